This design comes from an exercise in tuning for small area on the open sky130 flow, not from production work. RTL that was checked went through simulation tests only; none was proved equivalent to the original. The runs stand in the order in which they began. Some may have run side by side, so a run need not build on the results above it, and the first need not be the original design. Some runs may be left out. An edit can pass the tests and still lose a function that they never use. Only the layout flow was run in runs 2, 3 and 7; the RTL was not checked for function there. Power figures rest on the tool's default switching activity, not on a simulated workload.

$ cat design/flow/run.sh
#!/bin/bash
# synth_recipe.tcl (not shown) runs the flow's synth.tcl, then flattens the netlist and writes it again
# the make line also repeats each setting of config.mk as NAME=value (left out here)
make -C /OpenROAD-flow-scripts/flow DESIGN_CONFIG=/design/flow/config.mk WORK_HOME=/design/flow/orfs CLKGATE_MAP_FILE= SYNTH_SCRIPT=/design/flow/synth_recipe.tcl finish
$ cat design/flow/config.mk
export PLATFORM = sky130hd
export DESIGN_NAME = error_correction
export DESIGN_NICKNAME = error_correction
export VERILOG_FILES = /design/flow/design.v
export SDC_FILE = /design/flow/constraint.sdc
export NUM_CORES = 4
export LEC_CHECK = 0
export CAP_MARGIN = 20
export CORE_MARGIN = 2
export CORE_UTILIZATION = 40
export PLACE_DENSITY = 0.6
export SLEW_MARGIN = 20
$ cat design/flow/constraint.sdc
create_clock -name core_clock -period 5.0 [get_ports {clk}]
set_input_delay 1.0000 -clock core_clock [delete_from_list [all_inputs] [get_ports {clk}]]
set_output_delay 1.0000 -clock core_clock [all_outputs]
set_load 0.01 [all_outputs]
$ cat design/flow/design.v
module	inv (A, Y);
   input A;
   output Y;
   not u1 (Y,A);
endmodule 
module	and2 (A, B, Y);
   input A, B;
   output Y;
   and u1 (Y,A,B);
endmodule 
module	and3 (A, B, C, Y);
   input A, B,C;
   output Y;
   and u1 (Y,A,B,C);
endmodule 
module	and4 (A,B,C,D, Y);
   input A,B,C,D;
   output Y;
   and u1 (Y,A,B,C,D);
endmodule 
module	and5 (A,B,C,D,E, Y);
   input A,B,C,D,E;
   output Y;
   and u1 (Y,A,B,C,D,E);
endmodule 
module	and8 (A,B,C,D,E,F,G,H, Y);
   input A,B,C,D,E,F,G,H;
   output Y;
   and u1 (Y,A,B,C,D,E,F,G,H);
endmodule 
module	nand2 (A, B, Y);
   input A, B;
   output Y;
   nand u1 (Y,A,B);
endmodule 
module	nand3 (A, B, C, Y);
   input A, B,C;
   output Y;
   nand u1 (Y,A,B,C);
endmodule 
module	nand4 (A,B,C,D, Y);
   input A,B,C,D;
   output Y;
   nand u1 (Y,A,B,C,D);
endmodule 
module	nand5 (A,B,C,D,E, Y);
   input A,B,C,D,E;
   output Y;
   nand u1 (Y,A,B,C,D,E);
endmodule 
module	nand8 (A,B,C,D,E,F,G,H, Y);
   input A,B,C,D,E,F,G,H;
   output Y;
   nand u1 (Y,A,B,C,D,E,F,G,H);
endmodule 
module	xor2 (A, B, Y);
   input A, B;
   output Y;
   xor u1 (Y,A,B);
endmodule 
module	xor3 (A, B, C, Y);
   input A, B,C;
   output Y;
   xor u1 (Y,A,B,C);
endmodule 
module	xor4 (A,B,C,D, Y);
   input A,B,C,D;
   output Y;
   xor u1 (Y,A,B,C,D);
endmodule 
module	xor5 (A,B,C,D,E, Y);
   input A,B,C,D,E;
   output Y;
   xor u1 (Y,A,B,C,D,E);
endmodule 
module	xor8 (A,B,C,D,E,F,G,H, Y);
   input A,B,C,D,E,F,G,H;
   output Y;
   xor u1 (Y,A,B,C,D,E,F,G,H);
endmodule 
module	nor2 (A, B, Y);
   input A, B;
   output Y;
   nor u1 (Y,A,B);
endmodule 
module	or2 (A, B, Y);
   input A, B;
   output Y;
   or u1 (Y,A,B);
endmodule 
module	or8 (A,B,C,D,E,F,G,H, Y);
   input A,B,C,D,E,F,G,H;
   output Y;
   or u1 (Y,A,B,C,D,E,F,G,H);
endmodule 
module	c1908 (InDataBus, InCheckBits, InExtSynBits,
				    ContE, ContB, ContF, ContG, ContH, ContK, ContL,
				    OutDataBus, OutSynCheckBits,
				    ByteParLo, ByteParHi, UncorrError);
   input [15:0] 	InDataBus;
   output [15:0] 	OutDataBus;
   input [5:0] 	InCheckBits;
   output [5:0] 	OutSynCheckBits;
   input [3:0] 	InExtSynBits;
   input 	ContE, ContB, ContF, ContG, ContH, ContK, ContL;
   output 	ByteParLo, ByteParHi, UncorrError;
   TopLevel1908 Ckt1908(InDataBus, InCheckBits, InExtSynBits,
				    ContE, ContB, ContF, ContG, ContH, ContK, ContL,
				    OutDataBus, OutSynCheckBits,
				    ByteParLo, ByteParHi, UncorrError);
endmodule  
module TopLevel1908(InDataBus, InCheckBits, InExtSynBits,
				    ContE, ContB, ContF, ContG, ContH, ContK, ContL,
				    OutDataBus, OutSynCheckBits,
				    ByteParLo, ByteParHi, UncorrError);
   input [15:0]  InDataBus;
   input [5:0]	  InCheckBits;
   input [3:0]	  InExtSynBits;
   input		  ContE, ContB, ContF, ContG, ContH, ContK, ContL;
   output [15:0] OutDataBus;
   output [5:0]  OutSynCheckBits;
   output		  ByteParLo, ByteParHi, UncorrError;
   wire [5:0]	  SynBits, NewSynBits, Not_NewSynBits, AllExtSynBits;
   wire		  ContIntM, ContIntP, CorrectionFlag;
   wire		  CorrectionFlagLo, CorrectionFlagHi;
   wire		  InDBParityLo, InDBParityHi;
   wire [15:0]	  DecodedSyn;
   wire [11:0]	  ProductSyn;
   SyndromeGenerator M1(InDataBus, InCheckBits, ContB, ContG, ContH,
			SynBits, InDBParityLo, InDBParityHi);
   ModifySyndrome M2(SynBits, InExtSynBits, InCheckBits, ContE, ContG, ContH,
		     NewSynBits, Not_NewSynBits, AllExtSynBits,
		     ContIntM, ContIntP);
   SyndromeDecode M3(NewSynBits, Not_NewSynBits, ContIntM, ContIntP,
		     ContE, ContB, ContF, ContG, ContH, ContK, ContL,
		     DecodedSyn, ProductSyn,
		     CorrectionFlag, CorrectionFlagLo, CorrectionFlagHi);
   DataBusCorrect M4(InDataBus, DecodedSyn, OutDataBus);
   SynCheckGenerator M5(SynBits, AllExtSynBits, CorrectionFlag, ContE, ContF, ContB,
			OutSynCheckBits);
   ByteParity M6(InDBParityHi, InCheckBits[3], CorrectionFlagHi, ContB, ContL,
		 ByteParHi);
   ByteParity M7(InDBParityLo, InCheckBits[5], CorrectionFlagLo, ContB, ContK,
		 ByteParLo);
   UncorrErrorGenerator M8(ProductSyn, Not_NewSynBits, CorrectionFlagHi, CorrectionFlagLo,
			   InCheckBits[1], InCheckBits[4],			   
			   ContE, ContF, ContB, ContG, ContH, ContIntM, ContIntP,
			   UncorrError);
endmodule  
module SyndromeGenerator(InDataBus, InCheckBits, ContB, ContG, ContH,
				    SynBits, InDBParityLo, InDBParityHi);
   input [15:0] InDataBus;
   input [5:0]	 InCheckBits;
   input		 ContB, ContG, ContH;
   output [5:0] SynBits;
   output		 InDBParityLo, InDBParityHi;
   wire         line0, line1, line2, line3, line4, line5, line6, line7, line8, line9, line10, 
                   line11, line12, line13, line14, line15, line16, line17, line18, line19, line20,
                   line21, line22, line23, line24, line25, line26, line27, line28, line29, line30, 
                   line31, line32, line33, line34, line35, line36, line37, line38, line39, line40,
                   line41, line42, line43, line44, line45, line46, line47, line48, line49, line50, 
                   line51, line52, line53, line54, line55, line56, line57, line58, line59, line60,
                   line61, line62, line63, line64, line65, line66, line67, line68, line69, line70, 
                   line71, line72, line73, line74, line75, line76, line77, line78, line79,
                   line80, line81, line82, line83, line84, line85, line86, line87, line88, line89, 
                   line90, line91, line92, line93;
  wire         Not_ContB, Not_ContH;
  wire         temp0, temp1, temp2, temp3, temp4, temp5;
   wire [15:0]	 NotInDataBus;
   inv UM1_0( .A(ContB), .Y(Not_ContB) );
   inv UM1_1( .A(ContH), .Y(Not_ContH) );
   and3 UM1_2( .A(InCheckBits[0]), .B(ContG), .C(Not_ContB), .Y(temp0) );
   and3 UM1_3( .A(InCheckBits[1]), .B(Not_ContH), .C(Not_ContB), .Y(temp1) );
   and3 UM1_4( .A(InCheckBits[2]), .B(Not_ContH), .C(Not_ContB), .Y(temp2) );
   and2 UM1_5( .A(InCheckBits[3]), .B(Not_ContB), .Y(temp3) );
   and3 UM1_6( .A(InCheckBits[4]), .B(ContG), .C(Not_ContB), .Y(temp4) );
   and2 UM1_7( .A(InCheckBits[5]), .B(Not_ContB), .Y(temp5) );
   inv UM1_8( .A(InDataBus[0]), .Y(NotInDataBus[0]) ),
      UM1_9( .A(InDataBus[1]), .Y(NotInDataBus[1]) ),
      UM1_10( .A(InDataBus[2]), .Y(NotInDataBus[2]) ),
      UM1_11( .A(InDataBus[3]), .Y(NotInDataBus[3]) ),
      UM1_12( .A(InDataBus[4]), .Y(NotInDataBus[4]) ),
      UM1_13( .A(InDataBus[5]), .Y(NotInDataBus[5]) ),
      UM1_14( .A(InDataBus[6]), .Y(NotInDataBus[6]) ),
      UM1_15( .A(InDataBus[7]), .Y(NotInDataBus[7]) ),
      UM1_16( .A(InDataBus[8]), .Y(NotInDataBus[8]) ),
      UM1_17( .A(InDataBus[9]), .Y(NotInDataBus[9]) ),
      UM1_18( .A(InDataBus[10]), .Y(NotInDataBus[10]) ),
      UM1_19( .A(InDataBus[11]), .Y(NotInDataBus[11]) ),
      UM1_20( .A(InDataBus[12]), .Y(NotInDataBus[12]) ),
      UM1_21( .A(InDataBus[13]), .Y(NotInDataBus[13]) ),
      UM1_22( .A(InDataBus[14]), .Y(NotInDataBus[14]) ),
      UM1_23( .A(InDataBus[15]), .Y(NotInDataBus[15]) );
   xor2 UM1_46( .A(NotInDataBus[7]), .B(NotInDataBus[5]), .Y(line46) );
   xor2 UM1_47( .A(line46), .B(NotInDataBus[2]), .Y(line47) );
   xor2 UM1_48( .A(NotInDataBus[14]), .B(NotInDataBus[9]), .Y(line48) );
   xor2 UM1_49( .A(line48), .B(NotInDataBus[11]), .Y(line49) );
   xor2 UM1_50( .A(line47), .B(line49), .Y(line50) );
   xor2 UM1_51( .A(line50), .B(temp0), .Y(SynBits[0]) );
   xor2 UM1_38( .A(NotInDataBus[8]), .B(NotInDataBus[13]), .Y(line38) );
   xor2 UM1_39( .A(line38), .B(NotInDataBus[15]), .Y(line39) );
   xor2 UM1_40( .A(NotInDataBus[14]), .B(temp1), .Y(line40) );
   xor2 UM1_41( .A(line40), .B(NotInDataBus[10]), .Y(line41) );
   xor2 UM1_42( .A(line39), .B(line41), .Y(line42) );
   xor2 UM1_43( .A(NotInDataBus[7]), .B(NotInDataBus[4]), .Y(line43) );
   xor2 UM1_44( .A(line43), .B(NotInDataBus[1]), .Y(line44) );
   xor2 UM1_45( .A(line42), .B(line44), .Y(SynBits[1]) );
   xor2 UM1_24( .A(NotInDataBus[0]), .B(temp2), .Y(line24) );
   xor2 UM1_25( .A(NotInDataBus[12]), .B(NotInDataBus[11]), .Y(line25) );
   xor2 UM1_26( .A(line25), .B(NotInDataBus[10]), .Y(line26) );
   inv UM1_27( .A(line26), .Y(line27) );
   xor2 UM1_28( .A(NotInDataBus[15]), .B(NotInDataBus[14]), .Y(line28) );
   xor2 UM1_29( .A(line28), .B(NotInDataBus[9]), .Y(line29) );
   xor2 UM1_30( .A(line27), .B(line29), .Y(line30) );
   xor2 UM1_31( .A(NotInDataBus[6]), .B(NotInDataBus[5]), .Y(line31) );
   xor2 UM1_32( .A(line31), .B(NotInDataBus[4]), .Y(line32) );
   inv UM1_33( .A(line32), .Y(line33) );
   xor2 UM1_34( .A(line30), .B(line33), .Y(line34) );
   inv UM1_35( .A(line34), .Y(line35) );
   inv UM1_36( .A(line24), .Y(line36) );
   xor2 UM1_37( .A(line36), .B(line35), .Y(SynBits[2]) );
   xor2 UM1_76( .A(NotInDataBus[3]), .B(NotInDataBus[13]), .Y(line76) );
   xor2 UM1_77( .A(line76), .B(temp3), .Y(line77) );
   xor2 UM1_78( .A(NotInDataBus[2]), .B(NotInDataBus[1]), .Y(line78) );
   xor2 UM1_79( .A(line78), .B(NotInDataBus[0]), .Y(line79) );
   xor2 UM1_80( .A(NotInDataBus[15]), .B(NotInDataBus[14]), .Y(line80) );
   xor2 UM1_81( .A(line80), .B(NotInDataBus[9]), .Y(line81) );
   inv UM1_82( .A(line81), .Y(line82) );
   xor2 UM1_83( .A(line79), .B(line82), .Y(line83) );
   xor2 UM1_84( .A(line83), .B(line27), .Y(line84) );
   inv UM1_85( .A(line84), .Y(line85) );
   xor2 UM1_86( .A(line77), .B(line85), .Y(SynBits[3]) );
   xor2 UM1_52( .A(NotInDataBus[8]), .B(NotInDataBus[13]), .Y(line52) );
   xor2 UM1_53( .A(line52), .B(NotInDataBus[15]), .Y(line53) );
   inv UM1_54( .A(line53), .Y(line54) );
   xor2 UM1_55( .A(NotInDataBus[9]), .B(NotInDataBus[6]), .Y(line55) );
   xor2 UM1_56( .A(line55), .B(NotInDataBus[3]), .Y(line56) );
   inv UM1_57( .A(line56), .Y(line57) );
   xor2 UM1_58( .A(line54), .B(line57), .Y(line58) );
   xor2 UM1_59( .A(temp4), .B(NotInDataBus[12]), .Y(line59) );
   inv UM1_60( .A(line59), .Y(line60) );
   xor2 UM1_61( .A(line58), .B(line60), .Y(SynBits[4]) );
   xor2 UM1_62( .A(line29), .B(NotInDataBus[8]), .Y(line62) );
   xor2 UM1_63( .A(line62), .B(temp5), .Y(line63) );
   inv UM1_64( .A(line63), .Y(line64) );
   xor2 UM1_65( .A(NotInDataBus[2]), .B(NotInDataBus[1]), .Y(line65) );
   xor2 UM1_66( .A(line65), .B(NotInDataBus[0]), .Y(line66) );
   inv UM1_67( .A(line66), .Y(line67) );
   xor2 UM1_68( .A(NotInDataBus[6]), .B(NotInDataBus[5]), .Y(line68) );
   xor2 UM1_69( .A(line68), .B(NotInDataBus[4]), .Y(line69) );
   xor2 UM1_70( .A(line67), .B(line69), .Y(line70) );
   xor2 UM1_71( .A(NotInDataBus[7]), .B(NotInDataBus[3]), .Y(line71) );
   inv UM1_72( .A(line71), .Y(line72) );
   xor2 UM1_73( .A(line70), .B(line72), .Y(line73) );
   xor2 UM1_74( .A(line64), .B(line73), .Y(line74) );
   inv UM1_75( .A(line74), .Y(SynBits[5]) );
   xor2 UM1_87( .A(line67), .B(line69), .Y(line87) );
   xor2 UM1_88( .A(line87), .B(line72), .Y(InDBParityLo) );
   xor2 UM1_89( .A(NotInDataBus[12]), .B(NotInDataBus[11]), .Y(line89) );
   xor2 UM1_90( .A(line89), .B(NotInDataBus[10]), .Y(line90) );
   xor2 UM1_91( .A(line82), .B(line90), .Y(line91) );
   xor2 UM1_92( .A(NotInDataBus[13]), .B(NotInDataBus[8]), .Y(line92) );
   inv UM1_93( .A(line92), .Y(line93) );
   xor2 UM1_94( .A(line91), .B(line93), .Y(InDBParityHi) );
endmodule  
module ModifySyndrome(SynBits, InExtSynBits, InCheckBits, ContE, ContG, ContH,
				  NewSynBits, Not_NewSynBits, AllExtSynBits,
				  ContIntM, ContIntP);
   input [5:0]	 SynBits;
   input [3:0]	 InExtSynBits;
   input [5:0]	 InCheckBits;
   input		 ContE, ContG, ContH;
   output [5:0] NewSynBits, Not_NewSynBits, AllExtSynBits;
   output		 ContIntM, ContIntP;
   wire         Not_ContE, Not_ContH;
   wire         temp0, temp1, temp2, temp3, temp4, temp5, line7, line10;
   inv  UM2_0( .A(ContE), .Y(Not_ContE) );
   and2 UM2_1( .A(SynBits[0]), .B(Not_ContE), .Y(temp0) ),
        UM2_2( .A(SynBits[1]), .B(Not_ContE), .Y(temp1) ),
        UM2_3( .A(SynBits[2]), .B(Not_ContE), .Y(temp2) ),
        UM2_4( .A(SynBits[3]), .B(Not_ContE), .Y(temp3) ),
        UM2_5( .A(SynBits[4]), .B(Not_ContE), .Y(temp4) ),
        UM2_6( .A(SynBits[5]), .B(Not_ContE), .Y(temp5) );
   assign AllExtSynBits[3:0] = InExtSynBits[3:0];
   nand2 UM2_7( .A(ContG), .B(Not_ContE), .Y(line7) );
   and2 UM2_8( .A(InCheckBits[0]), .B(line7), .Y(AllExtSynBits[4]) );
   inv  UM2_9( .A(ContH), .Y(Not_ContH) );
   nand2 UM2_10( .A(Not_ContH), .B(Not_ContE), .Y(line10) );
   and2 UM2_11( .A(line10), .B(InCheckBits[2]), .Y(AllExtSynBits[5]) );
   nand2 UM2_12( .A(InCheckBits[1]), .B(line10), .Y(ContIntM) );
   nand2 UM2_13( .A(InCheckBits[4]), .B(line7), .Y(ContIntP) );
   xor2  UM2_14( .A(temp0), .B(AllExtSynBits[0]), .Y(NewSynBits[0]) ),
        UM2_15( .A(temp1), .B(AllExtSynBits[1]), .Y(NewSynBits[1]) ),
        UM2_16( .A(temp2), .B(AllExtSynBits[2]), .Y(NewSynBits[2]) ),
        UM2_17( .A(temp3), .B(AllExtSynBits[3]), .Y(NewSynBits[3]) ),
        UM2_18( .A(temp4), .B(AllExtSynBits[4]), .Y(NewSynBits[4]) ),
        UM2_19( .A(temp5), .B(AllExtSynBits[5]), .Y(NewSynBits[5]) );
   inv  UM2_20( .A(NewSynBits[0]), .Y(Not_NewSynBits[0]) ),
        UM2_21( .A(NewSynBits[1]), .Y(Not_NewSynBits[1]) ),
        UM2_22( .A(NewSynBits[2]), .Y(Not_NewSynBits[2]) ),
        UM2_23( .A(NewSynBits[3]), .Y(Not_NewSynBits[3]) ),
        UM2_24( .A(NewSynBits[4]), .Y(Not_NewSynBits[4]) ),
        UM2_25( .A(NewSynBits[5]), .Y(Not_NewSynBits[5]) );
endmodule  
module SyndromeDecode(NewSynBits, Not_NewSynBits, ContIntM, ContIntP,
				  ContE, ContB, ContF, ContG, ContH, ContK, ContL,
				  DecodedSyn, ProductSyn,
				  CorrectionFlag, CorrectionFlagLo, CorrectionFlagHi);
   input [5:0]	  NewSynBits, Not_NewSynBits;
   input		  ContIntM, ContIntP;
   input		  ContE, ContB, ContF, ContG, ContH, ContK, ContL;
   output [15:0] DecodedSyn;
   output [11:0] ProductSyn;
   output		  CorrectionFlag, CorrectionFlagLo, CorrectionFlagHi;
   wire         line0, line1, line2, line3, line4, line5, line6, line7;
   wire         Not_ContK, Not_ContL, Not_ContB, NotGH, ContIntLo, ContIntHi;
   inv  UM3_0( .A(ContK), .Y(Not_ContK) );
   inv  UM3_1( .A(ContL), .Y(Not_ContL) );  
   inv  UM3_2( .A(ContB), .Y(Not_ContB) );
   nand2 UM3_3( .A(ContG), .B(ContH), .Y(NotGH) );
   nand4 UM3_4( .A(Not_ContK), .B(ContE), .C(ContB), .D(NotGH), .Y(line4) );
   nand3 UM3_5( .A(ContF), .B(Not_ContB), .C(NotGH), .Y(line5) );
   nand2 UM3_6( .A(line4), .B(line5), .Y(ContIntLo) );
   nand4 UM3_7( .A(Not_ContL), .B(ContE), .C(ContB), .D(NotGH), .Y(line7) );
   nand2 UM3_8( .A(line7), .B(line5), .Y(ContIntHi) );
   and2 UM3_9 ( .A(ContIntM), .B(NewSynBits[5]), .Y(ProductSyn[0]) ),
       UM3_10( .A(Not_NewSynBits[0]), .B(Not_NewSynBits[1]), .Y(ProductSyn[1]) ),
       UM3_11( .A(Not_NewSynBits[4]), .B(Not_NewSynBits[2]), .Y(ProductSyn[2]) ),
       UM3_12( .A(Not_NewSynBits[0]), .B(NewSynBits[1]), .Y(ProductSyn[3]) ),
       UM3_13( .A(NewSynBits[0]), .B(Not_NewSynBits[1]), .Y(ProductSyn[4]) ),
       UM3_14( .A(NewSynBits[4]), .B(Not_NewSynBits[2]), .Y(ProductSyn[5]) ),
       UM3_15( .A(ContIntP), .B(Not_NewSynBits[3]), .Y(ProductSyn[6]) ),
       UM3_16( .A(NewSynBits[4]), .B(NewSynBits[2]), .Y(ProductSyn[7]) ),
       UM3_17( .A(ContIntM), .B(Not_NewSynBits[5]), .Y(ProductSyn[8]) ),
       UM3_18( .A(Not_NewSynBits[4]), .B(NewSynBits[2]), .Y(ProductSyn[9]) ),
       UM3_19( .A(ContIntP), .B(NewSynBits[3]), .Y(ProductSyn[10]) ),
       UM3_20( .A(NewSynBits[0]), .B(NewSynBits[1]), .Y(ProductSyn[11]) );
   and5 UM3_21( .A(ProductSyn[0]), .B(ProductSyn[10]), .C(ProductSyn[9]),
			.D(ProductSyn[1]), .E(ContIntLo), .Y(DecodedSyn[0]) ),
       UM3_22( .A(ProductSyn[0]), .B(ProductSyn[10]), .C(ProductSyn[2]),
			.D(ProductSyn[3]), .E(ContIntLo), .Y(DecodedSyn[1]) ),
       UM3_23( .A(ProductSyn[0]), .B(ProductSyn[10]), .C(ProductSyn[2]),
			.D(ProductSyn[4]), .E(ContIntLo), .Y(DecodedSyn[2]) ),
       UM3_24( .A(ProductSyn[0]), .B(ProductSyn[10]), .C(ProductSyn[5]),
			.D(ProductSyn[1]), .E(ContIntLo), .Y(DecodedSyn[3]) ),
       UM3_25( .A(ProductSyn[0]), .B(ProductSyn[6]), .C(ProductSyn[9]),
			.D(ProductSyn[3]), .E(ContIntLo), .Y(DecodedSyn[4]) ),
       UM3_26( .A(ProductSyn[0]), .B(ProductSyn[6]), .C(ProductSyn[9]),
			.D(ProductSyn[4]), .E(ContIntLo), .Y(DecodedSyn[5]) ),
       UM3_27( .A(ProductSyn[0]), .B(ProductSyn[6]), .C(ProductSyn[7]),
			.D(ProductSyn[1]), .E(ContIntLo), .Y(DecodedSyn[6]) ),
       UM3_28( .A(ProductSyn[0]), .B(ProductSyn[6]), .C(ProductSyn[2]),
			.D(ProductSyn[11]), .E(ContIntLo), .Y(DecodedSyn[7]) ),
       UM3_29( .A(ProductSyn[0]), .B(ProductSyn[6]), .C(ProductSyn[5]),
			.D(ProductSyn[3]), .E(ContIntHi), .Y(DecodedSyn[8]) ),
       UM3_30( .A(ProductSyn[0]), .B(ProductSyn[10]), .C(ProductSyn[7]),
			.D(ProductSyn[4]), .E(ContIntHi), .Y(DecodedSyn[9]) ),
       UM3_31( .A(ProductSyn[8]), .B(ProductSyn[10]), .C(ProductSyn[9]),
			.D(ProductSyn[3]), .E(ContIntHi), .Y(DecodedSyn[10]) ),
       UM3_32( .A(ProductSyn[8]), .B(ProductSyn[10]), .C(ProductSyn[9]),
			.D(ProductSyn[4]), .E(ContIntHi), .Y(DecodedSyn[11]) ),
       UM3_33( .A(ProductSyn[8]), .B(ProductSyn[10]), .C(ProductSyn[7]),
			.D(ProductSyn[1]), .E(ContIntHi), .Y(DecodedSyn[12]) ),
       UM3_34( .A(ProductSyn[8]), .B(ProductSyn[10]), .C(ProductSyn[5]),
			.D(ProductSyn[3]), .E(ContIntHi), .Y(DecodedSyn[13]) ),
       UM3_35( .A(ProductSyn[0]), .B(ProductSyn[10]), .C(ProductSyn[9]),
			.D(ProductSyn[11]), .E(ContIntHi), .Y(DecodedSyn[14]) ),
       UM3_36( .A(ProductSyn[0]), .B(ProductSyn[10]), .C(ProductSyn[7]),
			.D(ProductSyn[3]), .E(ContIntHi), .Y(DecodedSyn[15]) );
   or8 UM3_37( .A(DecodedSyn[0]), .B(DecodedSyn[1]), .C(DecodedSyn[2]),
			.D(DecodedSyn[3]), .E(DecodedSyn[4]), .F(DecodedSyn[5]),
			.G(DecodedSyn[6]), .H(DecodedSyn[7]), .Y(CorrectionFlagLo) );
   or8 UM3_38( .A(DecodedSyn[8]), .B(DecodedSyn[9]), .C(DecodedSyn[10]),
			.D(DecodedSyn[11]), .E(DecodedSyn[12]), .F(DecodedSyn[13]),
			.G(DecodedSyn[14]), .H(DecodedSyn[15]), .Y(CorrectionFlagHi) );
   or2 UM3_39( .A(CorrectionFlagLo), .B(CorrectionFlagHi), .Y(CorrectionFlag) );
endmodule  
module DataBusCorrect(InDataBus, DecodedSyn, OutDataBus);
   input [15:0]  InDataBus, DecodedSyn;
   output [15:0] OutDataBus;
   xor2 UM4_0( .A(InDataBus[0]), .B(DecodedSyn[0]), .Y(OutDataBus[0]) ),
      UM4_1( .A(InDataBus[1]), .B(DecodedSyn[1]), .Y(OutDataBus[1]) ),
      UM4_2( .A(InDataBus[2]), .B(DecodedSyn[2]), .Y(OutDataBus[2]) ),
      UM4_3( .A(InDataBus[3]), .B(DecodedSyn[3]), .Y(OutDataBus[3]) ),
      UM4_4( .A(InDataBus[4]), .B(DecodedSyn[4]), .Y(OutDataBus[4]) ),
      UM4_5( .A(InDataBus[5]), .B(DecodedSyn[5]), .Y(OutDataBus[5]) ),
      UM4_6( .A(InDataBus[6]), .B(DecodedSyn[6]), .Y(OutDataBus[6]) ),
      UM4_7( .A(InDataBus[7]), .B(DecodedSyn[7]), .Y(OutDataBus[7]) ),
      UM4_8( .A(InDataBus[8]), .B(DecodedSyn[8]), .Y(OutDataBus[8]) ),
      UM4_9( .A(InDataBus[9]), .B(DecodedSyn[9]), .Y(OutDataBus[9]) ),
      UM4_10( .A(InDataBus[10]), .B(DecodedSyn[10]), .Y(OutDataBus[10]) ),
      UM4_11( .A(InDataBus[11]), .B(DecodedSyn[11]), .Y(OutDataBus[11]) ),
      UM4_12( .A(InDataBus[12]), .B(DecodedSyn[12]), .Y(OutDataBus[12]) ),
      UM4_13( .A(InDataBus[13]), .B(DecodedSyn[13]), .Y(OutDataBus[13]) ),
      UM4_14( .A(InDataBus[14]), .B(DecodedSyn[14]), .Y(OutDataBus[14]) ),
      UM4_15( .A(InDataBus[15]), .B(DecodedSyn[15]), .Y(OutDataBus[15]) );
endmodule  
module SynCheckGenerator(SynBits, AllExtSynBits, CorrectionFlag, ContE,
					ContF, ContB, OutSynCheckBits);
   input [5:0]	 SynBits, AllExtSynBits;
   input		 CorrectionFlag;
   input		 ContE, ContF, ContB;
   output [5:0] OutSynCheckBits;
   wire         Not_ContF;
   inv  UM5_0( .A(ContF), .Y(Not_ContF) );
   SynCheckSlice UM5_1(SynBits[0], AllExtSynBits[0], CorrectionFlag, ContE,
				   Not_ContF, ContB, OutSynCheckBits[0]),
                 UM5_2(SynBits[1], AllExtSynBits[1], CorrectionFlag, ContE,
				   Not_ContF, ContB, OutSynCheckBits[1]),
                 UM5_3(SynBits[2], AllExtSynBits[2], CorrectionFlag, ContE,
				   Not_ContF, ContB, OutSynCheckBits[2]),
                 UM5_4(SynBits[3], AllExtSynBits[3], CorrectionFlag, ContE,
				   Not_ContF, ContB, OutSynCheckBits[3]),
                 UM5_5(SynBits[4], AllExtSynBits[4], CorrectionFlag, ContE,
				   Not_ContF, ContB, OutSynCheckBits[4]),
                 UM5_6(SynBits[5], AllExtSynBits[5], CorrectionFlag, ContE,
				   Not_ContF, ContB, OutSynCheckBits[5]);
endmodule  
module SynCheckSlice(SynBits_i, AllExtSynBits_i, CorrectionFlag, ContE,
				 NotContF, ContB, OutSynCheckBits_i);
   input	SynBits_i, AllExtSynBits_i;
   input	CorrectionFlag;
   input	ContE, NotContF, ContB;
   output	OutSynCheckBits_i;
   wire         line0, line1, line2 ;
   and3 SCS_0( .A(AllExtSynBits_i), .B(ContE), .C(CorrectionFlag), .Y(line0) );
   xor2  SCS_1( .A(SynBits_i), .B(line0), .Y(line1) );
   nand2 SCS_2( .A(NotContF), .B(ContB), .Y(line2) );
   and2 SCS_3( .A(line2), .B(line1), .Y(OutSynCheckBits_i) );
endmodule  
module ByteParity (InDBParity_N, InCheckBit_N, CorrectionFlag_N, ContB, Cont_N,
			    ByteParity_N);
   input	InDBParity_N, InCheckBit_N, CorrectionFlag_N;
   input	ContB, Cont_N;
   output	ByteParity_N;
   wire         line0, line1, line2, line3, line4, line5, line6, line7, line8;
   wire         Not_Cont_N, Not_ContB, Not_InDBParity_N;
   inv UM6_7_0( .A(ContB), .Y(Not_ContB) ),
      UM6_7_1( .A(Cont_N), .Y(Not_Cont_N) ),
      UM6_7_2( .A(InDBParity_N), .Y(Not_InDBParity_N) );
   nand2 UM6_7_3( .A(ContB), .B(Not_Cont_N), .Y(line3) );
   and2 UM6_7_4( .A(line3), .B(Not_InDBParity_N), .Y(line4) );
   and2 UM6_7_5( .A(CorrectionFlag_N), .B(Not_ContB), .Y(line5) );
   xor2  UM6_7_6( .A(line5), .B(line4), .Y(line6) );
   nand2 UM6_7_7( .A(InCheckBit_N), .B(Cont_N), .Y(line7) );
   and2 UM6_7_8( .A(line7), .B(ContB), .Y(line8) );
   xor2  UM6_7_9( .A(line6), .B(line8), .Y(ByteParity_N) );
endmodule  
module UncorrErrorGenerator (ProductSyn, Not_NewSynBits, CorrectionFlagHi, CorrectionFlagLo,
			     InCheckBit1, InCheckBit4,
			     ContE,ContF, ContB, ContG, ContH, ContIntM, ContIntP,
			     UncorrError);
   input [11:0]	ProductSyn;
   input [5:0]	Not_NewSynBits;
   input	InCheckBit1, InCheckBit4;	
   input	CorrectionFlagHi, CorrectionFlagLo;
   input	ContE, ContF, ContB, ContG, ContH, ContIntM, ContIntP;
   output	UncorrError;
   wire		 UESignal, ErrorFREE;
   wire         line0, line1, line2, line3, line4, line5, line6, line7, line8, line9,
		line10, line11, line12, line13, line14, line15, line16, line17, line18;
   wire         Not_ContH, Not_ContE, Not_ContB, Not_ContF, NotM, NotP, NotGH, ContIntUE, NotCorrFlagHi, NotCorrFlagLo;
   inv  UM8_0( .A(ContH), .Y(Not_ContH) ),
        UM8_1( .A(ContE), .Y(Not_ContE) ),
        UM8_2( .A(ContB), .Y(Not_ContB) ),
        UM8_3( .A(ContF), .Y(Not_ContF) ),
        UM8_4( .A(ContIntM), .Y(NotM) ),
        UM8_5( .A(ContIntP), .Y(NotP) );
   nand2 UM8_6( .A(ContG), .B(ContH), .Y(NotGH) );
   and3 UM8_7( .A(ContF), .B(Not_ContB), .C(NotGH), .Y(ContIntUE) );
   UEGen UM8_8(ProductSyn, ContIntUE, NotM, NotP, Not_NewSynBits[3], Not_NewSynBits[5],
	       UESignal);
   nand2 UM8_9( .A(Not_ContH), .B(Not_ContE), .Y(line9) ),
         UM8_10( .A(InCheckBit1), .B(line9), .Y(line10) ),
         UM8_11( .A(ContG), .B(Not_ContE), .Y(line11) ),
         UM8_12( .A(InCheckBit4), .B(line11), .Y(line12 ) );
   nand8 UM8_13( .A(Not_NewSynBits[0]), .B(Not_NewSynBits[1]), .C(Not_NewSynBits[2]),
		 .D(Not_NewSynBits[3]), .E(Not_NewSynBits[4]), .F(Not_NewSynBits[5]),
		 .G(line10), .H(line12), .Y(ErrorFREE) );
   inv  UM8_14( .A(CorrectionFlagHi), .Y(NotCorrFlagHi) ),
        UM8_15( .A(CorrectionFlagLo), .Y(NotCorrFlagLo) );
   and3 UM8_16( .A(NotCorrFlagLo), .B(NotCorrFlagHi), .C(UESignal), .Y(line16) );
   and4 UM8_17( .A(Not_ContB), .B(ErrorFREE), .C(ContF), .D(line16), .Y(line17) );
   and3 UM8_18( .A(Not_ContB), .B(ErrorFREE), .C(Not_ContF), .Y(line18) );
   nor2 UM8_19( .A(line18), .B(line17), .Y(UncorrError) );
endmodule  
module UEGen(ProductSyn, ContIntUE, NotM, NotP, NotNewSynBit3, NotNewSynBit5,
		   UESignal);
   input [11:0] ProductSyn;
   input	ContIntUE, NotM, NotP, NotNewSynBit3, NotNewSynBit5;
   output	UESignal;
   wire line0, line1, line2, line3, line4, line5, line6, line7, line8, line9;
   and2 UEG_0( .A(NotP), .B(NotNewSynBit3), .Y(line0) ),
        UEG_1( .A(NotM), .B(NotNewSynBit5), .Y(line1) );
   nand5 UEG_2( .A(ProductSyn[0]), .B(ProductSyn[6]), .C(ProductSyn[2]),
		.D(ProductSyn[1]), .E(ContIntUE), .Y(line2) ),
         UEG_3( .A(ProductSyn[8]), .B(ProductSyn[10]), .C(ProductSyn[2]),
		.D(ProductSyn[1]), .E(ContIntUE), .Y(line3) ),
         UEG_4( .A(ProductSyn[8]), .B(ProductSyn[6]), .C(ProductSyn[9]),
		.D(ProductSyn[1]), .E(ContIntUE), .Y(line4) ),
         UEG_5( .A(ProductSyn[8]), .B(ProductSyn[6]), .C(ProductSyn[2]),
		.D(ProductSyn[3]), .E(ContIntUE), .Y(line5) ),
         UEG_6( .A(ProductSyn[8]), .B(ProductSyn[6]), .C(ProductSyn[2]),
		.D(ProductSyn[4]), .E(ContIntUE), .Y(line6) ),
         UEG_7( .A(ProductSyn[8]), .B(ProductSyn[6]), .C(ProductSyn[5]),
		.D(ProductSyn[1]), .E(ContIntUE), .Y(line7) ),
         UEG_8( .A(ProductSyn[8]), .B(line0), .C(ProductSyn[2]),
		.D(ProductSyn[1]), .E(ContIntUE), .Y(line8) ),
         UEG_9( .A(line1), .B(ProductSyn[6]), .C(ProductSyn[2]),
	        .D(ProductSyn[1]), .E(ContIntUE), .Y(line9) );
   and8 UEG_10( .A(line2), .B(line3), .C(line4), .D(line5), .E(line6),
		.F(line7), .G(line8), .H(line9), .Y(UESignal) );
endmodule  
module error_correction # (
    parameter puf_sig_length     = 256,
    parameter ipid_N             = 16
)
(
    input                                clk,
    input                                rst_n,
    input        [1:0]                   pcm_instruction,
    input        [puf_sig_length-1:0]    pcm_puf_in,
    input                                pcm_puf_in_valid,
    input        [$clog2(ipid_N)-1:0]    pcm_ipid_number,
    output logic [puf_sig_length-1:0]    pcm_puf_out,
    output logic                         pcm_puf_out_valid,
    output logic                         pcm_S_c  
);  
typedef enum logic [1:0] {IDLE, PROVISION_ID, CORRECT_SIG} state_t;
state_t state_r; 
logic [(6*(puf_sig_length/16))-1:0] parity_bits [0:ipid_N-1];
wire [puf_sig_length-1:0] temp_corrected_out; 
genvar j;
generate
    for (j =0; j < puf_sig_length/16; j++) begin
        error_module errorX (.data(pcm_puf_in[((j+1)*16)-1:j*16]), .parity(parity_bits[pcm_ipid_number][((j+1)*6)-1:j*6]), .corrected_out(temp_corrected_out[((j+1)*16)-1:j*16]));
    end 
endgenerate 
always @(posedge clk) begin
    if (state_r == PROVISION_ID && pcm_puf_in_valid) begin
        for (int i = 0; i < puf_sig_length/16; i++) begin
            parity_bits[pcm_ipid_number][0+(6*i)] <= pcm_puf_in[2+(16*i)] ^ pcm_puf_in[5+(16*i)] ^ pcm_puf_in[7+(16*i)] ^ pcm_puf_in[9+(16*i)] ^ pcm_puf_in[11+(16*i)] ^ pcm_puf_in[14+(16*i)];
            parity_bits[pcm_ipid_number][1+(6*i)] <= pcm_puf_in[1+(16*i)] ^ pcm_puf_in[4+(16*i)] ^ pcm_puf_in[7+(16*i)] ^ pcm_puf_in[8+(16*i)] ^ pcm_puf_in[10+(16*i)] ^ pcm_puf_in[13+(16*i)] ^ pcm_puf_in[14+(16*i)] ^ pcm_puf_in[15+(16*i)];
            parity_bits[pcm_ipid_number][2+(6*i)] <= pcm_puf_in[0+(16*i)] ^ pcm_puf_in[4+(16*i)] ^ pcm_puf_in[5+(16*i)] ^ pcm_puf_in[6+(16*i)] ^ pcm_puf_in[9+(16*i)] ^ pcm_puf_in[10+(16*i)] ^ pcm_puf_in[11+(16*i)] ^ pcm_puf_in[12+(16*i)] ^ pcm_puf_in[14+(16*i)] ^ pcm_puf_in[15+(16*i)];
            parity_bits[pcm_ipid_number][3+(6*i)] <= pcm_puf_in[0+(16*i)] ^ pcm_puf_in[1+(16*i)] ^ pcm_puf_in[2+(16*i)] ^ pcm_puf_in[3+(16*i)] ^ pcm_puf_in[4+(16*i)] ^ pcm_puf_in[9+(16*i)] ^ pcm_puf_in[10+(16*i)] ^ pcm_puf_in[11+(16*i)] ^ pcm_puf_in[12+(16*i)] ^ pcm_puf_in[13+(16*i)] ^ pcm_puf_in[14+(16*i)] ^ pcm_puf_in[15+(16*i)];
            parity_bits[pcm_ipid_number][4+(6*i)] <= pcm_puf_in[3+(16*i)] ^ pcm_puf_in[6+(16*i)] ^ pcm_puf_in[8+(16*i)] ^ pcm_puf_in[9+(16*i)] ^ pcm_puf_in[12+(16*i)]  ^ pcm_puf_in[13+(16*i)] ^ pcm_puf_in[15+(16*i)];
            parity_bits[pcm_ipid_number][5+(6*i)] <= pcm_puf_in[0+(16*i)] ^ pcm_puf_in[1+(16*i)] ^ pcm_puf_in[2+(16*i)] ^ pcm_puf_in[3+(16*i)] ^ pcm_puf_in[4+(16*i)] ^ pcm_puf_in[5+(16*i)] ^ pcm_puf_in[6+(16*i)] ^ pcm_puf_in[7+(16*i)] ^ pcm_puf_in[8+(16*i)] ^ pcm_puf_in[9+(16*i)] ^ pcm_puf_in[14+(16*i)] ^ pcm_puf_in[15+(16*i)];                 
        end 
    end
end
always @(posedge clk, negedge rst_n) begin
    if (~rst_n) begin
        state_r <= IDLE; 
        pcm_puf_out_valid <= 0;
        pcm_puf_out <= 0; 
        pcm_S_c <= 0; 
    end 
    else begin
        case (state_r) 
            IDLE : begin
                pcm_S_c <= 0; 
                pcm_puf_out_valid <= 0;
                pcm_puf_out_valid <= 0;
                if (pcm_instruction == 2'b01) begin
                    state_r <= PROVISION_ID; 
                end 
                else if (pcm_instruction == 2'b10) begin
                    state_r <= CORRECT_SIG; 
                end 
            end 
            PROVISION_ID : begin  
                if (pcm_puf_in_valid) begin 
                    pcm_S_c <= 1; 
                    if (pcm_instruction == 2'b00) begin 
                        state_r <= IDLE; 
                        pcm_S_c <= 0; 
                    end 
                end 
            end 
            CORRECT_SIG : begin
                pcm_puf_out <= temp_corrected_out; 
                pcm_puf_out_valid <= 1;
                if (pcm_instruction == 2'b00) begin
                    state_r <= IDLE; 
                end 
            end 
        endcase 
    end 
end 
endmodule 
module error_module (
    input   [15:0]  data, 
    input   [5:0]   parity, 
    output logic [15:0]  corrected_out
    );
	wire ContG = 1'b1;
	wire ContH = 1'b0;
	wire ContB = 1'b0;
	wire ContE = 1'b0;
	wire ContF = 1'b1;
	wire ContK = 1'b1;
	wire ContL = 1'b1;
    wire ByteParLo1, ByteParHi1;
	wire UncorrError1;
    wire [5 :0] OutSynCheckBits;
	c1908 error_correction_1 (.InDataBus(data), .InCheckBits(parity), .InExtSynBits(4'b0000), 
	.ContE(ContE), .ContB(ContB), .ContF(ContF), .ContG(ContG), .ContH(ContH), .ContK(ContK), .ContL(ContL),
	.OutDataBus(corrected_out), .ByteParLo(ByteParLo1), .ByteParHi(ByteParHi1), .UncorrError(UncorrError1),
	.OutSynCheckBits(OutSynCheckBits));
endmodule
==> impl_table.tex, run 1 <==
\begin{tabular}{lr}
\hline
Metric & Value \\
\hline
\multicolumn{2}{l}{\textbf{Hold path}} \\
Classification of the worst-slack hold path & input pin to async pin \\
\multicolumn{2}{l}{\textbf{Detailed routing}} \\
Number of nets with antenna violations after detailed routing & 0 \\
Average wire per cell in the routed design & 26.2 um \\
Sum of routed wire length over all layers & 208 mm \\
Routed metal-1 wirelength & 91.8 mm \\
Initial drt markers & 3,820 \\
Met3 wire length & 11.2 mm \\
Drt via density & 5.48 \\
Met2 wire len & 102 mm \\
DRC Markers & 0 \\
Top metal layer carrying routed signals & met4 \\
Number of vias in the routed layout & 43,611 \\
Detailed-router iteration count before antenna repair & 5 \\
\multicolumn{2}{l}{\textbf{CTS}} \\
Worst-skew pair later-pin latency & 840 ps \\
Number of buffers on the longest clock path & 3 \\
Number of clock sinks & 1,796 \\
Root buffer cell & sky130\_fd\_sc\_hd\_\_clkbuf\_16 \\
Clock slew at reported path FFs & 60 ps \\
CTS H-tree lvls & 4 \\
Num CTS Buffers & 188 \\
TritonCTS clock tree & done \\
Number of buffers inserted by hold repair at cts & 0 \\
CTS-repair resized insts & 0 \\
Post-CTS setup buffers & 0 \\
\multicolumn{2}{l}{\textbf{Timing}} \\
Maximum clock rate & 265 MHz \\
Rel. slew slack & 0.299 \\
Transition time of the tightest slew-check pin & 1050 ps \\
Fin crit period & 3770 ps \\
Setup repair after global routing missed its margin & no \\
Maximum clock skew at final layout & 59.6 ps \\
Number of setup violations in the final report & 0 \\
Fraction of the cycle the final worst path needs & 0.753 \\
Number of endpoints with negative hold slack in the final report & 0 \\
Count of final max-slew check failures & 0 \\
\multicolumn{2}{l}{\textbf{Setup path}} \\
Crit path DAT & 4460 ps \\
Kind of end point of the critical path & register \\
Largest incremental delay on the critical path & 630 ps \\
Type of the worst setup path & input pin to register \\
CP startpoint & pcm\_ipid\_number[0] \\
CP startpoint kind & input pin \\
Worst-path maximum fanout & 37 \\
Worst EP required & 5690 ps \\
Setup slack of the worst register-to-register path & 1890 ps \\
Worst-path cell chain & buf\_8 -> buf\_12 -> buf\_4 -> mux4\_1 -> mux4\_2 -> xnor3\_1 -> nand2\_1 -> nor4\_1 -> xnor2\_1 -> a21oi\_1 \\
Launching point of the worst reg2reg path & parity\_bits[15][51] \\
Slowest stage cell, crit path & sky130\_fd\_sc\_hd\_\_nor4\_1 \\
\multicolumn{2}{l}{\textbf{Logic synthesis}} \\
Primary FF master, synth & sky130\_fd\_sc\_hd\_\_edfxtp\_1 \\
Complex-gate fraction of the synthesized area & 0.0294 \\
Synthesized-area fraction occupied by xor and xnor cells & 0.110 \\
Sequential element share of the synthesized area & 0.651 \\
Post-synthesis area per instance & 18.3 um\^{}2 \\
Adder and majority cell fraction of the synthesized area & 0.000928 \\
Dominant combinational cell family by area after synthesis & multiplexers \\
Number of enable-type register cells in the synthesized netlist & 1,536 \\
Number of distinct library cells after synthesis & 80 \\
Flop and latch count out of synthesis & 1,796 \\
Synthesized area & 80,900 um\^{}2 \\
Gate count of the mapped netlist & 4,432 \\
Area share of the largest cell type after synthesis & 0.570 \\
Syn nets & 4,703 \\
Share of flip-flops with an asynchronous set or reset & 0.145 \\
Cell taking the most area after synthesis & sky130\_fd\_sc\_hd\_\_edfxtp\_1 \\
Multiplexer share of the synthesized area & 0.134 \\
Simple-gate area share of the yosys netlist & 0.0575 \\
Biggest area contributors in the synthesized netlist & sky130\_fd\_sc\_hd\_\_edfxtp\_1, sky130\_fd\_sc\_hd\_\_mux4\_2, sky130\_fd\_sc\_hd\_\_dfrtp\_1 \\
Yosys synthesis warning count & 1 \\
\multicolumn{2}{l}{\textbf{Final layout}} \\
Commonest cells after routing, fill and taps aside & sky130\_fd\_sc\_hd\_\_edfxtp\_1, sky130\_fd\_sc\_hd\_\_clkdlybuf4s50\_1, sky130\_fd\_sc\_hd\_\_mux4\_2 \\
Ratio of cells with drive above 1 in the final layout & 0.201 \\
Finished layout cell area & 96,800 um\^{}2 \\
Filler instances & 16,871 \\
Nets & 5,393 \\
Growth of design area from synthesis to finish & 19.7\% \\
Final core utilization & 0.481 \\
Commonest non-fill, non-tap cell in the layout & sky130\_fd\_sc\_hd\_\_edfxtp\_1 \\
\multicolumn{2}{l}{\textbf{Global routing}} \\
Antenna violations before repair & 2 \\
Via count of the first global-routing pass & 44,705 \\
Pin count of the biggest net entering global routing & 162 \\
Remaining Overflow, GRT & 0 \\
GRT Total Usage & 0.200 \\
Global-route wire length before repair & 305 mm \\
\multicolumn{2}{l}{\textbf{Placement}} \\
Weighted congestion at the end of routability-driven global placement & 0.848 \\
HPWL after DPL & 127 mm \\
Port bufs & 522 \\
Area post-placement & 90,400 um\^{}2 \\
\multicolumn{2}{l}{\textbf{Power and ir drop}} \\
Maximum ir drop on the vdd rail & 0.000370 V \\
Cell area power density & 491 nW/um\^{}2 \\
Leakage power of the design & 0.0323 uW \\
Sum of internal, switching and leakage power & 47,600 uW \\
\multicolumn{2}{l}{\textbf{Floorplan}} \\
Starting utilization of the core area & 0.401 \\
I/O pin count & 523 \\
Total Die Area & 206,000 um\^{}2 \\
Row count & 165 \\
Die Height & 454 um \\
Horizontal die dimension & 454 um \\
Core area & 201,000 um\^{}2 \\
\multicolumn{2}{l}{\textbf{Job}} \\
Max cap viols & 0 \\
\multicolumn{2}{l}{\textbf{Run status}} \\
Outcome & no timing/DRC/antenna violations \\
\hline
\end{tabular}
==> area by class of cell <==
type / count / area [um^2] / share of cell area
diodes: 2 / 5.00 / 0.0000517
clock buffers: 227 / 4850 / 0.0501
clock inverters: 123 / 1480 / 0.0152
inverters: 19 / 71.3 / 0.000737
multi-input cells: 2413 / 27100 / 0.280
flip-flops and latches: 1796 / 52600 / 0.544
well taps: 2672 / 3340 / 0.0345
repair buffers: 704 / 7350 / 0.0759
==> metal layers <==
metal | vias to the layer above | global-route usage
met1 | 22900 | 0.283
li1 | 19114 | -
met5 | - | 0
met4 | 0 | 0.0459
met2 | 1380 | 0.329
met3 | 217 | 0.0287
==> power by group <==
group / total [uW] / leakage, uW / switching [uW] / internal, uW
Clock: 14300 / 0.00307 / 6080 / 8240
Sequential: 20100 / 0.0167 / 902 / 19200
Combinational: 13100 / 0.0125 / 7660 / 5490
Total: 47600 / 0.0323 / 14600 / 32900
==> worst paths after layout <==
check	cells past startpoint	endpoint
worst min-delay path	1	pcm_puf_out[76]
min in group core_clock	2	pcm_puf_out[224]
max in group asynchronous	2	pcm_puf_out[136]
worst min register to register	2	pcm_puf_out[224]
worst max register to register	6	pcm_puf_out[137]
worst max-delay path	10	pcm_puf_out[73]
==> critical path: cells and delay by family <==
family	cells	cell delay, ps
AOI/OAI and AO/OA	1	90
xor gates and xnor gates	2	470
buffers and inverters	3	890
muxes	2	1110
and+or+nand+nor	2	780
==> kinds of logic (layout without fill, tap and decap cells) <==
logic type | count (synthesis) | in the layout
AO/OA/AOI/OAI | 386 | 386
XOR/XNOR | 731 | 731
adder cells (fa/ha/maj) | 6 | 6
buffers and inverters | 223 | 1073
flip-flops | 1796 | 1796
multiplexers | 484 | 484
other | 0 | 2
AND/OR/NAND/NOR | 806 | 806
==> registers in the layout, summed over array words and instances (netlist names) <==
register	cells
parity_bits	1536
pcm_S_c	1
pcm_puf_out	256
pcm_puf_out_valid	1
state_r	2
==> synth_stat cells, types with 8 or more instances <==
cell type and number:
sky130_fd_sc_hd__a2111o_1 15, sky130_fd_sc_hd__a21oi_1 175, sky130_fd_sc_hd__a22oi_1 10, sky130_fd_sc_hd__a31oi_1 69, sky130_fd_sc_hd__and2_1 8, sky130_fd_sc_hd__buf_12 12
sky130_fd_sc_hd__buf_2 44, sky130_fd_sc_hd__buf_6 34, sky130_fd_sc_hd__clkbuf_1 93, sky130_fd_sc_hd__dfrtp_1 260, sky130_fd_sc_hd__edfxtp_1 1536, sky130_fd_sc_hd__inv_1 19
sky130_fd_sc_hd__mux2i_1 11, sky130_fd_sc_hd__mux4_1 25, sky130_fd_sc_hd__mux4_2 445, sky130_fd_sc_hd__nand2_1 90, sky130_fd_sc_hd__nand2b_1 42, sky130_fd_sc_hd__nand3_1 64
sky130_fd_sc_hd__nand4_1 34, sky130_fd_sc_hd__nand4b_1 10, sky130_fd_sc_hd__nor2_1 256, sky130_fd_sc_hd__nor2b_1 18, sky130_fd_sc_hd__nor3_1 53, sky130_fd_sc_hd__nor4_1 32
sky130_fd_sc_hd__nor4_2 37, sky130_fd_sc_hd__nor4b_2 24, sky130_fd_sc_hd__o21ai_0 43, sky130_fd_sc_hd__o31ai_1 27, sky130_fd_sc_hd__or2_2 8, sky130_fd_sc_hd__or3_1 44
sky130_fd_sc_hd__or4_1 37, sky130_fd_sc_hd__xnor2_1 421, sky130_fd_sc_hd__xnor2_2 21, sky130_fd_sc_hd__xnor3_1 123, sky130_fd_sc_hd__xor2_1 125, sky130_fd_sc_hd__xor3_1 31
==> stage by stage <==
| step | hold WS (ps) | cells | setup slack, ps | TNS [ps] |
|---|---|---|---|---|
| after CTS | 81.1 | 7954 | 1280 | 0 |
| after detailed placement | 477 | 7604 | 366 | 0 |
| after global placement | 477 | 7604 | 435 | 0 |
| after floorplan | 519 | 4432 | -617 | -573790 |
| final | 104 | 7956 | 1230 | 0 |
| after global routing | 101 | 7956 | 1090 | 0 |
==> run 2: changes to the inputs <==
==> design/flow/design.v (replaced) <==
module error_correction # (
    parameter puf_sig_length     = 256,
    parameter ipid_N             = 16
)
(
    input                                clk,
    input                                rst_n,
    input        [1:0]                   pcm_instruction,
    input        [puf_sig_length-1:0]    pcm_puf_in,
    input                                pcm_puf_in_valid,
    input        [$clog2(ipid_N)-1:0]    pcm_ipid_number,
    output logic [puf_sig_length-1:0]    pcm_puf_out,
    output logic                         pcm_puf_out_valid,
    output logic                         pcm_S_c  
);
localparam NW = puf_sig_length/16;
localparam [1:0] IDLE = 2'd0, PROVISION_ID = 2'd1, CORRECT_SIG = 2'd2;
logic [1:0] state_r;
wire [6*NW-1:0] par;    
wire [6*NW-1:0] wchk;   
genvar j;
generate
    for (j = 0; j < NW; j++) begin : w
        wire [15:0] s = pcm_puf_in[16*j +: 16];
        wire t3 = s[0]^s[1]^s[2]^s[3]^s[9]^s[10]^s[11]^s[12]^s[13]^s[14]^s[15];
        assign par[6*j +: 6] = {
            s[0]^s[1]^s[2]^s[3]^s[4]^s[5]^s[6]^s[7]^s[8]^s[9]^s[14]^s[15],
            s[3]^s[6]^s[8]^s[9]^s[12]^s[13]^s[15],
            t3,
            s[0]^s[4]^s[5]^s[6]^s[9]^s[10]^s[11]^s[12]^s[14]^s[15],
            s[1]^s[4]^s[7]^s[8]^s[10]^s[13]^s[14]^s[15],
            s[2]^s[5]^s[7]^s[9]^s[11]^s[14]};
        assign wchk[6*j +: 6] = par[6*j +: 6] ^ {2'b00, s[4], 3'b000};
    end
endgenerate
logic [6*NW-1:0] parity_bits [0:ipid_N-1];
always @(posedge clk) begin
    if (state_r == PROVISION_ID && pcm_puf_in_valid)
        parity_bits[pcm_ipid_number] <= wchk;
end
wire [6*NW-1:0] rd = parity_bits[pcm_ipid_number];
localparam [6*16-1:0] COL = {
    6'b111110, 6'b101111, 6'b011010, 6'b011100, 6'b001101, 6'b001110, 6'b111101, 6'b110010,
    6'b100011, 6'b110100, 6'b100101, 6'b100110, 6'b111000, 6'b101001, 6'b101010, 6'b101100};
wire [puf_sig_length-1:0] corrected;
generate
    for (j = 0; j < NW; j++) begin : d
        wire [5:0] syn = par[6*j +: 6] ^ rd[6*j +: 6];
        genvar i;
        for (i = 0; i < 16; i++) begin : b
            assign corrected[16*j+i] = pcm_puf_in[16*j+i] ^ (syn == COL[6*i +: 6]);
        end
    end
endgenerate
always @(posedge clk, negedge rst_n) begin
    if (~rst_n) begin
        state_r <= IDLE;
        pcm_puf_out_valid <= 0;
        pcm_puf_out <= 0;
        pcm_S_c <= 0;
    end
    else begin
        case (state_r)
            IDLE : begin
                pcm_S_c <= 0;
                pcm_puf_out_valid <= 0;
                if (pcm_instruction == 2'd1) state_r <= PROVISION_ID;
                else if (pcm_instruction == 2'd2) state_r <= CORRECT_SIG;
            end
            PROVISION_ID : begin
                if (pcm_puf_in_valid) begin
                    pcm_S_c <= 1;
                    if (pcm_instruction == 2'd0) begin
                        state_r <= IDLE;
                        pcm_S_c <= 0;
                    end
                end
            end
            CORRECT_SIG : begin
                pcm_puf_out <= corrected;
                pcm_puf_out_valid <= 1;
                if (pcm_instruction == 2'd0) state_r <= IDLE;
            end
            default : ;
        endcase
    end
end
endmodule
==> design/flow/flow/run.sh (new file) <==
#!/bin/bash
set -euo pipefail
here=$(pwd)
{
  echo '# synth_recipe.tcl with the ABC script replaced'
  echo 'proc abc {args} {'
  echo '  set i [lsearch -exact $args -script]'
  echo "  if { \$i >= 0 } { set args [lreplace \$args [expr {\$i + 1}] [expr {\$i + 1}] $here/flow/area.abc] }"
  echo '  yosys abc {*}$args'
  echo '}'
  cat synth_recipe.tcl
} > my_synth.tcl
sed -e "s#SYNTH_SCRIPT=[^ ]*#SYNTH_SCRIPT=$here/my_synth.tcl#" standard.sh > my_standard.sh
grep -q "SYNTH_SCRIPT=$here/my_synth.tcl" my_standard.sh
export BUFFER_PORTS_ARGS="-buffer_cell sky130_fd_sc_hd__buf_1"
bash my_standard.sh > flow_make.log 2>&1
==> design/flow/flow/area.abc (new file) <==
strash
&get -n
&fraig -x
&put
dc2
strash
&get -n
&dch -f
&nf -R 1000 -p
&put
==> design/flow/standard.sh (new file) <==
#!/bin/bash
# synth_recipe.tcl (not shown) runs the flow's synth.tcl, then flattens the netlist and writes it again
# the make line also repeats each setting of config.mk as NAME=value (left out here)
make -C /OpenROAD-flow-scripts/flow DESIGN_CONFIG=/design/flow/config.mk WORK_HOME=/design/flow/orfs CLKGATE_MAP_FILE= SYNTH_SCRIPT=/design/flow/synth_recipe.tcl "${@:-finish}"
--- a/design/flow/config.mk
+++ b/design/flow/config.mk
@@ -8,5 +8,8 @@
 export CAP_MARGIN = 20
 export CORE_MARGIN = 2
-export CORE_UTILIZATION = 40
-export PLACE_DENSITY = 0.6
+export CORE_UTILIZATION = 55
+export CTS_BUF_LIST = sky130_fd_sc_hd__clkbuf_16
+export CTS_CLUSTER_DIAMETER = 60
+export CTS_CLUSTER_SIZE = 20
+export PLACE_DENSITY = 0.65
 export SLEW_MARGIN = 20
removed: design/flow/run.sh
==> run 2 against run 1 <==
  * Clock skew fell by 39 ps
  * Cell area fell by 12%
  * First-iteration DRC count grew 29%
  * Global-route usage is 7.5 points higher
  * Sequential power hardly changed
  * Via count grew 9.1%
  * Cell count shrank 1.4%
  * Wire length decreased by 7.7%
  * Total power down 13%
  * Maximum frequency increased by 1.5%
  * Synthesized cell count increased by 16%
  * Critical path type unchanged
  * Highest routed layer unchanged
==> impl_table.tex, run 2 <==
\begin{tabular}{lr}
\hline
Metric & Value \\
\hline
\multicolumn{2}{l}{\textbf{Run status}} \\
Outcome & no timing/DRC/antenna violations \\
\multicolumn{2}{l}{\textbf{Timing}} \\
Maximum clock skew at final layout & 20.5 ps (-39.2 ps) \\
Setup repair after global routing missed its margin & no \\
Setup TNS Final & 0 ps (unchanged) \\
Count of final max-slew check failures & 0 (unchanged) \\
Transition time of the tightest slew-check pin & 1120 ps (+77.0 ps) \\
Number of setup violations in the final report & 0 (unchanged) \\
Fraction of the cycle the final worst path needs & 0.742 (-0.0111) \\
Rel. slew slack & 0.245 (-0.0543) \\
Number of endpoints with negative hold slack in the final report & 0 (unchanged) \\
Fin crit period & 3710 ps (-55.4 ps) \\
Maximum clock rate & 269 MHz (+1.5\%) \\
\multicolumn{2}{l}{\textbf{Floorplan}} \\
Total Die Area & 137,000 um\^{}2 (-33\%) \\
Row count & 134 (-19\%) \\
Core area & 133,000 um\^{}2 (-34\%) \\
I/O pin count & 523 (unchanged) \\
Starting utilization of the core area & 0.554 (+0.153) \\
Horizontal die dimension & 370 um (-18\%) \\
Die Height & 370 um (-18\%) \\
\multicolumn{2}{l}{\textbf{Global routing}} \\
Pin count of the biggest net entering global routing & 117 (-28\%) \\
GRT Total Usage & 0.275 (+0.0751) \\
Via count of the first global-routing pass & 46,508 (+4.0\%) \\
Antenna violations before repair & 0 (-2) \\
Remaining Overflow, GRT & 0 (unchanged) \\
Global-route wire length before repair & 287 mm (-5.7\%) \\
\multicolumn{2}{l}{\textbf{Setup path}} \\
Critical Path End & pcm\_puf\_out[78] \\
CP startpoint & pcm\_ipid\_number[0] \\
Crit path top cell by count & sky130\_fd\_sc\_hd\_\_xnor2\_1 \\
R2r worst-path depth & 5 (-1) \\
Worst EP required & 5650 ps (-40 ps) \\
Kind of end point of the critical path & register \\
Setup slack of the worst register-to-register path & 2070 ps (+180 ps) \\
Reg-to-reg endpoint & parity\_bits[5][1] \\
CP startpoint kind & input pin \\
Type of the worst setup path & input pin to register \\
Crit path DAT & 4360 ps (-100 ps) \\
Worst-path cell chain & buf\_1 -> nand2b\_4 -> buf\_4 -> o22ai\_1 -> o21ai\_0 -> nand4\_1 -> xnor2\_1 -> nand2\_1 -> nor4\_1 -> xnor2\_1 -> a21oi\_1 \\
Largest incremental delay on the critical path & 590 ps (-40 ps) \\
Launching point of the worst reg2reg path & state\_r[1] \\
Slowest stage cell, crit path & sky130\_fd\_sc\_hd\_\_nor4\_1 \\
Worst-path maximum fanout & 35 (-5.4\%) \\
\multicolumn{2}{l}{\textbf{Final layout}} \\
Antenna cells & 0 (-2) \\
Largest reg by FF count & parity\_bits \\
Commonest cells after routing, fill and taps aside & sky130\_fd\_sc\_hd\_\_edfxtp\_1, sky130\_fd\_sc\_hd\_\_o22ai\_1, sky130\_fd\_sc\_hd\_\_xnor2\_1 \\
Nets & 6,256 (+16\%) \\
Ratio of cells with drive above 1 in the final layout & 0.0762 (-0.125) \\
Final instance count without filler cells & 7,847 (-1.4\%) \\
Flip-flop count of the largest register after layout & 1,536 (unchanged) \\
Commonest non-fill, non-tap cell in the layout & sky130\_fd\_sc\_hd\_\_edfxtp\_1 \\
Growth of design area from synthesis to finish & 15.3\% \\
Largest registers & parity\_bits: 1536 flops, pcm\_puf\_out: 256 flops, state\_r: 2 flops \\
\multicolumn{2}{l}{\textbf{Logic synthesis}} \\
Primary FF master, synth & sky130\_fd\_sc\_hd\_\_edfxtp\_1 \\
Number of enable-type register cells in the synthesized netlist & 1,536 (unchanged) \\
Post-synthesis area per instance & 14.4 um\^{}2 (-21\%) \\
Biggest area contributors in the synthesized netlist & sky130\_fd\_sc\_hd\_\_edfxtp\_1, sky130\_fd\_sc\_hd\_\_dfrtp\_1, sky130\_fd\_sc\_hd\_\_xnor2\_1 \\
Gate count of the mapped netlist & 5,133 (+16\%) \\
Flop and latch count out of synthesis & 1,796 (unchanged) \\
Syn nets & 5,404 (+15\%) \\
Area share of the largest cell type after synthesis & 0.625 (+0.0544) \\
Dominant cell by count in the synthesized netlist & sky130\_fd\_sc\_hd\_\_edfxtp\_1 \\
Top cells by count, synth & sky130\_fd\_sc\_hd\_\_edfxtp\_1, sky130\_fd\_sc\_hd\_\_o22ai\_1, sky130\_fd\_sc\_hd\_\_xnor2\_1, sky130\_fd\_sc\_hd\_\_o21ai\_0, sky130\_fd\_sc\_hd\_\_nor2\_1 \\
Sequential element share of the synthesized area & 0.713 (+0.0621) \\
Cell taking the most area after synthesis & sky130\_fd\_sc\_hd\_\_edfxtp\_1 \\
Synthesized area & 73,800 um\^{}2 (-8.7\%) \\
Yosys synthesis warning count & 1 (unchanged) \\
Share of flip-flops with an asynchronous set or reset & 0.145 (unchanged) \\
Number of distinct library cells after synthesis & 27 (-66\%) \\
\multicolumn{2}{l}{\textbf{Detailed routing}} \\
Average wire per cell in the routed design & 24.5 um (-6.4\%) \\
Detailed-router iteration count before antenna repair & 5 (unchanged) \\
DRC Markers & 0 (unchanged) \\
Number of vias in the routed layout & 47,583 (+9.1\%) \\
Number of nets with antenna violations after detailed routing & 0 (unchanged) \\
Initial drt markers & 4,923 (+29\%) \\
Sum of routed wire length over all layers & 192 mm (-7.7\%) \\
Drt via density & 6.06 (+11\%) \\
\multicolumn{2}{l}{\textbf{Power and ir drop}} \\
Leakage power of the design & 0.0269 uW (-17\%) \\
Cell area power density & 487 nW/um\^{}2 (-0.83\%) \\
Maximum ir drop on the vdd rail & 0.000329 V (-11\%) \\
\multicolumn{2}{l}{\textbf{CTS}} \\
Clock slew at reported path FFs & 80 ps (+20 ps) \\
Number of buffers on the longest clock path & 3 (unchanged) \\
CTS H-tree lvls & 4 (unchanged) \\
TritonCTS clock tree & done \\
Num CTS Buffers & 137 (-27\%) \\
Number of buffers inserted by hold repair at cts & 0 (unchanged) \\
CTS-repair resized insts & 0 (unchanged) \\
Worst-skew pair later-pin latency & 800 ps (-40 ps) \\
Root buffer cell & sky130\_fd\_sc\_hd\_\_clkbuf\_16 \\
Number of clock sinks & 1,796 (unchanged) \\
Post-CTS setup buffers & 0 (unchanged) \\
\multicolumn{2}{l}{\textbf{Job}} \\
Max cap viols & 0 (unchanged) \\
\multicolumn{2}{l}{\textbf{Hold path}} \\
Classification of the worst-slack hold path & input pin to async pin \\
\multicolumn{2}{l}{\textbf{Placement}} \\
HPWL after DPL & 107 mm (-16\%) \\
Inst Count DP & 7,614 (+0.13\%) \\
Port bufs & 522 (unchanged) \\
Weighted congestion at the end of routability-driven global placement & 0.860 (+1.4\%) \\
\hline
\end{tabular}
[run 2: cell count changes after synthesis, moves of 81 or more]
cell                       before  now
sky130_fd_sc_hd__o22ai_1        1  769
sky130_fd_sc_hd__mux4_2       445    0
sky130_fd_sc_hd__o21ai_0       43  387
sky130_fd_sc_hd__xor2_1       125  382
sky130_fd_sc_hd__xnor2_1      421  611
sky130_fd_sc_hd__nor2_1       256  385
sky130_fd_sc_hd__xnor3_1      123    0
sky130_fd_sc_hd__clkbuf_1      93    0
sky130_fd_sc_hd__a21oi_1      175  256
[run 2: cell families after synthesis]
logic type,after synthesis,share of synthesized area
adders and majority gates,6,0.00102
DFF,1796,0.713
and+or+nand+nor,902,0.0584
buffers and inverters,22,0.00112
AOI/OAI and AO/OA,1414,0.109
xor gates and xnor gates,993,0.118
[run 2: stage by stage]
step	hold slack [ps]	setup WS (ps)	total power (uW)	utilization	instance area, um^2
after global routing	360	1060	43400	0.639	85100
after detailed placement	468	486	30400	0.603	80400
final	321	1290	41500	0.639	85100
after global placement	462	581	30200	0.603	80300
after CTS	320	1330	41600	0.638	85000
after floorplan	521	-5540	26600	-	73900
[run 2: how the worst min path moves through the flow]
stage                                  from                 to  cells past startpoint
after global routing                  rst_n    pcm_puf_out[18]                      1
after global placement    pcm_puf_out_valid  pcm_puf_out_valid                      1
final                                 rst_n    pcm_puf_out[18]                      1
after floorplan           pcm_puf_out_valid  pcm_puf_out_valid                      1
after CTS                             rst_n    pcm_puf_out[18]                      1
after detailed placement  pcm_puf_out_valid  pcm_puf_out_valid                      1
[run 2: area by class of cell]
| type | count | area, um^2 |
|---|---|---|
| sequential | 1796 | 52600 |
| tap | 1768 | 2210 |
| inverter | 22 | 82.6 |
| clock inverter | 88 | 941 |
| timing repair buffer | 713 | 4100 |
| clock buffer | 145 | 3630 |
| fill | 10031 | 48200 |
| multi-input combinational | 3315 | 21500 |
[run 2: power breakdown]
part	leakage, uW	internal [uW]	switching (uW)
registers	0.0166	19200	688
clock network	0.00225	5730	5530
logic	0.00795	3260	7090
total	0.0269	28100	13300
[run 2: worst max-delay path: cells and delay by family]
kind	cells	cell delay, ps
compound gates	3	410
buf+inv	2	800
simple gates	4	1500
xor+xnor	2	610
[run 2: layer usage]
metal | routed length, um | track usage
met5 | 0 | 0
met4 | 4060 | 0.0701
met3 | 13400 | 0.0372
met2 | 93100 | 0.450
met1 | 81600 | 0.393
==> run 3: changes to the inputs <==
--- a/design/flow/config.mk
+++ b/design/flow/config.mk
@@ -9,7 +9,7 @@
 export CORE_MARGIN = 2
 export CORE_UTILIZATION = 55
-export CTS_BUF_LIST = sky130_fd_sc_hd__clkbuf_16
-export CTS_CLUSTER_DIAMETER = 60
-export CTS_CLUSTER_SIZE = 20
+export CTS_BUF_LIST = sky130_fd_sc_hd__clkbuf_8
+export CTS_CLUSTER_DIAMETER = 50
+export CTS_CLUSTER_SIZE = 16
 export PLACE_DENSITY = 0.65
 export SLEW_MARGIN = 20
==> run 3 against run 2 <==
  * Critical path type unchanged
  * Die area stayed put
  * Via count is 0.18% higher
  * Area after synthesis stayed put
  * Critical path depth is 1 higher
  * First-iteration DRC count is 1.1% lower
  * Core utilization is 0.81 points lower
  * Clock skew is 22 ps higher
  * Sequential share of layout area is 0.79 points higher
==> impl_table.tex, run 3 <==
\begin{tabular}{lr}
\hline
Metric & Value \\
\hline
\multicolumn{2}{l}{\textbf{Placement}} \\
Port bufs & 522 (unchanged) \\
Weighted congestion at the end of routability-driven global placement & 0.860 (unchanged) \\
Placement-stage worst setup slack & 486 ps (unchanged) \\
HPWL after DPL & 107 mm (unchanged) \\
Area post-placement & 80,400 um\^{}2 (unchanged) \\
\multicolumn{2}{l}{\textbf{Final layout}} \\
Nets & 6,284 (+0.45\%) \\
Largest reg by FF count & parity\_bits \\
Finished layout cell area & 84,000 um\^{}2 (-1.3\%) \\
Commonest cells after routing, fill and taps aside & sky130\_fd\_sc\_hd\_\_edfxtp\_1, sky130\_fd\_sc\_hd\_\_o22ai\_1, sky130\_fd\_sc\_hd\_\_xnor2\_1 \\
Largest registers & parity\_bits: 1536 flops, pcm\_puf\_out: 256 flops, state\_r: 2 flops \\
Growth of design area from synthesis to finish & 13.8\% \\
Commonest non-fill, non-tap cell in the layout & sky130\_fd\_sc\_hd\_\_edfxtp\_1 \\
Flip-flop count of the largest register after layout & 1,536 (unchanged) \\
Ratio of cells with drive above 1 in the final layout & 0.0824 (+0.00626) \\
Filler instances & 10,191 (+1.6\%) \\
\multicolumn{2}{l}{\textbf{CTS}} \\
CTS-repair resized insts & 0 (unchanged) \\
TritonCTS clock tree & done \\
Number of buffers inserted by hold repair at cts & 0 (unchanged) \\
Number of clock sinks & 1,796 (unchanged) \\
Number of buffers on the longest clock path & 3 (unchanged) \\
CTS H-tree lvls & 4 (unchanged) \\
Worst-skew pair later-pin latency & 930 ps (+130 ps) \\
Num CTS Buffers & 165 (+20\%) \\
Post-CTS setup buffers & 0 (unchanged) \\
Clock slew at reported path FFs & 90 ps (about the same) \\
Root buffer cell & sky130\_fd\_sc\_hd\_\_clkbuf\_8 \\
\multicolumn{2}{l}{\textbf{Setup path}} \\
Type of the worst setup path & input pin to register \\
Largest incremental delay on the critical path & 500 ps (-90 ps) \\
Kind of end point of the critical path & register \\
Crit path DAT & 4330 ps (-30 ps) \\
Setup slack of the worst register-to-register path & 2060 ps (about the same) \\
Slowest stage cell, crit path & sky130\_fd\_sc\_hd\_\_nor4\_1 \\
Reg-to-reg endpoint & parity\_bits[5][1] \\
CP startpoint kind & input pin \\
Launching point of the worst reg2reg path & state\_r[1] \\
Worst EP required & 5770 ps (+120 ps) \\
Worst-path cell chain & buf\_1 -> nand2b\_4 -> buf\_12 -> buf\_4 -> o22ai\_1 -> o21ai\_0 -> nand4\_1 -> xor2\_1 -> nand2\_1 -> nor4\_1 -> xnor2\_1 -> a21oi\_1 \\
Worst-path maximum fanout & 34 (-2.9\%) \\
Cell family with most CP delay & simple AND/OR/NAND/NOR gates \\
R2r worst-path depth & 5 (unchanged) \\
CP Buf/Inv Count & 3 (+1) \\
\multicolumn{2}{l}{\textbf{Logic synthesis}} \\
Gate count of the mapped netlist & 5,133 (unchanged) \\
Number of enable-type register cells in the synthesized netlist & 1,536 (unchanged) \\
Yosys synthesis warning count & 1 (unchanged) \\
Area share of the largest cell type after synthesis & 0.625 (unchanged) \\
Biggest area contributors in the synthesized netlist & sky130\_fd\_sc\_hd\_\_edfxtp\_1, sky130\_fd\_sc\_hd\_\_dfrtp\_1, sky130\_fd\_sc\_hd\_\_xnor2\_1 \\
Cell taking the most area after synthesis & sky130\_fd\_sc\_hd\_\_edfxtp\_1 \\
Sequential element share of the synthesized area & 0.713 (unchanged) \\
Top cells by count, synth & sky130\_fd\_sc\_hd\_\_edfxtp\_1, sky130\_fd\_sc\_hd\_\_o22ai\_1, sky130\_fd\_sc\_hd\_\_xnor2\_1, sky130\_fd\_sc\_hd\_\_o21ai\_0, sky130\_fd\_sc\_hd\_\_nor2\_1 \\
Number of distinct library cells after synthesis & 27 (unchanged) \\
Primary FF master, synth & sky130\_fd\_sc\_hd\_\_edfxtp\_1 \\
Share of flip-flops with an asynchronous set or reset & 0.145 (unchanged) \\
Post-synthesis area per instance & 14.4 um\^{}2 (unchanged) \\
Dominant cell by count in the synthesized netlist & sky130\_fd\_sc\_hd\_\_edfxtp\_1 \\
Synthesized area & 73,800 um\^{}2 (unchanged) \\
Flop and latch count out of synthesis & 1,796 (unchanged) \\
Syn nets & 5,404 (unchanged) \\
\multicolumn{2}{l}{\textbf{Timing}} \\
Maximum clock rate & 281 MHz (+4.2\%) \\
Worst-case setup margin in the final layout & 1440 ps (+151 ps) \\
Transition time of the tightest slew-check pin & 1070 ps (-52.9 ps) \\
Number of endpoints with negative hold slack in the final report & 0 (unchanged) \\
Number of setup violations in the final report & 0 (unchanged) \\
Setup repair after global routing missed its margin & no \\
Fraction of the cycle the final worst path needs & 0.712 (-0.0302) \\
Count of final max-slew check failures & 0 (unchanged) \\
Fin crit period & 3560 ps (-151 ps) \\
Rel. slew slack & 0.280 (+0.0355) \\
Maximum clock skew at final layout & 42.6 ps (+22.1 ps) \\
\multicolumn{2}{l}{\textbf{Floorplan}} \\
Starting utilization of the core area & 0.554 (unchanged) \\
Core area & 133,000 um\^{}2 (unchanged) \\
Die Height & 370 um (unchanged) \\
I/O pin count & 523 (unchanged) \\
Horizontal die dimension & 370 um (unchanged) \\
Total Die Area & 137,000 um\^{}2 (unchanged) \\
Row count & 134 (unchanged) \\
\multicolumn{2}{l}{\textbf{Detailed routing}} \\
DRC Markers & 0 (unchanged) \\
Number of vias in the routed layout & 47,670 (+0.18\%) \\
Number of nets with antenna violations after detailed routing & 0 (unchanged) \\
Sum of routed wire length over all layers & 192 mm (+0.15\%) \\
Average wire per cell in the routed design & 24.4 um (-0.47\%) \\
Detailed-router iteration count before antenna repair & 6 (+1) \\
Initial drt markers & 4,869 (-1.1\%) \\
Drt via density & 6.04 (-0.44\%) \\
\multicolumn{2}{l}{\textbf{Global routing}} \\
Remaining Overflow, GRT & 0 (unchanged) \\
Global-route wire length before repair & 287 mm (about the same) \\
Pin count of the biggest net entering global routing & 117 (unchanged) \\
Via count of the first global-routing pass & 46,484 (-0.052\%) \\
GRT Total Usage & 0.275 (about the same) \\
Antenna violations before repair & 1 (+1) \\
\multicolumn{2}{l}{\textbf{Run status}} \\
Outcome & no timing/DRC/antenna violations \\
\multicolumn{2}{l}{\textbf{Hold path}} \\
Classification of the worst-slack hold path & input pin to async pin \\
\multicolumn{2}{l}{\textbf{Job}} \\
Max cap viols & 0 (unchanged) \\
\multicolumn{2}{l}{\textbf{Power and ir drop}} \\
Maximum ir drop on the vdd rail & 0.000333 V (+1.2\%) \\
Cell area power density & 470 nW/um\^{}2 (-3.5\%) \\
Leakage power of the design & 0.0264 uW (-1.5\%) \\
\hline
\end{tabular}
run 3: cell counts after synthesis:
Identical to the previous run, type by type.
run 3: per-stage QoR:
step,util,power (uW),TNS [ps],instances,hold slack [ps]
detailed placement,0.603,30400,0,7614,468
global route,0.631,41400,0,7896,185
finish,0.631,39500,0,7896,188
global placement,0.603,30200,0,7612,462
floorplan,-,26600,-7503390,5133,521
CTS,0.629,39600,0,7895,141
run 3: worst reg2reg max path, stage by stage (launching register included):
cell	delay, ps
sky130_fd_sc_hd__dfrtp_1	430
sky130_fd_sc_hd__clkinv_1	100
sky130_fd_sc_hd__ha_1	200
sky130_fd_sc_hd__nand2_1	540
sky130_fd_sc_hd__nor3_2	820
sky130_fd_sc_hd__buf_12	430
run 3: cell type report:
cell class                 instances  area [um^2]  share of cell area
clock inverter                   107         1100              0.0130
clock buffer                     174         2390              0.0285
sequential                      1796        52600               0.626
multi-input combinational       3315        21500               0.256
timing repair buffer             713         4100              0.0488
inverter                          22         82.6            0.000983
antenna                            1         2.50           0.0000298
tap                             1768         2210              0.0263
run 3: power breakdown:
| group | switching (uW) | leakage, uW | internal (uW) |
|---|---|---|---|
| logic | 7090 | 0.00795 | 3260 |
| registers | 688 | 0.0166 | 19100 |
| clock network | 5300 | 0.00184 | 4010 |
| total | 13100 | 0.0264 | 26400 |
run 3: layer usage:
metal | vias up | global-route usage | wire, um
met5 | - | 0 | 0
met4 | 0 | 0.0674 | 3870
met3 | 285 | 0.0372 | 13300
met2 | 1967 | 0.451 | 93400
met1 | 23775 | 0.394 | 81900
li1 | 21643 | - | -
run 3: worst max path at each step:
stage | from | end | slack [ps] | cells past startpoint
floorplan | pcm_ipid_number[0] | parity_bits[14][0] | -5540 | 2
global placement | pcm_ipid_number[1] | pcm_puf_out[78] | 580 | 12
detailed placement | pcm_ipid_number[0] | pcm_puf_out[78] | 490 | 11
CTS | pcm_ipid_number[0] | pcm_puf_out[78] | 1520 | 11
global route | pcm_ipid_number[1] | pcm_puf_out[10] | 1230 | 12
finish | pcm_ipid_number[1] | pcm_puf_out[46] | 1440 | 12
run 3: cells by family (layout without fill, tap and decap cells):
logic type / Yosys count / count (layout) / synth area share
DFF: 1796 / 1796 / 0.713
AOI/OAI and AO/OA: 1414 / 1414 / 0.109
xor gates and xnor gates: 993 / 993 / 0.118
and+or+nand+nor: 902 / 902 / 0.0584
buffers and inverters: 22 / 1016 / 0.00112
adders and majority gates: 6 / 6 / 0.00102
other: 0 / 1 / 0
==> run 4: changes to the inputs <==
==> design/flow/design.v (replaced) <==
module error_correction # (
    parameter puf_sig_length     = 256,
    parameter ipid_N             = 16
)
(
    input                                clk,
    input                                rst_n,
    input        [1:0]                   pcm_instruction,
    input        [puf_sig_length-1:0]    pcm_puf_in,
    input                                pcm_puf_in_valid,
    input        [$clog2(ipid_N)-1:0]    pcm_ipid_number,
    output logic [puf_sig_length-1:0]    pcm_puf_out,
    output logic                         pcm_puf_out_valid,
    output logic                         pcm_S_c  
);
localparam NW = puf_sig_length/16;
localparam NB = 6*NW;
localparam [1:0] IDLE = 2'd0, PROVISION_ID = 2'd1, CORRECT_SIG = 2'd2;
logic [1:0] state_r;
wire correcting = (state_r == CORRECT_SIG);
wire ncorrecting = ~(state_r == CORRECT_SIG);
wire wen = (state_r == PROVISION_ID) && pcm_puf_in_valid;
wire [ipid_N-1:0] rsel, we, nwe;
genvar k, j;
generate
    for (k = 0; k < ipid_N; k++) begin : sel
        assign rsel[k] = (pcm_ipid_number == k);
        assign we[k]   = wen & rsel[k];
        assign nwe[k]  = ~(wen & rsel[k]);
    end
endgenerate
wire [NB-1:0] wchk;
logic [NB-1:0] parity_bits [0:ipid_N-1];
wire  [NB-1:0] parity_next [0:ipid_N-1];
generate
    for (k = 0; k < ipid_N; k++) begin : st
        ec_hold #(.W(NB)) u_hold (.q(parity_bits[k]), .w(wchk), .we(we[k]), .nwe(nwe[k]), .d(parity_next[k]));
        always @(posedge clk) parity_bits[k] <= parity_next[k];
    end
endgenerate
wire [NB-1:0] rd_n;
ec_read #(.W(NB)) u_read (
    .v0(parity_bits[0]), .v1(parity_bits[1]), .v2(parity_bits[2]), .v3(parity_bits[3]),
    .v4(parity_bits[4]), .v5(parity_bits[5]), .v6(parity_bits[6]), .v7(parity_bits[7]),
    .v8(parity_bits[8]), .v9(parity_bits[9]), .v10(parity_bits[10]), .v11(parity_bits[11]),
    .v12(parity_bits[12]), .v13(parity_bits[13]), .v14(parity_bits[14]), .v15(parity_bits[15]),
    .sel(pcm_ipid_number), .y_n(rd_n));
wire [puf_sig_length-1:0] out_next;
generate
    for (j = 0; j < NW; j++) begin : w
        ec_word u_word (.s(pcm_puf_in[16*j +: 16]), .rd_n(rd_n[6*j +: 6]), .en(correcting), .nen(ncorrecting),
                        .q(pcm_puf_out[16*j +: 16]), .wchk(wchk[6*j +: 6]), .q_next(out_next[16*j +: 16]));
    end
endgenerate
always @(posedge clk, negedge rst_n) begin
    if (~rst_n) begin
        state_r <= IDLE;
        pcm_puf_out_valid <= 0;
        pcm_puf_out <= 0;
        pcm_S_c <= 0;
    end
    else begin
        pcm_puf_out <= out_next;
        case (state_r)
            IDLE : begin
                pcm_S_c <= 0;
                pcm_puf_out_valid <= 0;
                if (pcm_instruction == 2'd1) state_r <= PROVISION_ID;
                else if (pcm_instruction == 2'd2) state_r <= CORRECT_SIG;
            end
            PROVISION_ID : begin
                if (pcm_puf_in_valid) begin
                    pcm_S_c <= 1;
                    if (pcm_instruction == 2'd0) begin
                        state_r <= IDLE;
                        pcm_S_c <= 0;
                    end
                end
            end
            CORRECT_SIG : begin
                pcm_puf_out_valid <= 1;
                if (pcm_instruction == 2'd0) state_r <= IDLE;
            end
            default : ;
        endcase
    end
end
endmodule
module ec_hold #(parameter W = 96) (
    input  [W-1:0] q,
    input  [W-1:0] w,
    input          we,
    input          nwe,
    output [W-1:0] d
);
assign d = (q & {W{nwe}}) | (w & {W{we}});
endmodule
module ec_read #(parameter W = 96) (
    input  [W-1:0] v0, v1, v2, v3, v4, v5, v6, v7, v8, v9, v10, v11, v12, v13, v14, v15,
    input  [3:0]   sel,
    output [W-1:0] y_n
);
wire [15:0] dec;
genvar k;
generate
    for (k = 0; k < 16; k++) begin : d
        assign dec[k] = (sel == k);
    end
endgenerate
assign y_n = ~((v0 & {W{dec[0]}}) | (v1 & {W{dec[1]}}) | (v2 & {W{dec[2]}}) | (v3 & {W{dec[3]}}) |
               (v4 & {W{dec[4]}}) | (v5 & {W{dec[5]}}) | (v6 & {W{dec[6]}}) | (v7 & {W{dec[7]}}) |
               (v8 & {W{dec[8]}}) | (v9 & {W{dec[9]}}) | (v10 & {W{dec[10]}}) | (v11 & {W{dec[11]}}) |
               (v12 & {W{dec[12]}}) | (v13 & {W{dec[13]}}) | (v14 & {W{dec[14]}}) | (v15 & {W{dec[15]}}));
endmodule
module ec_word (
    input  [15:0] s,
    input  [5:0]  rd_n,
    input         en,
    input         nen,    
    input  [15:0] q,
    output [5:0]  wchk,
    output [15:0] q_next
);
wire t3 = s[0]^s[1]^s[2]^s[3]^s[9]^s[10]^s[11]^s[12]^s[13]^s[14]^s[15];
wire [5:0] par = {
    s[0]^s[1]^s[2]^s[3]^s[4]^s[5]^s[6]^s[7]^s[8]^s[9]^s[14]^s[15],
    s[3]^s[6]^s[8]^s[9]^s[12]^s[13]^s[15],
    t3,
    s[0]^s[4]^s[5]^s[6]^s[9]^s[10]^s[11]^s[12]^s[14]^s[15],
    s[1]^s[4]^s[7]^s[8]^s[10]^s[13]^s[14]^s[15],
    s[2]^s[5]^s[7]^s[9]^s[11]^s[14]};
assign wchk = par ^ {2'b00, s[4], 3'b000};
localparam [6*16-1:0] COL = {
    6'b111110, 6'b101111, 6'b011010, 6'b011100, 6'b001101, 6'b001110, 6'b111101, 6'b110010,
    6'b100011, 6'b110100, 6'b100101, 6'b100110, 6'b111000, 6'b101001, 6'b101010, 6'b101100};
wire [5:0] syn = ~(par ^ rd_n);
wire [3:0] pa_n, pb_n, pc_n;
genvar i;
generate
    for (i = 0; i < 4; i++) begin : p
        assign pa_n[i] = ~(syn[1:0] == i);
        assign pb_n[i] = ~(syn[3:2] == i);
        assign pc_n[i] = ~(syn[5:4] == i);
    end
    for (i = 0; i < 16; i++) begin : b
        ec_obit u_bit (.s(s[i]), .a_n(pa_n[COL[6*i +: 2]]), .b_n(pb_n[COL[6*i+2 +: 2]]), .c_n(pc_n[COL[6*i+4 +: 2]]),
                       .q(q[i]), .en(en), .nen(nen), .q_next(q_next[i]));
    end
endgenerate
endmodule
module ec_obit (
    input  s,
    input  a_n,
    input  b_n,
    input  c_n,
    input  q,
    input  en,
    input  nen,    
    output q_next
);
wire x = s ^ ~(a_n | b_n | c_n);
assign q_next = (q & nen) | (x & en);
endmodule
--- a/design/flow/flow/run.sh
+++ b/design/flow/flow/run.sh
@@ -1,3 +1,9 @@
 #!/bin/bash
+# The standard layout (standard.sh), with three changes:
+#  - synthesis maps the logic with an area-oriented ABC script (flow/area.abc);
+#    everything else in synthesis, and so every register, is as in synth_recipe.tcl
+#  - the port buffers use the smallest buffer cell
+#  - CTS uses small clock buffers and no dummy loads
+# Each tool's output is in flow_make.log here and in orfs/logs/.
 set -euo pipefail
 here=$(pwd)
@@ -14,3 +20,4 @@
 grep -q "SYNTH_SCRIPT=$here/my_synth.tcl" my_standard.sh
 export BUFFER_PORTS_ARGS="-buffer_cell sky130_fd_sc_hd__buf_1"
+export CTS_ARGS="-sink_clustering_enable -repair_clock_nets -buf_list sky130_fd_sc_hd__clkbuf_4 -sink_clustering_size 10 -sink_clustering_max_diameter 40 -dont_use_dummy_load"
 bash my_standard.sh > flow_make.log 2>&1
--- a/design/flow/config.mk
+++ b/design/flow/config.mk
@@ -9,7 +9,6 @@
 export CORE_MARGIN = 2
 export CORE_UTILIZATION = 55
-export CTS_BUF_LIST = sky130_fd_sc_hd__clkbuf_8
-export CTS_CLUSTER_DIAMETER = 50
-export CTS_CLUSTER_SIZE = 16
 export PLACE_DENSITY = 0.65
 export SLEW_MARGIN = 20
+export SYNTH_HIERARCHICAL = 1
+export SYNTH_MINIMUM_KEEP_SIZE = 0
==> run 4 against run 3 <==
  * Still clean
  * First-iteration DRC count is 86% higher
  * Total power is 14% higher
  * Via count is 33% higher
  * Sequential share of layout area is 16 points lower
  * Maximum frequency is 11% lower
  * Largest cell class unchanged
  * Largest power group unchanged
==> impl_table.tex, run 4 <==
\begin{tabular}{lr}
\hline
Metric & Value \\
\hline
\multicolumn{2}{l}{\textbf{Run status}} \\
Outcome & no timing/DRC/antenna violations \\
\multicolumn{2}{l}{\textbf{CTS}} \\
Root buffer cell & sky130\_fd\_sc\_hd\_\_clkbuf\_4 \\
Clock slew at reported path FFs & 100 ps (about the same) \\
CTS H-tree lvls & 4 (unchanged) \\
CTS-repair resized insts & 0 (unchanged) \\
Number of clock sinks & 1,796 (unchanged) \\
Post-CTS setup buffers & 0 (unchanged) \\
TritonCTS clock tree & done \\
Worst-skew pair later-pin latency & 1340 ps (+410 ps) \\
Number of buffers on the longest clock path & 3 (unchanged) \\
Num CTS Buffers & 237 (+44\%) \\
\multicolumn{2}{l}{\textbf{Global routing}} \\
Via count of the first global-routing pass & 61,175 (+32\%) \\
Pin count of the biggest net entering global routing & 129 (+10\%) \\
Remaining Overflow, GRT & 0 (unchanged) \\
GRT Total Usage & 0.382 (+0.106) \\
Global-route wire length before repair & 389 mm (+35\%) \\
Antenna violations before repair & 6 (+5) \\
\multicolumn{2}{l}{\textbf{Power and ir drop}} \\
Switching component of the power & 16,500 uW (+26\%) \\
Share of total power consumed by net switching & 0.366 (+0.0348) \\
Share of power burned in the clock network & 0.154 (-0.082) \\
Share of total power in combinational logic & 0.356 (+0.094) \\
Maximum ir drop on the vdd rail & 0.000309 V (-7.1\%) \\
Internal & 28,600 uW (+8.1\%) \\
Leakage power of the design & 0.0316 uW (+20\%) \\
Cell area power density & 558 nW/um\^{}2 (+19\%) \\
Sequential power share & 0.490 (-0.012) \\
\multicolumn{2}{l}{\textbf{Timing}} \\
Worst-case setup margin in the final layout & 985 ps (-454 ps) \\
Worst Hold Slack & 76.1 ps (-112 ps) \\
Setup TNS Final & 0 ps (unchanged) \\
Maximum clock rate & 249 MHz (-11\%) \\
Number of setup violations in the final report & 0 (unchanged) \\
Number of endpoints with negative hold slack in the final report & 0 (unchanged) \\
Count of final max-slew check failures & 0 (unchanged) \\
Rel. slew slack & 0.215 (-0.0652) \\
Transition time of the tightest slew-check pin & 1180 ps (+105 ps) \\
Fin crit period & 4010 ps (+454 ps) \\
Fraction of the cycle the final worst path needs & 0.803 (+0.0908) \\
Maximum clock skew at final layout & 83.7 ps (+41.1 ps) \\
Setup repair after global routing missed its margin & no \\
\multicolumn{2}{l}{\textbf{Placement}} \\
Weighted congestion at the end of routability-driven global placement & 0.881 (+2.5\%) \\
Port bufs & 522 (unchanged) \\
HPWL after DPL & 144 mm (+35\%) \\
Area post-placement & 78,600 um\^{}2 (-2.3\%) \\
Placement-stage worst setup slack & 338 ps (-148 ps) \\
\multicolumn{2}{l}{\textbf{Logic synthesis}} \\
Number of enable-type register cells in the synthesized netlist & 0 (-100\%) \\
Flop and latch count out of synthesis & 1,796 (unchanged) \\
Yosys synthesis warning count & 9 (+8) \\
Syn nets & 6,639 (+23\%) \\
Biggest area contributors in the synthesized netlist & sky130\_fd\_sc\_hd\_\_dfxtp\_1, sky130\_fd\_sc\_hd\_\_a22o\_1, sky130\_fd\_sc\_hd\_\_dfrtp\_1 \\
Area share of the largest cell type after synthesis & 0.431 (-0.194) \\
Sequential element share of the synthesized area & 0.522 (-0.191) \\
Primary FF master, synth & sky130\_fd\_sc\_hd\_\_dfxtp\_1 \\
Share of flip-flops with an asynchronous set or reset & 0.145 (unchanged) \\
Gate count of the mapped netlist & 6,368 (+24\%) \\
Cell taking the most area after synthesis & sky130\_fd\_sc\_hd\_\_dfxtp\_1 \\
Synthesized area & 71,300 um\^{}2 (-3.4\%) \\
Dominant cell by count in the synthesized netlist & sky130\_fd\_sc\_hd\_\_a22o\_1 \\
Top cells by count, synth & sky130\_fd\_sc\_hd\_\_a22o\_1, sky130\_fd\_sc\_hd\_\_dfxtp\_1, sky130\_fd\_sc\_hd\_\_xnor2\_1, sky130\_fd\_sc\_hd\_\_nand2\_1, sky130\_fd\_sc\_hd\_\_a222oi\_1 \\
Number of distinct library cells after synthesis & 28 (+3.7\%) \\
Post-synthesis area per instance & 11.2 um\^{}2 (-22\%) \\
\multicolumn{2}{l}{\textbf{Setup path}} \\
Crit path DAT & 5200 ps (+870 ps) \\
Slowest stage cell, crit path & sky130\_fd\_sc\_hd\_\_inv\_6 \\
Worst-path maximum fanout & 54 (+59\%) \\
CP startpoint & state\_r[1] \\
Type of the worst setup path & register to register \\
CP startpoint kind & register \\
Reg-to-reg endpoint & parity\_bits[8][48] \\
Launching point of the worst reg2reg path & state\_r[1] \\
Cell family with most CP delay & buffers and inverters \\
R2r worst-path depth & 9 (+4) \\
Largest incremental delay on the critical path & 730 ps (+230 ps) \\
Kind of end point of the critical path & register \\
Setup slack of the worst register-to-register path & 990 ps (-1070 ps) \\
CP Buf/Inv Count & 4 (+1) \\
Worst EP required & 6180 ps (+410 ps) \\
Worst-path cell chain & clkinv\_1 -> ha\_1 -> nand2\_1 -> nor3\_1 -> buf\_4 -> nand2\_8 -> inv\_6 -> buf\_12 -> a22o\_1 \\
\multicolumn{2}{l}{\textbf{Floorplan}} \\
I/O pin count & 523 (unchanged) \\
Core area & 129,000 um\^{}2 (-3.1\%) \\
Horizontal die dimension & 364 um (-1.7\%) \\
Starting utilization of the core area & 0.552 (-0.00161) \\
Row count & 132 (-1.5\%) \\
Die Height & 364 um (-1.7\%) \\
Total Die Area & 133,000 um\^{}2 (-3.3\%) \\
\multicolumn{2}{l}{\textbf{Hold path}} \\
Source of the worst hold timing path & pcm\_puf\_in[247] \\
Worst Hold End & pcm\_puf\_out[247] \\
Number of instances on the worst hold path & 3 \\
Classification of the worst-slack hold path & input pin to register \\
\multicolumn{2}{l}{\textbf{Final layout}} \\
Largest reg by FF count & parity\_bits \\
Final core utilization & 0.624 (-0.00608) \\
Growth of design area from synthesis to finish & 13.0\% \\
Largest registers & parity\_bits: 1536 flops, pcm\_puf\_out: 256 flops, state\_r: 2 flops \\
Commonest non-fill, non-tap cell in the layout & sky130\_fd\_sc\_hd\_\_a22o\_1 \\
Commonest cells after routing, fill and taps aside & sky130\_fd\_sc\_hd\_\_a22o\_1, sky130\_fd\_sc\_hd\_\_dfxtp\_1, sky130\_fd\_sc\_hd\_\_buf\_1 \\
Ratio of cells with drive above 1 in the final layout & 0.0718 (-0.0106) \\
Finished layout cell area & 80,600 um\^{}2 (-4.0\%) \\
Nets & 7,670 (+22\%) \\
Flip-flop count of the largest register after layout & 1,536 (unchanged) \\
\multicolumn{2}{l}{\textbf{Detailed routing}} \\
Initial drt markers & 9,070 (+86\%) \\
Sum of routed wire length over all layers & 262 mm (+36\%) \\
Average wire per cell in the routed design & 28.7 um (+18\%) \\
Number of nets with antenna violations after detailed routing & 0 (unchanged) \\
DRC Markers & 0 (unchanged) \\
Number of vias in the routed layout & 63,593 (+33\%) \\
Drt via density & 6.95 (+15\%) \\
Detailed-router iteration count before antenna repair & 7 (+1) \\
\multicolumn{2}{l}{\textbf{Job}} \\
Max cap viols & 0 (unchanged) \\
\hline
\end{tabular}
run 4: cell types whose count changed after synthesis, sizes merged, moves of 291 or more:
cell and change:
a22o +1568, dfxtp +1536, edfxtp -1536, o22ai -768, a222oi +365, nor2 -291
run 4: layer usage:
layer  vias to the layer above  track usage  routed length, um
met1                     31346        0.519             107000
met5                         -      0.00218                 46
met2                      3996        0.590             116000
met4                         6        0.139               8530
met3                       681       0.0920              30000
li1                      27564            -                  -
run 4: kinds of logic (layout without fill, tap and decap cells):
| kind of cell | count (synthesis) | count (layout) | synth area share |
|---|---|---|---|
| other | 0 | 8 | 0 |
| AOI/OAI and AO/OA | 2841 | 2841 | 0.322 |
| DFF | 1796 | 1796 | 0.522 |
| and+or+nand+nor | 902 | 902 | 0.0567 |
| buffers and inverters | 39 | 1068 | 0.00205 |
| adders and majority gates | 6 | 6 | 0.00105 |
| xor gates and xnor gates | 784 | 784 | 0.0962 |
run 4: worst reg2reg max path, cell delays in order, from the launching register on:
cell and delay, ps:
sky130_fd_sc_hd__dfrtp_1 430, sky130_fd_sc_hd__clkinv_1 100, sky130_fd_sc_hd__ha_1 400, sky130_fd_sc_hd__nand2_1 470, sky130_fd_sc_hd__nor3_1 590, sky130_fd_sc_hd__buf_4 280, sky130_fd_sc_hd__nand2_8 320, sky130_fd_sc_hd__inv_6 740
sky130_fd_sc_hd__buf_12 400, sky130_fd_sc_hd__a22o_1 210
run 4: final cells by class:
cell class / count / area [um^2]
well taps: 1742 / 2180
fillers: 10915 / 48500
inverters: 39 / 231
diodes: 8 / 20.0
repair buffers: 792 / 4860
flip-flops and latches: 1796 / 37300
clock buffers: 237 / 1780
multi-input cells: 4533 / 34300
run 4: per-module statistics from Yosys (local to each module, per instance), excerpt:
module / copies in the design / flip-flops and latches / area, um^2 / cells inside
error_correction: 1 / 1796 / 37600 / 1866
ec_word: 16 / 0 / 478 / 62
ec_obit: 256 / 0 / 22.5 / 4
run 4: stage by stage:
stage | instances | total power (uW)
after floorplan | 6368 | 32900
after global placement | 8874 | 37500
after detailed placement | 8874 | 38000
after CTS | 9139 | 44800
after global routing | 9143 | 47500
final | 9147 | 45000
run 4: power by group through the flow:
| stage | clock (uW) | combinational (uW) | sequential (uW) |
|---|---|---|---|
| 2_1_floorplan | 0 | 10900 | 22000 |
| 3_3_place_gp | 0 | 15500 | 22100 |
| 3_5_place_dp | 0 | 15800 | 22200 |
| 4_1_cts | 7020 | 15800 | 21900 |
| 5_1_grt | 7600 | 17400 | 22600 |
| 6_report | 6940 | 16000 | 22100 |
run 4: worst max-delay path by stage:
stage / depth (start not counted) / to / slack [ps]
2_1_floorplan: 5 / parity_bits[5][0] / -520
3_3_place_gp: 13 / pcm_puf_out[229] / 400
3_5_place_dp: 13 / pcm_puf_out[229] / 340
4_1_cts: 9 / parity_bits[0][52] / 1060
5_1_grt: 9 / parity_bits[8][48] / 950
6_report: 9 / parity_bits[8][48] / 990
run 4: timing repair:
item	CTS	global route
setup endpoints to repair	0	0
hold buffers	28	0
endpoints found under the hold margin	71	0
==> run 5: changes to the inputs <==
--- a/design/flow/config.mk
+++ b/design/flow/config.mk
@@ -6,9 +6,10 @@
 export NUM_CORES = 4
 export LEC_CHECK = 0
-export CAP_MARGIN = 20
+export CAP_MARGIN = 5
 export CORE_MARGIN = 2
 export CORE_UTILIZATION = 55
+export GPL_TIMING_DRIVEN = 0
 export PLACE_DENSITY = 0.65
-export SLEW_MARGIN = 20
+export SLEW_MARGIN = 5
 export SYNTH_HIERARCHICAL = 1
 export SYNTH_MINIMUM_KEEP_SIZE = 0
==> run 5 against run 4 <==
  * Still clean
  * Cell count fell by 0.67%
  * Wire length rose by 1.9%
  * Core utilization rose by 1.3 points
  * Synthesized cell count did not move
  * Maximum frequency fell by 14%
  * Worst hold slack improved by 6.7 ps
  * Clock power barely moved
==> impl_table.tex, run 5 <==
\begin{tabular}{lr}
\hline
Metric & Value \\
\hline
\multicolumn{2}{l}{\textbf{Run status}} \\
Outcome & no timing/DRC/antenna violations \\
\multicolumn{2}{l}{\textbf{CTS}} \\
Number of clock sinks & 1,796 (unchanged) \\
Worst-skew pair later-pin latency & 1340 ps (about the same) \\
CTS H-tree lvls & 4 (unchanged) \\
Num CTS Buffers & 239 (+0.84\%) \\
TritonCTS clock tree & done \\
Number of buffers on the longest clock path & 3 (unchanged) \\
Root buffer cell & sky130\_fd\_sc\_hd\_\_clkbuf\_4 \\
Clock slew at reported path FFs & 100 ps (about the same) \\
CTS-repair resized insts & 0 (unchanged) \\
\multicolumn{2}{l}{\textbf{Power and ir drop}} \\
Maximum ir drop on the vdd rail & 0.000425 V (+37\%) \\
Cell area power density & 545 nW/um\^{}2 (-2.3\%) \\
Leakage power of the design & 0.0323 uW (+2.1\%) \\
\multicolumn{2}{l}{\textbf{Hold path}} \\
Classification of the worst-slack hold path & input pin to register \\
\multicolumn{2}{l}{\textbf{Final layout}} \\
Flip-flop and latch area & 37,300 um\^{}2 (unchanged) \\
Growth of design area from synthesis to finish & 15.4\% \\
Filler instances & 10,635 (-2.6\%) \\
Flip-flop count of the largest register after layout & 1,536 (unchanged) \\
Commonest non-fill, non-tap cell in the layout & sky130\_fd\_sc\_hd\_\_a22o\_1 \\
Ratio of cells with drive above 1 in the final layout & 0.0729 (+0.00116) \\
Largest registers & parity\_bits: 1536 flops, pcm\_puf\_out: 256 flops, state\_r: 2 flops \\
Largest reg by FF count & parity\_bits \\
Commonest cells after routing, fill and taps aside & sky130\_fd\_sc\_hd\_\_a22o\_1, sky130\_fd\_sc\_hd\_\_dfxtp\_1, sky130\_fd\_sc\_hd\_\_buf\_1 \\
Multi-input logic area & 34,900 um\^{}2 (+1.7\%) \\
Nets & 7,607 (-0.82\%) \\
Final core utilization & 0.637 (+0.0128) \\
\multicolumn{2}{l}{\textbf{Placement}} \\
HPWL after DPL & 154 mm (+6.9\%) \\
Weighted congestion at the end of routability-driven global placement & 0.869 (-1.3\%) \\
Port bufs & 522 (unchanged) \\
\multicolumn{2}{l}{\textbf{Detailed routing}} \\
Number of nets with antenna violations after detailed routing & 0 (unchanged) \\
DRC Markers & 0 (unchanged) \\
Average wire per cell in the routed design & 29.4 um (+2.6\%) \\
Initial drt markers & 9,902 (+9.2\%) \\
Sum of routed wire length over all layers & 267 mm (+1.9\%) \\
Number of vias in the routed layout & 63,811 (+0.34\%) \\
Detailed-router iteration count before antenna repair & 10 (+3) \\
Drt via density & 7.02 (+1.0\%) \\
\multicolumn{2}{l}{\textbf{Setup path}} \\
Worst EP required & 6280 ps (+100 ps) \\
Crit path DAT & 5930 ps (+730 ps) \\
CP startpoint kind & input pin \\
Reg-to-reg endpoint & parity\_bits[14][23] \\
Kind of end point of the critical path & register \\
Critical Path End & pcm\_puf\_out[85] \\
R2r worst-path depth & 9 (unchanged) \\
Launching point of the worst reg2reg path & state\_r[1] \\
Worst-path maximum fanout & 15 (-72\%) \\
Setup slack of the worst register-to-register path & 670 ps (-320 ps) \\
CP startpoint & pcm\_ipid\_number[2] \\
Type of the worst setup path & input pin to register \\
\multicolumn{2}{l}{\textbf{Timing}} \\
Maximum clock rate & 215 MHz (-14\%) \\
Fraction of the cycle the final worst path needs & 0.930 (+0.127) \\
Count of final max-slew check failures & 0 (unchanged) \\
Number of endpoints with negative hold slack in the final report & 0 (unchanged) \\
Setup repair after global routing missed its margin & no \\
Rel. slew slack & 0.0965 (-0.118) \\
Transition time of the tightest slew-check pin & 1350 ps (+168 ps) \\
Number of setup violations in the final report & 0 (unchanged) \\
Fin crit period & 4650 ps (+637 ps) \\
Maximum clock skew at final layout & 102 ps (+18.6 ps) \\
Worst Hold Slack & 82.8 ps (+6.74 ps) \\
\multicolumn{2}{l}{\textbf{Logic synthesis}} \\
Flop and latch count out of synthesis & 1,796 (unchanged) \\
Primary FF master, synth & sky130\_fd\_sc\_hd\_\_dfxtp\_1 \\
Area share of the largest cell type after synthesis & 0.431 (unchanged) \\
Complex-gate fraction of the synthesized area & 0.322 (unchanged) \\
Simple-gate area share of the yosys netlist & 0.0567 (unchanged) \\
Post-synthesis area per instance & 11.2 um\^{}2 (unchanged) \\
Syn nets & 6,639 (unchanged) \\
Number of distinct library cells after synthesis & 28 (unchanged) \\
Synthesized area & 71,300 um\^{}2 (unchanged) \\
Share of flip-flops with an asynchronous set or reset & 0.145 (unchanged) \\
Number of enable-type register cells in the synthesized netlist & 0 (unchanged) \\
Adder and majority cell fraction of the synthesized area & 0.00105 (unchanged) \\
Multiplexer share of the synthesized area & 0 (unchanged) \\
Sequential element share of the synthesized area & 0.522 (unchanged) \\
Dominant combinational cell family by area after synthesis & compound AO/OA/AOI/OAI gates \\
Cell taking the most area after synthesis & sky130\_fd\_sc\_hd\_\_dfxtp\_1 \\
Gate count of the mapped netlist & 6,368 (unchanged) \\
Synthesized-area fraction occupied by xor and xnor cells & 0.0962 (unchanged) \\
Yosys synthesis warning count & 9 (unchanged) \\
Biggest area contributors in the synthesized netlist & sky130\_fd\_sc\_hd\_\_dfxtp\_1, sky130\_fd\_sc\_hd\_\_a22o\_1, sky130\_fd\_sc\_hd\_\_dfrtp\_1 \\
Top cells by count, synth & sky130\_fd\_sc\_hd\_\_a22o\_1, sky130\_fd\_sc\_hd\_\_dfxtp\_1, sky130\_fd\_sc\_hd\_\_xnor2\_1, sky130\_fd\_sc\_hd\_\_nand2\_1, sky130\_fd\_sc\_hd\_\_a222oi\_1 \\
Dominant cell by count in the synthesized netlist & sky130\_fd\_sc\_hd\_\_a22o\_1 \\
\multicolumn{2}{l}{\textbf{Floorplan}} \\
I/O pin count & 523 (unchanged) \\
Die Height & 364 um (unchanged) \\
Core area & 129,000 um\^{}2 (unchanged) \\
Horizontal die dimension & 364 um (unchanged) \\
Row count & 132 (unchanged) \\
Total Die Area & 133,000 um\^{}2 (unchanged) \\
Starting utilization of the core area & 0.552 (unchanged) \\
\multicolumn{2}{l}{\textbf{Global routing}} \\
Pin count of the biggest net entering global routing & 130 (+0.78\%) \\
Remaining Overflow, GRT & 0 (unchanged) \\
GRT Total Usage & 0.388 (+0.00679) \\
Via count of the first global-routing pass & 61,091 (-0.14\%) \\
Global-route wire length before repair & 394 mm (+1.3\%) \\
Antenna violations before repair & 11 (+5) \\
\multicolumn{2}{l}{\textbf{Job}} \\
Max cap viols & 0 (unchanged) \\
\hline
\end{tabular}
## run 5: worst max-delay path, stage by stage
cell	delay [ps]
sky130_fd_sc_hd__buf_1	870
sky130_fd_sc_hd__nand2b_1	490
sky130_fd_sc_hd__nor3_4	830
sky130_fd_sc_hd__buf_16	240
sky130_fd_sc_hd__buf_16	180
sky130_fd_sc_hd__buf_8	210
sky130_fd_sc_hd__buf_16	180
sky130_fd_sc_hd__a222oi_1	90
sky130_fd_sc_hd__nand4_1	120
sky130_fd_sc_hd__nor2_1	80
sky130_fd_sc_hd__xnor2_1	200
sky130_fd_sc_hd__nand2_1	230
sky130_fd_sc_hd__nor3_1	370
sky130_fd_sc_hd__o21ai_0	130
sky130_fd_sc_hd__a21oi_1	530
sky130_fd_sc_hd__a21o_1	140
## run 5: worst min-delay path by stage
stage / depth (start not counted) / slack (ps) / from / to
after global routing: 3 / 60 / pcm_puf_in[134] / pcm_puf_out[134]
after global placement: 1 / 460 / pcm_puf_out[179] / pcm_puf_out[179]
after floorplan: 1 / 450 / parity_bits[10][11] / parity_bits[10][11]
final: 3 / 80 / pcm_puf_in[195] / pcm_puf_out[195]
after detailed placement: 1 / 470 / pcm_puf_out[224] / pcm_puf_out[224]
after CTS: 3 / 0.8 / pcm_puf_in[172] / pcm_puf_out[172]
## run 5: final cells by class
cell class | count | area share
diodes | 10 | 0.000304
clock buffers | 239 | 0.0218
inverters | 39 | 0.00290
multi-input cells | 4533 | 0.424
flip-flops and latches | 1796 | 0.453
well taps | 1742 | 0.0265
repair buffers | 727 | 0.0718
## run 5: per-stage QoR
stage / cells / setup TNS (ps) / cell area (um^2) / power [uW] / setup slack, ps
2_1_floorplan: 6368 / -99590 / 71500 / 32900 / -519
3_3_place_gp: 8632 / - / 75600 / 36800 / -10680
3_5_place_dp: 8799 / -125550 / 80000 / 37700 / -752
4_1_cts: 9076 / 0 / 82200 / 44500 / 629
5_1_grt: 9082 / 0 / 82300 / 47300 / 194
6_report: 9086 / 0 / 82300 / 44900 / 348
## run 5: logic make-up after synthesis
kind of cell,after synthesis
AO/OA/AOI/OAI,2841
flip-flops,1796
XOR/XNOR,784
buffers and inverters,39
adder cells (fa/ha/maj),6
AND/OR/NAND/NOR,902
## run 5: what timing repair did
action | 4_1_cts | 5_1_grt
setup buffers | 0 | 0
hold endpoints to repair | 56 | 0
hold buffers | 38 | 0
## run 5: where the power goes
part / internal, uW / total, uW / switching (uW)
logic: 7050 / 15900 / 8900
clock network: 2170 / 6950 / 4780
registers: 19300 / 22000 / 2710
total: 28500 / 44900 / 16400
## run 5: per-module statistics from Yosys, one instance, submodules excluded, excerpt
module,flops+latches,area (um^2),cells inside
ec_obit,0,22.5,4
ec_word,0,478,62
error_correction,1796,37600,1866
## run 5: per-layer routing
layer  up-vias  track usage  part of all wire
met5         -            0           0.00027
met4        12        0.138             0.032
met3       714       0.0915              0.12
met2      4225        0.599              0.44
met1     31407        0.532              0.40
li1      27453            -                 -
==> run 6: changes to the inputs <==
--- a/design/flow/flow/run.sh
+++ b/design/flow/flow/run.sh
@@ -20,4 +20,4 @@
 grep -q "SYNTH_SCRIPT=$here/my_synth.tcl" my_standard.sh
 export BUFFER_PORTS_ARGS="-buffer_cell sky130_fd_sc_hd__buf_1"
-export CTS_ARGS="-sink_clustering_enable -repair_clock_nets -buf_list sky130_fd_sc_hd__clkbuf_4 -sink_clustering_size 10 -sink_clustering_max_diameter 40 -dont_use_dummy_load"
+export CTS_ARGS="-sink_clustering_enable -repair_clock_nets -buf_list sky130_fd_sc_hd__clkbuf_4 -sink_clustering_size 9 -sink_clustering_max_diameter 40 -dont_use_dummy_load"
 bash my_standard.sh > flow_make.log 2>&1
--- a/design/flow/config.mk
+++ b/design/flow/config.mk
@@ -6,10 +6,9 @@
 export NUM_CORES = 4
 export LEC_CHECK = 0
-export CAP_MARGIN = 5
+export CAP_MARGIN = 20
 export CORE_MARGIN = 2
 export CORE_UTILIZATION = 55
-export GPL_TIMING_DRIVEN = 0
 export PLACE_DENSITY = 0.65
-export SLEW_MARGIN = 5
+export SLEW_MARGIN = 20
 export SYNTH_HIERARCHICAL = 1
 export SYNTH_MINIMUM_KEEP_SIZE = 0
==> run 6 against run 5 <==
  * Area after synthesis did not move
  * Largest cell class unchanged
  * Sequential power barely moved
  * Critical endpoint is now parity_bits[8][48]
  * Critical path type is now register to register
  * Synthesized cell count did not move
  * Still clean on timing, DRC and antenna
  * Clock-buffer cell count rose by 45
  * Global-route usage fell by 0.53 points
  * Wire length fell by 1.6%
  * Core utilization fell by 1.0 points
==> impl_table.tex, run 6 <==
\begin{tabular}{lr}
\hline
Metric & Value \\
\hline
\multicolumn{2}{l}{\textbf{Detailed routing}} \\
Drt via density & 6.94 (-1.2\%) \\
Number of vias in the routed layout & 63,759 (-0.081\%) \\
Sum of routed wire length over all layers & 263 mm (-1.6\%) \\
Detailed-router iteration count before antenna repair & 9 (-1) \\
DRC Markers & 0 (unchanged) \\
Met2 wire len & 116 mm (-2.1\%) \\
Routed metal-1 wirelength & 107 mm (-1.5\%) \\
Number of nets with antenna violations after detailed routing & 0 (unchanged) \\
Top metal layer carrying routed signals & met5 \\
Initial drt markers & 9,505 (-4.0\%) \\
Average wire per cell in the routed design & 28.6 um (-2.7\%) \\
Met3 wire length & 31.5 mm (-1.8\%) \\
\multicolumn{2}{l}{\textbf{Logic synthesis}} \\
Flop and latch count out of synthesis & 1,796 (unchanged) \\
Number of enable-type register cells in the synthesized netlist & 0 (unchanged) \\
Top cells by count, synth & sky130\_fd\_sc\_hd\_\_a22o\_1, sky130\_fd\_sc\_hd\_\_dfxtp\_1, sky130\_fd\_sc\_hd\_\_xnor2\_1, sky130\_fd\_sc\_hd\_\_nand2\_1, sky130\_fd\_sc\_hd\_\_a222oi\_1 \\
Dominant cell by count in the synthesized netlist & sky130\_fd\_sc\_hd\_\_a22o\_1 \\
Number of distinct library cells after synthesis & 28 (unchanged) \\
Synthesized area & 71,300 um\^{}2 (unchanged) \\
Yosys synthesis warning count & 9 (unchanged) \\
Cell taking the most area after synthesis & sky130\_fd\_sc\_hd\_\_dfxtp\_1 \\
Area share of the largest cell type after synthesis & 0.431 (unchanged) \\
Gate count of the mapped netlist & 6,368 (unchanged) \\
Biggest area contributors in the synthesized netlist & sky130\_fd\_sc\_hd\_\_dfxtp\_1, sky130\_fd\_sc\_hd\_\_a22o\_1, sky130\_fd\_sc\_hd\_\_dfrtp\_1 \\
Share of flip-flops with an asynchronous set or reset & 0.145 (unchanged) \\
Post-synthesis area per instance & 11.2 um\^{}2 (unchanged) \\
Syn nets & 6,639 (unchanged) \\
Primary FF master, synth & sky130\_fd\_sc\_hd\_\_dfxtp\_1 \\
Sequential element share of the synthesized area & 0.522 (unchanged) \\
\multicolumn{2}{l}{\textbf{Setup path}} \\
Worst-path cell chain & clkinv\_1 -> ha\_1 -> nand2\_1 -> nor3\_1 -> buf\_4 -> nand2\_8 -> inv\_6 -> buf\_12 -> a22o\_1 \\
Worst EP required & 6160 ps (-120 ps) \\
R2r worst-path depth & 9 (unchanged) \\
Cell family with most CP delay & buffers and inverters \\
Largest incremental delay on the critical path & 740 ps (-130 ps) \\
Kind of end point of the critical path & register \\
Crit path DAT & 5260 ps (-670 ps) \\
Critical path depth & 9 (-7) \\
Type of the worst setup path & register to register \\
CP startpoint kind & register \\
CP Buf/Inv Count & 4 (-1) \\
Worst-path maximum fanout & 54 (+39) \\
Slowest stage cell, crit path & sky130\_fd\_sc\_hd\_\_inv\_6 \\
\multicolumn{2}{l}{\textbf{Timing}} \\
Transition time of the tightest slew-check pin & 1190 ps (-155 ps) \\
Number of setup violations in the final report & 0 (unchanged) \\
Maximum clock skew at final layout & 113 ps (+10.5 ps) \\
Maximum clock rate & 244 MHz (+14\%) \\
Fraction of the cycle the final worst path needs & 0.819 (-0.111) \\
Count of final max-slew check failures & 0 (unchanged) \\
Setup repair after global routing missed its margin & no \\
Number of endpoints with negative hold slack in the final report & 0 (unchanged) \\
Fin crit period & 4100 ps (-556 ps) \\
Rel. slew slack & 0.206 (+0.110) \\
\multicolumn{2}{l}{\textbf{CTS}} \\
Number of buffers on the longest clock path & 4 (+1) \\
Post-CTS setup buffers & 0 (unchanged) \\
Root buffer cell & sky130\_fd\_sc\_hd\_\_clkbuf\_4 \\
Number of clock sinks & 1,796 (unchanged) \\
TritonCTS clock tree & done \\
CTS H-tree lvls & 5 (+1) \\
Num CTS Buffers & 284 (+19\%) \\
Worst-skew pair later-pin latency & 1310 ps (-30 ps) \\
Clock slew at reported path FFs & 100 ps (about the same) \\
\multicolumn{2}{l}{\textbf{Final layout}} \\
Commonest non-fill, non-tap cell in the layout & sky130\_fd\_sc\_hd\_\_a22o\_1 \\
Ratio of cells with drive above 1 in the final layout & 0.0777 (+0.00471) \\
Growth of design area from synthesis to finish & 13.5\% \\
Largest reg by FF count & parity\_bits \\
Nets & 7,716 (+1.4\%) \\
Largest registers & parity\_bits: 1536 flops, pcm\_puf\_out: 256 flops, state\_r: 2 flops \\
Flip-flop count of the largest register after layout & 1,536 (unchanged) \\
Finished layout cell area & 81,000 um\^{}2 (-1.6\%) \\
Commonest cells after routing, fill and taps aside & sky130\_fd\_sc\_hd\_\_a22o\_1, sky130\_fd\_sc\_hd\_\_dfxtp\_1, sky130\_fd\_sc\_hd\_\_buf\_1 \\
\multicolumn{2}{l}{\textbf{Floorplan}} \\
Starting utilization of the core area & 0.552 (unchanged) \\
Core area & 129,000 um\^{}2 (unchanged) \\
I/O pin count & 523 (unchanged) \\
Row count & 132 (unchanged) \\
Die Height & 364 um (unchanged) \\
Horizontal die dimension & 364 um (unchanged) \\
Total Die Area & 133,000 um\^{}2 (unchanged) \\
\multicolumn{2}{l}{\textbf{Global routing}} \\
Pin count of the biggest net entering global routing & 129 (-0.77\%) \\
Antenna violations before repair & 6 (-5) \\
GRT Total Usage & 0.383 (-0.00534) \\
Global-route wire length before repair & 391 mm (-0.90\%) \\
Via count of the first global-routing pass & 61,520 (+0.70\%) \\
Remaining Overflow, GRT & 0 (unchanged) \\
\multicolumn{2}{l}{\textbf{Power and ir drop}} \\
Maximum ir drop on the vdd rail & 0.000285 V (-33\%) \\
Sum of internal, switching and leakage power & 45,700 uW (+1.7\%) \\
Cell area power density & 564 nW/um\^{}2 (+3.4\%) \\
Leakage power of the design & 0.0318 uW (-1.4\%) \\
\multicolumn{2}{l}{\textbf{Placement}} \\
HPWL after DPL & 144 mm (-6.4\%) \\
Weighted congestion at the end of routability-driven global placement & 0.881 (+1.4\%) \\
Area post-placement & 78,600 um\^{}2 (-1.8\%) \\
Port bufs & 522 (unchanged) \\
\multicolumn{2}{l}{\textbf{Hold path}} \\
Number of instances on the worst hold path & 3 (unchanged) \\
Classification of the worst-slack hold path & input pin to register \\
\multicolumn{2}{l}{\textbf{Job}} \\
Max cap viols & 0 (unchanged) \\
\multicolumn{2}{l}{\textbf{Run status}} \\
Outcome & no timing/DRC/antenna violations \\
\hline
\end{tabular}
run 6: cell types whose count changed in the layout (fill, tap and decap cells not counted), moves of 2 or more:
| cell | change |
|---|---|
| sky130_fd_sc_hd__diode_2 | -2 |
| sky130_fd_sc_hd__xnor2_1 | +76 |
| sky130_fd_sc_hd__buf_8 | -33 |
| sky130_fd_sc_hd__clkinv_4 | -16 |
| sky130_fd_sc_hd__dlygate4sd3_1 | -11 |
| sky130_fd_sc_hd__buf_4 | +176 |
| sky130_fd_sc_hd__xnor2_2 | -76 |
| sky130_fd_sc_hd__buf_16 | -73 |
| sky130_fd_sc_hd__buf_6 | -15 |
| sky130_fd_sc_hd__clkbuf_4 | +46 |
| sky130_fd_sc_hd__buf_12 | +20 |
| sky130_fd_sc_hd__inv_6 | +15 |
run 6: final cells by class:
| type | instances | area (um^2) |
|---|---|---|
| fillers | 10902 | 48200 |
| flip-flops and latches | 1796 | 37300 |
| multi-input cells | 4533 | 34300 |
| repair buffers | 791 | 4850 |
| well taps | 1742 | 2180 |
| clock buffers | 284 | 2130 |
| inverters | 39 | 231 |
| diodes | 8 | 20.0 |
run 6: worst register-to-register path: stages (launching register included):
cell and delay [ps]:
sky130_fd_sc_hd__dfrtp_1 440, sky130_fd_sc_hd__clkinv_1 100, sky130_fd_sc_hd__ha_1 430, sky130_fd_sc_hd__nand2_1 480, sky130_fd_sc_hd__nor3_1 590, sky130_fd_sc_hd__buf_4 280
sky130_fd_sc_hd__nand2_8 320, sky130_fd_sc_hd__inv_6 750, sky130_fd_sc_hd__buf_12 410, sky130_fd_sc_hd__a22o_1 210
run 6: power breakdown:
part           total [uW]  internal (uW)  switching [uW]
logic               16000           7120            8910
registers           22100          19300            2780
clock network        7570           2620            4950
total               45700          29000           16600
run 6: what timing repair did:
action / 4_1_cts / 5_1_grt
gates resized for setup: 0 / 0
endpoints found under the hold margin: 70 / 0
hold buffers: 27 / 0
run 6: final timing paths:
kind	startpoint	endpoint	slack, ps
max in group asynchronous	rst_n	pcm_puf_out[2]	3490
hold / removal	pcm_puf_in[24]	pcm_puf_out[24]	110
hold reg to reg	pcm_puf_out[8]	pcm_puf_out[8]	480
setup / recovery	state_r[1]	parity_bits[8][48]	900
setup reg to reg	state_r[1]	parity_bits[8][48]	900
min in group asynchronous	rst_n	pcm_puf_out[223]	430
run 6: stage by stage:
stage           util  setup WS (ps)  hold slack [ps]  setup TNS, ps  std cells
2_1_floorplan      -           -519              455         -99590       6368
3_3_place_gp   0.608            395              459              0       8874
3_5_place_dp   0.608            338              466              0       8874
4_1_cts        0.627           1020            0.393              0       9185
5_1_grt        0.627            916             51.3              0       9189
6_report       0.627            904              112              0       9193
run 6: kinds of logic (layout without fill, tap and decap cells):
| group | Yosys count | in the layout | share of synthesized area |
|---|---|---|---|
| fa+ha+maj | 6 | 6 | 0.00105 |
| buf+inv | 39 | 1114 | 0.00205 |
| other cells | 0 | 8 | 0 |
| simple gates | 902 | 902 | 0.0567 |
| xor+xnor | 784 | 784 | 0.0962 |
| compound gates | 2841 | 2841 | 0.322 |
| flops | 1796 | 1796 | 0.522 |
run 6: per-module statistics from Yosys (local to each module, per instance), excerpt:
module	cells	copies in the design
ec_obit	4	256
ec_word	62	16
error_correction	1866	1
run 6: routing by layer:
metal | track usage | up-vias
met3 | 0.100 | 738
met1 | 0.520 | 31247
met2 | 0.588 | 4079
met4 | 0.139 | 6
met5 | 0 | -
li1 | - | 27689
==> run 7: changes to the inputs <==
--- a/design/flow/design.v
+++ b/design/flow/design.v
@@ -21,19 +21,19 @@
 wire ncorrecting = ~(state_r == CORRECT_SIG);
 wire wen = (state_r == PROVISION_ID) && pcm_puf_in_valid;
-wire [ipid_N-1:0] rsel, we, nwe;
+wire [ipid_N-1:0] dec, nwe;
 genvar k, j;
 generate
     for (k = 0; k < ipid_N; k++) begin : sel
-        assign rsel[k] = (pcm_ipid_number == k);
-        assign we[k]   = wen & rsel[k];
-        assign nwe[k]  = ~(wen & rsel[k]);
+        assign dec[k] = (pcm_ipid_number == k);
+        assign nwe[k] = ~(wen & dec[k]);
     end
 endgenerate
 wire [NB-1:0] wchk;
+wire [NB-1:0] wdata = wchk & {NB{wen}};
 logic [NB-1:0] parity_bits [0:ipid_N-1];
 wire  [NB-1:0] parity_next [0:ipid_N-1];
 generate
     for (k = 0; k < ipid_N; k++) begin : st
-        ec_hold #(.W(NB)) u_hold (.q(parity_bits[k]), .w(wchk), .we(we[k]), .nwe(nwe[k]), .d(parity_next[k]));
+        ec_hold #(.W(NB)) u_hold (.q(parity_bits[k]), .w(wdata), .load(dec[k]), .keep(nwe[k]), .d(parity_next[k]));
         always @(posedge clk) parity_bits[k] <= parity_next[k];
     end
@@ -45,5 +45,5 @@
     .v8(parity_bits[8]), .v9(parity_bits[9]), .v10(parity_bits[10]), .v11(parity_bits[11]),
     .v12(parity_bits[12]), .v13(parity_bits[13]), .v14(parity_bits[14]), .v15(parity_bits[15]),
-    .sel(pcm_ipid_number), .y_n(rd_n));
+    .dec(dec), .y_n(rd_n));
 wire [puf_sig_length-1:0] out_next;
 generate
@@ -90,22 +90,15 @@
     input  [W-1:0] q,
     input  [W-1:0] w,
-    input          we,
-    input          nwe,
+    input          load,
+    input          keep,
     output [W-1:0] d
 );
-assign d = (q & {W{nwe}}) | (w & {W{we}});
+assign d = (q & {W{keep}}) | (w & {W{load}});
 endmodule
 module ec_read #(parameter W = 96) (
     input  [W-1:0] v0, v1, v2, v3, v4, v5, v6, v7, v8, v9, v10, v11, v12, v13, v14, v15,
-    input  [3:0]   sel,
+    input  [15:0]  dec,    
     output [W-1:0] y_n
 );
-wire [15:0] dec;
-genvar k;
-generate
-    for (k = 0; k < 16; k++) begin : d
-        assign dec[k] = (sel == k);
-    end
-endgenerate
 assign y_n = ~((v0 & {W{dec[0]}}) | (v1 & {W{dec[1]}}) | (v2 & {W{dec[2]}}) | (v3 & {W{dec[3]}}) |
                (v4 & {W{dec[4]}}) | (v5 & {W{dec[5]}}) | (v6 & {W{dec[6]}}) | (v7 & {W{dec[7]}}) |
==> run 7 against run 6 <==
  * Clock power down 2%
  * Total power down 3.3%
  * Global-route usage fell by 4.6 points
  * First-iteration DRC count decreased by 17%
  * Combinational power is 8% lower
  * Cell area up 1.2%
  * Area after synthesis increased by 0.74%
  * Via count decreased by 3.0%
  * Register-to-register slack gained 930 ps
  * Critical endpoint is now pcm_puf_out[224]
==> impl_table.tex, run 7 <==
\begin{tabular}{lr}
\hline
Metric & Value \\
\hline
\multicolumn{2}{l}{\textbf{Run status}} \\
Outcome & no timing/DRC/antenna violations \\
\multicolumn{2}{l}{\textbf{Global routing}} \\
Global-route wire length before repair & 355 mm (-9.0\%) \\
Antenna violations before repair & 7 (+1) \\
GRT Total Usage & 0.337 (-0.0464) \\
Via count of the first global-routing pass & 59,165 (-3.8\%) \\
Pin count of the biggest net entering global routing & 125 (-3.1\%) \\
Remaining Overflow, GRT & 0 (unchanged) \\
\multicolumn{2}{l}{\textbf{Setup path}} \\
CP startpoint kind & input pin \\
Critical path depth & 14 (+5) \\
Setup slack of the worst register-to-register path & 1830 ps (+930 ps) \\
R2r worst-path depth & 6 (-3) \\
CP Buf/Inv Count & 3 (-1) \\
Worst EP required & 6160 ps (about the same) \\
Kind of end point of the critical path & register \\
Type of the worst setup path & input pin to register \\
Slowest stage cell, crit path & sky130\_fd\_sc\_hd\_\_a211oi\_1 \\
Worst-path cell chain & buf\_1 -> nand2b\_1 -> nor3\_4 -> buf\_12 -> a222oi\_1 -> nand4\_1 -> a211oi\_1 -> buf\_4 -> xor2\_1 -> nand2\_2 -> nor3\_1 -> o21ai\_0 -> a21oi\_1 -> a21o\_1 \\
Critical Path End & pcm\_puf\_out[224] \\
Cell family with most CP delay & compound AO/OA/AOI/OAI gates \\
Worst-path maximum fanout & 41 (-24\%) \\
Largest incremental delay on the critical path & 500 ps (-240 ps) \\
Launching point of the worst reg2reg path & state\_r[1] \\
Reg-to-reg endpoint & parity\_bits[11][25] \\
CP startpoint & pcm\_ipid\_number[3] \\
Crit path DAT & 4680 ps (-580 ps) \\
\multicolumn{2}{l}{\textbf{Final layout}} \\
Largest registers & parity\_bits: 1536 flops, pcm\_puf\_out: 256 flops, state\_r: 2 flops \\
Finished layout cell area & 82,000 um\^{}2 (+1.2\%) \\
Nets & 7,749 (+0.43\%) \\
Growth of design area from synthesis to finish & 14.1\% \\
Flip-flop count of the largest register after layout & 1,536 (unchanged) \\
Commonest non-fill, non-tap cell in the layout & sky130\_fd\_sc\_hd\_\_a22o\_1 \\
Final instance count without filler cells & 9,228 (+0.38\%) \\
Largest reg by FF count & parity\_bits \\
Ratio of cells with drive above 1 in the final layout & 0.0939 (+0.0162) \\
Final core utilization & 0.632 (+0.00534) \\
Commonest cells after routing, fill and taps aside & sky130\_fd\_sc\_hd\_\_a22o\_1, sky130\_fd\_sc\_hd\_\_dfxtp\_1, sky130\_fd\_sc\_hd\_\_buf\_1 \\
\multicolumn{2}{l}{\textbf{Floorplan}} \\
Die Height & 365 um (+0.37\%) \\
Starting utilization of the core area & 0.554 (+0.00197) \\
Row count & 132 (unchanged) \\
Core area & 130,000 um\^{}2 (+0.38\%) \\
Horizontal die dimension & 365 um (+0.37\%) \\
I/O pin count & 523 (unchanged) \\
Total Die Area & 134,000 um\^{}2 (+0.73\%) \\
\multicolumn{2}{l}{\textbf{Power and ir drop}} \\
Cell area power density & 539 nW/um\^{}2 (-4.5\%) \\
Leakage power of the design & 0.0324 uW (+1.7\%) \\
Maximum ir drop on the vdd rail & 0.000698 V (+140\%) \\
\multicolumn{2}{l}{\textbf{Job}} \\
Max cap viols & 0 (unchanged) \\
\multicolumn{2}{l}{\textbf{Logic synthesis}} \\
Syn nets & 6,720 (+1.2\%) \\
Cell taking the most area after synthesis & sky130\_fd\_sc\_hd\_\_dfxtp\_1 \\
Yosys synthesis warning count & 9 (unchanged) \\
Post-synthesis area per instance & 11.1 um\^{}2 (-0.52\%) \\
Flop and latch count out of synthesis & 1,796 (unchanged) \\
Top cells by count, synth & sky130\_fd\_sc\_hd\_\_a22o\_1, sky130\_fd\_sc\_hd\_\_dfxtp\_1, sky130\_fd\_sc\_hd\_\_xnor2\_1, sky130\_fd\_sc\_hd\_\_nand2\_1, sky130\_fd\_sc\_hd\_\_a222oi\_1 \\
Synthesized area & 71,900 um\^{}2 (+0.74\%) \\
Share of flip-flops with an asynchronous set or reset & 0.145 (unchanged) \\
Gate count of the mapped netlist & 6,449 (+1.3\%) \\
Dominant cell by count in the synthesized netlist & sky130\_fd\_sc\_hd\_\_a22o\_1 \\
Biggest area contributors in the synthesized netlist & sky130\_fd\_sc\_hd\_\_dfxtp\_1, sky130\_fd\_sc\_hd\_\_a22o\_1, sky130\_fd\_sc\_hd\_\_dfrtp\_1 \\
Sequential element share of the synthesized area & 0.518 (-0.00385) \\
Number of distinct library cells after synthesis & 26 (-7.1\%) \\
Area share of the largest cell type after synthesis & 0.428 (-0.00317) \\
Number of enable-type register cells in the synthesized netlist & 0 (unchanged) \\
Primary FF master, synth & sky130\_fd\_sc\_hd\_\_dfxtp\_1 \\
\multicolumn{2}{l}{\textbf{Timing}} \\
Setup repair after global routing missed its margin & no \\
Count of final max-slew check failures & 0 (unchanged) \\
Number of setup violations in the final report & 0 (unchanged) \\
Maximum clock rate & 284 MHz (+16\%) \\
Transition time of the tightest slew-check pin & 1080 ps (-110 ps) \\
Fin crit period & 3520 ps (-577 ps) \\
Maximum clock skew at final layout & 93.2 ps (-19.5 ps) \\
Number of endpoints with negative hold slack in the final report & 0 (unchanged) \\
Fraction of the cycle the final worst path needs & 0.704 (-0.115) \\
Rel. slew slack & 0.280 (+0.0732) \\
\multicolumn{2}{l}{\textbf{Placement}} \\
Port bufs & 522 (unchanged) \\
Weighted congestion at the end of routability-driven global placement & 0.893 (+1.4\%) \\
Inst Count DP & 8,934 (+0.68\%) \\
HPWL after DPL & 141 mm (-2.2\%) \\
Area post-placement & 79,800 um\^{}2 (+1.6\%) \\
\multicolumn{2}{l}{\textbf{CTS}} \\
Num CTS Buffers & 277 (-2.5\%) \\
Number of clock sinks & 1,796 (unchanged) \\
CTS H-tree lvls & 5 (unchanged) \\
Clock slew at reported path FFs & 90 ps (about the same) \\
CTS-repair resized insts & 0 (unchanged) \\
TritonCTS clock tree & done \\
Number of buffers on the longest clock path & 4 (unchanged) \\
Root buffer cell & sky130\_fd\_sc\_hd\_\_clkbuf\_4 \\
Worst-skew pair later-pin latency & 1320 ps (about the same) \\
\multicolumn{2}{l}{\textbf{Detailed routing}} \\
Number of vias in the routed layout & 61,835 (-3.0\%) \\
Initial drt markers & 7,914 (-17\%) \\
Sum of routed wire length over all layers & 233 mm (-11\%) \\
Drt via density & 6.70 (-3.4\%) \\
Detailed-router iteration count before antenna repair & 8 (-1) \\
Average wire per cell in the routed design & 25.3 um (-12\%) \\
DRC Markers & 0 (unchanged) \\
Number of nets with antenna violations after detailed routing & 0 (unchanged) \\
\multicolumn{2}{l}{\textbf{Hold path}} \\
Classification of the worst-slack hold path & input pin to register \\
\hline
\end{tabular}
[run 7: cell types whose count changed after synthesis, moves of 2 or more]
cell / delta
sky130_fd_sc_hd__and3_1: +96
sky130_fd_sc_hd__a222oi_1: -28
sky130_fd_sc_hd__a22oi_1: +25
sky130_fd_sc_hd__clkinv_1: -15
sky130_fd_sc_hd__a221oi_1: +9
sky130_fd_sc_hd__a22o_1: +9
sky130_fd_sc_hd__nand3_1: -6
sky130_fd_sc_hd__nor2_1: -5
sky130_fd_sc_hd__nor2b_1: -3
sky130_fd_sc_hd__a21oi_1: +2
sky130_fd_sc_hd__nand4_1: +2
[run 7: modules after synthesis, one instance, submodules excluded, excerpt]
module            flip-flops and latches  area (um^2)  times used
error_correction                    1796        38200           1
ec_word                                0          478          16
ec_obit                                0         22.5         256
[run 7: worst min-delay path by stage]
stage | start | end | cells past startpoint
after floorplan | parity_bits[10][15] | parity_bits[10][15] | 1
after detailed placement | pcm_puf_out[157] | pcm_puf_out[157] | 1
final | pcm_puf_in[122] | pcm_puf_out[122] | 3
after global placement | pcm_puf_out[157] | pcm_puf_out[157] | 1
after global routing | pcm_puf_in[122] | pcm_puf_out[122] | 3
after CTS | pcm_puf_in[215] | pcm_puf_out[215] | 3
[run 7: logic make-up after synthesis]
logic type,Yosys count,synth area share
AOI/OAI and AO/OA,2857,0.320
xor gates and xnor gates,784,0.0955
adders and majority gates,6,0.00104
buffers and inverters,24,0.00125
DFF,1796,0.518
and+or+nand+nor,982,0.0635
[run 7: layout make-up]
cell class | instances | area [um^2]
Fill cell | 10891 | 47700
Sequential cell | 1796 | 37300
Multi-Input combinational cell | 4629 | 35600
Timing Repair Buffer | 750 | 4780
Tap cell | 1742 | 2180
Clock buffer | 277 | 2080
Inverter | 24 | 97.6
Antenna cell | 10 | 25.0
[run 7: report_power, final]
group	leakage [uW]	switching (uW)	internal (uW)	total (uW)
combinational	0.0154	7920	6810	14700
sequential	0.0157	2740	19300	22000
clock	0.00127	4870	2560	7430
[run 7: worst min-delay path: stages]
cell                      delay [ps]
sky130_fd_sc_hd__buf_1           120
sky130_fd_sc_hd__a21oi_1         140
sky130_fd_sc_hd__a21o_1           90
[run 7: repair_timing]
item / CTS / global route
endpoints found under the hold margin: 33 / 0
setup buffers: 0 / 0
endpoints found under the setup margin: 0 / 0
hold buffers: 7 / 0
[run 7: metal layers]
layer	wire length [um]	track usage
met1	103000	0.479
met2	106000	0.530
met3	17600	0.0441
met4	6560	0.107
met5	13	0
[run 7: per-stage QoR]
stage               hold slack (ps)  setup TNS (ps)  total power [uW]  setup WS (ps)
floorplan                       455        -5393350             32600          -4080
global placement                460               0             36400            360
detailed placement              467               0             36700            342
CTS                           0.453               0             44100           1640
global route                   45.2               0             46700           1180
finish                         99.2               0             44200           1480
==> run 8: changes to the inputs <==
--- a/design/flow/design.v
+++ b/design/flow/design.v
@@ -21,19 +21,19 @@
 wire ncorrecting = ~(state_r == CORRECT_SIG);
 wire wen = (state_r == PROVISION_ID) && pcm_puf_in_valid;
-wire [ipid_N-1:0] dec, nwe;
+wire [ipid_N-1:0] rsel, we, nwe;
 genvar k, j;
 generate
     for (k = 0; k < ipid_N; k++) begin : sel
-        assign dec[k] = (pcm_ipid_number == k);
-        assign nwe[k] = ~(wen & dec[k]);
+        assign rsel[k] = (pcm_ipid_number == k);
+        assign we[k]   = wen & rsel[k];
+        assign nwe[k]  = ~(wen & rsel[k]);
     end
 endgenerate
 wire [NB-1:0] wchk;
-wire [NB-1:0] wdata = wchk & {NB{wen}};
 logic [NB-1:0] parity_bits [0:ipid_N-1];
 wire  [NB-1:0] parity_next [0:ipid_N-1];
 generate
     for (k = 0; k < ipid_N; k++) begin : st
-        ec_hold #(.W(NB)) u_hold (.q(parity_bits[k]), .w(wdata), .load(dec[k]), .keep(nwe[k]), .d(parity_next[k]));
+        ec_hold #(.W(NB)) u_hold (.q(parity_bits[k]), .w(wchk), .we(we[k]), .nwe(nwe[k]), .d(parity_next[k]));
         always @(posedge clk) parity_bits[k] <= parity_next[k];
     end
@@ -45,5 +45,5 @@
     .v8(parity_bits[8]), .v9(parity_bits[9]), .v10(parity_bits[10]), .v11(parity_bits[11]),
     .v12(parity_bits[12]), .v13(parity_bits[13]), .v14(parity_bits[14]), .v15(parity_bits[15]),
-    .dec(dec), .y_n(rd_n));
+    .sel(pcm_ipid_number), .y_n(rd_n));
 wire [puf_sig_length-1:0] out_next;
 generate
@@ -90,15 +90,22 @@
     input  [W-1:0] q,
     input  [W-1:0] w,
-    input          load,
-    input          keep,
+    input          we,
+    input          nwe,
     output [W-1:0] d
 );
-assign d = (q & {W{keep}}) | (w & {W{load}});
+assign d = (q & {W{nwe}}) | (w & {W{we}});
 endmodule
 module ec_read #(parameter W = 96) (
     input  [W-1:0] v0, v1, v2, v3, v4, v5, v6, v7, v8, v9, v10, v11, v12, v13, v14, v15,
-    input  [15:0]  dec,    
+    input  [3:0]   sel,
     output [W-1:0] y_n
 );
+wire [15:0] dec;
+genvar k;
+generate
+    for (k = 0; k < 16; k++) begin : d
+        assign dec[k] = (sel == k);
+    end
+endgenerate
 assign y_n = ~((v0 & {W{dec[0]}}) | (v1 & {W{dec[1]}}) | (v2 & {W{dec[2]}}) | (v3 & {W{dec[3]}}) |
                (v4 & {W{dec[4]}}) | (v5 & {W{dec[5]}}) | (v6 & {W{dec[6]}}) | (v7 & {W{dec[7]}}) |
--- a/design/flow/config.mk
+++ b/design/flow/config.mk
@@ -8,6 +8,6 @@
 export CAP_MARGIN = 20
 export CORE_MARGIN = 2
-export CORE_UTILIZATION = 55
-export PLACE_DENSITY = 0.65
+export CORE_UTILIZATION = 65
+export PLACE_DENSITY = 0.75
 export SLEW_MARGIN = 20
 export SYNTH_HIERARCHICAL = 1
==> run 8 against run 7 <==
  * Still clean
  * Die area down 16%
  * Worst hold slack better by 37 ps
  * Wire length up 7.2%
  * Area after synthesis down 0.74%
  * Total power up 2.1%
  * Cell area down 2.6%
  * Combinational power up 9.5%
  * Synthesized cell count down 1.3%
  * Via count up 4.2%
  * First-iteration DRC count up 30%
  * Critical endpoint is now pcm_puf_out[92]
==> impl_table.tex, run 8 <==
\begin{tabular}{lr}
\hline
Metric & Value \\
\hline
\multicolumn{2}{l}{\textbf{Final layout}} \\
Largest reg by FF count & parity\_bits \\
Ratio of cells with drive above 1 in the final layout & 0.0709 (-0.0230) \\
Growth of design area from synthesis to finish & 11.9\% \\
Largest registers & parity\_bits: 1536 flops, pcm\_puf\_out: 256 flops, state\_r: 2 flops \\
Commonest cells after routing, fill and taps aside & sky130\_fd\_sc\_hd\_\_a22o\_1, sky130\_fd\_sc\_hd\_\_dfxtp\_1, sky130\_fd\_sc\_hd\_\_buf\_1 \\
Flip-flop count of the largest register after layout & 1,536 (unchanged) \\
Final core utilization & 0.734 (+0.101) \\
Commonest non-fill, non-tap cell in the layout & sky130\_fd\_sc\_hd\_\_a22o\_1 \\
Nets & 7,631 (-1.5\%) \\
\multicolumn{2}{l}{\textbf{Timing}} \\
Setup repair after global routing missed its margin & no \\
Number of setup violations in the final report & 0 (unchanged) \\
Transition time of the tightest slew-check pin & 1310 ps (+234 ps) \\
Fin crit period & 3790 ps (+270 ps) \\
Maximum clock skew at final layout & 85.8 ps (-7.43 ps) \\
Maximum clock rate & 264 MHz (-7.1\%) \\
Number of endpoints with negative hold slack in the final report & 0 (unchanged) \\
Worst-case setup margin in the final layout & 1210 ps (-270 ps) \\
Fraction of the cycle the final worst path needs & 0.758 (+0.0540) \\
Count of final max-slew check failures & 0 (unchanged) \\
Worst Hold Slack & 136 ps (+36.6 ps) \\
Rel. slew slack & 0.124 (-0.156) \\
\multicolumn{2}{l}{\textbf{CTS}} \\
Worst-skew pair later-pin latency & 1240 ps (-80 ps) \\
Number of clock sinks & 1,796 (unchanged) \\
Root buffer cell & sky130\_fd\_sc\_hd\_\_clkbuf\_4 \\
TritonCTS clock tree & done \\
Clock slew at reported path FFs & 80 ps (about the same) \\
CTS H-tree lvls & 4 (-1) \\
CTS-repair resized insts & 0 (unchanged) \\
Number of buffers on the longest clock path & 3 (-1) \\
Num CTS Buffers & 239 (-14\%) \\
\multicolumn{2}{l}{\textbf{Job}} \\
Max cap viols & 0 (unchanged) \\
\multicolumn{2}{l}{\textbf{Logic synthesis}} \\
Number of distinct library cells after synthesis & 28 (+7.7\%) \\
Sequential element share of the synthesized area & 0.522 (+0.00385) \\
Dominant cell by count in the synthesized netlist & sky130\_fd\_sc\_hd\_\_a22o\_1 \\
Primary FF master, synth & sky130\_fd\_sc\_hd\_\_dfxtp\_1 \\
Synthesized area & 71,300 um\^{}2 (-0.74\%) \\
Syn nets & 6,639 (-1.2\%) \\
Share of flip-flops with an asynchronous set or reset & 0.145 (unchanged) \\
Area share of the largest cell type after synthesis & 0.431 (+0.00317) \\
Gate count of the mapped netlist & 6,368 (-1.3\%) \\
Number of enable-type register cells in the synthesized netlist & 0 (unchanged) \\
Yosys synthesis warning count & 9 (unchanged) \\
Post-synthesis area per instance & 11.2 um\^{}2 (+0.53\%) \\
Top cells by count, synth & sky130\_fd\_sc\_hd\_\_a22o\_1, sky130\_fd\_sc\_hd\_\_dfxtp\_1, sky130\_fd\_sc\_hd\_\_xnor2\_1, sky130\_fd\_sc\_hd\_\_nand2\_1, sky130\_fd\_sc\_hd\_\_a222oi\_1 \\
Flop and latch count out of synthesis & 1,796 (unchanged) \\
Biggest area contributors in the synthesized netlist & sky130\_fd\_sc\_hd\_\_dfxtp\_1, sky130\_fd\_sc\_hd\_\_a22o\_1, sky130\_fd\_sc\_hd\_\_dfrtp\_1 \\
Cell taking the most area after synthesis & sky130\_fd\_sc\_hd\_\_dfxtp\_1 \\
\multicolumn{2}{l}{\textbf{Power and ir drop}} \\
Leakage power of the design & 0.0315 uW (-2.9\%) \\
Maximum ir drop on the vdd rail & 0.000331 V (-52\%) \\
Cell area power density & 565 nW/um\^{}2 (+4.8\%) \\
Sum of internal, switching and leakage power & 45,100 uW (+2.1\%) \\
\multicolumn{2}{l}{\textbf{Global routing}} \\
Remaining Overflow, GRT & 0 (unchanged) \\
GR peak layer & met2 \\
Via count of the first global-routing pass & 62,009 (+4.8\%) \\
Antenna violations before repair & 5 (-2) \\
Pin count of the biggest net entering global routing & 132 (+5.6\%) \\
Met2 Use GR & 0.647 (+0.117) \\
Met1 Usage GRT & 0.579 (+0.0997) \\
GRT Total Usage & 0.426 (+0.0891) \\
Global-route wire length before repair & 375 mm (+5.5\%) \\
Grt met3 use & 0.102 (+0.0584) \\
\multicolumn{2}{l}{\textbf{Detailed routing}} \\
DRC Markers & 0 (unchanged) \\
Average wire per cell in the routed design & 28.5 um (+13\%) \\
Number of vias in the routed layout & 64,445 (+4.2\%) \\
Sum of routed wire length over all layers & 250 mm (+7.2\%) \\
Drt via density & 7.34 (+9.6\%) \\
Number of nets with antenna violations after detailed routing & 0 (unchanged) \\
Initial drt markers & 10,301 (+30\%) \\
Detailed-router iteration count before antenna repair & 11 (+3) \\
\multicolumn{2}{l}{\textbf{Floorplan}} \\
Total Die Area & 112,000 um\^{}2 (-16\%) \\
Row count & 121 (-8.3\%) \\
Die Height & 335 um (-8.3\%) \\
Core area & 109,000 um\^{}2 (-16\%) \\
I/O pin count & 523 (unchanged) \\
Starting utilization of the core area & 0.655 (+0.101) \\
Horizontal die dimension & 335 um (-8.3\%) \\
\multicolumn{2}{l}{\textbf{Setup path}} \\
Worst-path maximum fanout & 23 (-44\%) \\
Type of the worst setup path & input pin to register \\
Worst EP required & 6110 ps (-50 ps) \\
Largest incremental delay on the critical path & 1020 ps (+520 ps) \\
Worst-path cell chain & buf\_1 -> nand2b\_1 -> nor2\_4 -> a222oi\_1 -> nand4\_1 -> a211oi\_1 -> buf\_4 -> xnor2\_1 -> nand2\_1 -> nor3\_1 -> o21ai\_0 -> a21oi\_1 -> a21o\_1 \\
CP startpoint kind & input pin \\
CP Buf/Inv Count & 2 (-1) \\
Crit path DAT & 4900 ps (+220 ps) \\
Kind of end point of the critical path & register \\
Slowest stage cell, crit path & sky130\_fd\_sc\_hd\_\_nor2\_4 \\
CP startpoint & pcm\_ipid\_number[0] \\
Cell family with most CP delay & simple AND/OR/NAND/NOR gates \\
Launching point of the worst reg2reg path & state\_r[1] \\
\multicolumn{2}{l}{\textbf{Placement}} \\
Placement-stage worst setup slack & 276 ps (-66.4 ps) \\
Weighted congestion at the end of routability-driven global placement & 0.945 (+5.8\%) \\
HPWL after DPL & 142 mm (+0.68\%) \\
Port bufs & 522 (unchanged) \\
\multicolumn{2}{l}{\textbf{Hold path}} \\
Source of the worst hold timing path & pcm\_puf\_in[122] \\
Classification of the worst-slack hold path & input pin to register \\
\multicolumn{2}{l}{\textbf{Run status}} \\
Outcome & no timing/DRC/antenna violations \\
\hline
\end{tabular}
run 8: cells by family after synthesis:
kind of cell / after synthesis / synth area share
compound gates: 2841 / 0.322
xor+xnor: 784 / 0.0962
fa+ha+maj: 6 / 0.00105
buf+inv: 39 / 0.00205
flops: 1796 / 0.522
simple gates: 902 / 0.0567
run 8: modules after synthesis, one instance, submodules excluded, a selection:
module / copies in the design / area, um^2 / cells inside
error_correction: 1 / 37600 / 1866
ec_obit: 256 / 22.5 / 4
ec_word: 16 / 478 / 62
run 8: per-stage QoR:
step | setup TNS [ps] | cells | cell area (um^2)
2_1_floorplan | -99590 | 6368 | 71500
3_3_place_gp | 0 | 8531 | 78000
3_5_place_dp | 0 | 8532 | 78000
4_1_cts | 0 | 8772 | 79800
5_1_grt | 0 | 8773 | 79800
6_report | 0 | 8774 | 79800
run 8: final timing paths:
path / cells past startpoint / end / slack [ps]
setup / recovery: 13 / pcm_puf_out[92] / 1210
hold / removal: 3 / pcm_puf_out[122] / 140
max in group asynchronous: 4 / pcm_puf_out[229] / 3420
hold reg to reg: 1 / pcm_puf_out[21] / 480
setup reg to reg: 8 / parity_bits[12][84] / 1510
min in group asynchronous: 2 / pcm_puf_out[126] / 460
run 8: layout make-up:
type                       count  area [um^2]
timing repair buffer         751         4440
antenna                        2         5.00
sequential                  1796        37300
inverter                      39          234
fill                        8159        29000
clock buffer                 239         1790
multi-input combinational   4533        34300
tap                         1414         1770
run 8: worst min-delay path: stages:
cell and delay (ps):
sky130_fd_sc_hd__buf_1 110, sky130_fd_sc_hd__a21oi_1 130, sky130_fd_sc_hd__a21o_1 90
run 8: what timing repair did:
| item | 4_1_cts | 5_1_grt |
|---|---|---|
| hold buffers | 1 | 0 |
| endpoints found under the hold margin | 42 | 0 |
| setup buffers | 0 | 0 |
run 8: where the power goes:
part           leakage [uW]  switching, uW  total [uW]  internal (uW)
logic                0.0146           9010       16100           7090
clock network       0.00110           4730        6900           2170
registers            0.0157           2810       22100          19300
total                0.0315          16500       45100          28600
run 8: layer usage:
layer,routed length [um],part of all wire
met5,60,0.00024
met4,11100,0.044
met3,34100,0.14
met2,109000,0.43
met1,96500,0.39
==> run 9: changes to the inputs <==
--- a/design/flow/design.v
+++ b/design/flow/design.v
@@ -101,15 +101,15 @@
     output [W-1:0] y_n
 );
-wire [15:0] dec;
+wire [15:0] dec_n;    
 genvar k;
 generate
     for (k = 0; k < 16; k++) begin : d
-        assign dec[k] = (sel == k);
-    end
-endgenerate
-assign y_n = ~((v0 & {W{dec[0]}}) | (v1 & {W{dec[1]}}) | (v2 & {W{dec[2]}}) | (v3 & {W{dec[3]}}) |
-               (v4 & {W{dec[4]}}) | (v5 & {W{dec[5]}}) | (v6 & {W{dec[6]}}) | (v7 & {W{dec[7]}}) |
-               (v8 & {W{dec[8]}}) | (v9 & {W{dec[9]}}) | (v10 & {W{dec[10]}}) | (v11 & {W{dec[11]}}) |
-               (v12 & {W{dec[12]}}) | (v13 & {W{dec[13]}}) | (v14 & {W{dec[14]}}) | (v15 & {W{dec[15]}}));
+        assign dec_n[k] = ~(sel == k);
+    end
+endgenerate
+assign y_n = ~((v0 | {W{dec_n[0]}}) & (v1 | {W{dec_n[1]}}) & (v2 | {W{dec_n[2]}}) & (v3 | {W{dec_n[3]}}) &
+               (v4 | {W{dec_n[4]}}) & (v5 | {W{dec_n[5]}}) & (v6 | {W{dec_n[6]}}) & (v7 | {W{dec_n[7]}}) &
+               (v8 | {W{dec_n[8]}}) & (v9 | {W{dec_n[9]}}) & (v10 | {W{dec_n[10]}}) & (v11 | {W{dec_n[11]}}) &
+               (v12 | {W{dec_n[12]}}) & (v13 | {W{dec_n[13]}}) & (v14 | {W{dec_n[14]}}) & (v15 | {W{dec_n[15]}}));
 endmodule
 module ec_word (
@@ -122,17 +122,54 @@
     output [15:0] q_next
 );
-wire t3 = s[0]^s[1]^s[2]^s[3]^s[9]^s[10]^s[11]^s[12]^s[13]^s[14]^s[15];
-wire [5:0] par = {
-    s[0]^s[1]^s[2]^s[3]^s[4]^s[5]^s[6]^s[7]^s[8]^s[9]^s[14]^s[15],
-    s[3]^s[6]^s[8]^s[9]^s[12]^s[13]^s[15],
-    t3,
-    s[0]^s[4]^s[5]^s[6]^s[9]^s[10]^s[11]^s[12]^s[14]^s[15],
-    s[1]^s[4]^s[7]^s[8]^s[10]^s[13]^s[14]^s[15],
-    s[2]^s[5]^s[7]^s[9]^s[11]^s[14]};
-assign wchk = par ^ {2'b00, s[4], 3'b000};
+wire [47:0] x;
+wire       par3;    
+assign x[15:0] = s;
+ec_xor u_x0 (.a(x[13]), .b(x[15]), .y(x[16]));
+ec_xor u_x1 (.a(x[10]), .b(x[14]), .y(x[17]));
+ec_xor u_x2 (.a(x[9]), .b(x[11]), .y(x[18]));
+ec_xor u_x3 (.a(x[12]), .b(x[18]), .y(x[19]));
+ec_xor u_x4 (.a(x[1]), .b(x[16]), .y(x[20]));
+ec_xor u_x5 (.a(x[0]), .b(x[19]), .y(x[21]));
+ec_xor u_x6 (.a(x[17]), .b(x[21]), .y(x[22]));
+ec_xor u_x7 (.a(x[5]), .b(x[6]), .y(x[23]));
+ec_xor u_x8 (.a(x[3]), .b(x[8]), .y(x[24]));
+ec_xor u_x9 (.a(x[4]), .b(x[23]), .y(x[25]));
+ec_xor u_x10 (.a(x[7]), .b(x[14]), .y(x[26]));
+ec_xor u_x11 (.a(x[3]), .b(x[22]), .y(x[27]));
+ec_xor u_x12 (.a(x[4]), .b(x[20]), .y(x[28]));
+ec_xor u_x13 (.a(x[9]), .b(x[24]), .y(x[29]));
+ec_xor u_x14 (.a(x[2]), .b(x[27]), .y(x[30]));
+ec_xor u_x15 (.a(x[2]), .b(x[26]), .y(x[31]));
+assign wchk[3] = x[28] ^ x[30];
+ec_xor u_x17 (.a(x[15]), .b(x[25]), .y(x[33]));
+ec_xor u_x18 (.a(x[16]), .b(x[29]), .y(x[34]));
+ec_xor u_x19 (.a(x[0]), .b(x[29]), .y(x[35]));
+ec_xor u_x20 (.a(x[6]), .b(x[34]), .y(x[36]));
+ec_xor u_x21 (.a(x[8]), .b(x[17]), .y(x[37]));
+ec_xor u_x22 (.a(x[5]), .b(x[18]), .y(x[38]));
+ec_xor u_x23 (.a(x[7]), .b(x[28]), .y(x[39]));
+assign wchk[1] = x[37] ^ x[39];
+assign wchk[4] = x[12] ^ x[36];
+ec_xor u_x26 (.a(x[31]), .b(x[35]), .y(x[42]));
+assign par3 = x[20] ^ x[30];
+ec_xor u_x28 (.a(x[1]), .b(x[42]), .y(x[44]));
+assign wchk[0] = x[31] ^ x[38];
+assign wchk[5] = x[33] ^ x[44];
+assign wchk[2] = x[22] ^ x[33];
+wire [5:0] syn_n = {wchk[5:4], par3, wchk[2:0]} ^ rd_n;    
+ec_dec u_dec (.syn_n(syn_n), .s(s), .q(q), .en(en), .nen(nen), .q_next(q_next));
+endmodule
+module ec_dec (
+    input  [5:0]  syn_n,    
+    input  [15:0] s,
+    input  [15:0] q,
+    input         en,
+    input         nen,    
+    output [15:0] q_next
+);
 localparam [6*16-1:0] COL = {
     6'b111110, 6'b101111, 6'b011010, 6'b011100, 6'b001101, 6'b001110, 6'b111101, 6'b110010,
     6'b100011, 6'b110100, 6'b100101, 6'b100110, 6'b111000, 6'b101001, 6'b101010, 6'b101100};
-wire [5:0] syn = ~(par ^ rd_n);
+wire [5:0] syn = ~syn_n;
 wire [3:0] pa_n, pb_n, pc_n;
 genvar i;
@@ -162,2 +199,9 @@
 assign q_next = (q & nen) | (x & en);
 endmodule
+module ec_xor (
+    input  a,
+    input  b,
+    output y
+);
+assign y = a ^ b;
+endmodule
--- a/design/flow/config.mk
+++ b/design/flow/config.mk
@@ -8,6 +8,6 @@
 export CAP_MARGIN = 20
 export CORE_MARGIN = 2
-export CORE_UTILIZATION = 65
-export PLACE_DENSITY = 0.75
+export CORE_UTILIZATION = 72
+export PLACE_DENSITY = 0.8
 export SLEW_MARGIN = 20
 export SYNTH_HIERARCHICAL = 1
==> run 9 against run 8 <==
  * Still clean
  * Global-route usage is 5.2 points higher
  * Combinational power down 2%
  * Register-to-register slack got worse by 310 ps
  * Critical path type is now register to register
==> impl_table.tex, run 9 <==
\begin{tabular}{lr}
\hline
Metric & Value \\
\hline
\multicolumn{2}{l}{\textbf{Run status}} \\
Outcome & no timing/DRC/antenna violations \\
\multicolumn{2}{l}{\textbf{Placement}} \\
Port bufs & 522 (unchanged) \\
Weighted congestion at the end of routability-driven global placement & 0.950 (+0.56\%) \\
HPWL after DPL & 139 mm (-2.2\%) \\
Area post-placement & 76,300 um\^{}2 (-2.3\%) \\
Placement-stage worst setup slack & 494 ps (+218 ps) \\
Inst Count DP & 8,353 (-2.1\%) \\
\multicolumn{2}{l}{\textbf{Global routing}} \\
Via count of the first global-routing pass & 63,169 (+1.9\%) \\
Remaining Overflow, GRT & 0 (unchanged) \\
Pin count of the biggest net entering global routing & 114 (-14\%) \\
GRT Total Usage & 0.478 (+0.0522) \\
Global-route wire length before repair & 371 mm (-1.2\%) \\
Antenna violations before repair & 10 (+5) \\
\multicolumn{2}{l}{\textbf{Final layout}} \\
Flip-flop and latch area & 37,300 um\^{}2 (unchanged) \\
Finished layout cell area & 78,100 um\^{}2 (-2.2\%) \\
Nets & 7,582 (-0.64\%) \\
Flip-flop count of the largest register after layout & 1,536 (unchanged) \\
Ratio of cells with drive above 1 in the final layout & 0.0744 (+0.00349) \\
Largest reg by FF count & parity\_bits \\
Growth of design area from synthesis to finish & 12.0\% (about the same) \\
Multi-input logic area & 32,800 um\^{}2 (-4.5\%) \\
Final instance count without filler cells & 8,600 (-2.0\%) \\
Filler instances & 6,330 (-22\%) \\
Largest registers & parity\_bits: 1536 flops, pcm\_puf\_out: 256 flops, state\_r: 2 flops \\
Commonest cells after routing, fill and taps aside & sky130\_fd\_sc\_hd\_\_a22o\_1, sky130\_fd\_sc\_hd\_\_dfxtp\_1, sky130\_fd\_sc\_hd\_\_o22ai\_1 \\
\multicolumn{2}{l}{\textbf{Setup path}} \\
Setup slack of the worst register-to-register path & 1200 ps (-310 ps) \\
Worst EP required & 6140 ps (+30 ps) \\
Type of the worst setup path & register to register \\
CP startpoint kind & register \\
Launching point of the worst reg2reg path & state\_r[1] \\
Kind of end point of the critical path & register \\
R2r worst-path depth & 8 (unchanged) \\
Worst-path maximum fanout & 59 (+160\%) \\
Crit path DAT & 4940 ps (+40 ps) \\
Reg-to-reg endpoint & parity\_bits[9][1] \\
\multicolumn{2}{l}{\textbf{Timing}} \\
Rel. slew slack & 0.143 (+0.0194) \\
Number of endpoints with negative hold slack in the final report & 0 (unchanged) \\
Worst-case setup margin in the final layout & 1200 ps (-6.97 ps) \\
Number of setup violations in the final report & 0 (unchanged) \\
Count of final max-slew check failures & 0 (unchanged) \\
Maximum clock rate & 263 MHz (-0.18\%) \\
Fraction of the cycle the final worst path needs & 0.759 (+0.00139) \\
Transition time of the tightest slew-check pin & 1290 ps (-29.1 ps) \\
Maximum clock skew at final layout & 143 ps (+57.5 ps) \\
Setup repair after global routing missed its margin & no \\
Fin crit period & 3800 ps (+6.97 ps) \\
\multicolumn{2}{l}{\textbf{Job}} \\
Max cap viols & 0 (unchanged) \\
\multicolumn{2}{l}{\textbf{Hold path}} \\
Source of the worst hold timing path & pcm\_puf\_in[11] \\
Number of instances on the worst hold path & 3 (unchanged) \\
Classification of the worst-slack hold path & input pin to register \\
Worst Hold End & pcm\_puf\_out[11] \\
\multicolumn{2}{l}{\textbf{Floorplan}} \\
Total Die Area & 99,300 um\^{}2 (-12\%) \\
Row count & 114 (-5.8\%) \\
I/O pin count & 523 (unchanged) \\
Horizontal die dimension & 315 um (-6.0\%) \\
Core area & 96,300 um\^{}2 (-12\%) \\
Starting utilization of the core area & 0.724 (+0.0687) \\
Die Height & 315 um (-6.0\%) \\
\multicolumn{2}{l}{\textbf{Logic synthesis}} \\
Number of enable-type register cells in the synthesized netlist & 0 (unchanged) \\
Primary FF master, synth & sky130\_fd\_sc\_hd\_\_dfxtp\_1 \\
Biggest area contributors in the synthesized netlist & sky130\_fd\_sc\_hd\_\_dfxtp\_1, sky130\_fd\_sc\_hd\_\_a22o\_1, sky130\_fd\_sc\_hd\_\_dfrtp\_1 \\
Cell taking the most area after synthesis & sky130\_fd\_sc\_hd\_\_dfxtp\_1 \\
Sequential element share of the synthesized area & 0.534 (+0.0122) \\
Number of distinct library cells after synthesis & 25 (-11\%) \\
Flop and latch count out of synthesis & 1,796 (unchanged) \\
Syn nets & 6,575 (-0.96\%) \\
Gate count of the mapped netlist & 6,304 (-1.0\%) \\
Post-synthesis area per instance & 11.1 um\^{}2 (-1.3\%) \\
Area share of the largest cell type after synthesis & 0.441 (+0.0100) \\
Synthesized area & 69,700 um\^{}2 (-2.3\%) \\
Yosys synthesis warning count & 9 (unchanged) \\
Share of flip-flops with an asynchronous set or reset & 0.145 (unchanged) \\
Top cells by count, synth & sky130\_fd\_sc\_hd\_\_a22o\_1, sky130\_fd\_sc\_hd\_\_dfxtp\_1, sky130\_fd\_sc\_hd\_\_o22ai\_1, sky130\_fd\_sc\_hd\_\_xor2\_1, sky130\_fd\_sc\_hd\_\_dfrtp\_1 \\
\multicolumn{2}{l}{\textbf{CTS}} \\
Worst-skew pair later-pin latency & 1270 ps (+30 ps) \\
Number of clock sinks & 1,796 (unchanged) \\
Clock slew at reported path FFs & 100 ps (+20 ps) \\
CTS H-tree lvls & 4 (unchanged) \\
Num CTS Buffers & 231 (-3.3\%) \\
TritonCTS clock tree & done \\
Root buffer cell & sky130\_fd\_sc\_hd\_\_clkbuf\_4 \\
Number of buffers on the longest clock path & 3 (unchanged) \\
\multicolumn{2}{l}{\textbf{Detailed routing}} \\
Average wire per cell in the routed design & 28.8 um (+1.1\%) \\
Sum of routed wire length over all layers & 248 mm (-0.91\%) \\
Detailed-router iteration count before antenna repair & 6 (-5) \\
Drt via density & 7.59 (+3.3\%) \\
DRC Markers & 0 (unchanged) \\
Number of vias in the routed layout & 65,234 (+1.2\%) \\
Number of nets with antenna violations after detailed routing & 0 (unchanged) \\
Initial drt markers & 9,755 (-5.3\%) \\
\multicolumn{2}{l}{\textbf{Power and ir drop}} \\
Cell area power density & 572 nW/um\^{}2 (+1.3\%) \\
Leakage power of the design & 0.0325 uW (+3.4\%) \\
Maximum ir drop on the vdd rail & 0.000443 V (+34\%) \\
\hline
\end{tabular}
run 9: cell types whose count changed after synthesis, moves of 86 or more:
| cell | delta |
|---|---|
| sky130_fd_sc_hd__nor2_1 | -87 |
| sky130_fd_sc_hd__xnor2_1 | -480 |
| sky130_fd_sc_hd__nor4_1 | +191 |
| sky130_fd_sc_hd__a22oi_1 | -86 |
| sky130_fd_sc_hd__nand2b_1 | +92 |
| sky130_fd_sc_hd__xor2_1 | +304 |
| sky130_fd_sc_hd__nand2_1 | -231 |
| sky130_fd_sc_hd__a222oi_1 | -365 |
| sky130_fd_sc_hd__o22ai_1 | +768 |
| sky130_fd_sc_hd__nand4_1 | -96 |
run 9: logic make-up after synthesis:
family,share of synthesized area
XOR/XNOR,0.0764
AND/OR/NAND/NOR,0.0602
buffers and inverters,0.00124
AO/OA/AOI/OAI,0.327
adder cells (fa/ha/maj),0.00108
flip-flops,0.534
run 9: final cells by class:
cell class,instances,share of cell area
Tap cell,1276,0.0205
Sequential cell,1796,0.477
Antenna cell,15,0.000481
Timing Repair Buffer,774,0.0573
Multi-Input combinational cell,4485,0.420
Inverter,23,0.00223
Clock buffer,231,0.0222
run 9: stage by stage:
step	total power (uW)	setup TNS, ps	hold WS, ps	util
global route	46700	0	160	0.811
global placement	36800	0	459	0.792
floorplan	32500	-99710	456	-
finish	44700	0	97.8	0.811
CTS	44000	0	91.7	0.810
detailed placement	37500	0	466	0.792
run 9: what timing repair did:
item | in CTS | in global routing
endpoints found under the hold margin | 43 | 0
resized for setup | 0 | 0
hold buffers | 1 | 0
setup buffers | 0 | 0
run 9: worst max-delay path: stages (launching register included):
cell and delay (ps):
sky130_fd_sc_hd__dfrtp_1 430, sky130_fd_sc_hd__clkinv_1 100, sky130_fd_sc_hd__ha_1 260, sky130_fd_sc_hd__nand2_1 240, sky130_fd_sc_hd__nor2_1 730, sky130_fd_sc_hd__nand2_8 530
sky130_fd_sc_hd__inv_6 840, sky130_fd_sc_hd__buf_12 370, sky130_fd_sc_hd__a22o_1 180
run 9: per-layer routing:
| layer | vias up | wire, um | track usage |
|---|---|---|---|
| li1 | 27319 | - | - |
| met1 | 30763 | 88700 | 0.617 |
| met2 | 5678 | 106000 | 0.715 |
| met3 | 1470 | 36800 | 0.138 |
| met4 | 4 | 16500 | 0.284 |
| met5 | - | 21 | 0 |
run 9: worst max path at each step:
stage / from / endpoint / depth (start not counted)
detailed placement: pcm_ipid_number[3] / pcm_puf_out[65] / 14
finish: state_r[1] / parity_bits[9][1] / 8
global route: pcm_ipid_number[3] / pcm_puf_out[79] / 14
floorplan: pcm_puf_in_valid / parity_bits[5][0] / 5
CTS: state_r[1] / parity_bits[9][1] / 8
global placement: pcm_ipid_number[3] / pcm_puf_out[72] / 14
run 9: per-module statistics from Yosys (local to each module, per instance), excerpt:
module | area, um^2 | copies in the design
ec_word | 114 | 16
error_correction | 37600 | 1
ec_dec | 67.6 | 16
ec_xor | 8.76 | 400
ec_obit | 22.5 | 256
run 9: power breakdown:
part           internal (uW)  switching (uW)  leakage, uW
clock                   2100            4640      0.00106
sequential             19300            2930       0.0157
combinational           7010            8690       0.0157
==> run 10: changes to the inputs <==
--- a/design/flow/config.mk
+++ b/design/flow/config.mk
@@ -8,6 +8,6 @@
 export CAP_MARGIN = 20
 export CORE_MARGIN = 2
-export CORE_UTILIZATION = 72
-export PLACE_DENSITY = 0.8
+export CORE_UTILIZATION = 65
+export PLACE_DENSITY = 0.75
 export SLEW_MARGIN = 20
 export SYNTH_HIERARCHICAL = 1
==> run 10 against run 9 <==
  * Still clean
  * Cell area grew 0.22%
  * Sequential cell count is the same
  * Die area grew 11%
  * Synthesized cell count is the same
  * Worst hold slack gained 14 ps
  * Via count shrank 2.3%
  * Sequential share of layout area shrank 0.10 points
  * Non-clock buffer count grew 3
  * Register-to-register slack gained 110 ps
  * Core utilization shrank 7.8 points
  * Critical endpoint is now parity_bits[1][22]
  * Largest cell class unchanged
==> impl_table.tex, run 10 <==
\begin{tabular}{lr}
\hline
Metric & Value \\
\hline
\multicolumn{2}{l}{\textbf{Timing}} \\
Number of setup violations in the final report & 0 (unchanged) \\
Setup TNS Final & 0 ps (unchanged) \\
Fin crit period & 3690 ps (-107 ps) \\
Maximum clock rate & 271 MHz (+2.9\%) \\
Count of final max-slew check failures & 0 (unchanged) \\
Setup repair after global routing missed its margin & no \\
Rel. slew slack & 0.146 (+0.00332) \\
Maximum clock skew at final layout & 122 ps (-21.6 ps) \\
Transition time of the tightest slew-check pin & 1280 ps (-4.99 ps) \\
Number of endpoints with negative hold slack in the final report & 0 (unchanged) \\
Fraction of the cycle the final worst path needs & 0.738 (-0.0214) \\
\multicolumn{2}{l}{\textbf{Global routing}} \\
Grt met3 use & 0.0997 (-0.0378) \\
Met1 Usage GRT & 0.572 (-0.0441) \\
Global-route wire length before repair & 370 mm (about the same) \\
Antenna violations before repair & 3 (-7) \\
GR peak layer & met2 \\
Met2 Use GR & 0.664 (-0.0502) \\
Pin count of the biggest net entering global routing & 129 (+13\%) \\
GRT Total Usage & 0.427 (-0.0507) \\
Via count of the first global-routing pass & 61,620 (-2.5\%) \\
Remaining Overflow, GRT & 0 (unchanged) \\
\multicolumn{2}{l}{\textbf{Power and ir drop}} \\
Leakage power of the design & 0.0326 uW (+0.11\%) \\
Cell area power density & 568 nW/um\^{}2 (-0.70\%) \\
Maximum ir drop on the vdd rail & 0.000402 V (-9.4\%) \\
Sum of internal, switching and leakage power & 44,500 uW (-0.48\%) \\
\multicolumn{2}{l}{\textbf{CTS}} \\
CTS-repair resized insts & 0 (unchanged) \\
Clock slew at reported path FFs & 90 ps (about the same) \\
CTS H-tree lvls & 4 (unchanged) \\
Number of buffers on the longest clock path & 3 (unchanged) \\
Root buffer cell & sky130\_fd\_sc\_hd\_\_clkbuf\_4 \\
Num CTS Buffers & 235 (+1.7\%) \\
Number of clock sinks & 1,796 (unchanged) \\
TritonCTS clock tree & done \\
Worst-skew pair later-pin latency & 1270 ps (about the same) \\
\multicolumn{2}{l}{\textbf{Logic synthesis}} \\
Number of distinct library cells after synthesis & 25 (unchanged) \\
Post-synthesis area per instance & 11.1 um\^{}2 (unchanged) \\
Sequential element share of the synthesized area & 0.534 (unchanged) \\
Gate count of the mapped netlist & 6,304 (unchanged) \\
Biggest area contributors in the synthesized netlist & sky130\_fd\_sc\_hd\_\_dfxtp\_1, sky130\_fd\_sc\_hd\_\_a22o\_1, sky130\_fd\_sc\_hd\_\_dfrtp\_1 \\
Simple-gate area share of the yosys netlist & 0.0602 (unchanged) \\
Primary FF master, synth & sky130\_fd\_sc\_hd\_\_dfxtp\_1 \\
Yosys synthesis warning count & 9 (unchanged) \\
Share of flip-flops with an asynchronous set or reset & 0.145 (unchanged) \\
Dominant combinational cell family by area after synthesis & compound AO/OA/AOI/OAI gates \\
Multiplexer share of the synthesized area & 0 (unchanged) \\
Syn nets & 6,575 (unchanged) \\
Top cells by count, synth & sky130\_fd\_sc\_hd\_\_a22o\_1, sky130\_fd\_sc\_hd\_\_dfxtp\_1, sky130\_fd\_sc\_hd\_\_o22ai\_1, sky130\_fd\_sc\_hd\_\_xor2\_1, sky130\_fd\_sc\_hd\_\_dfrtp\_1 \\
Complex-gate fraction of the synthesized area & 0.327 (unchanged) \\
Adder and majority cell fraction of the synthesized area & 0.00108 (unchanged) \\
Cell taking the most area after synthesis & sky130\_fd\_sc\_hd\_\_dfxtp\_1 \\
Synthesized area & 69,700 um\^{}2 (unchanged) \\
Flop and latch count out of synthesis & 1,796 (unchanged) \\
Area share of the largest cell type after synthesis & 0.441 (unchanged) \\
Synthesized-area fraction occupied by xor and xnor cells & 0.0764 (unchanged) \\
Number of enable-type register cells in the synthesized netlist & 0 (unchanged) \\
\multicolumn{2}{l}{\textbf{Setup path}} \\
Largest incremental delay on the critical path & 800 ps (-40 ps) \\
CP startpoint kind & register \\
Worst-path maximum fanout & 60 (+1.7\%) \\
Crit path DAT & 4800 ps (-140 ps) \\
Type of the worst setup path & register to register \\
Worst-path cell chain & clkinv\_1 -> ha\_1 -> nand2\_1 -> nor2\_1 -> nand2\_8 -> inv\_6 -> buf\_4 -> a22o\_1 \\
Worst EP required & 6110 ps (-30 ps) \\
Kind of end point of the critical path & register \\
Slowest stage cell, crit path & sky130\_fd\_sc\_hd\_\_inv\_6 \\
\multicolumn{2}{l}{\textbf{Final layout}} \\
Nets & 7,589 (+0.092\%) \\
Growth of design area from synthesis to finish & 12.2\% \\
Largest registers & parity\_bits: 1536 flops, pcm\_puf\_out: 256 flops, state\_r: 2 flops \\
Flip-flop and latch area & 37,300 um\^{}2 (unchanged) \\
Flip-flop count of the largest register after layout & 1,536 (unchanged) \\
Multi-input logic area & 32,800 um\^{}2 (unchanged) \\
Filler instances & 8,091 (+28\%) \\
Final instance count without filler cells & 8,722 (+1.4\%) \\
Largest reg by FF count & parity\_bits \\
Ratio of cells with drive above 1 in the final layout & 0.0753 (+0.000886) \\
Commonest cells after routing, fill and taps aside & sky130\_fd\_sc\_hd\_\_a22o\_1, sky130\_fd\_sc\_hd\_\_dfxtp\_1, sky130\_fd\_sc\_hd\_\_o22ai\_1 \\
\multicolumn{2}{l}{\textbf{Floorplan}} \\
Starting utilization of the core area & 0.653 (-0.0710) \\
Row count & 120 (+5.3\%) \\
I/O pin count & 523 (unchanged) \\
Horizontal die dimension & 332 um (+5.2\%) \\
Total Die Area & 110,000 um\^{}2 (+11\%) \\
Die Height & 332 um (+5.2\%) \\
Core area & 107,000 um\^{}2 (+11\%) \\
\multicolumn{2}{l}{\textbf{Job}} \\
Max cap viols & 0 (unchanged) \\
\multicolumn{2}{l}{\textbf{Detailed routing}} \\
Initial drt markers & 7,699 (-21\%) \\
DRC Markers & 0 (unchanged) \\
Detailed-router iteration count before antenna repair & 17 (+11) \\
Drt via density & 7.30 (-3.7\%) \\
Number of vias in the routed layout & 63,704 (-2.3\%) \\
Number of nets with antenna violations after detailed routing & 0 (unchanged) \\
Average wire per cell in the routed design & 28.2 um (-2.0\%) \\
Sum of routed wire length over all layers & 246 mm (-0.62\%) \\
\multicolumn{2}{l}{\textbf{Hold path}} \\
Classification of the worst-slack hold path & input pin to register \\
\multicolumn{2}{l}{\textbf{Placement}} \\
Weighted congestion at the end of routability-driven global placement & 0.937 (-1.4\%) \\
Port bufs & 522 (unchanged) \\
Inst Count DP & 8,483 (+1.6\%) \\
HPWL after DPL & 137 mm (-1.6\%) \\
\multicolumn{2}{l}{\textbf{Run status}} \\
Outcome & no timing/DRC/antenna violations \\
\hline
\end{tabular}
## run 10: final timing paths
path	startpoint	endpoint	slack [ps]	cells after the start
min in group asynchronous	rst_n	pcm_puf_out[102]	460	2
min reg2reg	pcm_puf_out[9]	pcm_puf_out[9]	480	1
max in group asynchronous	rst_n	pcm_puf_out[13]	3490	3
max reg2reg	state_r[1]	parity_bits[1][22]	1310	8
min	pcm_puf_in[93]	pcm_puf_out[93]	110	3
max	state_r[1]	parity_bits[1][22]	1310	8
## run 10: Yosys stat by module (local to each module, per instance), a selection
module,area [um^2],cells,times used,flops+latches
ec_xor,8.76,1,400,0
ec_dec,67.6,12,16,0
ec_obit,22.5,4,256,0
error_correction,37600,1866,1,1796
ec_word,114,13,16,0
## run 10: cell type report
type	count	area share
multi-input combinational	4485	0.419
antenna	3	0.0000960
tap	1403	0.0224
timing repair buffer	777	0.0573
clock buffer	235	0.0226
inverter	23	0.00222
sequential	1796	0.476
## run 10: metrics by stage
stage / area, um^2 / hold slack (ps) / utilization / setup WS [ps]
finish: 78200 / 112 / 0.733 / 1310
global route: 78200 / 121 / 0.733 / 1250
CTS: 78200 / 43.7 / 0.733 / 1450
detailed placement: 76400 / 466 / 0.716 / 411
global placement: 76400 / 460 / 0.716 / 437
floorplan: 69800 / 456 / - / -519
## run 10: worst max-delay path: cells and delay by family (launching register included)
family	cells	cell delay, ps
adder cells (fa/ha/maj)	1	210
flip-flops	1	440
buffers and inverters	3	1360
AO/OA/AOI/OAI	1	180
AND/OR/NAND/NOR	3	1370
## run 10: metal layers
layer / vias to the layer above / part of all wire
met4: 0 / 0.044
met1: 30839 / 0.39
met2: 4655 / 0.44
met5: - / 0
met3: 913 / 0.12
li1: 27297 / -
## run 10: cell families after synthesis
logic type / count (synthesis)
DFF: 1796
adders and majority gates: 6
and+or+nand+nor: 793
xor gates and xnor gates: 608
buffers and inverters: 23
AOI/OAI and AO/OA: 3078
## run 10: timing repair
item                      CTS  global route
hold buffers                1             0
hold endpoints to repair   39             0
setup buffers               0             0
## run 10: power by group
| part | leakage, uW | switching [uW] | internal, uW | total [uW] |
|---|---|---|---|---|
| combinational | 0.0158 | 8570 | 7010 | 15600 |
| clock | 0.00108 | 4660 | 2140 | 6790 |
| sequential | 0.0157 | 2790 | 19300 | 22100 |
| total | 0.0326 | 16000 | 28400 | 44500 |
==> run 11: changes to the inputs <==
--- a/design/flow/config.mk
+++ b/design/flow/config.mk
@@ -6,9 +6,9 @@
 export NUM_CORES = 4
 export LEC_CHECK = 0
-export CAP_MARGIN = 20
+export CAP_MARGIN = 0
 export CORE_MARGIN = 2
 export CORE_UTILIZATION = 65
 export PLACE_DENSITY = 0.75
-export SLEW_MARGIN = 20
+export SLEW_MARGIN = 0
 export SYNTH_HIERARCHICAL = 1
 export SYNTH_MINIMUM_KEEP_SIZE = 0
==> run 11 against run 10 <==
  * Still clean on timing, DRC and antenna
  * Worst hold slack improved by 25 ps
  * Area after synthesis stayed put
  * Clock power hardly changed
  * Register-to-register slack improved by 40 ps
  * Critical path depth is the same
  * Wire length hardly changed
  * Critical path type unchanged
  * Largest cell class unchanged
  * Largest power group unchanged
==> impl_table.tex, run 11 <==
\begin{tabular}{lr}
\hline
Metric & Value \\
\hline
\multicolumn{2}{l}{\textbf{Run status}} \\
Outcome & no timing/DRC/antenna violations \\
\multicolumn{2}{l}{\textbf{Logic synthesis}} \\
Share of flip-flops with an asynchronous set or reset & 0.145 (unchanged) \\
Yosys synthesis warning count & 9 (unchanged) \\
Gate count of the mapped netlist & 6,304 (unchanged) \\
Number of enable-type register cells in the synthesized netlist & 0 (unchanged) \\
Multiplexer share of the synthesized area & 0 (unchanged) \\
Primary FF master, synth & sky130\_fd\_sc\_hd\_\_dfxtp\_1 \\
Biggest area contributors in the synthesized netlist & sky130\_fd\_sc\_hd\_\_dfxtp\_1, sky130\_fd\_sc\_hd\_\_a22o\_1, sky130\_fd\_sc\_hd\_\_dfrtp\_1 \\
Area share of the largest cell type after synthesis & 0.441 (unchanged) \\
Adder and majority cell fraction of the synthesized area & 0.00108 (unchanged) \\
Dominant combinational cell family by area after synthesis & compound AO/OA/AOI/OAI gates \\
Cell taking the most area after synthesis & sky130\_fd\_sc\_hd\_\_dfxtp\_1 \\
Synthesized area & 69,700 um\^{}2 (unchanged) \\
Sequential element share of the synthesized area & 0.534 (unchanged) \\
Number of distinct library cells after synthesis & 25 (unchanged) \\
Complex-gate fraction of the synthesized area & 0.327 (unchanged) \\
Post-synthesis area per instance & 11.1 um\^{}2 (unchanged) \\
Syn nets & 6,575 (unchanged) \\
Synthesized-area fraction occupied by xor and xnor cells & 0.0764 (unchanged) \\
Top cells by count, synth & sky130\_fd\_sc\_hd\_\_a22o\_1, sky130\_fd\_sc\_hd\_\_dfxtp\_1, sky130\_fd\_sc\_hd\_\_o22ai\_1, sky130\_fd\_sc\_hd\_\_xor2\_1, sky130\_fd\_sc\_hd\_\_dfrtp\_1 \\
Simple-gate area share of the yosys netlist & 0.0602 (unchanged) \\
Flop and latch count out of synthesis & 1,796 (unchanged) \\
\multicolumn{2}{l}{\textbf{Setup path}} \\
Worst EP required & 6120 ps (about the same) \\
Crit path DAT & 4770 ps (-30 ps) \\
Kind of end point of the critical path & register \\
Slowest stage cell, crit path & sky130\_fd\_sc\_hd\_\_inv\_6 \\
Worst-path maximum fanout & 60 (unchanged) \\
Worst-path cell chain & clkinv\_1 -> ha\_1 -> nand2\_1 -> nor2\_1 -> nand2\_8 -> inv\_6 -> buf\_4 -> a22o\_1 \\
Type of the worst setup path & register to register \\
Largest incremental delay on the critical path & 780 ps (-20 ps) \\
CP startpoint kind & register \\
\multicolumn{2}{l}{\textbf{Floorplan}} \\
I/O pin count & 523 (unchanged) \\
Total Die Area & 110,000 um\^{}2 (unchanged) \\
Row count & 120 (unchanged) \\
Horizontal die dimension & 332 um (unchanged) \\
Die Height & 332 um (unchanged) \\
Core area & 107,000 um\^{}2 (unchanged) \\
Starting utilization of the core area & 0.653 (unchanged) \\
\multicolumn{2}{l}{\textbf{Timing}} \\
Fraction of the cycle the final worst path needs & 0.730 (-0.00814) \\
Setup TNS Final & 0 ps (unchanged) \\
Maximum clock rate & 274 MHz (+1.1\%) \\
Count of final max-slew check failures & 0 (unchanged) \\
Fin crit period & 3650 ps (-40.7 ps) \\
Rel. slew slack & 0.172 (+0.0261) \\
Number of setup violations in the final report & 0 (unchanged) \\
Setup repair after global routing missed its margin & no \\
Number of endpoints with negative hold slack in the final report & 0 (unchanged) \\
Transition time of the tightest slew-check pin & 1240 ps (-39.2 ps) \\
Maximum clock skew at final layout & 111 ps (-10.6 ps) \\
\multicolumn{2}{l}{\textbf{Power and ir drop}} \\
Share of total power consumed by net switching & 0.360 (about the same) \\
Leakage power of the design & 0.0326 uW (about the same) \\
Internal & 28,400 uW (about the same) \\
Share of total power in combinational logic & 0.351 (about the same) \\
Sum of internal, switching and leakage power & 44,500 uW (about the same) \\
Cell area power density & 569 nW/um\^{}2 (about the same) \\
Sequential power share & 0.496 (about the same) \\
Share of power burned in the clock network & 0.153 (about the same) \\
Maximum ir drop on the vdd rail & 0.000437 V (+8.7\%) \\
Switching component of the power & 16,000 uW (+0.10\%) \\
\multicolumn{2}{l}{\textbf{Detailed routing}} \\
Number of vias in the routed layout & 63,420 (-0.45\%) \\
Initial drt markers & 7,727 (+0.36\%) \\
Number of nets with antenna violations after detailed routing & 0 (unchanged) \\
Drt via density & 7.27 (-0.45\%) \\
Average wire per cell in the routed design & 28.3 um (about the same) \\
Sum of routed wire length over all layers & 246 mm (about the same) \\
Detailed-router iteration count before antenna repair & 8 (-9) \\
DRC Markers & 0 (unchanged) \\
\multicolumn{2}{l}{\textbf{Global routing}} \\
Via count of the first global-routing pass & 61,484 (-0.22\%) \\
Remaining Overflow, GRT & 0 (unchanged) \\
Antenna violations before repair & 4 (+1) \\
Global-route wire length before repair & 370 mm (about the same) \\
GRT Total Usage & 0.428 (+0.000523) \\
Pin count of the biggest net entering global routing & 129 (unchanged) \\
\multicolumn{2}{l}{\textbf{Final layout}} \\
Flip-flop count of the largest register after layout & 1,536 (unchanged) \\
Largest reg by FF count & parity\_bits \\
Largest registers & parity\_bits: 1536 flops, pcm\_puf\_out: 256 flops, state\_r: 2 flops \\
Nets & 7,590 (+0.013\%) \\
Ratio of cells with drive above 1 in the final layout & 0.0753 (about the same) \\
Commonest cells after routing, fill and taps aside & sky130\_fd\_sc\_hd\_\_a22o\_1, sky130\_fd\_sc\_hd\_\_dfxtp\_1, sky130\_fd\_sc\_hd\_\_o22ai\_1 \\
Flip-flop and latch area & 37,300 um\^{}2 (unchanged) \\
Filler instances & 8,051 (-0.49\%) \\
Final core utilization & 0.733 (about the same) \\
Growth of design area from synthesis to finish & 12.2\% (about the same) \\
Multi-input logic area & 32,800 um\^{}2 (about the same) \\
\multicolumn{2}{l}{\textbf{Job}} \\
Max cap viols & 0 (unchanged) \\
\multicolumn{2}{l}{\textbf{CTS}} \\
Clock slew at reported path FFs & 100 ps (about the same) \\
Root buffer cell & sky130\_fd\_sc\_hd\_\_clkbuf\_4 \\
Number of buffers on the longest clock path & 3 (unchanged) \\
Worst-skew pair later-pin latency & 1250 ps (-20 ps) \\
CTS-repair resized insts & 0 (unchanged) \\
TritonCTS clock tree & done \\
CTS H-tree lvls & 4 (unchanged) \\
Num CTS Buffers & 235 (unchanged) \\
Number of clock sinks & 1,796 (unchanged) \\
\multicolumn{2}{l}{\textbf{Hold path}} \\
Classification of the worst-slack hold path & input pin to register \\
\multicolumn{2}{l}{\textbf{Placement}} \\
Weighted congestion at the end of routability-driven global placement & 0.937 (unchanged) \\
Port bufs & 522 (unchanged) \\
HPWL after DPL & 137 mm (about the same) \\
\hline
\end{tabular}
-- run 11: final timing paths --
path | from | end | slack [ps] | cells past startpoint
max reg2reg | state_r[1] | parity_bits[1][22] | 1350 | 8
max in group asynchronous | rst_n | pcm_puf_out[13] | 3480 | 3
min in group asynchronous | rst_n | pcm_puf_out[205] | 470 | 2
min reg2reg | pcm_puf_out[15] | pcm_puf_out[15] | 470 | 1
min | pcm_puf_in[93] | pcm_puf_out[93] | 140 | 3
max | state_r[1] | parity_bits[1][22] | 1350 | 8
-- run 11: cells by family after synthesis --
logic type,Yosys count
AO/OA/AOI/OAI,3078
flip-flops,1796
AND/OR/NAND/NOR,793
XOR/XNOR,608
buffers and inverters,23
adder cells (fa/ha/maj),6
-- run 11: through the flow --
step | hold WS (ps) | instances | worst slack (ps) | area (um^2)
after detailed placement | 466 | 8483 | 406 | 76400
after CTS | 52.9 | 8719 | 1470 | 78200
final | 137 | 8722 | 1350 | 78200
after floorplan | 456 | 6304 | -519 | 69800
after global routing | 126 | 8722 | 1270 | 78200
after global placement | 460 | 8483 | 437 | 76400
-- run 11: power by group through the flow --
stage	Sequential (uW)	Clock (uW)	Combinational, uW
2_1_floorplan	22000	0	10500
3_3_place_gp	22000	0	14800
3_5_place_dp	22200	0	15200
4_1_cts	21900	6810	15300
5_1_grt	22500	7380	16700
6_report	22100	6810	15600
-- run 11: critical path: cells and delay by family (launching register included) --
family / cells / cell delay (ps)
flops: 1 / 440
simple gates: 3 / 1350
buf+inv: 3 / 1330
compound gates: 1 / 190
fa+ha+maj: 1 / 210
-- run 11: routing by layer --
layer | wire length, um | GRT usage | share of wire
met5 | 24 | 0 | 0.000097
met4 | 10100 | 0.173 | 0.041
met3 | 30600 | 0.103 | 0.12
met2 | 109000 | 0.669 | 0.44
met1 | 96600 | 0.572 | 0.39
-- run 11: what timing repair did --
action / 4_1_cts / 5_1_grt
hold endpoints to repair: 39 / 0
hold buffers: 1 / 0
setup buffers: 0 / 0
-- run 11: layout make-up --
type	instances	share of cell area
Multi-Input combinational cell	4485	0.419
Antenna cell	2	0.0000640
Tap cell	1403	0.0224
Sequential cell	1796	0.476
Timing Repair Buffer	778	0.0574
Inverter	23	0.00222
Clock buffer	235	0.0226
-- run 11: modules after synthesis (local to each module, per instance), a selection --
module	cell area (um^2)	flip-flops and latches
ec_obit	22.5	0
ec_word	114	0
error_correction	37600	1796
ec_dec	67.6	0
ec_xor	8.76	0
==> run 12: changes to the inputs <==
--- a/design/flow/flow/run.sh
+++ b/design/flow/flow/run.sh
@@ -5,4 +5,6 @@
 #  - the port buffers use the smallest buffer cell
 #  - CTS uses small clock buffers and no dummy loads
+#  - no setup repair at floorplan (the netlist has no buffers to remove), and global route
+#    downsizes gates that have positive slack (RECOVER_POWER)
 # Each tool's output is in flow_make.log here and in orfs/logs/.
 set -euo pipefail
@@ -21,3 +23,5 @@
 export BUFFER_PORTS_ARGS="-buffer_cell sky130_fd_sc_hd__buf_1"
 export CTS_ARGS="-sink_clustering_enable -repair_clock_nets -buf_list sky130_fd_sc_hd__clkbuf_4 -sink_clustering_size 9 -sink_clustering_max_diameter 40 -dont_use_dummy_load"
+export REMOVE_ABC_BUFFERS=1
+export RECOVER_POWER=100
 bash my_standard.sh > flow_make.log 2>&1
--- a/design/flow/config.mk
+++ b/design/flow/config.mk
@@ -6,9 +6,9 @@
 export NUM_CORES = 4
 export LEC_CHECK = 0
-export CAP_MARGIN = 0
+export CAP_MARGIN = 20
 export CORE_MARGIN = 2
 export CORE_UTILIZATION = 65
 export PLACE_DENSITY = 0.75
-export SLEW_MARGIN = 0
+export SLEW_MARGIN = 20
 export SYNTH_HIERARCHICAL = 1
 export SYNTH_MINIMUM_KEEP_SIZE = 0
==> run 12 against run 11 <==
  * The layout now fails its checks (capacitance limit, slew limit)
  * Largest cell class unchanged
  * Sequential power about the same
  * Area after synthesis stayed put
  * Maximum frequency shrank 19%
  * Setup slack got worse by 850 ps
  * Sequential share of layout area grew 0.097 points
  * Global-route usage grew 0.24 points
  * Worst hold slack worse by 13 ps
==> impl_table.tex, run 12 <==
\begin{tabular}{lr}
\hline
Metric & Value \\
\hline
\multicolumn{2}{l}{\textbf{Run status}} \\
Outcome & finished with violations \\
Failed layout checks & capacitance limit, slew limit \\
\multicolumn{2}{l}{\textbf{Logic synthesis}} \\
Number of enable-type register cells in the synthesized netlist & 0 (unchanged) \\
Synthesized area & 69,700 um\^{}2 (unchanged) \\
Primary FF master, synth & sky130\_fd\_sc\_hd\_\_dfxtp\_1 \\
Flop and latch count out of synthesis & 1,796 (unchanged) \\
Yosys synthesis warning count & 9 (unchanged) \\
Gate count of the mapped netlist & 6,304 (unchanged) \\
Share of flip-flops with an asynchronous set or reset & 0.145 (unchanged) \\
Cell taking the most area after synthesis & sky130\_fd\_sc\_hd\_\_dfxtp\_1 \\
Top cells by count, synth & sky130\_fd\_sc\_hd\_\_a22o\_1, sky130\_fd\_sc\_hd\_\_dfxtp\_1, sky130\_fd\_sc\_hd\_\_o22ai\_1, sky130\_fd\_sc\_hd\_\_xor2\_1, sky130\_fd\_sc\_hd\_\_dfrtp\_1 \\
Number of distinct library cells after synthesis & 25 (unchanged) \\
Area share of the largest cell type after synthesis & 0.441 (unchanged) \\
Post-synthesis area per instance & 11.1 um\^{}2 (unchanged) \\
Biggest area contributors in the synthesized netlist & sky130\_fd\_sc\_hd\_\_dfxtp\_1, sky130\_fd\_sc\_hd\_\_a22o\_1, sky130\_fd\_sc\_hd\_\_dfrtp\_1 \\
Sequential element share of the synthesized area & 0.534 (unchanged) \\
\multicolumn{2}{l}{\textbf{Setup path}} \\
Largest incremental delay on the critical path & 1480 ps (+700 ps) \\
Cell family with most CP delay & buffers and inverters \\
Kind of end point of the critical path & register \\
Type of the worst setup path & register to register \\
CP startpoint kind & register \\
Worst-path maximum fanout & 55 (-8.3\%) \\
Worst EP required & 6050 ps (-70 ps) \\
Worst-path cell chain & clkinv\_1 -> ha\_1 -> nand2\_1 -> nor2\_1 -> nand3\_4 -> clkinvlp\_4 -> clkbuf\_1 -> a22o\_1 \\
Slowest stage cell, crit path & sky130\_fd\_sc\_hd\_\_clkinvlp\_4 \\
CP Buf/Inv Count & 3 (unchanged) \\
Crit path DAT & 5560 ps (+790 ps) \\
\multicolumn{2}{l}{\textbf{Power and ir drop}} \\
Maximum ir drop on the vdd rail & 0.000330 V (-24\%) \\
Leakage power of the design & 0.0325 uW (-0.21\%) \\
Cell area power density & 569 nW/um\^{}2 (about the same) \\
\multicolumn{2}{l}{\textbf{Final layout}} \\
Ratio of cells with drive above 1 in the final layout & 0.0714 (-0.00390) \\
Flip-flop count of the largest register after layout & 1,536 (unchanged) \\
Multi-input logic area & 32,600 um\^{}2 (-0.47\%) \\
Largest registers & parity\_bits: 1536 flops, pcm\_puf\_out: 256 flops, state\_r: 2 flops \\
Final core utilization & 0.731 (-0.00149) \\
Growth of design area from synthesis to finish & 12.0\% \\
Final instance count without filler cells & 8,738 (+0.18\%) \\
Commonest cells after routing, fill and taps aside & sky130\_fd\_sc\_hd\_\_a22o\_1, sky130\_fd\_sc\_hd\_\_dfxtp\_1, sky130\_fd\_sc\_hd\_\_o22ai\_1 \\
Filler instances & 8,094 (+0.53\%) \\
Flip-flop and latch area & 37,300 um\^{}2 (unchanged) \\
Nets & 7,597 (+0.092\%) \\
Largest reg by FF count & parity\_bits \\
\multicolumn{2}{l}{\textbf{Placement}} \\
HPWL after DPL & 138 mm (+0.61\%) \\
Weighted congestion at the end of routability-driven global placement & 0.922 (-1.6\%) \\
Inst Count DP & 8,492 (+0.11\%) \\
Port bufs & 522 (unchanged) \\
Placement-stage worst setup slack & 389 ps (-16.9 ps) \\
\multicolumn{2}{l}{\textbf{Timing}} \\
Worst Hold Slack & 124 ps (-12.7 ps) \\
Number of setup violations in the final report & 0 (unchanged) \\
Count of final max-slew check failures & 945 (+945) \\
Maximum clock skew at final layout & 99.3 ps (-11.7 ps) \\
Setup repair after global routing missed its margin & no \\
Fraction of the cycle the final worst path needs & 0.900 (+0.170) \\
Rel. slew slack & -1.44 (-1.61) \\
Maximum clock rate & 222 MHz (-19\%) \\
Transition time of the tightest slew-check pin & 3660 ps (+2420 ps) \\
Fin crit period & 4500 ps (+852 ps) \\
Setup TNS Final & 0 ps (unchanged) \\
Worst-case setup margin in the final layout & 500 ps (-852 ps) \\
Number of endpoints with negative hold slack in the final report & 0 (unchanged) \\
\multicolumn{2}{l}{\textbf{CTS}} \\
Num CTS Buffers & 234 (-0.43\%) \\
CTS H-tree lvls & 4 (unchanged) \\
Number of buffers on the longest clock path & 3 (unchanged) \\
Worst-skew pair later-pin latency & 1260 ps (about the same) \\
CTS-repair resized insts & 0 (unchanged) \\
TritonCTS clock tree & done \\
Root buffer cell & sky130\_fd\_sc\_hd\_\_clkbuf\_4 \\
Post-CTS setup buffers & 0 (unchanged) \\
Number of clock sinks & 1,796 (unchanged) \\
Clock slew at reported path FFs & 100 ps (about the same) \\
\multicolumn{2}{l}{\textbf{Detailed routing}} \\
Average wire per cell in the routed design & 28.4 um (+0.31\%) \\
Number of nets with antenna violations after detailed routing & 0 (unchanged) \\
Top metal layer carrying routed signals & met5 \\
DRC Markers & 0 (unchanged) \\
Sum of routed wire length over all layers & 248 mm (+0.50\%) \\
Routed metal-1 wirelength & 96.6 mm (about the same) \\
Detailed-router iteration count before antenna repair & 8 (unchanged) \\
Met3 wire length & 30.5 mm (-0.37\%) \\
Number of vias in the routed layout & 63,593 (+0.27\%) \\
Initial drt markers & 8,106 (+4.9\%) \\
Drt via density & 7.28 (about the same) \\
Met2 wire len & 108 mm (-1.0\%) \\
\multicolumn{2}{l}{\textbf{Floorplan}} \\
Row count & 120 (unchanged) \\
Starting utilization of the core area & 0.653 (unchanged) \\
I/O pin count & 523 (unchanged) \\
Horizontal die dimension & 332 um (unchanged) \\
Total Die Area & 110,000 um\^{}2 (unchanged) \\
Core area & 107,000 um\^{}2 (unchanged) \\
Die Height & 332 um (unchanged) \\
\multicolumn{2}{l}{\textbf{Global routing}} \\
Global-route wire length before repair & 371 mm (+0.34\%) \\
Pin count of the biggest net entering global routing & 130 (+0.78\%) \\
Via count of the first global-routing pass & 61,460 (-0.039\%) \\
Remaining Overflow, GRT & 0 (unchanged) \\
Antenna violations before repair & 7 (+3) \\
GRT Total Usage & 0.430 (+0.00239) \\
\multicolumn{2}{l}{\textbf{Hold path}} \\
Classification of the worst-slack hold path & input pin to register \\
\multicolumn{2}{l}{\textbf{Job}} \\
Max cap viols & 17 (+17) \\
\hline
\end{tabular}
## run 12: cell count changes in the layout (fill, tap and decap cells not counted), moves of 5 or more
cell	previous run	this run
sky130_fd_sc_hd__clkbuf_1	0	21
sky130_fd_sc_hd__buf_4	207	187
sky130_fd_sc_hd__or2_0	35	48
sky130_fd_sc_hd__clkbuf_2	0	9
sky130_fd_sc_hd__diode_2	2	11
sky130_fd_sc_hd__inv_6	16	8
sky130_fd_sc_hd__nand2_8	8	0
sky130_fd_sc_hd__or2_1	8	0
sky130_fd_sc_hd__clkinvlp_4	0	7
sky130_fd_sc_hd__nor3_1	252	258
sky130_fd_sc_hd__nor3_2	6	0
sky130_fd_sc_hd__or2_4	5	0
## run 12: path summary, 6_finish.rpt
| path | start | endpoint | slack, ps | cells after the start |
|---|---|---|---|---|
| worst min register to register | pcm_puf_out[157] | pcm_puf_out[157] | 480 | 1 |
| worst max register to register | state_r[1] | parity_bits[13][40] | 500 | 8 |
| worst max-delay path | state_r[1] | parity_bits[13][40] | 500 | 8 |
| max in group asynchronous | rst_n | pcm_puf_out[120] | 1320 | 2 |
| worst min-delay path | pcm_puf_in[107] | pcm_puf_out[107] | 120 | 3 |
| min in group asynchronous | rst_n | pcm_puf_out[116] | 1600 | 2 |
## run 12: cells by family (layout without fill, tap and decap cells)
| logic type | count (synthesis) | count (layout) | share of synthesized area |
|---|---|---|---|
| xor gates and xnor gates | 608 | 608 | 0.0764 |
| and+or+nand+nor | 793 | 793 | 0.0602 |
| AOI/OAI and AO/OA | 3078 | 3078 | 0.327 |
| adders and majority gates | 6 | 6 | 0.00108 |
| DFF | 1796 | 1796 | 0.534 |
| buffers and inverters | 23 | 1043 | 0.00124 |
| other | 0 | 11 | 0 |
## run 12: report_power, final
part           switching [uW]  internal, uW
logic                    8550          6970
clock network            4660          2130
registers                2830         19300
total                   16000         28400
## run 12: tightest hold or removal path: stages
cell	delay (ps)
sky130_fd_sc_hd__buf_1	100
sky130_fd_sc_hd__a21oi_1	130
sky130_fd_sc_hd__a21o_1	90
## run 12: layout make-up
class / count / area share
timing repair buffer: 786 / 0.0574
inverter: 23 / 0.00205
antenna: 11 / 0.000353
tap: 1403 / 0.0225
clock buffer: 234 / 0.0225
sequential: 1796 / 0.477
multi-input combinational: 4485 / 0.418
## run 12: metal layers
metal,track usage,vias up
met3,0.108,1043
met1,0.571,30578
met4,0.205,2
li1,-,27342
met2,0.660,4628
met5,0,-
## run 12: timing repair
item	in CTS	in global routing
hold buffers	1	0
setup endpoints to repair	0	0
hold endpoints to repair	48	0
## run 12: Yosys stat by module (local to each module, per instance), excerpt
module / area [um^2] / cells / flops+latches / times used
ec_dec: 67.6 / 12 / 0 / 16
ec_xor: 8.76 / 1 / 0 / 400
error_correction: 37600 / 1866 / 1796 / 1
ec_obit: 22.5 / 4 / 0 / 256
ec_word: 114 / 13 / 0 / 16
## run 12: through the flow
stage / area (um^2) / total power [uW]
floorplan: 69700 / 32500
global placement: 76400 / 36800
detailed placement: 76400 / 37400
CTS: 78200 / 44000
global route: 78100 / 46600
finish: 78100 / 44400
==> run 13: changes to the inputs <==
--- a/design/flow/flow/run.sh
+++ b/design/flow/flow/run.sh
@@ -7,4 +7,6 @@
 #  - no setup repair at floorplan (the netlist has no buffers to remove), and global route
 #    downsizes gates that have positive slack (RECOVER_POWER)
+#  - timing-driven global placement does not keep its early buffering (GPL_KEEP_OVERFLOW=0);
+#    the resizer step after placement buffers the nets instead
 # Each tool's output is in flow_make.log here and in orfs/logs/.
 set -euo pipefail
@@ -25,3 +27,4 @@
 export REMOVE_ABC_BUFFERS=1
 export RECOVER_POWER=100
+export GPL_KEEP_OVERFLOW=0
 bash my_standard.sh > flow_make.log 2>&1
==> run 13 against run 12 <==
  * Fails layout checks on capacitance limit, slew limit, setup timing
  * Sequential power about the same
  * Highest routed layer unchanged
  * Largest power group unchanged
  * Critical path type unchanged
  * Area after synthesis unchanged
  * Die area is the same
  * First-iteration DRC count rose by 7.7%
  * Total power fell by 0.18%
  * Worst hold slack improved by 24 ps
  * Cell count down 1.7%
  * Critical path depth unchanged
  * Sequential share of layout area decreased by 0.46 points
  * Synthesized cell count is the same
  * Critical endpoint is now parity_bits[4][77]
==> impl_table.tex, run 13 <==
\begin{tabular}{lr}
\hline
Metric & Value \\
\hline
\multicolumn{2}{l}{\textbf{Run status}} \\
Outcome & finished with violations \\
Failed layout checks & capacitance limit, slew limit, setup timing \\
\multicolumn{2}{l}{\textbf{Detailed routing}} \\
Average wire per cell in the routed design & 29.3 um (+3.2\%) \\
Top metal layer carrying routed signals & met5 \\
DRC Markers & 0 (unchanged) \\
Number of nets with antenna violations after detailed routing & 0 (unchanged) \\
Met3 wire length & 33.6 mm (+10\%) \\
Met2 wire len & 109 mm (+1.2\%) \\
Routed metal-1 wirelength & 95.9 mm (-0.68\%) \\
Drt via density & 7.44 (+2.2\%) \\
Sum of routed wire length over all layers & 251 mm (+1.5\%) \\
Initial drt markers & 8,732 (+7.7\%) \\
Number of vias in the routed layout & 63,908 (+0.50\%) \\
Detailed-router iteration count before antenna repair & 9 (+1) \\
\multicolumn{2}{l}{\textbf{Global routing}} \\
Via count of the first global-routing pass & 61,597 (+0.22\%) \\
Global-route wire length before repair & 377 mm (+1.4\%) \\
Remaining Overflow, GRT & 0 (unchanged) \\
Pin count of the biggest net entering global routing & 86 (-34\%) \\
GRT Total Usage & 0.436 (+0.00628) \\
Antenna violations before repair & 6 (-1) \\
\multicolumn{2}{l}{\textbf{Logic synthesis}} \\
Synthesized-area fraction occupied by xor and xnor cells & 0.0764 (unchanged) \\
Flop and latch count out of synthesis & 1,796 (unchanged) \\
Adder and majority cell fraction of the synthesized area & 0.00108 (unchanged) \\
Dominant combinational cell family by area after synthesis & compound AO/OA/AOI/OAI gates \\
Primary FF master, synth & sky130\_fd\_sc\_hd\_\_dfxtp\_1 \\
Share of flip-flops with an asynchronous set or reset & 0.145 (unchanged) \\
Sequential element share of the synthesized area & 0.534 (unchanged) \\
Synthesized area & 69,700 um\^{}2 (unchanged) \\
Yosys synthesis warning count & 9 (unchanged) \\
Number of enable-type register cells in the synthesized netlist & 0 (unchanged) \\
Biggest area contributors in the synthesized netlist & sky130\_fd\_sc\_hd\_\_dfxtp\_1, sky130\_fd\_sc\_hd\_\_a22o\_1, sky130\_fd\_sc\_hd\_\_dfrtp\_1 \\
Post-synthesis area per instance & 11.1 um\^{}2 (unchanged) \\
Top cells by count, synth & sky130\_fd\_sc\_hd\_\_a22o\_1, sky130\_fd\_sc\_hd\_\_dfxtp\_1, sky130\_fd\_sc\_hd\_\_o22ai\_1, sky130\_fd\_sc\_hd\_\_xor2\_1, sky130\_fd\_sc\_hd\_\_dfrtp\_1 \\
Area share of the largest cell type after synthesis & 0.441 (unchanged) \\
Simple-gate area share of the yosys netlist & 0.0602 (unchanged) \\
Gate count of the mapped netlist & 6,304 (unchanged) \\
Complex-gate fraction of the synthesized area & 0.327 (unchanged) \\
Multiplexer share of the synthesized area & 0 (unchanged) \\
Cell taking the most area after synthesis & sky130\_fd\_sc\_hd\_\_dfxtp\_1 \\
Number of distinct library cells after synthesis & 25 (unchanged) \\
\multicolumn{2}{l}{\textbf{Timing}} \\
Transition time of the tightest slew-check pin & 2660 ps (-1000 ps) \\
Setup repair after global routing missed its margin & no \\
Rel. slew slack & -0.776 (+0.665) \\
Worst Hold Slack & 148 ps (+24.0 ps) \\
Maximum clock rate & 200 MHz (-10\%) \\
Count of final max-slew check failures & 677 (-28\%) \\
Maximum clock skew at final layout & 129 ps (+29.4 ps) \\
Fin crit period & 5010 ps (+507 ps) \\
Number of endpoints with negative hold slack in the final report & 0 (unchanged) \\
Worst-case setup margin in the final layout & -7.93 ps (-507 ps) \\
Fraction of the cycle the final worst path needs & 1.00 (+0.101) \\
Number of setup violations in the final report & 1 (+1) \\
\multicolumn{2}{l}{\textbf{CTS}} \\
Clock slew at reported path FFs & 90 ps (about the same) \\
Number of clock sinks & 1,796 (unchanged) \\
Num CTS Buffers & 238 (+1.7\%) \\
CTS H-tree lvls & 4 (unchanged) \\
TritonCTS clock tree & done \\
Number of buffers on the longest clock path & 3 (unchanged) \\
Worst-skew pair later-pin latency & 1290 ps (+30 ps) \\
Root buffer cell & sky130\_fd\_sc\_hd\_\_clkbuf\_4 \\
\multicolumn{2}{l}{\textbf{Setup path}} \\
Crit path DAT & 6100 ps (+540 ps) \\
Launching point of the worst reg2reg path & state\_r[1] \\
Worst EP required & 6100 ps (+50 ps) \\
Kind of end point of the critical path & register \\
Type of the worst setup path & register to register \\
Worst-path maximum fanout & 58 (+5.5\%) \\
CP startpoint kind & register \\
CP startpoint & state\_r[1] \\
\multicolumn{2}{l}{\textbf{Hold path}} \\
Classification of the worst-slack hold path & input pin to register \\
Source of the worst hold timing path & pcm\_puf\_in[189] \\
\multicolumn{2}{l}{\textbf{Floorplan}} \\
Horizontal die dimension & 332 um (unchanged) \\
Starting utilization of the core area & 0.653 (unchanged) \\
Core area & 107,000 um\^{}2 (unchanged) \\
Total Die Area & 110,000 um\^{}2 (unchanged) \\
Die Height & 332 um (unchanged) \\
I/O pin count & 523 (unchanged) \\
Row count & 120 (unchanged) \\
\multicolumn{2}{l}{\textbf{Power and ir drop}} \\
Share of total power consumed by net switching & 0.364 (+0.00303) \\
Share of power burned in the clock network & 0.155 (+0.002) \\
Cell area power density & 563 nW/um\^{}2 (-1.1\%) \\
Switching component of the power & 16,100 uW (+0.66\%) \\
Maximum ir drop on the vdd rail & 0.000458 V (+39\%) \\
Leakage power of the design & 0.0324 uW (-0.21\%) \\
Internal & 28,200 uW (-0.65\%) \\
Sum of internal, switching and leakage power & 44,300 uW (-0.18\%) \\
Sequential power share & 0.499 (about the same) \\
Share of total power in combinational logic & 0.346 (-0.003) \\
\multicolumn{2}{l}{\textbf{Job}} \\
Max cap viols & 17 (unchanged) \\
\multicolumn{2}{l}{\textbf{Final layout}} \\
Largest registers & parity\_bits: 1536 flops, pcm\_puf\_out: 256 flops, state\_r: 2 flops \\
Filler instances & 7,666 (-5.3\%) \\
Ratio of cells with drive above 1 in the final layout & 0.0687 (-0.00268) \\
Nets & 7,461 (-1.8\%) \\
Commonest cells after routing, fill and taps aside & sky130\_fd\_sc\_hd\_\_a22o\_1, sky130\_fd\_sc\_hd\_\_dfxtp\_1, sky130\_fd\_sc\_hd\_\_o22ai\_1 \\
Final instance count without filler cells & 8,593 (-1.7\%) \\
Growth of design area from synthesis to finish & 13.1\% \\
Flip-flop count of the largest register after layout & 1,536 (unchanged) \\
Largest reg by FF count & parity\_bits \\
\multicolumn{2}{l}{\textbf{Placement}} \\
HPWL after DPL & 143 mm (+3.5\%) \\
Inst Count DP & 8,351 (-1.7\%) \\
Weighted congestion at the end of routability-driven global placement & 0.915 (-0.81\%) \\
Port bufs & 522 (unchanged) \\
\hline
\end{tabular}
[run 13: cell counts after synthesis]
Identical to the previous run, type by type.
[run 13: final timing paths]
kind | end | slack (ps) | cells past startpoint
setup / recovery | parity_bits[4][77] | -8 | 8
hold / removal | pcm_puf_out[189] | 150 | 3
setup reg to reg | parity_bits[4][77] | -8 | 8
hold reg to reg | pcm_puf_out[125] | 470 | 1
max in group asynchronous | pcm_puf_out[18] | 950 | 6
min in group asynchronous | pcm_puf_out[72] | 420 | 2
[run 13: kinds of logic (layout without fill, tap and decap cells)]
group,Yosys count,after routing
other,0,2
and+or+nand+nor,793,793
buffers and inverters,23,907
adders and majority gates,6,6
DFF,1796,1796
xor gates and xnor gates,608,608
AOI/OAI and AO/OA,3078,3078
[run 13: what timing repair did]
item                                   4_1_cts  5_1_grt
setup buffers                                0        0
gates resized for setup                      0        0
endpoints found under the hold margin       15        0
hold buffers                                 1        0
[run 13: cell type report]
| type | instances | area, um^2 | share of cell area |
|---|---|---|---|
| diodes | 2 | 5.00 | 0.0000635 |
| clock buffers | 238 | 1790 | 0.0227 |
| inverters | 23 | 149 | 0.00189 |
| multi-input cells | 4485 | 33300 | 0.423 |
| flip-flops and latches | 1796 | 37300 | 0.473 |
| well taps | 1403 | 1760 | 0.0223 |
| repair buffers | 646 | 4570 | 0.0579 |
[run 13: power groups by stage]
stage	logic, uW	clock network [uW]	registers, uW
finish	15400	6860	22100
global route	16500	7380	22600
CTS	15000	6840	22000
detailed placement	14900	0	22200
global placement	14100	0	22000
floorplan	10500	0	22000
[run 13: routing by layer]
metal,vias to the layer above,global-route usage
li1,26940,-
met1,30798,0.580
met2,5059,0.666
met3,1103,0.114
met4,8,0.206
met5,-,0
[run 13: worst max-delay path, stage by stage, from the launching register on]
cell,delay (ps)
sky130_fd_sc_hd__dfrtp_1,400
sky130_fd_sc_hd__clkinv_1,140
sky130_fd_sc_hd__ha_1,260
sky130_fd_sc_hd__nand4b_1,120
sky130_fd_sc_hd__or3_1,1500
sky130_fd_sc_hd__buf_16,350
sky130_fd_sc_hd__clkinvlp_4,1050
sky130_fd_sc_hd__buf_6,690
sky130_fd_sc_hd__a22o_1,320
[run 13: Yosys stat by module (local to each module, per instance), a selection]
module / times used / cell area [um^2] / cells inside
ec_dec: 16 / 67.6 / 12
ec_obit: 256 / 22.5 / 4
error_correction: 1 / 37600 / 1866
ec_xor: 400 / 8.76 / 1
ec_word: 16 / 114 / 13
[run 13: stage by stage]
stage / TNS, ps / utilization / setup slack (ps) / area [um^2]
2_1_floorplan: -2055570 / - / -4740 / 69700
3_3_place_gp: - / 0.688 / -12120 / 73400
3_5_place_dp: -105360 / 0.723 / -595 / 77200
4_1_cts: 0 / 0.740 / 653 / 79000
5_1_grt: 0 / 0.738 / 121 / 78800
6_report: -7.93 / 0.738 / -7.93 / 78800
==> run 14: changes to the inputs <==
--- a/design/flow/flow/run.sh
+++ b/design/flow/flow/run.sh
@@ -5,6 +5,5 @@
 #  - the port buffers use the smallest buffer cell
 #  - CTS uses small clock buffers and no dummy loads
-#  - no setup repair at floorplan (the netlist has no buffers to remove), and global route
-#    downsizes gates that have positive slack (RECOVER_POWER)
+#  - no setup repair at floorplan (the netlist has no buffers to remove)
 #  - timing-driven global placement does not keep its early buffering (GPL_KEEP_OVERFLOW=0);
 #    the resizer step after placement buffers the nets instead
@@ -26,5 +25,4 @@
 export CTS_ARGS="-sink_clustering_enable -repair_clock_nets -buf_list sky130_fd_sc_hd__clkbuf_4 -sink_clustering_size 9 -sink_clustering_max_diameter 40 -dont_use_dummy_load"
 export REMOVE_ABC_BUFFERS=1
-export RECOVER_POWER=100
 export GPL_KEEP_OVERFLOW=0
 bash my_standard.sh > flow_make.log 2>&1
==> run 14 against run 13 <==
  * Now clean on timing, DRC and antenna
  * Clock-buffer cell count is the same
  * Via count shrank 0.24%
  * Critical path depth grew 6
  * Die area is the same
  * Core utilization grew 0.33 points
  * Cell area grew 0.45%
  * Clock skew grew 5.3 ps
  * Sequential power is essentially flat
  * Worst hold slack gained 12 ps
  * Register-to-register slack gained 510 ps
  * Sequential cell count is the same
  * Largest power group unchanged
==> impl_table.tex, run 14 <==
\begin{tabular}{lr}
\hline
Metric & Value \\
\hline
\multicolumn{2}{l}{\textbf{Detailed routing}} \\
Sum of routed wire length over all layers & 252 mm (about the same) \\
DRC Markers & 0 (unchanged) \\
Initial drt markers & 8,982 (+2.9\%) \\
Drt via density & 7.42 (-0.24\%) \\
Average wire per cell in the routed design & 29.3 um (about the same) \\
Number of vias in the routed layout & 63,757 (-0.24\%) \\
Detailed-router iteration count before antenna repair & 8 (-1) \\
Number of nets with antenna violations after detailed routing & 0 (unchanged) \\
\multicolumn{2}{l}{\textbf{Floorplan}} \\
Horizontal die dimension & 332 um (unchanged) \\
Total Die Area & 110,000 um\^{}2 (unchanged) \\
Starting utilization of the core area & 0.653 (unchanged) \\
I/O pin count & 523 (unchanged) \\
Die Height & 332 um (unchanged) \\
Core area & 107,000 um\^{}2 (unchanged) \\
Row count & 120 (unchanged) \\
\multicolumn{2}{l}{\textbf{Final layout}} \\
Filler instances & 7,609 (-0.74\%) \\
Commonest cells after routing, fill and taps aside & sky130\_fd\_sc\_hd\_\_a22o\_1, sky130\_fd\_sc\_hd\_\_dfxtp\_1, sky130\_fd\_sc\_hd\_\_o22ai\_1 \\
Flip-flop count of the largest register after layout & 1,536 (unchanged) \\
Nets & 7,461 (unchanged) \\
Growth of design area from synthesis to finish & 13.6\% \\
Final instance count without filler cells & 8,593 (unchanged) \\
Largest registers & parity\_bits: 1536 flops, pcm\_puf\_out: 256 flops, state\_r: 2 flops \\
Ratio of cells with drive above 1 in the final layout & 0.0704 (+0.00167) \\
Largest reg by FF count & parity\_bits \\
\multicolumn{2}{l}{\textbf{Logic synthesis}} \\
Share of flip-flops with an asynchronous set or reset & 0.145 (unchanged) \\
Sequential element share of the synthesized area & 0.534 (unchanged) \\
Yosys synthesis warning count & 9 (unchanged) \\
Post-synthesis area per instance & 11.1 um\^{}2 (unchanged) \\
Area share of the largest cell type after synthesis & 0.441 (unchanged) \\
Flop and latch count out of synthesis & 1,796 (unchanged) \\
Gate count of the mapped netlist & 6,304 (unchanged) \\
Synthesized area & 69,700 um\^{}2 (unchanged) \\
Cell taking the most area after synthesis & sky130\_fd\_sc\_hd\_\_dfxtp\_1 \\
Primary FF master, synth & sky130\_fd\_sc\_hd\_\_dfxtp\_1 \\
Biggest area contributors in the synthesized netlist & sky130\_fd\_sc\_hd\_\_dfxtp\_1, sky130\_fd\_sc\_hd\_\_a22o\_1, sky130\_fd\_sc\_hd\_\_dfrtp\_1 \\
Top cells by count, synth & sky130\_fd\_sc\_hd\_\_a22o\_1, sky130\_fd\_sc\_hd\_\_dfxtp\_1, sky130\_fd\_sc\_hd\_\_o22ai\_1, sky130\_fd\_sc\_hd\_\_xor2\_1, sky130\_fd\_sc\_hd\_\_dfrtp\_1 \\
Number of distinct library cells after synthesis & 25 (unchanged) \\
Number of enable-type register cells in the synthesized netlist & 0 (unchanged) \\
\multicolumn{2}{l}{\textbf{Setup path}} \\
R2r worst-path depth & 11 (+3) \\
Type of the worst setup path & input pin to register \\
Setup slack of the worst register-to-register path & 500 ps (+510 ps) \\
Worst-path maximum fanout & 40 (-31\%) \\
Reg-to-reg endpoint & parity\_bits[7][76] \\
CP startpoint kind & input pin \\
Worst EP required & 6110 ps (about the same) \\
Kind of end point of the critical path & register \\
Crit path DAT & 5720 ps (-380 ps) \\
Launching point of the worst reg2reg path & state\_r[1] \\
\multicolumn{2}{l}{\textbf{Global routing}} \\
GRT Total Usage & 0.436 (unchanged) \\
Antenna violations before repair & 6 (unchanged) \\
Remaining Overflow, GRT & 0 (unchanged) \\
Via count of the first global-routing pass & 61,597 (unchanged) \\
Global-route wire length before repair & 377 mm (unchanged) \\
Pin count of the biggest net entering global routing & 86 (unchanged) \\
\multicolumn{2}{l}{\textbf{Run status}} \\
Outcome & no timing/DRC/antenna violations \\
\multicolumn{2}{l}{\textbf{Hold path}} \\
Number of instances on the worst hold path & 3 (unchanged) \\
Source of the worst hold timing path & pcm\_puf\_in[189] \\
Worst Hold End & pcm\_puf\_out[189] \\
Classification of the worst-slack hold path & input pin to register \\
\multicolumn{2}{l}{\textbf{Timing}} \\
Setup repair after global routing missed its margin & no \\
Number of setup violations in the final report & 0 (-1) \\
Maximum clock skew at final layout & 134 ps (+5.33 ps) \\
Worst Hold Slack & 160 ps (+11.6 ps) \\
Maximum clock rate & 217 MHz (+8.6\%) \\
Fraction of the cycle the final worst path needs & 0.923 (-0.0790) \\
Fin crit period & 4610 ps (-395 ps) \\
Transition time of the tightest slew-check pin & 1130 ps (-1540 ps) \\
Count of final max-slew check failures & 0 (-100\%) \\
Number of endpoints with negative hold slack in the final report & 0 (unchanged) \\
Rel. slew slack & 0.249 (+1.03) \\
\multicolumn{2}{l}{\textbf{Placement}} \\
Inst Count DP & 8,351 (unchanged) \\
Port bufs & 522 (unchanged) \\
Weighted congestion at the end of routability-driven global placement & 0.915 (unchanged) \\
HPWL after DPL & 143 mm (unchanged) \\
\multicolumn{2}{l}{\textbf{CTS}} \\
Num CTS Buffers & 238 (unchanged) \\
Number of buffers on the longest clock path & 3 (unchanged) \\
Post-CTS setup buffers & 0 (unchanged) \\
TritonCTS clock tree & done \\
Clock slew at reported path FFs & 90 ps (about the same) \\
Root buffer cell & sky130\_fd\_sc\_hd\_\_clkbuf\_4 \\
Number of clock sinks & 1,796 (unchanged) \\
Worst-skew pair later-pin latency & 1270 ps (-20 ps) \\
CTS H-tree lvls & 4 (unchanged) \\
\multicolumn{2}{l}{\textbf{Power and ir drop}} \\
Maximum ir drop on the vdd rail & 0.000459 V (+0.24\%) \\
Leakage power of the design & 0.0327 uW (+0.86\%) \\
Sum of internal, switching and leakage power & 44,400 uW (about the same) \\
Cell area power density & 560 nW/um\^{}2 (-0.40\%) \\
\multicolumn{2}{l}{\textbf{Job}} \\
Max cap viols & 0 (-17) \\
\hline
\end{tabular}
[run 14: report_power, final]
group / switching, uW / internal (uW) / leakage (uW)
Sequential: 2840 / 19300 / 0.0157
Clock: 4700 / 2160 / 0.00109
Combinational: 8620 / 6760 / 0.0159
Total: 16200 / 28200 / 0.0327
[run 14: logic make-up (layout without fill, tap and decap cells)]
logic type	count (synthesis)	in the layout	synth area share
AO/OA/AOI/OAI	3078	3078	0.327
XOR/XNOR	608	608	0.0764
adder cells (fa/ha/maj)	6	6	0.00108
buffers and inverters	23	907	0.00124
flip-flops	1796	1796	0.534
other	0	2	0
AND/OR/NAND/NOR	793	793	0.0602
[run 14: what timing repair did]
action,4_1_cts,5_1_grt
hold buffers,1,0
hold endpoints to repair,15,0
gates resized for setup,0,0
[run 14: worst max-delay path, stage by stage]
cell and delay, ps:
sky130_fd_sc_hd__buf_1 810, sky130_fd_sc_hd__nor2_1 430, sky130_fd_sc_hd__nand2_4 560, sky130_fd_sc_hd__buf_16 350, sky130_fd_sc_hd__buf_16 320, sky130_fd_sc_hd__o22ai_1 130
sky130_fd_sc_hd__nor4_1 490, sky130_fd_sc_hd__nand2_1 150, sky130_fd_sc_hd__xor2_1 210, sky130_fd_sc_hd__or2_0 430, sky130_fd_sc_hd__nor3_1 400, sky130_fd_sc_hd__o21ai_0 130
sky130_fd_sc_hd__a21oi_1 130, sky130_fd_sc_hd__a21o_1 100
[run 14: layer usage]
layer  track usage  vias to the layer above  part of all wire
li1              -                    26934                 -
met1         0.580                    30722              0.38
met2         0.666                     5024              0.44
met3         0.114                     1069              0.13
met4         0.206                        8             0.048
met5             0                        -           0.00099
[run 14: area by class of cell]
cell class	instances	area, um^2	share of cell area
Sequential cell	1796	37300	0.470
Timing Repair Buffer	646	4820	0.0609
Antenna cell	2	5.00	0.0000632
Multi-Input combinational cell	4485	33400	0.422
Clock buffer	238	1790	0.0226
Tap cell	1403	1760	0.0222
Inverter	23	171	0.00216
[run 14: through the flow]
stage | worst slack (ps) | util | cell area (um^2) | TNS [ps]
global route | 242 | 0.742 | 79200 | 0
global placement | -12120 | 0.688 | 73400 | -
detailed placement | -595 | 0.723 | 77200 | -105360
finish | 387 | 0.742 | 79200 | 0
CTS | 653 | 0.740 | 79000 | 0
floorplan | -4740 | - | 69700 | -2055570
[run 14: how the worst max path moves through the flow]
stage | startpoint | to | slack, ps
finish | pcm_ipid_number[2] | pcm_puf_out[136] | 390
detailed placement | pcm_ipid_number[3] | pcm_puf_out[136] | -590
floorplan | state_r[0] | pcm_puf_out[0] | -4740
CTS | pcm_ipid_number[3] | pcm_puf_out[136] | 650
global placement | state_r[0] | pcm_puf_out[167] | -12120
global route | pcm_ipid_number[2] | pcm_puf_out[136] | 240
[run 14: Yosys stat by module, one instance, submodules excluded, a selection]
module            copies in the design  cells
ec_word                             16     13
ec_obit                            256      4
error_correction                     1   1866
ec_xor                             400      1
ec_dec                              16     12
==> run 15: changes to the inputs <==
--- a/design/flow/flow/run.sh
+++ b/design/flow/flow/run.sh
@@ -6,6 +6,4 @@
 #  - CTS uses small clock buffers and no dummy loads
 #  - no setup repair at floorplan (the netlist has no buffers to remove)
-#  - timing-driven global placement does not keep its early buffering (GPL_KEEP_OVERFLOW=0);
-#    the resizer step after placement buffers the nets instead
 # Each tool's output is in flow_make.log here and in orfs/logs/.
 set -euo pipefail
@@ -25,4 +23,3 @@
 export CTS_ARGS="-sink_clustering_enable -repair_clock_nets -buf_list sky130_fd_sc_hd__clkbuf_4 -sink_clustering_size 9 -sink_clustering_max_diameter 40 -dont_use_dummy_load"
 export REMOVE_ABC_BUFFERS=1
-export GPL_KEEP_OVERFLOW=0
 bash my_standard.sh > flow_make.log 2>&1
==> run 15 against run 14 <==
  * Area after synthesis unchanged
  * Sequential power about the same
  * Register-to-register slack improved by 880 ps
  * Clock power down 1%
  * First-iteration DRC count decreased by 9.6%
  * Critical path depth down 6
  * Non-clock buffer count grew 140
  * Cell area down 1.2%
  * Highest routed layer unchanged
==> impl_table.tex, run 15 <==
\begin{tabular}{lr}
\hline
Metric & Value \\
\hline
\multicolumn{2}{l}{\textbf{Global routing}} \\
GR peak layer & met2 \\
Via count of the first global-routing pass & 61,460 (-0.22\%) \\
GRT Total Usage & 0.430 (-0.00628) \\
Met1 Usage GRT & 0.571 (-0.00925) \\
Remaining Overflow, GRT & 0 (unchanged) \\
Met2 Use GR & 0.660 (-0.00647) \\
Pin count of the biggest net entering global routing & 130 (+51\%) \\
Antenna violations before repair & 7 (+1) \\
Global-route wire length before repair & 371 mm (-1.4\%) \\
Grt met3 use & 0.108 (-0.00608) \\
\multicolumn{2}{l}{\textbf{CTS}} \\
Number of clock sinks & 1,796 (unchanged) \\
Root buffer cell & sky130\_fd\_sc\_hd\_\_clkbuf\_4 \\
TritonCTS clock tree & done \\
CTS-repair resized insts & 0 (unchanged) \\
Clock slew at reported path FFs & 100 ps (about the same) \\
Num CTS Buffers & 234 (-1.7\%) \\
CTS H-tree lvls & 4 (unchanged) \\
Worst-skew pair later-pin latency & 1270 ps (about the same) \\
Number of buffers on the longest clock path & 3 (unchanged) \\
\multicolumn{2}{l}{\textbf{Power and ir drop}} \\
Sum of internal, switching and leakage power & 44,500 uW (+0.18\%) \\
Internal & 28,400 uW (+0.63\%) \\
Leakage power of the design & 0.0327 uW (-0.14\%) \\
Maximum ir drop on the vdd rail & 0.000330 V (-28\%) \\
Share of total power consumed by net switching & 0.361 (-0.00287) \\
Sequential power share & 0.498 (about the same) \\
Share of power burned in the clock network & 0.153 (-0.002) \\
Cell area power density & 568 nW/um\^{}2 (+1.4\%) \\
Switching component of the power & 16,100 uW (-0.61\%) \\
Share of total power in combinational logic & 0.349 (+0.002) \\
\multicolumn{2}{l}{\textbf{Setup path}} \\
Worst EP required & 6130 ps (+20 ps) \\
Type of the worst setup path & register to register \\
CP startpoint kind & register \\
Crit path DAT & 4750 ps (-970 ps) \\
Worst-path maximum fanout & 60 (+50\%) \\
Kind of end point of the critical path & register \\
\multicolumn{2}{l}{\textbf{Detailed routing}} \\
Drt via density & 7.28 (-1.9\%) \\
Number of nets with antenna violations after detailed routing & 0 (unchanged) \\
Detailed-router iteration count before antenna repair & 5 (-3) \\
Average wire per cell in the routed design & 28.4 um (-3.1\%) \\
Sum of routed wire length over all layers & 248 mm (-1.5\%) \\
DRC Markers & 0 (unchanged) \\
Initial drt markers & 8,121 (-9.6\%) \\
Number of vias in the routed layout & 63,615 (-0.22\%) \\
\multicolumn{2}{l}{\textbf{Placement}} \\
Inst Count DP & 8,492 (+1.7\%) \\
HPWL after DPL & 138 mm (-3.4\%) \\
Placement-stage worst setup slack & 389 ps (+984 ps) \\
Port bufs & 522 (unchanged) \\
Weighted congestion at the end of routability-driven global placement & 0.922 (+0.82\%) \\
\multicolumn{2}{l}{\textbf{Logic synthesis}} \\
Cell taking the most area after synthesis & sky130\_fd\_sc\_hd\_\_dfxtp\_1 \\
Sequential element share of the synthesized area & 0.534 (unchanged) \\
Top cells by count, synth & sky130\_fd\_sc\_hd\_\_a22o\_1, sky130\_fd\_sc\_hd\_\_dfxtp\_1, sky130\_fd\_sc\_hd\_\_o22ai\_1, sky130\_fd\_sc\_hd\_\_xor2\_1, sky130\_fd\_sc\_hd\_\_dfrtp\_1 \\
Number of enable-type register cells in the synthesized netlist & 0 (unchanged) \\
Number of distinct library cells after synthesis & 25 (unchanged) \\
Share of flip-flops with an asynchronous set or reset & 0.145 (unchanged) \\
Yosys synthesis warning count & 9 (unchanged) \\
Synthesized area & 69,700 um\^{}2 (unchanged) \\
Area share of the largest cell type after synthesis & 0.441 (unchanged) \\
Biggest area contributors in the synthesized netlist & sky130\_fd\_sc\_hd\_\_dfxtp\_1, sky130\_fd\_sc\_hd\_\_a22o\_1, sky130\_fd\_sc\_hd\_\_dfrtp\_1 \\
Post-synthesis area per instance & 11.1 um\^{}2 (unchanged) \\
Gate count of the mapped netlist & 6,304 (unchanged) \\
Primary FF master, synth & sky130\_fd\_sc\_hd\_\_dfxtp\_1 \\
Flop and latch count out of synthesis & 1,796 (unchanged) \\
\multicolumn{2}{l}{\textbf{Floorplan}} \\
Core area & 107,000 um\^{}2 (unchanged) \\
Total Die Area & 110,000 um\^{}2 (unchanged) \\
Horizontal die dimension & 332 um (unchanged) \\
Starting utilization of the core area & 0.653 (unchanged) \\
I/O pin count & 523 (unchanged) \\
Row count & 120 (unchanged) \\
Die Height & 332 um (unchanged) \\
\multicolumn{2}{l}{\textbf{Timing}} \\
Number of setup violations in the final report & 0 (unchanged) \\
Setup repair after global routing missed its margin & no \\
Worst Hold Slack & 114 ps (-45.6 ps) \\
Worst-case setup margin in the final layout & 1380 ps (+989 ps) \\
Rel. slew slack & 0.119 (-0.130) \\
Count of final max-slew check failures & 0 (unchanged) \\
Maximum clock skew at final layout & 111 ps (-22.9 ps) \\
Fin crit period & 3620 ps (-989 ps) \\
Maximum clock rate & 276 MHz (+27\%) \\
Transition time of the tightest slew-check pin & 1320 ps (+195 ps) \\
Number of endpoints with negative hold slack in the final report & 0 (unchanged) \\
Fraction of the cycle the final worst path needs & 0.725 (-0.198) \\
\multicolumn{2}{l}{\textbf{Final layout}} \\
Largest registers & parity\_bits: 1536 flops, pcm\_puf\_out: 256 flops, state\_r: 2 flops \\
Flip-flop and latch area & 37,300 um\^{}2 (unchanged) \\
Multi-input logic area & 32,700 um\^{}2 (-2.1\%) \\
Final core utilization & 0.733 (-0.00894) \\
Filler instances & 8,054 (+5.8\%) \\
Ratio of cells with drive above 1 in the final layout & 0.0747 (+0.00429) \\
Growth of design area from synthesis to finish & 12.2\% \\
Final instance count without filler cells & 8,739 (+1.7\%) \\
Flip-flop count of the largest register after layout & 1,536 (unchanged) \\
Commonest cells after routing, fill and taps aside & sky130\_fd\_sc\_hd\_\_a22o\_1, sky130\_fd\_sc\_hd\_\_dfxtp\_1, sky130\_fd\_sc\_hd\_\_o22ai\_1 \\
Nets & 7,597 (+1.8\%) \\
Largest reg by FF count & parity\_bits \\
\multicolumn{2}{l}{\textbf{Job}} \\
Max cap viols & 0 (unchanged) \\
\multicolumn{2}{l}{\textbf{Hold path}} \\
Classification of the worst-slack hold path & input pin to register \\
\multicolumn{2}{l}{\textbf{Run status}} \\
Outcome & no timing/DRC/antenna violations \\
\hline
\end{tabular}
run 15: logic make-up after synthesis:
group                      Yosys count  share of synthesized area
and+or+nand+nor                    793                     0.0602
xor gates and xnor gates           608                     0.0764
adders and majority gates            6                    0.00108
DFF                               1796                      0.534
AOI/OAI and AO/OA                 3078                      0.327
buffers and inverters               23                    0.00124
run 15: what timing repair did:
action,4_1_cts,5_1_grt
hold buffers,1,0
setup buffers,0,0
endpoints found under the hold margin,48,0
run 15: path summary, 6_finish.rpt:
kind | startpoint | endpoint | slack [ps] | cells past startpoint
max in group asynchronous | rst_n | pcm_puf_out[12] | 3450 | 3
setup reg to reg | state_r[1] | parity_bits[10][59] | 1380 | 8
setup / recovery | state_r[1] | parity_bits[10][59] | 1380 | 8
hold / removal | pcm_puf_in[107] | pcm_puf_out[107] | 110 | 3
min in group asynchronous | rst_n | pcm_puf_out[35] | 500 | 2
hold reg to reg | pcm_puf_out[157] | pcm_puf_out[157] | 470 | 1
run 15: layout make-up:
type                       count  share of cell area
clock buffer                 234              0.0225
timing repair buffer         786              0.0586
antenna                       12            0.000384
multi-input combinational   4485               0.418
inverter                      23             0.00222
sequential                  1796               0.476
tap                         1403              0.0224
run 15: metrics by stage:
stage | setup TNS, ps | instance area, um^2
after floorplan | -2055570 | 69700
after global routing | 0 | 78200
after global placement | 0 | 76400
final | 0 | 78200
after detailed placement | 0 | 76400
after CTS | 0 | 78200
run 15: Yosys stat by module, one instance, submodules excluded, a selection:
module            cells  area, um^2
ec_dec               12        67.6
ec_word              13         114
error_correction   1866       37600
ec_xor                1        8.76
ec_obit               4        22.5
run 15: layer usage:
layer	vias to the layer above	wire, um
li1	27351	-
met1	30565	96400
met2	4671	108000
met3	1026	30900
met4	2	12400
met5	-	13
run 15: worst max-delay path, cell delays in order (launching register included):
cell and delay (ps):
sky130_fd_sc_hd__dfrtp_1 430, sky130_fd_sc_hd__clkinv_1 140, sky130_fd_sc_hd__ha_1 290, sky130_fd_sc_hd__nand2_1 310, sky130_fd_sc_hd__nor2_1 220, sky130_fd_sc_hd__nand2_4 140, sky130_fd_sc_hd__buf_4 640, sky130_fd_sc_hd__buf_4 1050
sky130_fd_sc_hd__a22o_1 310
run 15: power by group through the flow:
| stage | combinational (uW) | sequential, uW | clock (uW) |
|---|---|---|---|
| detailed placement | 15200 | 22200 | 0 |
| floorplan | 10500 | 22000 | 0 |
| global placement | 14800 | 22100 | 0 |
| CTS | 15200 | 21900 | 6770 |
| finish | 15500 | 22100 | 6790 |
| global route | 16700 | 22600 | 7330 |
==> run 16: changes to the inputs <==
--- a/design/flow/config.mk
+++ b/design/flow/config.mk
@@ -9,5 +9,5 @@
 export CORE_MARGIN = 2
 export CORE_UTILIZATION = 65
-export PLACE_DENSITY = 0.75
+export PLACE_DENSITY = 0.9
 export SLEW_MARGIN = 20
 export SYNTH_HIERARCHICAL = 1
==> run 16 against run 15 <==
  * Global-route usage down 0.39 points
  * Highest routed layer is now met4
  * Die area unchanged
  * Still clean
  * Core utilization down 0.060 points
  * Cell count down 0.19%
  * Sequential share of layout area about the same
  * Critical path type unchanged
  * Cell area about the same
==> impl_table.tex, run 16 <==
\begin{tabular}{lr}
\hline
Metric & Value \\
\hline
\multicolumn{2}{l}{\textbf{Run status}} \\
Outcome & no timing/DRC/antenna violations \\
\multicolumn{2}{l}{\textbf{Global routing}} \\
GR peak layer & met2 \\
Antenna violations before repair & 3 (-4) \\
Global-route wire length before repair & 373 mm (+0.29\%) \\
Met2 Use GR & 0.644 (-0.0162) \\
GRT Total Usage & 0.426 (-0.00391) \\
Pin count of the biggest net entering global routing & 145 (+12\%) \\
Remaining Overflow, GRT & 0 (unchanged) \\
Via count of the first global-routing pass & 64,217 (+4.5\%) \\
Met1 Usage GRT & 0.544 (-0.0265) \\
Grt met3 use & 0.114 (+0.00626) \\
\multicolumn{2}{l}{\textbf{Timing}} \\
Maximum clock rate & 236 MHz (-15\%) \\
Setup repair after global routing missed its margin & no \\
Count of final max-slew check failures & 0 (unchanged) \\
Number of endpoints with negative hold slack in the final report & 0 (unchanged) \\
Fin crit period & 4240 ps (+618 ps) \\
Transition time of the tightest slew-check pin & 1300 ps (-23.6 ps) \\
Worst Hold Slack & 133 ps (+19.3 ps) \\
Maximum clock skew at final layout & 148 ps (+37.3 ps) \\
Fraction of the cycle the final worst path needs & 0.848 (+0.124) \\
Number of setup violations in the final report & 0 (unchanged) \\
Rel. slew slack & 0.135 (+0.0157) \\
\multicolumn{2}{l}{\textbf{CTS}} \\
Number of clock sinks & 1,796 (unchanged) \\
TritonCTS clock tree & done \\
Number of buffers on the longest clock path & 3 (unchanged) \\
Num CTS Buffers & 234 (unchanged) \\
Root buffer cell & sky130\_fd\_sc\_hd\_\_clkbuf\_4 \\
Post-CTS setup buffers & 0 (unchanged) \\
CTS H-tree lvls & 4 (unchanged) \\
Clock slew at reported path FFs & 90 ps (about the same) \\
Worst-skew pair later-pin latency & 1240 ps (-30 ps) \\
\multicolumn{2}{l}{\textbf{Final layout}} \\
Filler instances & 7,390 (-8.2\%) \\
Largest registers & parity\_bits: 1536 flops, pcm\_puf\_out: 256 flops, state\_r: 2 flops \\
Commonest cells after routing, fill and taps aside & sky130\_fd\_sc\_hd\_\_a22o\_1, sky130\_fd\_sc\_hd\_\_dfxtp\_1, sky130\_fd\_sc\_hd\_\_o22ai\_1 \\
Nets & 7,586 (-0.14\%) \\
Ratio of cells with drive above 1 in the final layout & 0.0740 (-0.000708) \\
Growth of design area from synthesis to finish & 12.1\% (about the same) \\
Finished layout cell area & 78,200 um\^{}2 (about the same) \\
Largest reg by FF count & parity\_bits \\
Flip-flop count of the largest register after layout & 1,536 (unchanged) \\
\multicolumn{2}{l}{\textbf{Logic synthesis}} \\
Post-synthesis area per instance & 11.1 um\^{}2 (unchanged) \\
Number of enable-type register cells in the synthesized netlist & 0 (unchanged) \\
Primary FF master, synth & sky130\_fd\_sc\_hd\_\_dfxtp\_1 \\
Gate count of the mapped netlist & 6,304 (unchanged) \\
Flop and latch count out of synthesis & 1,796 (unchanged) \\
Cell taking the most area after synthesis & sky130\_fd\_sc\_hd\_\_dfxtp\_1 \\
Share of flip-flops with an asynchronous set or reset & 0.145 (unchanged) \\
Number of distinct library cells after synthesis & 25 (unchanged) \\
Sequential element share of the synthesized area & 0.534 (unchanged) \\
Area share of the largest cell type after synthesis & 0.441 (unchanged) \\
Biggest area contributors in the synthesized netlist & sky130\_fd\_sc\_hd\_\_dfxtp\_1, sky130\_fd\_sc\_hd\_\_a22o\_1, sky130\_fd\_sc\_hd\_\_dfrtp\_1 \\
Top cells by count, synth & sky130\_fd\_sc\_hd\_\_a22o\_1, sky130\_fd\_sc\_hd\_\_dfxtp\_1, sky130\_fd\_sc\_hd\_\_o22ai\_1, sky130\_fd\_sc\_hd\_\_xor2\_1, sky130\_fd\_sc\_hd\_\_dfrtp\_1 \\
Yosys synthesis warning count & 9 (unchanged) \\
Synthesized area & 69,700 um\^{}2 (unchanged) \\
\multicolumn{2}{l}{\textbf{Detailed routing}} \\
Average wire per cell in the routed design & 28.2 um (-0.57\%) \\
Sum of routed wire length over all layers & 246 mm (-0.77\%) \\
Initial drt markers & 9,320 (+15\%) \\
DRC Markers & 0 (unchanged) \\
Detailed-router iteration count before antenna repair & 14 (+9) \\
Number of nets with antenna violations after detailed routing & 0 (unchanged) \\
Drt via density & 7.50 (+3.0\%) \\
Number of vias in the routed layout & 65,401 (+2.8\%) \\
\multicolumn{2}{l}{\textbf{Setup path}} \\
Worst EP required & 6050 ps (-80 ps) \\
CP startpoint kind & register \\
Kind of end point of the critical path & register \\
Worst-path maximum fanout & 61 (+1.7\%) \\
R2r worst-path depth & 8 (unchanged) \\
Crit path DAT & 5290 ps (+540 ps) \\
Type of the worst setup path & register to register \\
\multicolumn{2}{l}{\textbf{Floorplan}} \\
I/O pin count & 523 (unchanged) \\
Starting utilization of the core area & 0.653 (unchanged) \\
Horizontal die dimension & 332 um (unchanged) \\
Total Die Area & 110,000 um\^{}2 (unchanged) \\
Die Height & 332 um (unchanged) \\
Row count & 120 (unchanged) \\
Core area & 107,000 um\^{}2 (unchanged) \\
\multicolumn{2}{l}{\textbf{Power and ir drop}} \\
Share of total power consumed by net switching & 0.365 (+0.00353) \\
Switching component of the power & 16,300 uW (+1.5\%) \\
Cell area power density & 572 nW/um\^{}2 (+0.63\%) \\
Share of power burned in the clock network & 0.152 (about the same) \\
Internal & 28,400 uW (about the same) \\
Leakage power of the design & 0.0326 uW (about the same) \\
Share of total power in combinational logic & 0.351 (+0.002) \\
Maximum ir drop on the vdd rail & 0.000339 V (+2.5\%) \\
Sequential power share & 0.497 (about the same) \\
Sum of internal, switching and leakage power & 44,700 uW (+0.55\%) \\
\multicolumn{2}{l}{\textbf{Placement}} \\
Port bufs & 522 (unchanged) \\
Area post-placement & 76,300 um\^{}2 (-0.11\%) \\
Weighted congestion at the end of routability-driven global placement & 0.944 (+2.3\%) \\
HPWL after DPL & 140 mm (+1.9\%) \\
\multicolumn{2}{l}{\textbf{Hold path}} \\
Number of instances on the worst hold path & 3 (unchanged) \\
Classification of the worst-slack hold path & input pin to register \\
\multicolumn{2}{l}{\textbf{Job}} \\
Max cap viols & 0 (unchanged) \\
\hline
\end{tabular}
## run 16: cell counts after synthesis
No cell type changed its count.
## run 16: repair_timing
action	CTS	global route
hold endpoints to repair	34	0
gates resized for setup	0	0
hold buffers	1	0
setup endpoints to repair	0	0
## run 16: stage by stage
step	util	worst slack, ps	TNS, ps	cells
after CTS	0.732	969	0	8716
after floorplan	-	-4740	-2055570	6304
after global placement	0.715	621	0	8481
after detailed placement	0.715	530	0	8481
after global routing	0.732	720	0	8719
final	0.732	759	0	8722
## run 16: cells by family (layout without fill, tap and decap cells)
kind of cell / count (synthesis) / in the layout / share of synthesized area
AOI/OAI and AO/OA: 3078 / 3078 / 0.327
DFF: 1796 / 1796 / 0.534
and+or+nand+nor: 793 / 793 / 0.0602
xor gates and xnor gates: 608 / 608 / 0.0764
buffers and inverters: 23 / 1032 / 0.00124
adders and majority gates: 6 / 6 / 0.00108
other: 0 / 6 / 0
## run 16: power groups by stage
stage | clock network (uW) | logic [uW] | registers [uW]
finish | 6800 | 15700 | 22200
global route | 7280 | 16700 | 22600
CTS | 6750 | 15200 | 22000
detailed placement | 0 | 15200 | 22300
global placement | 0 | 14600 | 22000
floorplan | 0 | 10500 | 22000
## run 16: per-layer routing
| layer | share of wire | wire [um] | vias to the layer above |
|---|---|---|---|
| li1 | - | - | 27282 |
| met1 | 0.36 | 89500 | 30780 |
| met2 | 0.43 | 106000 | 5887 |
| met3 | 0.14 | 34200 | 1452 |
| met4 | 0.065 | 16000 | 0 |
| met5 | 0 | 0 | - |
## run 16: area by class of cell
| type | instances | area (um^2) | share of cell area |
|---|---|---|---|
| diodes | 6 | 15.0 | 0.000192 |
| clock buffers | 234 | 1760 | 0.0225 |
| inverters | 23 | 134 | 0.00171 |
| multi-input cells | 4485 | 32700 | 0.418 |
| flip-flops and latches | 1796 | 37300 | 0.477 |
| well taps | 1403 | 1760 | 0.0225 |
| repair buffers | 775 | 4540 | 0.0581 |
## run 16: worst paths after layout
path,slack [ps],from,endpoint
min in group asynchronous,340,rst_n,pcm_puf_out[125]
setup reg to reg,760,state_r[1],parity_bits[6][10]
hold reg to reg,470,pcm_puf_out[246],pcm_puf_out[246]
hold / removal,130,pcm_puf_in[11],pcm_puf_out[11]
max in group asynchronous,3470,rst_n,pcm_puf_out[84]
setup / recovery,760,state_r[1],parity_bits[6][10]
## run 16: modules after synthesis (local to each module, per instance), a selection
module	flops+latches	cells	times used	cell area, um^2
ec_xor	0	1	400	8.76
ec_dec	0	12	16	67.6
ec_obit	0	4	256	22.5
ec_word	0	13	16	114
error_correction	1796	1866	1	37600
## run 16: worst max-delay path: stages (launching register included)
cell	delay [ps]
sky130_fd_sc_hd__dfrtp_1	430
sky130_fd_sc_hd__clkinv_1	90
sky130_fd_sc_hd__ha_1	250
sky130_fd_sc_hd__nand2_1	220
sky130_fd_sc_hd__nor3b_1	810
sky130_fd_sc_hd__nand2_4	720
sky130_fd_sc_hd__inv_4	850
sky130_fd_sc_hd__buf_12	500
sky130_fd_sc_hd__a22o_1	200
==> run 17: changes to the inputs <==
--- a/design/flow/config.mk
+++ b/design/flow/config.mk
@@ -9,5 +9,6 @@
 export CORE_MARGIN = 2
 export CORE_UTILIZATION = 65
-export PLACE_DENSITY = 0.9
+export GPL_ROUTABILITY_DRIVEN = 0
+export PLACE_DENSITY = 0.75
 export SLEW_MARGIN = 20
 export SYNTH_HIERARCHICAL = 1
==> run 17 against run 16 <==
  * Via count down 2.6%
  * Largest cell class unchanged
  * Wire length up 0.99%
  * Critical path type unchanged
  * Critical endpoint is now parity_bits[9][32]
  * Die area unchanged
  * Synthesized cell count unchanged
  * Sequential power about the same
  * Largest power group unchanged
==> impl_table.tex, run 17 <==
\begin{tabular}{lr}
\hline
Metric & Value \\
\hline
\multicolumn{2}{l}{\textbf{Global routing}} \\
Via count of the first global-routing pass & 61,726 (-3.9\%) \\
Remaining Overflow, GRT & 0 (unchanged) \\
Global-route wire length before repair & 372 mm (about the same) \\
Antenna violations before repair & 7 (+4) \\
Pin count of the biggest net entering global routing & 182 (+26\%) \\
GRT Total Usage & 0.430 (+0.00379) \\
\multicolumn{2}{l}{\textbf{CTS}} \\
Post-CTS setup buffers & 0 (unchanged) \\
Number of buffers inserted by hold repair at cts & 1 (unchanged) \\
Number of clock sinks & 1,796 (unchanged) \\
TritonCTS clock tree & done \\
Worst-skew pair later-pin latency & 1220 ps (-20 ps) \\
Num CTS Buffers & 236 (+0.85\%) \\
Number of buffers on the longest clock path & 3 (unchanged) \\
Root buffer cell & sky130\_fd\_sc\_hd\_\_clkbuf\_4 \\
CTS H-tree lvls & 4 (unchanged) \\
CTS-repair resized insts & 0 (unchanged) \\
Clock slew at reported path FFs & 100 ps (about the same) \\
\multicolumn{2}{l}{\textbf{Final layout}} \\
Largest registers & parity\_bits: 1536 flops, pcm\_puf\_out: 256 flops, state\_r: 2 flops \\
Ratio of cells with drive above 1 in the final layout & 0.0749 (+0.000961) \\
Commonest cells after routing, fill and taps aside & sky130\_fd\_sc\_hd\_\_a22o\_1, sky130\_fd\_sc\_hd\_\_dfxtp\_1, sky130\_fd\_sc\_hd\_\_o22ai\_1 \\
Filler instances & 7,944 (+7.5\%) \\
Largest reg by FF count & parity\_bits \\
Multi-input logic area & 32,700 um\^{}2 (-0.11\%) \\
Final core utilization & 0.733 (about the same) \\
Finished layout cell area & 78,200 um\^{}2 (about the same) \\
Growth of design area from synthesis to finish & 12.2\% (about the same) \\
Final instance count without filler cells & 8,737 (+0.17\%) \\
Flip-flop count of the largest register after layout & 1,536 (unchanged) \\
Flip-flop and latch area & 37,300 um\^{}2 (unchanged) \\
Nets & 7,599 (+0.17\%) \\
\multicolumn{2}{l}{\textbf{Logic synthesis}} \\
Primary FF master, synth & sky130\_fd\_sc\_hd\_\_dfxtp\_1 \\
Gate count of the mapped netlist & 6,304 (unchanged) \\
Flop and latch count out of synthesis & 1,796 (unchanged) \\
Number of distinct library cells after synthesis & 25 (unchanged) \\
Share of flip-flops with an asynchronous set or reset & 0.145 (unchanged) \\
Synthesized area & 69,700 um\^{}2 (unchanged) \\
Sequential element share of the synthesized area & 0.534 (unchanged) \\
Number of enable-type register cells in the synthesized netlist & 0 (unchanged) \\
Biggest area contributors in the synthesized netlist & sky130\_fd\_sc\_hd\_\_dfxtp\_1, sky130\_fd\_sc\_hd\_\_a22o\_1, sky130\_fd\_sc\_hd\_\_dfrtp\_1 \\
Cell taking the most area after synthesis & sky130\_fd\_sc\_hd\_\_dfxtp\_1 \\
Top cells by count, synth & sky130\_fd\_sc\_hd\_\_a22o\_1, sky130\_fd\_sc\_hd\_\_dfxtp\_1, sky130\_fd\_sc\_hd\_\_o22ai\_1, sky130\_fd\_sc\_hd\_\_xor2\_1, sky130\_fd\_sc\_hd\_\_dfrtp\_1 \\
Yosys synthesis warning count & 9 (unchanged) \\
Area share of the largest cell type after synthesis & 0.441 (unchanged) \\
Post-synthesis area per instance & 11.1 um\^{}2 (unchanged) \\
\multicolumn{2}{l}{\textbf{Hold path}} \\
Number of instances on the worst hold path & 3 (unchanged) \\
Worst Hold End & pcm\_puf\_out[170] \\
Source of the worst hold timing path & pcm\_puf\_in[170] \\
Classification of the worst-slack hold path & input pin to register \\
\multicolumn{2}{l}{\textbf{Timing}} \\
Fraction of the cycle the final worst path needs & 0.769 (-0.0798) \\
Setup repair after global routing missed its margin & no \\
Number of endpoints with negative hold slack in the final report & 0 (unchanged) \\
Fin crit period & 3840 ps (-399 ps) \\
Rel. slew slack & 0.161 (+0.0262) \\
Number of setup violations in the final report & 0 (unchanged) \\
Maximum clock rate & 260 MHz (+10\%) \\
Count of final max-slew check failures & 0 (unchanged) \\
Maximum clock skew at final layout & 98.4 ps (-49.9 ps) \\
Worst-case setup margin in the final layout & 1160 ps (+399 ps) \\
Transition time of the tightest slew-check pin & 1260 ps (-39.4 ps) \\
\multicolumn{2}{l}{\textbf{Floorplan}} \\
I/O pin count & 523 (unchanged) \\
Starting utilization of the core area & 0.653 (unchanged) \\
Row count & 120 (unchanged) \\
Total Die Area & 110,000 um\^{}2 (unchanged) \\
Die Height & 332 um (unchanged) \\
Core area & 107,000 um\^{}2 (unchanged) \\
Horizontal die dimension & 332 um (unchanged) \\
\multicolumn{2}{l}{\textbf{Placement}} \\
Port bufs & 522 (unchanged) \\
HPWL after DPL & 137 mm (-2.5\%) \\
Placement-stage worst setup slack & 374 ps (-156 ps) \\
Area post-placement & 76,400 um\^{}2 (about the same) \\
Inst Count DP & 8,491 (+0.12\%) \\
\multicolumn{2}{l}{\textbf{Detailed routing}} \\
Number of vias in the routed layout & 63,704 (-2.6\%) \\
Met2 wire len & 107 mm (+0.51\%) \\
Average wire per cell in the routed design & 28.4 um (+0.81\%) \\
Met3 wire length & 32.4 mm (-5.2\%) \\
Number of nets with antenna violations after detailed routing & 0 (unchanged) \\
Routed metal-1 wirelength & 97.5 mm (+9.0\%) \\
Drt via density & 7.29 (-2.8\%) \\
Sum of routed wire length over all layers & 248 mm (+0.99\%) \\
Top metal layer carrying routed signals & met5 \\
DRC Markers & 0 (unchanged) \\
Initial drt markers & 7,854 (-16\%) \\
Detailed-router iteration count before antenna repair & 6 (-8) \\
\multicolumn{2}{l}{\textbf{Setup path}} \\
R2r worst-path depth & 8 (unchanged) \\
Worst-path cell chain & clkinv\_1 -> ha\_1 -> nand2\_1 -> nor2\_1 -> nand2\_4 -> inv\_6 -> buf\_4 -> a22o\_1 \\
Largest incremental delay on the critical path & 840 ps (about the same) \\
Launching point of the worst reg2reg path & state\_r[1] \\
Cell family with most CP delay & buffers and inverters \\
Setup slack of the worst register-to-register path & 1160 ps (+400 ps) \\
Worst-path maximum fanout & 61 (unchanged) \\
Reg-to-reg endpoint & parity\_bits[9][32] \\
CP Buf/Inv Count & 3 (unchanged) \\
Type of the worst setup path & register to register \\
Crit path DAT & 4950 ps (-340 ps) \\
Worst EP required & 6110 ps (+60 ps) \\
Slowest stage cell, crit path & sky130\_fd\_sc\_hd\_\_inv\_6 \\
CP startpoint kind & register \\
Kind of end point of the critical path & register \\
\multicolumn{2}{l}{\textbf{Power and ir drop}} \\
Cell area power density & 568 nW/um\^{}2 (-0.59\%) \\
Share of total power in combinational logic & 0.350 (about the same) \\
Leakage power of the design & 0.0327 uW (about the same) \\
Switching component of the power & 16,100 uW (-1.5\%) \\
Internal & 28,400 uW (+0.10\%) \\
Maximum ir drop on the vdd rail & 0.000478 V (+41\%) \\
Share of total power consumed by net switching & 0.361 (-0.00380) \\
Sequential power share & 0.497 (about the same) \\
Share of power burned in the clock network & 0.153 (about the same) \\
\multicolumn{2}{l}{\textbf{Run status}} \\
Outcome & no timing/DRC/antenna violations \\
\multicolumn{2}{l}{\textbf{Job}} \\
Max cap viols & 0 (unchanged) \\
\hline
\end{tabular}
run 17: layer usage:
layer  vias up  track usage
li1      27337            -
met1     30686        0.580
met2      4718        0.652
met3       955        0.112
met4         8        0.192
met5         -            0
run 17: worst reg2reg max path, delay by kind of cell (launching register included):
kind,cells,cell delay (ps)
compound gates,1,210
buf+inv,3,1440
flops,1,450
fa+ha+maj,1,300
simple gates,3,1350
run 17: metrics by stage:
step / setup TNS [ps] / hold WS, ps / power [uW]
after CTS: 0 / 90.8 / 44000
after global routing: 0 / 150 / 46600
after detailed placement: 0 / 466 / 37400
after floorplan: -2055570 / 456 / 32500
final: 0 / 168 / 44500
after global placement: 0 / 460 / 36800
run 17: area by class of cell:
cell class	count	share of cell area
antenna	8	0.000256
clock buffer	236	0.0226
multi-input combinational	4485	0.418
tap	1403	0.0224
inverter	23	0.00222
timing repair buffer	786	0.0587
sequential	1796	0.476
run 17: modules after synthesis, one instance, submodules excluded, a selection:
module	flip-flops and latches	copies in the design
error_correction	1796	1
ec_dec	0	16
ec_obit	0	256
ec_word	0	16
ec_xor	0	400
run 17: cells by family after synthesis:
| family | share of synthesized area |
|---|---|
| AO/OA/AOI/OAI | 0.327 |
| XOR/XNOR | 0.0764 |
| adder cells (fa/ha/maj) | 0.00108 |
| buffers and inverters | 0.00124 |
| flip-flops | 0.534 |
| AND/OR/NAND/NOR | 0.0602 |
run 17: power by group through the flow:
| stage | clock network (uW) | registers, uW | logic [uW] |
|---|---|---|---|
| 2_1_floorplan | 0 | 22000 | 10500 |
| 3_3_place_gp | 0 | 22000 | 14800 |
| 3_5_place_dp | 0 | 22200 | 15200 |
| 4_1_cts | 6840 | 21900 | 15200 |
| 5_1_grt | 7380 | 22600 | 16700 |
| 6_report | 6830 | 22100 | 15600 |
run 17: worst max path at each step:
stage	cells past startpoint	slack, ps	start	to
floorplan	4	-4740	state_r[0]	pcm_puf_out[0]
global placement	14	480	pcm_ipid_number[0]	pcm_puf_out[25]
detailed placement	14	370	pcm_ipid_number[0]	pcm_puf_out[25]
CTS	8	1330	state_r[1]	parity_bits[9][32]
global route	8	1230	state_r[1]	parity_bits[9][54]
finish	8	1160	state_r[1]	parity_bits[9][32]
==> run 18: changes to the inputs <==
--- a/design/flow/design.v
+++ b/design/flow/design.v
@@ -178,5 +178,5 @@
         assign pa_n[i] = ~(syn[1:0] == i);
         assign pb_n[i] = ~(syn[3:2] == i);
-        assign pc_n[i] = ~(syn[5:4] == i);
+        assign pc_n[i] = ~((syn[5:4] == i) & en);
     end
     for (i = 0; i < 16; i++) begin : b
@@ -196,6 +196,6 @@
     output q_next
 );
-wire x = s ^ ~(a_n | b_n | c_n);
-assign q_next = (q & nen) | (x & en);
+wire m = (q & nen) | (s & en);
+assign q_next = m ^ ~(a_n | b_n | c_n);
 endmodule
 module ec_xor (
--- a/design/flow/config.mk
+++ b/design/flow/config.mk
@@ -9,6 +9,5 @@
 export CORE_MARGIN = 2
 export CORE_UTILIZATION = 65
-export GPL_ROUTABILITY_DRIVEN = 0
-export PLACE_DENSITY = 0.75
+export PLACE_DENSITY = 0.9
 export SLEW_MARGIN = 20
 export SYNTH_HIERARCHICAL = 1
==> run 18 against run 17 <==
  * Register-to-register slack improved by 210 ps
  * Worst hold slack lost 46 ps
  * First-iteration DRC count up 21%
  * Cell count shrank 3.3%
  * Total power increased by 1.7%
  * Synthesized cell count decreased by 4.1%
  * Clock skew rose by 35 ps
  * Sequential share of layout area rose by 0.34 points
  * Non-clock buffer count is 20 lower
  * Via count hardly changed
  * Largest cell class unchanged
==> impl_table.tex, run 18 <==
\begin{tabular}{lr}
\hline
Metric & Value \\
\hline
\multicolumn{2}{l}{\textbf{Timing}} \\
Rel. slew slack & 0.107 (-0.0546) \\
Number of endpoints with negative hold slack in the final report & 0 (unchanged) \\
Fin crit period & 3720 ps (-126 ps) \\
Worst-case setup margin in the final layout & 1280 ps (+126 ps) \\
Count of final max-slew check failures & 0 (unchanged) \\
Transition time of the tightest slew-check pin & 1340 ps (+81.9 ps) \\
Maximum clock skew at final layout & 133 ps (+34.9 ps) \\
Setup TNS Final & 0 ps (unchanged) \\
Setup repair after global routing missed its margin & no \\
Fraction of the cycle the final worst path needs & 0.743 (-0.0253) \\
Maximum clock rate & 269 MHz (+3.4\%) \\
Number of setup violations in the final report & 0 (unchanged) \\
\multicolumn{2}{l}{\textbf{Logic synthesis}} \\
Gate count of the mapped netlist & 6,048 (-4.1\%) \\
Synthesized area & 69,500 um\^{}2 (-0.32\%) \\
Top cells by count, synth & sky130\_fd\_sc\_hd\_\_a22o\_1, sky130\_fd\_sc\_hd\_\_dfxtp\_1, sky130\_fd\_sc\_hd\_\_o22ai\_1, sky130\_fd\_sc\_hd\_\_xor2\_1, sky130\_fd\_sc\_hd\_\_xnor2\_1 \\
Cell taking the most area after synthesis & sky130\_fd\_sc\_hd\_\_dfxtp\_1 \\
Number of enable-type register cells in the synthesized netlist & 0 (unchanged) \\
Biggest area contributors in the synthesized netlist & sky130\_fd\_sc\_hd\_\_dfxtp\_1, sky130\_fd\_sc\_hd\_\_a22o\_1, sky130\_fd\_sc\_hd\_\_dfrtp\_1 \\
Post-synthesis area per instance & 11.5 um\^{}2 (+3.9\%) \\
Number of distinct library cells after synthesis & 26 (+4.0\%) \\
Share of flip-flops with an asynchronous set or reset & 0.145 (unchanged) \\
Flop and latch count out of synthesis & 1,796 (unchanged) \\
Primary FF master, synth & sky130\_fd\_sc\_hd\_\_dfxtp\_1 \\
Area share of the largest cell type after synthesis & 0.442 (+0.00140) \\
Sequential element share of the synthesized area & 0.536 (+0.00169) \\
Yosys synthesis warning count & 9 (unchanged) \\
\multicolumn{2}{l}{\textbf{Floorplan}} \\
I/O pin count & 523 (unchanged) \\
Starting utilization of the core area & 0.657 (+0.00433) \\
Row count & 119 (-0.83\%) \\
Total Die Area & 110,000 um\^{}2 (-0.31\%) \\
Core area & 106,000 um\^{}2 (-0.97\%) \\
Die Height & 331 um (-0.16\%) \\
Horizontal die dimension & 331 um (-0.16\%) \\
\multicolumn{2}{l}{\textbf{Detailed routing}} \\
Drt via density & 7.55 (+3.5\%) \\
Average wire per cell in the routed design & 28.6 um (+0.56\%) \\
Number of vias in the routed layout & 63,749 (+0.071\%) \\
Number of nets with antenna violations after detailed routing & 0 (unchanged) \\
Initial drt markers & 9,486 (+21\%) \\
DRC Markers & 0 (unchanged) \\
Detailed-router iteration count before antenna repair & 9 (+3) \\
Sum of routed wire length over all layers & 241 mm (-2.8\%) \\
\multicolumn{2}{l}{\textbf{Setup path}} \\
Worst EP required & 6020 ps (-90 ps) \\
Type of the worst setup path & input pin to register \\
Kind of end point of the critical path & register \\
Setup slack of the worst register-to-register path & 1370 ps (+210 ps) \\
Launching point of the worst reg2reg path & state\_r[1] \\
Crit path DAT & 4740 ps (-210 ps) \\
Worst-path maximum fanout & 27 (-56\%) \\
CP startpoint kind & input pin \\
CP startpoint & pcm\_ipid\_number[1] \\
\multicolumn{2}{l}{\textbf{CTS}} \\
Number of buffers on the longest clock path & 3 (unchanged) \\
CTS-repair resized insts & 0 (unchanged) \\
Clock slew at reported path FFs & 100 ps (about the same) \\
Num CTS Buffers & 230 (-2.5\%) \\
Number of clock sinks & 1,796 (unchanged) \\
TritonCTS clock tree & done \\
CTS H-tree lvls & 4 (unchanged) \\
Root buffer cell & sky130\_fd\_sc\_hd\_\_clkbuf\_4 \\
Worst-skew pair later-pin latency & 1260 ps (+40 ps) \\
Post-CTS setup buffers & 0 (unchanged) \\
\multicolumn{2}{l}{\textbf{Final layout}} \\
Ratio of cells with drive above 1 in the final layout & 0.0747 (-0.000265) \\
Nets & 7,317 (-3.7\%) \\
Flip-flop count of the largest register after layout & 1,536 (unchanged) \\
Growth of design area from synthesis to finish & 11.8\% \\
Largest reg by FF count & parity\_bits \\
Largest registers & parity\_bits: 1536 flops, pcm\_puf\_out: 256 flops, state\_r: 2 flops \\
Commonest cells after routing, fill and taps aside & sky130\_fd\_sc\_hd\_\_a22o\_1, sky130\_fd\_sc\_hd\_\_dfxtp\_1, sky130\_fd\_sc\_hd\_\_o22ai\_1 \\
Filler instances & 6,971 (-12\%) \\
\multicolumn{2}{l}{\textbf{Global routing}} \\
GRT Total Usage & 0.420 (-0.0104) \\
Remaining Overflow, GRT & 0 (unchanged) \\
Antenna violations before repair & 8 (+1) \\
Via count of the first global-routing pass & 63,447 (+2.8\%) \\
Pin count of the biggest net entering global routing & 122 (-33\%) \\
Global-route wire length before repair & 361 mm (-3.0\%) \\
\multicolumn{2}{l}{\textbf{Run status}} \\
Outcome & no timing/DRC/antenna violations \\
\multicolumn{2}{l}{\textbf{Power and ir drop}} \\
Maximum ir drop on the vdd rail & 0.000372 V (-22\%) \\
Sum of internal, switching and leakage power & 45,200 uW (+1.7\%) \\
Sequential power share & 0.492 (-0.005) \\
Share of power burned in the clock network & 0.149 (-0.004) \\
Leakage power of the design & 0.0305 uW (-6.5\%) \\
Cell area power density & 582 nW/um\^{}2 (+2.4\%) \\
Internal & 28,700 uW (+0.96\%) \\
Share of total power in combinational logic & 0.359 (+0.009) \\
Switching component of the power & 16,500 uW (+3.0\%) \\
Share of total power consumed by net switching & 0.366 (+0.00454) \\
\multicolumn{2}{l}{\textbf{Placement}} \\
Port bufs & 522 (unchanged) \\
HPWL after DPL & 134 mm (-2.1\%) \\
Weighted congestion at the end of routability-driven global placement & 0.912 \\
Placement-stage worst setup slack & 311 ps (-62.9 ps) \\
\multicolumn{2}{l}{\textbf{Hold path}} \\
Source of the worst hold timing path & pcm\_puf\_in[61] \\
Classification of the worst-slack hold path & input pin to register \\
\multicolumn{2}{l}{\textbf{Job}} \\
Max cap viols & 0 (unchanged) \\
\hline
\end{tabular}
run 18: Yosys stat by module, one instance, submodules excluded, excerpt:
module,copies in the design,area [um^2],cells,flops+latches
ec_dec,16,73.8,12,0
ec_obit,256,21.3,3,0
error_correction,1,37600,1866,1796
ec_word,16,114,13,0
ec_xor,400,8.76,1,0
run 18: area by class of cell:
class / count / area [um^2] / share of cell area
sequential: 1796 / 37300 / 0.480
multi-input combinational: 4229 / 32500 / 0.418
timing repair buffer: 766 / 4290 / 0.0553
tap: 1391 / 1740 / 0.0224
clock buffer: 230 / 1730 / 0.0222
inverter: 23 / 174 / 0.00224
antenna: 10 / 25.0 / 0.000322
run 18: power by group through the flow:
stage                     Sequential, uW  Clock [uW]  Combinational, uW
after floorplan                    22100           0              11100
final                              22200        6740              16200
after detailed placement           22300           0              15800
after global placement             22000           0              15200
after CTS                          22100        6670              15800
after global routing               22600        7220              17300
run 18: path summary, 6_finish.rpt:
kind,to,cells after the start
setup / recovery,pcm_puf_out[248],11
hold / removal,pcm_puf_out[61],3
setup reg to reg,parity_bits[13][87],7
hold reg to reg,parity_bits[13][67],1
max in group asynchronous,pcm_puf_out[158],3
min in group asynchronous,pcm_puf_out[48],2
run 18: routing by layer:
metal  vias to the layer above  GRT usage  share of wire
li1                      26268          -              -
met1                     30283      0.533           0.36
met2                      5764      0.636           0.43
met3                      1428      0.136           0.15
met4                         6      0.229          0.061
met5                         -          0        0.00017
run 18: worst max-delay path: stages:
cell	delay (ps)
sky130_fd_sc_hd__buf_1	360
sky130_fd_sc_hd__nor2b_1	670
sky130_fd_sc_hd__nand3_4	650
sky130_fd_sc_hd__buf_4	510
sky130_fd_sc_hd__o22ai_1	200
sky130_fd_sc_hd__nor4_1	70
sky130_fd_sc_hd__nand2_1	200
sky130_fd_sc_hd__xor2_1	170
sky130_fd_sc_hd__or3b_1	510
sky130_fd_sc_hd__nor3_1	270
sky130_fd_sc_hd__xnor2_1	120
run 18: cells by family (layout without fill, tap and decap cells):
kind of cell | count (synthesis) | after routing | share of synthesized area
AOI/OAI and AO/OA | 2566 | 2566 | 0.291
DFF | 1796 | 1796 | 0.536
xor gates and xnor gates | 864 | 864 | 0.109
and+or+nand+nor | 793 | 793 | 0.0618
buffers and inverters | 23 | 1019 | 0.00124
adders and majority gates | 6 | 6 | 0.00108
other | 0 | 10 | 0
run 18: what timing repair did:
action | CTS | global route
hold buffers | 1 | 0
hold endpoints to repair | 46 | 0
setup endpoints to repair | 0 | 0
run 18: stage by stage:
stage,instance area (um^2),util,hold WS (ps),std cells
after floorplan,69500,-,456,6048
after global placement,75900,0.718,465,8203
after detailed placement,75900,0.718,470,8203
after CTS,77600,0.734,53.2,8434
after global routing,77700,0.735,119,8445
final,77700,0.735,122,8445
==> run 19: changes to the inputs <==
--- a/design/flow/design.v
+++ b/design/flow/design.v
@@ -122,40 +122,33 @@
     output [15:0] q_next
 );
-wire [47:0] x;
-wire       par3;    
+wire pm1, pm3;    
+wire [39:0] x;
 assign x[15:0] = s;
-ec_xor u_x0 (.a(x[13]), .b(x[15]), .y(x[16]));
-ec_xor u_x1 (.a(x[10]), .b(x[14]), .y(x[17]));
-ec_xor u_x2 (.a(x[9]), .b(x[11]), .y(x[18]));
-ec_xor u_x3 (.a(x[12]), .b(x[18]), .y(x[19]));
-ec_xor u_x4 (.a(x[1]), .b(x[16]), .y(x[20]));
-ec_xor u_x5 (.a(x[0]), .b(x[19]), .y(x[21]));
-ec_xor u_x6 (.a(x[17]), .b(x[21]), .y(x[22]));
-ec_xor u_x7 (.a(x[5]), .b(x[6]), .y(x[23]));
-ec_xor u_x8 (.a(x[3]), .b(x[8]), .y(x[24]));
-ec_xor u_x9 (.a(x[4]), .b(x[23]), .y(x[25]));
-ec_xor u_x10 (.a(x[7]), .b(x[14]), .y(x[26]));
-ec_xor u_x11 (.a(x[3]), .b(x[22]), .y(x[27]));
-ec_xor u_x12 (.a(x[4]), .b(x[20]), .y(x[28]));
-ec_xor u_x13 (.a(x[9]), .b(x[24]), .y(x[29]));
-ec_xor u_x14 (.a(x[2]), .b(x[27]), .y(x[30]));
-ec_xor u_x15 (.a(x[2]), .b(x[26]), .y(x[31]));
-assign wchk[3] = x[28] ^ x[30];
-ec_xor u_x17 (.a(x[15]), .b(x[25]), .y(x[33]));
-ec_xor u_x18 (.a(x[16]), .b(x[29]), .y(x[34]));
-ec_xor u_x19 (.a(x[0]), .b(x[29]), .y(x[35]));
-ec_xor u_x20 (.a(x[6]), .b(x[34]), .y(x[36]));
-ec_xor u_x21 (.a(x[8]), .b(x[17]), .y(x[37]));
-ec_xor u_x22 (.a(x[5]), .b(x[18]), .y(x[38]));
-ec_xor u_x23 (.a(x[7]), .b(x[28]), .y(x[39]));
-assign wchk[1] = x[37] ^ x[39];
-assign wchk[4] = x[12] ^ x[36];
-ec_xor u_x26 (.a(x[31]), .b(x[35]), .y(x[42]));
-assign par3 = x[20] ^ x[30];
-ec_xor u_x28 (.a(x[1]), .b(x[42]), .y(x[44]));
-assign wchk[0] = x[31] ^ x[38];
-assign wchk[5] = x[33] ^ x[44];
-assign wchk[2] = x[22] ^ x[33];
-wire [5:0] syn_n = {wchk[5:4], par3, wchk[2:0]} ^ rd_n;    
+ec_xor u_x0 (.a(x[14]), .b(x[15]), .y(x[16]));
+ec_xor u_x1 (.a(x[6]), .b(x[16]), .y(x[17]));
+ec_xor u_x2 (.a(x[2]), .b(x[3]), .y(x[18]));
+ec_xor u_x3 (.a(x[5]), .b(x[17]), .y(x[19]));
+ec_xor u_x4 (.a(x[1]), .b(x[19]), .y(x[20]));
+ec_xor u_x5 (.a(x[16]), .b(x[18]), .y(x[21]));
+ec_xor u_x6 (.a(x[2]), .b(x[11]), .y(x[22]));
+ec_xor u_x7 (.a(x[14]), .b(x[22]), .y(x[23]));
+ec_xor u_x8 (.a(x[12]), .b(x[20]), .y(x[24]));
+ec_xor u_x9 (.a(x[9]), .b(x[23]), .y(x[25]));
+assign pm3 = x[11] ^ x[24];
+assign wchk[1] = x[10] ^ x[21];
+ec_xor u_x12 (.a(x[5]), .b(x[7]), .y(x[28]));
+assign wchk[0] = x[25] ^ x[28];
+ec_xor u_x14 (.a(x[0]), .b(x[21]), .y(x[30]));
+ec_xor u_x15 (.a(x[8]), .b(x[25]), .y(x[31]));
+ec_xor u_x16 (.a(x[9]), .b(x[30]), .y(x[32]));
+ec_xor u_x17 (.a(x[4]), .b(x[31]), .y(x[33]));
+ec_xor u_x18 (.a(x[10]), .b(x[20]), .y(x[34]));
+assign wchk[2] = x[1] ^ x[32];
+assign pm1 = x[4] ^ wchk[1];
+assign wchk[5] = x[6] ^ x[33];
+assign wchk[3] = x[4] ^ pm3;
+assign wchk[4] = x[13] ^ x[34];
+wire [5:0] msyn_par = {wchk[5], wchk[4], pm3, wchk[2], pm1, wchk[0]};
+wire [5:0] syn_n = msyn_par ^ rd_n;    
 ec_dec u_dec (.syn_n(syn_n), .s(s), .q(q), .en(en), .nen(nen), .q_next(q_next));
 endmodule
@@ -169,6 +162,6 @@
 );
 localparam [6*16-1:0] COL = {
-    6'b111110, 6'b101111, 6'b011010, 6'b011100, 6'b001101, 6'b001110, 6'b111101, 6'b110010,
-    6'b100011, 6'b110100, 6'b100101, 6'b100110, 6'b111000, 6'b101001, 6'b101010, 6'b101100};
+    6'b011110, 6'b111111, 6'b010000, 6'b001000, 6'b101001, 6'b010010, 6'b100101, 6'b100000,
+    6'b000001, 6'b111000, 6'b011001, 6'b100010, 6'b000110, 6'b100111, 6'b011100, 6'b000100};
 wire [5:0] syn = ~syn_n;
 wire [3:0] pa_n, pb_n, pc_n;
==> run 19 against run 18 <==
  * Critical path type unchanged
  * Total power is 4.1% lower
  * Critical endpoint is now pcm_puf_out[78]
  * Largest power group unchanged
  * Area after synthesis decreased by 1.6%
  * Sequential share of layout area is 0.68 points higher
  * Clock power increased by 0.6%
  * Synthesized cell count shrank 2.1%
  * Sequential cell count stayed put
==> impl_table.tex, run 19 <==
\begin{tabular}{lr}
\hline
Metric & Value \\
\hline
\multicolumn{2}{l}{\textbf{Floorplan}} \\
Horizontal die dimension & 328 um (-0.80\%) \\
I/O pin count & 523 (unchanged) \\
Row count & 118 (-0.84\%) \\
Die Height & 328 um (-0.80\%) \\
Core area & 104,000 um\^{}2 (-1.7\%) \\
Starting utilization of the core area & 0.658 (about the same) \\
Total Die Area & 108,000 um\^{}2 (-1.6\%) \\
\multicolumn{2}{l}{\textbf{Setup path}} \\
Launching point of the worst reg2reg path & state\_r[1] \\
R2r worst-path depth & 8 (+1) \\
Type of the worst setup path & input pin to register \\
Crit path DAT & 4690 ps (-50 ps) \\
Worst-path maximum fanout & 30 (+11\%) \\
Setup slack of the worst register-to-register path & 1440 ps (+70 ps) \\
Reg-to-reg endpoint & parity\_bits[3][11] \\
CP startpoint kind & input pin \\
Kind of end point of the critical path & register \\
Worst EP required & 6030 ps (about the same) \\
\multicolumn{2}{l}{\textbf{CTS}} \\
Worst-skew pair later-pin latency & 1310 ps (+50 ps) \\
TritonCTS clock tree & done \\
Clock slew at reported path FFs & 100 ps (about the same) \\
Number of clock sinks & 1,796 (unchanged) \\
Root buffer cell & sky130\_fd\_sc\_hd\_\_clkbuf\_4 \\
CTS H-tree lvls & 4 (unchanged) \\
Number of buffers on the longest clock path & 3 (unchanged) \\
Num CTS Buffers & 231 (+0.43\%) \\
\multicolumn{2}{l}{\textbf{Detailed routing}} \\
Drt via density & 7.70 (+2.0\%) \\
Number of nets with antenna violations after detailed routing & 0 (unchanged) \\
Sum of routed wire length over all layers & 248 mm (+2.9\%) \\
Average wire per cell in the routed design & 29.9 um (+4.5\%) \\
Number of vias in the routed layout & 64,016 (+0.42\%) \\
Initial drt markers & 10,578 (+12\%) \\
DRC Markers & 0 (unchanged) \\
Detailed-router iteration count before antenna repair & 19 (+10) \\
\multicolumn{2}{l}{\textbf{Final layout}} \\
Ratio of cells with drive above 1 in the final layout & 0.0779 (+0.00325) \\
Multi-input logic area & 31,400 um\^{}2 (-3.5\%) \\
Flip-flop count of the largest register after layout & 1,536 (unchanged) \\
Filler instances & 6,940 (-0.44\%) \\
Largest registers & parity\_bits: 1536 flops, pcm\_puf\_out: 256 flops, state\_r: 2 flops \\
Commonest cells after routing, fill and taps aside & sky130\_fd\_sc\_hd\_\_a22o\_1, sky130\_fd\_sc\_hd\_\_dfxtp\_1, sky130\_fd\_sc\_hd\_\_o22ai\_1 \\
Nets & 7,203 (-1.6\%) \\
Largest reg by FF count & parity\_bits \\
Finished layout cell area & 76,600 um\^{}2 (-1.4\%) \\
Growth of design area from synthesis to finish & 12.0\% \\
Flip-flop and latch area & 37,300 um\^{}2 (unchanged) \\
\multicolumn{2}{l}{\textbf{Power and ir drop}} \\
Leakage power of the design & 0.0300 uW (-1.9\%) \\
Maximum ir drop on the vdd rail & 0.000730 V (+96\%) \\
Cell area power density & 566 nW/um\^{}2 (-2.7\%) \\
\multicolumn{2}{l}{\textbf{Hold path}} \\
Number of instances on the worst hold path & 3 (unchanged) \\
Worst Hold End & pcm\_puf\_out[40] \\
Classification of the worst-slack hold path & input pin to register \\
Source of the worst hold timing path & pcm\_puf\_in[40] \\
\multicolumn{2}{l}{\textbf{Global routing}} \\
Remaining Overflow, GRT & 0 (unchanged) \\
Global-route wire length before repair & 371 mm (+2.6\%) \\
GRT Total Usage & 0.439 (+0.0196) \\
Pin count of the biggest net entering global routing & 129 (+5.7\%) \\
Via count of the first global-routing pass & 63,045 (-0.63\%) \\
Antenna violations before repair & 4 (-4) \\
\multicolumn{2}{l}{\textbf{Timing}} \\
Number of endpoints with negative hold slack in the final report & 0 (unchanged) \\
Fin crit period & 3670 ps (-50.7 ps) \\
Fraction of the cycle the final worst path needs & 0.733 (-0.0101) \\
Setup TNS Final & 0 ps (unchanged) \\
Count of final max-slew check failures & 0 (unchanged) \\
Number of setup violations in the final report & 0 (unchanged) \\
Maximum clock skew at final layout & 181 ps (+47.6 ps) \\
Transition time of the tightest slew-check pin & 1330 ps (-11.2 ps) \\
Maximum clock rate & 273 MHz (+1.4\%) \\
Rel. slew slack & 0.114 (+0.00746) \\
Setup repair after global routing missed its margin & no \\
\multicolumn{2}{l}{\textbf{Logic synthesis}} \\
Post-synthesis area per instance & 11.5 um\^{}2 (+0.51\%) \\
Synthesized area & 68,400 um\^{}2 (-1.6\%) \\
Number of enable-type register cells in the synthesized netlist & 0 (unchanged) \\
Gate count of the mapped netlist & 5,920 (-2.1\%) \\
Number of distinct library cells after synthesis & 26 (unchanged) \\
Cell taking the most area after synthesis & sky130\_fd\_sc\_hd\_\_dfxtp\_1 \\
Top cells by count, synth & sky130\_fd\_sc\_hd\_\_a22o\_1, sky130\_fd\_sc\_hd\_\_dfxtp\_1, sky130\_fd\_sc\_hd\_\_o22ai\_1, sky130\_fd\_sc\_hd\_\_xor2\_1, sky130\_fd\_sc\_hd\_\_xnor2\_1 \\
Share of flip-flops with an asynchronous set or reset & 0.145 (unchanged) \\
Primary FF master, synth & sky130\_fd\_sc\_hd\_\_dfxtp\_1 \\
Sequential element share of the synthesized area & 0.545 (+0.00879) \\
Area share of the largest cell type after synthesis & 0.450 (+0.00725) \\
Biggest area contributors in the synthesized netlist & sky130\_fd\_sc\_hd\_\_dfxtp\_1, sky130\_fd\_sc\_hd\_\_a22o\_1, sky130\_fd\_sc\_hd\_\_dfrtp\_1 \\
Yosys synthesis warning count & 9 (unchanged) \\
Flop and latch count out of synthesis & 1,796 (unchanged) \\
\multicolumn{2}{l}{\textbf{Placement}} \\
Area post-placement & 74,800 um\^{}2 (-1.4\%) \\
Weighted congestion at the end of routability-driven global placement & 0.931 (+2.1\%) \\
HPWL after DPL & 140 mm (+4.5\%) \\
Port bufs & 522 (unchanged) \\
\multicolumn{2}{l}{\textbf{Run status}} \\
Outcome & no timing/DRC/antenna violations \\
\multicolumn{2}{l}{\textbf{Job}} \\
Max cap viols & 0 (unchanged) \\
\hline
\end{tabular}
## run 19: cell types whose count changed after synthesis, sizes merged
cell,previous run,this run
xor2,576,400
xnor2,288,336
## run 19: per-module statistics from Yosys, one instance, submodules excluded, excerpt
| module | cells inside | times used | flip-flops and latches | cell area (um^2) |
|---|---|---|---|---|
| error_correction | 1866 | 1 | 1796 | 37600 |
| ec_word | 14 | 16 | 0 | 123 |
| ec_dec | 12 | 16 | 0 | 73.8 |
| ec_xor | 1 | 256 | 0 | 8.76 |
| ec_obit | 3 | 256 | 0 | 21.3 |
## run 19: metrics by stage
| step | std cells | power (uW) | hold slack, ps | setup WS (ps) | util |
|---|---|---|---|---|---|
| after floorplan | 5920 | 31700 | 456 | -8400 | - |
| after global placement | 8078 | 35400 | 466 | 530 | 0.720 |
| after detailed placement | 8078 | 36200 | 467 | 386 | 0.720 |
| after CTS | 8310 | 42700 | 71.1 | 1550 | 0.737 |
| after global routing | 8312 | 45100 | 118 | 1250 | 0.737 |
| final | 8317 | 43400 | 44.9 | 1330 | 0.737 |
## run 19: layout make-up
| class | count | area share |
|---|---|---|
| well taps | 1380 | 0.0225 |
| diodes | 7 | 0.000229 |
| repair buffers | 779 | 0.0566 |
| clock buffers | 231 | 0.0226 |
| flip-flops and latches | 1796 | 0.486 |
| multi-input cells | 4101 | 0.409 |
| inverters | 23 | 0.00227 |
## run 19: cells by family after synthesis
family	count (synthesis)	synth area share
buf+inv	23	0.00126
flops	1796	0.545
xor+xnor	736	0.0943
fa+ha+maj	6	0.00110
compound gates	2566	0.296
simple gates	793	0.0628
## run 19: how the worst max path moves through the flow
stage                                   from                to  slack, ps  cells past startpoint
final                     pcm_ipid_number[0]   pcm_puf_out[78]       1330                     11
after detailed placement  pcm_ipid_number[1]  pcm_puf_out[110]        390                     12
after global routing      pcm_ipid_number[0]   pcm_puf_out[74]       1250                     11
after floorplan                   state_r[0]    pcm_puf_out[0]      -8400                      5
after CTS                 pcm_ipid_number[0]   pcm_puf_out[78]       1550                     11
after global placement    pcm_ipid_number[0]  pcm_puf_out[110]        530                     13
## run 19: critical path, stage by stage
cell and delay (ps):
sky130_fd_sc_hd__buf_1 480, sky130_fd_sc_hd__nor2b_1 340, sky130_fd_sc_hd__nand2_4 570, sky130_fd_sc_hd__buf_12 330
sky130_fd_sc_hd__o22ai_1 140, sky130_fd_sc_hd__nor4_1 590, sky130_fd_sc_hd__nand2_1 170, sky130_fd_sc_hd__xor2_1 240
sky130_fd_sc_hd__or3b_1 430, sky130_fd_sc_hd__nor3_1 250, sky130_fd_sc_hd__xnor2_1 110
## run 19: power breakdown
part | switching (uW) | total, uW | internal (uW)
logic | 7800 | 14500 | 6730
registers | 2980 | 22100 | 19100
clock network | 4680 | 6780 | 2100
total | 15500 | 43400 | 27900
## run 19: what timing repair did
action	in CTS	in global routing
hold endpoints to repair	44	0
hold buffers	1	0
resized for setup	0	0
buffers inserted	0	0
## run 19: routing by layer
layer,vias to the layer above,wire length [um],GRT usage
met5,-,26,0
met4,4,16400,0.239
met3,1597,40000,0.147
met2,6195,104000,0.650
met1,30305,87800,0.568
li1,25915,-,-
==> run 20: changes to the inputs <==
--- a/design/flow/flow/run.sh
+++ b/design/flow/flow/run.sh
@@ -21,5 +21,5 @@
 grep -q "SYNTH_SCRIPT=$here/my_synth.tcl" my_standard.sh
 export BUFFER_PORTS_ARGS="-buffer_cell sky130_fd_sc_hd__buf_1"
-export CTS_ARGS="-sink_clustering_enable -repair_clock_nets -buf_list sky130_fd_sc_hd__clkbuf_4 -sink_clustering_size 9 -sink_clustering_max_diameter 40 -dont_use_dummy_load"
+export CTS_ARGS="-sink_clustering_enable -repair_clock_nets -buf_list sky130_fd_sc_hd__clkbuf_4 -sink_clustering_size 10 -sink_clustering_max_diameter 50 -dont_use_dummy_load"
 export REMOVE_ABC_BUFFERS=1
 bash my_standard.sh > flow_make.log 2>&1
==> run 20 against run 19 <==
  * Sequential share of layout area grew 0.11 points
  * Largest cell class unchanged
  * Worst hold slack better by 100 ps
  * Highest routed layer unchanged
  * Critical path depth grew 1
  * Critical endpoint is now pcm_puf_out[110]
  * Largest power group unchanged
==> impl_table.tex, run 20 <==
\begin{tabular}{lr}
\hline
Metric & Value \\
\hline
\multicolumn{2}{l}{\textbf{Timing}} \\
Rel. slew slack & 0.102 (-0.0122) \\
Maximum clock skew at final layout & 153 ps (-27.9 ps) \\
Number of endpoints with negative hold slack in the final report & 0 (unchanged) \\
Fin crit period & 3760 ps (+93.8 ps) \\
Maximum clock rate & 266 MHz (-2.5\%) \\
Setup TNS Final & 0 ps (unchanged) \\
Setup repair after global routing missed its margin & no \\
Worst Hold Slack & 146 ps (+101 ps) \\
Count of final max-slew check failures & 0 (unchanged) \\
Fraction of the cycle the final worst path needs & 0.752 (+0.0187) \\
Number of setup violations in the final report & 0 (unchanged) \\
Transition time of the tightest slew-check pin & 1350 ps (+18.4 ps) \\
\multicolumn{2}{l}{\textbf{CTS}} \\
Post-CTS setup buffers & 0 (unchanged) \\
Worst-skew pair later-pin latency & 1210 ps (-100 ps) \\
CTS H-tree lvls & 4 (unchanged) \\
Number of buffers on the longest clock path & 3 (unchanged) \\
TritonCTS clock tree & done \\
Num CTS Buffers & 202 (-13\%) \\
Root buffer cell & sky130\_fd\_sc\_hd\_\_clkbuf\_4 \\
Number of clock sinks & 1,796 (unchanged) \\
Clock slew at reported path FFs & 110 ps (about the same) \\
\multicolumn{2}{l}{\textbf{Power and ir drop}} \\
Leakage power of the design & 0.0299 uW (-0.38\%) \\
Share of total power consumed by net switching & 0.357 (+0.000749) \\
Share of power burned in the clock network & 0.150 (-0.006) \\
Internal & 27,700 uW (-0.93\%) \\
Sum of internal, switching and leakage power & 43,000 uW (-0.81\%) \\
Sequential power share & 0.513 (+0.004) \\
Maximum ir drop on the vdd rail & 0.000696 V (-4.6\%) \\
Switching component of the power & 15,400 uW (-0.60\%) \\
Cell area power density & 563 nW/um\^{}2 (-0.59\%) \\
Share of total power in combinational logic & 0.338 (+0.003) \\
\multicolumn{2}{l}{\textbf{Hold path}} \\
Source of the worst hold timing path & pcm\_puf\_in[63] \\
Classification of the worst-slack hold path & input pin to register \\
Number of instances on the worst hold path & 3 (unchanged) \\
\multicolumn{2}{l}{\textbf{Logic synthesis}} \\
Number of enable-type register cells in the synthesized netlist & 0 (unchanged) \\
Flop and latch count out of synthesis & 1,796 (unchanged) \\
Primary FF master, synth & sky130\_fd\_sc\_hd\_\_dfxtp\_1 \\
Share of flip-flops with an asynchronous set or reset & 0.145 (unchanged) \\
Area share of the largest cell type after synthesis & 0.450 (unchanged) \\
Sequential element share of the synthesized area & 0.545 (unchanged) \\
Cell taking the most area after synthesis & sky130\_fd\_sc\_hd\_\_dfxtp\_1 \\
Post-synthesis area per instance & 11.5 um\^{}2 (unchanged) \\
Number of distinct library cells after synthesis & 26 (unchanged) \\
Biggest area contributors in the synthesized netlist & sky130\_fd\_sc\_hd\_\_dfxtp\_1, sky130\_fd\_sc\_hd\_\_a22o\_1, sky130\_fd\_sc\_hd\_\_dfrtp\_1 \\
Top cells by count, synth & sky130\_fd\_sc\_hd\_\_a22o\_1, sky130\_fd\_sc\_hd\_\_dfxtp\_1, sky130\_fd\_sc\_hd\_\_o22ai\_1, sky130\_fd\_sc\_hd\_\_xor2\_1, sky130\_fd\_sc\_hd\_\_xnor2\_1 \\
Gate count of the mapped netlist & 5,920 (unchanged) \\
Yosys synthesis warning count & 9 (unchanged) \\
Synthesized area & 68,400 um\^{}2 (unchanged) \\
\multicolumn{2}{l}{\textbf{Setup path}} \\
Crit path top cell by count & sky130\_fd\_sc\_hd\_\_xor2\_1 \\
CP startpoint kind & input pin \\
Worst-path maximum fanout & 17 (-43\%) \\
Crit path DAT & 4800 ps (+110 ps) \\
Kind of end point of the critical path & register \\
Largest incremental delay on the critical path & 680 ps (+90 ps) \\
Launching point of the worst reg2reg path & state\_r[1] \\
Type of the worst setup path & input pin to register \\
Worst EP required & 6040 ps (about the same) \\
CP startpoint & pcm\_puf\_in[110] \\
Worst-path cell chain & buf\_1 -> xor2\_1 -> xor2\_1 -> xor2\_1 -> xor2\_1 -> xor2\_1 -> xor2\_1 -> buf\_4 -> xor2\_1 -> or3b\_1 -> nor3\_1 -> xnor2\_1 \\
R2r worst-path depth & 8 (unchanged) \\
Slowest stage cell, crit path & sky130\_fd\_sc\_hd\_\_xor2\_1 \\
\multicolumn{2}{l}{\textbf{Floorplan}} \\
Starting utilization of the core area & 0.658 (unchanged) \\
Total Die Area & 108,000 um\^{}2 (unchanged) \\
Row count & 118 (unchanged) \\
Horizontal die dimension & 328 um (unchanged) \\
Core area & 104,000 um\^{}2 (unchanged) \\
Die Height & 328 um (unchanged) \\
I/O pin count & 523 (unchanged) \\
\multicolumn{2}{l}{\textbf{Global routing}} \\
Pin count of the biggest net entering global routing & 129 (unchanged) \\
Remaining Overflow, GRT & 0 (unchanged) \\
Via count of the first global-routing pass & 62,895 (-0.24\%) \\
Global-route wire length before repair & 369 mm (-0.31\%) \\
Antenna violations before repair & 3 (-1) \\
GRT Total Usage & 0.437 (-0.00175) \\
\multicolumn{2}{l}{\textbf{Final layout}} \\
Largest reg by FF count & parity\_bits \\
Finished layout cell area & 76,400 um\^{}2 (-0.23\%) \\
Nets & 7,176 (-0.37\%) \\
Growth of design area from synthesis to finish & 11.8\% \\
Largest registers & parity\_bits: 1536 flops, pcm\_puf\_out: 256 flops, state\_r: 2 flops \\
Final instance count without filler cells & 8,287 (-0.36\%) \\
Commonest cells after routing, fill and taps aside & sky130\_fd\_sc\_hd\_\_a22o\_1, sky130\_fd\_sc\_hd\_\_dfxtp\_1, sky130\_fd\_sc\_hd\_\_o22ai\_1 \\
Flip-flop count of the largest register after layout & 1,536 (unchanged) \\
Ratio of cells with drive above 1 in the final layout & 0.0743 (-0.00361) \\
\multicolumn{2}{l}{\textbf{Detailed routing}} \\
DRC Markers & 0 (unchanged) \\
Number of vias in the routed layout & 63,802 (-0.33\%) \\
Initial drt markers & 10,639 (+0.58\%) \\
Drt via density & 7.70 (about the same) \\
Top metal layer carrying routed signals & met5 \\
Met2 wire len & 104 mm (-0.50\%) \\
Sum of routed wire length over all layers & 247 mm (-0.38\%) \\
Average wire per cell in the routed design & 29.9 um (about the same) \\
Met3 wire length & 39.5 mm (-1.3\%) \\
Number of nets with antenna violations after detailed routing & 0 (unchanged) \\
Detailed-router iteration count before antenna repair & 9 (-10) \\
Routed metal-1 wirelength & 88.1 mm (+0.25\%) \\
\multicolumn{2}{l}{\textbf{Placement}} \\
HPWL after DPL & 140 mm (unchanged) \\
Port bufs & 522 (unchanged) \\
Inst Count DP & 8,078 (unchanged) \\
Area post-placement & 74,800 um\^{}2 (unchanged) \\
Weighted congestion at the end of routability-driven global placement & 0.931 (unchanged) \\
\multicolumn{2}{l}{\textbf{Job}} \\
Max cap viols & 0 (unchanged) \\
\multicolumn{2}{l}{\textbf{Run status}} \\
Outcome & no timing/DRC/antenna violations \\
\hline
\end{tabular}
## run 20: modules after synthesis (local to each module, per instance), excerpt
module            cells inside  area (um^2)  flip-flops and latches
ec_dec                      12         73.8                       0
ec_obit                      3         21.3                       0
ec_word                     14          123                       0
ec_xor                       1         8.76                       0
error_correction          1866        37600                    1796
## run 20: timing repair
item / in CTS / in global routing
gates resized for setup: 0 / 0
hold buffers: 1 / 0
endpoints found under the hold margin: 44 / 0
## run 20: logic make-up after synthesis
family | count (synthesis) | share of synthesized area
AOI/OAI and AO/OA | 2566 | 0.296
xor gates and xnor gates | 736 | 0.0943
adders and majority gates | 6 | 0.00110
buffers and inverters | 23 | 0.00126
DFF | 1796 | 0.545
and+or+nand+nor | 793 | 0.0628
## run 20: path summary, 6_finish.rpt
check	slack (ps)	endpoint
min	150	pcm_puf_out[63]
max	1240	pcm_puf_out[110]
max in group asynchronous	3410	pcm_puf_out[92]
min reg2reg	490	parity_bits[2][30]
min in group asynchronous	440	pcm_puf_out[230]
max reg2reg	1410	parity_bits[0][21]
## run 20: layout make-up
cell class	count	area [um^2]
antenna	4	10.0
clock buffer	202	1520
fill	6959	27500
inverter	23	171
multi-input combinational	4101	31400
sequential	1796	37300
tap	1380	1730
timing repair buffer	781	4390
## run 20: worst max-delay path, delay by kind of cell
family / cells / cell delay [ps]
simple gates: 2 / 1020
xor+xnor: 8 / 2280
buf+inv: 2 / 490
## run 20: metrics by stage
step           setup slack [ps]  utilization
2_1_floorplan             -8400            -
4_1_cts                    1590        0.735
3_3_place_gp                530        0.720
6_report                   1240        0.735
5_1_grt                    1230        0.735
3_5_place_dp                386        0.720
## run 20: layer usage
layer  track usage  up-vias
met5             0        -
met4         0.243        6
met3         0.147     1586
met2         0.649     6192
met1         0.562    30185
li1              -    25833
## run 20: power groups by stage
stage	Clock (uW)	Sequential [uW]	Combinational, uW
2_1_floorplan	0	21700	9950
3_3_place_gp	0	21800	13500
3_5_place_dp	0	22000	14100
4_1_cts	6330	21800	14200
5_1_grt	6910	22400	15500
6_report	6430	22100	14500
==> run 21: changes to the inputs <==
--- a/design/flow/flow/run.sh
+++ b/design/flow/flow/run.sh
@@ -21,5 +21,6 @@
 grep -q "SYNTH_SCRIPT=$here/my_synth.tcl" my_standard.sh
 export BUFFER_PORTS_ARGS="-buffer_cell sky130_fd_sc_hd__buf_1"
-export CTS_ARGS="-sink_clustering_enable -repair_clock_nets -buf_list sky130_fd_sc_hd__clkbuf_4 -sink_clustering_size 10 -sink_clustering_max_diameter 50 -dont_use_dummy_load"
+export CTS_ARGS="-sink_clustering_enable -repair_clock_nets -buf_list sky130_fd_sc_hd__clkbuf_4 -sink_clustering_size 9 -sink_clustering_max_diameter 40 -dont_use_dummy_load"
 export REMOVE_ABC_BUFFERS=1
+export GPL_KEEP_OVERFLOW=0.3
 bash my_standard.sh > flow_make.log 2>&1
==> run 21 against run 20 <==
  * Setup slack gained 56 ps
  * Global-route usage grew 0.46 points
  * Synthesized cell count unchanged
  * Cell area is 1.3% higher
  * Largest cell class unchanged
  * Wire length is 1.2% higher
  * Critical path type is now register to register
  * Highest routed layer unchanged
  * Largest power group unchanged
  * Core utilization is 0.96 points higher
  * Sequential share of layout area is 0.63 points lower
==> impl_table.tex, run 21 <==
\begin{tabular}{lr}
\hline
Metric & Value \\
\hline
\multicolumn{2}{l}{\textbf{Setup path}} \\
CP startpoint kind & register \\
Kind of end point of the critical path & register \\
Worst-path maximum fanout & 39 (+22) \\
Crit path DAT & 4780 ps (-20 ps) \\
Worst EP required & 6070 ps (+30 ps) \\
Type of the worst setup path & register to register \\
\multicolumn{2}{l}{\textbf{Logic synthesis}} \\
Top cells by count, synth & sky130\_fd\_sc\_hd\_\_a22o\_1, sky130\_fd\_sc\_hd\_\_dfxtp\_1, sky130\_fd\_sc\_hd\_\_o22ai\_1, sky130\_fd\_sc\_hd\_\_xor2\_1, sky130\_fd\_sc\_hd\_\_xnor2\_1 \\
Primary FF master, synth & sky130\_fd\_sc\_hd\_\_dfxtp\_1 \\
Synthesized area & 68,400 um\^{}2 (unchanged) \\
Number of distinct library cells after synthesis & 26 (unchanged) \\
Gate count of the mapped netlist & 5,920 (unchanged) \\
Post-synthesis area per instance & 11.5 um\^{}2 (unchanged) \\
Sequential element share of the synthesized area & 0.545 (unchanged) \\
Yosys synthesis warning count & 9 (unchanged) \\
Cell taking the most area after synthesis & sky130\_fd\_sc\_hd\_\_dfxtp\_1 \\
Share of flip-flops with an asynchronous set or reset & 0.145 (unchanged) \\
Biggest area contributors in the synthesized netlist & sky130\_fd\_sc\_hd\_\_dfxtp\_1, sky130\_fd\_sc\_hd\_\_a22o\_1, sky130\_fd\_sc\_hd\_\_dfrtp\_1 \\
Number of enable-type register cells in the synthesized netlist & 0 (unchanged) \\
Flop and latch count out of synthesis & 1,796 (unchanged) \\
Area share of the largest cell type after synthesis & 0.450 (unchanged) \\
\multicolumn{2}{l}{\textbf{CTS}} \\
Num CTS Buffers & 232 (+15\%) \\
Clock slew at reported path FFs & 100 ps (about the same) \\
CTS-repair resized insts & 0 (unchanged) \\
Root buffer cell & sky130\_fd\_sc\_hd\_\_clkbuf\_4 \\
Worst-skew pair later-pin latency & 1240 ps (+30 ps) \\
Number of clock sinks & 1,796 (unchanged) \\
CTS H-tree lvls & 4 (unchanged) \\
Number of buffers on the longest clock path & 3 (unchanged) \\
TritonCTS clock tree & done \\
\multicolumn{2}{l}{\textbf{Floorplan}} \\
I/O pin count & 523 (unchanged) \\
Row count & 118 (unchanged) \\
Total Die Area & 108,000 um\^{}2 (unchanged) \\
Core area & 104,000 um\^{}2 (unchanged) \\
Die Height & 328 um (unchanged) \\
Horizontal die dimension & 328 um (unchanged) \\
Starting utilization of the core area & 0.658 (unchanged) \\
\multicolumn{2}{l}{\textbf{Detailed routing}} \\
Number of nets with antenna violations after detailed routing & 0 (unchanged) \\
Detailed-router iteration count before antenna repair & 14 (+5) \\
Number of vias in the routed layout & 64,650 (+1.3\%) \\
Sum of routed wire length over all layers & 250 mm (+1.2\%) \\
Initial drt markers & 11,293 (+6.1\%) \\
Drt via density & 7.74 (+0.56\%) \\
Average wire per cell in the routed design & 30.0 um (+0.39\%) \\
DRC Markers & 0 (unchanged) \\
\multicolumn{2}{l}{\textbf{Final layout}} \\
Commonest cells after routing, fill and taps aside & sky130\_fd\_sc\_hd\_\_a22o\_1, sky130\_fd\_sc\_hd\_\_dfxtp\_1, sky130\_fd\_sc\_hd\_\_o22ai\_1 \\
Largest reg by FF count & parity\_bits \\
Filler instances & 6,771 (-2.7\%) \\
Flip-flop count of the largest register after layout & 1,536 (unchanged) \\
Finished layout cell area & 77,400 um\^{}2 (+1.3\%) \\
Nets & 7,236 (+0.84\%) \\
Growth of design area from synthesis to finish & 13.2\% \\
Flip-flop and latch area & 37,300 um\^{}2 (unchanged) \\
Multi-input logic area & 31,300 um\^{}2 (about the same) \\
Ratio of cells with drive above 1 in the final layout & 0.0820 (+0.00769) \\
Largest registers & parity\_bits: 1536 flops, pcm\_puf\_out: 256 flops, state\_r: 2 flops \\
\multicolumn{2}{l}{\textbf{Timing}} \\
Setup TNS Final & 0 ps (unchanged) \\
Maximum clock skew at final layout & 157 ps (+4.37 ps) \\
Setup repair after global routing missed its margin & no \\
Transition time of the tightest slew-check pin & 1310 ps (-34.3 ps) \\
Number of setup violations in the final report & 0 (unchanged) \\
Rel. slew slack & 0.125 (+0.0229) \\
Worst Hold Slack & 133 ps (-12.7 ps) \\
Fraction of the cycle the final worst path needs & 0.741 (-0.0113) \\
Maximum clock rate & 270 MHz (+1.5\%) \\
Worst-case setup margin in the final layout & 1300 ps (+56.5 ps) \\
Number of endpoints with negative hold slack in the final report & 0 (unchanged) \\
Count of final max-slew check failures & 0 (unchanged) \\
Fin crit period & 3700 ps (-56.5 ps) \\
\multicolumn{2}{l}{\textbf{Global routing}} \\
Remaining Overflow, GRT & 0 (unchanged) \\
GRT Total Usage & 0.442 (+0.00465) \\
Global-route wire length before repair & 372 mm (+0.69\%) \\
Antenna violations before repair & 4 (+1) \\
Pin count of the biggest net entering global routing & 161 (+25\%) \\
Via count of the first global-routing pass & 63,404 (+0.81\%) \\
\multicolumn{2}{l}{\textbf{Power and ir drop}} \\
Maximum ir drop on the vdd rail & 0.000931 V (+34\%) \\
Cell area power density & 560 nW/um\^{}2 (-0.43\%) \\
Sum of internal, switching and leakage power & 43,400 uW (+0.88\%) \\
Leakage power of the design & 0.0304 uW (+1.7\%) \\
\multicolumn{2}{l}{\textbf{Placement}} \\
Area post-placement & 75,700 um\^{}2 (+1.1\%) \\
HPWL after DPL & 142 mm (+1.7\%) \\
Weighted congestion at the end of routability-driven global placement & 0.936 (+0.54\%) \\
Port bufs & 522 (unchanged) \\
Placement-stage worst setup slack & 454 ps (+67.7 ps) \\
\multicolumn{2}{l}{\textbf{Run status}} \\
Outcome & no timing/DRC/antenna violations \\
\multicolumn{2}{l}{\textbf{Hold path}} \\
Classification of the worst-slack hold path & input pin to register \\
\multicolumn{2}{l}{\textbf{Job}} \\
Max cap viols & 0 (unchanged) \\
\hline
\end{tabular}
## run 21: changes by cell type in the layout (fill, tap and decap cells not counted), sizes merged
cell	change
buf	+30
clkbuf	+30
diode	+3
## run 21: through the flow
stage,utilization,cells
6_report,0.745,8350
5_1_grt,0.745,8344
3_3_place_gp,0.728,8110
3_5_place_dp,0.728,8110
2_1_floorplan,-,5920
4_1_cts,0.745,8343
## run 21: routing by layer
| metal | vias up | wire (um) | global-route usage |
|---|---|---|---|
| li1 | 26003 | - | - |
| met1 | 30454 | 87900 | 0.566 |
| met2 | 6529 | 104000 | 0.648 |
| met3 | 1662 | 41800 | 0.162 |
| met4 | 2 | 16300 | 0.246 |
| met5 | - | 11 | 0 |
## run 21: what timing repair did
item | in CTS | in global routing
hold buffers | 1 | 0
hold endpoints to repair | 46 | 0
setup endpoints to repair | 0 | 0
buffers inserted | 0 | 0
## run 21: critical path, stage by stage (launching register included)
cell                       delay, ps
sky130_fd_sc_hd__dfrtp_1         430
sky130_fd_sc_hd__clkinv_1         90
sky130_fd_sc_hd__ha_1            220
sky130_fd_sc_hd__nand2_1         180
sky130_fd_sc_hd__nor3_1          790
sky130_fd_sc_hd__nand3_4         670
sky130_fd_sc_hd__inv_6           680
sky130_fd_sc_hd__buf_12          300
sky130_fd_sc_hd__a22o_1          180
## run 21: cells by family (layout without fill, tap and decap cells)
| kind of cell | Yosys count | after routing | synth area share |
|---|---|---|---|
| compound gates | 2566 | 2566 | 0.296 |
| xor+xnor | 736 | 736 | 0.0943 |
| fa+ha+maj | 6 | 6 | 0.00110 |
| buf+inv | 23 | 1066 | 0.00126 |
| flops | 1796 | 1796 | 0.545 |
| other cells | 0 | 7 | 0 |
| simple gates | 793 | 793 | 0.0628 |
## run 21: where the power goes
group          internal (uW)  switching (uW)
combinational           6780            7760
sequential             19100            3010
clock                   2110            4650
total                  28000           15400
## run 21: final timing paths
path	end	slack, ps	from	cells after the start
worst min register to register	parity_bits[1][73]	490	parity_bits[1][73]	1
min in group asynchronous	pcm_puf_out[134]	460	rst_n	2
worst min-delay path	pcm_puf_out[163]	130	pcm_puf_in[163]	3
worst max-delay path	parity_bits[12][33]	1300	state_r[1]	8
max in group asynchronous	pcm_puf_out[90]	3390	rst_n	3
worst max register to register	parity_bits[12][33]	1300	state_r[1]	8
## run 21: per-module statistics from Yosys (local to each module, per instance), a selection
module            cells  cell area, um^2  times used  flip-flops and latches
ec_xor                1             8.76         256                       0
ec_word              14              123          16                       0
ec_dec               12             73.8          16                       0
error_correction   1866            37600           1                    1796
ec_obit               3             21.3         256                       0
## run 21: area by class of cell
cell class                 instances  area share
sequential                      1796       0.481
multi-input combinational       4101       0.405
timing repair buffer             811      0.0668
clock buffer                     232      0.0225
tap                             1380      0.0223
inverter                          23     0.00225
antenna                            7    0.000226

[what the ideal ports hide]
Ports are ideal in the flow. The routed layouts listed here were re-timed in OpenROAD. Step 1, drivers: a clkbuf_16 drives clk and a buf_2 each remaining input, both assumed. Step 2 adds t to the input delays and takes it off the output delays; t is the mean of the earliest and latest rising clock arrival at the registers after step 1. Input paths then give back, and output paths get back, about the clock's delay inside the block. a / b / c = no drivers / after step 1 / after step 2; a / b = the first two.
| run | t, ns | slack for setup (ns) | worst register clock-pin slew, ns |
|---|---|---|---|
| run 1 | 0.899 | 1.233 / 1.271 / 0.372 | 0.07 / 0.07 |
| run 2 | 0.867 | 1.288 / 1.296 / 0.428 | 0.08 / 0.08 |
| run 3 | 0.982 | 1.439 / 1.439 / 0.457 | 0.10 / 0.10 |
| run 4 | 1.365 | 0.985 / 0.985 / 0.126 | 0.12 / 0.12 |
| run 5 | 1.372 | 0.348 / 0.378 / -0.994 | 0.12 / 0.12 |
| run 6 | 1.339 | 0.904 / 0.904 / 0.157 | 0.11 / 0.11 |
| run 7 | 1.346 | 1.481 / 1.477 / 0.131 | 0.11 / 0.11 |
| run 8 | 1.261 | 1.211 / 1.234 / -0.027 | 0.11 / 0.11 |
| run 9 | 1.281 | 1.204 / 1.204 / 0.167 | 0.12 / 0.12 |
| run 10 | 1.281 | 1.311 / 1.311 / 0.209 | 0.11 / 0.11 |
| run 11 | 1.272 | 1.352 / 1.352 / 0.190 | 0.11 / 0.11 |
| run 12 | 1.284 | 0.500 / 0.500 / -0.433 | 0.12 / 0.12 |
| run 13 | 1.294 | -0.008 / -0.008 / -1.082 | 0.11 / 0.11 |
| run 14 | 1.272 | 0.387 / 0.412 / -0.861 | 0.11 / 0.11 |
| run 15 | 1.290 | 1.376 / 1.376 / 0.219 | 0.11 / 0.11 |
| run 16 | 1.248 | 0.759 / 0.759 / 0.142 | 0.11 / 0.11 |
| run 17 | 1.256 | 1.157 / 1.157 / 0.120 | 0.11 / 0.11 |
| run 18 | 1.264 | 1.284 / 1.322 / 0.058 | 0.11 / 0.11 |
| run 19 | 1.289 | 1.334 / 1.328 / 0.039 | 0.11 / 0.11 |
| run 20 | 1.216 | 1.241 / 1.264 / 0.047 | 0.12 / 0.12 |
| run 21 | 1.232 | 1.297 / 1.297 / 0.188 | 0.11 / 0.11 |
The setup slack of run 7, which loses most, moves by -0.004 ns with the drivers and by -1.350 ns with both steps.
